What follows belongs to an exercise in optimizing a design on an open flow for small area; a production flow would make more cautious choices. At most, simulation tests tie the RTL to the original design; equivalence was not proved. Order is by start time. A run may have started before the one above it ended, and the first run may already hold edits. Some runs may be left out. An edit can pass the tests and still lose a function that they never use. Function not checked in runs 4 to 9, 15 to 18, 23, 33, 34, 36 and 37: the RTL went through the layout flow alone. Power figures rest on the tool's default switching activity, not on a simulated workload.

==> flow/design.v <==
module inc_cond_mppt (
    input wire clk,
    input wire reset,
    input wire start,
    input wire [15:0] voltage_in,
    input wire [15:0] current_in,
    output reg [15:0] duty_cycle,
    output reg mpp_found,
    output reg [15:0] power_out
);
    parameter DUTY_STEP = 16'h0040;  
    parameter DELTA_V = 16'h0008;    
    parameter MAX_DUTY = 16'h3FFF;   
    parameter MIN_DUTY = 16'h0001;   
    reg [15:0] v_prev, i_prev, p_prev;
    reg [16:0] dv, di;
    reg [16:0] duty_up, duty_dn;
    reg [31:0] power_calc;
    reg [1:0] state;
    localparam IDLE = 2'b00;
    localparam CALCULATE = 2'b01;
    localparam UPDATE = 2'b10;
    always @* begin
        power_calc = voltage_in * current_in;  
        power_out = power_calc[23:8];  
    end
    always @* begin
        dv = {1'b0, voltage_in} - {1'b0, v_prev};
        di = {1'b0, current_in} - {1'b0, i_prev};
        duty_up = {1'b0, duty_cycle} + {1'b0, DUTY_STEP};
        duty_dn = {1'b0, duty_cycle} - {1'b0, DUTY_STEP};
        if (duty_up > {1'b0, MAX_DUTY})
            duty_up = {1'b0, MAX_DUTY};
        if (duty_dn[16] || duty_dn < {1'b0, MIN_DUTY})
            duty_dn = {1'b0, MIN_DUTY};
    end
    always @(posedge clk or posedge reset) begin
        if (reset) begin
            state <= IDLE;
            v_prev <= 16'h0000;
            i_prev <= 16'h0000;
            p_prev <= 16'h0000;
            duty_cycle <= 16'h2000;  
            mpp_found <= 1'b0;
        end else begin
            case (state)
                IDLE: begin
                    if (start) begin
                        v_prev <= voltage_in;
                        i_prev <= current_in;
                        p_prev <= power_out;
                        state <= CALCULATE;
                    end
                end
                CALCULATE: begin
                    if (dv == 0) begin
                        if (di == 0) begin
                            mpp_found <= 1'b1;
                        end else begin
                            if (!di[16]) begin
                                duty_cycle <= duty_up[15:0];
                            end else begin
                                duty_cycle <= duty_dn[15:0];
                            end
                            mpp_found <= 1'b0;
                        end
                    end else begin
                        if (di == 0) begin
                            mpp_found <= 1'b1;
                        end else if (di[16] == dv[16]) begin
                            duty_cycle <= duty_up[15:0];
                            mpp_found <= 1'b0;
                        end else begin
                            duty_cycle <= duty_dn[15:0];
                            mpp_found <= 1'b0;
                        end
                    end
                    state <= UPDATE;
                end
                UPDATE: begin
                    v_prev <= voltage_in;
                    i_prev <= current_in;
                    p_prev <= power_out;
                    state <= IDLE;
                end
            endcase
        end
    end
endmodule
==> flow/run.sh <==
#!/bin/bash
# synth_recipe.tcl (not shown) runs the flow's synth.tcl, then flattens the netlist and writes it again
# the make line also repeats each setting of config.mk as NAME=value (left out here)
make -C /OpenROAD-flow-scripts/flow DESIGN_CONFIG=/design/flow/config.mk WORK_HOME=/design/flow/orfs CLKGATE_MAP_FILE= SYNTH_SCRIPT=/design/flow/synth_recipe.tcl finish
==> flow/config.mk <==
export PLATFORM = sky130hd
export DESIGN_NAME = inc_cond_mppt
export DESIGN_NICKNAME = inc_cond_mppt
export VERILOG_FILES = /design/flow/design.v
export SDC_FILE = /design/flow/constraint.sdc
export NUM_CORES = 4
export LEC_CHECK = 0
export CAP_MARGIN = 20
export CORE_MARGIN = 2
export CORE_UTILIZATION = 40
export SLEW_MARGIN = 20
==> flow/constraint.sdc <==
create_clock -name core_clock -period 10.0 [get_ports {clk}]
set_input_delay 2.0000 -clock core_clock [delete_from_list [all_inputs] [get_ports {clk}]]
set_output_delay 2.0000 -clock core_clock [all_outputs]
set_load 0.01 [all_outputs]
==> flow_summary.ini, run 1 <==
[cts]
clockBufferDepth = 2
clkSinkCount = 51
root_buffer = clkbuf_16
cts_tree = done
path_clk_slew_ps = 60
htree_levels = 2
numCtsBuffers = 5
clk_latency_ps = 290

[grt]
met2_usage_pct = 34.3
grtUsageMet3_pct = 1.44
use_met1_pct = 27.0
grtUsageTotal_pct = 19.6
grt_pass1_wl_mm = 44.6
antenna_found_initial = 0
first_global_vias = 8971
grt-ovfl-total = 0
grt_max_degree = 52
busiest_layer = met2

[detailed_routing]
dr.pass1.iters = 16
detail_route.iter0.violations = 411
ant_nets = 0
wl_per_cell_um = 15.6
drt_wl_total_mm = 26.9
via_per_inst = 5.07
drc = 0
vias = 8769

[logic_synthesis]
yosys.area.top_type_share_pct = 31.6
ys_top_cells_by_area = fa_1, ha_1, dfrtp_1
yosys.area.top_type = fa_1
async_flop_share_pct = 100
ys_seq_area_share_pct = 11.9
syn_area_per_cell_um2 = 8.69
yosys.cell_types.count = 64
synth_ff_type = dfrtp_1
syn_area_um2 = 10700
synth-edff-count = 0
ys_warn_count = 1
syn-instance-count = 1230
synth-seq-cells = 51

[worst_setup_path]
max_stage_delay_ps = 560
startpoint_type = primary input
crit_top_cell = fa_1
worst_setup_path_end_kind = output pin
critPathKind = in -> out
cpMaxStageDelayCell = fa_1
cp_cell_sequence = dlymetal6s2s_1 -> buf_6 -> and2_1 -> fa_1 -> inv_1 -> fa_1 -> inv_1 -> fa_1 -> fa_1 -> fa_1 -> inv_1 -> fa_1 -> inv_1 -> ha_4 -> nand4_1 -> or4b_4 -> nand3_2 -> o211ai_1 -> buf_4 -> o21ba_2 -> xnor2_1 -> dlygate4sd2_1
r2r_cells = 9
path_max_fanout = 8
r2r_slack_ps = 6450
r2r_end = duty_cycle[10]$_DFFE_PP0P_
r2r_start = duty_cycle[8]$_DFFE_PP0P_
arrival_ps = 7730
cp.required_ps = 8000

[timing]
finalCritPeriodShare_pct = 97.3
finalCriticalPeriod_ps = 9730
finalSetupViolations = 0
max_freq_mhz = 103
slew_viol_final = 0
slew_headroom_pct = 37.6
setup_ws_ps = 268
worst_pin_slew_ps = 936
clock_skew_ps = 7.99
hold_viol_final = 0
fin_setup_tns_ps = 0

[finish]
areaGrowthSynthToFinish_pct = 23.2
layout.nets = 1700
instances_no_fill = 1729
fillCellCount = 2499
final_common_cell = inv_1
antenna_cells = 0
layout-drive-gt1-share_pct = 17.2
final_cell_mix = inv_1, fa_1, nand2_1
final_cell_area_um2 = 13200

[placed_design]
place_ws_ps = -647
port_buffers = 67
dpl_cell_area_um2 = 12500
finalWeightedCongestion = 0.862
dp_hpwl_mm = 22.0
dp.cells = 1692

[die]
boundaryPins = 68
start_util_pct = 40.9
die_h_um = 168
core-area_um2 = 26100
row_count = 59
dieArea_um2 = 28100
die_x_um = 168

[hold_path]
hold_path.class = reg -> reg
hold_end = v_prev[0]$_DFFE_PP0P_
worstHoldStart = v_prev[0]$_DFFE_PP0P_
hold_depth = 2

[job]
cap_viol_max_count = 0

[run_status]
status = timing/DRC/antenna clean
==> synth_stat cells (all sizes together), types with 2 or more instances <==
cell type  number
inv           248
fa            169
nand2         165
ha            103
and2           92
dfrtp          50
nor2           43
clkbuf         41
o21ai          40
xnor2          32
mux2           31
a21oi          27
nor3           19
nand3          12
nand4          12
buf            10
o21a           10
a211oi          9
o31ai           9
nor2b           8
nor4            7
xor2            7
a21o            6
nand2b          6
o21bai          6
a2bb2oi         5
and3            5
mux2i           5
o211ai          4
o22ai           4
or2             4
or3             4
a31oi           3
a2111oi         2
a221oi          2
and4            2
nor3b           2
nor4b           2
o2111ai         2
o22a            2
o32a            2
==> critical path, delay by kind of cell <==
kind / cells / cell delay [ps]
compound gates: 2 / 360
xor+xnor: 1 / 140
fa+ha+maj: 7 / 3340
buf+inv: 8 / 970
simple gates: 4 / 910
==> layer usage <==
metal | part of all wire (%) | vias to the layer above
met5 | 0 | -
met4 | 0.93 | 0
met3 | 3.2 | 23
met2 | 50 | 176
met1 | 46 | 4380
li1 | - | 4190
==> final cells by class <==
| class | instances | area, um2 | area share [%] |
|---|---|---|---|
| Sequential cell | 51 | 1280 | 9.70 |
| Clock buffer | 8 | 136 | 1.04 |
| Inverter | 248 | 931 | 7.07 |
| Tap cell | 335 | 419 | 3.18 |
| Timing Repair Buffer | 207 | 1930 | 14.6 |
| Multi-Input combinational cell | 880 | 8480 | 64.4 |
==> flip-flops by register name, summed over array words and instances (netlist names) <==
register    flops
state           2
mpp_found       1
v_prev         16
i_prev         16
duty_cycle     16
==> worst max-delay path by stage <==
stage,startpoint,to,slack [ps],cells past startpoint
2_1_floorplan,current_in[1],power_out[14],480,20
3_3_place_gp,current_in[1],power_out[15],-570,24
3_5_place_dp,current_in[1],power_out[15],-650,24
4_1_cts,voltage_in[5],power_out[12],9,24
5_1_grt,current_in[4],power_out[15],-7,24
6_report,voltage_in[5],power_out[11],270,22
==> timing repair <==
item                                    in CTS  in global routing
endpoints found under the setup margin      11                 10
hold buffers                                 0                  0
gates resized for setup                     26                112
setup buffers                                0                 28
endpoints found under the hold margin        0                  0
gates cloned                                 0                  1
pin swaps                                    4                 61
==> cells by family after synthesis <==
kind of cell             Yosys count  synth area share, %
multiplexers                      36                 3.73
AND/OR/NAND/NOR                  387                 17.6
AO/OA/AOI/OAI                    146                 9.18
flip-flops                        51                 11.9
XOR/XNOR                          39                 3.19
adder cells (fa/ha/maj)          272                 43.7
buffers and inverters            299                 10.6
==> per-stage QoR <==
stage / hold WS [ps] / util (%)
global route: 516 / 50.4
global placement: 471 / 47.8
floorplan: 454 / -
finish: 491 / 50.4
detailed placement: 480 / 47.8
CTS: 495 / 48.4
Power of run 1 is not shown: the default activity estimate is doubtful for this run.
--- run 2: outline of the changes from run 1 ---
flow/design.v: 89 -> 468 lines; modules unchanged: 0
  inc_cond_mppt: edited, 89 -> 63 lines, not shown
  mul24: new, 405 lines, shown in part
==> module mul24 as of run 2, first 41 of 405 lines <==
module mul24(input [15:0] a, input [15:0] b, output [15:0] p);
  wire [15:0] pp [0:15];
  genvar gi, gj;
  generate for (gi = 0; gi < 16; gi = gi + 1) begin : g_pp
    for (gj = 0; gj < 16; gj = gj + 1) begin : g_ppj
      assign pp[gi][gj] = a[gi] & b[gj];
    end
  end endgenerate
  wire s1, c2;
  assign {c2, s1} = pp[0][1] + pp[1][0];
  wire s3, c4;
  assign {c4, s3} = pp[0][2] + pp[1][1] + pp[2][0];
  wire s5, c6;
  assign {c6, s5} = c2 + s3;
  wire s7, c8;
  assign {c8, s7} = pp[0][3] + pp[1][2] + pp[2][1];
  wire s9, c10;
  assign {c10, s9} = pp[3][0] + c4 + s7;
  wire s11, c12;
  assign {c12, s11} = c6 + s9;
  wire s13, c14;
  assign {c14, s13} = pp[0][4] + pp[1][3] + pp[2][2];
  wire s15, c16;
  assign {c16, s15} = pp[3][1] + pp[4][0] + c8;
  wire s17, c18;
  assign {c18, s17} = s13 + c10 + s15;
  wire s19, c20;
  assign {c20, s19} = c12 + s17;
  wire s21, c22;
  assign {c22, s21} = pp[0][5] + pp[1][4] + pp[2][3];
  wire s23, c24;
  assign {c24, s23} = pp[3][2] + pp[4][1] + pp[5][0];
  wire s25, c26;
  assign {c26, s25} = c14 + s21 + s23;
  wire s27, c28;
  assign {c28, s27} = c16 + s25 + c18;
  wire s29, c30;
  assign {c30, s29} = c20 + s27;
  wire s31, c32;
  assign {c32, s31} = pp[0][6] + pp[1][5] + pp[2][4];
  wire s33, c34;
--- a/flow/config.mk
+++ b/flow/config.mk
@@ -7,5 +7,5 @@
 export LEC_CHECK = 0
 export CAP_MARGIN = 20
 export CORE_MARGIN = 2
-export CORE_UTILIZATION = 40
+export CORE_UTILIZATION = 70
 export SLEW_MARGIN = 20
==> flow_summary.ini, run 2 <==
[finish]
multiInputGateArea_um2 = 6950
post-route-util_pct = 83.3
final_common_cell = inv_1
largestRegisters = i_prev x16, v_prev x16, duty_hi x8
fillCellCount = 735
layout-drive-gt1-share_pct = 8.96
antenna_cells = 0
final_cell_mix = inv_1, and2_1, fa_1
regArea_um2 = 967
layout.nets = 1304
instances_no_fill = 1206
final_cell_area_um2 = 10100
areaGrowthSynthToFinish_pct = 15.2

[detailed_routing]
drt_wl_total_mm = 23.0
drc = 0
ant_nets = 0
via_per_inst = 5.79
wl_per_cell_um = 19.1
vias = 6982
dr.pass1.iters = 5
detail_route.iter0.violations = 541

[worst_setup_path]
startpoint_type = primary input
max_stage_delay_ps = 550
critPathKind = in -> out
path_max_fanout = 13
arrival_ps = 7850
cpMaxStageDelayCell = fa_1
cp_cell_sequence = clkdlybuf4s50_1 -> buf_4 -> buf_4 -> and2_1 -> fa_1 -> fa_1 -> inv_1 -> fa_1 -> fa_1 -> fa_1 -> inv_1 -> ha_1 -> ha_1 -> ha_1 -> and2_1 -> a31oi_2 -> o21ai_2 -> o41ai_2 -> buf_4 -> o21ai_1 -> xnor2_1 -> dlygate4sd2_1
cp.required_ps = 8000
crit_top_cell = fa_1
worst_setup_path_end_kind = output pin

[logic_synthesis]
yosys.area.top_type = fa_1
async_flop_share_pct = 28.9
ys_top_cells_by_area = fa_1, and2_1, inv_1
synth_ff_type = dfxtp_1
ys_warn_count = 2
synth.most_common_cell = inv_1
yosys.cell_types.count = 60
synth-edff-count = 0
syn_area_per_cell_um2 = 9.22
yosys.area.top_type_share_pct = 40.0
synth-seq-cells = 45
synthTopCellsByCount = inv_1, and2_1, fa_1
syn-instance-count = 950
syn_area_um2 = 8760
ys_seq_area_share_pct = 11.0

[die]
row_count = 40
core-area_um2 = 12100
boundaryPins = 68
die_h_um = 116
die_x_um = 116
dieArea_um2 = 13400
start_util_pct = 72.3

[timing]
clock_skew_ps = 5.17
finalCriticalPeriod_ps = 9850
max_freq_mhz = 101
slew_headroom_pct = 54.9
finalSetupViolations = 0
slew_viol_final = 0
setup_ws_ps = 146
hold_viol_final = 0
finalCritPeriodShare_pct = 98.5
worst_pin_slew_ps = 676

[grt]
grt_pass1_wl_mm = 37.3
grtUsageTotal_pct = 36.4
first_global_vias = 7598
grt-ovfl-total = 0
grt_max_degree = 18
antenna_found_initial = 0

[cts]
clkSinkCount = 45
cts_tree = done
htree_levels = 2
numCtsBuffers = 5
clockBufferDepth = 2
clk_latency_ps = 280
path_clk_slew_ps = 60
root_buffer = clkbuf_16

[placed_design]
place_ws_ps = -786
finalWeightedCongestion = 0.951
dp.cells = 1189
dp_hpwl_mm = 18.0
port_buffers = 65
dpl_cell_area_um2 = 9800

[hold_path]
hold_path.class = reg -> reg

[job]
cap_viol_max_count = 0

[run_status]
status = timing/DRC/antenna clean
==> run 2: worst paths after layout <==
| path | cells after the start | startpoint | slack, ps | end |
|---|---|---|---|---|
| worst max-delay path | 22 | current_in[0] | 150 | power_out[15] |
| worst min-delay path | 1 | upd$_DFF_PP0_ | 410 | calc$_DFF_PP0_ |
| worst max register to register | 10 | v_prev[9]$_DFF_P_ | 6870 | duty_hi[0]$_DFFE_PP0P_ |
| worst min register to register | 1 | upd$_DFF_PP0_ | 410 | calc$_DFF_PP0_ |
| max in group asynchronous | 2 | reset | 7560 | duty_hi[7]$_DFFE_PP1P_ |
| min in group asynchronous | 2 | reset | 2070 | upd$_DFF_PP0_ |
==> run 2: layer usage <==
| metal | part of all wire [%] | vias to the layer above | global-route usage (%) |
|---|---|---|---|
| li1 | - | 3057 | - |
| met1 | 36 | 3449 | 45.5 |
| met2 | 50 | 377 | 63.5 |
| met3 | 7.7 | 99 | 5.70 |
| met4 | 5.5 | 0 | 15.3 |
| met5 | 0 | - | 0 |
==> run 2: metrics by stage <==
step                TNS [ps]  hold WS, ps
floorplan                  0          382
global placement       -2850          390
detailed placement     -3600          400
CTS                    -27.3          408
global route            -110          438
finish                     0          406
==> run 2: critical path, delay by kind of cell <==
kind,cells,cell delay [ps]
compound gates,4,570
buf+inv,7,1350
fa+ha+maj,8,3450
simple gates,2,360
xor+xnor,1,120
==> run 2: cell families after synthesis <==
family                     synth area share (%)
xor gates and xnor gates                   2.80
DFF                                        11.0
AOI/OAI and AO/OA                          7.30
buffers and inverters                      10.6
adders and majority gates                  48.1
muxes                                     0.486
and+or+nand+nor                            19.6
other                                    0.0428
==> run 2: layout make-up <==
class	instances	area share (%)
Timing Repair Buffer	122	10.9
Sequential cell	45	9.58
Clock buffer	6	1.28
Clock inverter	2	0.136
Tap cell	168	2.08
Inverter	193	7.18
Multi-Input combinational cell	670	68.9
==> run 2: repair_timing <==
action | CTS | global route
gates resized for setup | 25 | 16
setup endpoints to repair | 9 | 11
buffers inserted | 4 | 5
pin swaps | 7 | 9
hold buffers | 0 | 0
Power of run 2 is not shown: the default activity estimate is doubtful for this run.
==> inputs of run 3 (changes only) <==
--- a/flow/config.mk
+++ b/flow/config.mk
@@ -7,5 +7,5 @@
 export LEC_CHECK = 0
 export CAP_MARGIN = 20
 export CORE_MARGIN = 2
-export CORE_UTILIZATION = 70
+export CORE_UTILIZATION = 40
 export SLEW_MARGIN = 20
==> flow_summary.ini, run 3 <==
[run_status]
status = timing/DRC/antenna clean

[hold_path]
hold_depth = 1
hold_path.class = reg -> reg
worstHoldStart = upd$_DFF_PP0_
hold_end = calc$_DFF_PP0_

[finish]
multiInputGateArea_um2 = 6960
final_common_cell = inv_1
layout-drive-gt1-share_pct = 9.86
areaGrowthSynthToFinish_pct = 17.1
instances_no_fill = 1325
antenna_cells = 0
regArea_um2 = 967
final_cell_area_um2 = 10300
fillCellCount = 2085
largestRegisters = i_prev x16, v_prev x16, duty_hi x8
layout.nets = 1311
final_cell_mix = inv_1, and2_1, fa_1

[logic_synthesis]
syn_area_um2 = 8760
ys_warn_count = 2
yosys.cell_types.count = 60
synth.most_common_cell = inv_1
ys_seq_area_share_pct = 11.0
synth-seq-cells = 45
async_flop_share_pct = 28.9
syn-instance-count = 950
synth_ff_type = dfxtp_1
syn_area_per_cell_um2 = 9.22
yosys.area.top_type_share_pct = 40.0
yosys.area.top_type = fa_1
ys_top_cells_by_area = fa_1, and2_1, inv_1
synth-edff-count = 0
synthTopCellsByCount = inv_1, and2_1, fa_1

[detailed_routing]
wl_per_cell_um = 16.3
via_per_inst = 4.95
drt_wl_total_mm = 21.6
vias = 6561
ant_nets = 0
dr.pass1.iters = 4
drc = 0
detail_route.iter0.violations = 427

[placed_design]
finalWeightedCongestion = 0.898
dp.cells = 1315
place_ws_ps = -716
port_buffers = 65
dpl_cell_area_um2 = 10000
dp_hpwl_mm = 17.7

[worst_setup_path]
r2r_end = duty_hi[0]$_DFFE_PP0P_
r2r_cells = 10
arrival_ps = 7810
cpMaxStageDelayCell = fa_1
crit_top_cell = fa_1
r2r_slack_ps = 6940
cp.required_ps = 8000
startpoint_type = primary input
critPathKind = in -> out
path_max_fanout = 10
worst_setup_path_end_kind = output pin
max_stage_delay_ps = 600
cp_cell_sequence = clkdlybuf4s50_1 -> buf_4 -> buf_4 -> and2_1 -> fa_1 -> fa_1 -> inv_1 -> fa_1 -> fa_1 -> fa_1 -> inv_1 -> ha_1 -> ha_1 -> ha_4 -> and2_1 -> a31oi_1 -> o21ai_2 -> o41ai_2 -> buf_4 -> buf_4 -> xnor2_1 -> dlygate4sd2_1
r2r_start = v_prev[9]$_DFF_P_

[timing]
slew_headroom_pct = 54.4
slew_viol_final = 0
finalCritPeriodShare_pct = 98.1
rsz0062_at_grt = false
setup_ws_ps = 190
hold_viol_final = 0
max_freq_mhz = 102
finalCriticalPeriod_ps = 9810
finalSetupViolations = 0
worst_pin_slew_ps = 683
clock_skew_ps = 4.70

[grt]
grt_pass1_wl_mm = 35.9
grt-ovfl-total = 0
antenna_found_initial = 0
grtUsageTotal_pct = 19.4
grt_max_degree = 18
first_global_vias = 6893

[die]
dieArea_um2 = 23100
start_util_pct = 40.4
die_h_um = 152
die_x_um = 152
core-area_um2 = 21700
boundaryPins = 68
row_count = 54

[cts]
path_clk_slew_ps = 60
clkSinkCount = 45
cts_tree = done
clk_latency_ps = 280
root_buffer = clkbuf_16
clockBufferDepth = 2
numCtsBuffers = 5
htree_levels = 2
ctsHoldBuffers = 0

[job]
cap_viol_max_count = 0
-- run 3: worst max-delay path: cells and delay by family --
kind	cells	cell delay, ps
AND/OR/NAND/NOR	2	310
XOR/XNOR	1	90
AO/OA/AOI/OAI	3	600
adder cells (fa/ha/maj)	8	3360
buffers and inverters	8	1450
-- run 3: metal layers --
layer,wire length (um),vias to the layer above,part of all wire (%),track usage (%)
met2,10800,158,50,32.8
met3,1010,30,4.7,2.60
met1,9290,3309,43,26.5
met5,0,-,0,0
met4,499,0,2.3,4.98
li1,-,3064,-,-
-- run 3: kinds of logic after synthesis --
family / after synthesis / share of synthesized area, %
DFF: 45 / 11.0
other: 1 / 0.0428
buffers and inverters: 236 / 10.6
xor gates and xnor gates: 28 / 2.80
adders and majority gates: 232 / 48.1
and+or+nand+nor: 313 / 19.6
AOI/OAI and AO/OA: 91 / 7.30
muxes: 4 / 0.486
-- run 3: through the flow --
step / setup TNS, ps / hold slack, ps / util (%)
2_1_floorplan: 0 / 382 / -
3_3_place_gp: -2790 / 387 / 46.2
3_5_place_dp: -3490 / 392 / 46.2
4_1_cts: 0 / 402 / 47.2
5_1_grt: 0 / 417 / 47.3
6_report: 0 / 402 / 47.3
-- run 3: repair_timing --
| action | in CTS | in global routing |
|---|---|---|
| pin swaps | 6 | 8 |
| buffers inserted | 1 | 1 |
| endpoints found under the setup margin | 9 | 8 |
| resized for setup | 26 | 18 |
-- run 3: cell type report --
type | instances | share of cell area [%]
Clock buffer | 5 | 1.22
Clock inverter | 3 | 0.171
Inverter | 193 | 7.06
Multi-Input combinational cell | 670 | 67.8
Sequential cell | 45 | 9.43
Tap cell | 280 | 3.42
Timing Repair Buffer | 129 | 10.9
-- run 3: worst max-delay path by stage --
stage	from	endpoint	slack (ps)
after floorplan	current_in[1]	power_out[12]	440
after global placement	voltage_in[2]	power_out[12]	-600
after detailed placement	current_in[1]	power_out[12]	-720
after CTS	current_in[1]	power_out[12]	10
after global routing	voltage_in[2]	power_out[8]	7
final	current_in[0]	power_out[11]	190
Power of run 3 is not shown: the default activity estimate is doubtful for this run.
--- run 4: outline of the changes from run 3 ---
flow/design.v: 468 -> 534 lines; modules unchanged: 1
  mfa: new, 3 lines
  mul24: edited, 405 -> 468 lines, shown in part
==> module mfa as of run 4 <==
module mfa(input a, input b, input c, output s, output co);
  assign {co, s} = a + b + c;
endmodule
==> module mul24, changes in run 4, first 6 of 678 lines <==
@@ -1,405 +1,468 @@
 module mul24(input [15:0] a, input [15:0] b, output [15:0] p);
-  wire [15:0] pp [0:15];
+  wire [255:0] n;
   genvar gi, gj;
   generate for (gi = 0; gi < 16; gi = gi + 1) begin : g_pp
new, not shown: flow/flow/run.sh
removed: flow/run.sh
==> flow/flow/abc.script (new file) <==
strash
&get -n
&fraig -x
&put
scorr
dc2
strash
&get -n
&dch -f
&nf
&put
topo
stime -c
==> flow/flow/map.py (new file) <==
#!/usr/bin/env python3
# Replace the bodies of the adder modules mfa/mha with sky130 cells.
import re, sys
src = open(sys.argv[1]).read()
cells = {
    'mfa': "  sky130_fd_sc_hd__fa_1 u (.A(a), .B(b), .CIN(c), .SUM(s), .COUT(co));\n",
    'mha': "  sky130_fd_sc_hd__ha_1 u (.A(a), .B(b), .SUM(s), .COUT(co));\n",
}
def rep(m):
    name, ports = m.group(1), m.group(2)
    if name in cells:
        return f"module {name}({ports});\n{cells[name]}endmodule"
    return m.group(0)
out = re.sub(r"module\s+(\w+)\s*\(([^;]*?)\);(.*?)endmodule", rep, src, flags=re.S)
open(sys.argv[2], 'w').write(out)
==> flow/flow/settings.sh (new file) <==
MAKE_ARGS=(CAP_MARGIN=20 CORE_MARGIN=2 CORE_UTILIZATION=40 SLEW_MARGIN=20
  "BUFFER_PORTS_ARGS=-buffer_cell sky130_fd_sc_hd__buf_1")
==> flow/standard.sh (new file) <==
#!/bin/bash
# synth_recipe.tcl (not shown) runs the flow's synth.tcl, then flattens the netlist and writes it again
# the make line also repeats each setting of config.mk as NAME=value (left out here)
make -C /OpenROAD-flow-scripts/flow DESIGN_CONFIG=/design/flow/config.mk WORK_HOME=/design/flow/orfs CLKGATE_MAP_FILE= SYNTH_SCRIPT=/design/flow/synth_recipe.tcl "${@:-finish}"
==> flow_summary.ini, run 4 <==
[placed_design]
dp.cells = 1061
dp_hpwl_mm = 14.7
dpl_cell_area_um2 = 7920
finalWeightedCongestion = 0.852
port_buffers = 65

[grt]
grt-ovfl-total = 0
grt_max_degree = 21
grtUsageTotal_pct = 20.2
antenna_found_initial = 0
grt_pass1_wl_mm = 29.4
first_global_vias = 5708

[cts]
post_cts_buffers = 0
numCtsBuffers = 5
ctsHoldBuffers = 0
cts_tree = done
clkSinkCount = 45
root_buffer = clkbuf_16
post_cts_resized = 0
clockBufferDepth = 2
path_clk_slew_ps = 60
htree_levels = 2
clk_latency_ps = 280

[logic_synthesis]
ys_seq_area_share_pct = 13.6
synth-edff-count = 0
synthTopCellsByCount = nand2_1, fa_1, dfxtp_1
synth-seq-cells = 45
ys_warn_count = 1
yosys.cell_types.count = 51
yosys.area.top_type_share_pct = 49.0
syn-instance-count = 734
ys_top_cells_by_area = fa_1, nand2_1, dfxtp_1
async_flop_share_pct = 28.9
syn_area_per_cell_um2 = 9.68
synth.most_common_cell = nand2_1
syn_area_um2 = 7100
yosys.area.top_type = fa_1
synth_ff_type = dfxtp_1

[die]
die_x_um = 137
boundaryPins = 68
start_util_pct = 40.9
core-area_um2 = 17400
die_h_um = 137
row_count = 48
dieArea_um2 = 18800

[detailed_routing]
wl_per_cell_um = 17.1
detail_route.iter0.violations = 292
via_per_inst = 5.25
dr.pass1.iters = 5
ant_nets = 0
drt_wl_total_mm = 18.2
drc = 0
vias = 5607

[finish]
final_common_cell = nand2_1
areaGrowthSynthToFinish_pct = 14.3
final_cell_mix = nand2_1, fa_1, buf_1
fillCellCount = 1690
layout-drive-gt1-share_pct = 7.94
largestRegisters = i_prev x16, v_prev x16, duty_hi x8
instances_no_fill = 1069
post-route-util_pct = 46.8
antenna_cells = 0
final_cell_area_um2 = 8120
multiInputGateArea_um2 = 6010
regArea_um2 = 967
layout.nets = 1052

[run_status]
status = timing/DRC/antenna clean

[timing]
clock_skew_ps = 4.92
worst_pin_slew_ps = 929
finalSetupViolations = 0
finalCriticalPeriod_ps = 9520
slew_viol_final = 0
max_freq_mhz = 105
finalCritPeriodShare_pct = 95.2
slew_headroom_pct = 37.9
hold_viol_final = 0

[worst_setup_path]
cp.required_ps = 8000
critPathKind = in -> out
worst_setup_path_end_kind = output pin
arrival_ps = 7520
path_max_fanout = 12
startpoint_type = primary input

[hold_path]
hold_path.class = reg -> reg

[job]
cap_viol_max_count = 0
[run 4: cell types whose count changed in the layout (fill, tap and decap cells not counted), moves of 8 or more]
cell             change
inv_1              -192
nand2_1            +186
and2_1             -177
clkdlybuf4s50_1     -57
buf_1               +55
ha_1                -55
clkinv_1            +28
buf_4               -21
nand2b_1            +12
nor2b_1             +12
maj3_1              +11
xor2_1               +9
nor2_1               +8
[run 4: path summary, 6_finish.rpt]
kind / start / end / slack, ps / cells after the start
setup / recovery: voltage_in[2] / power_out[15] / 480 / 24
hold / removal: upd$_DFF_PP0_ / calc$_DFF_PP0_ / 410 / 1
setup reg to reg: v_prev[0]$_DFF_P_ / duty_hi[5]$_DFFE_PP0P_ / 5550 / 16
hold reg to reg: upd$_DFF_PP0_ / calc$_DFF_PP0_ / 410 / 1
max in group asynchronous: reset / duty_hi[7]$_DFFE_PP1P_ / 8050 / 2
min in group asynchronous: reset / mpp_found$_DFFE_PP0P_ / 1650 / 2
[run 4: metrics by stage]
step                TNS [ps]  setup slack, ps  hold slack (ps)
detailed placement         0              105              416
global route           -16.9            -16.9              431
finish                     0              481              405
floorplan                  0             1240              382
CTS                        0             81.2              411
global placement           0              203              386
[run 4: layout make-up]
| type | instances | area share, % |
|---|---|---|
| Timing Repair Buffer | 109 | 7.52 |
| Multi-Input combinational cell | 654 | 74.0 |
| Inverter | 28 | 1.29 |
| Sequential cell | 45 | 11.9 |
| Clock buffer | 8 | 1.80 |
| Tap cell | 225 | 3.47 |
[run 4: kinds of logic after synthesis]
| group | count (synthesis) | share of synthesized area, % |
|---|---|---|
| AND/OR/NAND/NOR | 352 | 21.1 |
| adder cells (fa/ha/maj) | 185 | 50.6 |
| AO/OA/AOI/OAI | 72 | 6.99 |
| flip-flops | 45 | 13.6 |
| XOR/XNOR | 42 | 5.18 |
| buffers and inverters | 36 | 2.33 |
| other | 1 | 0.0528 |
| multiplexers | 1 | 0.159 |
[run 4: routing by layer]
metal | part of all wire (%) | vias up | GRT usage, % | routed length (um)
li1 | - | 2575 | - | -
met3 | 5.9 | 19 | 2.76 | 1080
met1 | 44 | 2822 | 28.7 | 8000
met2 | 49 | 191 | 33.7 | 8890
met4 | 1.5 | 0 | 3.32 | 274
met5 | 0 | - | 0 | 0
[run 4: critical path: stages]
cell and delay, ps:
clkbuf_2 240, buf_4 260, nand2_1 90, fa_1 470, fa_1 410, fa_1 440
fa_1 540, fa_1 450, xnor2_1 160, or3_1 300, nand2_1 90, a21o_1 150
a21oi_2 80, o21bai_1 180, a21oi_1 110, o21ai_0 230, a21o_1 220, a21oi_2 90
o21ai_0 180, nand2_1 110, a21oi_1 230, o21ai_0 130, xnor2_1 160, buf_1 160
Power of run 4 is not shown: the default activity estimate is doubtful for this run.
==> inputs of run 5 (changes only) <==
==> flow/flow/settings.sh (replaced) <==
MAKE_ARGS=(CAP_MARGIN=20 CORE_MARGIN=2 CORE_UTILIZATION=40 SLEW_MARGIN=20
"BUFFER_PORTS_ARGS=-buffer_cell sky130_fd_sc_hd__buf_2"
)
==> flow_summary.ini, run 5 <==
[placed_design]
finalWeightedCongestion = 0.852
port_buffers = 65
dp_hpwl_mm = 14.5
dpl_cell_area_um2 = 7800

[cts]
path_clk_slew_ps = 60
clk_latency_ps = 280
cts_tree = done
htree_levels = 2
clockBufferDepth = 2
numCtsBuffers = 5
root_buffer = clkbuf_16
clkSinkCount = 45
ctsHoldBuffers = 0
post_cts_buffers = 0

[finish]
antenna_cells = 0
multiInputGateArea_um2 = 6000
largestRegisters = i_prev x16, v_prev x16, duty_hi x8
regArea_um2 = 967
layout.nets = 1028
fillCellCount = 1664
final_cell_mix = nand2_1, fa_1, buf_2
final_common_cell = nand2_1
layout-drive-gt1-share_pct = 12.0
final_cell_area_um2 = 8000
areaGrowthSynthToFinish_pct = 12.6

[logic_synthesis]
yosys.cell_types.count = 51
synth.most_common_cell = nand2_1
yosys.area.top_type_share_pct = 49.0
ys_warn_count = 1
yosys.area.top_type = fa_1
synth_ff_type = dfxtp_1
syn_area_um2 = 7100
async_flop_share_pct = 28.9
ys_seq_area_share_pct = 13.6
synth-seq-cells = 45
synth-edff-count = 0
synthTopCellsByCount = nand2_1, fa_1, dfxtp_1
ys_top_cells_by_area = fa_1, nand2_1, dfxtp_1
syn_area_per_cell_um2 = 9.68
syn-instance-count = 734

[worst_setup_path]
worst_setup_path_end_kind = output pin
startpoint_type = primary input
cpMaxStageDelayCell = fa_1
max_stage_delay_ps = 530
arrival_ps = 7440
critPathKind = in -> out
cp.required_ps = 8000
crit_path_end = power_out[15]
crit_top_cell = fa_1
r2r_slack_ps = 5660
r2r_cells = 16
r2r_start = v_prev[0]$_DFF_P_
cp-startpoint = current_in[7]
r2r_end = duty_hi[5]$_DFFE_PP0P_
cp_cell_sequence = buf_2 -> buf_4 -> nand2_1 -> fa_1 -> fa_1 -> fa_1 -> fa_1 -> fa_1 -> xnor2_1 -> o21ai_0 -> nand2_1 -> a21o_1 -> a21oi_2 -> o21bai_2 -> a21oi_1 -> o21ai_1 -> a21o_1 -> a21oi_2 -> o21ai_0 -> nand2_1 -> a21oi_1 -> o21ai_0 -> xnor2_1 -> buf_2
path_max_fanout = 11

[timing]
finalSetupViolations = 0
whs_ps = 398
fin_setup_tns_ps = 0
hold_viol_final = 0
rsz0062_at_grt = false
max_freq_mhz = 106
clock_skew_ps = 4.11
slew_viol_final = 0
finalCritPeriodShare_pct = 94.4
finalCriticalPeriod_ps = 9440
worst_pin_slew_ps = 906
slew_headroom_pct = 39.5

[die]
die_h_um = 137
dieArea_um2 = 18800
start_util_pct = 40.9
core-area_um2 = 17400
row_count = 48
die_x_um = 137
boundaryPins = 68

[grt]
busiest_layer = met2
antenna_found_initial = 0
grtUsageTotal_pct = 21.0
grt_pass1_wl_mm = 30.4
grt-ovfl-total = 0
grt_max_degree = 21
use_met1_pct = 29.0
grtUsageMet3_pct = 4.67
first_global_vias = 5841
met2_usage_pct = 34.0

[detailed_routing]
detail_route.iter0.violations = 285
ant_nets = 0
wl_per_cell_um = 17.8
dr.pass1.iters = 5
via_per_inst = 5.31
drc = 0
drt_wl_total_mm = 18.6
vias = 5549

[job]
cap_viol_max_count = 0

[run_status]
status = timing/DRC/antenna clean

[hold_path]
hold_path.class = reg -> reg
==> run 5: cell count changes in the layout (fill, tap and decap cells not counted), moves of 3 or more <==
cell / previous run / this run
buf_1: 55 / 0
buf_4: 40 / 20
clkbuf_2: 10 / 0
buf_6: 3 / 0
buf_2: 0 / 55
clkbuf_4: 0 / 10
==> run 5: cell type report <==
type	count	share of cell area [%]
multi-input combinational	654	75.0
sequential	45	12.1
timing repair buffer	85	6.26
tap	225	3.52
clock buffer	6	1.61
inverter	28	1.31
clock inverter	2	0.172
==> run 5: how the worst min path moves through the flow <==
stage	cells after the start	end	slack, ps	startpoint
after detailed placement	1	calc$_DFF_PP0_	390	upd$_DFF_PP0_
after global routing	1	calc$_DFF_PP0_	420	upd$_DFF_PP0_
after floorplan	1	calc$_DFF_PP0_	380	upd$_DFF_PP0_
after CTS	1	calc$_DFF_PP0_	400	upd$_DFF_PP0_
final	1	calc$_DFF_PP0_	400	upd$_DFF_PP0_
after global placement	1	calc$_DFF_PP0_	380	upd$_DFF_PP0_
==> run 5: cells by family after synthesis <==
kind of cell,Yosys count,share of synthesized area [%]
other cells,1,0.0528
mux,1,0.159
xor+xnor,42,5.18
simple gates,352,21.1
compound gates,72,6.99
buf+inv,36,2.33
flops,45,13.6
fa+ha+maj,185,50.6
==> run 5: worst max-delay path: cells and delay by family <==
kind / cells / cell delay [ps]
simple gates: 3 / 350
xor+xnor: 2 / 300
compound gates: 11 / 1840
fa+ha+maj: 5 / 2240
buf+inv: 3 / 700
==> run 5: what timing repair did <==
action | 4_1_cts | 5_1_grt
setup endpoints to repair | 0 | 3
endpoints found under the hold margin | 0 | 0
gates resized for setup | 0 | 17
==> run 5: layer usage <==
metal  vias up  wire, um
li1       2524         -
met3        26      1270
met4         0       342
met5         -         0
met1      2803      7920
met2       196      9050
==> run 5: metrics by stage <==
stage	utilization, %	setup slack [ps]	std cells
2_1_floorplan	-	1240	735
3_3_place_gp	45.0	295	1037
3_5_place_dp	45.0	181	1037
4_1_cts	45.8	151	1045
5_1_grt	46.1	19.5	1045
6_report	46.1	555	1045
Power of run 5 is not shown: the default activity estimate is doubtful for this run.
==> inputs of run 6 (changes only) <==
--- a/flow/design.v
+++ b/flow/design.v
@@ -19,12 +19,20 @@
         i_prev <= current_in;
     end
     wire i_eq = current_in == i_prev;
-    wire i_gt = current_in > i_prev;
-    wire v_eq = voltage_in == v_prev;
-    wire v_gt = voltage_in > v_prev;
-    wire up = v_eq ? i_gt : (i_gt == v_gt);
-    wire hi_max = &duty_hi;
-    wire dn_sat = (duty_hi[7:1] == 7'd0) & (duty_hi[0] ? ~duty_lo : 1'b1);
+    wire i_ge = current_in >= i_prev;
+    wire v_ge = voltage_in >= v_prev;
+    wire up = ~(i_ge ^ v_ge);
+    wire step = calc & ~i_eq;
+    wire [7:0] m = ~(duty_hi ^ {8{up}});
+    wire [8:0] t;
+    assign t[0] = 1'b1;
+    genvar k;
+    generate for (k = 0; k < 8; k = k + 1) begin : g_t
+        assign t[k+1] = t[k] & m[k];
+    end endgenerate
+    wire sat = t[8];                        
+    wire lo_zero = (duty_hi == 8'd1) & ~duty_lo;  
+    wire set_l = sat | (~up & lo_zero);
     always @(posedge clk or posedge reset) begin
         if (reset) begin
             calc <= 1'b0;
@@ -36,26 +44,13 @@
         end else begin
             calc <= ~calc & ~upd & start;
             upd <= calc;
-            if (calc) begin
+            if (calc)
                 mpp_found <= i_eq;
-                if (!i_eq) begin
-                    if (up) begin
-                        if (hi_max) begin
-                            duty_mid <= 1'b1;
-                            duty_lo <= 1'b1;
-                        end else begin
-                            duty_hi <= duty_hi + 8'd1;
-                        end
-                    end else begin
-                        if (dn_sat) begin
-                            duty_hi <= 8'd0;
-                            duty_mid <= 1'b0;
-                            duty_lo <= 1'b1;
-                        end else begin
-                            duty_hi <= duty_hi - 8'd1;
-                        end
-                    end
-                end
+            if (step & ~sat)
+                duty_hi <= duty_hi ^ t[7:0];
+            if (step & set_l) begin
+                duty_mid <= up;
+                duty_lo <= 1'b1;
             end
         end
     end
==> flow/flow/settings.sh (replaced) <==
MAKE_ARGS=(CAP_MARGIN=20 CORE_MARGIN=2 CORE_UTILIZATION=40 SLEW_MARGIN=20
"BUFFER_PORTS_ARGS=-buffer_cell sky130_fd_sc_hd__buf_2"
"CTS_BUF_LIST=sky130_fd_sc_hd__clkbuf_8"
"MIN_BUF_CELL_AND_PORTS=sky130_fd_sc_hd__buf_1 A X"
"GPL_TIMING_DRIVEN=0"
)
==> flow_summary.ini, run 6 <==
[run_status]
status = timing/DRC/antenna clean

[detailed_routing]
dr.pass1.iters = 5
dr_wl_met3_mm = 1.05
ant_nets = 0
wl_met1_mm = 7.61
vias = 5380
drc = 0
wl_per_cell_um = 17.3
via_per_inst = 5.32
detail_route.iter0.violations = 329
met2_length_mm = 8.53
drt_wl_total_mm = 17.5
highest_layer = met4

[timing]
whs_ps = 406
slew_headroom_pct = 46.6
worst_pin_slew_ps = 799
finalCritPeriodShare_pct = 95.1
clock_skew_ps = 4.22
slew_viol_final = 0
finalCriticalPeriod_ps = 9510
fin_setup_tns_ps = 0
max_freq_mhz = 105
finalSetupViolations = 0
hold_viol_final = 0

[cts]
htree_levels = 2
clkSinkCount = 45
cts_tree = done
clockBufferDepth = 2
numCtsBuffers = 5
clk_latency_ps = 300
root_buffer = clkbuf_8
path_clk_slew_ps = 80

[worst_setup_path]
cp.required_ps = 8000
critPathKind = in -> out
cp-startpoint = voltage_in[9]
path_max_fanout = 17
arrival_ps = 7510
r2r_start = v_prev[0]$_DFF_P_
startpoint_type = primary input
worst_setup_path_end_kind = output pin

[logic_synthesis]
ys_seq_area_share_pct = 13.9
synthTopCellsByCount = nand2_1, fa_1, dfxtp_1
syn_area_per_cell_um2 = 9.77
synth_ff_type = dfxtp_1
async_flop_share_pct = 28.9
syn-instance-count = 713
yosys.area.top_type_share_pct = 50.0
synth-edff-count = 0
synth.most_common_cell = nand2_1
ys_warn_count = 1
synth-seq-cells = 45
yosys.cell_types.count = 45
yosys.area.top_type = fa_1
ys_top_cells_by_area = fa_1, nand2_1, dfxtp_1
syn_area_um2 = 6970

[die]
die_h_um = 136
core-area_um2 = 17200
die_x_um = 136
boundaryPins = 68
row_count = 48
dieArea_um2 = 18500
start_util_pct = 40.6

[placed_design]
port_buffers = 65
dp_hpwl_mm = 12.5
finalWeightedCongestion = 0.808

[grt]
first_global_vias = 5654
grt-ovfl-total = 0
grt_max_degree = 22
antenna_found_initial = 0
grt_pass1_wl_mm = 28.8
grtUsageTotal_pct = 20.0

[hold_path]
worstHoldStart = upd$_DFF_PP0_
hold_path.class = reg -> reg

[finish]
layout.nets = 995
largestRegisters = i_prev x16, v_prev x16, duty_hi x8
final_common_cell = nand2_1
areaGrowthSynthToFinish_pct = 11.1
layout-drive-gt1-share_pct = 9.78
antenna_cells = 0
final_cell_mix = nand2_1, fa_1, buf_2

[job]
cap_viol_max_count = 0
-- run 6: area by class of cell --
| class | instances | area, um2 |
|---|---|---|
| timing repair buffer | 65 | 370 |
| clock buffer | 6 | 82.6 |
| clock inverter | 2 | 7.51 |
| multi-input combinational | 634 | 5900 |
| sequential | 45 | 967 |
| fill | 1647 | 9440 |
| buffer | 8 | 30.0 |
| tap | 225 | 282 |
| inverter | 27 | 101 |
-- run 6: critical path, stage by stage --
cell,delay [ps]
buf_2,360
nand2_1,130
fa_1,470
fa_1,450
fa_1,560
fa_1,450
or3_1,440
nand2_1,110
xnor2_1,80
a21oi_1,200
o21bai_1,130
a21o_1,220
a21oi_1,230
o21bai_1,130
a21oi_1,260
o21ai_2,110
a21oi_2,190
o21bai_1,120
a21boi_1,220
o21ai_1,120
a31oi_1,220
xnor2_1,140
buf_2,150
-- run 6: worst paths after layout --
kind                                     endpoint  slack [ps]  cells past startpoint
max                                 power_out[15]         490                     23
min                                calc$_DFF_PP0_         410                      1
max reg2reg                duty_hi[3]$_DFFE_PP0P_        5270                     20
min reg2reg                        calc$_DFF_PP0_         410                      1
max in group asynchronous  duty_hi[7]$_DFFE_PP1P_        8060                      2
min in group asynchronous    duty_mid$_DFFE_PP0P_        1640                      2
-- run 6: kinds of logic (layout without fill, tap and decap cells) --
| kind of cell | count (synthesis) | in the layout | share of synthesized area, % |
|---|---|---|---|
| mux | 4 | 4 | 0.646 |
| xor+xnor | 47 | 47 | 5.91 |
| other cells | 1 | 2 | 0.0538 |
| buf+inv | 35 | 108 | 1.89 |
| simple gates | 338 | 338 | 20.8 |
| fa+ha+maj | 184 | 184 | 51.4 |
| compound gates | 59 | 59 | 5.40 |
| flops | 45 | 45 | 13.9 |
-- run 6: routing by layer --
layer  vias up  track usage, %
li1       2403               -
met1      2758            27.8
met2       192            33.1
met3        27            2.91
met4         0            5.09
met5         -               0
-- run 6: timing repair --
action | 4_1_cts | 5_1_grt
setup endpoints to repair | 2 | 4
resized for setup | 4 | 23
hold buffers | 0 | 0
pin swaps | 0 | 0
buffers inserted | 0 | 0
-- run 6: per-stage QoR --
step | cells | worst slack (ps) | area, um2 | util, %
floorplan | 714 | 1240 | 6970 | -
global placement | 1004 | 14.6 | 7580 | 44.1
detailed placement | 1004 | -39.2 | 7580 | 44.1
CTS | 1012 | 14.7 | 7680 | 44.7
global route | 1012 | -14.2 | 7740 | 45.1
finish | 1012 | 495 | 7740 | 45.1
Power of run 6 is not shown: the default activity estimate is doubtful for this run.
==> inputs of run 7 (changes only) <==
==> flow/flow/settings.sh (replaced) <==
MAKE_ARGS=(CAP_MARGIN=20 CORE_MARGIN=2 CORE_UTILIZATION=40 SLEW_MARGIN=20
"BUFFER_PORTS_ARGS=-buffer_cell sky130_fd_sc_hd__buf_2"
"CTS_BUF_LIST=sky130_fd_sc_hd__clkbuf_8"
"MIN_BUF_CELL_AND_PORTS=sky130_fd_sc_hd__buf_1 A X"
)
==> flow_summary.ini, run 7 <==
[placed_design]
finalWeightedCongestion = 0.833
port_buffers = 65
dp_hpwl_mm = 14.2

[die]
die_h_um = 136
die_x_um = 136
row_count = 48
boundaryPins = 68
start_util_pct = 40.6
core-area_um2 = 17200
dieArea_um2 = 18500

[cts]
clockBufferDepth = 2
htree_levels = 2
ctsHoldBuffers = 0
post_cts_resized = 0
post_cts_buffers = 0
root_buffer = clkbuf_8
clkSinkCount = 45
cts_tree = done
path_clk_slew_ps = 90
clk_latency_ps = 290
numCtsBuffers = 5

[timing]
finalSetupViolations = 0
slew_headroom_pct = 35.9
worst_pin_slew_ps = 959
finalCriticalPeriod_ps = 9490
clock_skew_ps = 10.6
slew_viol_final = 0
fin_setup_tns_ps = 0
max_freq_mhz = 105
finalCritPeriodShare_pct = 94.9
rsz0062_at_grt = false
hold_viol_final = 0

[worst_setup_path]
startpoint_type = primary input
worst_setup_path_end_kind = output pin
path_max_fanout = 18
cp.required_ps = 8000
arrival_ps = 7490
critPathKind = in -> out

[logic_synthesis]
synth.area.mux_share_pct = 0.646
synth.most_common_cell = nand2_1
synth_compound_area_share_pct = 5.40
yosys.area.top_type_share_pct = 50.0
synth_xor_area_share_pct = 5.91
ys_top_cells_by_area = fa_1, nand2_1, dfxtp_1
synthSimpleGateAreaFrac_pct = 20.8
synth-seq-cells = 45
synth_ff_type = dfxtp_1
yosys.cell_types.count = 45
ys_seq_area_share_pct = 13.9
syn_area_um2 = 6970
synth_fa_ha_area_share_pct = 51.4
syn-instance-count = 713
syn_area_per_cell_um2 = 9.77
synth-edff-count = 0
synthTopCellsByCount = nand2_1, fa_1, dfxtp_1
ys_warn_count = 1
synth_top_family_by_area = adder cells
async_flop_share_pct = 28.9
yosys.area.top_type = fa_1

[detailed_routing]
vias = 5424
wl_per_cell_um = 17.4
drt_wl_total_mm = 17.8
detail_route.iter0.violations = 320
via_per_inst = 5.30
dr.pass1.iters = 5
drc = 0
ant_nets = 0

[grt]
grt-ovfl-total = 0
grtUsageTotal_pct = 20.3
first_global_vias = 5693
antenna_found_initial = 0
grt_max_degree = 21
grt_pass1_wl_mm = 29.3

[finish]
largestRegisters = i_prev x16, v_prev x16, duty_hi x8
areaGrowthSynthToFinish_pct = 12.2
post-route-util_pct = 45.5
antenna_cells = 0
fillCellCount = 1689
layout-drive-gt1-share_pct = 12.0
layout.nets = 1006
final_common_cell = nand2_1
final_cell_mix = nand2_1, fa_1, buf_2

[job]
cap_viol_max_count = 0

[hold_path]
hold_path.class = reg -> reg

[run_status]
status = timing/DRC/antenna clean
==> run 7: cell counts after synthesis <==
No cell type changed its count.
==> run 7: cell families after synthesis <==
family	count (synthesis)
mux	4
other cells	1
compound gates	59
simple gates	338
fa+ha+maj	184
buf+inv	35
flops	45
xor+xnor	47
==> run 7: worst paths after layout <==
check                             startpoint                      to  slack (ps)  cells past startpoint
max                            voltage_in[4]           power_out[15]         510                     25
min                            upd$_DFF_PP0_          calc$_DFF_PP0_         410                      1
max reg2reg                v_prev[0]$_DFF_P_  duty_hi[3]$_DFFE_PP0P_        5110                     20
min reg2reg                    upd$_DFF_PP0_          calc$_DFF_PP0_         410                      1
max in group asynchronous              reset  duty_hi[7]$_DFFE_PP1P_        8060                      2
min in group asynchronous              reset     duty_lo$_DFFE_PP0P_        1640                      2
==> run 7: area by class of cell <==
| cell class | instances | area [um2] | area share (%) |
|---|---|---|---|
| clock buffer | 6 | 82.6 | 1.06 |
| multi-input combinational | 634 | 5890 | 75.3 |
| clock inverter | 2 | 13.8 | 0.176 |
| inverter | 27 | 101 | 1.30 |
| timing repair buffer | 84 | 483 | 6.18 |
| sequential | 45 | 967 | 12.4 |
| tap | 225 | 282 | 3.60 |
==> run 7: worst max-delay path, cell delays in order <==
cell,delay [ps]
buf_2,330
nand2_1,130
fa_1,490
fa_1,410
fa_1,460
nor4_1,320
xnor2_1,220
xor2_1,120
o21bai_1,200
a21oi_1,220
o21ai_1,120
a21oi_1,240
o21bai_1,130
a21o_1,220
a21oi_1,260
o21bai_2,110
a21oi_1,210
o21ai_1,120
a21oi_2,200
o21bai_1,120
a21boi_0,230
o21ai_1,130
a31oi_1,220
xnor2_1,130
buf_2,140
==> run 7: routing by layer <==
metal / vias up / GRT usage [%] / share of wire, % / wire [um]
li1: 2428 / - / - / -
met1: 2778 / 29.1 / 45 / 7960
met2: 190 / 33.2 / 48 / 8540
met3: 28 / 2.76 / 5.4 / 954
met4: 0 / 4.22 / 1.8 / 314
met5: - / 0 / 0 / 0
==> run 7: stage by stage <==
| stage | setup WS, ps | area, um2 | hold slack, ps | std cells |
|---|---|---|---|---|
| floorplan | 1240 | 6970 | 383 | 714 |
| global placement | 300 | 7690 | 388 | 1015 |
| detailed placement | 116 | 7690 | 398 | 1015 |
| finish | 512 | 7820 | 414 | 1023 |
| CTS | 104 | 7790 | 419 | 1023 |
| global route | 2.46 | 7820 | 426 | 1023 |
Power of run 7 is not shown: the default activity estimate is doubtful for this run.
==> inputs of run 8 (changes only) <==
==> flow/flow/place_pre.tcl (new file) <==
# Buffer every input and output port (as the standard flow does), with a
# buffer cell sized for each side: inputs drive many loads, outputs one pin.
buffer_ports -inputs -buffer_cell sky130_fd_sc_hd__buf_2
buffer_ports -outputs -buffer_cell sky130_fd_sc_hd__buf_1
==> flow/flow/settings.sh (replaced) <==
MAKE_ARGS=(CAP_MARGIN=20 CORE_MARGIN=2 CORE_UTILIZATION=40 SLEW_MARGIN=20
DONT_BUFFER_PORTS=1 PRE_GLOBAL_PLACE_TCL=$F/place_pre.tcl
"MIN_BUF_CELL_AND_PORTS=sky130_fd_sc_hd__buf_1 A X"
"GPL_TIMING_DRIVEN=0"
"CTS_BUF_LIST=sky130_fd_sc_hd__clkbuf_8"
)
==> flow_summary.ini, run 8 <==
[run_status]
status = timing/DRC/antenna clean

[timing]
finalCritPeriodShare_pct = 95.2
worst_pin_slew_ps = 809
max_freq_mhz = 105
whs_ps = 401
finalCriticalPeriod_ps = 9520
fin_setup_tns_ps = 0
slew_headroom_pct = 45.9
hold_viol_final = 0
finalSetupViolations = 0
slew_viol_final = 0
setup_ws_ps = 480
clock_skew_ps = 4.76

[finish]
final_cell_mix = nand2_1, fa_1, buf_1
areaGrowthSynthToFinish_pct = 10.4
antenna_cells = 0
post-route-util_pct = 44.8
layout.nets = 995
largestRegisters = i_prev x16, v_prev x16, duty_hi x8
layout-drive-gt1-share_pct = 5.84
final_common_cell = nand2_1

[placed_design]
port_buffers = 65
place_ws_ps = -24.4
finalWeightedCongestion = 0.807
dp_hpwl_mm = 12.7

[cts]
ctsHoldBuffers = 0
root_buffer = clkbuf_8
clockBufferDepth = 2
path_clk_slew_ps = 80
clk_latency_ps = 300
clkSinkCount = 45
cts_tree = done
htree_levels = 2
numCtsBuffers = 5

[die]
boundaryPins = 68
start_util_pct = 40.6
core-area_um2 = 17200
dieArea_um2 = 18500
die_x_um = 136
row_count = 48
die_h_um = 136

[grt]
grt_max_degree = 22
grtUsageTotal_pct = 19.9
grt_pass1_wl_mm = 28.5
antenna_found_initial = 0
grt-ovfl-total = 0
first_global_vias = 5650

[worst_setup_path]
r2r_slack_ps = 5310
path_max_fanout = 18
critPathKind = in -> out
arrival_ps = 7520
worst_setup_path_end_kind = output pin
cp.required_ps = 8000
startpoint_type = primary input

[detailed_routing]
vias = 5368
wl_per_cell_um = 17.1
dr.pass1.iters = 4
via_per_inst = 5.30
detail_route.iter0.violations = 331
ant_nets = 0
drc = 0
drt_wl_total_mm = 17.3

[job]
cap_viol_max_count = 0

[logic_synthesis]
syn-instance-count = 713
synth-seq-cells = 45
synth-edff-count = 0
yosys.area.top_type_share_pct = 50.0
synth_ff_type = dfxtp_1
synthTopCellsByCount = nand2_1, fa_1, dfxtp_1
ys_warn_count = 1
yosys.cell_types.count = 45
synth.most_common_cell = nand2_1
ys_top_cells_by_area = fa_1, nand2_1, dfxtp_1
async_flop_share_pct = 28.9
syn_area_um2 = 6970
syn_area_per_cell_um2 = 9.77
yosys.area.top_type = fa_1
ys_seq_area_share_pct = 13.9

[hold_path]
hold_path.class = reg -> reg
-- run 8: kinds of logic (layout without fill, tap and decap cells) --
kind of cell / count (synthesis) / after routing / synth area share (%)
multiplexers: 4 / 4 / 0.646
other: 1 / 2 / 0.0538
XOR/XNOR: 47 / 47 / 5.91
buffers and inverters: 35 / 108 / 1.89
AND/OR/NAND/NOR: 338 / 338 / 20.8
flip-flops: 45 / 45 / 13.9
AO/OA/AOI/OAI: 59 / 59 / 5.40
adder cells (fa/ha/maj): 184 / 184 / 51.4
-- run 8: final timing paths --
path                       cells past startpoint                endpoint               from
setup / recovery                              23           power_out[15]      voltage_in[5]
hold / removal                                 1          calc$_DFF_PP0_      upd$_DFF_PP0_
setup reg to reg                              20  duty_hi[3]$_DFFE_PP0P_  v_prev[0]$_DFF_P_
hold reg to reg                                1          calc$_DFF_PP0_      upd$_DFF_PP0_
max in group asynchronous                      2  duty_hi[7]$_DFFE_PP1P_              reset
min in group asynchronous                      2    duty_mid$_DFFE_PP0P_              reset
-- run 8: timing repair --
action                     CTS  global route
setup buffers                0             0
setup endpoints to repair    2             3
gates resized for setup      4            26
-- run 8: stage by stage --
stage | cell area, um2 | instances
2_1_floorplan | 6970 | 714
3_3_place_gp | 7540 | 1004
3_5_place_dp | 7540 | 1004
4_1_cts | 7630 | 1012
5_1_grt | 7690 | 1012
6_report | 7690 | 1012
-- run 8: worst max-delay path, stage by stage --
cell      delay [ps]
clkbuf_4         280
nand2_1          140
fa_1             480
fa_1             480
fa_1             560
fa_1             450
or3_1            450
nand2_1          110
xnor2_1          140
a21oi_1          100
o21bai_1         230
a21o_1           210
a21oi_2           90
o21bai_1         230
a21oi_1          140
o21ai_1          270
a21oi_2          120
o21bai_1         230
a21boi_1         120
o21ai_1          220
a31oi_1          140
xnor2_1          160
buf_1            170
-- run 8: layout make-up --
cell class | count | area [um2]
Multi-Input combinational cell | 634 | 5890
Tap cell | 225 | 282
Sequential cell | 45 | 967
Clock inverter | 3 | 13.8
Clock buffer | 5 | 68.8
Buffer | 8 | 30.0
Fill cell | 1710 | 9480
Timing Repair Buffer | 65 | 337
Inverter | 27 | 101
-- run 8: routing by layer --
metal	vias up	global-route usage, %	share of wire, %
met4	0	3.53	0.92
met1	2747	27.8	43
met3	16	2.68	6.8
met2	201	33.6	49
met5	-	0	0
li1	2404	-	-
Power of run 8 is not shown: the default activity estimate is doubtful for this run.
==> inputs of run 9 (changes only) <==
--- a/flow/design.v
+++ b/flow/design.v
@@ -59,6 +59,9 @@
 module mfa(input a, input b, input c, output s, output co);
   assign {co, s} = a + b + c;
 endmodule
+module mha(input a, input b, output s, output co);
+  assign {co, s} = a + b;
+endmodule
 module mul24(input [15:0] a, input [15:0] b, output [15:0] p);
   wire [255:0] n;
   genvar gi, gj;
@@ -462,16 +465,9 @@
   mfa f378 (.a(s373), .b(c362), .c(s375), .s(s377), .co(c378));
   wire [23:0] rx = {c364, s363, c330, c310, c288, s287, c238, s235, c182, c156, c132, c110, s107, c72, s69, s53, s39, s29, s17, s11, s3, n[32], n[16], n[0]};
   wire [23:0] ry = {s377, c348, s347, s329, s309, c264, s263, s237, s209, s181, s155, s131, s109, s89, s71, s55, s41, s27, s19, s9, s5, s1, n[1], 1'b1};
-  wire [8:0] lc;
-  assign lc[0] = 1'b1;
-  genvar gk;
-  generate for (gk = 0; gk < 8; gk = gk + 1) begin : g_lc
-    assign lc[gk+1] = (rx[gk] & ry[gk]) | (lc[gk] & (rx[gk] | ry[gk]));
-  end endgenerate
-  wire [15:0] g0 = rx[23:8] & ry[23:8];
-  wire [15:0] p0 = rx[23:8] ^ ry[23:8];
-  wire pg379 = g0[0] | (p0[0] & lc[8]);
-  wire pp380 = p0[0] & 1'b0;
+  wire [23:0] g0 = rx & ry;
+  wire [23:0] p0 = rx ^ ry;
+  wire pg379 = g0[0] | (p0[0] & 1'b1);
   wire pg381 = g0[2] | (p0[2] & g0[1]);
   wire pp382 = p0[2] & p0[1];
   wire pg383 = g0[4] | (p0[4] & g0[3]);
@@ -486,44 +482,51 @@
   wire pp392 = p0[12] & p0[11];
   wire pg393 = g0[14] | (p0[14] & g0[13]);
   wire pp394 = p0[14] & p0[13];
-  wire pg395 = pg381 | (pp382 & pg379);
-  wire pp396 = pp382 & pp380;
-  wire pg397 = pg385 | (pp386 & pg383);
-  wire pp398 = pp386 & pp384;
-  wire pg399 = pg389 | (pp390 & pg387);
-  wire pp400 = pp390 & pp388;
-  wire pg401 = pg393 | (pp394 & pg391);
-  wire pp402 = pp394 & pp392;
-  wire pg403 = pg397 | (pp398 & pg395);
-  wire pp404 = pp398 & pp396;
-  wire pg405 = pg401 | (pp402 & pg399);
-  wire pp406 = pp402 & pp400;
-  wire pg407 = pg405 | (pp406 & pg403);
-  wire pp408 = pp406 & pp404;
-  wire pg409 = pg399 | (pp400 & pg403);
-  wire pp410 = pp400 & pp404;
-  wire pg411 = pg383 | (pp384 & pg395);
-  wire pp412 = pp384 & pp396;
-  wire pg413 = pg387 | (pp388 & pg403);
-  wire pp414 = pp388 & pp404;
-  wire pg415 = pg391 | (pp392 & pg409);
-  wire pp416 = pp392 & pp410;
-  wire pg417 = g0[1] | (p0[1] & pg379);
-  wire pp418 = p0[1] & pp380;
-  wire pg419 = g0[3] | (p0[3] & pg395);
-  wire pp420 = p0[3] & pp396;
-  wire pg421 = g0[5] | (p0[5] & pg411);
-  wire pp422 = p0[5] & pp412;
-  wire pg423 = g0[7] | (p0[7] & pg403);
-  wire pp424 = p0[7] & pp404;
-  wire pg425 = g0[9] | (p0[9] & pg413);
-  wire pp426 = p0[9] & pp414;
-  wire pg427 = g0[11] | (p0[11] & pg409);
-  wire pp428 = p0[11] & pp410;
-  wire pg429 = g0[13] | (p0[13] & pg415);
-  wire pp430 = p0[13] & pp416;
-  wire pg431 = g0[15] | (p0[15] & pg407);
-  wire pp432 = p0[15] & pp408;
-  wire [15:0] hc = {pg407, pg429, pg415, pg427, pg409, pg425, pg413, pg423, pg403, pg421, pg411, pg419, pg395, pg417, pg379, lc[8]};
-  assign p = ~(p0 ^ hc);
+  wire pg395 = g0[16] | (p0[16] & g0[15]);
+  wire pp396 = p0[16] & p0[15];
+  wire pg397 = g0[18] | (p0[18] & g0[17]);
+  wire pp398 = p0[18] & p0[17];
+  wire pg399 = g0[20] | (p0[20] & g0[19]);
+  wire pp400 = p0[20] & p0[19];
+  wire pg401 = g0[22] | (p0[22] & g0[21]);
+  wire pp402 = p0[22] & p0[21];
+  wire pg403 = pg381 | (pp382 & pg379);
+  wire pg405 = pg385 | (pp386 & pg383);
+  wire pp406 = pp386 & pp384;
+  wire pg407 = pg389 | (pp390 & pg387);
+  wire pp408 = pp390 & pp388;
+  wire pg409 = pg393 | (pp394 & pg391);
+  wire pp410 = pp394 & pp392;
+  wire pg411 = pg397 | (pp398 & pg395);
+  wire pp412 = pp398 & pp396;
+  wire pg413 = pg401 | (pp402 & pg399);
+  wire pp414 = pp402 & pp400;
+  wire pg415 = pg405 | (pp406 & pg403);
+  wire pg417 = pg409 | (pp410 & pg407);
+  wire pp418 = pp410 & pp408;
+  wire pg419 = pg413 | (pp414 & pg411);
+  wire pp420 = pp414 & pp412;
+  wire pg421 = pg417 | (pp418 & pg415);
+  wire pg423 = pg419 | (pp420 & pg421);
+  wire pg425 = pg407 | (pp408 & pg415);
+  wire pg427 = pg411 | (pp412 & pg421);
+  wire pg429 = pg383 | (pp384 & pg403);
+  wire pg431 = pg387 | (pp388 & pg415);
+  wire pg433 = pg391 | (pp392 & pg425);
+  wire pg435 = pg395 | (pp396 & pg421);
+  wire pg437 = pg399 | (pp400 & pg427);
+  wire pg439 = g0[1] | (p0[1] & pg379);
+  wire pg441 = g0[3] | (p0[3] & pg403);
+  wire pg443 = g0[5] | (p0[5] & pg429);
+  wire pg445 = g0[7] | (p0[7] & pg415);
+  wire pg447 = g0[9] | (p0[9] & pg431);
+  wire pg449 = g0[11] | (p0[11] & pg425);
+  wire pg451 = g0[13] | (p0[13] & pg433);
+  wire pg453 = g0[15] | (p0[15] & pg421);
+  wire pg455 = g0[17] | (p0[17] & pg435);
+  wire pg457 = g0[19] | (p0[19] & pg427);
+  wire pg459 = g0[21] | (p0[21] & pg437);
+  wire pg461 = g0[23] | (p0[23] & pg423);
+  wire [15:0] hc = {pg423, pg459, pg437, pg457, pg427, pg455, pg435, pg453, pg421, pg451, pg433, pg449, pg425, pg447, pg431, pg445};
+  assign p = ~(p0[23:8] ^ hc);
 endmodule
==> flow/flow/abc.script (replaced) <==
strash
dch
map -a
topo
stime -c
--- a/flow/flow/settings.sh
+++ b/flow/flow/settings.sh
@@ -3,4 +3,5 @@
 "MIN_BUF_CELL_AND_PORTS=sky130_fd_sc_hd__buf_1 A X"
 "GPL_TIMING_DRIVEN=0"
 "CTS_BUF_LIST=sky130_fd_sc_hd__clkbuf_8"
+"SYNTH_INSBUF=0"
 )
==> flow_summary.ini, run 9 <==
[run_status]
status = timing/DRC/antenna clean

[cts]
clockBufferDepth = 2
ctsHoldBuffers = 0
post_cts_resized = 0
htree_levels = 2
root_buffer = clkbuf_8
path_clk_slew_ps = 80
cts_tree = done
numCtsBuffers = 5
clkSinkCount = 45
clk_latency_ps = 290
post_cts_buffers = 0

[timing]
clock_skew_ps = 3.56
finalCriticalPeriod_ps = 9310
worst_pin_slew_ps = 513
finalSetupViolations = 0
fin_setup_tns_ps = 0
slew_viol_final = 0
finalCritPeriodShare_pct = 93.1
max_freq_mhz = 107
slew_headroom_pct = 65.8
hold_viol_final = 0
rsz0062_at_grt = false

[hold_path]
hold_path.class = reg -> reg

[logic_synthesis]
async_flop_share_pct = 28.9
synthTopCellsByCount = nand2_1, fa_1, clkinv_1
synth-edff-count = 0
synth-seq-cells = 45
synth.most_common_cell = nand2_1
synth_ff_type = dfxtp_1
ys_seq_area_share_pct = 13.5
ys_warn_count = 1
yosys.area.top_type = fa_1
syn_area_um2 = 7150
syn-instance-count = 828
yosys.area.top_type_share_pct = 48.7
ys_top_cells_by_area = fa_1, nand2_1, dfxtp_1
yosys.cell_types.count = 36
syn_area_per_cell_um2 = 8.64

[worst_setup_path]
arrival_ps = 7310
worst_setup_path_end_kind = output pin
r2r_end = duty_hi[5]$_DFFE_PP0P_
r2r_start = v_prev[1]$_DFF_P_
crit_path_end = power_out[15]
cp.required_ps = 8000
path_max_fanout = 19
r2r_slack_ps = 6600
cp-startpoint = voltage_in[6]
critPathKind = in -> out
startpoint_type = primary input
r2r_cells = 16

[detailed_routing]
drt_wl_total_mm = 18.0
wl_per_cell_um = 16.0
vias = 5791
detail_route.iter0.violations = 346
drc = 0
dr.pass1.iters = 4
via_per_inst = 5.14
ant_nets = 0

[finish]
final_common_cell = nand2_1
areaGrowthSynthToFinish_pct = 9.45
final_cell_area_um2 = 7830
layout-drive-gt1-share_pct = 7.10
final_cell_mix = nand2_1, fa_1, clkinv_1
largestRegisters = i_prev x16, v_prev x16, duty_hi x8
instances_no_fill = 1126
layout.nets = 1110
regArea_um2 = 967
multiInputGateArea_um2 = 5880
fillCellCount = 1753
antenna_cells = 0

[placed_design]
finalWeightedCongestion = 0.798
dpl_cell_area_um2 = 7720
port_buffers = 65
dp.cells = 1119
dp_hpwl_mm = 13.2

[die]
dieArea_um2 = 19000
core-area_um2 = 17400
die_h_um = 138
boundaryPins = 68
start_util_pct = 41.1
row_count = 48
die_x_um = 138

[job]
cap_viol_max_count = 0

[grt]
grt-ovfl-total = 0
antenna_found_initial = 0
grt_max_degree = 20
grtUsageTotal_pct = 20.6
first_global_vias = 6002
grt_pass1_wl_mm = 30.3
-- run 9: cell count changes in the layout (fill, tap and decap cells not counted), moves of 14 or more --
cell / before / now
buf_2: 14 / 34
clkbuf_4: 14 / 0
clkinv_1: 27 / 82
nand2_1: 249 / 314
nand2b_1: 20 / 0
nor2_1: 16 / 64
xnor2_1: 26 / 9
-- run 9: worst min path at each step --
stage / start / to / slack [ps] / cells past startpoint
2_1_floorplan: upd$_DFF_PP0_ / calc$_DFF_PP0_ / 380 / 1
3_3_place_gp: upd$_DFF_PP0_ / calc$_DFF_PP0_ / 390 / 1
3_5_place_dp: upd$_DFF_PP0_ / calc$_DFF_PP0_ / 390 / 1
4_1_cts: upd$_DFF_PP0_ / calc$_DFF_PP0_ / 410 / 1
5_1_grt: upd$_DFF_PP0_ / calc$_DFF_PP0_ / 430 / 1
6_report: upd$_DFF_PP0_ / calc$_DFF_PP0_ / 400 / 1
-- run 9: logic make-up after synthesis --
kind of cell             Yosys count  synth area share [%]
adder cells (fa/ha/maj)          174                  48.7
AO/OA/AOI/OAI                     67                  5.81
AND/OR/NAND/NOR                  432                  24.3
buffers and inverters             82                  4.30
flip-flops                        45                  13.5
XOR/XNOR                          27                  3.31
other                              1                0.0524
-- run 9: critical path: stages --
cell and delay, ps:
buf_2 390, nand2_1 150, fa_1 540, fa_1 460
fa_1 400, fa_1 400, fa_1 460, fa_1 390
fa_1 470, or2_2 320, nand3_1 90, o21ai_0 100
a21oi_1 250, o21ai_0 230, a221oi_1 330, xor2_1 170
buf_1 170
-- run 9: final cells by class --
class                   count  share of cell area (%)
multi-input cells         702                    75.1
flip-flops and latches     45                    12.4
inverters                  82                    3.93
repair buffers             65                    3.66
well taps                 225                    3.60
clock buffers               5                   0.879
clock inverters             2                   0.447
-- run 9: routing by layer --
metal / track usage [%] / vias to the layer above / share of wire, %
met5: 0 / - / 0
met4: 3.29 / 0 / 0.71
met3: 1.77 / 13 / 5.2
met2: 35.8 / 171 / 50
met1: 28.7 / 2891 / 44
li1: - / 2716 / -
-- run 9: metrics by stage --
stage	setup slack [ps]	hold slack (ps)	util (%)
after detailed placement	588	395	44.4
final	685	404	44.9
after global placement	608	392	44.4
after CTS	576	405	44.9
after floorplan	1610	382	-
after global routing	152	428	44.9
Power of run 9 is not shown: the default activity estimate is doubtful for this run.
--- run 10: outline of the changes from run 9 ---
flow/design.v: 532 -> 507 lines; modules unchanged: 3
  mul24: edited, 468 -> 443 lines, not shown
==> flow_summary.ini, run 10 <==
[finish]
largestRegisters = i_prev x16, v_prev x16, duty_hi x8
layout.nets = 1026
antenna_cells = 0
instances_no_fill = 1116
final_cell_area_um2 = 7290
areaGrowthSynthToFinish_pct = 10.5
final_cell_mix = nand2_1, xor2_1, o22ai_1
layout-drive-gt1-share_pct = 6.78
post-route-util_pct = 45.6
final_common_cell = nand2_1

[worst_setup_path]
crit_top_cell = fa_1
r2r_cells = 17
max_stage_delay_ps = 540
cp_cell_sequence = buf_2 -> clkinv_2 -> nand2_1 -> nand2_1 -> nand2_1 -> o22ai_1 -> xor2_1 -> fa_1 -> fa_1 -> fa_1 -> fa_1 -> fa_1 -> clkinv_1 -> nor2_1 -> nor2_1 -> a21oi_1 -> o311ai_0 -> a31oi_1 -> buf_4 -> o311ai_2 -> a221oi_1 -> xor2_1 -> buf_1
critPathKind = in -> out
cp.required_ps = 8000
crit_path_end = power_out[15]
arrival_ps = 7540
cp-startpoint = current_in[9]
worst_setup_path_end_kind = output pin
path_max_fanout = 21
cpMaxStageDelayCell = fa_1
r2r_end = duty_hi[5]$_DFFE_PP0P_
startpoint_type = primary input
r2r_start = i_prev[9]$_DFF_P_
r2r_slack_ps = 6060

[timing]
rsz0062_at_grt = false
slew_viol_final = 0
worst_pin_slew_ps = 847
clock_skew_ps = 10.9
max_freq_mhz = 105
finalCriticalPeriod_ps = 9540
finalSetupViolations = 0
hold_viol_final = 0
slew_headroom_pct = 42.0
finalCritPeriodShare_pct = 95.4

[detailed_routing]
drt_wl_total_mm = 16.3
drc = 0
vias = 5801
detail_route.iter0.violations = 394
ant_nets = 0
wl_per_cell_um = 14.6
via_per_inst = 5.20
dr.pass1.iters = 4

[logic_synthesis]
synth_ff_type = dfxtp_1
syn-instance-count = 824
async_flop_share_pct = 28.9
ys_top_cells_by_area = fa_1, xor2_1, o22ai_1
synth-edff-count = 0
synthTopCellsByCount = nand2_1, xor2_1, o22ai_1
synth.most_common_cell = nand2_1
syn_area_per_cell_um2 = 8.01
ys_seq_area_share_pct = 14.7
yosys.cell_types.count = 31
ys_warn_count = 1
synth-seq-cells = 45
yosys.area.top_type = fa_1
yosys.area.top_type_share_pct = 26.7
syn_area_um2 = 6600

[cts]
path_clk_slew_ps = 100
root_buffer = clkbuf_8
clk_latency_ps = 310
ctsHoldBuffers = 0
numCtsBuffers = 5
htree_levels = 2
clockBufferDepth = 2
clkSinkCount = 45
cts_tree = done

[die]
boundaryPins = 68
die_h_um = 132
dieArea_um2 = 17500
row_count = 46
start_util_pct = 41.2
die_x_um = 132
core-area_um2 = 16000

[grt]
grt-ovfl-total = 0
first_global_vias = 5586
grt_max_degree = 22
antenna_found_initial = 0
grt_pass1_wl_mm = 27.4
grtUsageTotal_pct = 18.8

[placed_design]
port_buffers = 65
dp.cells = 1106
finalWeightedCongestion = 0.829
dp_hpwl_mm = 12.8
dpl_cell_area_um2 = 7160

[job]
cap_viol_max_count = 0

[hold_path]
hold_path.class = reg -> reg

[run_status]
status = timing/DRC/antenna clean
==> run 10: changes by cell type after synthesis, moves of 4 or more <==
cell	delta
nand2_1	-176
xor2_1	+117
o22ai_1	+105
fa_1	-86
nor2_1	+28
o21ai_0	+11
and2_2	-8
clkinv_1	+8
ha_1	+4
nand3_1	-4
==> run 10: timing repair <==
item,in CTS,in global routing
setup buffers,0,2
endpoints found under the hold margin,0,0
setup endpoints to repair,5,4
gates cloned,0,0
resized for setup,7,6
==> run 10: worst min path at each step <==
stage / from / endpoint / cells after the start
2_1_floorplan: upd$_DFF_PP0_ / calc$_DFF_PP0_ / 1
3_3_place_gp: upd$_DFF_PP0_ / calc$_DFF_PP0_ / 1
3_5_place_dp: upd$_DFF_PP0_ / calc$_DFF_PP0_ / 1
4_1_cts: upd$_DFF_PP0_ / calc$_DFF_PP0_ / 1
5_1_grt: upd$_DFF_PP0_ / calc$_DFF_PP0_ / 1
6_report: upd$_DFF_PP0_ / calc$_DFF_PP0_ / 1
==> run 10: stage by stage <==
step                hold slack [ps]  TNS [ps]  setup WS, ps
finish                          400         0           463
global route                    448         0         0.142
CTS                             403         0          37.4
detailed placement              390     -2520          -842
global placement                389     -1840          -692
floorplan                       382         0           632
==> run 10: worst max-delay path, delay by kind of cell <==
kind | cells | cell delay (ps)
buf+inv | 5 | 870
compound gates | 6 | 1060
xor+xnor | 2 | 360
simple gates | 5 | 950
fa+ha+maj | 5 | 2280
==> run 10: cells by family (layout without fill, tap and decap cells) <==
logic type | Yosys count | in the layout | share of synthesized area [%]
XOR/XNOR | 146 | 146 | 19.4
other | 1 | 2 | 0.0568
adder cells (fa/ha/maj) | 92 | 92 | 27.5
AO/OA/AOI/OAI | 184 | 184 | 17.1
flip-flops | 45 | 45 | 14.7
AND/OR/NAND/NOR | 266 | 266 | 16.2
buffers and inverters | 90 | 165 | 5.12
==> run 10: area by class of cell <==
| class | count | area (um2) |
|---|---|---|
| flip-flops and latches | 45 | 967 |
| inverters | 90 | 354 |
| multi-input cells | 690 | 5310 |
| clock buffers | 5 | 68.8 |
| repair buffers | 67 | 302 |
| clock inverters | 3 | 25.0 |
| well taps | 216 | 270 |
| fillers | 1638 | 8710 |
==> run 10: per-layer routing <==
metal	track usage [%]	part of all wire, %	routed length (um)
met1	26.5	47	7680
met4	4.00	1.7	269
met5	0	0	0
met3	1.53	2.9	464
met2	31.8	48	7850
Power of run 10 is not shown: the default activity estimate is doubtful for this run.
==> inputs of run 11 (changes only) <==
--- a/flow/design.v
+++ b/flow/design.v
@@ -18,9 +18,24 @@
         v_prev <= voltage_in;
         i_prev <= current_in;
     end
-    wire i_eq = current_in == i_prev;
-    wire i_ge = current_in >= i_prev;
-    wire v_ge = voltage_in >= v_prev;
+    wire [15:0] i_same = ~(current_in ^ i_prev);
+    wire [15:0] v_same = ~(voltage_in ^ v_prev);
+    wire i_eq = &i_same;
+    wire [16:0] ic, vc;
+    assign ic[0] = 1'b1;
+    assign vc[0] = 1'b1;
+    genvar q;
+    generate for (q = 0; q < 16; q = q + 1) begin : g_cmp
+        if (q % 2 == 0) begin : g_even
+            assign ic[q+1] = ~(i_same[q] ? ic[q] : current_in[q]);
+            assign vc[q+1] = ~(v_same[q] ? vc[q] : voltage_in[q]);
+        end else begin : g_odd
+            assign ic[q+1] = ~(i_same[q] ? ic[q] : i_prev[q]);
+            assign vc[q+1] = ~(v_same[q] ? vc[q] : v_prev[q]);
+        end
+    end endgenerate
+    wire i_ge = ic[16];
+    wire v_ge = vc[16];
     wire up = ~(i_ge ^ v_ge);
     wire step = calc & ~i_eq;
     wire [7:0] m = ~(duty_hi ^ {8{up}});
==> flow/flow/place_pre.tcl (replaced) <==
# Buffer every input and output port (as the standard flow does), with a
# buffer cell sized for each side: inputs drive many loads, outputs one pin.
buffer_ports -inputs -buffer_cell sky130_fd_sc_hd__buf_1
buffer_ports -outputs -buffer_cell sky130_fd_sc_hd__buf_1
==> flow_summary.ini, run 11 <==
[grt]
first_global_vias = 5565
grtUsageTotal_pct = 19.7
grt_max_degree = 22
grt_pass1_wl_mm = 28.0
grt-ovfl-total = 0
antenna_found_initial = 0

[timing]
slew_headroom_pct = 36.9
finalSetupViolations = 0
setup_ws_ps = 457
rsz0062_at_grt = false
slew_viol_final = 0
clock_skew_ps = 10.6
finalCritPeriodShare_pct = 95.4
whs_ps = 417
max_freq_mhz = 105
hold_viol_final = 0
worst_pin_slew_ps = 940
finalCriticalPeriod_ps = 9540

[die]
row_count = 46
start_util_pct = 40.9
die_x_um = 131
boundaryPins = 68
core-area_um2 = 15800
die_h_um = 131
dieArea_um2 = 17200

[detailed_routing]
drc = 0
drt_wl_total_mm = 16.7
dr.pass1.iters = 5
ant_nets = 0
via_per_inst = 5.35
detail_route.iter0.violations = 329
wl_per_cell_um = 15.6
vias = 5732

[logic_synthesis]
synth_ff_type = dfxtp_1
yosys.area.top_type = fa_1
ys_top_cells_by_area = fa_1, xor2_1, o22ai_1
ys_seq_area_share_pct = 15.0
syn-instance-count = 771
yosys.area.top_type_share_pct = 27.2
synth.most_common_cell = xor2_1
ys_warn_count = 1
yosys.cell_types.count = 33
syn_area_um2 = 6470
async_flop_share_pct = 28.9
syn_area_per_cell_um2 = 8.39
synth-edff-count = 0
synthTopCellsByCount = xor2_1, o22ai_1, nand2_1
synth-seq-cells = 45

[cts]
cts_tree = done
path_clk_slew_ps = 90
numCtsBuffers = 5
clkSinkCount = 45
clk_latency_ps = 300
clockBufferDepth = 2
htree_levels = 2
root_buffer = clkbuf_8

[finish]
instances_no_fill = 1071
final_common_cell = xor2_1
antenna_cells = 0
largestRegisters = i_prev x16, v_prev x16, duty_hi x8
fillCellCount = 1606
layout.nets = 981
layout-drive-gt1-share_pct = 5.61
areaGrowthSynthToFinish_pct = 11.8
final_cell_mix = xor2_1, o22ai_1, nand2_1
post-route-util_pct = 45.7

[worst_setup_path]
worst_setup_path_end_kind = output pin
critPathKind = in -> out
path_max_fanout = 21
arrival_ps = 7540
startpoint_type = primary input
cp.required_ps = 8000
r2r_cells = 30

[job]
cap_viol_max_count = 0

[placed_design]
finalWeightedCongestion = 0.841
port_buffers = 65
place_ws_ps = -822
dp.cells = 1053
dp_hpwl_mm = 12.5

[hold_path]
hold_depth = 1
hold_path.class = reg -> reg

[run_status]
status = timing/DRC/antenna clean
## run 11: cell types whose count changed in the layout (fill, tap and decap cells not counted), moves of 4 or more
cell / change
o21ai_0: -13
nor2_1: -24
clkinv_1: -5
nand2_1: -40
nand4_1: +4
a21oi_1: +10
buf_1: +31
clkinvlp_4: +4
nand2_2: +4
maj3_1: +14
nand3_1: -5
buf_2: -34
buf_4: +7
## run 11: logic make-up (layout without fill, tap and decap cells)
logic type,after synthesis,in the layout,share of synthesized area (%)
XOR/XNOR,146,146,19.8
other,1,2,0.0580
flip-flops,45,45,15.0
AO/OA/AOI/OAI,182,182,17.2
buffers and inverters,92,175,5.34
AND/OR/NAND/NOR,199,199,12.5
adder cells (fa/ha/maj),106,106,30.2
## run 11: critical path, stage by stage
cell and delay [ps]:
buf_1 140, inv_4 310, nand2_1 170, nand2_1 480
o22ai_1 170, xor2_1 190, fa_1 410, fa_1 440
fa_1 480, fa_1 400, fa_1 540, clkinv_1 60
nor2_1 170, nor2_1 110, a21oi_1 200, o221ai_1 150
a21oi_1 320, o21ai_1 180, a221oi_1 310, xor2_1 170
buf_1 160
## run 11: worst paths after layout
check / slack [ps] / to / start
worst max-delay path: 460 / power_out[15] / current_in[9]
worst max register to register: 2490 / duty_mid$_DFFE_PP0P_ / v_prev[1]$_DFF_P_
max in group asynchronous: 8070 / duty_hi[7]$_DFFE_PP1P_ / reset
worst min-delay path: 420 / calc$_DFF_PP0_ / upd$_DFF_PP0_
min in group asynchronous: 1630 / duty_hi[6]$_DFFE_PP0P_ / reset
worst min register to register: 420 / calc$_DFF_PP0_ / upd$_DFF_PP0_
## run 11: routing by layer
| metal | part of all wire (%) | global-route usage, % | up-vias |
|---|---|---|---|
| li1 | - | - | 2799 |
| met1 | 45 | 28.0 | 2753 |
| met2 | 49 | 33.4 | 166 |
| met3 | 4.6 | 1.50 | 14 |
| met4 | 0.90 | 3.44 | 0 |
| met5 | 0 | 0 | - |
## run 11: stage by stage
stage               cell area (um2)  TNS (ps)
finish                         7230         0
detailed placement             6990     -3890
floorplan                      6470         0
global placement               6990     -2900
global route                   7230         0
CTS                            7100         0
## run 11: final cells by class
| type | count | area (um2) | share of cell area (%) |
|---|---|---|---|
| Clock buffer | 5 | 68.8 | 0.952 |
| Clock inverter | 3 | 26.3 | 0.363 |
| Inverter | 92 | 392 | 5.42 |
| Multi-Input combinational cell | 635 | 5180 | 71.7 |
| Sequential cell | 45 | 967 | 13.4 |
| Tap cell | 216 | 270 | 3.74 |
| Timing Repair Buffer | 75 | 323 | 4.46 |
## run 11: repair_timing
item / CTS / global route
setup buffers: 0 / 9
pin swaps: 0 / 0
hold buffers: 0 / 0
gates resized for setup: 11 / 20
setup endpoints to repair: 9 / 13
Power of run 11 is not shown: the default activity estimate is doubtful for this run.
--- run 12: outline of the changes from run 11 ---
flow/design.v: 522 -> 501 lines; modules unchanged: 3
  mul24: edited, 443 -> 422 lines, not shown
==> flow_summary.ini, run 12 <==
[grt]
grtUsageTotal_pct = 20.3
first_global_vias = 5388
grt-ovfl-total = 0
grt_pass1_wl_mm = 27.1
grt_max_degree = 21
antenna_found_initial = 0

[timing]
finalSetupViolations = 0
hold_viol_final = 0
worst_pin_slew_ps = 757
setup_ws_ps = 475
rsz0062_at_grt = false
clock_skew_ps = 3.27
slew_headroom_pct = 49.6
slew_viol_final = 0
max_freq_mhz = 105
finalCritPeriodShare_pct = 95.3
finalCriticalPeriod_ps = 9530

[cts]
ctsHoldBuffers = 0
htree_levels = 2
cts_tree = done
numCtsBuffers = 5
clk_latency_ps = 300
clkSinkCount = 45
clockBufferDepth = 2
root_buffer = clkbuf_8
path_clk_slew_ps = 80

[job]
cap_viol_max_count = 0

[worst_setup_path]
crit_family = adder cells
cp.required_ps = 8000
cpMaxStageDelayCell = fa_1
r2r_cells = 23
r2r_slack_ps = 5600
r2r_start = v_prev[0]$_DFF_P_
max_stage_delay_ps = 520
arrival_ps = 7530
crit_top_cell = fa_1
r2r_end = duty_hi[1]$_DFFE_PP0P_
cp_cell_sequence = buf_1 -> clkinv_1 -> o22ai_1 -> xor2_1 -> fa_1 -> fa_1 -> fa_1 -> or2_2 -> fa_1 -> fa_1 -> nor2_1 -> nand4_1 -> nand2_1 -> clkinv_1 -> nor3_1 -> nor3_1 -> nor2_1 -> clkinv_1 -> o21ai_2 -> clkinv_1 -> nor2_1 -> a21oi_1 -> xor2_1 -> buf_1
critPathBufInv = 6
critPathKind = in -> out
startpoint_type = primary input
path_max_fanout = 17
worst_setup_path_end_kind = output pin

[finish]
multiInputGateArea_um2 = 5140
layout-drive-gt1-share_pct = 8.10
post-route-util_pct = 46.9
final_cell_mix = xor2_1, o22ai_1, fa_1
final_common_cell = xor2_1
areaGrowthSynthToFinish_pct = 13.4
instances_no_fill = 1026
antenna_cells = 0
largestRegisters = i_prev x16, v_prev x16, duty_hi x8
regArea_um2 = 967
fillCellCount = 1555
layout.nets = 948

[hold_path]
worstHoldStart = upd$_DFF_PP0_
hold_path.class = reg -> reg
hold_depth = 1
hold_end = calc$_DFF_PP0_

[logic_synthesis]
syn-instance-count = 728
yosys.area.top_type_share_pct = 30.1
yosys.cell_types.count = 29
synth.most_common_cell = xor2_1
synth_ff_type = dfxtp_1
syn_area_per_cell_um2 = 8.69
syn_area_um2 = 6330
synthTopCellsByCount = xor2_1, o22ai_1, nand2_1
synth-edff-count = 0
ys_seq_area_share_pct = 15.3
async_flop_share_pct = 28.9
ys_top_cells_by_area = fa_1, xor2_1, o22ai_1
ys_warn_count = 1
yosys.area.top_type = fa_1
synth-seq-cells = 45

[detailed_routing]
wl_per_cell_um = 16.3
dr.pass1.iters = 5
via_per_inst = 5.39
vias = 5531
detail_route.iter0.violations = 363
drc = 0
drt_wl_total_mm = 16.7
ant_nets = 0

[die]
core-area_um2 = 15300
die_h_um = 130
boundaryPins = 68
dieArea_um2 = 16800
die_x_um = 130
start_util_pct = 41.3
row_count = 45

[run_status]
status = timing/DRC/antenna clean

[placed_design]
dp_hpwl_mm = 12.4
place_ws_ps = -569
finalWeightedCongestion = 0.872
port_buffers = 65
dp.cells = 1005
-- run 12: what timing repair did --
item                                    4_1_cts  5_1_grt
endpoints found under the setup margin        3        3
pin swaps                                     0        2
resized for setup                            23       29
cloned                                        0        0
buffers inserted                              0       13
-- run 12: kinds of logic (layout without fill, tap and decap cells) --
group                      count (synthesis)  in the layout  synth area share (%)
adders and majority gates                 99             99                  30.8
and+or+nand+nor                          182            182                  11.6
AOI/OAI and AO/OA                        176            176                  17.1
DFF                                       45             45                  15.3
other                                      1              2                0.0593
xor gates and xnor gates                 148            148                  20.5
buffers and inverters                     77            163                  4.57
-- run 12: how the worst max path moves through the flow --
stage	slack (ps)	endpoint	startpoint	depth (start not counted)
final	470	power_out[15]	voltage_in[9]	24
after global routing	6	power_out[15]	voltage_in[2]	28
after CTS	7	power_out[15]	current_in[0]	29
after detailed placement	-570	power_out[15]	current_in[3]	27
after global placement	-540	power_out[15]	current_in[3]	27
after floorplan	710	power_out[15]	current_in[0]	27
-- run 12: layer usage --
metal  vias to the layer above  routed length [um]  track usage (%)  part of all wire (%)
li1                       2657                   -                -                     -
met1                      2664                7460             28.8                    45
met2                       190                8120             33.1                    49
met3                        20                 927             2.58                   5.6
met4                         0                 184             4.93                   1.1
met5                         -                   0                0                     0
-- run 12: through the flow --
step,instance area (um2),TNS (ps),hold WS (ps)
after floorplan,6330,0,382
after global placement,6840,-1270,393
after detailed placement,6840,-1350,402
after CTS,6980,0,414
after global routing,7180,0,436
final,7180,0,408
-- run 12: layout make-up --
class,count,area share (%)
multi-input cells,607,71.6
flip-flops and latches,45,13.5
inverters,77,5.04
repair buffers,78,5.02
well taps,211,3.68
clock buffers,5,0.959
clock inverters,3,0.192
Power of run 12 is not shown: the default activity estimate is doubtful for this run.
==> inputs of run 13 (changes only) <==
==> flow/flow/abc.script (replaced) <==
strash
dch -f
map -a
topo
stime -c
==> flow_summary.ini, run 13 <==
[detailed_routing]
detail_route.iter0.violations = 408
via_per_inst = 5.36
wl_per_cell_um = 16.7
drc = 0
dr.pass1.iters = 4
vias = 5347
ant_nets = 0
drt_wl_total_mm = 16.6

[worst_setup_path]
startpoint_type = primary input
critPathKind = in -> out
worst_setup_path_end_kind = output pin
max_stage_delay_ps = 510
cp.required_ps = 8000
r2r_start = v_prev[1]$_DFF_P_
critPathBufInv = 4
r2r_slack_ps = 2460
cp_cell_sequence = clkbuf_2 -> nor2_1 -> nand2_1 -> o21a_2 -> o22ai_1 -> xor2_1 -> fa_1 -> fa_1 -> fa_1 -> fa_1 -> or2_2 -> fa_1 -> and2_2 -> nor2_1 -> clkinv_1 -> nor3_1 -> a2111oi_2 -> nor2_1 -> clkinv_1 -> o211ai_1 -> nand3_1 -> nand2_1 -> xor2_1 -> buf_1
crit_top_cell = fa_1
crit_family = adder cells
path_max_fanout = 15
cpMaxStageDelayCell = fa_1
r2r_end = duty_hi[5]$_DFFE_PP0P_
arrival_ps = 7590
r2r_cells = 30

[die]
die_h_um = 130
core-area_um2 = 15300
row_count = 45
start_util_pct = 41.2
die_x_um = 130
boundaryPins = 68
dieArea_um2 = 16800

[timing]
finalCritPeriodShare_pct = 95.9
finalSetupViolations = 0
max_freq_mhz = 104
slew_headroom_pct = 51.4
clock_skew_ps = 12.6
slew_viol_final = 0
worst_pin_slew_ps = 729
hold_viol_final = 0
fin_setup_tns_ps = 0
finalCriticalPeriod_ps = 9590

[grt]
grtUsageTotal_pct = 20.3
antenna_found_initial = 0
grt-ovfl-total = 0
first_global_vias = 5313
grt_pass1_wl_mm = 27.0
grt_max_degree = 22

[cts]
path_clk_slew_ps = 90
root_buffer = clkbuf_8
numCtsBuffers = 5
htree_levels = 2
clkSinkCount = 45
clockBufferDepth = 2
cts_tree = done
clk_latency_ps = 300

[logic_synthesis]
synth-edff-count = 0
syn_area_per_cell_um2 = 8.94
ys_seq_area_share_pct = 15.3
yosys.cell_types.count = 30
synth.most_common_cell = xor2_1
synth_ff_type = dfxtp_1
synth-seq-cells = 45
ys_warn_count = 1
syn-instance-count = 705
ys_top_cells_by_area = fa_1, xor2_1, o22ai_1
syn_area_um2 = 6310
yosys.area.top_type_share_pct = 30.2
async_flop_share_pct = 28.9
synthTopCellsByCount = xor2_1, o22ai_1, fa_1
yosys.area.top_type = fa_1

[hold_path]
hold_path.class = reg -> reg
worstHoldStart = upd$_DFF_PP0_
hold_depth = 1
hold_end = calc$_DFF_PP0_

[finish]
fillCellCount = 1578
final_cell_mix = xor2_1, o22ai_1, fa_1
antenna_cells = 0
instances_no_fill = 998
final_common_cell = xor2_1
largestRegisters = i_prev x16, v_prev x16, duty_hi x8
layout.nets = 920
areaGrowthSynthToFinish_pct = 13.2
layout-drive-gt1-share_pct = 8.13

[placed_design]
port_buffers = 65
finalWeightedCongestion = 0.834
dp_hpwl_mm = 12.4
dp.cells = 982

[job]
cap_viol_max_count = 0

[run_status]
status = timing/DRC/antenna clean
run 13: per-layer routing:
metal,share of wire [%],vias to the layer above,GRT usage (%)
met5,0,-,0
met4,1.3,0,4.43
met3,5.8,21,2.31
met2,48,171,34.3
met1,44,2582,28.3
li1,-,2573,-
run 13: layout make-up:
cell class	instances	area, um2	share of cell area [%]
Inverter	68	313	4.38
Clock inverter	3	38.8	0.544
Multi-Input combinational cell	593	5160	72.3
Clock buffer	5	68.8	0.964
Timing Repair Buffer	73	322	4.51
Sequential cell	45	967	13.6
Tap cell	211	264	3.70
run 13: kinds of logic after synthesis:
group | synth area share [%]
fa+ha+maj | 33.2
buf+inv | 4.05
compound gates | 15.9
other cells | 0.0595
simple gates | 10.9
flops | 15.3
xor+xnor | 20.6
run 13: repair_timing:
item / CTS / global route
buffers inserted: 0 / 8
resized for setup: 14 / 31
hold buffers: 0 / 0
setup endpoints to repair: 5 / 7
run 13: how the worst max path moves through the flow:
stage | startpoint | to | slack (ps) | depth (start not counted)
global placement | current_in[7] | power_out[14] | -530 | 22
global route | current_in[7] | power_out[15] | -10 | 24
detailed placement | current_in[0] | power_out[14] | -460 | 25
finish | current_in[5] | power_out[15] | 410 | 24
floorplan | current_in[0] | power_out[14] | 820 | 23
CTS | voltage_in[1] | power_out[14] | 20 | 24
run 13: metrics by stage:
stage	setup WS [ps]	util, %	hold slack, ps	instance area [um2]
after global routing	-14.1	46.6	414	7140
after CTS	24.5	45.4	407	6960
after detailed placement	-456	44.6	395	6830
after global placement	-527	44.5	384	6820
final	405	46.6	409	7140
after floorplan	817	-	382	6310
Power of run 13 is not shown: the default activity estimate is doubtful for this run.
==> inputs of run 14 (changes only) <==
==> flow/flow/place_pre.tcl (replaced) <==
# Buffer every input and output port (as the standard flow does). Outputs
# drive one pin and a fixed load, so they get the smallest buffer; inputs
# get the smallest buffer too, except the multiplicand bits, which fan out
# to a whole column of Booth selectors and get a stronger one.
buffer_ports -inputs -buffer_cell sky130_fd_sc_hd__buf_1
buffer_ports -outputs -buffer_cell sky130_fd_sc_hd__buf_1
foreach inst [get_cells input*] {
  set net [get_full_name [get_nets -of_objects [get_pins [get_full_name $inst]/A]]]
  if { [string match "voltage_in*" $net] } {
    replace_cell $inst sky130_fd_sc_hd__buf_2
  }
}
--- a/flow/flow/settings.sh
+++ b/flow/flow/settings.sh
@@ -3,5 +3,7 @@
 "MIN_BUF_CELL_AND_PORTS=sky130_fd_sc_hd__buf_1 A X"
 "GPL_TIMING_DRIVEN=0"
 "CTS_BUF_LIST=sky130_fd_sc_hd__clkbuf_8"
+"CTS_CLUSTER_SIZE=50"
+"CTS_CLUSTER_DIAMETER=200"
 "SYNTH_INSBUF=0"
 )
==> flow_summary.ini, run 14 <==
[logic_synthesis]
synth-edff-count = 0
syn_area_per_cell_um2 = 8.94
yosys.area.top_type = fa_1
synth.most_common_cell = xor2_1
synth-seq-cells = 45
ys_warn_count = 1
ys_top_cells_by_area = fa_1, xor2_1, o22ai_1
ys_seq_area_share_pct = 15.3
synthTopCellsByCount = xor2_1, o22ai_1, fa_1
yosys.area.top_type_share_pct = 30.2
syn_area_um2 = 6310
synth_ff_type = dfxtp_1
async_flop_share_pct = 28.9
yosys.cell_types.count = 30
syn-instance-count = 705

[grt]
grt_pass1_wl_mm = 27.0
antenna_found_initial = 0
grt_max_degree = 22
first_global_vias = 5325
grtUsageTotal_pct = 20.4
grt-ovfl-total = 0

[worst_setup_path]
r2r_slack_ps = 2540
cp.required_ps = 8000
path_max_fanout = 16
arrival_ps = 7670
critPathKind = in -> out
startpoint_type = primary input
worst_setup_path_end_kind = output pin

[placed_design]
dp_hpwl_mm = 12.4
port_buffers = 65
finalWeightedCongestion = 0.839
dpl_cell_area_um2 = 6850

[finish]
final_cell_mix = xor2_1, o22ai_1, fa_1
largestRegisters = i_prev x16, v_prev x16, duty_hi x8
final_common_cell = xor2_1
fillCellCount = 1571
antenna_cells = 0
layout.nets = 922
final_cell_area_um2 = 7180
areaGrowthSynthToFinish_pct = 13.8
layout-drive-gt1-share_pct = 10.1

[detailed_routing]
drt_wl_total_mm = 16.7
detail_route.iter0.violations = 367
wl_per_cell_um = 16.7
vias = 5340
drc = 0
via_per_inst = 5.34
dr.pass1.iters = 4
ant_nets = 0

[cts]
root_buffer = clkbuf_8
clkSinkCount = 45
clk_latency_ps = 300
ctsHoldBuffers = 0
numCtsBuffers = 5
clockBufferDepth = 2
path_clk_slew_ps = 90
cts_tree = done
htree_levels = 2

[job]
cap_viol_max_count = 0

[timing]
finalCritPeriodShare_pct = 96.7
max_freq_mhz = 103
finalCriticalPeriod_ps = 9670
finalSetupViolations = 0
hold_viol_final = 0
clock_skew_ps = 8.52
slew_headroom_pct = 52.3
whs_ps = 400
slew_viol_final = 0
worst_pin_slew_ps = 716

[die]
die_h_um = 130
start_util_pct = 41.2
row_count = 45
boundaryPins = 68
core-area_um2 = 15300
dieArea_um2 = 16800
die_x_um = 130

[run_status]
status = timing/DRC/antenna clean

[hold_path]
hold_path.class = reg -> reg
==> run 14: cell counts after synthesis <==
No cell type changed its count.
==> run 14: layout make-up <==
type	count	area, um2	area share, %
Timing Repair Buffer	75	357	4.97
Inverter	68	300	4.18
Clock buffer	5	68.8	0.959
Multi-Input combinational cell	593	5180	72.2
Clock inverter	3	38.8	0.541
Sequential cell	45	967	13.5
Tap cell	211	264	3.68
==> run 14: final timing paths <==
path,depth (start not counted),endpoint,from
max in group asynchronous,2,duty_hi[7]$_DFFE_PP1P_,reset
worst min-delay path,1,calc$_DFF_PP0_,upd$_DFF_PP0_
worst min register to register,1,calc$_DFF_PP0_,upd$_DFF_PP0_
worst max-delay path,24,power_out[15],current_in[3]
min in group asynchronous,2,duty_lo$_DFFE_PP0P_,reset
worst max register to register,30,duty_hi[4]$_DFFE_PP0P_,v_prev[1]$_DFF_P_
==> run 14: timing repair <==
action	in CTS	in global routing
buffers inserted	0	10
endpoints found under the setup margin	5	7
pin swaps	0	2
gates resized for setup	13	31
==> run 14: cell families after synthesis <==
group           after synthesis  share of synthesized area (%)
simple gates                168                           10.9
compound gates              162                           15.9
xor+xnor                    148                           20.6
fa+ha+maj                   113                           33.2
buf+inv                      68                           4.05
flops                        45                           15.3
other cells                   1                         0.0595
==> run 14: critical path: stages <==
cell	delay (ps)
clkbuf_2	180
nor2_1	190
clkinv_1	90
nand2_2	320
o22ai_1	140
xor2_1	190
fa_1	460
fa_1	400
fa_1	510
fa_1	420
or2_2	340
fa_1	380
and2_2	200
nor2_1	200
clkinv_1	120
nor3_1	350
a2111oi_4	140
nor2_1	150
clkinv_1	110
o211ai_1	280
nand3_1	120
nand2_1	90
xor2_1	140
buf_1	160
==> run 14: layer usage <==
layer	vias to the layer above	GRT usage (%)	wire, um
met5	-	0	0
met4	0	4.68	167
met3	12	2.64	956
met2	157	34.2	8150
met1	2601	28.3	7390
li1	2570	-	-
==> run 14: per-stage QoR <==
step / setup TNS, ps / setup WS [ps] / std cells / utilization (%)
after floorplan: 0 / 817 / 706 / -
after global placement: -1580 / -514 / 982 / 44.6
after detailed placement: -1430 / -485 / 982 / 44.7
after CTS: 0 / 22.7 / 990 / 45.5
after global routing: -91.7 / -86.9 / 1000 / 46.9
final: 0 / 327 / 1000 / 46.9
Power of run 14 is not shown: the default activity estimate is doubtful for this run.
==> inputs of run 15 (changes only) <==
--- a/flow/design.v
+++ b/flow/design.v
@@ -246,8 +246,7 @@
   wire s29, c30;
   mfa f30 (.a(c20), .b(s25), .c(s27), .s(s29), .co(c30));
   wire s31, c32;
-  assign s31 = ~(c22 ^ s29);
-  assign c32 = c22 | s29;
+  mfa f32 (.a(c22), .b(s29), .c(c24), .s(s31), .co(c32));
   wire s33, c34;
   mfa f34 (.a(bp0_9), .b(bp1_7), .c(bp2_5), .s(s33), .co(c34));
   wire s35, c36;
@@ -255,7 +254,7 @@
   wire s37, c38;
   mfa f38 (.a(c28), .b(s33), .c(c30), .s(s37), .co(c38));
   wire s39, c40;
-  mfa f40 (.a(s35), .b(c32), .c(s37), .s(s39), .co(c40));
+  mfa f40 (.a(s35), .b(s37), .c(c32), .s(s39), .co(c40));
   wire s41, c42;
   mfa f42 (.a(~neg[5]), .b(bp0_10), .c(bp1_8), .s(s41), .co(c42));
   wire s43, c44;
@@ -265,7 +264,8 @@
   wire s47, c48;
   mfa f48 (.a(s43), .b(c36), .c(s45), .s(s47), .co(c48));
   wire s49, c50;
-  mfa f50 (.a(c38), .b(s47), .c(c40), .s(s49), .co(c50));
+  assign s49 = ~(c38 ^ s47);
+  assign c50 = c38 | s47;
   wire s51, c52;
   mfa f52 (.a(bp0_11), .b(bp1_9), .c(bp2_7), .s(s51), .co(c52));
   wire s53, c54;
@@ -275,8 +275,7 @@
   wire s57, c58;
   mfa f58 (.a(s53), .b(c46), .c(s55), .s(s57), .co(c58));
   wire s59, c60;
-  assign s59 = ~(c48 ^ s57);
-  assign c60 = c48 | s57;
+  mfa f60 (.a(c48), .b(s57), .c(c50), .s(s59), .co(c60));
   wire s61, c62;
   mfa f62 (.a(~neg[6]), .b(bp0_12), .c(bp1_10), .s(s61), .co(c62));
   wire s63, c64;
@@ -314,8 +313,7 @@
   wire s95, c96;
   mfa f96 (.a(s91), .b(c80), .c(s93), .s(s95), .co(c96));
   wire s97, c98;
-  assign s97 = ~(c82 ^ s95);
-  assign c98 = c82 | s95;
+  mfa f98 (.a(c82), .b(s95), .c(c84), .s(s97), .co(c98));
   wire s99, c100;
   mfa f100 (.a(bp0_15), .b(bp1_13), .c(bp2_11), .s(s99), .co(c100));
   wire s101, c102;
@@ -329,7 +327,8 @@
   wire s109, c110;
   mfa f110 (.a(s105), .b(c94), .c(s107), .s(s109), .co(c110));
   wire s111, c112;
-  mfa f112 (.a(c96), .b(s109), .c(c98), .s(s111), .co(c112));
+  assign s111 = ~(c96 ^ s109);
+  assign c112 = c96 | s109;
   wire s113, c114;
   mfa f114 (.a(bq0), .b(bp0_16), .c(bp1_14), .s(s113), .co(c114));
   wire s115, c116;
@@ -359,8 +358,7 @@
   wire s139, c140;
   mfa f140 (.a(s135), .b(c122), .c(s137), .s(s139), .co(c140));
   wire s141, c142;
-  assign s141 = ~(c124 ^ s139);
-  assign c142 = c124 | s139;
+  mfa f142 (.a(c124), .b(s139), .c(c126), .s(s141), .co(c142));
   wire s143, c144;
   mha h144 (.a(bq2), .b(bp1_16), .s(s143), .co(c144));
   wire s145, c146;
@@ -404,8 +402,7 @@
   wire s183, c184;
   mfa f184 (.a(s179), .b(c168), .c(s181), .s(s183), .co(c184));
   wire s185, c186;
-  assign s185 = ~(c170 ^ s183);
-  assign c186 = c170 | s183;
+  mfa f186 (.a(c170), .b(s183), .c(c172), .s(s185), .co(c186));
   wire s187, c188;
   mfa f188 (.a(neg[2]), .b(bq5), .c(bp3_15), .s(s187), .co(c188));
   wire s189, c190;
@@ -429,11 +426,10 @@
   wire s207, c208;
   mfa f208 (.a(s203), .b(c194), .c(s205), .s(s207), .co(c208));
   wire s209, c210;
-  assign s209 = ~(c196 ^ s207);
-  assign c210 = c196 | s207;
+  mfa f210 (.a(c196), .b(s207), .c(c198), .s(s209), .co(c210));
   wire x211 = ~(neg[3] ^ bp4_15 ^ bp5_13 ^ bp6_11 ^ bp7_9 ^ bq7 ^ c200 ^ c202 ^ c204 ^ c206 ^ c208 ^ c210);
-  wire [23:0] rx = {x211, s209, c186, s185, s171, s157, s141, s125, s111, s97, s83, s71, s59, s49, s39, s31, s23, s17, s11, s7, s3, s1, bp0_1, ~neg[0]};
-  wire [23:0] ry = {1'b1, c198, s197, c172, c158, 1'b1, c126, c112, 1'b1, c84, 1'b1, 1'b1, c50, 1'b1, 1'b1, c24, 1'b1, 1'b1, 1'b1, 1'b1, 1'b1, 1'b1, 1'b1, bp0_0};
+  wire [23:0] rx = {x211, s209, s197, s185, s171, s157, s141, c112, s111, s97, s83, s71, s59, s49, s39, s31, s23, s17, s11, s7, s3, s1, bp0_1, ~neg[0]};
+  wire [23:0] ry = {1'b1, 1'b1, c186, 1'b1, c158, 1'b1, 1'b1, s125, c98, 1'b1, 1'b1, 1'b1, 1'b1, c40, 1'b1, 1'b1, 1'b1, 1'b1, 1'b1, 1'b1, 1'b1, 1'b1, 1'b1, bp0_0};
   wire [23:0] g0 = rx & ry;
   wire [23:0] p0 = rx ^ ry;
   wire pg212 = g0[0] | (p0[0] & 1'b1);
==> flow/flow/place_pre.tcl (replaced) <==
# Buffer every input and output port (as the standard flow does), with a
# buffer cell sized for each side: inputs drive many loads, outputs one pin.
buffer_ports -inputs -buffer_cell sky130_fd_sc_hd__buf_1
buffer_ports -outputs -buffer_cell sky130_fd_sc_hd__buf_1
--- a/flow/flow/settings.sh
+++ b/flow/flow/settings.sh
@@ -3,7 +3,5 @@
 "MIN_BUF_CELL_AND_PORTS=sky130_fd_sc_hd__buf_1 A X"
 "GPL_TIMING_DRIVEN=0"
 "CTS_BUF_LIST=sky130_fd_sc_hd__clkbuf_8"
-"CTS_CLUSTER_SIZE=50"
-"CTS_CLUSTER_DIAMETER=200"
 "SYNTH_INSBUF=0"
 )
==> flow_summary.ini, run 15 <==
[worst_setup_path]
crit_family = adder cells
worst_setup_path_end_kind = output pin
startpoint_type = primary input
max_stage_delay_ps = 530
cp-startpoint = current_in[7]
r2r_slack_ps = 2660
critPathKind = in -> out
cp.required_ps = 8000
arrival_ps = 7740
path_max_fanout = 15
critPathBufInv = 6
cpMaxStageDelayCell = fa_1
crit_top_cell = fa_1
r2r_start = v_prev[1]$_DFF_P_

[grt]
grt-ovfl-total = 0
first_global_vias = 5976
grt_max_degree = 21
grtUsageTotal_pct = 22.4
antenna_found_initial = 0
busiest_layer = met2
use_met1_pct = 28.2
grtUsageMet3_pct = 4.16
grt_pass1_wl_mm = 29.2
met2_usage_pct = 38.2

[detailed_routing]
via_per_inst = 5.71
drc = 0
ant_nets = 0
detail_route.iter0.violations = 445
wl_per_cell_um = 18.4
dr.pass1.iters = 5
drt_wl_total_mm = 18.2
vias = 5655

[logic_synthesis]
ys_seq_area_share_pct = 15.5
synth-seq-cells = 45
synthTopCellsByCount = xor2_1, o22ai_1, fa_1
synth_ff_type = dfxtp_1
async_flop_share_pct = 28.9
syn_area_um2 = 6240
ys_top_cells_by_area = fa_1, xor2_1, o22ai_1
yosys.area.top_type_share_pct = 31.8
syn-instance-count = 678
yosys.area.top_type = fa_1
synth.most_common_cell = xor2_1
synth-edff-count = 0
yosys.cell_types.count = 27
ys_warn_count = 1
syn_area_per_cell_um2 = 9.20

[die]
dieArea_um2 = 16600
row_count = 45
boundaryPins = 68
die_h_um = 129
die_x_um = 129
core-area_um2 = 15200
start_util_pct = 41.0

[timing]
rsz0062_at_grt = true
finalSetupViolations = 0
whs_ps = 403
worst_pin_slew_ps = 1030
slew_headroom_pct = 31.0
max_freq_mhz = 103
slew_viol_final = 0
finalCritPeriodShare_pct = 97.4
finalCriticalPeriod_ps = 9740
fin_setup_tns_ps = 0
clock_skew_ps = 6.75
hold_viol_final = 0

[job]
cap_viol_max_count = 0

[finish]
areaGrowthSynthToFinish_pct = 22.7
largestRegisters = i_prev x16, v_prev x16, duty_hi x8
post-route-util_pct = 50.4
layout-drive-gt1-share_pct = 18.8
final_cell_area_um2 = 7650
layout.nets = 939
final_common_cell = xor2_1
final_cell_mix = xor2_1, o22ai_1, fa_1

[cts]
clockBufferDepth = 2
clk_latency_ps = 290
clkSinkCount = 45
path_clk_slew_ps = 70
htree_levels = 2
numCtsBuffers = 5
cts_tree = done
root_buffer = clkbuf_8

[hold_path]
hold_path.class = reg -> reg
worstHoldStart = upd$_DFF_PP0_

[run_status]
status = timing/DRC/antenna clean

[placed_design]
dp_hpwl_mm = 12.8
dpl_cell_area_um2 = 6790
port_buffers = 65
finalWeightedCongestion = 0.889
## run 15: cell types whose count changed after synthesis, moves of 3 or more
cell       delta
a2111oi_0     -3
a21oi_1       +8
fa_1          +4
nand2_1      -30
o21a_1        -3
o22ai_1       -4
## run 15: cell families (layout without fill, tap and decap cells)
family | Yosys count | in the layout | share of synthesized area [%]
AOI/OAI and AO/OA | 161 | 161 | 15.6
xor gates and xnor gates | 148 | 148 | 20.8
and+or+nand+nor | 137 | 137 | 9.11
adders and majority gates | 117 | 117 | 34.8
buffers and inverters | 69 | 192 | 4.15
DFF | 45 | 45 | 15.5
other | 1 | 3 | 0.0601
## run 15: worst register-to-register path: cells and delay by family (launching register included)
family	cells	cell delay [ps]
buffers and inverters	4	460
AO/OA/AOI/OAI	2	110
adder cells (fa/ha/maj)	14	4810
AND/OR/NAND/NOR	11	1380
flip-flops	1	340
XOR/XNOR	1	140
## run 15: path summary, 6_finish.rpt
kind	cells past startpoint	endpoint
hold / removal	1	calc$_DFF_PP0_
setup / recovery	26	power_out[14]
max in group asynchronous	2	duty_hi[7]$_DFFE_PP1P_
hold reg to reg	1	calc$_DFF_PP0_
min in group asynchronous	2	duty_hi[5]$_DFFE_PP0P_
setup reg to reg	32	duty_hi[4]$_DFFE_PP0P_
## run 15: what timing repair did
item                       CTS  global route
setup buffers               40            10
hold buffers                 0             0
gates resized for setup     93            28
cloned                       0             0
hold endpoints to repair     0             0
pin swaps                   23            20
setup endpoints to repair    8             5
## run 15: per-stage QoR
| stage | worst slack (ps) | std cells |
|---|---|---|
| floorplan | 13.0 | 679 |
| CTS | 2.86 | 981 |
| global placement | -1630 | 932 |
| finish | 256 | 991 |
| global route | -77.2 | 990 |
| detailed placement | -1400 | 933 |
## run 15: layer usage
layer / vias up / wire length [um] / part of all wire, %
met5: - / 0 / 0
met4: 0 / 508 / 2.8
met3: 51 / 1330 / 7.3
met2: 296 / 9160 / 50
met1: 2760 / 7230 / 40
li1: 2548 / - / -
## run 15: area by class of cell
type                            count  area, um2
Multi-Input combinational cell    565       5310
Antenna cell                        1       2.50
Clock inverter                      2       7.51
Timing Repair Buffer              115        696
Clock buffer                        6       82.6
Inverter                           69        355
Fill cell                        1433       7550
Tap cell                          188        235
Sequential cell                    45        967
Power of run 15 is not shown: the default activity estimate is doubtful for this run.
==> inputs of run 16 (changes only) <==
--- a/flow/design.v
+++ b/flow/design.v
@@ -254,7 +254,8 @@
   wire s37, c38;
   mfa f38 (.a(c28), .b(s33), .c(c30), .s(s37), .co(c38));
   wire s39, c40;
-  mfa f40 (.a(s35), .b(s37), .c(c32), .s(s39), .co(c40));
+  assign s39 = ~(s35 ^ s37);
+  assign c40 = s35 | s37;
   wire s41, c42;
   mfa f42 (.a(~neg[5]), .b(bp0_10), .c(bp1_8), .s(s41), .co(c42));
   wire s43, c44;
@@ -264,8 +265,7 @@
   wire s47, c48;
   mfa f48 (.a(s43), .b(c36), .c(s45), .s(s47), .co(c48));
   wire s49, c50;
-  assign s49 = ~(c38 ^ s47);
-  assign c50 = c38 | s47;
+  mfa f50 (.a(c38), .b(s47), .c(c40), .s(s49), .co(c50));
   wire s51, c52;
   mfa f52 (.a(bp0_11), .b(bp1_9), .c(bp2_7), .s(s51), .co(c52));
   wire s53, c54;
@@ -299,7 +299,8 @@
   wire s81, c82;
   mfa f82 (.a(c68), .b(s77), .c(s79), .s(s81), .co(c82));
   wire s83, c84;
-  mfa f84 (.a(c70), .b(s81), .c(c72), .s(s83), .co(c84));
+  assign s83 = ~(c70 ^ s81);
+  assign c84 = c70 | s81;
   wire s85, c86;
   mfa f86 (.a(~neg[7]), .b(bp0_14), .c(bp1_12), .s(s85), .co(c86));
   wire s87, c88;
@@ -327,8 +328,7 @@
   wire s109, c110;
   mfa f110 (.a(s105), .b(c94), .c(s107), .s(s109), .co(c110));
   wire s111, c112;
-  assign s111 = ~(c96 ^ s109);
-  assign c112 = c96 | s109;
+  mfa f112 (.a(c96), .b(s109), .c(c98), .s(s111), .co(c112));
   wire s113, c114;
   mfa f114 (.a(bq0), .b(bp0_16), .c(bp1_14), .s(s113), .co(c114));
   wire s115, c116;
@@ -374,7 +374,8 @@
   wire s155, c156;
   mfa f156 (.a(s151), .b(c138), .c(s153), .s(s155), .co(c156));
   wire s157, c158;
-  mfa f158 (.a(c140), .b(s155), .c(c142), .s(s157), .co(c158));
+  assign s157 = ~(c140 ^ s155);
+  assign c158 = c140 | s155;
   wire s159, c160;
   mfa f160 (.a(neg[1]), .b(bq3), .c(bp2_15), .s(s159), .co(c160));
   wire s161, c162;
@@ -428,8 +429,8 @@
   wire s209, c210;
   mfa f210 (.a(c196), .b(s207), .c(c198), .s(s209), .co(c210));
   wire x211 = ~(neg[3] ^ bp4_15 ^ bp5_13 ^ bp6_11 ^ bp7_9 ^ bq7 ^ c200 ^ c202 ^ c204 ^ c206 ^ c208 ^ c210);
-  wire [23:0] rx = {x211, s209, s197, s185, s171, s157, s141, c112, s111, s97, s83, s71, s59, s49, s39, s31, s23, s17, s11, s7, s3, s1, bp0_1, ~neg[0]};
-  wire [23:0] ry = {1'b1, 1'b1, c186, 1'b1, c158, 1'b1, 1'b1, s125, c98, 1'b1, 1'b1, 1'b1, 1'b1, c40, 1'b1, 1'b1, 1'b1, 1'b1, 1'b1, 1'b1, 1'b1, 1'b1, 1'b1, bp0_0};
+  wire [23:0] rx = {x211, s209, s197, s185, c158, s157, s141, s125, s111, s97, s83, s71, s59, s49, s39, s31, s23, s17, s11, s7, s3, s1, bp0_1, ~neg[0]};
+  wire [23:0] ry = {1'b1, 1'b1, c186, 1'b1, s171, c142, 1'b1, c112, 1'b1, 1'b1, c72, 1'b1, 1'b1, 1'b1, c32, 1'b1, 1'b1, 1'b1, 1'b1, 1'b1, 1'b1, 1'b1, 1'b1, bp0_0};
   wire [23:0] g0 = rx & ry;
   wire [23:0] p0 = rx ^ ry;
   wire pg212 = g0[0] | (p0[0] & 1'b1);
==> flow_summary.ini, run 16 <==
[run_status]
status = timing/DRC/antenna clean

[logic_synthesis]
ys_seq_area_share_pct = 15.5
synthTopCellsByCount = xor2_1, o22ai_1, fa_1
yosys.cell_types.count = 32
synth-seq-cells = 45
synth.most_common_cell = xor2_1
synth-edff-count = 0
syn-instance-count = 674
ys_warn_count = 1
syn_area_per_cell_um2 = 9.25
syn_area_um2 = 6240
yosys.area.top_type = fa_1
synth_ff_type = dfxtp_1
yosys.area.top_type_share_pct = 31.5
async_flop_share_pct = 28.9
ys_top_cells_by_area = fa_1, xor2_1, o22ai_1

[worst_setup_path]
critPathBufInv = 5
r2r_slack_ps = 2490
cp.required_ps = 8000
crit_top_cell = fa_1
startpoint_type = primary input
worst_setup_path_end_kind = output pin
cpMaxStageDelayCell = fa_1
crit_family = adder cells
critPathKind = in -> out
max_stage_delay_ps = 510
arrival_ps = 7770
path_max_fanout = 12

[cts]
root_buffer = clkbuf_8
clkSinkCount = 45
htree_levels = 2
clockBufferDepth = 2
path_clk_slew_ps = 80
numCtsBuffers = 5
cts_tree = done
clk_latency_ps = 300

[finish]
layout.nets = 917
final_cell_mix = xor2_1, o22ai_1, fa_1
largestRegisters = i_prev x16, v_prev x16, duty_hi x8
antenna_cells = 0
final_common_cell = xor2_1
fillCellCount = 1451
areaGrowthSynthToFinish_pct = 19.9
layout-drive-gt1-share_pct = 15.1
final_cell_area_um2 = 7470

[timing]
clock_skew_ps = 4.00
max_freq_mhz = 102
finalCritPeriodShare_pct = 97.7
slew_viol_final = 0
hold_viol_final = 0
finalSetupViolations = 0
finalCriticalPeriod_ps = 9770
rsz0062_at_grt = true
slew_headroom_pct = 39.9
worst_pin_slew_ps = 901

[grt]
grt_pass1_wl_mm = 29.3
grt-ovfl-total = 0
antenna_found_initial = 0
first_global_vias = 5630
grt_max_degree = 21
grtUsageTotal_pct = 22.2

[die]
start_util_pct = 41.0
die_x_um = 129
boundaryPins = 68
row_count = 45
die_h_um = 129
core-area_um2 = 15200
dieArea_um2 = 16600

[detailed_routing]
via_per_inst = 5.80
highest_layer = met4
met2_length_mm = 9.51
wl_met1_mm = 7.49
vias = 5623
ant_nets = 0
drt_wl_total_mm = 18.4
wl_per_cell_um = 19.0
dr.pass1.iters = 5
dr_wl_met3_mm = 1.12
detail_route.iter0.violations = 471
drc = 0

[placed_design]
dpl_cell_area_um2 = 6780
dp_hpwl_mm = 12.7
finalWeightedCongestion = 0.848
port_buffers = 65

[job]
cap_viol_max_count = 0

[hold_path]
hold_path.class = reg -> reg
## run 16: changes by cell type after synthesis, sizes merged, moves of 2 or more
cell,change
nor2,-8
nand2,+8
clkinv,-7
a21oi,-3
o22ai,+5
xor2,-7
o21ai,-5
o211ai,-2
o21a,+3
xnor2,+6
nor3,+2
## run 16: metal layers
metal / global-route usage [%] / vias to the layer above
met5: 0 / -
met4: 6.27 / 0
met3: 2.83 / 31
met2: 38.5 / 243
met1: 29.3 / 2827
li1: - / 2522
## run 16: cell type report
class	count	area, um2	area share [%]
clock inverter	3	65.1	0.870
clock buffer	5	68.8	0.921
inverter	62	319	4.27
tap	188	235	3.15
timing repair buffer	97	544	7.28
sequential	45	967	12.9
timing repair inverter	1	5.00	0.0670
multi-input combinational	568	5270	70.5
## run 16: path summary, 6_finish.rpt
| check | from | endpoint | cells after the start |
|---|---|---|---|
| max | current_in[1] | power_out[15] | 27 |
| min | upd$_DFF_PP0_ | calc$_DFF_PP0_ | 1 |
| max reg2reg | v_prev[1]$_DFF_P_ | duty_hi[3]$_DFFE_PP0P_ | 29 |
| min reg2reg | upd$_DFF_PP0_ | calc$_DFF_PP0_ | 1 |
| max in group asynchronous | reset | duty_hi[7]$_DFFE_PP1P_ | 2 |
| min in group asynchronous | reset | duty_mid$_DFFE_PP0P_ | 2 |
## run 16: per-stage QoR
step,hold slack [ps],TNS [ps],worst slack (ps),utilization [%],instances
floorplan,382,0,36.1,-,675
detailed placement,395,-6760,-1340,44.6,929
global placement,391,-5330,-1220,44.4,928
CTS,406,0,3.01,48.1,961
global route,432,-190,-134,49.2,969
finish,402,0,232,49.2,969
## run 16: cell families (layout without fill, tap and decap cells)
kind of cell | Yosys count | after routing | share of synthesized area, %
other | 1 | 2 | 0.0601
DFF | 45 | 45 | 15.5
and+or+nand+nor | 138 | 138 | 9.17
AOI/OAI and AO/OA | 164 | 164 | 16.2
xor gates and xnor gates | 147 | 147 | 20.6
buffers and inverters | 62 | 168 | 3.73
adders and majority gates | 117 | 117 | 34.7
## run 16: repair_timing
item                                    in CTS  in global routing
setup buffers                               23                  8
hold buffers                                 0                  0
gates cloned                                 1                  0
endpoints found under the hold margin        0                  0
pin swaps                                   18                  8
endpoints found under the setup margin       9                  7
resized for setup                           75                 20
## run 16: worst reg2reg max path: cells and delay by family (launching register included)
kind	cells	cell delay, ps
flip-flops	1	310
AO/OA/AOI/OAI	5	590
AND/OR/NAND/NOR	6	1100
buffers and inverters	3	520
XOR/XNOR	1	160
adder cells (fa/ha/maj)	14	4760
Power of run 16 is not shown: the default activity estimate is doubtful for this run.
==> inputs of run 17 (changes only) <==
--- a/flow/design.v
+++ b/flow/design.v
@@ -238,7 +238,8 @@
   wire s21, c22;
   mfa f22 (.a(bp3_1), .b(c14), .c(s19), .s(s21), .co(c22));
   wire s23, c24;
-  mfa f24 (.a(c16), .b(s21), .c(c18), .s(s23), .co(c24));
+  assign s23 = ~(c16 ^ s21);
+  assign c24 = c16 | s21;
   wire s25, c26;
   mfa f26 (.a(~neg[4]), .b(bp0_8), .c(bp1_6), .s(s25), .co(c26));
   wire s27, c28;
@@ -254,8 +255,7 @@
   wire s37, c38;
   mfa f38 (.a(c28), .b(s33), .c(c30), .s(s37), .co(c38));
   wire s39, c40;
-  assign s39 = ~(s35 ^ s37);
-  assign c40 = s35 | s37;
+  mfa f40 (.a(s35), .b(s37), .c(c32), .s(s39), .co(c40));
   wire s41, c42;
   mfa f42 (.a(~neg[5]), .b(bp0_10), .c(bp1_8), .s(s41), .co(c42));
   wire s43, c44;
@@ -265,7 +265,8 @@
   wire s47, c48;
   mfa f48 (.a(s43), .b(c36), .c(s45), .s(s47), .co(c48));
   wire s49, c50;
-  mfa f50 (.a(c38), .b(s47), .c(c40), .s(s49), .co(c50));
+  assign s49 = ~(c38 ^ s47);
+  assign c50 = c38 | s47;
   wire s51, c52;
   mfa f52 (.a(bp0_11), .b(bp1_9), .c(bp2_7), .s(s51), .co(c52));
   wire s53, c54;
@@ -287,7 +288,8 @@
   wire s69, c70;
   mfa f70 (.a(c56), .b(s65), .c(s67), .s(s69), .co(c70));
   wire s71, c72;
-  mfa f72 (.a(c58), .b(s69), .c(c60), .s(s71), .co(c72));
+  assign s71 = ~(c58 ^ s69);
+  assign c72 = c58 | s69;
   wire s73, c74;
   mfa f74 (.a(bp0_13), .b(bp1_11), .c(bp2_9), .s(s73), .co(c74));
   wire s75, c76;
@@ -299,8 +301,7 @@
   wire s81, c82;
   mfa f82 (.a(c68), .b(s77), .c(s79), .s(s81), .co(c82));
   wire s83, c84;
-  assign s83 = ~(c70 ^ s81);
-  assign c84 = c70 | s81;
+  mfa f84 (.a(c70), .b(c72), .c(s81), .s(s83), .co(c84));
   wire s85, c86;
   mfa f86 (.a(~neg[7]), .b(bp0_14), .c(bp1_12), .s(s85), .co(c86));
   wire s87, c88;
@@ -314,7 +315,8 @@
   wire s95, c96;
   mfa f96 (.a(s91), .b(c80), .c(s93), .s(s95), .co(c96));
   wire s97, c98;
-  mfa f98 (.a(c82), .b(s95), .c(c84), .s(s97), .co(c98));
+  assign s97 = ~(c82 ^ s95);
+  assign c98 = c82 | s95;
   wire s99, c100;
   mfa f100 (.a(bp0_15), .b(bp1_13), .c(bp2_11), .s(s99), .co(c100));
   wire s101, c102;
@@ -328,7 +330,8 @@
   wire s109, c110;
   mfa f110 (.a(s105), .b(c94), .c(s107), .s(s109), .co(c110));
   wire s111, c112;
-  mfa f112 (.a(c96), .b(s109), .c(c98), .s(s111), .co(c112));
+  assign s111 = ~(c96 ^ s109);
+  assign c112 = c96 | s109;
   wire s113, c114;
   mfa f114 (.a(bq0), .b(bp0_16), .c(bp1_14), .s(s113), .co(c114));
   wire s115, c116;
@@ -358,7 +361,8 @@
   wire s139, c140;
   mfa f140 (.a(s135), .b(c122), .c(s137), .s(s139), .co(c140));
   wire s141, c142;
-  mfa f142 (.a(c124), .b(s139), .c(c126), .s(s141), .co(c142));
+  assign s141 = ~(c124 ^ s139);
+  assign c142 = c124 | s139;
   wire s143, c144;
   mha h144 (.a(bq2), .b(bp1_16), .s(s143), .co(c144));
   wire s145, c146;
@@ -403,7 +407,8 @@
   wire s183, c184;
   mfa f184 (.a(s179), .b(c168), .c(s181), .s(s183), .co(c184));
   wire s185, c186;
-  mfa f186 (.a(c170), .b(s183), .c(c172), .s(s185), .co(c186));
+  assign s185 = ~(c170 ^ s183);
+  assign c186 = c170 | s183;
   wire s187, c188;
   mfa f188 (.a(neg[2]), .b(bq5), .c(bp3_15), .s(s187), .co(c188));
   wire s189, c190;
@@ -427,10 +432,11 @@
   wire s207, c208;
   mfa f208 (.a(s203), .b(c194), .c(s205), .s(s207), .co(c208));
   wire s209, c210;
-  mfa f210 (.a(c196), .b(s207), .c(c198), .s(s209), .co(c210));
+  assign s209 = ~(c196 ^ s207);
+  assign c210 = c196 | s207;
   wire x211 = ~(neg[3] ^ bp4_15 ^ bp5_13 ^ bp6_11 ^ bp7_9 ^ bq7 ^ c200 ^ c202 ^ c204 ^ c206 ^ c208 ^ c210);
-  wire [23:0] rx = {x211, s209, s197, s185, c158, s157, s141, s125, s111, s97, s83, s71, s59, s49, s39, s31, s23, s17, s11, s7, s3, s1, bp0_1, ~neg[0]};
-  wire [23:0] ry = {1'b1, 1'b1, c186, 1'b1, s171, c142, 1'b1, c112, 1'b1, 1'b1, c72, 1'b1, 1'b1, 1'b1, c32, 1'b1, 1'b1, 1'b1, 1'b1, 1'b1, 1'b1, 1'b1, 1'b1, bp0_0};
+  wire [23:0] rx = {x211, s209, c186, s185, c158, c142, s141, c112, c98, s97, s83, s71, s59, s49, s39, s31, s23, s17, s11, s7, s3, s1, bp0_1, ~neg[0]};
+  wire [23:0] ry = {1'b1, c198, s197, c172, s171, s157, c126, s125, s111, c84, 1'b1, c60, 1'b1, c40, 1'b1, 1'b1, c18, 1'b1, 1'b1, 1'b1, 1'b1, 1'b1, 1'b1, bp0_0};
   wire [23:0] g0 = rx & ry;
   wire [23:0] p0 = rx ^ ry;
   wire pg212 = g0[0] | (p0[0] & 1'b1);
==> flow_summary.ini, run 17 <==
[timing]
finalSetupViolations = 0
worst_pin_slew_ps = 604
finalCriticalPeriod_ps = 9680
finalCritPeriodShare_pct = 96.8
hold_viol_final = 0
max_freq_mhz = 103
slew_viol_final = 0
setup_ws_ps = 324
slew_headroom_pct = 59.8
clock_skew_ps = 5.42

[grt]
grt_pass1_wl_mm = 27.8
busiest_layer = met2
met2_usage_pct = 34.5
grtUsageTotal_pct = 20.7
use_met1_pct = 28.9
grt_max_degree = 21
antenna_found_initial = 0
grtUsageMet3_pct = 3.44
grt-ovfl-total = 0
first_global_vias = 5404

[finish]
largestRegisters = i_prev x16, v_prev x16, duty_hi x8
layout.nets = 975
areaGrowthSynthToFinish_pct = 19.8
fillCellCount = 1561
final_cell_mix = xor2_1, o22ai_1, fa_1
layout-drive-gt1-share_pct = 13.8
instances_no_fill = 1056
final_common_cell = xor2_1
antenna_cells = 0

[logic_synthesis]
synth.area.mux_share_pct = 0
synth_compound_area_share_pct = 17.7
ys_warn_count = 1
async_flop_share_pct = 28.9
syn-instance-count = 729
synth-edff-count = 0
synth_top_family_by_area = adder cells
synthTopCellsByCount = xor2_1, o22ai_1, fa_1
synth_fa_ha_area_share_pct = 30.2
synth_xor_area_share_pct = 21.0
synth-seq-cells = 45
yosys.cell_types.count = 30
syn_area_um2 = 6330
yosys.area.top_type_share_pct = 29.1
yosys.area.top_type = fa_1
ys_top_cells_by_area = fa_1, xor2_1, o22ai_1
synthSimpleGateAreaFrac_pct = 11.0
synth.most_common_cell = xor2_1
syn_area_per_cell_um2 = 8.68
ys_seq_area_share_pct = 15.3
synth_ff_type = dfxtp_1

[cts]
clkSinkCount = 45
path_clk_slew_ps = 90
clockBufferDepth = 2
cts_tree = done
ctsHoldBuffers = 0
root_buffer = clkbuf_8
htree_levels = 2
numCtsBuffers = 5
clk_latency_ps = 290

[die]
die_x_um = 130
start_util_pct = 41.3
die_h_um = 130
boundaryPins = 68
row_count = 45
dieArea_um2 = 16800
core-area_um2 = 15300

[detailed_routing]
ant_nets = 0
dr.pass1.iters = 5
drc = 0
drt_wl_total_mm = 17.7
via_per_inst = 5.44
vias = 5740
detail_route.iter0.violations = 388
wl_per_cell_um = 16.8

[worst_setup_path]
worst_setup_path_end_kind = output pin
cp-startpoint = current_in[7]
r2r_start = v_prev[0]$_DFF_P_
startpoint_type = primary input
critPathKind = in -> out
cp.required_ps = 8000
path_max_fanout = 16
arrival_ps = 7680

[hold_path]
worstHoldStart = upd$_DFF_PP0_
hold_path.class = reg -> reg

[job]
cap_viol_max_count = 0

[placed_design]
port_buffers = 65
finalWeightedCongestion = 0.872
dp.cells = 1006
place_ws_ps = -853
dp_hpwl_mm = 12.6

[run_status]
status = timing/DRC/antenna clean
## run 17: logic make-up after synthesis
logic type,after synthesis
other,1
xor gates and xnor gates,152
DFF,45
and+or+nand+nor,172
adders and majority gates,98
AOI/OAI and AO/OA,181
buffers and inverters,80
## run 17: layer usage
metal | vias to the layer above | wire, um
met1 | 2844 | 7960
met4 | 0 | 199
met3 | 17 | 953
met2 | 156 | 8630
met5 | - | 0
li1 | 2723 | -
## run 17: stage by stage
stage | instance area [um2] | TNS, ps | hold slack, ps | util, %
after floorplan | 6330 | 0 | 383 | -
after global placement | 6840 | -3090 | 391 | 44.7
after detailed placement | 6850 | -2720 | 398 | 44.7
after CTS | 7110 | 0 | 405 | 46.4
after global routing | 7580 | -24.1 | 437 | 49.5
final | 7580 | 0 | 402 | 49.5
## run 17: layout make-up
type                    instances  area, um2  area share (%)
clock inverters                 2       13.8           0.181
multi-input cells             605       5240            69.1
inverters                      80        363            4.78
repair inverters                1       5.00          0.0660
well taps                     211        264            3.48
clock buffers                   6       82.6            1.09
repair buffers                106        648            8.55
flip-flops and latches         45        967            12.8
## run 17: what timing repair did
item                       4_1_cts  5_1_grt
setup endpoints to repair        6        4
cloned                           0        1
pin swaps                        2        9
buffers inserted                 6       35
gates resized for setup         37       49
## run 17: path summary, 6_finish.rpt
path | endpoint | slack, ps | cells past startpoint
worst min-delay path | calc$_DFF_PP0_ | 400 | 1
max in group asynchronous | duty_hi[7]$_DFFE_PP1P_ | 8060 | 2
worst max-delay path | power_out[15] | 320 | 23
worst max register to register | duty_mid$_DFFE_PP0P_ | 5870 | 25
min in group asynchronous | duty_hi[4]$_DFFE_PP0P_ | 1630 | 2
worst min register to register | calc$_DFF_PP0_ | 400 | 1
## run 17: worst max-delay path: stages
cell and delay [ps]:
clkbuf_2 190, nor2_2 220, clkinv_1 130, nand2_4 250, o22ai_1 140, xor2_1 170
fa_1 450, fa_1 560, fa_1 420, or2_2 330, fa_1 540, o41ai_1 440
o41ai_2 160, nand2_1 130, o21ai_2 90, maj3_2 340, maj3_1 370, nand2_1 140
a31oi_4 110, nand2_1 110, a31oi_2 90, xor2_1 130, clkbuf_2 140
Power of run 17 is not shown: the default activity estimate is doubtful for this run.
==> inputs of run 18 (changes only) <==
--- a/flow/design.v
+++ b/flow/design.v
@@ -238,8 +238,7 @@
   wire s21, c22;
   mfa f22 (.a(bp3_1), .b(c14), .c(s19), .s(s21), .co(c22));
   wire s23, c24;
-  assign s23 = ~(c16 ^ s21);
-  assign c24 = c16 | s21;
+  mfa f24 (.a(c16), .b(s21), .c(c18), .s(s23), .co(c24));
   wire s25, c26;
   mfa f26 (.a(~neg[4]), .b(bp0_8), .c(bp1_6), .s(s25), .co(c26));
   wire s27, c28;
@@ -247,7 +246,8 @@
   wire s29, c30;
   mfa f30 (.a(c20), .b(s25), .c(s27), .s(s29), .co(c30));
   wire s31, c32;
-  mfa f32 (.a(c22), .b(s29), .c(c24), .s(s31), .co(c32));
+  assign s31 = ~(c22 ^ s29);
+  assign c32 = c22 | s29;
   wire s33, c34;
   mfa f34 (.a(bp0_9), .b(bp1_7), .c(bp2_5), .s(s33), .co(c34));
   wire s35, c36;
@@ -255,7 +255,7 @@
   wire s37, c38;
   mfa f38 (.a(c28), .b(s33), .c(c30), .s(s37), .co(c38));
   wire s39, c40;
-  mfa f40 (.a(s35), .b(s37), .c(c32), .s(s39), .co(c40));
+  mfa f40 (.a(s35), .b(c32), .c(s37), .s(s39), .co(c40));
   wire s41, c42;
   mfa f42 (.a(~neg[5]), .b(bp0_10), .c(bp1_8), .s(s41), .co(c42));
   wire s43, c44;
@@ -265,8 +265,7 @@
   wire s47, c48;
   mfa f48 (.a(s43), .b(c36), .c(s45), .s(s47), .co(c48));
   wire s49, c50;
-  assign s49 = ~(c38 ^ s47);
-  assign c50 = c38 | s47;
+  mfa f50 (.a(c38), .b(s47), .c(c40), .s(s49), .co(c50));
   wire s51, c52;
   mfa f52 (.a(bp0_11), .b(bp1_9), .c(bp2_7), .s(s51), .co(c52));
   wire s53, c54;
@@ -276,7 +275,8 @@
   wire s57, c58;
   mfa f58 (.a(s53), .b(c46), .c(s55), .s(s57), .co(c58));
   wire s59, c60;
-  mfa f60 (.a(c48), .b(s57), .c(c50), .s(s59), .co(c60));
+  assign s59 = ~(c48 ^ s57);
+  assign c60 = c48 | s57;
   wire s61, c62;
   mfa f62 (.a(~neg[6]), .b(bp0_12), .c(bp1_10), .s(s61), .co(c62));
   wire s63, c64;
@@ -288,8 +288,7 @@
   wire s69, c70;
   mfa f70 (.a(c56), .b(s65), .c(s67), .s(s69), .co(c70));
   wire s71, c72;
-  assign s71 = ~(c58 ^ s69);
-  assign c72 = c58 | s69;
+  mfa f72 (.a(c58), .b(s69), .c(c60), .s(s71), .co(c72));
   wire s73, c74;
   mfa f74 (.a(bp0_13), .b(bp1_11), .c(bp2_9), .s(s73), .co(c74));
   wire s75, c76;
@@ -301,7 +300,7 @@
   wire s81, c82;
   mfa f82 (.a(c68), .b(s77), .c(s79), .s(s81), .co(c82));
   wire s83, c84;
-  mfa f84 (.a(c70), .b(c72), .c(s81), .s(s83), .co(c84));
+  mfa f84 (.a(c70), .b(s81), .c(c72), .s(s83), .co(c84));
   wire s85, c86;
   mfa f86 (.a(~neg[7]), .b(bp0_14), .c(bp1_12), .s(s85), .co(c86));
   wire s87, c88;
@@ -330,8 +329,7 @@
   wire s109, c110;
   mfa f110 (.a(s105), .b(c94), .c(s107), .s(s109), .co(c110));
   wire s111, c112;
-  assign s111 = ~(c96 ^ s109);
-  assign c112 = c96 | s109;
+  mfa f112 (.a(c96), .b(s109), .c(c98), .s(s111), .co(c112));
   wire s113, c114;
   mfa f114 (.a(bq0), .b(bp0_16), .c(bp1_14), .s(s113), .co(c114));
   wire s115, c116;
@@ -378,8 +376,7 @@
   wire s155, c156;
   mfa f156 (.a(s151), .b(c138), .c(s153), .s(s155), .co(c156));
   wire s157, c158;
-  assign s157 = ~(c140 ^ s155);
-  assign c158 = c140 | s155;
+  mfa f158 (.a(c140), .b(s155), .c(c142), .s(s157), .co(c158));
   wire s159, c160;
   mfa f160 (.a(neg[1]), .b(bq3), .c(bp2_15), .s(s159), .co(c160));
   wire s161, c162;
@@ -435,8 +432,8 @@
   assign s209 = ~(c196 ^ s207);
   assign c210 = c196 | s207;
   wire x211 = ~(neg[3] ^ bp4_15 ^ bp5_13 ^ bp6_11 ^ bp7_9 ^ bq7 ^ c200 ^ c202 ^ c204 ^ c206 ^ c208 ^ c210);
-  wire [23:0] rx = {x211, s209, c186, s185, c158, c142, s141, c112, c98, s97, s83, s71, s59, s49, s39, s31, s23, s17, s11, s7, s3, s1, bp0_1, ~neg[0]};
-  wire [23:0] ry = {1'b1, c198, s197, c172, s171, s157, c126, s125, s111, c84, 1'b1, c60, 1'b1, c40, 1'b1, 1'b1, c18, 1'b1, 1'b1, 1'b1, 1'b1, 1'b1, 1'b1, bp0_0};
+  wire [23:0] rx = {x211, s209, c186, s185, s171, s157, s141, s125, s111, s97, s83, s71, s59, s49, s39, s31, s23, s17, s11, s7, s3, s1, bp0_1, ~neg[0]};
+  wire [23:0] ry = {1'b1, c198, s197, c172, c158, 1'b1, c126, c112, 1'b1, c84, 1'b1, 1'b1, c50, 1'b1, 1'b1, c24, 1'b1, 1'b1, 1'b1, 1'b1, 1'b1, 1'b1, 1'b1, bp0_0};
   wire [23:0] g0 = rx & ry;
   wire [23:0] p0 = rx ^ ry;
   wire pg212 = g0[0] | (p0[0] & 1'b1);
@@ -462,43 +459,67 @@
   wire pp233 = p0[20] & p0[19];
   wire pg234 = g0[22] | (p0[22] & g0[21]);
   wire pp235 = p0[22] & p0[21];
-  wire pg236 = pg214 | (pp215 & pg212);
-  wire pg238 = pg218 | (pp219 & pg216);
-  wire pp239 = pp219 & pp217;
-  wire pg240 = pg222 | (pp223 & pg220);
-  wire pp241 = pp223 & pp221;
-  wire pg242 = pg226 | (pp227 & pg224);
-  wire pp243 = pp227 & pp225;
-  wire pg244 = pg230 | (pp231 & pg228);
-  wire pp245 = pp231 & pp229;
-  wire pg246 = pg234 | (pp235 & pg232);
-  wire pp247 = pp235 & pp233;
-  wire pg248 = pg238 | (pp239 & pg236);
-  wire pg250 = pg242 | (pp243 & pg240);
-  wire pp251 = pp243 & pp241;
-  wire pg252 = pg246 | (pp247 & pg244);
-  wire pp253 = pp247 & pp245;
-  wire pg254 = pg250 | (pp251 & pg248);
-  wire pg256 = pg252 | (pp253 & pg254);
-  wire pg258 = pg240 | (pp241 & pg248);
-  wire pg260 = pg244 | (pp245 & pg254);
-  wire pg262 = pg216 | (pp217 & pg236);
-  wire pg264 = pg220 | (pp221 & pg248);
-  wire pg266 = pg224 | (pp225 & pg258);
-  wire pg268 = pg228 | (pp229 & pg254);
-  wire pg270 = pg232 | (pp233 & pg260);
-  wire pg272 = g0[1] | (p0[1] & pg212);
-  wire pg274 = g0[3] | (p0[3] & pg236);
-  wire pg276 = g0[5] | (p0[5] & pg262);
-  wire pg278 = g0[7] | (p0[7] & pg248);
-  wire pg280 = g0[9] | (p0[9] & pg264);
-  wire pg282 = g0[11] | (p0[11] & pg258);
-  wire pg284 = g0[13] | (p0[13] & pg266);
-  wire pg286 = g0[15] | (p0[15] & pg254);
-  wire pg288 = g0[17] | (p0[17] & pg268);
-  wire pg290 = g0[19] | (p0[19] & pg260);
-  wire pg292 = g0[21] | (p0[21] & pg270);
-  wire pg294 = g0[23] | (p0[23] & pg256);
-  wire [15:0] hc = {pg256, pg292, pg270, pg290, pg260, pg288, pg268, pg286, pg254, pg284, pg266, pg282, pg258, pg280, pg264, pg278};
+  wire pg236 = g0[1] | (p0[1] & pg212);
+  wire pg238 = pg214 | (pp215 & pg212);
+  wire pg240 = g0[5] | (p0[5] & pg216);
+  wire pp241 = p0[5] & pp217;
+  wire pg242 = pg218 | (pp219 & pg216);
+  wire pp243 = pp219 & pp217;
+  wire pg244 = g0[9] | (p0[9] & pg220);
+  wire pp245 = p0[9] & pp221;
+  wire pg246 = pg222 | (pp223 & pg220);
+  wire pp247 = pp223 & pp221;
+  wire pg248 = g0[13] | (p0[13] & pg224);
+  wire pp249 = p0[13] & pp225;
+  wire pg250 = pg226 | (pp227 & pg224);
+  wire pp251 = pp227 & pp225;
+  wire pg252 = g0[17] | (p0[17] & pg228);
+  wire pp253 = p0[17] & pp229;
+  wire pg254 = pg230 | (pp231 & pg228);
+  wire pp255 = pp231 & pp229;
+  wire pg256 = g0[21] | (p0[21] & pg232);
+  wire pp257 = p0[21] & pp233;
+  wire pg258 = pg234 | (pp235 & pg232);
+  wire pp259 = pp235 & pp233;
+  wire pg260 = g0[3] | (p0[3] & pg238);
+  wire pg262 = pg216 | (pp217 & pg238);
+  wire pg264 = pg240 | (pp241 & pg238);
+  wire pg266 = pg242 | (pp243 & pg238);
+  wire pg268 = g0[11] | (p0[11] & pg246);
+  wire pp269 = p0[11] & pp247;
+  wire pg270 = pg224 | (pp225 & pg246);
+  wire pp271 = pp225 & pp247;
+  wire pg272 = pg248 | (pp249 & pg246);
+  wire pp273 = pp249 & pp247;
+  wire pg274 = pg250 | (pp251 & pg246);
+  wire pp275 = pp251 & pp247;
+  wire pg276 = g0[19] | (p0[19] & pg254);
+  wire pp277 = p0[19] & pp255;
+  wire pg278 = pg232 | (pp233 & pg254);
+  wire pp279 = pp233 & pp255;
+  wire pg280 = pg256 | (pp257 & pg254);
+  wire pp281 = pp257 & pp255;
+  wire pg282 = pg258 | (pp259 & pg254);
+  wire pp283 = pp259 & pp255;
+  wire pg284 = g0[7] | (p0[7] & pg266);
+  wire pg286 = pg220 | (pp221 & pg266);
+  wire pg288 = pg244 | (pp245 & pg266);
+  wire pg290 = pg246 | (pp247 & pg266);
+  wire pg292 = pg268 | (pp269 & pg266);
+  wire pg294 = pg270 | (pp271 & pg266);
+  wire pg296 = pg272 | (pp273 & pg266);
+  wire pg298 = pg274 | (pp275 & pg266);
+  wire pg300 = g0[23] | (p0[23] & pg282);
+  wire pp301 = p0[23] & pp283;
+  wire pg302 = g0[15] | (p0[15] & pg298);
+  wire pg304 = pg228 | (pp229 & pg298);
+  wire pg306 = pg252 | (pp253 & pg298);
+  wire pg308 = pg254 | (pp255 & pg298);
+  wire pg310 = pg276 | (pp277 & pg298);
+  wire pg312 = pg278 | (pp279 & pg298);
+  wire pg314 = pg280 | (pp281 & pg298);
+  wire pg316 = pg282 | (pp283 & pg298);
+  wire pg318 = pg300 | (pp301 & pg298);
+  wire [15:0] hc = {pg316, pg314, pg312, pg310, pg308, pg306, pg304, pg302, pg298, pg296, pg294, pg292, pg290, pg288, pg286, pg284};
   assign p = ~(p0[23:8] ^ hc);
 endmodule
==> flow_summary.ini, run 18 <==
[cts]
htree_levels = 2
root_buffer = clkbuf_8
clockBufferDepth = 2
path_clk_slew_ps = 90
cts_tree = done
clkSinkCount = 45
numCtsBuffers = 5
clk_latency_ps = 300

[logic_synthesis]
yosys.area.top_type_share_pct = 30.2
ys_warn_count = 1
syn_area_per_cell_um2 = 8.88
async_flop_share_pct = 28.9
yosys.cell_types.count = 34
synthTopCellsByCount = xor2_1, o22ai_1, fa_1
synth-edff-count = 0
ys_top_cells_by_area = fa_1, xor2_1, o22ai_1
yosys.area.top_type = fa_1
synth_ff_type = dfxtp_1
synth-seq-cells = 45
syn_area_um2 = 6290
ys_seq_area_share_pct = 15.4
syn-instance-count = 709
synth.most_common_cell = xor2_1

[die]
row_count = 45
start_util_pct = 41.1
die_h_um = 129
core-area_um2 = 15300
boundaryPins = 68
die_x_um = 129
dieArea_um2 = 16800

[placed_design]
place_ws_ps = -1410
finalWeightedCongestion = 0.815
dp_hpwl_mm = 12.5
port_buffers = 65

[timing]
setup_ws_ps = 211
slew_headroom_pct = 63.3
max_freq_mhz = 102
clock_skew_ps = 11.7
hold_viol_final = 0
finalCriticalPeriod_ps = 9790
finalSetupViolations = 0
slew_viol_final = 0
worst_pin_slew_ps = 536
finalCritPeriodShare_pct = 97.9

[grt]
antenna_found_initial = 0
grtUsageTotal_pct = 21.7
grt-ovfl-total = 0
grt_pass1_wl_mm = 28.5
first_global_vias = 5661
grt_max_degree = 22

[job]
cap_viol_max_count = 0

[finish]
layout-drive-gt1-share_pct = 20.1
fillCellCount = 1509
final_cell_mix = xor2_1, o22ai_1, fa_1
final_common_cell = xor2_1
regArea_um2 = 967
areaGrowthSynthToFinish_pct = 23.3
largestRegisters = i_prev x16, v_prev x16, duty_hi x8
multiInputGateArea_um2 = 5410
antenna_cells = 0
layout.nets = 964

[run_status]
status = timing/DRC/antenna clean

[worst_setup_path]
cp.required_ps = 8000
path_max_fanout = 17
arrival_ps = 7790
crit_family = adder cells
critPathBufInv = 6
startpoint_type = primary input
critPathKind = in -> out
cpMaxStageDelayCell = fa_1
crit_top_cell = fa_1
max_stage_delay_ps = 540
worst_setup_path_end_kind = output pin

[detailed_routing]
wl_per_cell_um = 17.5
via_per_inst = 5.48
ant_nets = 0
dr.pass1.iters = 5
drt_wl_total_mm = 18.3
drc = 0
vias = 5712
detail_route.iter0.violations = 358

[hold_path]
hold_path.class = reg -> reg
[run 18: cell count changes in the layout (fill, tap and decap cells not counted), moves of 8 or more]
cell | previous run | this run
clkinv_4 | 3 | 15
nor2_1 | 56 | 42
o22ai_1 | 118 | 110
clkinv_1 | 58 | 44
buf_4 | 35 | 46
nand2_1 | 79 | 67
[run 18: path summary, 6_finish.rpt]
kind,slack [ps],from,end,cells past startpoint
max in group asynchronous,8080,reset,duty_hi[7]$_DFFE_PP1P_,2
hold / removal,400,upd$_DFF_PP0_,calc$_DFF_PP0_,1
min in group asynchronous,1620,reset,calc$_DFF_PP0_,2
hold reg to reg,400,upd$_DFF_PP0_,calc$_DFF_PP0_,1
setup / recovery,210,voltage_in[7],power_out[15],26
setup reg to reg,6060,v_prev[0]$_DFF_P_,duty_hi[6]$_DFFE_PP0P_,23
[run 18: cell type report]
type                            count  share of cell area, %
Multi-Input combinational cell    594                   69.7
Sequential cell                    45                   12.5
Timing Repair Buffer              113                   8.46
Clock inverter                      3                  0.500
Tap cell                          211                   3.40
Inverter                           71                   4.63
Clock buffer                        5                  0.887
[run 18: routing by layer]
| layer | vias up | share of wire [%] | global-route usage (%) |
|---|---|---|---|
| met3 | 26 | 5.9 | 2.85 |
| met4 | 0 | 1.7 | 6.07 |
| met1 | 2800 | 44 | 29.4 |
| met5 | - | 0 | 0 |
| met2 | 205 | 49 | 36.7 |
| li1 | 2681 | - | - |
[run 18: worst register-to-register path, stage by stage, from the launching register on]
cell and delay, ps:
dfxtp_1 300, a22oi_1 170, nor3_1 70, a221oi_1 210
o21ai_0 140, a221oi_1 290, o21ai_0 130, a221oi_1 250
o21ai_0 120, a21oi_1 140, a21oi_1 70, or2_2 280
nand2_1 240, clkinv_1 220, nor2_1 260, nand2_1 100
o21ai_0 100, nand2_1 100, clkinv_1 70, o211ai_1 100
nand2_1 180, nor2_1 110, nand2_1 80, xor2_1 140
[run 18: logic make-up after synthesis]
| logic type | count (synthesis) | share of synthesized area, % |
|---|---|---|
| AO/OA/AOI/OAI | 184 | 18.2 |
| adder cells (fa/ha/maj) | 100 | 31.2 |
| XOR/XNOR | 145 | 20.2 |
| buffers and inverters | 71 | 4.23 |
| AND/OR/NAND/NOR | 163 | 10.8 |
| flip-flops | 45 | 15.4 |
| other | 1 | 0.0596 |
[run 18: metrics by stage]
step	util [%]	setup TNS (ps)	cell area, um2	cells	hold slack [ps]
global route	50.7	-51.3	7760	1042	429
global placement	44.4	-5640	6810	986	383
CTS	48.5	0	7430	1025	406
finish	50.7	0	7760	1042	404
floorplan	-	0	6300	710	382
detailed placement	44.5	-5960	6810	986	392
[run 18: timing repair]
action | CTS | global route
pin swaps | 12 | 23
hold buffers | 0 | 0
hold endpoints to repair | 0 | 0
resized for setup | 93 | 62
setup buffers | 31 | 17
endpoints found under the setup margin | 7 | 3
Power of run 18 is not shown: the default activity estimate is doubtful for this run.
==> inputs of run 19 (changes only) <==
==> flow/design.v: back to that of run 12 <==
==> flow/flow/settings.sh (replaced) <==
MAKE_ARGS=(CAP_MARGIN=20 CORE_MARGIN=2 CORE_UTILIZATION=40 SLEW_MARGIN=20
DONT_BUFFER_PORTS=1 PRE_GLOBAL_PLACE_TCL=$F/place_pre.tcl
"MIN_BUF_CELL_AND_PORTS=sky130_fd_sc_hd__buf_1 A X"
"GPL_TIMING_DRIVEN=0"
"CTS_ARGS=-sink_clustering_enable -repair_clock_nets -sink_clustering_size 50 -sink_clustering_max_diameter 500 -buf_list sky130_fd_sc_hd__clkbuf_16 -root_buf sky130_fd_sc_hd__clkbuf_16"
"SYNTH_INSBUF=0"
)
==> flow_summary.ini, run 19 <==
[run_status]
status = timing/DRC/antenna clean

[detailed_routing]
detail_route.iter0.violations = 433
via_per_inst = 5.37
dr.pass1.iters = 5
vias = 5364
drc = 0
drt_wl_total_mm = 16.6
wl_per_cell_um = 16.6
ant_nets = 0

[logic_synthesis]
syn-instance-count = 705
async_flop_share_pct = 28.9
synthTopCellsByCount = xor2_1, o22ai_1, fa_1
yosys.cell_types.count = 30
ys_seq_area_share_pct = 15.3
ys_warn_count = 1
yosys.area.top_type_share_pct = 30.2
synth-seq-cells = 45
synth-edff-count = 0
ys_top_cells_by_area = fa_1, xor2_1, o22ai_1
syn_area_per_cell_um2 = 8.94
synth.most_common_cell = xor2_1
syn_area_um2 = 6310
yosys.area.top_type = fa_1
synth_ff_type = dfxtp_1

[hold_path]
worstHoldStart = upd$_DFF_PP0_
hold_end = calc$_DFF_PP0_
hold_path.class = reg -> reg
hold_depth = 1

[timing]
slew_headroom_pct = 51.1
clock_skew_ps = 7.04
slew_viol_final = 0
worst_pin_slew_ps = 734
hold_viol_final = 0
finalSetupViolations = 0
finalCriticalPeriod_ps = 9650
max_freq_mhz = 104
setup_ws_ps = 347
finalCritPeriodShare_pct = 96.5

[finish]
fillCellCount = 1580
final_cell_mix = xor2_1, o22ai_1, fa_1
multiInputGateArea_um2 = 5150
antenna_cells = 0
final_common_cell = xor2_1
final_cell_area_um2 = 7180
areaGrowthSynthToFinish_pct = 13.8
regArea_um2 = 967
layout-drive-gt1-share_pct = 7.99
largestRegisters = i_prev x16, v_prev x16, duty_hi x8
instances_no_fill = 999
layout.nets = 921

[grt]
first_global_vias = 5326
grtUsageTotal_pct = 20.4
grt_max_degree = 22
antenna_found_initial = 0
grt_pass1_wl_mm = 27.0
grt-ovfl-total = 0

[die]
boundaryPins = 68
row_count = 45
die_x_um = 130
dieArea_um2 = 16800
start_util_pct = 41.2
die_h_um = 130
core-area_um2 = 15300

[worst_setup_path]
cp-startpoint = current_in[7]
r2r_slack_ps = 2570
cp.required_ps = 8000
r2r_start = v_prev[1]$_DFF_P_
arrival_ps = 7650
critPathKind = in -> out
worst_setup_path_end_kind = output pin
startpoint_type = primary input
path_max_fanout = 16
r2r_end = duty_hi[5]$_DFFE_PP0P_
r2r_cells = 30

[cts]
clkSinkCount = 45
path_clk_slew_ps = 60
ctsHoldBuffers = 0
root_buffer = clkbuf_16
clockBufferDepth = 2
clk_latency_ps = 280
numCtsBuffers = 5
cts_tree = done
htree_levels = 2

[placed_design]
dp_hpwl_mm = 12.4
dp.cells = 982
place_ws_ps = -456
port_buffers = 65
dpl_cell_area_um2 = 6830
finalWeightedCongestion = 0.834

[job]
cap_viol_max_count = 0
run 19: cell count changes after synthesis, sizes merged, moves of 4 or more:
cell   previous run  this run
maj3              1        14
o21ai            19        14
nand2            81        86
xnor2            16        12
nor3              7         3
a22oi             9         4
nor2             53        59
xor2            129       136
a21oi            21        16
run 19: per-stage QoR:
stage | hold slack, ps | setup TNS [ps] | util, %
after floorplan | 382 | 0 | -
after global placement | 384 | -1760 | 44.5
after detailed placement | 395 | -1410 | 44.6
after CTS | 403 | 0 | 45.8
after global routing | 409 | -58.0 | 46.9
final | 405 | 0 | 46.9
run 19: cells by family after synthesis:
family | count (synthesis) | share of synthesized area, %
simple gates | 168 | 10.9
buf+inv | 68 | 4.05
xor+xnor | 148 | 20.6
compound gates | 162 | 15.9
flops | 45 | 15.3
fa+ha+maj | 113 | 33.2
other cells | 1 | 0.0595
run 19: layout make-up:
cell class / count / share of cell area (%)
multi-input cells: 593 / 71.8
clock buffers: 6 / 2.09
clock inverters: 2 / 0.122
repair buffers: 74 / 4.57
inverters: 68 / 4.24
well taps: 211 / 3.68
flip-flops and latches: 45 / 13.5
run 19: repair_timing:
action / in CTS / in global routing
resized for setup: 14 / 26
pin swaps: 0 / 1
buffers inserted: 0 / 9
setup endpoints to repair: 5 / 8
run 19: metal layers:
layer / vias to the layer above / GRT usage, % / wire length [um]
met4: 0 / 4.43 / 255
met3: 28 / 2.52 / 1060
met5: - / 0 / 0
met2: 185 / 34.6 / 8060
met1: 2575 / 28.3 / 7230
li1: 2576 / - / -
run 19: worst max-delay path by stage:
stage | end | slack [ps] | cells past startpoint
floorplan | power_out[14] | 820 | 23
global placement | power_out[14] | -530 | 22
detailed placement | power_out[14] | -460 | 25
CTS | power_out[14] | 20 | 24
global route | power_out[15] | -50 | 24
finish | power_out[15] | 350 | 24
run 19: critical path: stages:
cell	delay, ps
buf_1	170
nor2_1	280
clkinv_1	120
nand2_2	330
o22ai_1	150
xor2_1	170
fa_1	400
fa_1	400
fa_1	510
fa_1	420
or2_2	340
fa_1	380
and2_2	200
nor2_1	200
clkinv_1	130
nor3_1	260
a2111oi_2	140
nor2_1	150
clkinv_1	120
o211ai_1	280
nand3_1	110
nand2_1	90
xor2_1	140
buf_1	160
Power of run 19 is not shown: the default activity estimate is doubtful for this run.
==> inputs of run 20 (changes only) <==
==> flow/flow/settings.sh (replaced) <==
MAKE_ARGS=(CAP_MARGIN=20 CORE_MARGIN=2 CORE_UTILIZATION=40 SLEW_MARGIN=20
DONT_BUFFER_PORTS=1 PRE_GLOBAL_PLACE_TCL=$F/place_pre.tcl
"MIN_BUF_CELL_AND_PORTS=sky130_fd_sc_hd__buf_1 A X"
"GPL_TIMING_DRIVEN=0"
"CTS_BUF_LIST=sky130_fd_sc_hd__clkbuf_8"
"SYNTH_INSBUF=0"
"RECOVER_POWER=100"
)
==> flow_summary.ini, run 20 <==
[run_status]
status = timing/DRC/antenna clean

[grt]
antenna_found_initial = 0
grt-ovfl-total = 0
first_global_vias = 5313
grt_pass1_wl_mm = 27.0
grtUsageTotal_pct = 20.3
grt_max_degree = 22

[logic_synthesis]
synth.area.mux_share_pct = 0
synthTopCellsByCount = xor2_1, o22ai_1, fa_1
ys_top_cells_by_area = fa_1, xor2_1, o22ai_1
async_flop_share_pct = 28.9
synth_fa_ha_area_share_pct = 33.2
synth_compound_area_share_pct = 15.9
yosys.cell_types.count = 30
yosys.area.top_type_share_pct = 30.2
synth-edff-count = 0
synth-seq-cells = 45
synth_xor_area_share_pct = 20.6
syn_area_um2 = 6310
synthSimpleGateAreaFrac_pct = 10.9
synth.most_common_cell = xor2_1
ys_warn_count = 1
syn-instance-count = 705
ys_seq_area_share_pct = 15.3
yosys.area.top_type = fa_1
syn_area_per_cell_um2 = 8.94
synth_ff_type = dfxtp_1
synth_top_family_by_area = adder cells

[timing]
slew_viol_final = 0
slew_headroom_pct = 51.1
finalSetupViolations = 0
finalCritPeriodShare_pct = 95.9
hold_viol_final = 0
clock_skew_ps = 12.6
worst_pin_slew_ps = 733
finalCriticalPeriod_ps = 9590
max_freq_mhz = 104

[worst_setup_path]
crit_family = adder cells
cp_cell_sequence = clkbuf_2 -> nor2_1 -> nand2_1 -> o21a_2 -> o22ai_1 -> xor2_1 -> fa_1 -> fa_1 -> fa_1 -> fa_1 -> or2_2 -> fa_1 -> and2_2 -> nor2_1 -> clkinv_1 -> nor3_1 -> a2111oi_2 -> nor2_1 -> clkinv_1 -> o211ai_1 -> nand3_1 -> nand2_1 -> xor2_1 -> buf_1
cpMaxStageDelayCell = fa_1
worst_setup_path_end_kind = output pin
r2r_start = v_prev[1]$_DFF_P_
max_stage_delay_ps = 510
r2r_slack_ps = 2460
crit_top_cell = fa_1
startpoint_type = primary input
critPathKind = in -> out
cp-startpoint = current_in[5]
critPathBufInv = 4
arrival_ps = 7590
path_max_fanout = 15
cp.required_ps = 8000

[cts]
clkSinkCount = 45
numCtsBuffers = 5
clk_latency_ps = 300
htree_levels = 2
cts_tree = done
ctsHoldBuffers = 0
path_clk_slew_ps = 90
root_buffer = clkbuf_8
clockBufferDepth = 2

[finish]
areaGrowthSynthToFinish_pct = 13.2
final_common_cell = xor2_1
fillCellCount = 1578
antenna_cells = 0
final_cell_mix = xor2_1, o22ai_1, fa_1
layout-drive-gt1-share_pct = 8.13
largestRegisters = i_prev x16, v_prev x16, duty_hi x8
final_cell_area_um2 = 7140
layout.nets = 920

[job]
cap_viol_max_count = 0

[detailed_routing]
dr.pass1.iters = 5
via_per_inst = 5.38
drt_wl_total_mm = 16.6
drc = 0
wl_per_cell_um = 16.6
detail_route.iter0.violations = 404
vias = 5367
ant_nets = 0

[die]
core-area_um2 = 15300
dieArea_um2 = 16800
die_x_um = 130
boundaryPins = 68
row_count = 45
die_h_um = 130
start_util_pct = 41.2

[placed_design]
dpl_cell_area_um2 = 6830
finalWeightedCongestion = 0.834
port_buffers = 65
dp_hpwl_mm = 12.4

[hold_path]
worstHoldStart = upd$_DFF_PP0_
hold_path.class = reg -> reg
[run 20: cell counts after synthesis]
Identical to the previous run, type by type.
[run 20: layout make-up]
class	count	area, um2	share of cell area (%)
Multi-Input combinational cell	593	5160	72.3
Tap cell	211	264	3.70
Timing Repair Buffer	73	322	4.51
Sequential cell	45	967	13.6
Clock buffer	5	68.8	0.964
Clock inverter	3	38.8	0.544
Inverter	68	313	4.38
[run 20: metal layers]
metal	vias to the layer above	GRT usage [%]	part of all wire [%]
met2	195	34.3	48
met4	0	4.43	1.4
li1	2581	-	-
met3	25	2.31	6.6
met1	2566	28.3	44
met5	-	0	0
[run 20: repair_timing]
item | in CTS | in global routing
pin swaps | 0 | 0
resized for setup | 14 | 31
setup buffers | 0 | 8
gates cloned | 0 | 0
setup endpoints to repair | 5 | 7
endpoints found under the hold margin | 0 | 0
[run 20: kinds of logic (layout without fill, tap and decap cells)]
group,after synthesis,in the layout
compound gates,162,162
xor+xnor,148,148
fa+ha+maj,113,113
buf+inv,68,149
flops,45,45
other cells,1,2
simple gates,168,168
[run 20: final timing paths]
check,to,cells after the start
setup / recovery,power_out[15],24
hold / removal,calc$_DFF_PP0_,1
setup reg to reg,duty_hi[5]$_DFFE_PP0P_,30
hold reg to reg,calc$_DFF_PP0_,1
max in group asynchronous,duty_hi[7]$_DFFE_PP1P_,2
min in group asynchronous,mpp_found$_DFFE_PP0P_,2
[run 20: metrics by stage]
step	util [%]	hold WS [ps]	worst slack, ps	TNS (ps)	std cells
floorplan	-	382	817	0	706
detailed placement	44.6	395	-456	-1410	982
global route	46.6	414	-14.1	-26.0	998
finish	46.6	409	413	0	998
CTS	45.4	407	24.5	0	990
global placement	44.5	384	-527	-1760	982
Power of run 20 is not shown: the default activity estimate is doubtful for this run.
==> inputs of run 21 (changes only) <==
--- a/flow/flow/settings.sh
+++ b/flow/flow/settings.sh
@@ -4,5 +4,5 @@
 "GPL_TIMING_DRIVEN=0"
 "CTS_BUF_LIST=sky130_fd_sc_hd__clkbuf_8"
 "SYNTH_INSBUF=0"
-"RECOVER_POWER=100"
+"SETUP_SLACK_MARGIN=-0.25"
 )
==> flow_summary.ini, run 21 <==
[finish]
layout-drive-gt1-share_pct = 6.73
layout.nets = 921
instances_no_fill = 999
post-route-util_pct = 46.2
antenna_cells = 0
areaGrowthSynthToFinish_pct = 12.2
final_cell_mix = xor2_1, o22ai_1, fa_1
largestRegisters = i_prev x16, v_prev x16, duty_hi x8
final_common_cell = xor2_1

[logic_synthesis]
syn-instance-count = 705
yosys.area.top_type = fa_1
async_flop_share_pct = 28.9
ys_top_cells_by_area = fa_1, xor2_1, o22ai_1
ys_warn_count = 1
ys_seq_area_share_pct = 15.3
synth_xor_area_share_pct = 20.6
yosys.cell_types.count = 30
synth-edff-count = 0
synth.most_common_cell = xor2_1
synth_compound_area_share_pct = 15.9
synth_ff_type = dfxtp_1
syn_area_per_cell_um2 = 8.94
synth_top_family_by_area = adder cells
synthSimpleGateAreaFrac_pct = 10.9
synthTopCellsByCount = xor2_1, o22ai_1, fa_1
synth_fa_ha_area_share_pct = 33.2
syn_area_um2 = 6310
synth.area.mux_share_pct = 0
synth-seq-cells = 45
yosys.area.top_type_share_pct = 30.2

[timing]
hold_viol_final = 0
whs_ps = 408
finalSetupViolations = 0
finalCriticalPeriod_ps = 9840
slew_viol_final = 0
finalCritPeriodShare_pct = 98.4
clock_skew_ps = 9.14
worst_pin_slew_ps = 787
max_freq_mhz = 102
slew_headroom_pct = 47.5

[grt]
grt_pass1_wl_mm = 27.0
grt-ovfl-total = 0
first_global_vias = 5309
antenna_found_initial = 0
grtUsageTotal_pct = 20.3
grt_max_degree = 22

[detailed_routing]
wl_per_cell_um = 16.6
drc = 0
wl_met1_mm = 7.28
drt_wl_total_mm = 16.6
detail_route.iter0.violations = 385
vias = 5391
highest_layer = met4
ant_nets = 0
dr.pass1.iters = 5
met2_length_mm = 7.99
dr_wl_met3_mm = 1.05
via_per_inst = 5.40

[run_status]
status = timing/DRC/antenna clean

[worst_setup_path]
r2r_cells = 30
cp.required_ps = 8000
critPathKind = in -> out
startpoint_type = primary input
worst_setup_path_end_kind = output pin
cpMaxStageDelayCell = fa_1
crit_family = simple AND/OR/NAND/NOR gates
max_stage_delay_ps = 530
crit_cells = 23
path_max_fanout = 15
critPathBufInv = 5
arrival_ps = 7840
cp_cell_sequence = buf_1 -> clkinvlp_4 -> nor2_1 -> nor2_1 -> nand2_1 -> xor2_1 -> fa_1 -> fa_1 -> fa_1 -> or2_2 -> fa_1 -> and2_2 -> nor2_1 -> clkinv_1 -> nor3_1 -> a2111oi_2 -> nor2_1 -> clkinv_1 -> o211ai_1 -> nand3_1 -> nand2_1 -> xor2_1 -> buf_1

[cts]
clk_latency_ps = 300
root_buffer = clkbuf_8
path_clk_slew_ps = 90
htree_levels = 2
clkSinkCount = 45
clockBufferDepth = 2
numCtsBuffers = 5
cts_tree = done

[die]
die_h_um = 130
core-area_um2 = 15300
start_util_pct = 41.2
boundaryPins = 68
die_x_um = 130
row_count = 45
dieArea_um2 = 16800

[hold_path]
hold_path.class = reg -> reg
hold_depth = 1

[placed_design]
dp_hpwl_mm = 12.4
finalWeightedCongestion = 0.834
dp.cells = 982
port_buffers = 65

[job]
cap_viol_max_count = 0
-- run 21: cells by family (layout without fill, tap and decap cells) --
group,count (synthesis),after routing
adder cells (fa/ha/maj),113,113
flip-flops,45,45
XOR/XNOR,148,148
other,1,2
AO/OA/AOI/OAI,162,162
AND/OR/NAND/NOR,168,168
buffers and inverters,68,150
-- run 21: per-layer routing --
| metal | GRT usage (%) | vias up |
|---|---|---|
| li1 | - | 2578 |
| met2 | 34.3 | 198 |
| met3 | 2.31 | 34 |
| met5 | 0 | - |
| met1 | 28.4 | 2581 |
| met4 | 4.43 | 0 |
-- run 21: timing repair --
item,in CTS,in global routing
hold buffers,0,0
resized for setup,4,21
hold endpoints to repair,0,0
setup endpoints to repair,3,6
gates cloned,0,0
pin swaps,0,0
setup buffers,0,9
-- run 21: worst reg2reg max path: cells and delay by family (launching register included) --
family | cells | cell delay, ps
compound gates | 3 | 420
xor+xnor | 1 | 150
fa+ha+maj | 14 | 4800
buf+inv | 3 | 360
flops | 1 | 310
simple gates | 9 | 1380
-- run 21: stage by stage --
step,instance area [um2],setup WS (ps),setup TNS [ps]
6_report,7080,160,0
5_1_grt,7080,-233,-687
4_1_cts,6940,-232,-472
3_5_place_dp,6830,-456,-1410
3_3_place_gp,6820,-527,-1760
2_1_floorplan,6310,817,0
-- run 21: cell type report --
class | instances | area [um2]
Timing Repair Buffer | 74 | 312
Fill cell | 1592 | 8240
Inverter | 68 | 295
Clock inverter | 3 | 38.8
Clock buffer | 5 | 68.8
Multi-Input combinational cell | 593 | 5130
Sequential cell | 45 | 967
Tap cell | 211 | 264
-- run 21: final timing paths --
kind	endpoint	from	slack (ps)
min reg2reg	calc$_DFF_PP0_	upd$_DFF_PP0_	410
min	calc$_DFF_PP0_	upd$_DFF_PP0_	410
max reg2reg	duty_hi[5]$_DFFE_PP0P_	v_prev[1]$_DFF_P_	2480
min in group asynchronous	mpp_found$_DFFE_PP0P_	reset	1620
max in group asynchronous	duty_hi[7]$_DFFE_PP1P_	reset	8070
max	power_out[15]	current_in[13]	160
Power of run 21 is not shown: the default activity estimate is doubtful for this run.
==> inputs of run 22 (changes only) <==
--- a/flow/flow/settings.sh
+++ b/flow/flow/settings.sh
@@ -4,5 +4,5 @@
 "GPL_TIMING_DRIVEN=0"
 "CTS_BUF_LIST=sky130_fd_sc_hd__clkbuf_8"
 "SYNTH_INSBUF=0"
-"SETUP_SLACK_MARGIN=-0.25"
+"SETUP_SLACK_MARGIN=-0.15"
 )
==> flow_summary.ini, run 22 <==
[detailed_routing]
drt_wl_total_mm = 16.6
detail_route.iter0.violations = 394
dr.pass1.iters = 4
ant_nets = 0
via_per_inst = 5.38
vias = 5373
drc = 0
wl_per_cell_um = 16.6

[run_status]
status = timing/DRC/antenna clean

[finish]
areaGrowthSynthToFinish_pct = 12.3
final_common_cell = xor2_1
fillCellCount = 1591
layout.nets = 920
instances_no_fill = 998
final_cell_mix = xor2_1, o22ai_1, fa_1
antenna_cells = 0
regArea_um2 = 967
multiInputGateArea_um2 = 5140
layout-drive-gt1-share_pct = 7.37
largestRegisters = i_prev x16, v_prev x16, duty_hi x8
post-route-util_pct = 46.2

[grt]
grtUsageTotal_pct = 20.3
first_global_vias = 5309
antenna_found_initial = 0
grt_max_degree = 22
grt_pass1_wl_mm = 27.0
grt-ovfl-total = 0

[die]
die_h_um = 130
dieArea_um2 = 16800
start_util_pct = 41.2
boundaryPins = 68
row_count = 45
die_x_um = 130
core-area_um2 = 15300

[logic_synthesis]
syn_area_um2 = 6310
yosys.area.top_type = fa_1
syn_area_per_cell_um2 = 8.94
ys_top_cells_by_area = fa_1, xor2_1, o22ai_1
synth.most_common_cell = xor2_1
ys_seq_area_share_pct = 15.3
syn-instance-count = 705
yosys.area.top_type_share_pct = 30.2
synth_ff_type = dfxtp_1
yosys.cell_types.count = 30
async_flop_share_pct = 28.9
synthTopCellsByCount = xor2_1, o22ai_1, fa_1
synth-edff-count = 0
synth-seq-cells = 45
ys_warn_count = 1

[worst_setup_path]
cp-startpoint = current_in[9]
critPathKind = in -> out
path_max_fanout = 13
startpoint_type = primary input
r2r_slack_ps = 2470
r2r_start = v_prev[1]$_DFF_P_
cp.required_ps = 8000
worst_setup_path_end_kind = output pin
arrival_ps = 7750

[cts]
ctsHoldBuffers = 0
path_clk_slew_ps = 90
numCtsBuffers = 5
clk_latency_ps = 300
clockBufferDepth = 2
cts_tree = done
root_buffer = clkbuf_8
clkSinkCount = 45
htree_levels = 2

[placed_design]
dp_hpwl_mm = 12.4
port_buffers = 65
place_ws_ps = -456
finalWeightedCongestion = 0.834
dp.cells = 982

[hold_path]
worstHoldStart = upd$_DFF_PP0_
hold_path.class = reg -> reg

[timing]
worst_pin_slew_ps = 796
slew_viol_final = 0
whs_ps = 409
hold_viol_final = 0
max_freq_mhz = 103
finalSetupViolations = 0
setup_ws_ps = 248
slew_headroom_pct = 46.9
finalCriticalPeriod_ps = 9750
clock_skew_ps = 10.4
finalCritPeriodShare_pct = 97.5

[job]
cap_viol_max_count = 0
-- run 22: path summary, 6_finish.rpt --
path / end / cells past startpoint
hold / removal: calc$_DFF_PP0_ / 1
max in group asynchronous: duty_hi[7]$_DFFE_PP1P_ / 2
setup / recovery: power_out[15] / 22
setup reg to reg: duty_hi[5]$_DFFE_PP0P_ / 30
min in group asynchronous: mpp_found$_DFFE_PP0P_ / 2
hold reg to reg: calc$_DFF_PP0_ / 1
-- run 22: layout make-up --
cell class	instances	share of cell area, %
multi-input cells	593	72.5
flip-flops and latches	45	13.7
repair buffers	73	4.38
inverters	68	4.17
well taps	211	3.73
clock buffers	5	0.972
clock inverters	3	0.548
-- run 22: through the flow --
| stage | setup TNS [ps] | cell area, um2 |
|---|---|---|
| 6_report | 0 | 7080 |
| 5_1_grt | -278 | 7080 |
| 4_1_cts | -242 | 6940 |
| 3_5_place_dp | -1410 | 6830 |
| 3_3_place_gp | -1760 | 6820 |
| 2_1_floorplan | 0 | 6310 |
-- run 22: cell families (layout without fill, tap and decap cells) --
family	after synthesis	count (layout)	synth area share (%)
AO/OA/AOI/OAI	162	162	15.9
AND/OR/NAND/NOR	168	168	10.9
other	1	2	0.0595
XOR/XNOR	148	148	20.6
buffers and inverters	68	149	4.05
flip-flops	45	45	15.3
adder cells (fa/ha/maj)	113	113	33.2
-- run 22: routing by layer --
metal	routed length, um	share of wire (%)	vias to the layer above	GRT usage [%]
li1	-	-	2574	-
met1	7350	44	2601	28.4
met2	8040	48	172	34.3
met3	987	5.9	26	2.31
met4	219	1.3	0	4.43
met5	0	0	-	0
-- run 22: what timing repair did --
item | CTS | global route
setup buffers | 0 | 8
hold endpoints to repair | 0 | 0
setup endpoints to repair | 4 | 7
resized for setup | 7 | 26
-- run 22: critical path, stage by stage --
cell,delay [ps]
buf_1,340
nor2_1,150
a21oi_2,640
o22ai_1,170
xor2_1,200
fa_1,420
fa_1,420
fa_1,440
fa_1,530
fa_1,420
and2_2,220
nor2_1,200
clkinv_1,130
nor3_1,260
a2111oi_2,140
nor2_1,150
clkinv_1,110
o211ai_1,300
nand3_1,110
nand2_1,90
xor2_1,140
buf_1,160
Power of run 22 is not shown: the default activity estimate is doubtful for this run.
==> inputs of run 23 (changes only) <==
--- a/flow/design.v
+++ b/flow/design.v
@@ -275,8 +275,7 @@
   wire s57, c58;
   mfa f58 (.a(s53), .b(c46), .c(s55), .s(s57), .co(c58));
   wire s59, c60;
-  assign s59 = ~(c48 ^ s57);
-  assign c60 = c48 | s57;
+  mfa f60 (.a(c48), .b(s57), .c(c50), .s(s59), .co(c60));
   wire s61, c62;
   mfa f62 (.a(~neg[6]), .b(bp0_12), .c(bp1_10), .s(s61), .co(c62));
   wire s63, c64;
@@ -288,7 +287,8 @@
   wire s69, c70;
   mfa f70 (.a(c56), .b(s65), .c(s67), .s(s69), .co(c70));
   wire s71, c72;
-  mfa f72 (.a(c58), .b(s69), .c(c60), .s(s71), .co(c72));
+  assign s71 = ~(c58 ^ s69);
+  assign c72 = c58 | s69;
   wire s73, c74;
   mfa f74 (.a(bp0_13), .b(bp1_11), .c(bp2_9), .s(s73), .co(c74));
   wire s75, c76;
@@ -300,7 +300,7 @@
   wire s81, c82;
   mfa f82 (.a(c68), .b(s77), .c(s79), .s(s81), .co(c82));
   wire s83, c84;
-  mfa f84 (.a(c70), .b(s81), .c(c72), .s(s83), .co(c84));
+  mfa f84 (.a(c70), .b(c72), .c(s81), .s(s83), .co(c84));
   wire s85, c86;
   mfa f86 (.a(~neg[7]), .b(bp0_14), .c(bp1_12), .s(s85), .co(c86));
   wire s87, c88;
@@ -314,8 +314,7 @@
   wire s95, c96;
   mfa f96 (.a(s91), .b(c80), .c(s93), .s(s95), .co(c96));
   wire s97, c98;
-  assign s97 = ~(c82 ^ s95);
-  assign c98 = c82 | s95;
+  mfa f98 (.a(c82), .b(s95), .c(c84), .s(s97), .co(c98));
   wire s99, c100;
   mfa f100 (.a(bp0_15), .b(bp1_13), .c(bp2_11), .s(s99), .co(c100));
   wire s101, c102;
@@ -329,7 +328,8 @@
   wire s109, c110;
   mfa f110 (.a(s105), .b(c94), .c(s107), .s(s109), .co(c110));
   wire s111, c112;
-  mfa f112 (.a(c96), .b(s109), .c(c98), .s(s111), .co(c112));
+  assign s111 = ~(c96 ^ s109);
+  assign c112 = c96 | s109;
   wire s113, c114;
   mfa f114 (.a(bq0), .b(bp0_16), .c(bp1_14), .s(s113), .co(c114));
   wire s115, c116;
@@ -359,8 +359,7 @@
   wire s139, c140;
   mfa f140 (.a(s135), .b(c122), .c(s137), .s(s139), .co(c140));
   wire s141, c142;
-  assign s141 = ~(c124 ^ s139);
-  assign c142 = c124 | s139;
+  mfa f142 (.a(c124), .b(s139), .c(c126), .s(s141), .co(c142));
   wire s143, c144;
   mha h144 (.a(bq2), .b(bp1_16), .s(s143), .co(c144));
   wire s145, c146;
@@ -376,7 +375,8 @@
   wire s155, c156;
   mfa f156 (.a(s151), .b(c138), .c(s153), .s(s155), .co(c156));
   wire s157, c158;
-  mfa f158 (.a(c140), .b(s155), .c(c142), .s(s157), .co(c158));
+  assign s157 = ~(c140 ^ s155);
+  assign c158 = c140 | s155;
   wire s159, c160;
   mfa f160 (.a(neg[1]), .b(bq3), .c(bp2_15), .s(s159), .co(c160));
   wire s161, c162;
@@ -404,8 +404,7 @@
   wire s183, c184;
   mfa f184 (.a(s179), .b(c168), .c(s181), .s(s183), .co(c184));
   wire s185, c186;
-  assign s185 = ~(c170 ^ s183);
-  assign c186 = c170 | s183;
+  mfa f186 (.a(c170), .b(s183), .c(c172), .s(s185), .co(c186));
   wire s187, c188;
   mfa f188 (.a(neg[2]), .b(bq5), .c(bp3_15), .s(s187), .co(c188));
   wire s189, c190;
@@ -429,11 +428,10 @@
   wire s207, c208;
   mfa f208 (.a(s203), .b(c194), .c(s205), .s(s207), .co(c208));
   wire s209, c210;
-  assign s209 = ~(c196 ^ s207);
-  assign c210 = c196 | s207;
+  mfa f210 (.a(c196), .b(s207), .c(c198), .s(s209), .co(c210));
   wire x211 = ~(neg[3] ^ bp4_15 ^ bp5_13 ^ bp6_11 ^ bp7_9 ^ bq7 ^ c200 ^ c202 ^ c204 ^ c206 ^ c208 ^ c210);
-  wire [23:0] rx = {x211, s209, c186, s185, s171, s157, s141, s125, s111, s97, s83, s71, s59, s49, s39, s31, s23, s17, s11, s7, s3, s1, bp0_1, ~neg[0]};
-  wire [23:0] ry = {1'b1, c198, s197, c172, c158, 1'b1, c126, c112, 1'b1, c84, 1'b1, 1'b1, c50, 1'b1, 1'b1, c24, 1'b1, 1'b1, 1'b1, 1'b1, 1'b1, 1'b1, 1'b1, bp0_0};
+  wire [23:0] rx = {x211, s209, s197, s185, c158, s157, s141, c112, s111, s97, s83, s71, s59, s49, s39, s31, s23, s17, s11, s7, s3, s1, bp0_1, ~neg[0]};
+  wire [23:0] ry = {1'b1, 1'b1, c186, 1'b1, s171, c142, 1'b1, s125, c98, 1'b1, 1'b1, c60, 1'b1, 1'b1, 1'b1, c24, 1'b1, 1'b1, 1'b1, 1'b1, 1'b1, 1'b1, 1'b1, bp0_0};
   wire [23:0] g0 = rx & ry;
   wire [23:0] p0 = rx ^ ry;
   wire pg212 = g0[0] | (p0[0] & 1'b1);
==> flow_summary.ini, run 23 <==
[run_status]
status = timing/DRC/antenna clean

[cts]
cts_tree = done
htree_levels = 2
root_buffer = clkbuf_8
clockBufferDepth = 2
clk_latency_ps = 300
clkSinkCount = 45
path_clk_slew_ps = 80
numCtsBuffers = 5

[die]
die_h_um = 129
core-area_um2 = 15300
start_util_pct = 41.0
row_count = 45
boundaryPins = 68
dieArea_um2 = 16600
die_x_um = 129

[worst_setup_path]
crit_path_end = power_out[14]
r2r_cells = 27
r2r_slack_ps = 5680
path_max_fanout = 17
worst_setup_path_end_kind = output pin
crit_top_cell = fa_1
r2r_end = duty_hi[4]$_DFFE_PP0P_
max_stage_delay_ps = 530
cpMaxStageDelayCell = fa_2
critPathKind = in -> out
r2r_start = v_prev[1]$_DFF_P_
startpoint_type = primary input
cp.required_ps = 8000
arrival_ps = 7770
cp-startpoint = voltage_in[1]

[placed_design]
dp.cells = 974
finalWeightedCongestion = 0.876
dpl_cell_area_um2 = 6770
place_ws_ps = -1140
port_buffers = 65
dp_hpwl_mm = 12.8

[detailed_routing]
drc = 0
via_per_inst = 5.59
dr.pass1.iters = 7
wl_per_cell_um = 17.4
met2_length_mm = 8.49
highest_layer = met4
ant_nets = 0
detail_route.iter0.violations = 399
drt_wl_total_mm = 17.2
dr_wl_met3_mm = 1.07
vias = 5547
wl_met1_mm = 7.35

[timing]
slew_headroom_pct = 31.1
whs_ps = 407
clock_skew_ps = 4.61
slew_viol_final = 0
setup_ws_ps = 233
finalSetupViolations = 0
hold_viol_final = 0
max_freq_mhz = 102
finalCritPeriodShare_pct = 97.7
worst_pin_slew_ps = 1030
finalCriticalPeriod_ps = 9770

[finish]
antenna_cells = 0
instances_no_fill = 992
final_cell_area_um2 = 7120
final_cell_mix = xor2_1, o22ai_1, fa_1
fillCellCount = 1517
final_common_cell = xor2_1
areaGrowthSynthToFinish_pct = 13.9
largestRegisters = i_prev x16, v_prev x16, duty_hi x8
layout-drive-gt1-share_pct = 9.73
layout.nets = 916

[logic_synthesis]
ys_warn_count = 1
syn_area_um2 = 6250
yosys.area.top_type = fa_1
synth-edff-count = 0
synth-seq-cells = 45
syn-instance-count = 697
ys_seq_area_share_pct = 15.5
ys_top_cells_by_area = fa_1, xor2_1, o22ai_1
async_flop_share_pct = 28.9
synthTopCellsByCount = xor2_1, o22ai_1, fa_1
yosys.cell_types.count = 31
synth.most_common_cell = xor2_1
syn_area_per_cell_um2 = 8.97
synth_ff_type = dfxtp_1
yosys.area.top_type_share_pct = 31.1

[grt]
grtUsageTotal_pct = 21.2
antenna_found_initial = 0
first_global_vias = 5607
grt-ovfl-total = 0
grt_max_degree = 22
grt_pass1_wl_mm = 28.0

[hold_path]
hold_depth = 1
hold_path.class = reg -> reg

[job]
cap_viol_max_count = 0
## run 23: metrics by stage
stage          utilization (%)  TNS, ps
4_1_cts                   45.5     -336
3_3_place_gp              44.3    -4370
6_report                  46.7        0
3_5_place_dp              44.4    -5100
2_1_floorplan                -        0
5_1_grt                   46.7     -428
## run 23: worst min path at each step
| stage | to | slack [ps] | startpoint |
|---|---|---|---|
| 4_1_cts | calc$_DFF_PP0_ | 410 | upd$_DFF_PP0_ |
| 3_3_place_gp | calc$_DFF_PP0_ | 390 | upd$_DFF_PP0_ |
| 3_5_place_dp | calc$_DFF_PP0_ | 400 | upd$_DFF_PP0_ |
| 2_1_floorplan | calc$_DFF_PP0_ | 380 | upd$_DFF_PP0_ |
| 5_1_grt | calc$_DFF_PP0_ | 430 | upd$_DFF_PP0_ |
| 6_report | calc$_DFF_PP0_ | 410 | upd$_DFF_PP0_ |
## run 23: cell families after synthesis
| group | synth area share [%] |
|---|---|
| AOI/OAI and AO/OA | 17.5 |
| xor gates and xnor gates | 20.5 |
| adders and majority gates | 31.9 |
| buffers and inverters | 4.20 |
| DFF | 15.5 |
| other | 0.0600 |
| and+or+nand+nor | 10.4 |
## run 23: final cells by class
type | instances | area, um2 | share of cell area (%)
inverters | 70 | 319 | 4.48
repair buffers | 75 | 342 | 4.80
clock buffers | 5 | 68.8 | 0.966
multi-input cells | 583 | 5140 | 72.2
clock inverters | 3 | 17.5 | 0.246
flip-flops and latches | 45 | 967 | 13.6
well taps | 211 | 264 | 3.71
## run 23: what timing repair did
action	CTS	global route
hold buffers	0	0
setup endpoints to repair	7	4
resized for setup	36	28
setup buffers	0	10
pin swaps	0	8
## run 23: worst max-delay path: cells and delay by family
kind / cells / cell delay (ps)
and+or+nand+nor: 12 / 1420
buffers and inverters: 6 / 790
xor gates and xnor gates: 2 / 240
AOI/OAI and AO/OA: 4 / 720
adders and majority gates: 6 / 2570
## run 23: per-layer routing
metal | GRT usage (%) | vias up
met5 | 0 | -
li1 | - | 2581
met1 | 28.0 | 2722
met4 | 5.82 | 0
met3 | 3.67 | 34
met2 | 36.1 | 210
Power of run 23 is not shown: the default activity estimate is doubtful for this run.
==> inputs of run 24 (changes only) <==
--- a/flow/design.v
+++ b/flow/design.v
@@ -457,43 +457,67 @@
   wire pp233 = p0[20] & p0[19];
   wire pg234 = g0[22] | (p0[22] & g0[21]);
   wire pp235 = p0[22] & p0[21];
-  wire pg236 = pg214 | (pp215 & pg212);
-  wire pg238 = pg218 | (pp219 & pg216);
-  wire pp239 = pp219 & pp217;
-  wire pg240 = pg222 | (pp223 & pg220);
-  wire pp241 = pp223 & pp221;
-  wire pg242 = pg226 | (pp227 & pg224);
-  wire pp243 = pp227 & pp225;
-  wire pg244 = pg230 | (pp231 & pg228);
-  wire pp245 = pp231 & pp229;
-  wire pg246 = pg234 | (pp235 & pg232);
-  wire pp247 = pp235 & pp233;
-  wire pg248 = pg238 | (pp239 & pg236);
-  wire pg250 = pg242 | (pp243 & pg240);
-  wire pp251 = pp243 & pp241;
-  wire pg252 = pg246 | (pp247 & pg244);
-  wire pp253 = pp247 & pp245;
-  wire pg254 = pg250 | (pp251 & pg248);
-  wire pg256 = pg252 | (pp253 & pg254);
-  wire pg258 = pg240 | (pp241 & pg248);
-  wire pg260 = pg244 | (pp245 & pg254);
-  wire pg262 = pg216 | (pp217 & pg236);
-  wire pg264 = pg220 | (pp221 & pg248);
-  wire pg266 = pg224 | (pp225 & pg258);
-  wire pg268 = pg228 | (pp229 & pg254);
-  wire pg270 = pg232 | (pp233 & pg260);
-  wire pg272 = g0[1] | (p0[1] & pg212);
-  wire pg274 = g0[3] | (p0[3] & pg236);
-  wire pg276 = g0[5] | (p0[5] & pg262);
-  wire pg278 = g0[7] | (p0[7] & pg248);
-  wire pg280 = g0[9] | (p0[9] & pg264);
-  wire pg282 = g0[11] | (p0[11] & pg258);
-  wire pg284 = g0[13] | (p0[13] & pg266);
-  wire pg286 = g0[15] | (p0[15] & pg254);
-  wire pg288 = g0[17] | (p0[17] & pg268);
-  wire pg290 = g0[19] | (p0[19] & pg260);
-  wire pg292 = g0[21] | (p0[21] & pg270);
-  wire pg294 = g0[23] | (p0[23] & pg256);
-  wire [15:0] hc = {pg256, pg292, pg270, pg290, pg260, pg288, pg268, pg286, pg254, pg284, pg266, pg282, pg258, pg280, pg264, pg278};
+  wire pg236 = g0[1] | (p0[1] & pg212);
+  wire pg238 = pg214 | (pp215 & pg212);
+  wire pg240 = g0[5] | (p0[5] & pg216);
+  wire pp241 = p0[5] & pp217;
+  wire pg242 = pg218 | (pp219 & pg216);
+  wire pp243 = pp219 & pp217;
+  wire pg244 = g0[9] | (p0[9] & pg220);
+  wire pp245 = p0[9] & pp221;
+  wire pg246 = pg222 | (pp223 & pg220);
+  wire pp247 = pp223 & pp221;
+  wire pg248 = g0[13] | (p0[13] & pg224);
+  wire pp249 = p0[13] & pp225;
+  wire pg250 = pg226 | (pp227 & pg224);
+  wire pp251 = pp227 & pp225;
+  wire pg252 = g0[17] | (p0[17] & pg228);
+  wire pp253 = p0[17] & pp229;
+  wire pg254 = pg230 | (pp231 & pg228);
+  wire pp255 = pp231 & pp229;
+  wire pg256 = g0[21] | (p0[21] & pg232);
+  wire pp257 = p0[21] & pp233;
+  wire pg258 = pg234 | (pp235 & pg232);
+  wire pp259 = pp235 & pp233;
+  wire pg260 = g0[3] | (p0[3] & pg238);
+  wire pg262 = pg216 | (pp217 & pg238);
+  wire pg264 = pg240 | (pp241 & pg238);
+  wire pg266 = pg242 | (pp243 & pg238);
+  wire pg268 = g0[11] | (p0[11] & pg246);
+  wire pp269 = p0[11] & pp247;
+  wire pg270 = pg224 | (pp225 & pg246);
+  wire pp271 = pp225 & pp247;
+  wire pg272 = pg248 | (pp249 & pg246);
+  wire pp273 = pp249 & pp247;
+  wire pg274 = pg250 | (pp251 & pg246);
+  wire pp275 = pp251 & pp247;
+  wire pg276 = g0[19] | (p0[19] & pg254);
+  wire pp277 = p0[19] & pp255;
+  wire pg278 = pg232 | (pp233 & pg254);
+  wire pp279 = pp233 & pp255;
+  wire pg280 = pg256 | (pp257 & pg254);
+  wire pp281 = pp257 & pp255;
+  wire pg282 = pg258 | (pp259 & pg254);
+  wire pp283 = pp259 & pp255;
+  wire pg284 = g0[7] | (p0[7] & pg266);
+  wire pg286 = pg220 | (pp221 & pg266);
+  wire pg288 = pg244 | (pp245 & pg266);
+  wire pg290 = pg246 | (pp247 & pg266);
+  wire pg292 = pg268 | (pp269 & pg266);
+  wire pg294 = pg270 | (pp271 & pg266);
+  wire pg296 = pg272 | (pp273 & pg266);
+  wire pg298 = pg274 | (pp275 & pg266);
+  wire pg300 = g0[23] | (p0[23] & pg282);
+  wire pp301 = p0[23] & pp283;
+  wire pg302 = g0[15] | (p0[15] & pg298);
+  wire pg304 = pg228 | (pp229 & pg298);
+  wire pg306 = pg252 | (pp253 & pg298);
+  wire pg308 = pg254 | (pp255 & pg298);
+  wire pg310 = pg276 | (pp277 & pg298);
+  wire pg312 = pg278 | (pp279 & pg298);
+  wire pg314 = pg280 | (pp281 & pg298);
+  wire pg316 = pg282 | (pp283 & pg298);
+  wire pg318 = pg300 | (pp301 & pg298);
+  wire [15:0] hc = {pg316, pg314, pg312, pg310, pg308, pg306, pg304, pg302, pg298, pg296, pg294, pg292, pg290, pg288, pg286, pg284};
   assign p = ~(p0[23:8] ^ hc);
 endmodule
==> flow_summary.ini, run 24 <==
[timing]
max_freq_mhz = 102
finalCriticalPeriod_ps = 9790
slew_viol_final = 0
worst_pin_slew_ps = 1010
finalSetupViolations = 0
finalCritPeriodShare_pct = 97.9
clock_skew_ps = 6.04
fin_setup_tns_ps = 0
hold_viol_final = 0
slew_headroom_pct = 32.9

[placed_design]
finalWeightedCongestion = 0.888
dp.cells = 975
dp_hpwl_mm = 13.1
port_buffers = 65

[cts]
clkSinkCount = 45
root_buffer = clkbuf_8
htree_levels = 2
numCtsBuffers = 5
clk_latency_ps = 290
ctsHoldBuffers = 0
cts_tree = done
post_cts_buffers = 0
path_clk_slew_ps = 80
clockBufferDepth = 2

[grt]
grt_max_degree = 23
grt-ovfl-total = 0
grt_pass1_wl_mm = 27.9
grtUsageTotal_pct = 21.2
first_global_vias = 5522
antenna_found_initial = 0

[worst_setup_path]
r2r_start = v_prev[0]$_DFF_P_
worst_setup_path_end_kind = output pin
r2r_slack_ps = 6090
cp.required_ps = 8000
cp-startpoint = current_in[7]
crit_path_end = power_out[13]
arrival_ps = 7790
r2r_end = duty_hi[4]$_DFFE_PP0P_
startpoint_type = primary input
critPathKind = in -> out
path_max_fanout = 22
r2r_cells = 24

[die]
die_h_um = 129
die_x_um = 129
dieArea_um2 = 16700
boundaryPins = 68
core-area_um2 = 15300
row_count = 45
start_util_pct = 41.1

[logic_synthesis]
synth_ff_type = dfxtp_1
synth.most_common_cell = xor2_1
syn-instance-count = 696
syn_area_um2 = 6270
syn_area_per_cell_um2 = 9.01
async_flop_share_pct = 28.9
synth-edff-count = 0
yosys.area.top_type_share_pct = 31.0
ys_warn_count = 1
synthTopCellsByCount = xor2_1, o22ai_1, fa_1
yosys.cell_types.count = 30
ys_seq_area_share_pct = 15.4
synth-seq-cells = 45
ys_top_cells_by_area = fa_1, xor2_1, o22ai_1
yosys.area.top_type = fa_1

[detailed_routing]
drt_wl_total_mm = 17.4
vias = 5537
wl_per_cell_um = 17.7
detail_route.iter0.violations = 368
dr.pass1.iters = 5
drc = 0
ant_nets = 0
via_per_inst = 5.63

[finish]
areaGrowthSynthToFinish_pct = 12.5
final_common_cell = xor2_1
layout.nets = 907
layout-drive-gt1-share_pct = 6.22
antenna_cells = 0
largestRegisters = i_prev x16, v_prev x16, duty_hi x8
instances_no_fill = 983
final_cell_mix = xor2_1, o22ai_1, fa_1

[job]
cap_viol_max_count = 0

[hold_path]
hold_path.class = reg -> reg

[run_status]
status = timing/DRC/antenna clean
run 24: cell families (layout without fill, tap and decap cells):
kind of cell	count (synthesis)	after routing	share of synthesized area (%)
AND/OR/NAND/NOR	150	150	9.90
flip-flops	45	45	15.4
XOR/XNOR	149	149	20.8
AO/OA/AOI/OAI	182	182	18.0
buffers and inverters	68	143	4.07
other	1	2	0.0598
adder cells (fa/ha/maj)	101	101	31.8
run 24: worst max-delay path, stage by stage:
cell      delay [ps]
buf_1            200
inv_4            360
nor2_1           120
a21oi_2          710
o22ai_1          180
xor2_1           210
fa_1             440
fa_1             560
fa_1             420
or2_2            330
fa_1             420
fa_1             490
clkinv_1          80
nand2_1          110
nand2_1           90
nor3_2           170
nand2_1          120
o21ai_4          210
nand2_1           80
nand2_1          100
nor2_1            60
xnor2_1          120
buf_1            160
run 24: area by class of cell:
class                           count  area (um2)
Fill cell                        1517        8210
Multi-Input combinational cell    584        5150
Sequential cell                    45         967
Inverter                           68         285
Timing Repair Buffer               67         269
Tap cell                          211         264
Clock buffer                        6        82.6
Clock inverter                      2        33.8
run 24: through the flow:
stage | utilization (%) | instance area, um2 | hold WS, ps | setup WS, ps
after floorplan | - | 6270 | 383 | 512
after global placement | 44.4 | 6780 | 392 | -840
after detailed placement | 44.7 | 6820 | 404 | -1050
after CTS | 45.9 | 7000 | 421 | -128
after global routing | 46.2 | 7050 | 447 | -150
final | 46.2 | 7050 | 424 | 214
run 24: per-layer routing:
| metal | routed length [um] | up-vias | global-route usage [%] | part of all wire, % |
|---|---|---|---|---|
| li1 | - | 2551 | - | - |
| met5 | 0 | - | 0 | 0 |
| met1 | 7210 | 2730 | 28.5 | 41 |
| met2 | 8560 | 220 | 36.1 | 49 |
| met4 | 391 | 0 | 5.63 | 2.2 |
| met3 | 1260 | 36 | 3.01 | 7.2 |
run 24: worst min-delay path by stage:
stage                  start             end  depth (start not counted)
2_1_floorplan  upd$_DFF_PP0_  calc$_DFF_PP0_                          1
3_3_place_gp   upd$_DFF_PP0_  calc$_DFF_PP0_                          1
3_5_place_dp   upd$_DFF_PP0_  calc$_DFF_PP0_                          1
4_1_cts        upd$_DFF_PP0_  calc$_DFF_PP0_                          1
5_1_grt        upd$_DFF_PP0_  calc$_DFF_PP0_                          1
6_report       upd$_DFF_PP0_  calc$_DFF_PP0_                          1
run 24: timing repair:
| action | in CTS | in global routing |
|---|---|---|
| pin swaps | 1 | 0 |
| setup endpoints to repair | 7 | 5 |
| resized for setup | 23 | 15 |
Power of run 24 is not shown: the default activity estimate is doubtful for this run.
==> inputs of run 25 (changes only) <==
--- a/flow/flow/settings.sh
+++ b/flow/flow/settings.sh
@@ -4,5 +4,5 @@
 "GPL_TIMING_DRIVEN=0"
 "CTS_BUF_LIST=sky130_fd_sc_hd__clkbuf_8"
 "SYNTH_INSBUF=0"
-"SETUP_SLACK_MARGIN=-0.15"
+"SETUP_SLACK_MARGIN=-0.25"
 )
==> flow_summary.ini, run 25 <==
[run_status]
status = timing/DRC/antenna clean

[grt]
met2_usage_pct = 36.1
grtUsageMet3_pct = 3.01
grtUsageTotal_pct = 21.2
busiest_layer = met2
antenna_found_initial = 0
first_global_vias = 5522
grt_pass1_wl_mm = 27.9
use_met1_pct = 28.5
grt_max_degree = 23
grt-ovfl-total = 0

[logic_synthesis]
syn-instance-count = 696
synthTopCellsByCount = xor2_1, o22ai_1, fa_1
synth.most_common_cell = xor2_1
async_flop_share_pct = 28.9
syn_area_per_cell_um2 = 9.01
yosys.area.top_type_share_pct = 31.0
synth-edff-count = 0
ys_top_cells_by_area = fa_1, xor2_1, o22ai_1
synth-seq-cells = 45
yosys.cell_types.count = 30
yosys.area.top_type = fa_1
syn_area_um2 = 6270
synth_ff_type = dfxtp_1
ys_warn_count = 1
ys_seq_area_share_pct = 15.4

[timing]
finalSetupViolations = 0
slew_viol_final = 0
worst_pin_slew_ps = 994
max_freq_mhz = 101
finalCritPeriodShare_pct = 98.7
clock_skew_ps = 6.64
finalCriticalPeriod_ps = 9870
hold_viol_final = 0
slew_headroom_pct = 33.7

[die]
row_count = 45
die_x_um = 129
dieArea_um2 = 16700
core-area_um2 = 15300
start_util_pct = 41.1
die_h_um = 129
boundaryPins = 68

[finish]
layout-drive-gt1-share_pct = 6.45
layout.nets = 910
largestRegisters = i_prev x16, v_prev x16, duty_hi x8
areaGrowthSynthToFinish_pct = 12.8
final_common_cell = xor2_1
post-route-util_pct = 46.3
antenna_cells = 0
final_cell_area_um2 = 7070
final_cell_mix = xor2_1, o22ai_1, fa_1

[detailed_routing]
detail_route.iter0.violations = 370
dr.pass1.iters = 5
drt_wl_total_mm = 17.5
ant_nets = 0
drc = 0
via_per_inst = 5.62
wl_per_cell_um = 17.8
vias = 5539

[worst_setup_path]
cp_cell_sequence = buf_1 -> clkinv_2 -> nor2_1 -> a21oi_2 -> o22ai_1 -> xor2_1 -> fa_1 -> fa_1 -> fa_1 -> or2_2 -> fa_1 -> fa_1 -> clkinv_1 -> nand2_1 -> nand2_1 -> nor3_2 -> nand2_1 -> o21ai_4 -> nand2_1 -> nand2_1 -> nor2_1 -> xnor2_1 -> buf_1
crit_family = adder cells
r2r_slack_ps = 6080
max_stage_delay_ps = 720
cpMaxStageDelayCell = a21oi_2
startpoint_type = primary input
crit_cells = 23
critPathKind = in -> out
cp.required_ps = 8000
r2r_cells = 24
worst_setup_path_end_kind = output pin
critPathBufInv = 4
arrival_ps = 7870
path_max_fanout = 22

[cts]
ctsHoldBuffers = 0
clkSinkCount = 45
path_clk_slew_ps = 80
root_buffer = clkbuf_8
clk_latency_ps = 290
cts_tree = done
clockBufferDepth = 2
numCtsBuffers = 5
htree_levels = 2

[job]
cap_viol_max_count = 0

[placed_design]
port_buffers = 65
dpl_cell_area_um2 = 6820
dp_hpwl_mm = 13.1
finalWeightedCongestion = 0.888

[hold_path]
hold_path.class = reg -> reg
hold_depth = 1
[run 25: cell counts after synthesis]
No cell type changed its count.
[run 25: cell families after synthesis]
family,Yosys count,share of synthesized area (%)
buffers and inverters,68,4.07
DFF,45,15.4
and+or+nand+nor,150,9.90
adders and majority gates,101,31.8
AOI/OAI and AO/OA,182,18.0
xor gates and xnor gates,149,20.8
other,1,0.0598
[run 25: worst paths after layout]
path / from / end
worst max register to register: v_prev[0]$_DFF_P_ / duty_hi[4]$_DFFE_PP0P_
max in group asynchronous: reset / duty_hi[7]$_DFFE_PP1P_
worst min-delay path: upd$_DFF_PP0_ / calc$_DFF_PP0_
worst min register to register: upd$_DFF_PP0_ / calc$_DFF_PP0_
worst max-delay path: current_in[7] / power_out[13]
min in group asynchronous: reset / duty_lo$_DFFE_PP0P_
[run 25: stage by stage]
stage               instances  setup WS, ps  TNS (ps)  hold slack, ps
finish                    986           128         0             424
global route              986          -243      -750             447
CTS                       983          -193      -624             421
detailed placement        975         -1050     -5320             404
global placement          973          -840     -3780             392
floorplan                 697           512         0             383
[run 25: area by class of cell]
| cell class | count | area, um2 |
|---|---|---|
| inverters | 68 | 287 |
| fillers | 1515 | 8190 |
| multi-input cells | 584 | 5140 |
| well taps | 211 | 264 |
| repair buffers | 70 | 292 |
| clock inverters | 2 | 33.8 |
| clock buffers | 6 | 82.6 |
| flip-flops and latches | 45 | 967 |
[run 25: metal layers]
metal | vias to the layer above | routed length (um)
met3 | 37 | 1130
met1 | 2737 | 7360
met5 | - | 0
li1 | 2554 | -
met4 | 0 | 388
met2 | 211 | 8620
[run 25: what timing repair did]
action | in CTS | in global routing
gates resized for setup | 17 | 19
setup buffers | 0 | 3
endpoints found under the setup margin | 7 | 5
[run 25: worst register-to-register path, delay by kind of cell (launching register included)]
kind,cells,cell delay [ps]
buffers and inverters,3,400
AO/OA/AOI/OAI,10,1590
flip-flops,1,310
XOR/XNOR,1,140
AND/OR/NAND/NOR,10,1360
Power of run 25 is not shown: the default activity estimate is doubtful for this run.
==> inputs of run 26 (changes only) <==
--- a/flow/flow/settings.sh
+++ b/flow/flow/settings.sh
@@ -4,5 +4,6 @@
 "GPL_TIMING_DRIVEN=0"
 "CTS_BUF_LIST=sky130_fd_sc_hd__clkbuf_8"
 "SYNTH_INSBUF=0"
-"SETUP_SLACK_MARGIN=-0.25"
+"SETUP_SLACK_MARGIN=-0.15"
+"SKIP_CTS_REPAIR_TIMING=1"
 )
==> flow_summary.ini, run 26 <==
[run_status]
status = timing/DRC/antenna clean

[finish]
areaGrowthSynthToFinish_pct = 15.0
final_cell_area_um2 = 7210
antenna_cells = 0
final_cell_mix = xor2_1, o22ai_1, fa_1
post-route-util_pct = 47.3
layout-drive-gt1-share_pct = 8.62
layout.nets = 924
final_common_cell = xor2_1
largestRegisters = i_prev x16, v_prev x16, duty_hi x8

[die]
dieArea_um2 = 16700
boundaryPins = 68
row_count = 45
die_x_um = 129
core-area_um2 = 15300
die_h_um = 129
start_util_pct = 41.1

[cts]
numCtsBuffers = 5
clk_latency_ps = 290
clkSinkCount = 45
htree_levels = 2
root_buffer = clkbuf_8
clockBufferDepth = 2
path_clk_slew_ps = 80
cts_tree = done

[timing]
finalCritPeriodShare_pct = 97.8
clock_skew_ps = 8.07
max_freq_mhz = 102
worst_pin_slew_ps = 1020
slew_viol_final = 0
slew_headroom_pct = 32.1
setup_ws_ps = 218
finalSetupViolations = 0
hold_viol_final = 0
finalCriticalPeriod_ps = 9780
whs_ps = 425

[detailed_routing]
dr.pass1.iters = 5
detail_route.iter0.violations = 429
wl_per_cell_um = 17.8
drc = 0
drt_wl_total_mm = 17.8
ant_nets = 0
vias = 5590
via_per_inst = 5.59

[worst_setup_path]
cp.required_ps = 8000
worst_setup_path_end_kind = output pin
critPathKind = in -> out
crit_cells = 23
cp-startpoint = current_in[9]
max_stage_delay_ps = 590
startpoint_type = primary input
r2r_cells = 24
arrival_ps = 7780
r2r_end = duty_hi[4]$_DFFE_PP0P_
cpMaxStageDelayCell = clkinvlp_4
critPathBufInv = 4
r2r_slack_ps = 6070
path_max_fanout = 20
crit_path_end = power_out[13]
r2r_start = v_prev[0]$_DFF_P_
crit_family = adder cells
cp_cell_sequence = buf_1 -> clkinvlp_4 -> nor3_1 -> a21oi_2 -> o22ai_1 -> xor2_1 -> fa_1 -> fa_1 -> fa_1 -> or2_2 -> fa_1 -> fa_1 -> clkinv_1 -> nand2_1 -> nand2_1 -> nor3_2 -> nand2_1 -> o21ai_4 -> nand2_1 -> nand2_1 -> nor2_1 -> xnor2_1 -> buf_1

[logic_synthesis]
synth_ff_type = dfxtp_1
ys_seq_area_share_pct = 15.4
yosys.area.top_type_share_pct = 31.0
async_flop_share_pct = 28.9
synth_fa_ha_area_share_pct = 31.8
synthSimpleGateAreaFrac_pct = 9.90
synth_compound_area_share_pct = 18.0
ys_warn_count = 1
yosys.area.top_type = fa_1
yosys.cell_types.count = 30
ys_top_cells_by_area = fa_1, xor2_1, o22ai_1
synth.area.mux_share_pct = 0
synth-edff-count = 0
synth_top_family_by_area = adder cells
syn_area_per_cell_um2 = 9.01
synthTopCellsByCount = xor2_1, o22ai_1, fa_1
syn_area_um2 = 6270
syn-instance-count = 696
synth-seq-cells = 45
synth_xor_area_share_pct = 20.8
synth.most_common_cell = xor2_1

[placed_design]
port_buffers = 65
dpl_cell_area_um2 = 6820
finalWeightedCongestion = 0.888
place_ws_ps = -1050
dp_hpwl_mm = 13.1

[grt]
first_global_vias = 5486
grtUsageTotal_pct = 21.1
grt_pass1_wl_mm = 27.8
grt_max_degree = 23
antenna_found_initial = 0
grt-ovfl-total = 0

[hold_path]
hold_path.class = reg -> reg

[job]
cap_viol_max_count = 0
run 26: cell counts after synthesis:
Identical to the previous run, type by type.
run 26: through the flow:
| step | std cells | setup TNS (ps) |
|---|---|---|
| global route | 1000 | -480 |
| global placement | 973 | -3780 |
| detailed placement | 975 | -5320 |
| CTS | 983 | -5510 |
| finish | 1000 | 0 |
| floorplan | 697 | 0 |
run 26: cell families after synthesis:
logic type,after synthesis
AOI/OAI and AO/OA,182
xor gates and xnor gates,149
adders and majority gates,101
buffers and inverters,68
DFF,45
other,1
and+or+nand+nor,150
run 26: how the worst min path moves through the flow:
| stage | startpoint | to | slack, ps | cells after the start |
|---|---|---|---|---|
| 2_1_floorplan | upd$_DFF_PP0_ | calc$_DFF_PP0_ | 380 | 1 |
| 3_3_place_gp | upd$_DFF_PP0_ | calc$_DFF_PP0_ | 390 | 1 |
| 3_5_place_dp | upd$_DFF_PP0_ | calc$_DFF_PP0_ | 400 | 1 |
| 4_1_cts | upd$_DFF_PP0_ | calc$_DFF_PP0_ | 420 | 1 |
| 5_1_grt | upd$_DFF_PP0_ | calc$_DFF_PP0_ | 450 | 1 |
| 6_report | upd$_DFF_PP0_ | calc$_DFF_PP0_ | 420 | 1 |
run 26: metal layers:
| metal | wire length [um] | share of wire, % | global-route usage (%) | vias to the layer above |
|---|---|---|---|---|
| met1 | 7330 | 41 | 28.5 | 2758 |
| met3 | 1250 | 7.1 | 3.14 | 38 |
| met2 | 8740 | 49 | 35.6 | 207 |
| met5 | 0 | 0 | 0 | - |
| li1 | - | - | - | 2587 |
| met4 | 427 | 2.4 | 5.69 | 0 |
run 26: worst register-to-register path, stage by stage (launching register included):
cell and delay, ps:
dfxtp_1 310, a22oi_1 180, nor3_1 60, a221oi_1 220, o21ai_0 180, a221oi_1 290, o21ai_0 130, a221oi_1 230
o21ai_0 120, a21oi_1 140, a21oi_1 60, or2_2 280, nand2_1 220, clkinv_1 210, nor2_1 210, nand2_1 80
nand2_1 80, nand2_1 80, clkinv_1 70, nand3b_1 90, nand2_1 140, clkinv_1 120, nand2_1 110, a21oi_1 60
xor2_1 140
run 26: layout make-up:
type	count	area, um2
inverter	68	297
timing repair inverter	2	10.0
clock buffer	6	82.6
tap	211	264
timing repair buffer	82	404
sequential	45	967
multi-input combinational	584	5150
clock inverter	2	33.8
fill	1499	8050
Power of run 26 is not shown: the default activity estimate is doubtful for this run.
==> inputs of run 27 (changes only) <==
==> flow/flow/settings.sh (replaced) <==
MAKE_ARGS=(CAP_MARGIN=20 CORE_MARGIN=2 CORE_UTILIZATION=40 SLEW_MARGIN=20
DONT_BUFFER_PORTS=1 PRE_GLOBAL_PLACE_TCL=$F/place_pre.tcl
"MIN_BUF_CELL_AND_PORTS=sky130_fd_sc_hd__buf_1 A X"
"GPL_TIMING_DRIVEN=0"
"CTS_ARGS=-sink_clustering_enable -repair_clock_nets -sink_clustering_size 8 -sink_clustering_max_diameter 60 -buf_list sky130_fd_sc_hd__clkbuf_4 -root_buf sky130_fd_sc_hd__clkbuf_8"
"SYNTH_INSBUF=0"
"SETUP_SLACK_MARGIN=-0.15"
)
==> flow_summary.ini, run 27 <==
[grt]
grt-ovfl-total = 0
first_global_vias = 5522
grtUsageTotal_pct = 21.2
antenna_found_initial = 0
grt_pass1_wl_mm = 27.9
grt_max_degree = 23

[timing]
finalSetupViolations = 0
worst_pin_slew_ps = 1010
max_freq_mhz = 102
hold_viol_final = 0
slew_viol_final = 0
slew_headroom_pct = 32.9
finalCritPeriodShare_pct = 97.9
finalCriticalPeriod_ps = 9790
clock_skew_ps = 7.63
setup_ws_ps = 215

[cts]
htree_levels = 2
numCtsBuffers = 5
root_buffer = clkbuf_8
post_cts_buffers = 0
clockBufferDepth = 2
cts_tree = done
ctsHoldBuffers = 0
clk_latency_ps = 290
clkSinkCount = 45
path_clk_slew_ps = 80

[logic_synthesis]
synth_fa_ha_area_share_pct = 31.8
synthTopCellsByCount = xor2_1, o22ai_1, fa_1
yosys.cell_types.count = 30
synth.most_common_cell = xor2_1
synth_ff_type = dfxtp_1
synth_top_family_by_area = adder cells
ys_warn_count = 1
async_flop_share_pct = 28.9
synth-seq-cells = 45
syn-instance-count = 696
ys_top_cells_by_area = fa_1, xor2_1, o22ai_1
yosys.area.top_type = fa_1
yosys.area.top_type_share_pct = 31.0
synthSimpleGateAreaFrac_pct = 9.90
syn_area_um2 = 6270
syn_area_per_cell_um2 = 9.01
ys_seq_area_share_pct = 15.4
synth-edff-count = 0
synth_compound_area_share_pct = 18.0
synth_xor_area_share_pct = 20.8
synth.area.mux_share_pct = 0

[placed_design]
dp_hpwl_mm = 13.1
port_buffers = 65
place_ws_ps = -1050
finalWeightedCongestion = 0.888

[die]
boundaryPins = 68
die_x_um = 129
die_h_um = 129
core-area_um2 = 15300
start_util_pct = 41.1
row_count = 45
dieArea_um2 = 16700

[worst_setup_path]
max_stage_delay_ps = 710
cp.required_ps = 8000
crit_family = adder cells
critPathKind = in -> out
path_max_fanout = 22
critPathBufInv = 4
startpoint_type = primary input
cpMaxStageDelayCell = a21oi_2
cp_cell_sequence = buf_1 -> inv_4 -> nor2_1 -> a21oi_2 -> o22ai_1 -> xor2_1 -> fa_1 -> fa_1 -> fa_1 -> or2_2 -> fa_1 -> fa_1 -> clkinv_1 -> nand2_1 -> nand2_1 -> nor3_2 -> nand2_1 -> o21ai_4 -> nand2_1 -> nand2_1 -> nor2_1 -> xnor2_1 -> buf_1
arrival_ps = 7790
worst_setup_path_end_kind = output pin

[finish]
antenna_cells = 0
final_cell_mix = xor2_1, o22ai_1, fa_1
largestRegisters = i_prev x16, v_prev x16, duty_hi x8
areaGrowthSynthToFinish_pct = 12.4
layout.nets = 907
final_common_cell = xor2_1
layout-drive-gt1-share_pct = 6.22

[job]
cap_viol_max_count = 0

[detailed_routing]
detail_route.iter0.violations = 368
drt_wl_total_mm = 17.4
wl_per_cell_um = 17.7
via_per_inst = 5.62
vias = 5527
drc = 0
dr.pass1.iters = 5
ant_nets = 0

[hold_path]
hold_path.class = reg -> reg

[run_status]
status = timing/DRC/antenna clean
run 27: cell counts after synthesis:
No cell type changed its count.
run 27: timing repair:
item,CTS,global route
endpoints found under the setup margin,7,5
pin swaps,1,0
resized for setup,23,15
run 27: path summary, 6_finish.rpt:
check                                  startpoint                endpoint  slack, ps  cells past startpoint
min in group asynchronous                   reset     duty_lo$_DFFE_PP0P_       1620                      2
max in group asynchronous                   reset  duty_hi[7]$_DFFE_PP1P_       8090                      2
worst max register to register  v_prev[0]$_DFF_P_  duty_hi[4]$_DFFE_PP0P_       6080                     24
worst min-delay path                upd$_DFF_PP0_          calc$_DFF_PP0_        420                      1
worst min register to register      upd$_DFF_PP0_          calc$_DFF_PP0_        420                      1
worst max-delay path                current_in[7]           power_out[13]        210                     23
run 27: metrics by stage:
stage / instances / area, um2 / util, % / hold slack, ps / TNS (ps)
floorplan: 697 / 6270 / - / 383 / 0
global placement: 973 / 6780 / 44.4 / 392 / -3780
detailed placement: 975 / 6820 / 44.7 / 404 / -5320
CTS: 983 / 6990 / 45.8 / 421 / -371
global route: 983 / 7050 / 46.2 / 447 / -359
finish: 983 / 7050 / 46.2 / 424 / 0
run 27: cell families after synthesis:
group           after synthesis
xor+xnor                    149
simple gates                150
buf+inv                      68
other cells                   1
flops                        45
fa+ha+maj                   101
compound gates              182
run 27: worst reg2reg max path, cell delays in order, from the launching register on:
cell and delay, ps:
dfxtp_1 310, a22oi_1 180, nor3_1 70, a221oi_1 230, o21ai_0 170, a221oi_1 280
o21ai_0 130, a221oi_1 230, o21ai_0 120, a21oi_1 140, a21oi_1 60, or2_2 280
nand2_1 220, clkinv_1 210, nor2_1 210, nand2_1 80, nand2_1 80, nand2_1 80
clkinv_1 70, nand3b_1 90, nand2_1 140, clkinv_1 120, nand2_1 110, a21oi_1 60
xor2_1 140
run 27: layer usage:
layer / global-route usage (%) / wire (um) / up-vias
met1: 28.5 / 7250 / 2729
met3: 3.01 / 1230 / 36
met4: 5.63 / 391 / 0
met5: 0 / 0 / -
li1: - / - / 2547
met2: 36.1 / 8560 / 215
run 27: cell type report:
| cell class | count | area [um2] |
|---|---|---|
| Fill cell | 1516 | 8210 |
| Inverter | 68 | 285 |
| Clock buffer | 6 | 76.3 |
| Multi-Input combinational cell | 584 | 5150 |
| Sequential cell | 45 | 967 |
| Clock inverter | 2 | 33.8 |
| Timing Repair Buffer | 67 | 269 |
| Tap cell | 211 | 264 |
Power of run 27 is not shown: the default activity estimate is doubtful for this run.
==> inputs of run 28 (changes only) <==
==> flow/flow/settings.sh (replaced) <==
MAKE_ARGS=(CAP_MARGIN=20 CORE_MARGIN=2 CORE_UTILIZATION=40 SLEW_MARGIN=20
DONT_BUFFER_PORTS=1 PRE_GLOBAL_PLACE_TCL=$F/place_pre.tcl
"MIN_BUF_CELL_AND_PORTS=sky130_fd_sc_hd__buf_1 A X"
"GPL_TIMING_DRIVEN=0"
"CTS_BUF_LIST=sky130_fd_sc_hd__clkbuf_4 sky130_fd_sc_hd__clkbuf_8"
"SYNTH_INSBUF=0"
"SETUP_SLACK_MARGIN=-0.15"
)
==> flow_summary.ini, run 28 <==
[finish]
final_cell_mix = xor2_1, o22ai_1, fa_1
layout-drive-gt1-share_pct = 6.35
layout.nets = 907
antenna_cells = 0
largestRegisters = i_prev x16, v_prev x16, duty_hi x8
final_common_cell = xor2_1
areaGrowthSynthToFinish_pct = 12.5

[grt]
grtUsageTotal_pct = 21.2
grt_pass1_wl_mm = 27.9
grt-ovfl-total = 0
antenna_found_initial = 0
first_global_vias = 5522
grt_max_degree = 23

[cts]
path_clk_slew_ps = 80
clk_latency_ps = 290
cts_tree = done
root_buffer = clkbuf_8
ctsHoldBuffers = 0
post_cts_buffers = 0
htree_levels = 2
clockBufferDepth = 2
clkSinkCount = 45
numCtsBuffers = 5

[worst_setup_path]
r2r_cells = 24
path_max_fanout = 22
cp.required_ps = 8000
crit_path_end = power_out[13]
r2r_slack_ps = 6090
r2r_end = duty_hi[4]$_DFFE_PP0P_
startpoint_type = primary input
cp-startpoint = current_in[7]
critPathKind = in -> out
r2r_start = v_prev[0]$_DFF_P_
arrival_ps = 7790
worst_setup_path_end_kind = output pin

[placed_design]
place_ws_ps = -1050
dp_hpwl_mm = 13.1
port_buffers = 65
finalWeightedCongestion = 0.888

[detailed_routing]
drt_wl_total_mm = 17.4
dr.pass1.iters = 5
ant_nets = 0
drc = 0
via_per_inst = 5.63
detail_route.iter0.violations = 368
vias = 5537
wl_per_cell_um = 17.7

[logic_synthesis]
async_flop_share_pct = 28.9
yosys.cell_types.count = 30
synthSimpleGateAreaFrac_pct = 9.90
synth.most_common_cell = xor2_1
synth.area.mux_share_pct = 0
syn_area_per_cell_um2 = 9.01
ys_warn_count = 1
synth_fa_ha_area_share_pct = 31.8
synth-edff-count = 0
synth-seq-cells = 45
synth_ff_type = dfxtp_1
yosys.area.top_type = fa_1
ys_top_cells_by_area = fa_1, xor2_1, o22ai_1
syn-instance-count = 696
synthTopCellsByCount = xor2_1, o22ai_1, fa_1
synth_compound_area_share_pct = 18.0
ys_seq_area_share_pct = 15.4
synth_top_family_by_area = adder cells
yosys.area.top_type_share_pct = 31.0
synth_xor_area_share_pct = 20.8
syn_area_um2 = 6270

[die]
dieArea_um2 = 16700
die_h_um = 129
start_util_pct = 41.1
die_x_um = 129
boundaryPins = 68
row_count = 45
core-area_um2 = 15300

[timing]
finalCritPeriodShare_pct = 97.9
setup_ws_ps = 214
slew_headroom_pct = 32.9
slew_viol_final = 0
finalSetupViolations = 0
hold_viol_final = 0
finalCriticalPeriod_ps = 9790
max_freq_mhz = 102
worst_pin_slew_ps = 1010
clock_skew_ps = 5.82

[job]
cap_viol_max_count = 0

[run_status]
status = timing/DRC/antenna clean

[hold_path]
hold_path.class = reg -> reg
## run 28: cell counts after synthesis
No cell type changed its count.
## run 28: cell families (layout without fill, tap and decap cells)
| family | after synthesis | in the layout |
|---|---|---|
| other | 1 | 2 |
| AND/OR/NAND/NOR | 150 | 150 |
| AO/OA/AOI/OAI | 182 | 182 |
| buffers and inverters | 68 | 143 |
| XOR/XNOR | 149 | 149 |
| flip-flops | 45 | 45 |
| adder cells (fa/ha/maj) | 101 | 101 |
## run 28: metrics by stage
stage | hold slack [ps] | cell area [um2] | setup TNS, ps | std cells | util (%)
floorplan | 383 | 6270 | 0 | 697 | -
global placement | 392 | 6780 | -3780 | 973 | 44.4
detailed placement | 404 | 6820 | -5320 | 975 | 44.7
CTS | 421 | 7000 | -371 | 983 | 45.9
global route | 447 | 7060 | -359 | 983 | 46.2
finish | 424 | 7060 | 0 | 983 | 46.2
## run 28: how the worst min path moves through the flow
stage                     endpoint  depth (start not counted)  slack (ps)     startpoint
CTS                 calc$_DFF_PP0_                          1         420  upd$_DFF_PP0_
global route        calc$_DFF_PP0_                          1         450  upd$_DFF_PP0_
floorplan           calc$_DFF_PP0_                          1         380  upd$_DFF_PP0_
detailed placement  calc$_DFF_PP0_                          1         400  upd$_DFF_PP0_
finish              calc$_DFF_PP0_                          1         420  upd$_DFF_PP0_
global placement    calc$_DFF_PP0_                          1         390  upd$_DFF_PP0_
## run 28: layout make-up
cell class | count | area [um2]
fill | 1515 | 8200
multi-input combinational | 584 | 5150
timing repair buffer | 67 | 269
tap | 211 | 264
inverter | 68 | 285
sequential | 45 | 967
clock buffer | 7 | 90.1
clock inverter | 1 | 30.0
## run 28: worst max-delay path, stage by stage
cell	delay (ps)
buf_1	200
inv_4	360
nor2_1	120
a21oi_2	710
o22ai_1	180
xor2_1	210
fa_1	440
fa_1	560
fa_1	420
or2_2	330
fa_1	420
fa_1	490
clkinv_1	80
nand2_1	110
nand2_1	90
nor3_2	170
nand2_1	120
o21ai_4	210
nand2_1	80
nand2_1	100
nor2_1	60
xnor2_1	120
buf_1	160
## run 28: metal layers
| layer | vias to the layer above | global-route usage [%] | wire (um) |
|---|---|---|---|
| li1 | 2551 | - | - |
| met1 | 2730 | 28.5 | 7210 |
| met2 | 220 | 36.1 | 8560 |
| met3 | 36 | 3.01 | 1260 |
| met4 | 0 | 5.63 | 391 |
| met5 | - | 0 | 0 |
## run 28: repair_timing
item / in CTS / in global routing
gates resized for setup: 23 / 15
setup endpoints to repair: 7 / 5
pin swaps: 1 / 0
Power of run 28 is not shown: the default activity estimate is doubtful for this run.
==> inputs of run 29 (changes only) <==
==> flow/flow/settings.sh (replaced) <==
MAKE_ARGS=(CAP_MARGIN=20 CORE_MARGIN=2 CORE_UTILIZATION=60 SLEW_MARGIN=20
DONT_BUFFER_PORTS=1 PRE_GLOBAL_PLACE_TCL=$F/place_pre.tcl
"MIN_BUF_CELL_AND_PORTS=sky130_fd_sc_hd__buf_1 A X"
"GPL_TIMING_DRIVEN=0"
"CTS_BUF_LIST=sky130_fd_sc_hd__clkbuf_8"
"SYNTH_INSBUF=0"
"SETUP_SLACK_MARGIN=-0.15"
)
==> flow_summary.ini, run 29 <==
[run_status]
status = timing/DRC/antenna clean

[logic_synthesis]
ys_seq_area_share_pct = 15.4
synth-edff-count = 0
ys_top_cells_by_area = fa_1, xor2_1, o22ai_1
synth_top_family_by_area = adder cells
syn_area_um2 = 6270
syn-instance-count = 696
synth.most_common_cell = xor2_1
synth_ff_type = dfxtp_1
ys_warn_count = 1
synth_xor_area_share_pct = 20.8
yosys.cell_types.count = 30
synthTopCellsByCount = xor2_1, o22ai_1, fa_1
synth-seq-cells = 45
synth_fa_ha_area_share_pct = 31.8
synth.area.mux_share_pct = 0
yosys.area.top_type = fa_1
yosys.area.top_type_share_pct = 31.0
async_flop_share_pct = 28.9
synth_compound_area_share_pct = 18.0
synthSimpleGateAreaFrac_pct = 9.90
syn_area_per_cell_um2 = 9.01

[grt]
busiest_layer = met2
first_global_vias = 5704
grt-ovfl-total = 0
met2_usage_pct = 52.4
antenna_found_initial = 0
grtUsageTotal_pct = 30.8
grt_pass1_wl_mm = 27.4
grt_max_degree = 23
grtUsageMet3_pct = 4.90
use_met1_pct = 40.5

[die]
die_x_um = 106
dieArea_um2 = 11300
boundaryPins = 68
core-area_um2 = 10200
row_count = 37
die_h_um = 106
start_util_pct = 61.3

[placed_design]
dp_hpwl_mm = 12.5
port_buffers = 65
dp.cells = 898
finalWeightedCongestion = 0.902

[finish]
final_common_cell = xor2_1
instances_no_fill = 910
multiInputGateArea_um2 = 5160
fillCellCount = 880
antenna_cells = 0
final_cell_mix = xor2_1, o22ai_1, fa_1
largestRegisters = i_prev x16, v_prev x16, duty_hi x8
areaGrowthSynthToFinish_pct = 11.3
layout.nets = 909
layout-drive-gt1-share_pct = 6.59
regArea_um2 = 967

[cts]
clkSinkCount = 45
path_clk_slew_ps = 80
root_buffer = clkbuf_8
clk_latency_ps = 300
htree_levels = 2
ctsHoldBuffers = 0
clockBufferDepth = 2
numCtsBuffers = 5
cts_tree = done

[timing]
finalCritPeriodShare_pct = 97.6
slew_viol_final = 0
slew_headroom_pct = 25.5
finalSetupViolations = 0
hold_viol_final = 0
worst_pin_slew_ps = 1120
whs_ps = 411
max_freq_mhz = 102
clock_skew_ps = 4.32
finalCriticalPeriod_ps = 9760

[detailed_routing]
drt_wl_total_mm = 16.9
dr.pass1.iters = 8
ant_nets = 0
via_per_inst = 6.22
wl_per_cell_um = 18.6
detail_route.iter0.violations = 434
drc = 0
vias = 5657

[job]
cap_viol_max_count = 0

[worst_setup_path]
cp.required_ps = 8000
worst_setup_path_end_kind = output pin
critPathKind = in -> out
path_max_fanout = 16
startpoint_type = primary input
cpMaxStageDelayCell = fa_1
max_stage_delay_ps = 440
arrival_ps = 7760

[hold_path]
hold_path.class = reg -> reg
## run 29: layout make-up
class / count / area share, %
repair inverters: 1 / 0.0717
repair buffers: 68 / 3.87
clock inverters: 3 / 0.610
flip-flops and latches: 45 / 13.9
well taps: 136 / 2.44
multi-input cells: 584 / 74.0
inverters: 68 / 4.18
clock buffers: 5 / 0.987
## run 29: per-stage QoR
stage	util (%)	area [um2]	setup TNS, ps	worst slack [ps]
finish	68.2	6980	0	238
global route	68.2	6980	-311	-116
floorplan	-	6270	0	512
CTS	67.2	6880	-331	-129
detailed placement	65.5	6700	-4640	-972
global placement	65.4	6690	-3730	-845
## run 29: timing repair
| item | in CTS | in global routing |
|---|---|---|
| cloned | 0 | 1 |
| setup buffers | 0 | 3 |
| resized for setup | 25 | 16 |
| endpoints found under the setup margin | 7 | 6 |
## run 29: cell families after synthesis
logic type,after synthesis
AO/OA/AOI/OAI,182
XOR/XNOR,149
adder cells (fa/ha/maj),101
buffers and inverters,68
flip-flops,45
other,1
AND/OR/NAND/NOR,150
## run 29: routing by layer
metal  part of all wire (%)  vias to the layer above
li1                       -                     2560
met1                     41                     2771
met2                     49                      292
met3                    7.9                       34
met4                    1.8                        0
met5                      0                        -
## run 29: final timing paths
check                                   from                      to  slack (ps)  depth (start not counted)
max in group asynchronous              reset  duty_hi[7]$_DFFE_PP1P_        8080                          2
max reg2reg                v_prev[0]$_DFF_P_  duty_hi[4]$_DFFE_PP0P_        5940                         24
max                            current_in[1]           power_out[13]         240                         30
min reg2reg                    upd$_DFF_PP0_          calc$_DFF_PP0_         410                          1
min                            upd$_DFF_PP0_          calc$_DFF_PP0_         410                          1
min in group asynchronous              reset          calc$_DFF_PP0_        1620                          2
## run 29: critical path: cells and delay by family
family	cells	cell delay, ps
buffers and inverters	5	670
AND/OR/NAND/NOR	14	1660
AO/OA/AOI/OAI	3	690
XOR/XNOR	2	270
adder cells (fa/ha/maj)	6	2450
Power of run 29 is not shown: the default activity estimate is doubtful for this run.
==> inputs of run 30 (changes only) <==
==> flow/flow/settings.sh (replaced) <==
MAKE_ARGS=(CAP_MARGIN=20 CORE_MARGIN=2 CORE_UTILIZATION=75 SLEW_MARGIN=20
DONT_BUFFER_PORTS=1 PRE_GLOBAL_PLACE_TCL=$F/place_pre.tcl
"MIN_BUF_CELL_AND_PORTS=sky130_fd_sc_hd__buf_1 A X"
"GPL_TIMING_DRIVEN=0"
"CTS_BUF_LIST=sky130_fd_sc_hd__clkbuf_8"
"SYNTH_INSBUF=0"
"SETUP_SLACK_MARGIN=-0.15"
)
==> flow_summary.ini, run 30 <==
[cts]
clockBufferDepth = 2
path_clk_slew_ps = 70
cts_tree = done
numCtsBuffers = 5
clk_latency_ps = 300
clkSinkCount = 45
ctsHoldBuffers = 0
htree_levels = 2
root_buffer = clkbuf_8

[timing]
clock_skew_ps = 4.84
finalSetupViolations = 0
finalCriticalPeriod_ps = 9840
slew_headroom_pct = 39.2
slew_viol_final = 0
worst_pin_slew_ps = 906
finalCritPeriodShare_pct = 98.4
whs_ps = 404
max_freq_mhz = 102
hold_viol_final = 0

[die]
start_util_pct = 76.7
core-area_um2 = 8180
die_h_um = 95.4
boundaryPins = 68
dieArea_um2 = 9110
die_x_um = 95.4
row_count = 33

[hold_path]
hold_end = calc$_DFF_PP0_
worstHoldStart = upd$_DFF_PP0_
hold_depth = 1
hold_path.class = reg -> reg

[grt]
grt-ovfl-total = 0
grt_max_degree = 23
grt_pass1_wl_mm = 27.9
grtUsageTotal_pct = 39.7
antenna_found_initial = 0
first_global_vias = 6129

[logic_synthesis]
yosys.cell_types.count = 30
synthTopCellsByCount = xor2_1, o22ai_1, fa_1
synth-edff-count = 0
ys_top_cells_by_area = fa_1, xor2_1, o22ai_1
syn_area_per_cell_um2 = 9.01
ys_warn_count = 1
synth_ff_type = dfxtp_1
synth-seq-cells = 45
syn_area_um2 = 6270
synth.most_common_cell = xor2_1
yosys.area.top_type = fa_1
yosys.area.top_type_share_pct = 31.0
syn-instance-count = 696
ys_seq_area_share_pct = 15.4
async_flop_share_pct = 28.9

[finish]
antenna_cells = 0
final_common_cell = xor2_1
largestRegisters = i_prev x16, v_prev x16, duty_hi x8
final_cell_mix = xor2_1, o22ai_1, fa_1
fillCellCount = 501
layout-drive-gt1-share_pct = 7.44
layout.nets = 915
final_cell_area_um2 = 6970
areaGrowthSynthToFinish_pct = 11.2

[placed_design]
finalWeightedCongestion = 0.934
port_buffers = 65
dp_hpwl_mm = 12.4
dpl_cell_area_um2 = 6680

[detailed_routing]
vias = 5942
drc = 0
drt_wl_total_mm = 17.4
wl_per_cell_um = 19.7
via_per_inst = 6.71
detail_route.iter0.violations = 635
dr.pass1.iters = 5
ant_nets = 0

[worst_setup_path]
r2r_cells = 24
arrival_ps = 7840
r2r_slack_ps = 6070
path_max_fanout = 15
worst_setup_path_end_kind = output pin
critPathKind = in -> out
startpoint_type = primary input
cp-startpoint = current_in[13]
r2r_start = v_prev[0]$_DFF_P_
r2r_end = duty_hi[4]$_DFFE_PP0P_
cp.required_ps = 8000

[job]
cap_viol_max_count = 0

[run_status]
status = timing/DRC/antenna clean
==> run 30: cell types whose count changed in the layout (fill, tap and decap cells not counted) <==
| cell | change |
|---|---|
| buf_4 | +6 |
| inv_1 | +2 |
| a21oi_1 | -1 |
| a21oi_2 | +1 |
| buf_1 | -1 |
| buf_6 | +1 |
| bufinv_16 | -1 |
| clkbuf_2 | +1 |
| clkinv_2 | -1 |
| clkinvlp_2 | -1 |
| nor3_1 | -1 |
| nor3_2 | +1 |
==> run 30: per-layer routing <==
metal | part of all wire, % | track usage [%]
met1 | 36 | 49.8
met2 | 49 | 64.8
met3 | 11 | 9.01
met4 | 4.3 | 19.8
met5 | 0 | 0
==> run 30: how the worst max path moves through the flow <==
stage | cells after the start | slack, ps | to
floorplan | 26 | 510 | power_out[15]
global placement | 22 | -730 | power_out[15]
detailed placement | 26 | -1000 | power_out[15]
CTS | 27 | -140 | power_out[15]
global route | 28 | -260 | power_out[15]
finish | 19 | 160 | power_out[15]
==> run 30: area by class of cell <==
class,instances,area (um2),share of cell area (%)
inverter,68,295,4.24
clock inverter,3,11.3,0.162
clock buffer,5,68.8,0.987
timing repair buffer,75,328,4.70
tap,105,131,1.88
sequential,45,967,13.9
multi-input combinational,584,5170,74.2
==> run 30: cells by family after synthesis <==
| kind of cell | count (synthesis) | share of synthesized area [%] |
|---|---|---|
| compound gates | 182 | 18.0 |
| simple gates | 150 | 9.90 |
| xor+xnor | 149 | 20.8 |
| fa+ha+maj | 101 | 31.8 |
| buf+inv | 68 | 4.07 |
| flops | 45 | 15.4 |
| other cells | 1 | 0.0598 |
==> run 30: timing repair <==
action / in CTS / in global routing
pin swaps: 0 / 2
gates resized for setup: 26 / 19
setup endpoints to repair: 6 / 6
hold endpoints to repair: 0 / 0
cloned: 0 / 0
buffers inserted: 0 / 9
==> run 30: stage by stage <==
stage / worst slack, ps / std cells / utilization [%] / TNS, ps
finish: 159 / 885 / 85.3 / 0
global route: -262 / 885 / 85.3 / -879
CTS: -140 / 876 / 83.5 / -406
detailed placement: -1000 / 868 / 81.6 / -4810
global placement: -732 / 867 / 81.3 / -3050
floorplan: 512 / 697 / - / 0
==> run 30: worst max-delay path, stage by stage <==
cell	delay [ps]
buf_1	300
clkinv_1	720
nor2_1	410
nor2_1	130
clkinv_1	220
o22ai_1	140
xor2_1	180
fa_1	400
fa_1	420
fa_1	480
fa_1	400
fa_1	420
fa_1	420
xnor2_1	310
nor4_1	120
a221oi_2	320
nand2_1	100
xor2_1	140
buf_1	170
Power of run 30 is left out: the tool's default activity adds up to more than one toggle a clock period on the data nets, which glitch-free logic cannot reach.
==> inputs of run 31 (changes only) <==
==> flow/flow/abc.script (replaced) <==
strash
dch -f
map -a -F 2
topo
stime -c
==> flow/flow/settings.sh (replaced) <==
MAKE_ARGS=(CAP_MARGIN=20 CORE_MARGIN=2 CORE_UTILIZATION=40 SLEW_MARGIN=20
DONT_BUFFER_PORTS=1 PRE_GLOBAL_PLACE_TCL=$F/place_pre.tcl
"MIN_BUF_CELL_AND_PORTS=sky130_fd_sc_hd__buf_1 A X"
"GPL_TIMING_DRIVEN=0"
"CTS_BUF_LIST=sky130_fd_sc_hd__clkbuf_8"
"SYNTH_INSBUF=0"
"SETUP_SLACK_MARGIN=-0.15"
)
==> flow_summary.ini, run 31 <==
[cts]
cts_tree = done
root_buffer = clkbuf_8
post_cts_buffers = 0
clockBufferDepth = 2
numCtsBuffers = 5
clkSinkCount = 45
clk_latency_ps = 300
path_clk_slew_ps = 90
htree_levels = 2

[timing]
setup_ws_ps = 237
clock_skew_ps = 7.91
finalSetupViolations = 0
finalCritPeriodShare_pct = 97.6
hold_viol_final = 0
whs_ps = 411
finalCriticalPeriod_ps = 9760
slew_viol_final = 0
max_freq_mhz = 102
worst_pin_slew_ps = 1090
slew_headroom_pct = 27.1

[worst_setup_path]
r2r_end = duty_hi[4]$_DFFE_PP0P_
critPathKind = in -> out
crit_family = adder cells
cp.required_ps = 8000
path_max_fanout = 18
max_stage_delay_ps = 440
cpMaxStageDelayCell = fa_1
crit_top_cell = fa_1
arrival_ps = 7760
startpoint_type = primary input
r2r_cells = 22
r2r_start = v_prev[0]$_DFF_P_
r2r_slack_ps = 6090
worst_setup_path_end_kind = output pin
critPathBufInv = 4

[finish]
areaGrowthSynthToFinish_pct = 12.3
layout-drive-gt1-share_pct = 6.46
final_cell_area_um2 = 7050
largestRegisters = i_prev x16, v_prev x16, duty_hi x8
fillCellCount = 1523
post-route-util_pct = 46.2
final_cell_mix = xor2_1, o22ai_1, fa_1
final_common_cell = xor2_1
antenna_cells = 0
layout.nets = 909

[grt]
grt_max_degree = 21
grtUsageTotal_pct = 21.1
grt_pass1_wl_mm = 28.0
grt-ovfl-total = 0
antenna_found_initial = 0
first_global_vias = 5511

[placed_design]
dpl_cell_area_um2 = 6810
port_buffers = 65
place_ws_ps = -917
dp_hpwl_mm = 12.8
finalWeightedCongestion = 0.866

[logic_synthesis]
yosys.area.top_type = fa_1
synthTopCellsByCount = xor2_1, o22ai_1, fa_1
yosys.area.top_type_share_pct = 30.9
ys_seq_area_share_pct = 15.4
syn_area_um2 = 6280
synth-edff-count = 0
syn_area_per_cell_um2 = 8.97
syn-instance-count = 700
synth-seq-cells = 45
ys_top_cells_by_area = fa_1, xor2_1, o22ai_1
synth_ff_type = dfxtp_1
async_flop_share_pct = 28.9
ys_warn_count = 1
yosys.cell_types.count = 30
synth.most_common_cell = xor2_1

[detailed_routing]
via_per_inst = 5.59
drt_wl_total_mm = 17.1
wl_per_cell_um = 17.4
drc = 0
ant_nets = 0
highest_layer = met4
dr.pass1.iters = 5
vias = 5508
met2_length_mm = 8.36
wl_met1_mm = 7.44
dr_wl_met3_um = 959
detail_route.iter0.violations = 401

[die]
die_x_um = 129
boundaryPins = 68
row_count = 45
start_util_pct = 41.2
die_h_um = 129
core-area_um2 = 15300
dieArea_um2 = 16700

[job]
cap_viol_max_count = 0

[run_status]
status = timing/DRC/antenna clean

[hold_path]
worstHoldStart = upd$_DFF_PP0_
hold_end = calc$_DFF_PP0_
hold_path.class = reg -> reg
hold_depth = 1
[run 31: cell count changes after synthesis, moves of 2 or more]
cell,delta
nor2_1,+4
xor2_1,+3
xnor2_1,-2
a22o_2,+2
o21bai_1,-2
nand2_1,-5
a22oi_1,-2
clkinv_1,+5
o21ai_0,+2
[run 31: logic make-up after synthesis]
group,share of synthesized area (%)
buf+inv,4.36
xor+xnor,20.9
simple gates,9.68
compound gates,17.9
other cells,0.0597
fa+ha+maj,31.7
flops,15.4
[run 31: layer usage]
layer	GRT usage, %	vias up
li1	-	2552
met2	35.2	199
met1	29.4	2729
met4	6.20	0
met3	2.02	28
met5	0	-
[run 31: worst reg2reg max path, stage by stage, from the launching register on]
cell and delay [ps]:
dfxtp_1 310, a22oi_1 180, nor3_1 70, a221oi_1 230, o21ai_0 160, a221oi_1 260
o21ai_0 140, a221oi_1 250, o21ai_0 120, a21oi_1 140, a21oi_1 70, or2_2 290
nand2_1 230, clkinv_1 180, nor2_1 190, clkinv_1 80, o21ai_0 210, nand3b_1 130
nand2_1 140, clkinv_1 110, nand2_1 110, a21oi_1 60, xor2_1 140
[run 31: how the worst max path moves through the flow]
stage                  startpoint       endpoint  slack, ps  cells after the start
floorplan           current_in[0]  power_out[13]        580                     25
global placement    current_in[7]  power_out[15]       -850                     22
detailed placement  current_in[3]  power_out[13]       -920                     25
CTS                 current_in[5]  power_out[13]       -150                     24
global route        current_in[5]  power_out[13]       -140                     25
finish              voltage_in[1]  power_out[13]        240                     28
[run 31: area by class of cell]
cell class	count	area [um2]	share of cell area, %
Sequential cell	45	967	13.7
Multi-Input combinational cell	583	5170	73.3
Inverter	73	310	4.40
Tap cell	211	264	3.74
Clock inverter	2	11.3	0.160
Clock buffer	6	82.6	1.17
Timing Repair Buffer	65	250	3.55
[run 31: repair_timing]
| action | 4_1_cts | 5_1_grt |
|---|---|---|
| endpoints found under the setup margin | 7 | 5 |
| endpoints found under the hold margin | 0 | 0 |
| cloned | 0 | 0 |
| resized for setup | 24 | 21 |
| hold buffers | 0 | 0 |
[run 31: through the flow]
stage               instances  TNS, ps
global route              985     -251
detailed placement        977    -4460
floorplan                 701        0
finish                    985        0
global placement          977    -3980
CTS                       985     -413
Power of run 31 is not shown: the default activity estimate is doubtful for this run.
==> inputs of run 32 (changes only) <==
==> flow/flow/abc.script (replaced) <==
strash
dch -f
map -a
strash
dch -f
map -a
topo
stime -c
==> flow_summary.ini, run 32 <==
[die]
boundaryPins = 68
start_util_pct = 40.9
dieArea_um2 = 16600
core-area_um2 = 15200
row_count = 45
die_x_um = 129
die_h_um = 129

[worst_setup_path]
critPathBufInv = 4
cp.required_ps = 8000
r2r_start = v_prev[1]$_DFF_P_
max_stage_delay_ps = 450
startpoint_type = primary input
r2r_cells = 27
worst_setup_path_end_kind = output pin
r2r_slack_ps = 6080
crit_family = adder cells
r2r_end = duty_hi[4]$_DFFE_PP0P_
path_max_fanout = 3
critPathKind = in -> out
cp-startpoint = voltage_in[1]
cpMaxStageDelayCell = fa_1
arrival_ps = 7770

[grt]
grt-ovfl-total = 0
first_global_vias = 5601
grt_pass1_wl_mm = 27.6
antenna_found_initial = 0
grtUsageTotal_pct = 20.9
grt_max_degree = 22

[logic_synthesis]
syn-instance-count = 683
yosys.cell_types.count = 31
async_flop_share_pct = 28.9
synth-seq-cells = 45
synth.most_common_cell = xor2_1
ys_top_cells_by_area = fa_1, xor2_1, o22ai_1
synthTopCellsByCount = xor2_1, o22ai_1, fa_1
ys_warn_count = 1
yosys.area.top_type_share_pct = 31.2
ys_seq_area_share_pct = 15.6
synth-edff-count = 0
synth_ff_type = dfxtp_1
yosys.area.top_type = fa_1
syn_area_um2 = 6220
syn_area_per_cell_um2 = 9.10

[detailed_routing]
vias = 5514
wl_per_cell_um = 18.0
ant_nets = 0
dr.pass1.iters = 5
drt_wl_total_mm = 17.4
drc = 0
detail_route.iter0.violations = 344
via_per_inst = 5.70

[hold_path]
hold_path.class = reg -> reg
worstHoldStart = upd$_DFF_PP0_
hold_end = calc$_DFF_PP0_
hold_depth = 1

[cts]
root_buffer = clkbuf_8
htree_levels = 2
ctsHoldBuffers = 0
clk_latency_ps = 300
path_clk_slew_ps = 90
cts_tree = done
numCtsBuffers = 5
clockBufferDepth = 2
clkSinkCount = 45

[finish]
areaGrowthSynthToFinish_pct = 16.0
final_common_cell = xor2_1
layout.nets = 914
antenna_cells = 0
layout-drive-gt1-share_pct = 10.7
largestRegisters = i_prev x16, v_prev x16, duty_hi x8
final_cell_area_um2 = 7210
final_cell_mix = xor2_1, o22ai_1, fa_1
instances_no_fill = 967

[placed_design]
dp.cells = 939
dpl_cell_area_um2 = 6750
dp_hpwl_mm = 12.6
finalWeightedCongestion = 0.889
port_buffers = 65

[timing]
max_freq_mhz = 102
worst_pin_slew_ps = 941
finalSetupViolations = 0
fin_setup_tns_ps = 0
hold_viol_final = 0
finalCritPeriodShare_pct = 97.7
whs_ps = 410
slew_viol_final = 0
finalCriticalPeriod_ps = 9770
clock_skew_ps = 8.59
slew_headroom_pct = 36.9

[job]
cap_viol_max_count = 0

[run_status]
status = timing/DRC/antenna clean
run 32: cell types whose count changed in the layout (fill, tap and decap cells not counted), moves of 4 or more:
cell and change:
inv_4 +4, nand2_1 +9, nor2_1 -13, o21ai_0 -8
buf_4 +19, o221ai_1 +4, clkinv_1 -8
run 32: worst max-delay path by stage:
stage | end | slack, ps | cells past startpoint
after floorplan | power_out[15] | 150 | 27
after global placement | power_out[15] | -1200 | 22
after detailed placement | power_out[15] | -1210 | 27
after CTS | power_out[15] | -120 | 30
after global routing | power_out[15] | -170 | 30
final | power_out[15] | 230 | 28
run 32: cells by family after synthesis:
| kind of cell | count (synthesis) | synth area share (%) |
|---|---|---|
| flops | 45 | 15.6 |
| fa+ha+maj | 102 | 32.2 |
| buf+inv | 70 | 4.23 |
| compound gates | 177 | 17.8 |
| simple gates | 136 | 8.71 |
| xor+xnor | 152 | 21.4 |
| other cells | 1 | 0.0603 |
run 32: per-layer routing:
metal | GRT usage, % | wire length [um] | vias up
met3 | 3.58 | 1360 | 35
met5 | 0 | 0 | -
li1 | - | - | 2550
met1 | 27.7 | 7090 | 2646
met4 | 7.42 | 479 | 0
met2 | 34.6 | 8460 | 283
run 32: metrics by stage:
stage               utilization, %  setup slack (ps)
floorplan                        -               147
global placement              44.1             -1200
detailed placement            44.4             -1210
CTS                           46.6              -124
global route                  47.4              -170
finish                        47.4               228
run 32: repair_timing:
action | in CTS | in global routing
pin swaps | 4 | 11
cloned | 0 | 0
setup endpoints to repair | 9 | 4
resized for setup | 44 | 24
setup buffers | 11 | 9
run 32: final cells by class:
cell class | instances | area [um2]
Timing Repair Buffer | 87 | 443
Sequential cell | 45 | 967
Fill cell | 1430 | 7990
Clock inverter | 2 | 36.3
Clock buffer | 6 | 82.6
Inverter | 70 | 329
Tap cell | 188 | 235
Multi-Input combinational cell | 569 | 5120
Power of run 32 is not shown: the default activity estimate is doubtful for this run.
## Run 33: large edit since run 32, in outline
flow/design.v: 523 -> 580 lines; modules unchanged: 3
  mul24: edited, 444 -> 501 lines, not shown
==> flow/flow/abc.script (replaced) <==
strash
dch -f
map -a
topo
stime -c
==> flow_summary.ini, run 33 <==
[worst_setup_path]
crit_top_cell = fa_1
max_stage_delay_ps = 520
critPathKind = in -> out
startpoint_type = primary input
cpMaxStageDelayCell = fa_1
arrival_ps = 7810
cp.required_ps = 8000
path_max_fanout = 15
worst_setup_path_end_kind = output pin

[logic_synthesis]
synth-seq-cells = 45
syn_area_um2 = 5970
ys_seq_area_share_pct = 16.2
syn-instance-count = 780
synth-edff-count = 0
synthSimpleGateAreaFrac_pct = 20.4
ys_warn_count = 1
synth_fa_ha_area_share_pct = 26.5
synthTopCellsByCount = nor2_1, clkinv_1, fa_1
yosys.area.top_type_share_pct = 26.5
ys_top_cells_by_area = fa_1, nor2_1, dfxtp_1
syn_area_per_cell_um2 = 7.65
yosys.area.top_type = fa_1
yosys.cell_types.count = 38
async_flop_share_pct = 28.9
synth_compound_area_share_pct = 24.2
synth_ff_type = dfxtp_1
synth.area.mux_share_pct = 0.189
synth_top_family_by_area = adder cells
synth_xor_area_share_pct = 6.61
synth.most_common_cell = nor2_1

[cts]
numCtsBuffers = 5
clockBufferDepth = 2
cts_tree = done
htree_levels = 2
ctsHoldBuffers = 0
clk_latency_ps = 330
clkSinkCount = 45
root_buffer = clkbuf_8
path_clk_slew_ps = 100

[timing]
fin_setup_tns_ps = 0
worst_pin_slew_ps = 1150
finalCriticalPeriod_ps = 9810
finalCritPeriodShare_pct = 98.1
whs_ps = 403
slew_viol_final = 0
finalSetupViolations = 0
slew_headroom_pct = 22.9
hold_viol_final = 0
max_freq_mhz = 102
clock_skew_ps = 12.5

[finish]
layout-drive-gt1-share_pct = 20.2
final_cell_mix = nor2_1, clkinv_1, nand2_1
fillCellCount = 1471
largestRegisters = i_prev x16, v_prev x16, duty_hi x8
areaGrowthSynthToFinish_pct = 23.7
antenna_cells = 0
layout.nets = 993
final_common_cell = nor2_1

[grt]
grtUsageTotal_pct = 23.3
grt-ovfl-total = 0
grt_max_degree = 20
grt_pass1_wl_mm = 29.9
first_global_vias = 5842
antenna_found_initial = 0

[power]
p_leak_nw = 2.56
cellPowerDensity_nw_per_um2 = 341
peakVddDrop_v = 0.000400

[detailed_routing]
via_per_inst = 5.83
drc = 0
ant_nets = 0
vias = 6198
wl_per_cell_um = 17.8
dr.pass1.iters = 5
drt_wl_total_mm = 19.0
detail_route.iter0.violations = 552

[die]
die_x_um = 126
start_util_pct = 41.0
row_count = 44
dieArea_um2 = 15900
core-area_um2 = 14500
die_h_um = 126
boundaryPins = 68

[hold_path]
hold_path.class = reg -> reg

[placed_design]
finalWeightedCongestion = 0.957
dp_hpwl_mm = 14.4
port_buffers = 65

[run_status]
status = timing/DRC/antenna clean

[job]
cap_viol_max_count = 0
## run 33: cell count changes in the layout (fill, tap and decap cells not counted), moves of 18 or more
cell,delta
a21oi_1,+28
xor2_1,-115
o22ai_1,-81
clkinv_1,+18
nor2_2,+18
a221oi_1,+51
nor2_1,+123
fa_1,-30
## run 33: cells by family (layout without fill, tap and decap cells)
kind of cell	Yosys count	in the layout
xor gates and xnor gates	45	45
and+or+nand+nor	305	305
DFF	45	45
buffers and inverters	92	191
muxes	1	1
other	1	2
adders and majority gates	79	79
AOI/OAI and AO/OA	212	212
## run 33: worst paths after layout
check	depth (start not counted)	to	from	slack, ps
setup / recovery	35	power_out[15]	voltage_in[0]	190
hold / removal	1	calc$_DFF_PP0_	upd$_DFF_PP0_	400
setup reg to reg	27	duty_hi[5]$_DFFE_PP0P_	v_prev[0]$_DFF_P_	5770
hold reg to reg	1	calc$_DFF_PP0_	upd$_DFF_PP0_	400
max in group asynchronous	2	duty_hi[7]$_DFFE_PP1P_	reset	8120
min in group asynchronous	2	calc$_DFF_PP0_	reset	1580
## run 33: final cells by class
cell class	instances	area, um2	share of cell area (%)
Tap cell	184	230	3.12
Clock buffer	5	68.8	0.932
Sequential cell	45	967	13.1
Multi-Input combinational cell	644	5160	69.9
Clock inverter	3	25.0	0.339
Timing Repair Buffer	91	531	7.19
Inverter	92	400	5.42
## run 33: per-layer routing
metal / up-vias / share of wire, % / global-route usage, % / wire [um]
li1: 2919 / - / - / -
met1: 2953 / 43 / 32.8 / 8220
met2: 275 / 45 / 35.4 / 8610
met3: 51 / 7.3 / 4.29 / 1380
met4: 0 / 4.0 / 9.70 / 762
met5: - / 0 / 0 / 0
## run 33: report_power, final
group	switching, mW	internal [mW]	total, mW	leakage (nW)
combinational	1.21	0.945	2.16	2.09
sequential	0.0285	0.208	0.237	0.427
clock	0.0715	0.0505	0.122	0.0447
total	1.31	1.20	2.52	2.56
## run 33: per-stage QoR
| stage | setup WS [ps] | utilization [%] | power (mW) | cells | area [um2] |
|---|---|---|---|---|---|
| detailed placement | -2110 | 44.3 | 1.89 | 1030 | 6440 |
| finish | 187 | 50.8 | 2.52 | 1064 | 7380 |
| global placement | -2150 | 44.3 | 1.87 | 1030 | 6440 |
| floorplan | -54.6 | - | 1.46 | 781 | 5970 |
| global route | -213 | 50.8 | 2.76 | 1064 | 7380 |
| CTS | -227 | 48.1 | 2.24 | 1053 | 7000 |
## run 33: what timing repair did
action,4_1_cts,5_1_grt
resized for setup,104,78
pin swaps,26,43
endpoints found under the setup margin,11,6
setup buffers,15,11
## run 33: worst max-delay path, delay by kind of cell
kind	cells	cell delay [ps]
compound gates	7	1020
xor+xnor	2	270
fa+ha+maj	5	2210
buf+inv	10	970
simple gates	11	1320
==> inputs of run 34 (changes only) <==
--- a/flow/design.v
+++ b/flow/design.v
@@ -456,8 +456,7 @@
   wire s129, c130;
   mfa f130 (.a(s125), .b(c116), .c(s127), .s(s129), .co(c130));
   wire s131, c132;
-  assign s131 = ~(c118 ^ s129);
-  assign c132 = c118 | s129;
+  mfa f132 (.a(c118), .b(s129), .c(c120), .s(s131), .co(c132));
   wire s133, c134;
   mfa f134 (.a(bp2_16), .b(bp3_14), .c(bp4_12), .s(s133), .co(c134));
   wire s135, c136;
@@ -487,8 +486,8 @@
   wire s159, c160;
   mfa f160 (.a(s155), .b(c150), .c(s157), .s(s159), .co(c160));
   wire x161 = (bp3_17 ^ bp4_15 ^ bp5_13 ^ bp6_11 ^ bp7_9 ^ c154 ^ c156 ^ c158 ^ c160);
-  wire [23:0] rx = {x161, s159, s151, c132, s131, s119, c96, c84, s83, s71, c50, s49, s39, s31, c18, s17, c8, s7, c2, s1, bp0_3, bp0_2, bp0_1, bp0_0};
-  wire [23:0] ry = {1'b1, c152, 1'b1, s141, c120, 1'b1, s107, s95, c72, 1'b1, s59, 1'b1, c32, 1'b1, s23, 1'b1, s11, 1'b1, s3, 1'b1, bp1_1, bp1_0, 1'b1, 1'b1};
+  wire [23:0] rx = {x161, s159, s151, s141, s131, s119, c96, c84, s83, s71, c50, s49, s39, s31, c18, s17, c8, s7, c2, s1, bp0_3, bp0_2, bp0_1, bp0_0};
+  wire [23:0] ry = {1'b1, c152, 1'b1, c132, 1'b1, 1'b1, s107, s95, c72, 1'b1, s59, 1'b1, c32, 1'b1, s23, 1'b1, s11, 1'b1, s3, 1'b1, bp1_1, bp1_0, 1'b1, 1'b1};
   wire [23:0] g0 = rx & ry;
   wire [23:0] p0 = rx ^ ry;
   wire pg162 = g0[0] | (p0[0] & 1'b1);
==> flow/flow/abc.script (replaced) <==
strash
dch -f
map -a -F 2
topo
stime -c
==> flow_summary.ini, run 34 <==
[die]
die_x_um = 127
start_util_pct = 41.2
row_count = 44
core-area_um2 = 14600
dieArea_um2 = 16000
die_h_um = 127
boundaryPins = 68

[grt]
grt_pass1_wl_mm = 30.5
first_global_vias = 5882
grtUsageTotal_pct = 23.6
antenna_found_initial = 0
grt_max_degree = 21
grt-ovfl-total = 0

[job]
cap_viol_max_count = 0

[logic_synthesis]
yosys.area.top_type = fa_1
synth-seq-cells = 45
synthTopCellsByCount = nor2_1, a221oi_1, clkinv_1
ys_seq_area_share_pct = 16.1
async_flop_share_pct = 28.9
yosys.area.top_type_share_pct = 26.7
syn_area_per_cell_um2 = 7.67
ys_top_cells_by_area = fa_1, nor2_1, a221oi_1
synth.most_common_cell = nor2_1
syn_area_um2 = 6010
synth-edff-count = 0
yosys.cell_types.count = 35
ys_warn_count = 1
syn-instance-count = 783
synth_ff_type = dfxtp_1

[finish]
final_cell_area_um2 = 7250
areaGrowthSynthToFinish_pct = 20.7
layout-drive-gt1-share_pct = 15.4
antenna_cells = 0
fillCellCount = 1443
final_common_cell = nor2_1
largestRegisters = i_prev x16, v_prev x16, duty_hi x8
final_cell_mix = nor2_1, nand2_1, a221oi_1
instances_no_fill = 1065
layout.nets = 995

[placed_design]
dpl_cell_area_um2 = 6490
port_buffers = 65
finalWeightedCongestion = 0.933
dp_hpwl_mm = 14.0
place_ws_ps = -1780
dp.cells = 1034

[hold_path]
hold_path.class = reg -> reg

[detailed_routing]
wl_per_cell_um = 17.9
via_per_inst = 5.89
drc = 0
vias = 6274
drt_wl_total_mm = 19.1
ant_nets = 0
dr.pass1.iters = 5
detail_route.iter0.violations = 639

[timing]
slew_viol_final = 0
finalCritPeriodShare_pct = 98.3
whs_ps = 412
max_freq_mhz = 102
setup_ws_ps = 167
hold_viol_final = 0
finalSetupViolations = 0
finalCriticalPeriod_ps = 9830
worst_pin_slew_ps = 1190
clock_skew_ps = 6.62
slew_headroom_pct = 20.1

[worst_setup_path]
cpMaxStageDelayCell = fa_1
max_stage_delay_ps = 570
critPathKind = in -> out
worst_setup_path_end_kind = output pin
cp.required_ps = 8000
critPathBufInv = 8
path_max_fanout = 19
crit_top_cell = nor2_4
arrival_ps = 7830
crit_family = adder cells
startpoint_type = primary input

[cts]
numCtsBuffers = 5
clk_latency_ps = 320
path_clk_slew_ps = 90
ctsHoldBuffers = 0
clockBufferDepth = 2
clkSinkCount = 45
htree_levels = 2
root_buffer = clkbuf_8
cts_tree = done

[power]
cellPowerDensity_nw_per_um2 = 338
peakVddDrop_v = 0.000370
p_leak_nw = 2.53

[run_status]
status = timing/DRC/antenna clean
## run 34: cell types whose count changed after synthesis, moves of 2 or more
cell / delta
a21oi_1: -34
a31oi_1: +2
o21a_1: -2
o21ai_0: +5
nor2_1: +21
nor3_1: -3
nand2_1: +14
xor2_1: +6
nand3_1: +2
xnor2_1: -4
a22oi_1: +3
a221oi_1: +27
o22ai_1: -29
and2_2: -4
## run 34: path summary, 6_finish.rpt
path | start | endpoint | slack, ps | cells past startpoint
max in group asynchronous | reset | duty_hi[7]$_DFFE_PP1P_ | 8120 | 2
worst min-delay path | upd$_DFF_PP0_ | calc$_DFF_PP0_ | 410 | 1
worst max register to register | v_prev[1]$_DFF_P_ | duty_hi[6]$_DFFE_PP0P_ | 5630 | 27
worst min register to register | upd$_DFF_PP0_ | calc$_DFF_PP0_ | 410 | 1
worst max-delay path | voltage_in[3] | power_out[15] | 170 | 35
min in group asynchronous | reset | duty_mid$_DFFE_PP0P_ | 1590 | 2
## run 34: report_power, final
group	switching (mW)	total (mW)	internal [mW]	leakage, nW
sequential	0.0241	0.229	0.204	0.421
combinational	1.22	2.10	0.883	2.07
clock	0.0721	0.122	0.0497	0.0481
## run 34: timing repair
action,in CTS,in global routing
pin swaps,8,21
gates resized for setup,83,75
buffers inserted,6,16
setup endpoints to repair,12,8
## run 34: kinds of logic after synthesis
family	synth area share [%]
and+or+nand+nor	22.0
adders and majority gates	26.7
AOI/OAI and AO/OA	22.7
other	0.0624
xor gates and xnor gates	6.85
DFF	16.1
buffers and inverters	5.68
## run 34: cell type report
class / instances / area, um2 / area share (%)
flip-flops and latches: 45 / 967 / 13.3
repair buffers: 89 / 505 / 6.97
clock inverters: 3 / 22.5 / 0.311
multi-input cells: 648 / 5090 / 70.2
well taps: 184 / 230 / 3.18
inverters: 91 / 367 / 5.06
clock buffers: 5 / 68.8 / 0.949
## run 34: worst register-to-register path: stages (launching register included)
cell	delay [ps]
dfxtp_1	350
nor2_1	50
nor2_1	80
a21oi_1	40
nor2_1	90
a221oi_1	60
o211ai_1	200
a21oi_1	100
o21ai_0	220
a21oi_1	110
o211ai_1	180
o221ai_1	150
nand2_1	70
o21ai_0	260
or2_2	370
nand2_1	260
clkinv_1	260
nand3_1	110
o21ai_0	100
o211ai_1	100
clkinv_1	130
nand3_1	110
a21oi_1	60
nor2_1	250
clkinv_1	150
nor2_1	160
nand2_1	90
xor2_1	140
## run 34: stage by stage
stage	setup TNS (ps)	power, mW	util [%]
after CTS	-692	2.22	47.1
after global placement	-13850	1.93	44.5
after floorplan	0	1.49	-
after detailed placement	-13840	1.95	44.5
final	0	2.45	49.7
after global routing	-984	2.73	49.7
## run 34: routing by layer
| layer | share of wire (%) | wire length, um | GRT usage (%) | vias up |
|---|---|---|---|---|
| li1 | - | - | - | 2912 |
| met1 | 41 | 7810 | 31.5 | 3013 |
| met2 | 46 | 8830 | 37.4 | 304 |
| met3 | 9.0 | 1710 | 5.23 | 45 |
| met4 | 3.8 | 726 | 9.50 | 0 |
| met5 | 0 | 0 | 0 | - |
==> inputs of run 35 (changes only) <==
==> flow/design.v: back to that of run 24 <==
--- a/flow/flow/run.sh
+++ b/flow/flow/run.sh
@@ -19,5 +19,8 @@
 source $F/settings.sh
 make -C $FLOW_HOME DESIGN_CONFIG=$W/flow_config.mk WORK_HOME=$W/orfs CLKGATE_MAP_FILE= \
   SYNTH_SCRIPT=$W/flow_synth_recipe.tcl ADDER_MAP_FILE= \
-  "${MAKE_ARGS[@]}" finish > $W/make.log 2>&1
+  "${MAKE_ARGS[@]}" SETUP_SLACK_MARGIN=$CTS_SETUP_MARGIN cts > $W/make.log 2>&1
+make -C $FLOW_HOME DESIGN_CONFIG=$W/flow_config.mk WORK_HOME=$W/orfs CLKGATE_MAP_FILE= \
+  SYNTH_SCRIPT=$W/flow_synth_recipe.tcl ADDER_MAP_FILE= \
+  "${MAKE_ARGS[@]}" SETUP_SLACK_MARGIN=$GRT_SETUP_MARGIN finish > $W/make_finish.log 2>&1
 : # left out here: write the final layout as DEF
==> flow/flow/abc.script (replaced) <==
strash
dch -f
map -a
topo
stime -c
--- a/flow/flow/settings.sh
+++ b/flow/flow/settings.sh
@@ -4,5 +4,6 @@
 "GPL_TIMING_DRIVEN=0"
 "CTS_BUF_LIST=sky130_fd_sc_hd__clkbuf_8"
 "SYNTH_INSBUF=0"
-"SETUP_SLACK_MARGIN=-0.15"
 )
+CTS_SETUP_MARGIN=-0
+GRT_SETUP_MARGIN=-0.3
==> flow_summary.ini, run 35 <==
[run_status]
status = timing/DRC/antenna clean

[worst_setup_path]
r2r_end = duty_hi[4]$_DFFE_PP0P_
max_stage_delay_ps = 420
r2r_start = v_prev[0]$_DFF_P_
startpoint_type = primary input
cp.required_ps = 8000
r2r_slack_ps = 6050
cpMaxStageDelayCell = fa_1
critPathKind = in -> out
r2r_cells = 24
worst_setup_path_end_kind = output pin
path_max_fanout = 16
arrival_ps = 7870

[cts]
clkSinkCount = 45
htree_levels = 2
root_buffer = clkbuf_8
clk_latency_ps = 290
ctsHoldBuffers = 0
path_clk_slew_ps = 80
clockBufferDepth = 2
cts_tree = done
numCtsBuffers = 5

[hold_path]
hold_path.class = reg -> reg
worstHoldStart = upd$_DFF_PP0_
hold_end = calc$_DFF_PP0_
hold_depth = 1

[logic_synthesis]
synth_xor_area_share_pct = 20.8
ys_top_cells_by_area = fa_1, xor2_1, o22ai_1
ys_warn_count = 1
synth_fa_ha_area_share_pct = 31.8
synth.most_common_cell = xor2_1
ys_seq_area_share_pct = 15.4
synthSimpleGateAreaFrac_pct = 9.90
synth_top_family_by_area = adder cells
synth_ff_type = dfxtp_1
yosys.area.top_type = fa_1
synthTopCellsByCount = xor2_1, o22ai_1, fa_1
synth-seq-cells = 45
yosys.cell_types.count = 30
async_flop_share_pct = 28.9
synth_compound_area_share_pct = 18.0
syn_area_um2 = 6270
synth-edff-count = 0
syn_area_per_cell_um2 = 9.01
synth.area.mux_share_pct = 0
syn-instance-count = 696
yosys.area.top_type_share_pct = 31.0

[timing]
worst_pin_slew_ps = 1010
finalCriticalPeriod_ps = 9870
max_freq_mhz = 101
slew_headroom_pct = 32.7
slew_viol_final = 0
finalCritPeriodShare_pct = 98.7
finalSetupViolations = 0
clock_skew_ps = 6.98
hold_viol_final = 0

[finish]
final_cell_area_um2 = 7030
fillCellCount = 1512
antenna_cells = 0
final_common_cell = xor2_1
layout.nets = 907
largestRegisters = i_prev x16, v_prev x16, duty_hi x8
layout-drive-gt1-share_pct = 6.09
areaGrowthSynthToFinish_pct = 12.2
final_cell_mix = xor2_1, o22ai_1, fa_1

[detailed_routing]
wl_per_cell_um = 17.7
dr.pass1.iters = 7
drc = 0
via_per_inst = 5.61
drt_wl_total_mm = 17.4
detail_route.iter0.violations = 386
vias = 5518
ant_nets = 0

[grt]
grt-ovfl-total = 0
grtUsageTotal_pct = 21.3
antenna_found_initial = 0
grt_max_degree = 23
grt_pass1_wl_mm = 28.0
first_global_vias = 5538

[die]
die_h_um = 129
dieArea_um2 = 16700
core-area_um2 = 15300
boundaryPins = 68
start_util_pct = 41.1
row_count = 45
die_x_um = 129

[job]
cap_viol_max_count = 0

[placed_design]
dp_hpwl_mm = 13.1
port_buffers = 65
finalWeightedCongestion = 0.888
dpl_cell_area_um2 = 6820
run 35: cell count changes after synthesis, sizes merged, moves of 5 or more:
cell | previous run | this run
a221oi | 91 | 4
nand3 | 9 | 4
o22ai | 15 | 117
xor2 | 34 | 133
nand2 | 89 | 69
clkinv | 91 | 68
fa | 80 | 97
a21oi | 26 | 21
nor2 | 218 | 55
run 35: worst max-delay path by stage:
stage | startpoint | end | slack [ps] | cells past startpoint
after detailed placement | current_in[3] | power_out[15] | -1050 | 26
final | current_in[1] | power_out[13] | 130 | 30
after global placement | current_in[3] | power_out[15] | -840 | 26
after global routing | current_in[1] | power_out[13] | -290 | 30
after CTS | current_in[1] | power_out[15] | 60 | 29
after floorplan | current_in[0] | power_out[15] | 510 | 26
run 35: what timing repair did:
action	in CTS	in global routing
cloned	0	0
gates resized for setup	32	2
setup endpoints to repair	8	3
setup buffers	0	0
pin swaps	1	0
run 35: cell families (layout without fill, tap and decap cells):
| family | count (synthesis) | count (layout) |
|---|---|---|
| and+or+nand+nor | 150 | 150 |
| AOI/OAI and AO/OA | 182 | 182 |
| buffers and inverters | 68 | 143 |
| DFF | 45 | 45 |
| xor gates and xnor gates | 149 | 149 |
| other | 1 | 2 |
| adders and majority gates | 101 | 101 |
run 35: per-layer routing:
| metal | part of all wire [%] | vias to the layer above | global-route usage [%] | routed length (um) |
|---|---|---|---|---|
| met5 | 0 | - | 0 | 0 |
| met4 | 2.1 | 0 | 5.82 | 368 |
| met3 | 7.1 | 36 | 3.01 | 1230 |
| met2 | 49 | 214 | 36.2 | 8570 |
| met1 | 42 | 2716 | 28.6 | 7270 |
| li1 | - | 2552 | - | - |
run 35: worst max-delay path: cells and delay by family:
family | cells | cell delay [ps]
fa+ha+maj | 6 | 2440
simple gates | 14 | 1750
buf+inv | 5 | 700
compound gates | 3 | 690
xor+xnor | 2 | 270
run 35: layout make-up:
cell class              instances  area (um2)  share of cell area (%)
repair buffers                 67         270                    3.84
flip-flops and latches         45         967                    13.8
multi-input cells             584        5130                    73.0
clock buffers                   6        82.6                    1.17
inverters                      68         284                    4.04
clock inverters                 2        33.8                   0.480
well taps                     211         264                    3.75
run 35: metrics by stage:
step / hold slack (ps) / TNS (ps) / cells / setup WS, ps / utilization [%]
after floorplan: 383 / 0 / 697 / 512 / -
final: 424 / 0 / 983 / 133 / 46.1
after CTS: 421 / 0 / 983 / 55.8 / 46.0
after global routing: 447 / -947 / 983 / -292 / 46.1
after global placement: 392 / -3780 / 973 / -840 / 44.4
after detailed placement: 404 / -5320 / 975 / -1050 / 44.7
Power of run 35 is not shown: the default activity estimate is doubtful for this run.
==> run 36: too many edits to list; what changed since run 35 <==
flow/design.v: 523 -> 583 lines; modules unchanged: 3
  mul24: edited, 444 -> 504 lines, not shown
--- a/flow/flow/run.sh
+++ b/flow/flow/run.sh
@@ -19,8 +19,5 @@
 source $F/settings.sh
 make -C $FLOW_HOME DESIGN_CONFIG=$W/flow_config.mk WORK_HOME=$W/orfs CLKGATE_MAP_FILE= \
   SYNTH_SCRIPT=$W/flow_synth_recipe.tcl ADDER_MAP_FILE= \
-  "${MAKE_ARGS[@]}" SETUP_SLACK_MARGIN=$CTS_SETUP_MARGIN cts > $W/make.log 2>&1
-make -C $FLOW_HOME DESIGN_CONFIG=$W/flow_config.mk WORK_HOME=$W/orfs CLKGATE_MAP_FILE= \
-  SYNTH_SCRIPT=$W/flow_synth_recipe.tcl ADDER_MAP_FILE= \
-  "${MAKE_ARGS[@]}" SETUP_SLACK_MARGIN=$GRT_SETUP_MARGIN finish > $W/make_finish.log 2>&1
+  "${MAKE_ARGS[@]}" finish > $W/make.log 2>&1
 : # left out here: write the final layout as DEF
--- a/flow/flow/settings.sh
+++ b/flow/flow/settings.sh
@@ -4,6 +4,5 @@
 "GPL_TIMING_DRIVEN=0"
 "CTS_BUF_LIST=sky130_fd_sc_hd__clkbuf_8"
 "SYNTH_INSBUF=0"
+"SETUP_SLACK_MARGIN=-0.15"
 )
-CTS_SETUP_MARGIN=-0
-GRT_SETUP_MARGIN=-0.3
==> flow_summary.ini, run 36 <==
[cts]
cts_tree = done
clkSinkCount = 45
root_buffer = clkbuf_8
htree_levels = 2
clk_latency_ps = 310
numCtsBuffers = 5
path_clk_slew_ps = 90
clockBufferDepth = 2

[detailed_routing]
via_per_inst = 5.88
dr.pass1.iters = 8
drc = 0
detail_route.iter0.violations = 491
vias = 6404
wl_per_cell_um = 18.1
ant_nets = 0
drt_wl_total_mm = 19.7

[finish]
areaGrowthSynthToFinish_pct = 18.5
final_cell_mix = nor2_1, clkinv_1, nand2_1
final_common_cell = nor2_1
largestRegisters = i_prev x16, v_prev x16, duty_hi x8
layout.nets = 1015
antenna_cells = 0
layout-drive-gt1-share_pct = 12.7
final_cell_area_um2 = 7180

[worst_setup_path]
critPathKind = in -> out
crit_family = simple AND/OR/NAND/NOR gates
r2r_start = v_prev[0]$_DFF_P_
r2r_cells = 24
r2r_end = duty_hi[5]$_DFFE_PP0P_
max_stage_delay_ps = 550
worst_setup_path_end_kind = output pin
arrival_ps = 7810
startpoint_type = primary input
critPathBufInv = 7
cp.required_ps = 8000
path_max_fanout = 18
cpMaxStageDelayCell = fa_2
r2r_slack_ps = 5810

[die]
row_count = 44
die_h_um = 127
dieArea_um2 = 16100
die_x_um = 127
start_util_pct = 41.4
boundaryPins = 68
core-area_um2 = 14600

[timing]
slew_viol_final = 0
slew_headroom_pct = 26.0
worst_pin_slew_ps = 1110
finalCritPeriodShare_pct = 98.1
finalCriticalPeriod_ps = 9810
max_freq_mhz = 102
hold_viol_final = 0
clock_skew_ps = 14.3
finalSetupViolations = 0

[grt]
grtUsageTotal_pct = 25.1
grt-ovfl-total = 0
first_global_vias = 6109
antenna_found_initial = 0
grt_pass1_wl_mm = 32.3
grt_max_degree = 19

[logic_synthesis]
synth-edff-count = 0
syn-instance-count = 810
syn_area_um2 = 6060
yosys.area.top_type = fa_1
synth_ff_type = dfxtp_1
synth.most_common_cell = nor2_1
ys_warn_count = 1
syn_area_per_cell_um2 = 7.48
synth-seq-cells = 45
async_flop_share_pct = 28.9
ys_seq_area_share_pct = 16.0
ys_top_cells_by_area = fa_1, nor2_1, dfxtp_1
yosys.area.top_type_share_pct = 25.1
synthTopCellsByCount = nor2_1, clkinv_1, nand2_1
yosys.cell_types.count = 34

[job]
cap_viol_max_count = 0

[placed_design]
dpl_cell_area_um2 = 6540
dp_hpwl_mm = 14.9
port_buffers = 65
finalWeightedCongestion = 0.880

[run_status]
status = timing/DRC/antenna clean

[power]
cellPowerDensity_nw_per_um2 = 353
p_leak_nw = 2.52
peakVddDrop_v = 0.000568
power.total_mw = 2.54

[hold_path]
hold_depth = 1
hold_path.class = reg -> reg
hold_end = calc$_DFF_PP0_
worstHoldStart = upd$_DFF_PP0_
## run 36: cell types whose count changed after synthesis, moves of 4 or more
cell      change
nor2_1      +146
xor2_1       -98
o22ai_1      -69
a221oi_1     +63
clkinv_1     +39
a21oi_1      +33
fa_1         -21
nand2_1      +10
a22oi_1       +4
ha_1          -4
xnor2_1       -4
## run 36: layout make-up
class                   count  area, um2
clock inverters             3       22.5
flip-flops and latches     45        967
multi-input cells         659       4980
well taps                 184        230
repair buffers             86        465
fillers                  1508       7460
clock buffers               5       68.8
inverters                 107        440
## run 36: repair_timing
action | CTS | global route
hold buffers | 0 | 0
endpoints found under the setup margin | 12 | 7
pin swaps | 14 | 26
setup buffers | 11 | 9
hold endpoints to repair | 0 | 0
gates resized for setup | 72 | 45
## run 36: stage by stage
stage | worst slack, ps | cells | setup TNS (ps) | hold WS (ps) | util [%]
global route | -219 | 1089 | -662 | 441 | 49.0
finish | 187 | 1089 | 0 | 409 | 49.0
global placement | -2160 | 1060 | -16390 | 387 | 44.6
CTS | -148 | 1080 | -477 | 414 | 47.4
floorplan | -93.4 | 811 | -153 | 382 | -
detailed placement | -2210 | 1061 | -16940 | 403 | 44.7
## run 36: cell families (layout without fill, tap and decap cells)
group	Yosys count	count (layout)	share of synthesized area [%]
buffers and inverters	107	201	6.63
flip-flops	45	45	16.0
AND/OR/NAND/NOR	307	307	19.9
AO/OA/AOI/OAI	227	227	25.5
adder cells (fa/ha/maj)	76	76	25.1
XOR/XNOR	47	47	6.80
other	1	2	0.0619
## run 36: worst max-delay path by stage
stage,startpoint,slack [ps],end,cells past startpoint
after floorplan,voltage_in[2],-90,power_out[14],32
after global placement,voltage_in[2],-2160,power_out[14],34
after detailed placement,voltage_in[2],-2210,power_out[14],34
after CTS,voltage_in[3],-150,power_out[15],39
after global routing,voltage_in[2],-220,power_out[15],32
final,voltage_in[3],190,power_out[15],38
## run 36: layer usage
layer / wire length, um / GRT usage [%]
met5: 0 / 0
met4: 559 / 6.59
met3: 1390 / 4.23
met2: 9010 / 39.9
met1: 8760 / 35.7
## run 36: where the power goes
part	internal (mW)	leakage, nW	switching, mW
clock network	0.0496	0.0481	0.0675
logic	0.926	2.05	1.26
registers	0.209	0.426	0.0261
## Run 37: large edit since run 36, in outline
flow/design.v: 583 -> 582 lines; modules unchanged: 3
  mul24: edited, 504 -> 503 lines, not shown
==> flow_summary.ini, run 37 <==
[logic_synthesis]
yosys.area.top_type_share_pct = 25.7
syn_area_um2 = 5990
ys_top_cells_by_area = fa_1, nor2_1, dfxtp_1
yosys.area.top_type = fa_1
syn-instance-count = 787
synth-edff-count = 0
syn_area_per_cell_um2 = 7.61
synth_ff_type = dfxtp_1
ys_seq_area_share_pct = 16.1
async_flop_share_pct = 28.9
ys_warn_count = 1
synthTopCellsByCount = nor2_1, clkinv_1, fa_1
synth.most_common_cell = nor2_1
synth-seq-cells = 45
yosys.cell_types.count = 35

[power]
peakVddDrop_v = 0.000520
seq_power_share_pct = 10.5
p_clk_share_pct = 6.2
power.total_mw = 2.19
internal_power_mw = 1.04
cellPowerDensity_nw_per_um2 = 314
swShare_pct = 52.5
combPwrFrac_pct = 83.2
p_leak_nw = 2.46
power_switching_mw = 1.15

[finish]
layout.nets = 987
layout-drive-gt1-share_pct = 11.3
final_cell_area_um2 = 6990
largestRegisters = i_prev x16, v_prev x16, duty_hi x8
areaGrowthSynthToFinish_pct = 16.6
antenna_cells = 0
final_cell_mix = nor2_1, clkinv_1, fa_1
final_common_cell = nor2_1

[worst_setup_path]
startpoint_type = primary input
path_max_fanout = 17
r2r_cells = 24
r2r_slack_ps = 5690
cp.required_ps = 8000
critPathBufInv = 4
critPathKind = in -> out
worst_setup_path_end_kind = output pin
crit_cells = 27
crit_family = adder cells
cpMaxStageDelayCell = fa_1
max_stage_delay_ps = 540
arrival_ps = 7780
crit_top_cell = fa_1

[cts]
root_buffer = clkbuf_8
path_clk_slew_ps = 90
htree_levels = 2
numCtsBuffers = 5
clkSinkCount = 45
cts_tree = done
clockBufferDepth = 2
clk_latency_ps = 310

[grt]
grt-ovfl-total = 0
grtUsageTotal_pct = 24.4
antenna_found_initial = 0
first_global_vias = 6016
grt_max_degree = 20
grt_pass1_wl_mm = 31.6

[timing]
slew_viol_final = 0
hold_viol_final = 0
finalSetupViolations = 0
clock_skew_ps = 13.4
finalCriticalPeriod_ps = 9780
finalCritPeriodShare_pct = 97.8
setup_ws_ps = 222
worst_pin_slew_ps = 1080
max_freq_mhz = 102
fin_setup_tns_ps = 0
slew_headroom_pct = 27.8

[detailed_routing]
detail_route.iter0.violations = 667
drc = 0
drt_wl_total_mm = 19.1
wl_per_cell_um = 18.1
dr.pass1.iters = 6
via_per_inst = 5.85
vias = 6197
ant_nets = 0

[die]
boundaryPins = 68
die_h_um = 126
start_util_pct = 41.1
row_count = 44
dieArea_um2 = 16000
die_x_um = 126
core-area_um2 = 14600

[job]
cap_viol_max_count = 0

[run_status]
status = timing/DRC/antenna clean

[placed_design]
finalWeightedCongestion = 0.906
dpl_cell_area_um2 = 6470
place_ws_ps = -1550
port_buffers = 65
dp_hpwl_mm = 14.6

[hold_path]
hold_depth = 1
hold_path.class = reg -> reg
==> run 37: worst paths after layout <==
| check | end | start |
|---|---|---|
| worst max-delay path | power_out[14] | voltage_in[5] |
| worst min-delay path | calc$_DFF_PP0_ | upd$_DFF_PP0_ |
| worst max register to register | duty_hi[5]$_DFFE_PP0P_ | v_prev[0]$_DFF_P_ |
| worst min register to register | calc$_DFF_PP0_ | upd$_DFF_PP0_ |
| max in group asynchronous | duty_hi[7]$_DFFE_PP1P_ | reset |
| min in group asynchronous | mpp_found$_DFFE_PP0P_ | reset |
==> run 37: final cells by class <==
type,instances,area (um2)
clock buffer,5,68.8
inverter,102,398
tap,184,230
clock inverter,3,42.5
timing repair buffer,80,400
fill,1473,7600
sequential,45,967
multi-input combinational,641,4880
==> run 37: logic make-up after synthesis <==
group,count (synthesis),share of synthesized area [%]
AND/OR/NAND/NOR,291,19.1
AO/OA/AOI/OAI,220,25.0
buffers and inverters,102,6.39
adder cells (fa/ha/maj),77,25.7
XOR/XNOR,49,7.16
flip-flops,45,16.1
multiplexers,2,0.376
other,1,0.0626
==> run 37: stage by stage <==
| step | util [%] | std cells | hold WS [ps] |
|---|---|---|---|
| after floorplan | - | 788 | 382 |
| after global placement | 44.3 | 1037 | 387 |
| after detailed placement | 44.4 | 1037 | 388 |
| after CTS | 46.4 | 1054 | 400 |
| after global routing | 47.9 | 1060 | 414 |
| final | 47.9 | 1060 | 398 |
==> run 37: power groups by stage <==
stage | combinational [mW] | sequential, mW | clock, mW
2_1_floorplan | 1.21 | 0.244 | 0
3_3_place_gp | 1.64 | 0.235 | 0
3_5_place_dp | 1.64 | 0.235 | 0
4_1_cts | 1.76 | 0.232 | 0.141
5_1_grt | 2.08 | 0.236 | 0.148
6_report | 1.83 | 0.231 | 0.137
==> run 37: per-layer routing <==
layer / routed length (um) / track usage, %
met1: 8030 / 33.4
met2: 8800 / 39.3
met3: 1810 / 5.44
met4: 503 / 6.08
met5: 0 / 0
==> run 37: timing repair <==
action,4_1_cts,5_1_grt
gates resized for setup,45,43
pin swaps,6,7
setup endpoints to repair,10,7
setup buffers,9,4
hold buffers,0,0
## Run 38: large edit since run 37, in outline
flow/design.v: 582 -> 583 lines; modules unchanged: 3
  a3add: new, 117 lines, not shown
  mul24: edited, 503 -> 387 lines, not shown
==> flow/flow/run.sh (replaced) <==
#!/bin/bash
# Layout flow: the standard ORFS flow, except that
#  - the adder cells mfa/mha of the RTL are mapped straight onto the
#    sky130 full/half adder cells (map.py), and Yosys's own full-adder
#    extraction is off (the design's adders are already explicit),
#  - ABC uses an area-oriented mapping script (abc.script), except for the
#    3a adder of the multiplier (module a3add), which is kept apart until
#    after mapping and mapped for delay (abc_a3.script),
#  - port buffers use the smallest buffer cell.
# Each tool's output goes to a log in this folder (make.log, orfs/logs/).
set -euo pipefail
W=$(pwd)
F=$W/flow
python3 $F/map.py $W/design.v $W/design_mapped.v
sed "s#^\(\s*\)log_cmd abc {\*}\$abc_args#\1log_cmd abc {*}[lreplace \$abc_args 1 1 $F/abc.script] $FLOW_TOP\n\1log_cmd abc {*}[lreplace \$abc_args 1 1 $F/abc_a3.script] a3add#" \
  $FLOW_HOME/scripts/synth.tcl > $W/flow_synth.tcl
grep -q "abc_a3.script" $W/flow_synth.tcl
sed "s#source \$::env(SCRIPTS_DIR)/synth.tcl#source $W/flow_synth.tcl#" $W/synth_recipe.tcl > $W/flow_synth_recipe.tcl
grep -q "flow_synth.tcl" $W/flow_synth_recipe.tcl
sed "s#^export VERILOG_FILES = .*#export VERILOG_FILES = $W/design_mapped.v#" $W/config.mk > $W/flow_config.mk
source $F/settings.sh
make -C $FLOW_HOME DESIGN_CONFIG=$W/flow_config.mk WORK_HOME=$W/orfs CLKGATE_MAP_FILE= \
  SYNTH_SCRIPT=$W/flow_synth_recipe.tcl ADDER_MAP_FILE= SYNTH_KEEP_MODULES=a3add \
  "${MAKE_ARGS[@]}" finish > $W/make.log 2>&1
: # left out here: write the final layout as DEF
==> flow/flow/abc_a3.script (new file) <==
strash
dch
map -D 1200
topo
stime -c
==> flow_summary.ini, run 38 <==
[run_status]
status = timing/DRC/antenna clean

[grt]
grt-ovfl-total = 0
grt_max_degree = 26
antenna_found_initial = 0
first_global_vias = 5744
grtUsageTotal_pct = 23.7
grt_pass1_wl_mm = 30.6

[timing]
whs_ps = 395
finalSetupViolations = 0
max_freq_mhz = 103
slew_headroom_pct = 33.9
finalCriticalPeriod_ps = 9710
clock_skew_ps = 13.9
slew_viol_final = 0
hold_viol_final = 0
finalCritPeriodShare_pct = 97.1
worst_pin_slew_ps = 987

[die]
boundaryPins = 68
start_util_pct = 41.3
core-area_um2 = 14600
die_h_um = 127
row_count = 44
die_x_um = 127
dieArea_um2 = 16100

[worst_setup_path]
max_stage_delay_ps = 490
r2r_slack_ps = 5780
worst_setup_path_end_kind = output pin
cpMaxStageDelayCell = fa_1
path_max_fanout = 19
startpoint_type = primary input
critPathKind = in -> out
crit_top_cell = nor2_1
r2r_cells = 25
cp.required_ps = 8000
arrival_ps = 7710

[placed_design]
dp.cells = 1017
port_buffers = 65
dpl_cell_area_um2 = 6540
finalWeightedCongestion = 0.892
dp_hpwl_mm = 13.9

[logic_synthesis]
ys_top_cells_by_area = fa_1, a221oi_1, nor2_1
ys_seq_area_share_pct = 16.0
syn-instance-count = 767
syn_area_per_cell_um2 = 7.89
yosys.area.top_type = fa_1
synth.most_common_cell = nor2_1
synth-edff-count = 0
synth_ff_type = dfxtp_1
yosys.area.top_type_share_pct = 26.1
ys_warn_count = 1
synthTopCellsByCount = nor2_1, clkinv_1, a221oi_1
synth-seq-cells = 45
yosys.cell_types.count = 35
syn_area_um2 = 6050
async_flop_share_pct = 28.9

[power]
cellPowerDensity_nw_per_um2 = 310
peakVddDrop_v = 0.000531
p_leak_nw = 2.41

[finish]
instances_no_fill = 1029
largestRegisters = i_prev x16, v_prev x16, duty_hi x8
areaGrowthSynthToFinish_pct = 13.6
fillCellCount = 1496
layout-drive-gt1-share_pct = 8.99
final_common_cell = nor2_1
antenna_cells = 0
final_cell_mix = nor2_1, a221oi_1, clkinv_1
layout.nets = 958
final_cell_area_um2 = 6880

[detailed_routing]
drt_wl_total_mm = 19.0
dr.pass1.iters = 5
drc = 0
wl_per_cell_um = 18.5
detail_route.iter0.violations = 616
ant_nets = 0
vias = 6162
via_per_inst = 5.99

[cts]
path_clk_slew_ps = 90
root_buffer = clkbuf_8
clockBufferDepth = 2
ctsHoldBuffers = 0
numCtsBuffers = 5
htree_levels = 2
clkSinkCount = 45
clk_latency_ps = 310
cts_tree = done

[job]
cap_viol_max_count = 0

[hold_path]
hold_path.class = reg -> reg
hold_depth = 1
[run 38: final cells by class]
| type | instances | area, um2 | share of cell area, % |
|---|---|---|---|
| clock buffers | 5 | 68.8 | 1.00 |
| clock inverters | 3 | 20.0 | 0.291 |
| inverters | 102 | 423 | 6.15 |
| multi-input cells | 621 | 4820 | 70.2 |
| flip-flops and latches | 45 | 967 | 14.1 |
| well taps | 184 | 230 | 3.35 |
| repair buffers | 69 | 342 | 4.97 |
[run 38: per-module statistics from Yosys (local to each module, per instance)]
module | cells | cell area [um2]
inc_cond_mppt | 662 | 5510
a3add | 105 | 543
[run 38: where the power goes]
part,total (mW),internal (mW),switching [mW]
clock,0.115,0.0498,0.0652
combinational,1.78,0.731,1.05
sequential,0.235,0.207,0.0279
total,2.13,0.988,1.14
[run 38: kinds of logic (layout without fill, tap and decap cells)]
family	count (synthesis)	after routing	synth area share, %
fa+ha+maj	79	79	26.1
flops	45	45	16.0
other cells	1	2	0.0620
compound gates	208	208	25.8
buf+inv	102	179	6.33
simple gates	284	284	18.8
xor+xnor	48	48	6.95
[run 38: stage by stage]
step	power (mW)	worst slack [ps]	TNS (ps)	util, %
2_1_floorplan	1.47	690	0	-
3_3_place_gp	1.90	-1110	-4930	44.6
3_5_place_dp	1.91	-1110	-4830	44.7
4_1_cts	2.05	-137	-306	45.9
5_1_grt	2.38	-191	-389	46.9
6_report	2.13	292	0	46.9
[run 38: worst paths after layout]
| path | start | to |
|---|---|---|
| worst max-delay path | voltage_in[1] | power_out[15] |
| worst min-delay path | upd$_DFF_PP0_ | calc$_DFF_PP0_ |
| worst max register to register | v_prev[0]$_DFF_P_ | duty_hi[3]$_DFFE_PP0P_ |
| worst min register to register | upd$_DFF_PP0_ | calc$_DFF_PP0_ |
| max in group asynchronous | reset | duty_hi[7]$_DFFE_PP1P_ |
| min in group asynchronous | reset | calc$_DFF_PP0_ |
[run 38: routing by layer]
layer | vias to the layer above | global-route usage (%) | wire length [um]
li1 | 2887 | - | -
met1 | 2957 | 33.5 | 8360
met2 | 285 | 37.5 | 8840
met3 | 33 | 4.27 | 1440
met4 | 0 | 6.85 | 368
met5 | - | 0 | 0
[run 38: timing repair]
item / in CTS / in global routing
endpoints found under the setup margin: 6 / 5
buffers inserted: 1 / 1
pin swaps: 0 / 1
gates resized for setup: 57 / 40
[run 38: worst max-delay path, delay by kind of cell]
family	cells	cell delay, ps
XOR/XNOR	2	320
AO/OA/AOI/OAI	6	1010
buffers and inverters	6	900
AND/OR/NAND/NOR	14	1680
adder cells (fa/ha/maj)	4	1780
==> inputs of run 39 (changes only) <==
--- a/flow/design.v
+++ b/flow/design.v
@@ -459,8 +459,7 @@
   wire s129, c130;
   mfa f130 (.a(s125), .b(c116), .c(s127), .s(s129), .co(c130));
   wire s131, c132;
-  assign s131 = ~(c118 ^ s129);
-  assign c132 = c118 | s129;
+  mfa f132 (.a(c118), .b(s129), .c(c120), .s(s131), .co(c132));
   wire s133, c134;
   mfa f134 (.a(bp7_6), .b(bp6_8), .c(bp5_10), .s(s133), .co(c134));
   wire s135, c136;
@@ -490,8 +489,8 @@
   wire s159, c160;
   mfa f160 (.a(c148), .b(s157), .c(c150), .s(s159), .co(c160));
   wire x161 = (bp3_17 ^ bp4_15 ^ bp5_13 ^ bp6_11 ^ bp7_9 ^ c154 ^ c156 ^ c158 ^ c160);
-  wire [23:0] rx = {x161, s159, s151, c132, s131, s119, c96, c84, s83, s71, s59, s49, s39, s31, c18, s17, c8, s7, c2, s1, bp1_1, bp1_0, bp0_1, bp0_0};
-  wire [23:0] ry = {1'b1, c152, 1'b1, s141, c120, 1'b1, s107, s95, c72, 1'b1, c50, 1'b1, c32, 1'b1, s23, 1'b1, s11, 1'b1, s3, 1'b1, bp0_3, bp0_2, 1'b1, 1'b1};
+  wire [23:0] rx = {x161, s159, s151, s141, s131, s119, c96, c84, s83, s71, s59, s49, s39, s31, c18, s17, c8, s7, c2, s1, bp1_1, bp1_0, bp0_1, bp0_0};
+  wire [23:0] ry = {1'b1, c152, 1'b1, c132, 1'b1, 1'b1, s107, s95, c72, 1'b1, c50, 1'b1, c32, 1'b1, s23, 1'b1, s11, 1'b1, s3, 1'b1, bp0_3, bp0_2, 1'b1, 1'b1};
   wire [23:0] g0 = rx & ry;
   wire [23:0] p0 = rx ^ ry;
   wire pg162 = g0[0] | (p0[0] & 1'b1);
==> flow_summary.ini, run 39 <==
[finish]
post-route-util_pct = 46.6
layout-drive-gt1-share_pct = 9.62
areaGrowthSynthToFinish_pct = 13.1
antenna_cells = 0
final_common_cell = nor2_1
largestRegisters = i_prev x16, v_prev x16, duty_hi x8
final_cell_mix = nor2_1, a221oi_1, clkinv_1
layout.nets = 946

[logic_synthesis]
yosys.area.top_type = fa_1
syn_area_per_cell_um2 = 8.02
synth-edff-count = 0
yosys.area.top_type_share_pct = 26.6
synth-seq-cells = 45
yosys.cell_types.count = 35
synthTopCellsByCount = nor2_1, clkinv_1, a221oi_1
syn_area_um2 = 6030
syn-instance-count = 752
synth_ff_type = dfxtp_1
synth.most_common_cell = nor2_1
ys_warn_count = 1
ys_seq_area_share_pct = 16.0
ys_top_cells_by_area = fa_1, a221oi_1, dfxtp_1
async_flop_share_pct = 28.9

[die]
row_count = 44
dieArea_um2 = 16100
boundaryPins = 68
start_util_pct = 41.2
die_x_um = 127
die_h_um = 127
core-area_um2 = 14600

[grt]
grt_max_degree = 26
grt_pass1_wl_mm = 31.7
grtUsageTotal_pct = 24.6
antenna_found_initial = 0
busiest_layer = met2
first_global_vias = 6124
grtUsageMet3_pct = 5.27
use_met1_pct = 33.9
met2_usage_pct = 39.1
grt-ovfl-total = 0

[worst_setup_path]
critPathKind = in -> out
critPathBufInv = 7
worst_setup_path_end_kind = output pin
crit_family = adder cells
cp.required_ps = 8000
cpMaxStageDelayCell = fa_1
max_stage_delay_ps = 560
startpoint_type = primary input
arrival_ps = 7670
path_max_fanout = 21

[detailed_routing]
detail_route.iter0.violations = 671
wl_per_cell_um = 19.4
dr.pass1.iters = 5
drt_wl_total_mm = 19.7
drc = 0
ant_nets = 0
vias = 6209
via_per_inst = 6.11

[cts]
root_buffer = clkbuf_8
clockBufferDepth = 2
clk_latency_ps = 350
path_clk_slew_ps = 100
ctsHoldBuffers = 0
cts_tree = done
htree_levels = 2
clkSinkCount = 45
numCtsBuffers = 5

[timing]
max_freq_mhz = 103
hold_viol_final = 0
worst_pin_slew_ps = 1160
finalSetupViolations = 0
finalCritPeriodShare_pct = 96.7
slew_viol_final = 0
clock_skew_ps = 19.4
slew_headroom_pct = 22.4
finalCriticalPeriod_ps = 9670
fin_setup_tns_ps = 0
setup_ws_ps = 332

[power]
p_leak_nw = 2.38
peakVddDrop_v = 0.000202
cellPowerDensity_nw_per_um2 = 322

[job]
cap_viol_max_count = 0

[placed_design]
port_buffers = 65
place_ws_ps = -1140
dp_hpwl_mm = 14.5
finalWeightedCongestion = 0.961

[hold_path]
hold_path.class = reg -> reg

[run_status]
status = timing/DRC/antenna clean
## run 39: cell types whose count changed after synthesis, moves of 3 or more
cell      delta
nor2_1       -7
clkinv_1     -4
nand3_1      -3
a21oi_1      +4
xor2_1       +4
nand2_1     -10
## run 39: path summary, 6_finish.rpt
kind,start,to,slack [ps],depth (start not counted)
setup / recovery,voltage_in[4],power_out[14],330,30
hold / removal,upd$_DFF_PP0_,calc$_DFF_PP0_,420,1
setup reg to reg,v_prev[0]$_DFF_P_,duty_hi[5]$_DFFE_PP0P_,5640,22
hold reg to reg,upd$_DFF_PP0_,calc$_DFF_PP0_,420,1
max in group asynchronous,reset,duty_hi[7]$_DFFE_PP1P_,8120,2
min in group asynchronous,reset,upd$_DFF_PP0_,1590,2
## run 39: per-stage QoR
stage                     hold slack (ps)  power, mW  std cells  instance area (um2)
final                                 424       2.20       1016                 6820
after floorplan                       383       1.49        753                 6030
after global placement                390       1.96       1002                 6510
after detailed placement              407       1.98       1002                 6520
after CTS                             439       2.13       1012                 6680
after global routing                  440       2.45       1016                 6820
## run 39: layout make-up
class                      instances  area [um2]
fill                            1482        7820
multi-input combinational        610        4810
sequential                        45         967
inverter                          98         379
timing repair buffer              71         339
tap                              184         230
clock buffer                       5        68.8
clock inverter                     3        25.0
## run 39: kinds of logic (layout without fill, tap and decap cells)
family / count (synthesis) / count (layout) / share of synthesized area, %
AOI/OAI and AO/OA: 211 / 211 / 26.1
xor gates and xnor gates: 50 / 50 / 7.26
adders and majority gates: 80 / 80 / 26.6
buffers and inverters: 98 / 177 / 6.10
DFF: 45 / 45 / 16.0
other: 1 / 2 / 0.0622
and+or+nand+nor: 267 / 267 / 17.8
## run 39: report_power, final
part / internal (mW) / switching (mW) / leakage [nW] / total (mW)
logic: 0.743 / 1.09 / 1.91 / 1.83
clock network: 0.0507 / 0.0796 / 0.0447 / 0.130
registers: 0.207 / 0.0263 / 0.428 / 0.234
## run 39: per-module statistics from Yosys (local to each module, per instance)
module | cell area (um2) | flip-flops and latches
a3add | 543 | 0
inc_cond_mppt | 5490 | 45
## run 39: layer usage
layer  wire length, um  vias up
met5                 0        -
met2              8960      357
met4               488        0
met3              1900       38
met1              8320     2971
li1                  -     2843
## run 39: what timing repair did
item                                    CTS  global route
resized for setup                        34            49
pin swaps                                 0             2
setup buffers                             2             4
endpoints found under the setup margin    8             5
==> run 40: too many edits to list; what changed since run 39 <==
flow/design.v: 582 -> 693 lines; modules unchanged: 4
  cx_a222oi: new, 3 lines, not shown
  mul24: edited, 386 -> 494 lines, not shown
--- a/flow/flow/run.sh
+++ b/flow/flow/run.sh
@@ -1,8 +1,8 @@
 #!/bin/bash
 # Layout flow: the standard ORFS flow, except that
-#  - the adder cells mfa/mha of the RTL are mapped straight onto the
-#    sky130 full/half adder cells (map.py), and Yosys's own full-adder
-#    extraction is off (the design's adders are already explicit),
+#  - the cell modules of the RTL (mfa/mha adders, cx_a222oi selectors) are
+#    mapped straight onto the sky130 cells (map.py), and Yosys's own
+#    full-adder extraction is off (the design's adders are already explicit),
 #  - ABC uses an area-oriented mapping script (abc.script), except for the
 #    3a adder of the multiplier (module a3add), which is kept apart until
 #    after mapping and mapped for delay (abc_a3.script),
--- a/flow/flow/map.py
+++ b/flow/flow/map.py
@@ -1,10 +1,11 @@
 #!/usr/bin/env python3
-# Replace the bodies of the adder modules mfa/mha with sky130 cells.
+# Replace the bodies of the cell modules (mfa, mha, cx_a222oi) with sky130 cells.
 import re, sys
 src = open(sys.argv[1]).read()
 cells = {
     'mfa': "  sky130_fd_sc_hd__fa_1 u (.A(a), .B(b), .CIN(c), .SUM(s), .COUT(co));\n",
     'mha': "  sky130_fd_sc_hd__ha_1 u (.A(a), .B(b), .SUM(s), .COUT(co));\n",
+    'cx_a222oi': "  sky130_fd_sc_hd__a222oi_1 u (.A1(a1), .A2(a2), .B1(b1), .B2(b2), .C1(c1), .C2(c2), .Y(y));\n",
 }
 def rep(m):
     name, ports = m.group(1), m.group(2)
--- a/flow/flow/settings.sh
+++ b/flow/flow/settings.sh
@@ -4,5 +4,6 @@
 "GPL_TIMING_DRIVEN=0"
 "CTS_BUF_LIST=sky130_fd_sc_hd__clkbuf_8"
 "SYNTH_INSBUF=0"
+"CELL_PAD_IN_SITES_DETAIL_PLACEMENT=1"
 "SETUP_SLACK_MARGIN=-0.15"
 )
==> flow_summary.ini, run 40 <==
[run_status]
status = timing/DRC/antenna clean

[detailed_routing]
detail_route.iter0.violations = 1483
via_per_inst = 6.72
dr.pass1.iters = 14
drc = 0
drt_wl_total_mm = 20.5
vias = 6250
wl_per_cell_um = 22.1
ant_nets = 0

[die]
boundaryPins = 68
die_h_um = 125
start_util_pct = 40.5
core-area_um2 = 14400
die_x_um = 125
dieArea_um2 = 15500
row_count = 44

[timing]
whs_ps = 416
max_freq_mhz = 102
fin_setup_tns_ps = 0
worst_pin_slew_ps = 1210
hold_viol_final = 0
slew_viol_final = 0
slew_headroom_pct = 18.8
finalCritPeriodShare_pct = 97.9
finalCriticalPeriod_ps = 9790
finalSetupViolations = 0
setup_ws_ps = 208
clock_skew_ps = 7.99

[power]
seq_power_share_pct = 10.2
power.total_mw = 2.36
internal_power_mw = 1.05
peakVddDrop_v = 0.000273
p_leak_nw = 2.31
cellPowerDensity_nw_per_um2 = 353
power_switching_mw = 1.31
combPwrFrac_pct = 83.8
p_clk_share_pct = 6.0
swShare_pct = 55.4

[logic_synthesis]
synth_xor_area_share_pct = 6.92
yosys.area.top_type = fa_1
synth_ff_type = dfxtp_1
async_flop_share_pct = 28.9
synth_fa_ha_area_share_pct = 27.5
ys_top_cells_by_area = fa_1, a222oi_1, dfxtp_1
syn-instance-count = 665
synth_top_family_by_area = compound AO/OA/AOI/OAI gates
yosys.area.top_type_share_pct = 27.5
synth.area.mux_share_pct = 0.193
yosys.cell_types.count = 38
synth.most_common_cell = a222oi_1
syn_area_um2 = 5820
synth-seq-cells = 45
ys_warn_count = 1
synth-edff-count = 0
synthSimpleGateAreaFrac_pct = 15.0
syn_area_per_cell_um2 = 8.76
synthTopCellsByCount = a222oi_1, clkinv_1, nor2_1
synth_compound_area_share_pct = 27.6
ys_seq_area_share_pct = 16.6

[cts]
numCtsBuffers = 5
cts_tree = done
clk_latency_ps = 310
path_clk_slew_ps = 90
ctsHoldBuffers = 0
clkSinkCount = 45
root_buffer = clkbuf_8
htree_levels = 2
clockBufferDepth = 2

[worst_setup_path]
startpoint_type = primary input
cp_cell_sequence = clkdlybuf4s15_2 -> nand2_1 -> clkinv_1 -> nor2_1 -> nand2_1 -> nand2_1 -> a21oi_1 -> clkinv_1 -> a221oi_1 -> xor2_1 -> a222oi_1 -> fa_1 -> fa_1 -> fa_1 -> fa_1 -> fa_1 -> o21ai_0 -> nand3_1 -> nor2_1 -> xor2_1 -> buf_1
critPathBufInv = 4
max_stage_delay_ps = 550
cp-startpoint = voltage_in[10]
arrival_ps = 7790
r2r_start = v_prev[2]$_DFF_P_
critPathKind = in -> out
worst_setup_path_end_kind = output pin
path_max_fanout = 21
crit_family = adder cells
cp.required_ps = 8000
cpMaxStageDelayCell = fa_1
crit_top_cell = fa_1

[grt]
grt_pass1_wl_mm = 33.5
grt_max_degree = 27
grtUsageTotal_pct = 26.1
antenna_found_initial = 0
grt-ovfl-total = 0
first_global_vias = 6566

[placed_design]
port_buffers = 65
place_ws_ps = -1430
dp.cells = 915
dpl_cell_area_um2 = 6320
finalWeightedCongestion = 0.862
dp_hpwl_mm = 14.8

[finish]
final_common_cell = a222oi_1
final_cell_area_um2 = 6700
antenna_cells = 0
layout-drive-gt1-share_pct = 9.92
post-route-util_pct = 46.6
layout.nets = 860
areaGrowthSynthToFinish_pct = 15.0
largestRegisters = i_prev x16, v_prev x16, duty_hi x8
final_cell_mix = a222oi_1, clkinv_1, fa_1
fillCellCount = 1721
instances_no_fill = 930

[hold_path]
hold_path.class = reg -> reg
worstHoldStart = upd$_DFF_PP0_

[job]
cap_viol_max_count = 0
==> run 40: cell types whose count changed in the layout (fill, tap and decap cells not counted), moves of 8 or more <==
cell and change:
a221oi_1 -90, a222oi_1 +107, a22oi_1 -9, buf_4 +8
clkbuf_4 -8, inv_2 -8, nand2_1 +12, nand3_1 +8
nor2_1 -81, o22ai_1 -12
==> run 40: what timing repair did <==
action / 4_1_cts / 5_1_grt
pin swaps: 0 / 7
setup endpoints to repair: 9 / 5
gates resized for setup: 62 / 18
buffers inserted: 1 / 5
==> run 40: final timing paths <==
kind                                     endpoint  slack [ps]  cells after the start
min reg2reg                        calc$_DFF_PP0_         420                      1
min                                calc$_DFF_PP0_         420                      1
max in group asynchronous  duty_hi[7]$_DFFE_PP1P_        8080                      2
min in group asynchronous  duty_hi[2]$_DFFE_PP0P_        1610                      2
max reg2reg                  duty_mid$_DFFE_PP0P_        5330                     24
max                                 power_out[14]         210                     21
==> run 40: kinds of logic (layout without fill, tap and decap cells) <==
family,Yosys count,in the layout
flops,45,45
simple gates,208,208
compound gates,190,190
buf+inv,94,174
mux,1,1
xor+xnor,46,46
other cells,1,2
fa+ha+maj,80,80
==> run 40: cell type report <==
type | instances | area, um2 | area share, %
Clock inverter | 3 | 42.5 | 0.635
Inverter | 94 | 353 | 5.27
Clock buffer | 5 | 68.8 | 1.03
Timing Repair Buffer | 72 | 355 | 5.31
Multi-Input combinational cell | 527 | 4680 | 69.9
Sequential cell | 45 | 967 | 14.4
Tap cell | 184 | 230 | 3.44
==> run 40: power by group through the flow <==
stage | combinational (mW) | sequential [mW] | clock [mW]
2_1_floorplan | 1.31 | 0.252 | 0
3_3_place_gp | 1.80 | 0.241 | 0
3_5_place_dp | 1.88 | 0.243 | 0
4_1_cts | 1.91 | 0.239 | 0.144
5_1_grt | 2.22 | 0.245 | 0.151
6_report | 1.98 | 0.240 | 0.142
==> run 40: routing by layer <==
layer,wire (um),track usage [%],vias to the layer above,part of all wire (%)
li1,-,-,2677,-
met1,7830,33.3,3095,38
met2,9990,44.4,410,49
met3,1940,4.30,68,9.5
met4,750,10.4,0,3.7
met5,0,0,-,0
==> run 40: per-module statistics from Yosys, one instance, submodules excluded <==
module         flip-flops and latches  cells inside  area (um2)  copies in the design
inc_cond_mppt                      45           560        5280                     1
a3add                               0           105         543                     1
==> run 40: worst reg2reg max path, cell delays in order, from the launching register on <==
cell      delay, ps
dfxtp_1         320
clkinv_1         50
a22oi_1          70
a221oi_1        310
o221ai_1        160
a221oi_1        310
o221ai_1        260
nand2_1         140
o221ai_1        110
a221oi_1        290
a211oi_1         90
o22ai_1         200
nand2_1          80
nand2_1         220
clkinv_1        280
nor2_1          240
nand3_1         100
o31ai_1         110
nand2_1         190
clkinv_1        100
nand2_1          60
a21oi_1         230
nand3_1         110
a21oi_1         180
mux2_2          350
==> inputs of run 41 (changes only) <==
--- a/flow/flow/settings.sh
+++ b/flow/flow/settings.sh
@@ -5,5 +5,6 @@
 "CTS_BUF_LIST=sky130_fd_sc_hd__clkbuf_8"
 "SYNTH_INSBUF=0"
 "CELL_PAD_IN_SITES_DETAIL_PLACEMENT=1"
+"CELL_PAD_IN_SITES_GLOBAL_PLACEMENT=1"
 "SETUP_SLACK_MARGIN=-0.15"
 )
==> flow_summary.ini, run 41 <==
[detailed_routing]
dr.pass1.iters = 11
vias = 6117
drt_wl_total_mm = 21.3
via_per_inst = 6.61
detail_route.iter0.violations = 1196
wl_per_cell_um = 23.0
ant_nets = 0
drc = 0

[cts]
htree_levels = 2
clkSinkCount = 45
clk_latency_ps = 300
path_clk_slew_ps = 80
cts_tree = done
numCtsBuffers = 5
root_buffer = clkbuf_8
clockBufferDepth = 2

[worst_setup_path]
r2r_end = duty_mid$_DFFE_PP0P_
cp.required_ps = 8000
critPathKind = in -> out
arrival_ps = 7720
r2r_cells = 24
r2r_start = v_prev[2]$_DFF_P_
r2r_slack_ps = 5560
startpoint_type = primary input
path_max_fanout = 21
worst_setup_path_end_kind = output pin

[logic_synthesis]
ys_warn_count = 1
syn-instance-count = 665
synth_ff_type = dfxtp_1
yosys.area.top_type = fa_1
ys_top_cells_by_area = fa_1, a222oi_1, dfxtp_1
synth.most_common_cell = a222oi_1
synth-edff-count = 0
async_flop_share_pct = 28.9
yosys.area.top_type_share_pct = 27.5
syn_area_um2 = 5820
yosys.cell_types.count = 38
synthTopCellsByCount = a222oi_1, clkinv_1, nor2_1
syn_area_per_cell_um2 = 8.76
synth-seq-cells = 45
ys_seq_area_share_pct = 16.6

[finish]
layout-drive-gt1-share_pct = 9.84
layout.nets = 856
instances_no_fill = 926
areaGrowthSynthToFinish_pct = 14.5
antenna_cells = 0
post-route-util_pct = 46.4
regArea_um2 = 967
fillCellCount = 1737
largestRegisters = i_prev x16, v_prev x16, duty_hi x8
final_cell_mix = a222oi_1, clkinv_1, fa_1
multiInputGateArea_um2 = 4700
final_common_cell = a222oi_1

[placed_design]
place_ws_ps = -1600
finalWeightedCongestion = 0.874
port_buffers = 65
dp_hpwl_mm = 15.0
dp.cells = 915

[grt]
grt_pass1_wl_mm = 33.9
grtUsageMet3_pct = 3.69
use_met1_pct = 36.1
grt_max_degree = 27
grtUsageTotal_pct = 27.1
antenna_found_initial = 0
busiest_layer = met2
met2_usage_pct = 45.8
grt-ovfl-total = 0
first_global_vias = 6487

[die]
core-area_um2 = 14400
start_util_pct = 40.5
dieArea_um2 = 15500
boundaryPins = 68
die_h_um = 125
die_x_um = 125
row_count = 44

[timing]
slew_headroom_pct = 27.9
clock_skew_ps = 7.61
finalSetupViolations = 0
setup_ws_ps = 280
worst_pin_slew_ps = 1080
slew_viol_final = 0
max_freq_mhz = 103
finalCriticalPeriod_ps = 9720
whs_ps = 404
finalCritPeriodShare_pct = 97.2
hold_viol_final = 0

[run_status]
status = timing/DRC/antenna clean

[power]
peakVddDrop_v = 0.000322
p_leak_nw = 2.29
cellPowerDensity_nw_per_um2 = 340

[hold_path]
worstHoldStart = upd$_DFF_PP0_
hold_end = calc$_DFF_PP0_
hold_path.class = reg -> reg
hold_depth = 1

[job]
cap_viol_max_count = 0
-- run 41: cell counts after synthesis --
No cell type changed its count.
-- run 41: metal layers --
| layer | routed length (um) | up-vias | part of all wire (%) |
|---|---|---|---|
| met1 | 8470 | 3036 | 40 |
| met3 | 2130 | 37 | 10 |
| met5 | 0 | - | 0 |
| met2 | 10300 | 378 | 48 |
| met4 | 379 | 0 | 1.8 |
| li1 | - | 2666 | - |
-- run 41: modules after synthesis (local to each module, per instance) --
module         cell area (um2)  flops+latches
a3add                      543              0
inc_cond_mppt             5280             45
-- run 41: worst max path at each step --
stage               cells after the start  slack (ps)            end           start
floorplan                              28         860  power_out[15]   voltage_in[2]
global placement                       30       -1430  power_out[15]   voltage_in[2]
detailed placement                     30       -1600  power_out[15]   voltage_in[2]
CTS                                    30        -120  power_out[15]   voltage_in[2]
global route                           24        -230  power_out[15]  current_in[11]
finish                                 21         280  power_out[14]  voltage_in[10]
-- run 41: cell families (layout without fill, tap and decap cells) --
family	count (synthesis)	in the layout	share of synthesized area [%]
other cells	1	2	0.0644
fa+ha+maj	80	80	27.5
mux	1	1	0.193
flops	45	45	16.6
compound gates	190	190	27.6
buf+inv	94	170	6.06
simple gates	208	208	15.0
xor+xnor	46	46	6.92
-- run 41: timing repair --
item,4_1_cts,5_1_grt
gates resized for setup,60,17
endpoints found under the hold margin,0,0
buffers inserted,3,0
setup endpoints to repair,10,6
pin swaps,1,4
hold buffers,0,0
-- run 41: cell type report --
class | count | share of cell area [%]
Timing Repair Buffer | 68 | 4.99
Multi-Input combinational cell | 527 | 70.5
Sequential cell | 45 | 14.5
Clock buffer | 5 | 1.03
Inverter | 94 | 5.29
Clock inverter | 3 | 0.169
Tap cell | 184 | 3.45
-- run 41: critical path: stages --
cell             delay [ps]
clkdlybuf4s15_2         530
nand2_1                 140
clkinv_1                 70
nor2_1                   80
nand2_1                  70
nand2_1                  80
a21oi_1                 250
clkinv_1                140
a221oi_1                350
xor2_1                  510
a222oi_1                170
fa_1                    520
fa_1                    530
fa_1                    440
fa_1                    420
fa_1                    510
o21ai_0                 270
nand3_1                 160
nor2_1                  140
xor2_1                  170
buf_1                   160
-- run 41: through the flow --
step	power (mW)	TNS (ps)	area, um2
detailed placement	2.11	-9850	6330
floorplan	1.57	0	5830
CTS	2.24	-118	6570
finish	2.26	0	6670
global placement	2.05	-8250	6300
global route	2.53	-430	6670
-- run 41: report_power, final --
| part | internal, mW | total, mW | switching, mW |
|---|---|---|---|
| sequential | 0.210 | 0.240 | 0.0302 |
| clock | 0.0468 | 0.109 | 0.0622 |
| combinational | 0.739 | 1.91 | 1.18 |
==> inputs of run 42 (changes only) <==
--- a/flow/flow/settings.sh
+++ b/flow/flow/settings.sh
@@ -6,5 +6,5 @@
 "SYNTH_INSBUF=0"
 "CELL_PAD_IN_SITES_DETAIL_PLACEMENT=1"
 "CELL_PAD_IN_SITES_GLOBAL_PLACEMENT=1"
-"SETUP_SLACK_MARGIN=-0.15"
+"SETUP_SLACK_MARGIN=-0.25"
 )
==> flow_summary.ini, run 42 <==
[run_status]
status = timing/DRC/antenna clean

[finish]
instances_no_fill = 926
antenna_cells = 0
areaGrowthSynthToFinish_pct = 13.9
final_cell_area_um2 = 6630
layout.nets = 856
largestRegisters = i_prev x16, v_prev x16, duty_hi x8
layout-drive-gt1-share_pct = 9.43
final_cell_mix = a222oi_1, clkinv_1, fa_1
post-route-util_pct = 46.2
final_common_cell = a222oi_1

[placed_design]
dp_hpwl_mm = 15.0
finalWeightedCongestion = 0.874
port_buffers = 65
dpl_cell_area_um2 = 6330
dp.cells = 915

[detailed_routing]
drt_wl_total_mm = 21.2
via_per_inst = 6.65
vias = 6156
dr.pass1.iters = 17
detail_route.iter0.violations = 1056
ant_nets = 0
wl_per_cell_um = 22.9
drc = 0

[power]
swShare_pct = 56.0
power_switching_mw = 1.26
combPwrFrac_pct = 84.5
cellPowerDensity_nw_per_um2 = 339
p_clk_share_pct = 4.9
seq_power_share_pct = 10.7
p_leak_nw = 2.28
internal_power_mw = 0.989
peakVddDrop_v = 0.000322

[timing]
whs_ps = 404
slew_viol_final = 0
worst_pin_slew_ps = 1180
slew_headroom_pct = 21.1
max_freq_mhz = 102
finalCriticalPeriod_ps = 9810
hold_viol_final = 0
rsz0062_at_grt = true
finalSetupViolations = 0
clock_skew_ps = 7.92
finalCritPeriodShare_pct = 98.1

[worst_setup_path]
startpoint_type = primary input
arrival_ps = 7810
cp-startpoint = voltage_in[9]
worst_setup_path_end_kind = output pin
path_max_fanout = 22
cp.required_ps = 8000
critPathKind = in -> out
r2r_start = v_prev[2]$_DFF_P_
r2r_slack_ps = 5560
r2r_cells = 24
r2r_end = duty_mid$_DFFE_PP0P_
crit_path_end = power_out[15]

[logic_synthesis]
yosys.cell_types.count = 38
ys_seq_area_share_pct = 16.6
yosys.area.top_type_share_pct = 27.5
synthTopCellsByCount = a222oi_1, clkinv_1, nor2_1
syn_area_um2 = 5820
synth_ff_type = dfxtp_1
ys_top_cells_by_area = fa_1, a222oi_1, dfxtp_1
synth-seq-cells = 45
syn_area_per_cell_um2 = 8.76
async_flop_share_pct = 28.9
synth.most_common_cell = a222oi_1
yosys.area.top_type = fa_1
syn-instance-count = 665
ys_warn_count = 1
synth-edff-count = 0

[cts]
clockBufferDepth = 2
clk_latency_ps = 300
htree_levels = 2
numCtsBuffers = 5
root_buffer = clkbuf_8
clkSinkCount = 45
path_clk_slew_ps = 80
cts_tree = done

[grt]
grt-ovfl-total = 0
antenna_found_initial = 0
grt_pass1_wl_mm = 33.9
grtUsageTotal_pct = 27.1
first_global_vias = 6489
grt_max_degree = 27

[die]
boundaryPins = 68
row_count = 44
core-area_um2 = 14400
start_util_pct = 40.5
dieArea_um2 = 15500
die_x_um = 125
die_h_um = 125

[job]
cap_viol_max_count = 0

[hold_path]
hold_path.class = reg -> reg
-- run 42: cell families after synthesis --
group	after synthesis	synth area share [%]
AOI/OAI and AO/OA	190	27.6
xor gates and xnor gates	46	6.92
adders and majority gates	80	27.5
buffers and inverters	94	6.06
DFF	45	16.6
muxes	1	0.193
other	1	0.0644
and+or+nand+nor	208	15.0
-- run 42: final cells by class --
class / count / area (um2)
clock inverters: 3 / 11.3
clock buffers: 5 / 68.8
repair buffers: 68 / 327
multi-input cells: 527 / 4680
well taps: 184 / 230
flip-flops and latches: 45 / 967
inverters: 94 / 353
fillers: 1742 / 7730
-- run 42: Yosys stat by module (local to each module, per instance) --
module	flops+latches	copies in the design
inc_cond_mppt	45	1
a3add	0	1
-- run 42: power by group through the flow --
stage,sequential (mW),combinational (mW),clock (mW)
after floorplan,0.252,1.31,0
after global placement,0.242,1.81,0
after detailed placement,0.244,1.86,0
after CTS,0.240,1.88,0.114
after global routing,0.246,2.14,0.120
final,0.240,1.90,0.109
-- run 42: worst min-delay path by stage --
stage / cells past startpoint / start / to / slack, ps
after CTS: 1 / upd$_DFF_PP0_ / calc$_DFF_PP0_ / 410
after global placement: 1 / upd$_DFF_PP0_ / calc$_DFF_PP0_ / 390
after detailed placement: 1 / upd$_DFF_PP0_ / calc$_DFF_PP0_ / 400
final: 1 / upd$_DFF_PP0_ / calc$_DFF_PP0_ / 400
after global routing: 1 / upd$_DFF_PP0_ / calc$_DFF_PP0_ / 430
after floorplan: 1 / upd$_DFF_PP0_ / calc$_DFF_PP0_ / 380
-- run 42: metal layers --
layer,track usage [%],wire [um],vias up,share of wire (%)
met5,0,0,-,0
met4,8.53,482,0,2.3
met3,3.69,2200,43,10
met2,45.7,10200,395,48
met1,36.2,8310,3052,39
li1,-,-,2666,-
-- run 42: metrics by stage --
step | total power, mW | TNS, ps | setup WS, ps
after floorplan | 1.57 | 0 | 857
after global placement | 2.05 | -8250 | -1430
after detailed placement | 2.11 | -9850 | -1600
after CTS | 2.24 | -269 | -246
after global routing | 2.50 | -602 | -276
final | 2.25 | 0 | 191
-- run 42: what timing repair did --
item / in CTS / in global routing
hold buffers: 0 / 0
setup buffers: 3 / 0
setup endpoints to repair: 9 / 6
cloned: 0 / 0
gates resized for setup: 58 / 11
pin swaps: 1 / 2
-- run 42: critical path, stage by stage --
cell	delay, ps
clkdlybuf4s15_2	570
nor2_1	110
nor2_1	340
and3_2	300
a21oi_1	100
xnor2_2	410
a222oi_1	210
fa_1	610
fa_1	470
fa_1	530
nor3_2	240
nor3_1	100
nor2_2	190
clkinv_1	90
nor2_1	120
or3_2	160
nor2_1	50
nand2_1	80
clkinv_1	90
nor3_2	160
clkinv_1	100
nor2_2	170
clkinv_1	100
a31oi_1	170
xor2_1	160
buf_1	160
==> inputs of run 43 (changes only) <==
==> flow/flow/abc_a3.script (replaced) <==
strash
dch
map -D 1000
topo
stime -c
==> flow_summary.ini, run 43 <==
[placed_design]
port_buffers = 65
dpl_cell_area_um2 = 6380
dp_hpwl_mm = 15.2
finalWeightedCongestion = 0.928
place_ws_ps = -1490

[grt]
first_global_vias = 6191
grt_pass1_wl_mm = 34.0
grt_max_degree = 27
grtUsageTotal_pct = 27.1
antenna_found_initial = 0
grt-ovfl-total = 0

[finish]
largestRegisters = i_prev x16, v_prev x16, duty_hi x8
layout-drive-gt1-share_pct = 9.63
final_cell_mix = a222oi_1, clkinv_1, fa_1
layout.nets = 862
fillCellCount = 1727
areaGrowthSynthToFinish_pct = 15.5
final_cell_area_um2 = 6730
final_common_cell = a222oi_1
antenna_cells = 0

[worst_setup_path]
worst_setup_path_end_kind = output pin
crit_family = adder cells
critPathBufInv = 2
r2r_start = v_prev[2]$_DFF_P_
cp-startpoint = voltage_in[12]
arrival_ps = 7880
max_stage_delay_ps = 670
critPathKind = in -> out
r2r_cells = 24
crit_top_cell = fa_1
r2r_slack_ps = 5490
cp.required_ps = 8000
startpoint_type = primary input
cp_cell_sequence = clkdlybuf4s15_1 -> xnor2_1 -> o21ai_0 -> a21oi_1 -> xor2_1 -> a222oi_1 -> fa_1 -> fa_1 -> fa_1 -> fa_1 -> fa_1 -> o21ai_0 -> nand3_1 -> nor2_1 -> xor2_1 -> buf_1
r2r_end = duty_mid$_DFFE_PP0P_
path_max_fanout = 20
cpMaxStageDelayCell = xnor2_1

[detailed_routing]
ant_nets = 0
drt_wl_total_mm = 21.3
drc = 0
wl_per_cell_um = 22.8
detail_route.iter0.violations = 1125
via_per_inst = 6.56
vias = 6110
dr.pass1.iters = 12

[timing]
max_freq_mhz = 101
clock_skew_ps = 9.70
hold_viol_final = 0
fin_setup_tns_ps = 0
slew_viol_final = 0
setup_ws_ps = 116
slew_headroom_pct = 23.0
finalCritPeriodShare_pct = 98.8
finalSetupViolations = 0
finalCriticalPeriod_ps = 9880
worst_pin_slew_ps = 1150

[die]
start_util_pct = 40.5
boundaryPins = 68
core-area_um2 = 14400
row_count = 44
die_x_um = 125
die_h_um = 125
dieArea_um2 = 15500

[logic_synthesis]
syn_area_um2 = 5820
ys_top_cells_by_area = fa_1, a222oi_1, dfxtp_1
synth-seq-cells = 45
ys_warn_count = 1
async_flop_share_pct = 28.9
yosys.cell_types.count = 35
synthTopCellsByCount = a222oi_1, clkinv_1, nor2_1
syn-instance-count = 666
yosys.area.top_type = fa_1
yosys.area.top_type_share_pct = 27.5
synth-edff-count = 0
syn_area_per_cell_um2 = 8.75
synth_ff_type = dfxtp_1
synth.most_common_cell = a222oi_1
ys_seq_area_share_pct = 16.6

[cts]
cts_tree = done
htree_levels = 2
clkSinkCount = 45
clockBufferDepth = 2
clk_latency_ps = 300
root_buffer = clkbuf_8
path_clk_slew_ps = 90
numCtsBuffers = 5
ctsHoldBuffers = 0

[power]
peakVddDrop_v = 0.000546
p_leak_nw = 2.30
cellPowerDensity_nw_per_um2 = 345

[hold_path]
hold_path.class = reg -> reg
hold_end = calc$_DFF_PP0_
worstHoldStart = upd$_DFF_PP0_
hold_depth = 1

[job]
cap_viol_max_count = 0

[run_status]
status = timing/DRC/antenna clean
## run 43: cell count changes in the layout (fill, tap and decap cells not counted), sizes merged, moves of 2 or more
cell | previous run | this run
nand2 | 77 | 80
buf | 64 | 70
clkinv | 94 | 92
nor4 | 3 | 5
o21ai | 17 | 19
a21oi | 19 | 23
inv | 3 | 1
nor2 | 90 | 86
clkbuf | 6 | 8
clkdlybuf4s15 | 3 | 1
## run 43: power by group
part           switching (mW)  total, mW  internal (mW)
registers              0.0315      0.241          0.210
clock network          0.0640      0.146         0.0815
logic                    1.19       1.94          0.746
total                    1.28       2.32           1.04
## run 43: cell type report
type / instances / area, um2 / area share, %
clock buffer: 6 / 82.6 / 1.23
clock inverter: 2 / 36.3 / 0.540
inverter: 92 / 345 / 5.13
multi-input combinational: 530 / 4670 / 69.4
sequential: 45 / 967 / 14.4
tap: 184 / 230 / 3.42
timing repair buffer: 73 / 398 / 5.92
## run 43: per-layer routing
metal,global-route usage [%],wire length (um),vias to the layer above
li1,-,-,2695
met1,38.1,8710,3043
met2,44.4,10200,334
met3,3.69,1880,38
met4,6.35,439,0
met5,0,0,-
## run 43: per-module statistics from Yosys, one instance, submodules excluded
module	cells inside	area [um2]
inc_cond_mppt	560	5280
a3add	106	544
## run 43: worst max-delay path by stage
stage                     cells past startpoint            end
after floorplan                              28  power_out[15]
after global placement                       30  power_out[15]
after detailed placement                     30  power_out[15]
after CTS                                    30  power_out[15]
after global routing                         30  power_out[15]
final                                        16  power_out[14]
## run 43: stage by stage
step / hold slack (ps) / utilization (%) / std cells / total power, mW
after global routing: 423 / 46.8 / 932 / 2.61
after global placement: 388 / 43.9 / 916 / 2.06
final: 407 / 46.8 / 932 / 2.32
after floorplan: 382 / - / 667 / 1.56
after detailed placement: 396 / 44.4 / 919 / 2.12
after CTS: 409 / 45.8 / 927 / 2.29
## run 43: repair_timing
action / 4_1_cts / 5_1_grt
resized for setup: 55 / 26
endpoints found under the setup margin: 9 / 6
setup buffers: 0 / 4
hold endpoints to repair: 0 / 0
pin swaps: 1 / 5
## run 43: cells by family (layout without fill, tap and decap cells)
logic type | count (synthesis) | in the layout | share of synthesized area, %
AO/OA/AOI/OAI | 192 | 192 | 27.6
XOR/XNOR | 47 | 47 | 7.07
adder cells (fa/ha/maj) | 80 | 80 | 27.5
buffers and inverters | 92 | 173 | 5.93
flip-flops | 45 | 45 | 16.6
multiplexers | 1 | 1 | 0.193
other | 1 | 2 | 0.0644
AND/OR/NAND/NOR | 208 | 208 | 15.0
## run 43: worst register-to-register path, cell delays in order (launching register included)
cell and delay [ps]:
dfxtp_1 310, clkinv_1 50, a22oi_1 70, a221oi_1 290, o221ai_1 180, a221oi_1 300
o221ai_1 170, nand2_1 90, o221ai_1 100, a221oi_1 280, a211oi_1 70, o22ai_1 200
nand2_1 70, nand2_1 230, clkinv_1 290, nor2_1 250, nand3_1 100, o31ai_1 100
nand2_1 160, clkinv_1 90, nand2_1 60, a21oi_1 260, nand3_1 110, a21oi_1 210
mux2_2 350
==> inputs of run 44 (changes only) <==
==> flow/flow/abc.script (replaced) <==
strash
dch
map -a
topo
stime -c
==> flow/flow/abc_a3.script (replaced) <==
strash
dch
map -D 1200
topo
stime -c
==> flow_summary.ini, run 44 <==
[job]
cap_viol_max_count = 0

[power]
p_leak_nw = 2.24
swShare_pct = 54.1
p_clk_share_pct = 6.4
power_switching_mw = 1.20
seq_power_share_pct = 10.6
cellPowerDensity_nw_per_um2 = 337
peakVddDrop_v = 0.000442
internal_power_mw = 1.02
combPwrFrac_pct = 83.0

[grt]
grt_max_degree = 27
grt-ovfl-total = 0
antenna_found_initial = 0
grtUsageTotal_pct = 27.8
first_global_vias = 6143
grt_pass1_wl_mm = 32.7

[worst_setup_path]
r2r_start = v_prev[0]$_DFF_P_
arrival_ps = 7830
r2r_cells = 26
worst_setup_path_end_kind = output pin
cp-startpoint = voltage_in[4]
startpoint_type = primary input
cp.required_ps = 8000
max_stage_delay_ps = 550
critPathKind = in -> out
r2r_slack_ps = 5390
r2r_end = duty_hi[2]$_DFFE_PP0P_
crit_family = simple AND/OR/NAND/NOR gates
cpMaxStageDelayCell = fa_1
critPathBufInv = 6
path_max_fanout = 22

[finish]
final_cell_area_um2 = 6580
layout.nets = 822
multiInputGateArea_um2 = 4630
final_common_cell = a222oi_1
layout-drive-gt1-share_pct = 11.2
fillCellCount = 1648
regArea_um2 = 967
final_cell_mix = a222oi_1, fa_1, clkinv_1
areaGrowthSynthToFinish_pct = 15.4
largestRegisters = i_prev x16, v_prev x16, duty_hi x8
antenna_cells = 0

[detailed_routing]
detail_route.iter0.violations = 1026
highest_layer = met4
via_per_inst = 6.69
wl_met1_mm = 8.40
drt_wl_total_mm = 20.8
dr_wl_met3_mm = 2.12
met2_length_mm = 9.96
wl_per_cell_um = 23.4
vias = 5941
ant_nets = 0
drc = 0
dr.pass1.iters = 12

[timing]
max_freq_mhz = 102
finalCritPeriodShare_pct = 98.3
setup_ws_ps = 171
finalSetupViolations = 0
slew_headroom_pct = 22.3
hold_viol_final = 0
clock_skew_ps = 9.99
slew_viol_final = 0
finalCriticalPeriod_ps = 9830
worst_pin_slew_ps = 1160

[hold_path]
hold_end = calc$_DFF_PP0_
hold_depth = 1
hold_path.class = reg -> reg
worstHoldStart = upd$_DFF_PP0_

[logic_synthesis]
syn_area_um2 = 5700
synth_ff_type = dfxtp_1
synth.most_common_cell = a222oi_1
ys_top_cells_by_area = fa_1, a222oi_1, dfxtp_1
ys_warn_count = 1
yosys.cell_types.count = 37
syn-instance-count = 627
synth-edff-count = 0
synthTopCellsByCount = a222oi_1, nor2_1, fa_1
async_flop_share_pct = 28.9
synth-seq-cells = 45
yosys.area.top_type = fa_1
yosys.area.top_type_share_pct = 28.1
ys_seq_area_share_pct = 17.0
syn_area_per_cell_um2 = 9.09

[placed_design]
port_buffers = 65
dpl_cell_area_um2 = 6240
finalWeightedCongestion = 0.810
dp_hpwl_mm = 14.8
place_ws_ps = -1640

[die]
start_util_pct = 41.1
die_h_um = 123
dieArea_um2 = 15200
boundaryPins = 68
row_count = 43
die_x_um = 123
core-area_um2 = 13900

[cts]
clockBufferDepth = 2
clk_latency_ps = 310
clkSinkCount = 45
root_buffer = clkbuf_8
path_clk_slew_ps = 90
ctsHoldBuffers = 0
htree_levels = 2
cts_tree = done
numCtsBuffers = 5

[run_status]
status = timing/DRC/antenna clean
==> run 44: cell count changes in the layout (fill, tap and decap cells not counted), moves of 3 or more <==
cell / before / now
nand3_1: 12 / 8
o21ai_0: 18 / 12
nand2_1: 78 / 61
xnor2_2: 2 / 7
buf_6: 11 / 2
or2_2: 4 / 7
nor3b_1: 4 / 1
buf_4: 5 / 9
a21oi_1: 22 / 13
clkinv_1: 92 / 77
a31oi_1: 3 / 6
xor2_2: 4 / 1
==> run 44: logic make-up after synthesis <==
family	after synthesis	share of synthesized area (%)
multiplexers	1	0.197
AND/OR/NAND/NOR	186	13.8
adder cells (fa/ha/maj)	81	28.3
AO/OA/AOI/OAI	187	28.1
other	1	0.0658
buffers and inverters	77	5.07
flip-flops	45	17.0
XOR/XNOR	49	7.53
==> run 44: how the worst max path moves through the flow <==
stage | end | slack (ps) | cells after the start
2_1_floorplan | power_out[14] | 820 | 27
3_3_place_gp | power_out[15] | -1390 | 29
3_5_place_dp | power_out[15] | -1640 | 29
4_1_cts | power_out[15] | -190 | 29
5_1_grt | power_out[15] | -230 | 28
6_report | power_out[14] | 170 | 28
==> run 44: area by class of cell <==
type / instances / area share (%)
multi-input cells: 506 / 70.3
repair buffers: 72 / 5.53
clock buffers: 5 / 1.05
well taps: 180 / 3.42
flip-flops and latches: 45 / 14.7
clock inverters: 3 / 0.646
inverters: 77 / 4.39
==> run 44: power groups by stage <==
stage	clock, mW	sequential [mW]	combinational (mW)
floorplan	0	0.245	1.23
global placement	0	0.237	1.68
detailed placement	0	0.240	1.73
CTS	0.142	0.236	1.77
global route	0.150	0.241	2.07
finish	0.141	0.236	1.84
==> run 44: what timing repair did <==
item | in CTS | in global routing
gates cloned | 0 | 0
hold endpoints to repair | 0 | 0
endpoints found under the setup margin | 9 | 6
setup buffers | 2 | 2
pin swaps | 2 | 4
resized for setup | 56 | 27
==> run 44: through the flow <==
stage          power, mW  setup TNS, ps  cells  hold WS [ps]  util, %
2_1_floorplan       1.47              0    628           382        -
3_3_place_gp        1.92          -8840    873           387     44.5
3_5_place_dp        1.97         -11050    876           407     45.0
4_1_cts             2.15           -471    886           419     46.7
5_1_grt             2.46           -624    888           423     47.4
6_report            2.22              0    888           412     47.4
==> run 44: metal layers <==
layer	track usage, %	vias up
li1	-	2584
met1	38.0	2973
met2	45.3	352
met3	4.75	32
met4	8.17	0
met5	0	-
==> run 44: worst reg2reg max path: stages (launching register included) <==
cell	delay (ps)
dfxtp_1	310
nand2_1	60
o21ai_0	100
a221oi_1	250
o221ai_1	200
a221oi_1	310
o221ai_1	160
nand2_1	100
o221ai_1	100
a221oi_1	260
a211oi_1	70
o22ai_1	150
clkinv_1	120
or2_2	280
nand2_1	260
clkinv_1	250
nor2_1	220
nor2_1	60
nor2_1	220
nand3_1	150
clkinv_1	80
o21ai_0	110
nand2_1	200
clkinv_1	160
o21ai_0	100
a21oi_1	70
xor2_1	150
==> run 44: Yosys stat by module, one instance, submodules excluded <==
module,copies in the design,cell area [um2],flops+latches,cells inside
a3add,1,543,0,105
inc_cond_mppt,1,5160,45,522
==> inputs of run 45 (changes only) <==
==> flow/flow/abc.script (replaced) <==
strash
dch -f
amap
topo
stime -c
==> flow_summary.ini, run 45 <==
[run_status]
status = timing/DRC/antenna clean

[grt]
antenna_found_initial = 0
grt_pass1_wl_mm = 32.0
grt-ovfl-total = 0
grtUsageTotal_pct = 26.7
grt_max_degree = 27
first_global_vias = 6213

[power]
p_clk_share_pct = 5.6
cellPowerDensity_nw_per_um2 = 316
seq_power_share_pct = 11.1
power_switching_mw = 1.15
internal_power_mw = 0.917
swShare_pct = 55.5
peakVddDrop_v = 0.000434
p_leak_nw = 2.16
combPwrFrac_pct = 83.2
power.total_mw = 2.06

[logic_synthesis]
synth-edff-count = 0
synth-seq-cells = 45
async_flop_share_pct = 28.9
ys_seq_area_share_pct = 16.9
synth.most_common_cell = a222oi_1
yosys.area.top_type_share_pct = 28.1
synth_ff_type = dfxtp_1
yosys.cell_types.count = 45
syn_area_um2 = 5710
ys_warn_count = 1
syn_area_per_cell_um2 = 8.93
ys_top_cells_by_area = fa_1, a222oi_1, dfxtp_1
synthTopCellsByCount = a222oi_1, nor2_1, fa_1
yosys.area.top_type = fa_1
syn-instance-count = 639

[detailed_routing]
dr.pass1.iters = 13
drt_wl_total_mm = 19.8
detail_route.iter0.violations = 1223
drc = 0
vias = 6008
wl_per_cell_um = 22.1
ant_nets = 0
via_per_inst = 6.71

[cts]
clkSinkCount = 45
ctsHoldBuffers = 0
htree_levels = 2
numCtsBuffers = 5
clockBufferDepth = 2
clk_latency_ps = 320
cts_tree = done
root_buffer = clkbuf_8
path_clk_slew_ps = 90

[die]
row_count = 43
die_x_um = 123
boundaryPins = 68
dieArea_um2 = 15200
core-area_um2 = 13900
start_util_pct = 41.0
die_h_um = 123

[timing]
slew_viol_final = 0
clock_skew_ps = 12.0
finalCriticalPeriod_ps = 9780
max_freq_mhz = 102
finalSetupViolations = 0
slew_headroom_pct = 20.8
worst_pin_slew_ps = 1180
finalCritPeriodShare_pct = 97.8
hold_viol_final = 0
fin_setup_tns_ps = 0

[finish]
layout.nets = 830
areaGrowthSynthToFinish_pct = 14.4
antenna_cells = 0
final_common_cell = a222oi_1
layout-drive-gt1-share_pct = 8.52
final_cell_mix = a222oi_1, nor2_1, fa_1
largestRegisters = i_prev x16, v_prev x16, duty_hi x8
post-route-util_pct = 46.9
instances_no_fill = 896
final_cell_area_um2 = 6530

[job]
cap_viol_max_count = 0

[placed_design]
finalWeightedCongestion = 0.862
port_buffers = 65
dp.cells = 885
dpl_cell_area_um2 = 6210
dp_hpwl_mm = 14.7

[worst_setup_path]
worst_setup_path_end_kind = output pin
arrival_ps = 7780
cp.required_ps = 8000
path_max_fanout = 20
startpoint_type = primary input
critPathKind = in -> out

[hold_path]
hold_path.class = reg -> reg
[run 45: changes by cell type after synthesis, sizes merged, moves of 7 or more]
cell / previous run / this run
a211oi: 2 / 11
a21oi: 15 / 32
clkinv: 77 / 66
nor2: 84 / 102
o21a: 1 / 8
o21ai: 13 / 24
xnor2: 21 / 8
xor2: 28 / 11
[run 45: stage by stage]
stage	hold WS, ps	worst slack, ps
4_1_cts	429	-246
3_3_place_gp	389	-890
2_1_floorplan	383	991
3_5_place_dp	411	-1130
5_1_grt	450	-245
6_report	418	218
[run 45: cell type report]
class | count | area [um2]
tap | 180 | 225
fill | 1665 | 7400
timing repair buffer | 68 | 313
clock inverter | 3 | 18.8
multi-input combinational | 529 | 4690
inverter | 66 | 248
sequential | 45 | 967
clock buffer | 5 | 68.8
[run 45: per-module statistics from Yosys (local to each module, per instance)]
module | times used | flops+latches
a3add | 1 | 0
inc_cond_mppt | 1 | 45
[run 45: metal layers]
layer	share of wire [%]	vias up	GRT usage, %
li1	-	2687	-
met1	40	2915	35.4
met2	48	367	44.3
met3	9.6	39	4.84
met4	2.0	0	8.66
met5	0	-	0
[run 45: worst paths after layout]
path / from / end / depth (start not counted) / slack (ps)
setup / recovery: voltage_in[10] / power_out[15] / 22 / 220
hold / removal: upd$_DFF_PP0_ / calc$_DFF_PP0_ / 1 / 420
max in group asynchronous: reset / duty_hi[7]$_DFFE_PP1P_ / 2 / 8110
setup reg to reg: v_prev[1]$_DFF_P_ / duty_hi[5]$_DFFE_PP0P_ / 46 / 2440
min in group asynchronous: reset / calc$_DFF_PP0_ / 2 / 1590
hold reg to reg: upd$_DFF_PP0_ / calc$_DFF_PP0_ / 1 / 420
[run 45: what timing repair did]
action / 4_1_cts / 5_1_grt
endpoints found under the hold margin: 0 / 0
pin swaps: 0 / 4
buffers inserted: 2 / 1
setup endpoints to repair: 8 / 15
resized for setup: 44 / 46
[run 45: power groups by stage]
stage	Sequential [mW]	Clock, mW	Combinational, mW
floorplan	0.240	0	1.15
global placement	0.232	0	1.58
detailed placement	0.234	0	1.64
CTS	0.230	0.121	1.67
global route	0.235	0.126	1.97
finish	0.229	0.116	1.72
[run 45: worst max-delay path, stage by stage]
cell and delay, ps:
clkbuf_2 360, nand2_1 140, clkinv_1 60, nor2_1 70, nand2_1 70, nand2_1 80, a21oi_1 280, clkinv_1 150
a221oi_1 450, xor2_2 220, a222oi_1 350, fa_1 510, fa_1 530, fa_1 460, fa_1 440, fa_1 430
a21oi_1 280, nand2b_1 160, o41ai_2 360, nor2_1 90, nor2b_1 110, buf_1 160
[run 45: logic make-up (layout without fill, tap and decap cells)]
logic type                 Yosys count  after routing  share of synthesized area, %
buffers and inverters               66            142                          4.34
DFF                                 45             45                          16.9
xor gates and xnor gates            19             19                          2.91
and+or+nand+nor                    190            190                          13.7
adders and majority gates           80             80                          28.1
AOI/OAI and AO/OA                  238            238                          34.0
other                                1              2                        0.0657
==> inputs of run 46 (changes only) <==
--- a/flow/design.v
+++ b/flow/design.v
@@ -128,71 +128,59 @@
   wire tp_7 = tp[14] & tp[13];
   wire tg_8 = tg[16] | (tp[16] & tg[15]);
   wire tp_8 = tp[16] & tp[15];
-  wire tg_9 = tg[3] | (tp[3] & tg_1);
-  wire tp_9 = tp[3] & tp_1;
-  wire tg_10 = tg_2 | (tp_2 & tg_1);
-  wire tp_10 = tp_2 & tp_1;
-  wire tg_11 = tg[7] | (tp[7] & tg_3);
-  wire tp_11 = tp[7] & tp_3;
-  wire tg_12 = tg_4 | (tp_4 & tg_3);
-  wire tp_12 = tp_4 & tp_3;
-  wire tg_13 = tg[11] | (tp[11] & tg_5);
-  wire tp_13 = tp[11] & tp_5;
-  wire tg_14 = tg_6 | (tp_6 & tg_5);
-  wire tp_14 = tp_6 & tp_5;
-  wire tg_15 = tg[15] | (tp[15] & tg_7);
-  wire tp_15 = tp[15] & tp_7;
-  wire tg_16 = tg_8 | (tp_8 & tg_7);
-  wire tp_16 = tp_8 & tp_7;
-  wire tg_17 = tg[5] | (tp[5] & tg_10);
-  wire tp_17 = tp[5] & tp_10;
-  wire tg_18 = tg_3 | (tp_3 & tg_10);
-  wire tp_18 = tp_3 & tp_10;
-  wire tg_19 = tg_11 | (tp_11 & tg_10);
-  wire tp_19 = tp_11 & tp_10;
-  wire tg_20 = tg_12 | (tp_12 & tg_10);
-  wire tp_20 = tp_12 & tp_10;
-  wire tg_21 = tg[13] | (tp[13] & tg_14);
-  wire tp_21 = tp[13] & tp_14;
-  wire tg_22 = tg_7 | (tp_7 & tg_14);
-  wire tp_22 = tp_7 & tp_14;
-  wire tg_23 = tg_15 | (tp_15 & tg_14);
-  wire tp_23 = tp_15 & tp_14;
-  wire tg_24 = tg_16 | (tp_16 & tg_14);
-  wire tp_24 = tp_16 & tp_14;
-  wire tg_25 = tg[9] | (tp[9] & tg_20);
-  wire tp_25 = tp[9] & tp_20;
-  wire tg_26 = tg_5 | (tp_5 & tg_20);
-  wire tp_26 = tp_5 & tp_20;
-  wire tg_27 = tg_13 | (tp_13 & tg_20);
-  wire tp_27 = tp_13 & tp_20;
-  wire tg_28 = tg_14 | (tp_14 & tg_20);
-  wire tp_28 = tp_14 & tp_20;
-  wire tg_29 = tg_21 | (tp_21 & tg_20);
-  wire tp_29 = tp_21 & tp_20;
-  wire tg_30 = tg_22 | (tp_22 & tg_20);
-  wire tp_30 = tp_22 & tp_20;
-  wire tg_31 = tg_23 | (tp_23 & tg_20);
-  wire tp_31 = tp_23 & tp_20;
-  wire tg_32 = tg_24 | (tp_24 & tg_20);
-  wire tp_32 = tp_24 & tp_20;
+  wire tg_9 = tg_2 | (tp_2 & tg_1);
+  wire tp_9 = tp_2 & tp_1;
+  wire tg_10 = tg_4 | (tp_4 & tg_3);
+  wire tp_10 = tp_4 & tp_3;
+  wire tg_11 = tg_6 | (tp_6 & tg_5);
+  wire tp_11 = tp_6 & tp_5;
+  wire tg_12 = tg_8 | (tp_8 & tg_7);
+  wire tp_12 = tp_8 & tp_7;
+  wire tg_13 = tg_10 | (tp_10 & tg_9);
+  wire tp_13 = tp_10 & tp_9;
+  wire tg_14 = tg_12 | (tp_12 & tg_11);
+  wire tp_14 = tp_12 & tp_11;
+  wire tg_15 = tg_14 | (tp_14 & tg_13);
+  wire tp_15 = tp_14 & tp_13;
+  wire tg_16 = tg_11 | (tp_11 & tg_13);
+  wire tp_16 = tp_11 & tp_13;
+  wire tg_17 = tg_3 | (tp_3 & tg_9);
+  wire tp_17 = tp_3 & tp_9;
+  wire tg_18 = tg_5 | (tp_5 & tg_13);
+  wire tp_18 = tp_5 & tp_13;
+  wire tg_19 = tg_7 | (tp_7 & tg_16);
+  wire tp_19 = tp_7 & tp_16;
+  wire tg_20 = tg[3] | (tp[3] & tg_1);
+  wire tp_20 = tp[3] & tp_1;
+  wire tg_21 = tg[5] | (tp[5] & tg_9);
+  wire tp_21 = tp[5] & tp_9;
+  wire tg_22 = tg[7] | (tp[7] & tg_17);
+  wire tp_22 = tp[7] & tp_17;
+  wire tg_23 = tg[9] | (tp[9] & tg_13);
+  wire tp_23 = tp[9] & tp_13;
+  wire tg_24 = tg[11] | (tp[11] & tg_18);
+  wire tp_24 = tp[11] & tp_18;
+  wire tg_25 = tg[13] | (tp[13] & tg_16);
+  wire tp_25 = tp[13] & tp_16;
+  wire tg_26 = tg[15] | (tp[15] & tg_19);
+  wire tp_26 = tp[15] & tp_19;
   assign y[1] = tp[1] ^ 1'b0;
   assign y[2] = tp[2] ^ tg[1];
   assign y[3] = tp[3] ^ tg_1;
-  assign y[4] = tp[4] ^ tg_9;
-  assign y[5] = tp[5] ^ tg_10;
-  assign y[6] = tp[6] ^ tg_17;
-  assign y[7] = tp[7] ^ tg_18;
-  assign y[8] = tp[8] ^ tg_19;
-  assign y[9] = tp[9] ^ tg_20;
-  assign y[10] = tp[10] ^ tg_25;
-  assign y[11] = tp[11] ^ tg_26;
-  assign y[12] = tp[12] ^ tg_27;
-  assign y[13] = tp[13] ^ tg_28;
-  assign y[14] = tp[14] ^ tg_29;
-  assign y[15] = tp[15] ^ tg_30;
-  assign y[16] = tp[16] ^ tg_31;
-  assign y[17] = tg_32;
+  assign y[4] = tp[4] ^ tg_20;
+  assign y[5] = tp[5] ^ tg_9;
+  assign y[6] = tp[6] ^ tg_21;
+  assign y[7] = tp[7] ^ tg_17;
+  assign y[8] = tp[8] ^ tg_22;
+  assign y[9] = tp[9] ^ tg_13;
+  assign y[10] = tp[10] ^ tg_23;
+  assign y[11] = tp[11] ^ tg_18;
+  assign y[12] = tp[12] ^ tg_24;
+  assign y[13] = tp[13] ^ tg_16;
+  assign y[14] = tp[14] ^ tg_25;
+  assign y[15] = tp[15] ^ tg_19;
+  assign y[16] = tp[16] ^ tg_26;
+  assign y[17] = tg_15;
 endmodule
 module mha(input a, input b, output s, output co);
   assign {co, s} = a + b;
--- a/flow/flow/settings.sh
+++ b/flow/flow/settings.sh
@@ -6,5 +6,5 @@
 "SYNTH_INSBUF=0"
 "CELL_PAD_IN_SITES_DETAIL_PLACEMENT=1"
 "CELL_PAD_IN_SITES_GLOBAL_PLACEMENT=1"
-"SETUP_SLACK_MARGIN=-0.25"
+"SETUP_SLACK_MARGIN=-0.15"
 )
==> flow_summary.ini, run 46 <==
[run_status]
status = timing/DRC/antenna clean

[logic_synthesis]
yosys.area.top_type_share_pct = 28.3
syn-instance-count = 631
synth-edff-count = 0
async_flop_share_pct = 28.9
syn_area_per_cell_um2 = 8.96
ys_top_cells_by_area = fa_1, a222oi_1, dfxtp_1
yosys.area.top_type = fa_1
syn_area_um2 = 5650
synth_ff_type = dfxtp_1
yosys.cell_types.count = 38
ys_warn_count = 1
ys_seq_area_share_pct = 17.1
synth-seq-cells = 45
synth.most_common_cell = nor2_1
synthTopCellsByCount = nor2_1, a222oi_1, fa_1

[grt]
grtUsageTotal_pct = 27.8
first_global_vias = 6248
grt-ovfl-total = 0
grt_max_degree = 27
antenna_found_initial = 0
grt_pass1_wl_mm = 32.9

[timing]
finalSetupViolations = 0
fin_setup_tns_ps = 0
clock_skew_ps = 9.39
whs_ps = 414
worst_pin_slew_ps = 1040
hold_viol_final = 0
setup_ws_ps = 256
slew_viol_final = 0
rsz0062_at_grt = true
finalCritPeriodShare_pct = 97.4
finalCriticalPeriod_ps = 9740
max_freq_mhz = 103
slew_headroom_pct = 30.3

[die]
row_count = 43
boundaryPins = 68
dieArea_um2 = 15100
core-area_um2 = 13800
start_util_pct = 40.9
die_x_um = 123
die_h_um = 123

[detailed_routing]
drt_wl_total_mm = 20.0
drc = 0
wl_per_cell_um = 22.5
dr.pass1.iters = 13
detail_route.iter0.violations = 866
vias = 5995
via_per_inst = 6.72
ant_nets = 0

[cts]
ctsHoldBuffers = 0
htree_levels = 2
clk_latency_ps = 310
path_clk_slew_ps = 100
clockBufferDepth = 2
clkSinkCount = 45
root_buffer = clkbuf_8
numCtsBuffers = 5
cts_tree = done

[power]
peakVddDrop_v = 0.000371
p_leak_nw = 2.14
cellPowerDensity_nw_per_um2 = 319

[worst_setup_path]
critPathBufInv = 3
worst_setup_path_end_kind = output pin
cp_cell_sequence = clkbuf_4 -> clkinv_1 -> nand2_1 -> nand2_1 -> nor2_1 -> nand3_1 -> nand2_2 -> nand3_1 -> nand2_1 -> a21oi_1 -> xnor2_2 -> a222oi_1 -> fa_1 -> fa_1 -> fa_1 -> fa_1 -> fa_1 -> fa_1 -> a21oi_2 -> nand2b_1 -> o41ai_1 -> nor2_1 -> nor2b_1 -> buf_1
arrival_ps = 7740
startpoint_type = primary input
crit_top_cell = fa_1
max_stage_delay_ps = 500
path_max_fanout = 21
critPathKind = in -> out
cpMaxStageDelayCell = fa_1
cp.required_ps = 8000
crit_family = adder cells

[finish]
layout-drive-gt1-share_pct = 9.13
fillCellCount = 1659
areaGrowthSynthToFinish_pct = 15.3
largestRegisters = i_prev x16, v_prev x16, duty_hi x8
final_common_cell = a222oi_1
final_cell_mix = a222oi_1, nor2_1, fa_1
final_cell_area_um2 = 6520
antenna_cells = 0
regArea_um2 = 967
multiInputGateArea_um2 = 4630
layout.nets = 826
post-route-util_pct = 47.1

[placed_design]
finalWeightedCongestion = 0.886
dp_hpwl_mm = 14.7
dpl_cell_area_um2 = 6170
place_ws_ps = -1280
port_buffers = 65

[job]
cap_viol_max_count = 0

[hold_path]
hold_path.class = reg -> reg
-- run 46: cell count changes after synthesis, moves of 2 or more --
cell      before  now
or2_2          2    0
nand2_1       62   53
a31oi_1        2    0
o21ai_0       24   27
a21oi_1       32   34
nor2_1       102  111
clkinv_1      66   63
-- run 46: where the power goes --
part           switching [mW]  leakage [nW]  internal [mW]
clock                  0.0724        0.0447         0.0506
combinational            1.07          1.67          0.657
sequential             0.0233         0.428          0.206
total                    1.17          2.14          0.914
-- run 46: cells by family after synthesis --
group | after synthesis | synth area share [%]
AOI/OAI and AO/OA | 237 | 33.9
xor gates and xnor gates | 19 | 2.94
adders and majority gates | 80 | 28.3
buffers and inverters | 63 | 4.18
DFF | 45 | 17.1
other | 1 | 0.0664
and+or+nand+nor | 186 | 13.4
-- run 46: through the flow --
| stage | std cells | power, mW |
|---|---|---|
| floorplan | 632 | 1.39 |
| global placement | 877 | 1.82 |
| detailed placement | 879 | 1.89 |
| CTS | 891 | 2.05 |
| global route | 892 | 2.32 |
| finish | 892 | 2.08 |
-- run 46: worst reg2reg max path, delay by kind of cell, from the launching register on --
kind                   cells  cell delay (ps)
AOI/OAI and AO/OA         24             4150
buffers and inverters      3              530
DFF                        1              340
and+or+nand+nor           19             2080
-- run 46: per-module statistics from Yosys, one instance, submodules excluded --
module,cells inside,copies in the design
a3add,97,1
inc_cond_mppt,534,1
-- run 46: routing by layer --
layer	global-route usage, %	part of all wire [%]	vias up
met5	0	0	-
met4	6.47	1.9	0
met3	4.74	9.4	38
met2	47.1	48	338
met1	37.1	41	2960
li1	-	-	2659
-- run 46: cell type report --
class                   instances  share of cell area [%]
clock inverters                 3                   0.384
inverters                      63                    3.63
flip-flops and latches         45                    14.8
multi-input cells             524                    71.1
repair buffers                 72                    5.57
clock buffers                   5                    1.06
well taps                     180                    3.46
-- run 46: what timing repair did --
item / in CTS / in global routing
resized for setup: 58 / 37
gates cloned: 0 / 0
pin swaps: 4 / 3
buffers inserted: 4 / 1
endpoints found under the setup margin: 8 / 15
-- run 46: path summary, 6_finish.rpt --
check	start	endpoint	slack, ps	cells past startpoint
worst max-delay path	voltage_in[8]	power_out[15]	260	24
worst min-delay path	upd$_DFF_PP0_	calc$_DFF_PP0_	410	1
worst max register to register	v_prev[1]$_DFF_P_	duty_hi[5]$_DFFE_PP0P_	2800	46
worst min register to register	upd$_DFF_PP0_	calc$_DFF_PP0_	410	1
max in group asynchronous	reset	duty_hi[7]$_DFFE_PP1P_	8100	2
min in group asynchronous	reset	calc$_DFF_PP0_	1600	2
==> inputs of run 47 (changes only) <==
==> flow/flow/abc.script (replaced) <==
strash
dch
map -a
topo
stime -c
==> flow_summary.ini, run 47 <==
[cts]
clockBufferDepth = 2
cts_tree = done
clkSinkCount = 45
path_clk_slew_ps = 90
root_buffer = clkbuf_8
clk_latency_ps = 300
numCtsBuffers = 5
htree_levels = 2

[detailed_routing]
vias = 5842
dr.pass1.iters = 10
ant_nets = 0
drc = 0
detail_route.iter0.violations = 1171
via_per_inst = 6.63
wl_per_cell_um = 23.4
drt_wl_total_mm = 20.6

[logic_synthesis]
synth.most_common_cell = a222oi_1
ys_seq_area_share_pct = 17.1
syn-instance-count = 619
synth-seq-cells = 45
synth.area.mux_share_pct = 0.200
synth_compound_area_share_pct = 28.0
synth_top_family_by_area = adder cells
syn_area_per_cell_um2 = 9.12
syn_area_um2 = 5640
async_flop_share_pct = 28.9
yosys.area.top_type_share_pct = 28.4
synthSimpleGateAreaFrac_pct = 13.5
yosys.area.top_type = fa_1
synth_ff_type = dfxtp_1
synth_fa_ha_area_share_pct = 28.6
synthTopCellsByCount = a222oi_1, nor2_1, fa_1
synth_xor_area_share_pct = 7.60
synth-edff-count = 0
ys_top_cells_by_area = fa_1, a222oi_1, dfxtp_1
yosys.cell_types.count = 34
ys_warn_count = 1

[die]
boundaryPins = 68
core-area_um2 = 13800
start_util_pct = 40.8
die_x_um = 123
die_h_um = 123
row_count = 43
dieArea_um2 = 15100

[run_status]
status = timing/DRC/antenna clean

[grt]
grt_pass1_wl_mm = 33.0
first_global_vias = 6184
grt-ovfl-total = 0
grt_max_degree = 27
grtUsageTotal_pct = 28.2
antenna_found_initial = 0

[finish]
final_cell_mix = a222oi_1, fa_1, nor2_1
antenna_cells = 0
layout.nets = 815
areaGrowthSynthToFinish_pct = 15.6
largestRegisters = i_prev x16, v_prev x16, duty_hi x8
layout-drive-gt1-share_pct = 11.1
post-route-util_pct = 47.2
instances_no_fill = 881
final_common_cell = a222oi_1

[worst_setup_path]
max_stage_delay_ps = 510
r2r_slack_ps = 5140
r2r_start = v_prev[2]$_DFF_P_
startpoint_type = primary input
r2r_end = duty_hi[2]$_DFFE_PP0P_
path_max_fanout = 21
worst_setup_path_end_kind = output pin
crit_top_cell = nor2_1
cpMaxStageDelayCell = fa_1
r2r_cells = 26
critPathKind = in -> out
arrival_ps = 7780
cp-startpoint = voltage_in[9]
critPathBufInv = 5
crit_cells = 26
cp.required_ps = 8000
crit_path_end = power_out[14]
crit_family = simple AND/OR/NAND/NOR gates

[placed_design]
dp_hpwl_mm = 15.0
place_ws_ps = -1330
dp.cells = 869
finalWeightedCongestion = 0.850
port_buffers = 65

[timing]
slew_viol_final = 0
whs_ps = 412
setup_ws_ps = 220
max_freq_mhz = 102
finalCriticalPeriod_ps = 9780
finalCritPeriodShare_pct = 97.8
clock_skew_ps = 13.0
hold_viol_final = 0
worst_pin_slew_ps = 1080
slew_headroom_pct = 27.8
finalSetupViolations = 0

[power]
peakVddDrop_v = 0.000431
cellPowerDensity_nw_per_um2 = 333
p_leak_nw = 2.21

[job]
cap_viol_max_count = 0

[hold_path]
hold_path.class = reg -> reg
## run 47: changes by cell type in the layout (fill, tap and decap cells not counted), moves of 7 or more
cell / previous run / this run
xor2_1: 5 / 22
o21a_1: 8 / 1
o21ai_0: 22 / 15
nor2_1: 93 / 77
clkinv_1: 63 / 74
a21oi_1: 32 / 15
a211oi_1: 11 / 2
xnor2_1: 2 / 15
## run 47: layout make-up
cell class,instances,area [um2]
timing repair buffer,73,380
fill,1638,7300
clock inverter,3,20.0
sequential,45,967
multi-input combinational,501,4590
clock buffer,5,68.8
inverter,74,278
tap,180,225
## run 47: cells by family (layout without fill, tap and decap cells)
logic type	after synthesis	after routing
buffers and inverters	74	155
DFF	45	45
and+or+nand+nor	182	182
AOI/OAI and AO/OA	186	186
xor gates and xnor gates	49	49
other	1	2
muxes	1	1
adders and majority gates	81	81
## run 47: metal layers
metal  share of wire (%)  track usage (%)  routed length [um]  up-vias
li1                    -                -                   -     2563
met1                  41             38.2                8510     2913
met2                  47             45.9                9720      328
met3                 9.6             5.76                1980       38
met4                 2.0             7.26                 418        0
met5                   0                0                   0        -
## run 47: through the flow
stage	setup TNS (ps)	cell area, um2	total power [mW]
finish	0	6530	2.17
global route	-344	6530	2.42
CTS	-347	6410	2.14
detailed placement	-7860	6190	1.97
global placement	-6280	6120	1.93
floorplan	0	5650	1.46
## run 47: report_power, final
group,switching [mW],internal (mW),total [mW]
clock,0.0679,0.0499,0.118
combinational,1.09,0.733,1.82
sequential,0.0264,0.208,0.234
## run 47: worst min path at each step
| stage | depth (start not counted) | from | endpoint | slack, ps |
|---|---|---|---|---|
| after CTS | 1 | upd$_DFF_PP0_ | calc$_DFF_PP0_ | 420 |
| after floorplan | 1 | upd$_DFF_PP0_ | calc$_DFF_PP0_ | 380 |
| after global placement | 1 | upd$_DFF_PP0_ | calc$_DFF_PP0_ | 390 |
| after detailed placement | 1 | upd$_DFF_PP0_ | calc$_DFF_PP0_ | 400 |
| final | 1 | upd$_DFF_PP0_ | calc$_DFF_PP0_ | 410 |
| after global routing | 1 | upd$_DFF_PP0_ | calc$_DFF_PP0_ | 430 |
## run 47: modules after synthesis, one instance, submodules excluded
module         flops+latches  area (um2)  cells
inc_cond_mppt             45        5160    522
a3add                      0         485     97
## run 47: what timing repair did
item,4_1_cts,5_1_grt
pin swaps,2,3
setup buffers,2,2
setup endpoints to repair,9,6
hold buffers,0,0
gates resized for setup,58,32
==> inputs of run 48 (changes only) <==
==> flow/flow/abc.script (replaced) <==
strash
dch -f
map -a
strash
dch -f
map -a
topo
stime -c
==> flow_summary.ini, run 48 <==
[finish]
areaGrowthSynthToFinish_pct = 15.6
fillCellCount = 1658
final_cell_mix = a222oi_1, fa_1, clkinv_1
final_common_cell = a222oi_1
regArea_um2 = 967
layout.nets = 822
largestRegisters = i_prev x16, v_prev x16, duty_hi x8
multiInputGateArea_um2 = 4590
layout-drive-gt1-share_pct = 10.2
antenna_cells = 0

[power]
peakVddDrop_v = 0.000506
power.total_mw = 2.24
cellPowerDensity_nw_per_um2 = 343
p_leak_nw = 2.22

[cts]
cts_tree = done
htree_levels = 2
root_buffer = clkbuf_8
clockBufferDepth = 2
numCtsBuffers = 5
clk_latency_ps = 310
clkSinkCount = 45
path_clk_slew_ps = 90

[detailed_routing]
ant_nets = 0
vias = 5856
drt_wl_total_mm = 20.6
via_per_inst = 6.59
wl_per_cell_um = 23.2
detail_route.iter0.violations = 1037
dr.pass1.iters = 14
drc = 0

[logic_synthesis]
yosys.area.top_type = fa_1
syn-instance-count = 624
synth.most_common_cell = a222oi_1
ys_seq_area_share_pct = 17.1
ys_warn_count = 1
async_flop_share_pct = 28.9
yosys.cell_types.count = 35
ys_top_cells_by_area = fa_1, a222oi_1, dfxtp_1
syn_area_um2 = 5650
synth-edff-count = 0
syn_area_per_cell_um2 = 9.06
synthTopCellsByCount = a222oi_1, nor2_1, fa_1
yosys.area.top_type_share_pct = 28.3
synth-seq-cells = 45
synth_ff_type = dfxtp_1

[grt]
grt_max_degree = 27
grtUsageTotal_pct = 28.0
grt_pass1_wl_mm = 32.5
grt-ovfl-total = 0
antenna_found_initial = 0
first_global_vias = 6016

[job]
cap_viol_max_count = 0

[worst_setup_path]
startpoint_type = primary input
r2r_cells = 25
cp-startpoint = voltage_in[10]
cp.required_ps = 8000
arrival_ps = 7840
max_stage_delay_ps = 540
r2r_start = v_prev[2]$_DFF_P_
crit_path_end = power_out[14]
path_max_fanout = 20
cp_cell_sequence = clkbuf_2 -> clkinv_1 -> nor2_1 -> nor2_1 -> nand2_1 -> nor4_1 -> a21oi_1 -> o21a_1 -> xnor2_1 -> a222oi_1 -> fa_1 -> fa_1 -> fa_1 -> fa_1 -> fa_1 -> clkinv_1 -> nand2_1 -> nor4_1 -> o21ai_0 -> nor2_1 -> xor2_1 -> buf_1
critPathKind = in -> out
worst_setup_path_end_kind = output pin
cpMaxStageDelayCell = xnor2_1
crit_top_cell = fa_1
r2r_slack_ps = 5570
r2r_end = duty_hi[5]$_DFFE_PP0P_

[timing]
setup_ws_ps = 160
clock_skew_ps = 13.9
slew_viol_final = 0
whs_ps = 413
hold_viol_final = 0
finalCritPeriodShare_pct = 98.4
finalSetupViolations = 0
worst_pin_slew_ps = 1200
max_freq_mhz = 102
slew_headroom_pct = 19.6
finalCriticalPeriod_ps = 9840
fin_setup_tns_ps = 0

[die]
start_util_pct = 40.9
core-area_um2 = 13800
die_x_um = 123
row_count = 43
boundaryPins = 68
die_h_um = 123
dieArea_um2 = 15100

[placed_design]
dp_hpwl_mm = 14.9
port_buffers = 65
place_ws_ps = -1090
finalWeightedCongestion = 0.822

[run_status]
status = timing/DRC/antenna clean

[hold_path]
hold_path.class = reg -> reg
[run 48: cell count changes after synthesis, sizes merged, moves of 4 or more]
cell,previous run,this run
and2,5,1
xnor2,21,15
clkinv,74,79
o21ai,16,21
nand2,53,60
xor2,28,35
nor3,7,3
[run 48: per-module statistics from Yosys, one instance, submodules excluded]
module | flip-flops and latches | cells inside | times used | cell area (um2)
inc_cond_mppt | 45 | 527 | 1 | 5170
a3add | 0 | 97 | 1 | 485
[run 48: final cells by class]
type	count	share of cell area, %
inverter	79	4.54
timing repair buffer	75	5.63
tap	180	3.44
clock inverter	3	0.287
clock buffer	5	1.05
multi-input combinational	501	70.3
sequential	45	14.8
[run 48: kinds of logic (layout without fill, tap and decap cells)]
logic type	Yosys count	after routing	share of synthesized area, %
AOI/OAI and AO/OA	196	196	29.2
and+or+nand+nor	173	173	12.3
adders and majority gates	80	80	28.3
buffers and inverters	79	162	5.24
xor gates and xnor gates	50	50	7.75
DFF	45	45	17.1
other	1	2	0.0663
[run 48: worst max-delay path: cells and delay by family]
kind | cells | cell delay, ps
fa+ha+maj | 5 | 2320
simple gates | 7 | 1230
compound gates | 4 | 850
buf+inv | 4 | 730
xor+xnor | 2 | 690
[run 48: metal layers]
layer  GRT usage (%)  vias up  wire (um)
met5               0        -          0
met4            9.55        0        584
met3            3.74       43       1800
met2            46.2      341       9860
met1            37.9     2897       8360
li1                -     2575          -
[run 48: report_power, final]
group / internal, mW / switching [mW] / total, mW
registers: 0.209 / 0.0305 / 0.240
clock network: 0.0483 / 0.0646 / 0.113
logic: 0.717 / 1.17 / 1.89
[run 48: per-stage QoR]
| stage | util [%] | area, um2 | cells |
|---|---|---|---|
| 5_1_grt | 47.3 | 6540 | 888 |
| 6_report | 47.3 | 6540 | 888 |
| 3_3_place_gp | 44.3 | 6130 | 870 |
| 4_1_cts | 46.4 | 6410 | 883 |
| 3_5_place_dp | 44.6 | 6170 | 873 |
| 2_1_floorplan | - | 5660 | 625 |
[run 48: how the worst min path moves through the flow]
stage               cells past startpoint        endpoint  slack (ps)     startpoint
floorplan                               1  calc$_DFF_PP0_         380  upd$_DFF_PP0_
global placement                        1  calc$_DFF_PP0_         390  upd$_DFF_PP0_
detailed placement                      1  calc$_DFF_PP0_         400  upd$_DFF_PP0_
CTS                                     1  calc$_DFF_PP0_         420  upd$_DFF_PP0_
global route                            1  calc$_DFF_PP0_         430  upd$_DFF_PP0_
finish                                  1  calc$_DFF_PP0_         410  upd$_DFF_PP0_
[run 48: what timing repair did]
item | 4_1_cts | 5_1_grt
resized for setup | 46 | 46
hold buffers | 0 | 0
endpoints found under the setup margin | 8 | 7
endpoints found under the hold margin | 0 | 0
buffers inserted | 2 | 5
pin swaps | 1 | 5

==> static timing again, ports no longer ideal <==
No port has a modelled driver above. Below, the same layouts with a new extraction and two added sets of constraints.
Step 1, drivers: a clkbuf_16 drives clk and a buf_2 each remaining input, both assumed.
Step 2 adds t to the input delays and takes it off the output delays; t is the mean of the earliest and latest rising clock arrival at the registers after step 1. Input paths then give back, and output paths get back, about the clock's delay inside the block.
Three values: ideal, step 1, step 2; two values: the first two.
| run | t, ns | slack for setup (ns) | latest minus earliest clock arrival (ns) |
|---|---|---|---|
| run 1 | 0.324 | 0.268 / 0.247 / 0.247 | 0.009 / 0.008 |
| run 2 | 0.314 | 0.146 / 0.119 / 0.119 | 0.005 / 0.006 |
| run 3 | 0.317 | 0.190 / 0.166 / 0.166 | 0.004 / 0.005 |
| run 4 | 0.304 | 0.481 / 0.449 / 0.449 | 0.005 / 0.006 |
| run 5 | 0.308 | 0.555 / 0.531 / 0.531 | 0.005 / 0.005 |
| run 6 | 0.322 | 0.495 / 0.473 / 0.473 | 0.004 / 0.004 |
| run 7 | 0.315 | 0.512 / 0.491 / 0.491 | 0.010 / 0.011 |
| run 8 | 0.322 | 0.480 / 0.453 / 0.453 | 0.006 / 0.005 |
| run 9 | 0.315 | 0.685 / 0.656 / 0.656 | 0.003 / 0.003 |
| run 10 | 0.328 | 0.463 / 0.442 / 0.442 | 0.012 / 0.012 |
| run 11 | 0.328 | 0.457 / 0.427 / 0.371 | 0.011 / 0.011 |
| run 12 | 0.321 | 0.475 / 0.443 / 0.443 | 0.003 / 0.003 |
| run 13 | 0.321 | 0.405 / 0.374 / 0.263 | 0.012 / 0.013 |
| run 14 | 0.323 | 0.327 / 0.296 / 0.291 | 0.009 / 0.009 |
| run 15 | 0.321 | 0.256 / 0.223 / 0.223 | 0.007 / 0.007 |
| run 16 | 0.322 | 0.232 / 0.176 / 0.176 | 0.004 / 0.004 |
| run 17 | 0.317 | 0.324 / 0.301 / 0.301 | 0.009 / 0.009 |
| run 18 | 0.318 | 0.211 / 0.179 / 0.179 | 0.011 / 0.012 |
| run 19 | 0.311 | 0.347 / 0.325 / 0.325 | 0.007 / 0.007 |
| run 20 | 0.321 | 0.413 / 0.381 / 0.261 | 0.012 / 0.013 |
| run 21 | 0.318 | 0.160 / 0.122 / 0.122 | 0.009 / 0.009 |
| run 22 | 0.320 | 0.248 / 0.227 / 0.227 | 0.011 / 0.010 |
| run 23 | 0.319 | 0.233 / 0.205 / 0.205 | 0.005 / 0.004 |
| run 24 | 0.317 | 0.214 / 0.185 / 0.185 | 0.006 / 0.006 |
| run 25 | 0.317 | 0.128 / 0.099 / 0.099 | 0.006 / 0.007 |
| run 26 | 0.317 | 0.218 / 0.198 / 0.198 | 0.009 / 0.008 |
| run 27 | 0.317 | 0.215 / 0.186 / 0.186 | 0.007 / 0.007 |
| run 28 | 0.317 | 0.214 / 0.185 / 0.185 | 0.006 / 0.005 |
| run 29 | 0.328 | 0.238 / 0.215 / 0.215 | 0.005 / 0.005 |
| run 30 | 0.322 | 0.159 / 0.136 / 0.136 | 0.005 / 0.005 |
| run 31 | 0.321 | 0.237 / 0.213 / 0.213 | 0.008 / 0.008 |
| run 32 | 0.321 | 0.228 / 0.204 / 0.204 | 0.009 / 0.008 |
| run 33 | 0.362 | 0.187 / 0.121 / 0.121 | 0.012 / 0.012 |
| run 34 | 0.356 | 0.167 / 0.130 / 0.130 | 0.009 / 0.009 |
| run 35 | 0.318 | 0.133 / 0.108 / 0.108 | 0.007 / 0.007 |
| run 36 | 0.338 | 0.187 / 0.140 / 0.140 | 0.014 / 0.014 |
| run 37 | 0.337 | 0.222 / 0.193 / 0.193 | 0.013 / 0.014 |
| run 38 | 0.331 | 0.292 / 0.264 / 0.264 | 0.014 / 0.014 |
| run 39 | 0.364 | 0.332 / 0.307 / 0.307 | 0.024 / 0.024 |
| run 40 | 0.339 | 0.208 / 0.188 / 0.188 | 0.007 / 0.008 |
| run 41 | 0.325 | 0.280 / 0.251 / 0.251 | 0.008 / 0.008 |
| run 42 | 0.325 | 0.191 / 0.169 / 0.169 | 0.008 / 0.008 |
| run 43 | 0.319 | 0.116 / 0.093 / 0.093 | 0.009 / 0.010 |
| run 44 | 0.332 | 0.171 / 0.147 / 0.147 | 0.011 / 0.011 |
| run 45 | 0.349 | 0.218 / 0.195 / 0.195 | 0.012 / 0.012 |
| run 46 | 0.338 | 0.256 / 0.232 / 0.232 | 0.009 / 0.010 |
| run 47 | 0.331 | 0.220 / 0.194 / 0.194 | 0.015 / 0.014 |
| run 48 | 0.333 | 0.160 / 0.138 / 0.138 | 0.016 / 0.016 |
After both steps every run listed still meets setup and hold. The setup slack of run 20, which loses most, moves by -0.032 ns with the drivers and by -0.152 ns with both steps.
